Background: an optimization exercise with open tools, aiming at small area. Do not read the settings as production practice.
At most, simulation tests tie the RTL to the original design; equivalence was not proved.
Runs are listed by start time; runs that overlapped did not see each other's results, and the first one shown may already differ from the original design.
Some runs may be left out. An edit can pass the tests and still lose a function that they never use.
No functional check of the RTL was part of runs 2, 3, 5 to 10, 13, 17, 18, 21, 23 and 27.
Power is estimated from default activity; no workload was simulated.

## flow/run.sh

```bash
#!/bin/bash
# synth_recipe.tcl (not shown) runs the flow's synth.tcl, then flattens the netlist and writes it again
# the make line also repeats each setting of config.mk as NAME=value (left out here)
make -C /OpenROAD-flow-scripts/flow DESIGN_CONFIG=/design/flow/config.mk WORK_HOME=/design/flow/orfs CLKGATE_MAP_FILE= SYNTH_SCRIPT=/design/flow/synth_recipe.tcl finish
```

## flow/config.mk

```make
export PLATFORM = sky130hd
export DESIGN_NAME = HandwashSensor
export DESIGN_NICKNAME = HandwashSensor
export VERILOG_FILES = /design/flow/design.v
export SDC_FILE = /design/flow/constraint.sdc
export NUM_CORES = 4
export LEC_CHECK = 0
export CAP_MARGIN = 20
export CORE_MARGIN = 2
export CORE_UTILIZATION = 40
export SLEW_MARGIN = 20
```

## flow/constraint.sdc

```tcl
create_clock -name core_clock -period 7.0 [get_ports {clk}]
set_input_delay 1.4000 -clock core_clock [delete_from_list [all_inputs] [get_ports {clk}]]
set_output_delay 1.4000 -clock core_clock [all_outputs]
set_load 0.01 [all_outputs]
```

## flow/design.v

```verilog
module HandwashSensor(
    input clk,
    input reset,
    input acceptLeftHandDistance,
    input [15:0] leftHandDistance,
    input acceptLeftHandGain,
    input [7:0] leftHandGain,
    input acceptRightHandDistance,
    input [15:0] rightHandDistance,
    input acceptRightHandGain,
    input [7:0] rightHandGain,
    output waterOn
);
reg [15:0] leftHandDistanceHeld;
 always@(posedge clk)  begin
     if(reset)
         leftHandDistanceHeld <= 0;
     else if(acceptLeftHandDistance)
         leftHandDistanceHeld <= leftHandDistance;
     else
         leftHandDistanceHeld <= leftHandDistanceHeld;
 end
reg [7:0] leftHandGainHeld;
 always@(posedge clk)  begin
     if(reset)
         leftHandGainHeld <= 0;
     else if(acceptLeftHandGain)
         leftHandGainHeld <= leftHandGain;
     else
         leftHandGainHeld <= leftHandGainHeld;
 end
reg [15:0] rightHandDistanceHeld;
 always@(posedge clk)  begin
     if(reset)
         rightHandDistanceHeld <= 0;
     else if(acceptRightHandDistance)
         rightHandDistanceHeld <= rightHandDistance;
     else
         rightHandDistanceHeld <= rightHandDistanceHeld;
 end
reg [7:0] rightHandGainHeld;
 always@(posedge clk)  begin
     if(reset)
         rightHandGainHeld <= 0;
     else if(acceptRightHandGain)
         rightHandGainHeld <= rightHandGain;
     else
         rightHandGainHeld <= rightHandGainHeld;
 end
wire [15:0] leftHand;
 wire [23:0] leftHandDistanceHeld_Mult_leftHandGainHeld;
 DSP48_AxB dsp_leftHandDistanceHeld_Mult_leftHandGainHeld(
     .CLK(clk),
     .A({ {9{1'b0}}, leftHandDistanceHeld}),
     .B({ {10{1'b0}}, leftHandGainHeld}),
     .P(leftHandDistanceHeld_Mult_leftHandGainHeld)
 );
 reg [16:0] leftHandDistanceHeld_Mult_leftHandGainHeld_ShiftR_7;
 always@(posedge clk) begin
     if(reset)
         leftHandDistanceHeld_Mult_leftHandGainHeld_ShiftR_7 <= 0;
     else
         leftHandDistanceHeld_Mult_leftHandGainHeld_ShiftR_7 <= leftHandDistanceHeld_Mult_leftHandGainHeld >> 7;
 end
 assign leftHand = leftHandDistanceHeld_Mult_leftHandGainHeld_ShiftR_7;
wire [15:0] rightHand;
 wire [23:0] rightHandDistanceHeld_Mult_rightHandGainHeld;
 DSP48_AxB dsp_rightHandDistanceHeld_Mult_rightHandGainHeld(
     .CLK(clk),
     .A({ {9{1'b0}}, rightHandDistanceHeld}),
     .B({ {10{1'b0}}, rightHandGainHeld}),
     .P(rightHandDistanceHeld_Mult_rightHandGainHeld)
 );
 reg [16:0] rightHandDistanceHeld_Mult_rightHandGainHeld_ShiftR_7;
 always@(posedge clk) begin
     if(reset)
         rightHandDistanceHeld_Mult_rightHandGainHeld_ShiftR_7 <= 0;
     else
         rightHandDistanceHeld_Mult_rightHandGainHeld_ShiftR_7 <= rightHandDistanceHeld_Mult_rightHandGainHeld >> 7;
 end
 assign rightHand = rightHandDistanceHeld_Mult_rightHandGainHeld_ShiftR_7;
parameter threshold = 1500;
assign waterOn = leftHand != 0 && rightHand != 0 && (leftHand < threshold || rightHand < threshold);
endmodule
module DSP48_AxB
   (CLK,
    A,
    B,
    P);
  input CLK;
  input [24:0]A;
  input [17:0]B;
  output [42:0]P;
assign P = A*B;
endmodule
```

==> results by group, run 1 <==
Status
  – Status: finished clean

Worst setup path
  – Reg2reg setup slack: 1.90 ns
  – WS Path Type: reg2reg
  – CP Capture Type: flip-flop
  – Worst Path Arrival: between 5 and 6 ns
  – Worst Path Required: 7.25 ns
  – Critical path peak fanout: 17
  – CP startpoint kind: flip-flop
  – CP dominant cell by count: fa_1
  – Crit path max-delay cell type: dfxtp_1
  – Worst r2r path cells: 16
  – Cell Chain, Critical Path: nand2_1 > fa_1 > fa_1 > inv_1 > fa_1 > inv_1 > fa_1 > inv_1 > ha_1 > a21oi_1 > o21ai_0 > a221oi_4 > o21bai_1 > a41o_1 > a21oi_1 > mux2_2
  – R2r startpoint: leftHandGainHeld[2]
  – Max stage delay on crit path: 0.62 ns

Timing
  – Max Fclk: 0.196 GHz
  – Tcrit/Tclk final: 0.729
  – Worst clock skew: 0.0152 ns
  – Fin Setup TNS: 0 ns
  – RSZ-0062 raised after global routing: false
  – Max_slew headroom: 0.349
  – Endpoints failing setup: 0
  – Worst Tran Pin Value: 0.973 ns
  – Tmin final: 5.10 ns
  – Hold Vio Cnt, Final: 0
  – Slew Limit Fails: 0
  – Worst setup margin: 1.90 ns

Hold path
  – Hold Path Depth: 2
  – Hold_sp: rightHandDistanceHeld[0]
  – Worst hold path class: reg2reg
  – Hold Crit Endpoint: rightHandDistanceHeld[0]

Synth
  – Yosys reg bits: 80
  – Async S/R FF share, synth: 0
  – Net count after synthesis: 1435
  – Avg Cell Area, Syn: 8.99 um2
  – Yosys cell types: 53
  – Seq/Total Area, Yosys: 0.156
  – Dominant synthesized flop cell: dfxtp_1
  – Number of synthesized flops with an enable pin: 0
  – Syn Inst Count: 1139
  – Synth Cell Area: ~10000 um2
  – Syn. warnings: 3

Clock network
  – Post-CTS Resized: 0
  – Inserted Clock Buffers: 9
  – Worst skew pair latency: 0.37 ns
  – Clock-pin slew on the worst setup and hold paths: ~0.08 ns
  – CTS tree: built
  – # H-tree levels: 3
  – Sink Count: 80
  – Root buf cell: clkbuf_16
  – # hold bufs at CTS: 0
  – Post-CTS setup repair buffer count: 0
  – Clk buf depth: 2

Global route
  – Global-route wire length before repair: 37800 um
  – Congestion Overflow GR: 0
  – Vias in the first global route: 7739
  – Initial antenna violation count: 0
  – GRT Util Overall: 0.177
  – Largest net degree at the start of global routing: 88

Pwr
  – Comb power frac: 0.241
  – Seq pwr share: 0.388
  – Switch Pwr: 0.468 mW
  – Int Pwr: 0.941 mW
  – Leak: about 5.6 nW
  – Pwr dens: 124 nW/um2
  – Sw Ratio: 0.332
  – Clock share of power: 0.371
  – Peak VDD IR: 0.0885 mV

Drt
  – Iter 0 DRT Violations: approximately 290
  – Drt pass-1 iters: 4
  – Via count: about 7300
  – Remaining routing DRC violations: 0
  – Remaining antenna violation count: 0
  – Avg WL per Cell: roughly 14 um
  – Vias/cell: 4.85
  – Routed WL: between 20000 and 25000 um

Place
  – Dpl ws: 1.91 ns
  – Buffers on Ports: 54
  – Post-DP HPWL: between 15000 and 20000 um
  – GPL Wtd Cong: ~0.83
  – Placed insts: between 1000 and 1500
  – DP Area: 11000 um2

Final layout
  – Fill cells: 2487
  – Share of cells above drive strength 1: 0.0222
  – Fin util: 0.451
  – Diodes inserted: 0
  – Design area: 11400 um2
  – Final nets: 1462
  – Area Overhead vs Synth: 11.0%
  – Fin cells: 1501

Floorplan
  – Starting Density: 0.407
  – Core ar.: 25200 um2
  – Num ports: 55
  – Die area: approximately 27000 um2
  – Die Wd: ~160 um
  – Die Height: 164 um
  – Num rows: 58

Flow run
  – Max cap viols: 0
[how the worst max path moves through the flow]
| stage | from | to | slack, ns | cells after the start |
|---|---|---|---|---|
| 3_3_place_gp | leftHandGainHeld[2] | flip-flop | 2.05 | 16 |
| 4_1_cts | leftHandGainHeld[2] | flip-flop | 1.87 | 16 |
| 6_report | leftHandGainHeld[2] | flip-flop | 1.90 | 16 |
| 5_1_grt | leftHandGainHeld[2] | flip-flop | 1.58 | 16 |
| 3_5_place_dp | leftHandGainHeld[2] | flip-flop | 1.91 | 16 |
| 2_1_floorplan | leftHandGainHeld[2] | flip-flop | 2.24 | 17 |
[power by group through the flow]
stage                     registers, mW  clock network, mW  logic (mW)
after floorplan                   0.519                  0       0.261
after global placement            0.557                  0       0.342
after detailed placement          0.557                  0       0.345
after CTS                         0.547              0.540       0.347
after global routing              0.554              0.558       0.394
final                             0.547              0.522       0.339
[per-stage QoR]
stage                     hold slack, ns  power, mW
after floorplan                    0.529      0.780
after global placement             0.614      0.899
after detailed placement           0.622      0.902
after CTS                          0.634       1.43
after global routing               0.669       1.51
final                              0.622       1.41
[state kept, by name (all words and copies together), names as in the netlist]
name,count
leftHandGainHeld,8
leftHandDistanceHeld_Mult_leftHandGainHeld_ShiftR_7,16
rightHandDistanceHeld_Mult_rightHandGainHeld_ShiftR_7,16
rightHandDistanceHeld,16
leftHandDistanceHeld,16
rightHandGainHeld,8
[cells in the mapped netlist (2+ instances only)]
library cell	n	area [um2]
a311oi_1	2	17.5
fa_1	164	3280
a21o_1	9	67.6
a31oi_1	3	18.8
nand2_1	105	394
and3_1	6	37.5
and4b_1	2	20.0
and4_1	3	26.3
nor2_1	93	349
a221oi_1	2	17.5
buf_1	8	30.0
mux2_1	2	22.5
dfxtp_1	80	1600
o21ai_0	18	90.1
ha_1	78	976
o21bai_1	6	45.0
o21ai_1	2	10.0
and2_1	169	1060
inv_1	189	709
mux2i_1	48	480
nand3_1	9	45.0
nor2b_1	7	43.8
nor3_1	6	30.0
xor2_1	12	105
or4_1	3	22.5
a221o_1	2	20.0
xnor2_1	19	166
clkbuf_1	31	116
nand2b_1	3	18.8
a211oi_1	2	15.0
nor4_1	5	31.3
a21oi_1	30	150
[layout make-up]
type | instances | area [um2] | share of cell area
multi-input cells | 831 | 7780 | 0.685
flip-flops and latches | 80 | 1600 | 0.141
inverters | 189 | 709 | 0.0624
repair buffers | 55 | 543 | 0.0478
well taps | 330 | 413 | 0.0363
clock buffers | 10 | 239 | 0.0210
clock inverters | 6 | 73.8 | 0.00650
[routing by layer]
metal / up-vias / global-route usage / part of all wire
met5: - / 0 / 0
met4: 0 / 0.0443 / 0.015
met3: 22 / 0.0250 / 0.025
met2: 101 / 0.318 / 0.50
met1: 3573 / 0.223 / 0.46
li1: 3585 / - / -
[critical path: cells and delay by family (launching register included)]
family	cells	cell delay, ns
compound gates	6	1.33
fa+ha+maj	5	2.39
buf+inv	3	0.16
flops	1	0.62
mux	1	0.34
simple gates	1	0.17
[logic make-up (layout without fill, tap and decap cells)]
group | count (synthesis) | in the layout | synth area share
AND/OR/NAND/NOR | 416 | 416 | 0.207
adder cells (fa/ha/maj) | 242 | 242 | 0.416
buffers and inverters | 228 | 260 | 0.0836
AO/OA/AOI/OAI | 91 | 91 | 0.0609
flip-flops | 80 | 80 | 0.156
multiplexers | 51 | 51 | 0.0502
XOR/XNOR | 31 | 31 | 0.0265
[layout by cell type (no fill, tap or decap), types with 3 or more instances in the layout]
cell type / instances
nor3_1: 6
fa_1: 164
nand2_1: 105
xor2_1: 12
and3_1: 6
nor2b_1: 7
and2_1: 169
a21o_1: 9
mux2i_1: 48
nor4_1: 5
or4_1: 3
clkdlybuf4s50_1: 53
o21ai_0: 18
a21oi_1: 30
xnor2_1: 19
clkbuf_16: 9
nand2b_1: 3
inv_1: 189
dfxtp_1: 80
a31oi_1: 3
nand3_1: 9
and4_1: 3
nor2_1: 93
ha_1: 78
o21bai_1: 6
==> run 2, diff against run 1 <==
==> flow/design.v (replaced) <==
module HandwashSensor(
    input clk,
    input reset,
    input acceptLeftHandDistance,
    input [15:0] leftHandDistance,
    input acceptLeftHandGain,
    input [7:0] leftHandGain,
    input acceptRightHandDistance,
    input [15:0] rightHandDistance,
    input acceptRightHandGain,
    input [7:0] rightHandGain,
    output waterOn
);
reg [15:0] leftHandDistanceHeld;
reg [7:0]  leftHandGainHeld;
reg [15:0] rightHandDistanceHeld;
reg [7:0]  rightHandGainHeld;
always @(posedge clk) begin
    if (reset) begin
        leftHandDistanceHeld  <= 16'd0;
        leftHandGainHeld      <= 8'd0;
        rightHandDistanceHeld <= 16'd0;
        rightHandGainHeld     <= 8'd0;
    end else begin
        if (acceptLeftHandDistance)  leftHandDistanceHeld  <= leftHandDistance;
        if (acceptLeftHandGain)      leftHandGainHeld      <= leftHandGain;
        if (acceptRightHandDistance) rightHandDistanceHeld <= rightHandDistance;
        if (acceptRightHandGain)     rightHandGainHeld     <= rightHandGain;
    end
end
wire l_pp_0_0 = leftHandDistanceHeld[0] & leftHandGainHeld[0];
wire l_pp_0_1 = leftHandDistanceHeld[0] & leftHandGainHeld[1];
wire l_pp_0_2 = leftHandDistanceHeld[0] & leftHandGainHeld[2];
wire l_pp_0_3 = leftHandDistanceHeld[0] & leftHandGainHeld[3];
wire l_pp_0_4 = leftHandDistanceHeld[0] & leftHandGainHeld[4];
wire l_pp_0_5 = leftHandDistanceHeld[0] & leftHandGainHeld[5];
wire l_pp_0_6 = leftHandDistanceHeld[0] & leftHandGainHeld[6];
wire l_pp_0_7 = leftHandDistanceHeld[0] & leftHandGainHeld[7];
wire l_pp_1_0 = leftHandDistanceHeld[1] & leftHandGainHeld[0];
wire l_pp_1_1 = leftHandDistanceHeld[1] & leftHandGainHeld[1];
wire l_pp_1_2 = leftHandDistanceHeld[1] & leftHandGainHeld[2];
wire l_pp_1_3 = leftHandDistanceHeld[1] & leftHandGainHeld[3];
wire l_pp_1_4 = leftHandDistanceHeld[1] & leftHandGainHeld[4];
wire l_pp_1_5 = leftHandDistanceHeld[1] & leftHandGainHeld[5];
wire l_pp_1_6 = leftHandDistanceHeld[1] & leftHandGainHeld[6];
wire l_pp_1_7 = leftHandDistanceHeld[1] & leftHandGainHeld[7];
wire l_pp_2_0 = leftHandDistanceHeld[2] & leftHandGainHeld[0];
wire l_pp_2_1 = leftHandDistanceHeld[2] & leftHandGainHeld[1];
wire l_pp_2_2 = leftHandDistanceHeld[2] & leftHandGainHeld[2];
wire l_pp_2_3 = leftHandDistanceHeld[2] & leftHandGainHeld[3];
wire l_pp_2_4 = leftHandDistanceHeld[2] & leftHandGainHeld[4];
wire l_pp_2_5 = leftHandDistanceHeld[2] & leftHandGainHeld[5];
wire l_pp_2_6 = leftHandDistanceHeld[2] & leftHandGainHeld[6];
wire l_pp_2_7 = leftHandDistanceHeld[2] & leftHandGainHeld[7];
wire l_pp_3_0 = leftHandDistanceHeld[3] & leftHandGainHeld[0];
wire l_pp_3_1 = leftHandDistanceHeld[3] & leftHandGainHeld[1];
wire l_pp_3_2 = leftHandDistanceHeld[3] & leftHandGainHeld[2];
wire l_pp_3_3 = leftHandDistanceHeld[3] & leftHandGainHeld[3];
wire l_pp_3_4 = leftHandDistanceHeld[3] & leftHandGainHeld[4];
wire l_pp_3_5 = leftHandDistanceHeld[3] & leftHandGainHeld[5];
wire l_pp_3_6 = leftHandDistanceHeld[3] & leftHandGainHeld[6];
wire l_pp_3_7 = leftHandDistanceHeld[3] & leftHandGainHeld[7];
wire l_pp_4_0 = leftHandDistanceHeld[4] & leftHandGainHeld[0];
wire l_pp_4_1 = leftHandDistanceHeld[4] & leftHandGainHeld[1];
wire l_pp_4_2 = leftHandDistanceHeld[4] & leftHandGainHeld[2];
wire l_pp_4_3 = leftHandDistanceHeld[4] & leftHandGainHeld[3];
wire l_pp_4_4 = leftHandDistanceHeld[4] & leftHandGainHeld[4];
wire l_pp_4_5 = leftHandDistanceHeld[4] & leftHandGainHeld[5];
wire l_pp_4_6 = leftHandDistanceHeld[4] & leftHandGainHeld[6];
wire l_pp_4_7 = leftHandDistanceHeld[4] & leftHandGainHeld[7];
wire l_pp_5_0 = leftHandDistanceHeld[5] & leftHandGainHeld[0];
wire l_pp_5_1 = leftHandDistanceHeld[5] & leftHandGainHeld[1];
wire l_pp_5_2 = leftHandDistanceHeld[5] & leftHandGainHeld[2];
wire l_pp_5_3 = leftHandDistanceHeld[5] & leftHandGainHeld[3];
wire l_pp_5_4 = leftHandDistanceHeld[5] & leftHandGainHeld[4];
wire l_pp_5_5 = leftHandDistanceHeld[5] & leftHandGainHeld[5];
wire l_pp_5_6 = leftHandDistanceHeld[5] & leftHandGainHeld[6];
wire l_pp_5_7 = leftHandDistanceHeld[5] & leftHandGainHeld[7];
wire l_pp_6_0 = leftHandDistanceHeld[6] & leftHandGainHeld[0];
wire l_pp_6_1 = leftHandDistanceHeld[6] & leftHandGainHeld[1];
wire l_pp_6_2 = leftHandDistanceHeld[6] & leftHandGainHeld[2];
wire l_pp_6_3 = leftHandDistanceHeld[6] & leftHandGainHeld[3];
wire l_pp_6_4 = leftHandDistanceHeld[6] & leftHandGainHeld[4];
wire l_pp_6_5 = leftHandDistanceHeld[6] & leftHandGainHeld[5];
wire l_pp_6_6 = leftHandDistanceHeld[6] & leftHandGainHeld[6];
wire l_pp_6_7 = leftHandDistanceHeld[6] & leftHandGainHeld[7];
wire l_pp_7_0 = leftHandDistanceHeld[7] & leftHandGainHeld[0];
wire l_pp_7_1 = leftHandDistanceHeld[7] & leftHandGainHeld[1];
wire l_pp_7_2 = leftHandDistanceHeld[7] & leftHandGainHeld[2];
wire l_pp_7_3 = leftHandDistanceHeld[7] & leftHandGainHeld[3];
wire l_pp_7_4 = leftHandDistanceHeld[7] & leftHandGainHeld[4];
wire l_pp_7_5 = leftHandDistanceHeld[7] & leftHandGainHeld[5];
wire l_pp_7_6 = leftHandDistanceHeld[7] & leftHandGainHeld[6];
wire l_pp_7_7 = leftHandDistanceHeld[7] & leftHandGainHeld[7];
wire l_pp_8_0 = leftHandDistanceHeld[8] & leftHandGainHeld[0];
wire l_pp_8_1 = leftHandDistanceHeld[8] & leftHandGainHeld[1];
wire l_pp_8_2 = leftHandDistanceHeld[8] & leftHandGainHeld[2];
wire l_pp_8_3 = leftHandDistanceHeld[8] & leftHandGainHeld[3];
wire l_pp_8_4 = leftHandDistanceHeld[8] & leftHandGainHeld[4];
wire l_pp_8_5 = leftHandDistanceHeld[8] & leftHandGainHeld[5];
wire l_pp_8_6 = leftHandDistanceHeld[8] & leftHandGainHeld[6];
wire l_pp_8_7 = leftHandDistanceHeld[8] & leftHandGainHeld[7];
wire l_pp_9_0 = leftHandDistanceHeld[9] & leftHandGainHeld[0];
wire l_pp_9_1 = leftHandDistanceHeld[9] & leftHandGainHeld[1];
wire l_pp_9_2 = leftHandDistanceHeld[9] & leftHandGainHeld[2];
wire l_pp_9_3 = leftHandDistanceHeld[9] & leftHandGainHeld[3];
wire l_pp_9_4 = leftHandDistanceHeld[9] & leftHandGainHeld[4];
wire l_pp_9_5 = leftHandDistanceHeld[9] & leftHandGainHeld[5];
wire l_pp_9_6 = leftHandDistanceHeld[9] & leftHandGainHeld[6];
wire l_pp_9_7 = leftHandDistanceHeld[9] & leftHandGainHeld[7];
wire l_pp_10_0 = leftHandDistanceHeld[10] & leftHandGainHeld[0];
wire l_pp_10_1 = leftHandDistanceHeld[10] & leftHandGainHeld[1];
wire l_pp_10_2 = leftHandDistanceHeld[10] & leftHandGainHeld[2];
wire l_pp_10_3 = leftHandDistanceHeld[10] & leftHandGainHeld[3];
wire l_pp_10_4 = leftHandDistanceHeld[10] & leftHandGainHeld[4];
wire l_pp_10_5 = leftHandDistanceHeld[10] & leftHandGainHeld[5];
wire l_pp_10_6 = leftHandDistanceHeld[10] & leftHandGainHeld[6];
wire l_pp_10_7 = leftHandDistanceHeld[10] & leftHandGainHeld[7];
wire l_pp_11_0 = leftHandDistanceHeld[11] & leftHandGainHeld[0];
wire l_pp_11_1 = leftHandDistanceHeld[11] & leftHandGainHeld[1];
wire l_pp_11_2 = leftHandDistanceHeld[11] & leftHandGainHeld[2];
wire l_pp_11_3 = leftHandDistanceHeld[11] & leftHandGainHeld[3];
wire l_pp_11_4 = leftHandDistanceHeld[11] & leftHandGainHeld[4];
wire l_pp_11_5 = leftHandDistanceHeld[11] & leftHandGainHeld[5];
wire l_pp_11_6 = leftHandDistanceHeld[11] & leftHandGainHeld[6];
wire l_pp_11_7 = leftHandDistanceHeld[11] & leftHandGainHeld[7];
wire l_pp_12_0 = leftHandDistanceHeld[12] & leftHandGainHeld[0];
wire l_pp_12_1 = leftHandDistanceHeld[12] & leftHandGainHeld[1];
wire l_pp_12_2 = leftHandDistanceHeld[12] & leftHandGainHeld[2];
wire l_pp_12_3 = leftHandDistanceHeld[12] & leftHandGainHeld[3];
wire l_pp_12_4 = leftHandDistanceHeld[12] & leftHandGainHeld[4];
wire l_pp_12_5 = leftHandDistanceHeld[12] & leftHandGainHeld[5];
wire l_pp_12_6 = leftHandDistanceHeld[12] & leftHandGainHeld[6];
wire l_pp_12_7 = leftHandDistanceHeld[12] & leftHandGainHeld[7];
wire l_pp_13_0 = leftHandDistanceHeld[13] & leftHandGainHeld[0];
wire l_pp_13_1 = leftHandDistanceHeld[13] & leftHandGainHeld[1];
wire l_pp_13_2 = leftHandDistanceHeld[13] & leftHandGainHeld[2];
wire l_pp_13_3 = leftHandDistanceHeld[13] & leftHandGainHeld[3];
wire l_pp_13_4 = leftHandDistanceHeld[13] & leftHandGainHeld[4];
wire l_pp_13_5 = leftHandDistanceHeld[13] & leftHandGainHeld[5];
wire l_pp_13_6 = leftHandDistanceHeld[13] & leftHandGainHeld[6];
wire l_pp_13_7 = leftHandDistanceHeld[13] & leftHandGainHeld[7];
wire l_pp_14_0 = leftHandDistanceHeld[14] & leftHandGainHeld[0];
wire l_pp_14_1 = leftHandDistanceHeld[14] & leftHandGainHeld[1];
wire l_pp_14_2 = leftHandDistanceHeld[14] & leftHandGainHeld[2];
wire l_pp_14_3 = leftHandDistanceHeld[14] & leftHandGainHeld[3];
wire l_pp_14_4 = leftHandDistanceHeld[14] & leftHandGainHeld[4];
wire l_pp_14_5 = leftHandDistanceHeld[14] & leftHandGainHeld[5];
wire l_pp_14_6 = leftHandDistanceHeld[14] & leftHandGainHeld[6];
wire l_pp_14_7 = leftHandDistanceHeld[14] & leftHandGainHeld[7];
wire l_pp_15_0 = leftHandDistanceHeld[15] & leftHandGainHeld[0];
wire l_pp_15_1 = leftHandDistanceHeld[15] & leftHandGainHeld[1];
wire l_pp_15_2 = leftHandDistanceHeld[15] & leftHandGainHeld[2];
wire l_pp_15_3 = leftHandDistanceHeld[15] & leftHandGainHeld[3];
wire l_pp_15_4 = leftHandDistanceHeld[15] & leftHandGainHeld[4];
wire l_pp_15_5 = leftHandDistanceHeld[15] & leftHandGainHeld[5];
wire l_pp_15_6 = leftHandDistanceHeld[15] & leftHandGainHeld[6];
wire l_pp_15_7 = leftHandDistanceHeld[15] & leftHandGainHeld[7];
wire l_c1 = l_pp_0_1 & l_pp_1_0;
wire l_c2 = (l_pp_0_2 & l_pp_1_1) | ((l_pp_0_2 | l_pp_1_1) & l_pp_2_0);
wire l_s3 = l_pp_0_2 ^ l_pp_1_1 ^ l_pp_2_0;
wire l_c4 = l_c1 & l_s3;
wire l_c5 = (l_pp_0_3 & l_pp_1_2) | ((l_pp_0_3 | l_pp_1_2) & l_pp_2_1);
wire l_s6 = l_pp_0_3 ^ l_pp_1_2 ^ l_pp_2_1;
wire l_c7 = (l_pp_3_0 & l_c2) | ((l_pp_3_0 | l_c2) & l_s6);
wire l_s8 = l_pp_3_0 ^ l_c2 ^ l_s6;
wire l_c9 = l_c4 & l_s8;
wire l_c10 = (l_pp_0_4 & l_pp_1_3) | ((l_pp_0_4 | l_pp_1_3) & l_pp_2_2);
wire l_s11 = l_pp_0_4 ^ l_pp_1_3 ^ l_pp_2_2;
wire l_c12 = (l_pp_3_1 & l_pp_4_0) | ((l_pp_3_1 | l_pp_4_0) & l_c5);
wire l_s13 = l_pp_3_1 ^ l_pp_4_0 ^ l_c5;
wire l_c14 = (l_s11 & l_c7) | ((l_s11 | l_c7) & l_s13);
wire l_s15 = l_s11 ^ l_c7 ^ l_s13;
wire l_c16 = l_c9 & l_s15;
wire l_c17 = (l_pp_0_5 & l_pp_1_4) | ((l_pp_0_5 | l_pp_1_4) & l_pp_2_3);
wire l_s18 = l_pp_0_5 ^ l_pp_1_4 ^ l_pp_2_3;
wire l_c19 = (l_pp_3_2 & l_pp_4_1) | ((l_pp_3_2 | l_pp_4_1) & l_pp_5_0);
wire l_s20 = l_pp_3_2 ^ l_pp_4_1 ^ l_pp_5_0;
wire l_c21 = (l_c10 & l_s18) | ((l_c10 | l_s18) & l_s20);
wire l_s22 = l_c10 ^ l_s18 ^ l_s20;
wire l_c23 = (l_c12 & l_s22) | ((l_c12 | l_s22) & l_c14);
wire l_s24 = l_c12 ^ l_s22 ^ l_c14;
wire l_c25 = l_c16 & l_s24;
wire l_c26 = (l_pp_0_6 & l_pp_1_5) | ((l_pp_0_6 | l_pp_1_5) & l_pp_2_4);
wire l_s27 = l_pp_0_6 ^ l_pp_1_5 ^ l_pp_2_4;
wire l_c28 = (l_pp_3_3 & l_pp_4_2) | ((l_pp_3_3 | l_pp_4_2) & l_pp_5_1);
wire l_s29 = l_pp_3_3 ^ l_pp_4_2 ^ l_pp_5_1;
wire l_c30 = (l_pp_6_0 & l_c17) | ((l_pp_6_0 | l_c17) & l_c19);
wire l_s31 = l_pp_6_0 ^ l_c17 ^ l_c19;
wire l_c32 = (l_s27 & l_s29) | ((l_s27 | l_s29) & l_c21);
wire l_s33 = l_s27 ^ l_s29 ^ l_c21;
wire l_c34 = (l_s31 & l_s33) | ((l_s31 | l_s33) & l_c23);
wire l_s35 = l_s31 ^ l_s33 ^ l_c23;
wire l_c36 = l_c25 & l_s35;
wire l_c37 = (l_pp_0_7 & l_pp_1_6) | ((l_pp_0_7 | l_pp_1_6) & l_pp_2_5);
wire l_s38 = l_pp_0_7 ^ l_pp_1_6 ^ l_pp_2_5;
wire l_c39 = (l_pp_3_4 & l_pp_4_3) | ((l_pp_3_4 | l_pp_4_3) & l_pp_5_2);
wire l_s40 = l_pp_3_4 ^ l_pp_4_3 ^ l_pp_5_2;
wire l_c41 = (l_pp_6_1 & l_pp_7_0) | ((l_pp_6_1 | l_pp_7_0) & l_c26);
wire l_s42 = l_pp_6_1 ^ l_pp_7_0 ^ l_c26;
wire l_c43 = (l_c28 & l_s38) | ((l_c28 | l_s38) & l_s40);
wire l_s44 = l_c28 ^ l_s38 ^ l_s40;
wire l_c45 = (l_c30 & l_s42) | ((l_c30 | l_s42) & l_s44);
wire l_s46 = l_c30 ^ l_s42 ^ l_s44;
wire l_c47 = (l_c32 & l_s46) | ((l_c32 | l_s46) & l_c34);
wire l_s48 = l_c32 ^ l_s46 ^ l_c34;
wire l_c49 = l_c36 & l_s48;
wire l_s50 = l_c36 ^ l_s48;
wire l_c51 = (l_pp_1_7 & l_pp_2_6) | ((l_pp_1_7 | l_pp_2_6) & l_pp_3_5);
wire l_s52 = l_pp_1_7 ^ l_pp_2_6 ^ l_pp_3_5;
wire l_c53 = (l_pp_4_4 & l_pp_5_3) | ((l_pp_4_4 | l_pp_5_3) & l_pp_6_2);
wire l_s54 = l_pp_4_4 ^ l_pp_5_3 ^ l_pp_6_2;
wire l_c55 = (l_pp_7_1 & l_pp_8_0) | ((l_pp_7_1 | l_pp_8_0) & l_c37);
wire l_s56 = l_pp_7_1 ^ l_pp_8_0 ^ l_c37;
wire l_c57 = (l_c39 & l_s52) | ((l_c39 | l_s52) & l_s54);
wire l_s58 = l_c39 ^ l_s52 ^ l_s54;
wire l_c59 = (l_c41 & l_c43) | ((l_c41 | l_c43) & l_s56);
wire l_s60 = l_c41 ^ l_c43 ^ l_s56;
wire l_c61 = (l_s58 & l_c45) | ((l_s58 | l_c45) & l_s60);
wire l_s62 = l_s58 ^ l_c45 ^ l_s60;
wire l_c63 = (l_s62 & l_c47) | ((l_s62 | l_c47) & l_c49);
wire l_s64 = l_s62 ^ l_c47 ^ l_c49;
wire l_c65 = (l_pp_2_7 & l_pp_3_6) | ((l_pp_2_7 | l_pp_3_6) & l_pp_4_5);
wire l_s66 = l_pp_2_7 ^ l_pp_3_6 ^ l_pp_4_5;
wire l_c67 = (l_pp_5_4 & l_pp_6_3) | ((l_pp_5_4 | l_pp_6_3) & l_pp_7_2);
wire l_s68 = l_pp_5_4 ^ l_pp_6_3 ^ l_pp_7_2;
wire l_c69 = (l_pp_8_1 & l_pp_9_0) | ((l_pp_8_1 | l_pp_9_0) & l_c51);
wire l_s70 = l_pp_8_1 ^ l_pp_9_0 ^ l_c51;
wire l_c71 = (l_c53 & l_s66) | ((l_c53 | l_s66) & l_s68);
wire l_s72 = l_c53 ^ l_s66 ^ l_s68;
wire l_c73 = (l_c55 & l_c57) | ((l_c55 | l_c57) & l_s70);
wire l_s74 = l_c55 ^ l_c57 ^ l_s70;
wire l_c75 = (l_s72 & l_c59) | ((l_s72 | l_c59) & l_s74);
wire l_s76 = l_s72 ^ l_c59 ^ l_s74;
wire l_c77 = (l_c61 & l_s76) | ((l_c61 | l_s76) & l_c63);
wire l_s78 = l_c61 ^ l_s76 ^ l_c63;
wire l_c79 = (l_pp_10_0 & l_pp_3_7) | ((l_pp_10_0 | l_pp_3_7) & l_pp_4_6);
wire l_s80 = l_pp_10_0 ^ l_pp_3_7 ^ l_pp_4_6;
wire l_c81 = (l_pp_5_5 & l_pp_6_4) | ((l_pp_5_5 | l_pp_6_4) & l_pp_7_3);
wire l_s82 = l_pp_5_5 ^ l_pp_6_4 ^ l_pp_7_3;
wire l_c83 = (l_pp_8_2 & l_pp_9_1) | ((l_pp_8_2 | l_pp_9_1) & l_c65);
wire l_s84 = l_pp_8_2 ^ l_pp_9_1 ^ l_c65;
wire l_c85 = (l_c67 & l_s80) | ((l_c67 | l_s80) & l_s82);
wire l_s86 = l_c67 ^ l_s80 ^ l_s82;
wire l_c87 = (l_c69 & l_c71) | ((l_c69 | l_c71) & l_s84);
wire l_s88 = l_c69 ^ l_c71 ^ l_s84;
wire l_c89 = (l_s86 & l_c73) | ((l_s86 | l_c73) & l_s88);
wire l_s90 = l_s86 ^ l_c73 ^ l_s88;
wire l_c91 = (l_c75 & l_s90) | ((l_c75 | l_s90) & l_c77);
wire l_s92 = l_c75 ^ l_s90 ^ l_c77;
wire l_c93 = (l_pp_10_1 & l_pp_11_0) | ((l_pp_10_1 | l_pp_11_0) & l_pp_4_7);
wire l_s94 = l_pp_10_1 ^ l_pp_11_0 ^ l_pp_4_7;
wire l_c95 = (l_pp_5_6 & l_pp_6_5) | ((l_pp_5_6 | l_pp_6_5) & l_pp_7_4);
wire l_s96 = l_pp_5_6 ^ l_pp_6_5 ^ l_pp_7_4;
wire l_c97 = (l_pp_8_3 & l_pp_9_2) | ((l_pp_8_3 | l_pp_9_2) & l_c79);
wire l_s98 = l_pp_8_3 ^ l_pp_9_2 ^ l_c79;
wire l_c99 = (l_c81 & l_s94) | ((l_c81 | l_s94) & l_s96);
wire l_s100 = l_c81 ^ l_s94 ^ l_s96;
wire l_c101 = (l_c83 & l_c85) | ((l_c83 | l_c85) & l_s98);
wire l_s102 = l_c83 ^ l_c85 ^ l_s98;
wire l_c103 = (l_s100 & l_c87) | ((l_s100 | l_c87) & l_s102);
wire l_s104 = l_s100 ^ l_c87 ^ l_s102;
wire l_c105 = (l_c89 & l_s104) | ((l_c89 | l_s104) & l_c91);
wire l_s106 = l_c89 ^ l_s104 ^ l_c91;
wire l_c107 = (l_pp_10_2 & l_pp_11_1) | ((l_pp_10_2 | l_pp_11_1) & l_pp_12_0);
wire l_s108 = l_pp_10_2 ^ l_pp_11_1 ^ l_pp_12_0;
wire l_c109 = (l_pp_5_7 & l_pp_6_6) | ((l_pp_5_7 | l_pp_6_6) & l_pp_7_5);
wire l_s110 = l_pp_5_7 ^ l_pp_6_6 ^ l_pp_7_5;
wire l_c111 = (l_pp_8_4 & l_pp_9_3) | ((l_pp_8_4 | l_pp_9_3) & l_c93);
wire l_s112 = l_pp_8_4 ^ l_pp_9_3 ^ l_c93;
wire l_c113 = (l_c95 & l_s108) | ((l_c95 | l_s108) & l_s110);
wire l_s114 = l_c95 ^ l_s108 ^ l_s110;
wire l_c115 = (l_c97 & l_c99) | ((l_c97 | l_c99) & l_s112);
wire l_s116 = l_c97 ^ l_c99 ^ l_s112;
wire l_c117 = (l_s114 & l_c101) | ((l_s114 | l_c101) & l_s116);
wire l_s118 = l_s114 ^ l_c101 ^ l_s116;
wire l_c119 = (l_c103 & l_s118) | ((l_c103 | l_s118) & l_c105);
wire l_s120 = l_c103 ^ l_s118 ^ l_c105;
wire l_c121 = (l_pp_10_3 & l_pp_11_2) | ((l_pp_10_3 | l_pp_11_2) & l_pp_12_1);
wire l_s122 = l_pp_10_3 ^ l_pp_11_2 ^ l_pp_12_1;
wire l_c123 = (l_pp_13_0 & l_pp_6_7) | ((l_pp_13_0 | l_pp_6_7) & l_pp_7_6);
wire l_s124 = l_pp_13_0 ^ l_pp_6_7 ^ l_pp_7_6;
wire l_c125 = (l_pp_8_5 & l_pp_9_4) | ((l_pp_8_5 | l_pp_9_4) & l_c107);
wire l_s126 = l_pp_8_5 ^ l_pp_9_4 ^ l_c107;
wire l_c127 = (l_c109 & l_s122) | ((l_c109 | l_s122) & l_s124);
wire l_s128 = l_c109 ^ l_s122 ^ l_s124;
wire l_c129 = (l_c111 & l_c113) | ((l_c111 | l_c113) & l_s126);
wire l_s130 = l_c111 ^ l_c113 ^ l_s126;
wire l_c131 = (l_s128 & l_c115) | ((l_s128 | l_c115) & l_s130);
wire l_s132 = l_s128 ^ l_c115 ^ l_s130;
wire l_c133 = (l_c117 & l_s132) | ((l_c117 | l_s132) & l_c119);
wire l_s134 = l_c117 ^ l_s132 ^ l_c119;
wire l_c135 = (l_pp_10_4 & l_pp_11_3) | ((l_pp_10_4 | l_pp_11_3) & l_pp_12_2);
wire l_s136 = l_pp_10_4 ^ l_pp_11_3 ^ l_pp_12_2;
wire l_c137 = (l_pp_13_1 & l_pp_14_0) | ((l_pp_13_1 | l_pp_14_0) & l_pp_7_7);
wire l_s138 = l_pp_13_1 ^ l_pp_14_0 ^ l_pp_7_7;
wire l_c139 = (l_pp_8_6 & l_pp_9_5) | ((l_pp_8_6 | l_pp_9_5) & l_c121);
wire l_s140 = l_pp_8_6 ^ l_pp_9_5 ^ l_c121;
wire l_c141 = (l_c123 & l_s136) | ((l_c123 | l_s136) & l_s138);
wire l_s142 = l_c123 ^ l_s136 ^ l_s138;
wire l_c143 = (l_c125 & l_c127) | ((l_c125 | l_c127) & l_s140);
wire l_s144 = l_c125 ^ l_c127 ^ l_s140;
wire l_c145 = (l_s142 & l_c129) | ((l_s142 | l_c129) & l_s144);
wire l_s146 = l_s142 ^ l_c129 ^ l_s144;
wire l_c147 = (l_c131 & l_s146) | ((l_c131 | l_s146) & l_c133);
wire l_s148 = l_c131 ^ l_s146 ^ l_c133;
wire l_c149 = (l_pp_10_5 & l_pp_11_4) | ((l_pp_10_5 | l_pp_11_4) & l_pp_12_3);
wire l_s150 = l_pp_10_5 ^ l_pp_11_4 ^ l_pp_12_3;
wire l_c151 = (l_pp_13_2 & l_pp_14_1) | ((l_pp_13_2 | l_pp_14_1) & l_pp_15_0);
wire l_s152 = l_pp_13_2 ^ l_pp_14_1 ^ l_pp_15_0;
wire l_c153 = (l_pp_8_7 & l_pp_9_6) | ((l_pp_8_7 | l_pp_9_6) & l_c135);
wire l_s154 = l_pp_8_7 ^ l_pp_9_6 ^ l_c135;
wire l_c155 = (l_c137 & l_s150) | ((l_c137 | l_s150) & l_s152);
wire l_s156 = l_c137 ^ l_s150 ^ l_s152;
wire l_c157 = (l_c139 & l_c141) | ((l_c139 | l_c141) & l_s154);
wire l_s158 = l_c139 ^ l_c141 ^ l_s154;
wire l_c159 = (l_s156 & l_c143) | ((l_s156 | l_c143) & l_s158);
wire l_s160 = l_s156 ^ l_c143 ^ l_s158;
wire l_c161 = (l_c145 & l_s160) | ((l_c145 | l_s160) & l_c147);
wire l_s162 = l_c145 ^ l_s160 ^ l_c147;
wire l_c163 = (l_pp_10_6 & l_pp_11_5) | ((l_pp_10_6 | l_pp_11_5) & l_pp_12_4);
wire l_s164 = l_pp_10_6 ^ l_pp_11_5 ^ l_pp_12_4;
wire l_c165 = (l_pp_13_3 & l_pp_14_2) | ((l_pp_13_3 | l_pp_14_2) & l_pp_15_1);
wire l_s166 = l_pp_13_3 ^ l_pp_14_2 ^ l_pp_15_1;
wire l_c167 = (l_pp_9_7 & l_c149) | ((l_pp_9_7 | l_c149) & l_c151);
wire l_s168 = l_pp_9_7 ^ l_c149 ^ l_c151;
wire l_c169 = (l_s164 & l_s166) | ((l_s164 | l_s166) & l_c153);
wire l_s170 = l_s164 ^ l_s166 ^ l_c153;
wire l_c171 = (l_c155 & l_s168) | ((l_c155 | l_s168) & l_c157);
wire l_s172 = l_c155 ^ l_s168 ^ l_c157;
wire l_c173 = (l_s170 & l_c159) | ((l_s170 | l_c159) & l_s172);
wire l_s174 = l_s170 ^ l_c159 ^ l_s172;
wire l_c175 = l_s174 & l_c161;
wire l_s176 = l_s174 ^ l_c161;
wire l_c177 = (l_pp_10_7 & l_pp_11_6) | ((l_pp_10_7 | l_pp_11_6) & l_pp_12_5);
wire l_s178 = l_pp_10_7 ^ l_pp_11_6 ^ l_pp_12_5;
wire l_c179 = (l_pp_13_4 & l_pp_14_3) | ((l_pp_13_4 | l_pp_14_3) & l_pp_15_2);
wire l_s180 = l_pp_13_4 ^ l_pp_14_3 ^ l_pp_15_2;
wire l_c181 = (l_c163 & l_c165) | ((l_c163 | l_c165) & l_s178);
wire l_s182 = l_c163 ^ l_c165 ^ l_s178;
wire l_c183 = (l_s180 & l_c167) | ((l_s180 | l_c167) & l_s182);
wire l_s184 = l_s180 ^ l_c167 ^ l_s182;
wire l_c185 = (l_c169 & l_s184) | ((l_c169 | l_s184) & l_c171);
wire l_s186 = l_c169 ^ l_s184 ^ l_c171;
wire l_c187 = (l_c173 & l_s186) | ((l_c173 | l_s186) & l_c175);
wire l_s188 = l_c173 ^ l_s186 ^ l_c175;
wire l_c189 = (l_pp_11_7 & l_pp_12_6) | ((l_pp_11_7 | l_pp_12_6) & l_pp_13_5);
wire l_s190 = l_pp_11_7 ^ l_pp_12_6 ^ l_pp_13_5;
wire l_c191 = (l_pp_14_4 & l_pp_15_3) | ((l_pp_14_4 | l_pp_15_3) & l_c177);
wire l_s192 = l_pp_14_4 ^ l_pp_15_3 ^ l_c177;
wire l_c193 = (l_c179 & l_s190) | ((l_c179 | l_s190) & l_c181);
wire l_s194 = l_c179 ^ l_s190 ^ l_c181;
wire l_c195 = (l_s192 & l_c183) | ((l_s192 | l_c183) & l_s194);
wire l_s196 = l_s192 ^ l_c183 ^ l_s194;
wire l_c197 = (l_s196 & l_c185) | ((l_s196 | l_c185) & l_c187);
wire l_s198 = l_s196 ^ l_c185 ^ l_c187;
wire l_c199 = (l_pp_12_7 & l_pp_13_6) | ((l_pp_12_7 | l_pp_13_6) & l_pp_14_5);
wire l_s200 = l_pp_12_7 ^ l_pp_13_6 ^ l_pp_14_5;
wire l_c201 = (l_pp_15_4 & l_c189) | ((l_pp_15_4 | l_c189) & l_s200);
wire l_s202 = l_pp_15_4 ^ l_c189 ^ l_s200;
wire l_c203 = (l_c191 & l_s202) | ((l_c191 | l_s202) & l_c193);
wire l_s204 = l_c191 ^ l_s202 ^ l_c193;
wire l_c205 = (l_c195 & l_s204) | ((l_c195 | l_s204) & l_c197);
wire l_s206 = l_c195 ^ l_s204 ^ l_c197;
wire l_c207 = (l_pp_13_7 & l_pp_14_6) | ((l_pp_13_7 | l_pp_14_6) & l_pp_15_5);
wire l_s208 = l_pp_13_7 ^ l_pp_14_6 ^ l_pp_15_5;
wire l_c209 = (l_c199 & l_s208) | ((l_c199 | l_s208) & l_c201);
wire l_s210 = l_c199 ^ l_s208 ^ l_c201;
wire l_c211 = (l_s210 & l_c203) | ((l_s210 | l_c203) & l_c205);
wire l_s212 = l_s210 ^ l_c203 ^ l_c205;
wire l_c213 = (l_pp_14_7 & l_pp_15_6) | ((l_pp_14_7 | l_pp_15_6) & l_c207);
wire l_s214 = l_pp_14_7 ^ l_pp_15_6 ^ l_c207;
wire l_c215 = (l_s214 & l_c209) | ((l_s214 | l_c209) & l_c211);
wire l_s216 = l_s214 ^ l_c209 ^ l_c211;
wire l_s217 = l_pp_15_7 ^ l_c213 ^ l_c215;
wire [15:0] lHand = {l_s217, l_s216, l_s212, l_s206, l_s198, l_s188, l_s176, l_s162, l_s148, l_s134, l_s120, l_s106, l_s92, l_s78, l_s64, l_s50};
wire r_pp_0_0 = rightHandDistanceHeld[0] & rightHandGainHeld[0];
wire r_pp_0_1 = rightHandDistanceHeld[0] & rightHandGainHeld[1];
wire r_pp_0_2 = rightHandDistanceHeld[0] & rightHandGainHeld[2];
wire r_pp_0_3 = rightHandDistanceHeld[0] & rightHandGainHeld[3];
wire r_pp_0_4 = rightHandDistanceHeld[0] & rightHandGainHeld[4];
wire r_pp_0_5 = rightHandDistanceHeld[0] & rightHandGainHeld[5];
wire r_pp_0_6 = rightHandDistanceHeld[0] & rightHandGainHeld[6];
wire r_pp_0_7 = rightHandDistanceHeld[0] & rightHandGainHeld[7];
wire r_pp_1_0 = rightHandDistanceHeld[1] & rightHandGainHeld[0];
wire r_pp_1_1 = rightHandDistanceHeld[1] & rightHandGainHeld[1];
wire r_pp_1_2 = rightHandDistanceHeld[1] & rightHandGainHeld[2];
wire r_pp_1_3 = rightHandDistanceHeld[1] & rightHandGainHeld[3];
wire r_pp_1_4 = rightHandDistanceHeld[1] & rightHandGainHeld[4];
wire r_pp_1_5 = rightHandDistanceHeld[1] & rightHandGainHeld[5];
wire r_pp_1_6 = rightHandDistanceHeld[1] & rightHandGainHeld[6];
wire r_pp_1_7 = rightHandDistanceHeld[1] & rightHandGainHeld[7];
wire r_pp_2_0 = rightHandDistanceHeld[2] & rightHandGainHeld[0];
wire r_pp_2_1 = rightHandDistanceHeld[2] & rightHandGainHeld[1];
wire r_pp_2_2 = rightHandDistanceHeld[2] & rightHandGainHeld[2];
wire r_pp_2_3 = rightHandDistanceHeld[2] & rightHandGainHeld[3];
wire r_pp_2_4 = rightHandDistanceHeld[2] & rightHandGainHeld[4];
wire r_pp_2_5 = rightHandDistanceHeld[2] & rightHandGainHeld[5];
wire r_pp_2_6 = rightHandDistanceHeld[2] & rightHandGainHeld[6];
wire r_pp_2_7 = rightHandDistanceHeld[2] & rightHandGainHeld[7];
wire r_pp_3_0 = rightHandDistanceHeld[3] & rightHandGainHeld[0];
wire r_pp_3_1 = rightHandDistanceHeld[3] & rightHandGainHeld[1];
wire r_pp_3_2 = rightHandDistanceHeld[3] & rightHandGainHeld[2];
wire r_pp_3_3 = rightHandDistanceHeld[3] & rightHandGainHeld[3];
wire r_pp_3_4 = rightHandDistanceHeld[3] & rightHandGainHeld[4];
wire r_pp_3_5 = rightHandDistanceHeld[3] & rightHandGainHeld[5];
wire r_pp_3_6 = rightHandDistanceHeld[3] & rightHandGainHeld[6];
wire r_pp_3_7 = rightHandDistanceHeld[3] & rightHandGainHeld[7];
wire r_pp_4_0 = rightHandDistanceHeld[4] & rightHandGainHeld[0];
wire r_pp_4_1 = rightHandDistanceHeld[4] & rightHandGainHeld[1];
wire r_pp_4_2 = rightHandDistanceHeld[4] & rightHandGainHeld[2];
wire r_pp_4_3 = rightHandDistanceHeld[4] & rightHandGainHeld[3];
wire r_pp_4_4 = rightHandDistanceHeld[4] & rightHandGainHeld[4];
wire r_pp_4_5 = rightHandDistanceHeld[4] & rightHandGainHeld[5];
wire r_pp_4_6 = rightHandDistanceHeld[4] & rightHandGainHeld[6];
wire r_pp_4_7 = rightHandDistanceHeld[4] & rightHandGainHeld[7];
wire r_pp_5_0 = rightHandDistanceHeld[5] & rightHandGainHeld[0];
wire r_pp_5_1 = rightHandDistanceHeld[5] & rightHandGainHeld[1];
wire r_pp_5_2 = rightHandDistanceHeld[5] & rightHandGainHeld[2];
wire r_pp_5_3 = rightHandDistanceHeld[5] & rightHandGainHeld[3];
wire r_pp_5_4 = rightHandDistanceHeld[5] & rightHandGainHeld[4];
wire r_pp_5_5 = rightHandDistanceHeld[5] & rightHandGainHeld[5];
wire r_pp_5_6 = rightHandDistanceHeld[5] & rightHandGainHeld[6];
wire r_pp_5_7 = rightHandDistanceHeld[5] & rightHandGainHeld[7];
wire r_pp_6_0 = rightHandDistanceHeld[6] & rightHandGainHeld[0];
wire r_pp_6_1 = rightHandDistanceHeld[6] & rightHandGainHeld[1];
wire r_pp_6_2 = rightHandDistanceHeld[6] & rightHandGainHeld[2];
wire r_pp_6_3 = rightHandDistanceHeld[6] & rightHandGainHeld[3];
wire r_pp_6_4 = rightHandDistanceHeld[6] & rightHandGainHeld[4];
wire r_pp_6_5 = rightHandDistanceHeld[6] & rightHandGainHeld[5];
wire r_pp_6_6 = rightHandDistanceHeld[6] & rightHandGainHeld[6];
wire r_pp_6_7 = rightHandDistanceHeld[6] & rightHandGainHeld[7];
wire r_pp_7_0 = rightHandDistanceHeld[7] & rightHandGainHeld[0];
wire r_pp_7_1 = rightHandDistanceHeld[7] & rightHandGainHeld[1];
wire r_pp_7_2 = rightHandDistanceHeld[7] & rightHandGainHeld[2];
wire r_pp_7_3 = rightHandDistanceHeld[7] & rightHandGainHeld[3];
wire r_pp_7_4 = rightHandDistanceHeld[7] & rightHandGainHeld[4];
wire r_pp_7_5 = rightHandDistanceHeld[7] & rightHandGainHeld[5];
wire r_pp_7_6 = rightHandDistanceHeld[7] & rightHandGainHeld[6];
wire r_pp_7_7 = rightHandDistanceHeld[7] & rightHandGainHeld[7];
wire r_pp_8_0 = rightHandDistanceHeld[8] & rightHandGainHeld[0];
wire r_pp_8_1 = rightHandDistanceHeld[8] & rightHandGainHeld[1];
wire r_pp_8_2 = rightHandDistanceHeld[8] & rightHandGainHeld[2];
wire r_pp_8_3 = rightHandDistanceHeld[8] & rightHandGainHeld[3];
wire r_pp_8_4 = rightHandDistanceHeld[8] & rightHandGainHeld[4];
wire r_pp_8_5 = rightHandDistanceHeld[8] & rightHandGainHeld[5];
wire r_pp_8_6 = rightHandDistanceHeld[8] & rightHandGainHeld[6];
wire r_pp_8_7 = rightHandDistanceHeld[8] & rightHandGainHeld[7];
wire r_pp_9_0 = rightHandDistanceHeld[9] & rightHandGainHeld[0];
wire r_pp_9_1 = rightHandDistanceHeld[9] & rightHandGainHeld[1];
wire r_pp_9_2 = rightHandDistanceHeld[9] & rightHandGainHeld[2];
wire r_pp_9_3 = rightHandDistanceHeld[9] & rightHandGainHeld[3];
wire r_pp_9_4 = rightHandDistanceHeld[9] & rightHandGainHeld[4];
wire r_pp_9_5 = rightHandDistanceHeld[9] & rightHandGainHeld[5];
wire r_pp_9_6 = rightHandDistanceHeld[9] & rightHandGainHeld[6];
wire r_pp_9_7 = rightHandDistanceHeld[9] & rightHandGainHeld[7];
wire r_pp_10_0 = rightHandDistanceHeld[10] & rightHandGainHeld[0];
wire r_pp_10_1 = rightHandDistanceHeld[10] & rightHandGainHeld[1];
wire r_pp_10_2 = rightHandDistanceHeld[10] & rightHandGainHeld[2];
wire r_pp_10_3 = rightHandDistanceHeld[10] & rightHandGainHeld[3];
wire r_pp_10_4 = rightHandDistanceHeld[10] & rightHandGainHeld[4];
wire r_pp_10_5 = rightHandDistanceHeld[10] & rightHandGainHeld[5];
wire r_pp_10_6 = rightHandDistanceHeld[10] & rightHandGainHeld[6];
wire r_pp_10_7 = rightHandDistanceHeld[10] & rightHandGainHeld[7];
wire r_pp_11_0 = rightHandDistanceHeld[11] & rightHandGainHeld[0];
wire r_pp_11_1 = rightHandDistanceHeld[11] & rightHandGainHeld[1];
wire r_pp_11_2 = rightHandDistanceHeld[11] & rightHandGainHeld[2];
wire r_pp_11_3 = rightHandDistanceHeld[11] & rightHandGainHeld[3];
wire r_pp_11_4 = rightHandDistanceHeld[11] & rightHandGainHeld[4];
wire r_pp_11_5 = rightHandDistanceHeld[11] & rightHandGainHeld[5];
wire r_pp_11_6 = rightHandDistanceHeld[11] & rightHandGainHeld[6];
wire r_pp_11_7 = rightHandDistanceHeld[11] & rightHandGainHeld[7];
wire r_pp_12_0 = rightHandDistanceHeld[12] & rightHandGainHeld[0];
wire r_pp_12_1 = rightHandDistanceHeld[12] & rightHandGainHeld[1];
wire r_pp_12_2 = rightHandDistanceHeld[12] & rightHandGainHeld[2];
wire r_pp_12_3 = rightHandDistanceHeld[12] & rightHandGainHeld[3];
wire r_pp_12_4 = rightHandDistanceHeld[12] & rightHandGainHeld[4];
wire r_pp_12_5 = rightHandDistanceHeld[12] & rightHandGainHeld[5];
wire r_pp_12_6 = rightHandDistanceHeld[12] & rightHandGainHeld[6];
wire r_pp_12_7 = rightHandDistanceHeld[12] & rightHandGainHeld[7];
wire r_pp_13_0 = rightHandDistanceHeld[13] & rightHandGainHeld[0];
wire r_pp_13_1 = rightHandDistanceHeld[13] & rightHandGainHeld[1];
wire r_pp_13_2 = rightHandDistanceHeld[13] & rightHandGainHeld[2];
wire r_pp_13_3 = rightHandDistanceHeld[13] & rightHandGainHeld[3];
wire r_pp_13_4 = rightHandDistanceHeld[13] & rightHandGainHeld[4];
wire r_pp_13_5 = rightHandDistanceHeld[13] & rightHandGainHeld[5];
wire r_pp_13_6 = rightHandDistanceHeld[13] & rightHandGainHeld[6];
wire r_pp_13_7 = rightHandDistanceHeld[13] & rightHandGainHeld[7];
wire r_pp_14_0 = rightHandDistanceHeld[14] & rightHandGainHeld[0];
wire r_pp_14_1 = rightHandDistanceHeld[14] & rightHandGainHeld[1];
wire r_pp_14_2 = rightHandDistanceHeld[14] & rightHandGainHeld[2];
wire r_pp_14_3 = rightHandDistanceHeld[14] & rightHandGainHeld[3];
wire r_pp_14_4 = rightHandDistanceHeld[14] & rightHandGainHeld[4];
wire r_pp_14_5 = rightHandDistanceHeld[14] & rightHandGainHeld[5];
wire r_pp_14_6 = rightHandDistanceHeld[14] & rightHandGainHeld[6];
wire r_pp_14_7 = rightHandDistanceHeld[14] & rightHandGainHeld[7];
wire r_pp_15_0 = rightHandDistanceHeld[15] & rightHandGainHeld[0];
wire r_pp_15_1 = rightHandDistanceHeld[15] & rightHandGainHeld[1];
wire r_pp_15_2 = rightHandDistanceHeld[15] & rightHandGainHeld[2];
wire r_pp_15_3 = rightHandDistanceHeld[15] & rightHandGainHeld[3];
wire r_pp_15_4 = rightHandDistanceHeld[15] & rightHandGainHeld[4];
wire r_pp_15_5 = rightHandDistanceHeld[15] & rightHandGainHeld[5];
wire r_pp_15_6 = rightHandDistanceHeld[15] & rightHandGainHeld[6];
wire r_pp_15_7 = rightHandDistanceHeld[15] & rightHandGainHeld[7];
wire r_c1 = r_pp_0_1 & r_pp_1_0;
wire r_c2 = (r_pp_0_2 & r_pp_1_1) | ((r_pp_0_2 | r_pp_1_1) & r_pp_2_0);
wire r_s3 = r_pp_0_2 ^ r_pp_1_1 ^ r_pp_2_0;
wire r_c4 = r_c1 & r_s3;
wire r_c5 = (r_pp_0_3 & r_pp_1_2) | ((r_pp_0_3 | r_pp_1_2) & r_pp_2_1);
wire r_s6 = r_pp_0_3 ^ r_pp_1_2 ^ r_pp_2_1;
wire r_c7 = (r_pp_3_0 & r_c2) | ((r_pp_3_0 | r_c2) & r_s6);
wire r_s8 = r_pp_3_0 ^ r_c2 ^ r_s6;
wire r_c9 = r_c4 & r_s8;
wire r_c10 = (r_pp_0_4 & r_pp_1_3) | ((r_pp_0_4 | r_pp_1_3) & r_pp_2_2);
wire r_s11 = r_pp_0_4 ^ r_pp_1_3 ^ r_pp_2_2;
wire r_c12 = (r_pp_3_1 & r_pp_4_0) | ((r_pp_3_1 | r_pp_4_0) & r_c5);
wire r_s13 = r_pp_3_1 ^ r_pp_4_0 ^ r_c5;
wire r_c14 = (r_s11 & r_c7) | ((r_s11 | r_c7) & r_s13);
wire r_s15 = r_s11 ^ r_c7 ^ r_s13;
wire r_c16 = r_c9 & r_s15;
wire r_c17 = (r_pp_0_5 & r_pp_1_4) | ((r_pp_0_5 | r_pp_1_4) & r_pp_2_3);
wire r_s18 = r_pp_0_5 ^ r_pp_1_4 ^ r_pp_2_3;
wire r_c19 = (r_pp_3_2 & r_pp_4_1) | ((r_pp_3_2 | r_pp_4_1) & r_pp_5_0);
wire r_s20 = r_pp_3_2 ^ r_pp_4_1 ^ r_pp_5_0;
wire r_c21 = (r_c10 & r_s18) | ((r_c10 | r_s18) & r_s20);
wire r_s22 = r_c10 ^ r_s18 ^ r_s20;
wire r_c23 = (r_c12 & r_s22) | ((r_c12 | r_s22) & r_c14);
wire r_s24 = r_c12 ^ r_s22 ^ r_c14;
wire r_c25 = r_c16 & r_s24;
wire r_c26 = (r_pp_0_6 & r_pp_1_5) | ((r_pp_0_6 | r_pp_1_5) & r_pp_2_4);
wire r_s27 = r_pp_0_6 ^ r_pp_1_5 ^ r_pp_2_4;
wire r_c28 = (r_pp_3_3 & r_pp_4_2) | ((r_pp_3_3 | r_pp_4_2) & r_pp_5_1);
wire r_s29 = r_pp_3_3 ^ r_pp_4_2 ^ r_pp_5_1;
wire r_c30 = (r_pp_6_0 & r_c17) | ((r_pp_6_0 | r_c17) & r_c19);
wire r_s31 = r_pp_6_0 ^ r_c17 ^ r_c19;
wire r_c32 = (r_s27 & r_s29) | ((r_s27 | r_s29) & r_c21);
wire r_s33 = r_s27 ^ r_s29 ^ r_c21;
wire r_c34 = (r_s31 & r_s33) | ((r_s31 | r_s33) & r_c23);
wire r_s35 = r_s31 ^ r_s33 ^ r_c23;
wire r_c36 = r_c25 & r_s35;
wire r_c37 = (r_pp_0_7 & r_pp_1_6) | ((r_pp_0_7 | r_pp_1_6) & r_pp_2_5);
wire r_s38 = r_pp_0_7 ^ r_pp_1_6 ^ r_pp_2_5;
wire r_c39 = (r_pp_3_4 & r_pp_4_3) | ((r_pp_3_4 | r_pp_4_3) & r_pp_5_2);
wire r_s40 = r_pp_3_4 ^ r_pp_4_3 ^ r_pp_5_2;
wire r_c41 = (r_pp_6_1 & r_pp_7_0) | ((r_pp_6_1 | r_pp_7_0) & r_c26);
wire r_s42 = r_pp_6_1 ^ r_pp_7_0 ^ r_c26;
wire r_c43 = (r_c28 & r_s38) | ((r_c28 | r_s38) & r_s40);
wire r_s44 = r_c28 ^ r_s38 ^ r_s40;
wire r_c45 = (r_c30 & r_s42) | ((r_c30 | r_s42) & r_s44);
wire r_s46 = r_c30 ^ r_s42 ^ r_s44;
wire r_c47 = (r_c32 & r_s46) | ((r_c32 | r_s46) & r_c34);
wire r_s48 = r_c32 ^ r_s46 ^ r_c34;
wire r_c49 = r_c36 & r_s48;
wire r_s50 = r_c36 ^ r_s48;
wire r_c51 = (r_pp_1_7 & r_pp_2_6) | ((r_pp_1_7 | r_pp_2_6) & r_pp_3_5);
wire r_s52 = r_pp_1_7 ^ r_pp_2_6 ^ r_pp_3_5;
wire r_c53 = (r_pp_4_4 & r_pp_5_3) | ((r_pp_4_4 | r_pp_5_3) & r_pp_6_2);
wire r_s54 = r_pp_4_4 ^ r_pp_5_3 ^ r_pp_6_2;
wire r_c55 = (r_pp_7_1 & r_pp_8_0) | ((r_pp_7_1 | r_pp_8_0) & r_c37);
wire r_s56 = r_pp_7_1 ^ r_pp_8_0 ^ r_c37;
wire r_c57 = (r_c39 & r_s52) | ((r_c39 | r_s52) & r_s54);
wire r_s58 = r_c39 ^ r_s52 ^ r_s54;
wire r_c59 = (r_c41 & r_c43) | ((r_c41 | r_c43) & r_s56);
wire r_s60 = r_c41 ^ r_c43 ^ r_s56;
wire r_c61 = (r_s58 & r_c45) | ((r_s58 | r_c45) & r_s60);
wire r_s62 = r_s58 ^ r_c45 ^ r_s60;
wire r_c63 = (r_s62 & r_c47) | ((r_s62 | r_c47) & r_c49);
wire r_s64 = r_s62 ^ r_c47 ^ r_c49;
wire r_c65 = (r_pp_2_7 & r_pp_3_6) | ((r_pp_2_7 | r_pp_3_6) & r_pp_4_5);
wire r_s66 = r_pp_2_7 ^ r_pp_3_6 ^ r_pp_4_5;
wire r_c67 = (r_pp_5_4 & r_pp_6_3) | ((r_pp_5_4 | r_pp_6_3) & r_pp_7_2);
wire r_s68 = r_pp_5_4 ^ r_pp_6_3 ^ r_pp_7_2;
wire r_c69 = (r_pp_8_1 & r_pp_9_0) | ((r_pp_8_1 | r_pp_9_0) & r_c51);
wire r_s70 = r_pp_8_1 ^ r_pp_9_0 ^ r_c51;
wire r_c71 = (r_c53 & r_s66) | ((r_c53 | r_s66) & r_s68);
wire r_s72 = r_c53 ^ r_s66 ^ r_s68;
wire r_c73 = (r_c55 & r_c57) | ((r_c55 | r_c57) & r_s70);
wire r_s74 = r_c55 ^ r_c57 ^ r_s70;
wire r_c75 = (r_s72 & r_c59) | ((r_s72 | r_c59) & r_s74);
wire r_s76 = r_s72 ^ r_c59 ^ r_s74;
wire r_c77 = (r_c61 & r_s76) | ((r_c61 | r_s76) & r_c63);
wire r_s78 = r_c61 ^ r_s76 ^ r_c63;
wire r_c79 = (r_pp_10_0 & r_pp_3_7) | ((r_pp_10_0 | r_pp_3_7) & r_pp_4_6);
wire r_s80 = r_pp_10_0 ^ r_pp_3_7 ^ r_pp_4_6;
wire r_c81 = (r_pp_5_5 & r_pp_6_4) | ((r_pp_5_5 | r_pp_6_4) & r_pp_7_3);
wire r_s82 = r_pp_5_5 ^ r_pp_6_4 ^ r_pp_7_3;
wire r_c83 = (r_pp_8_2 & r_pp_9_1) | ((r_pp_8_2 | r_pp_9_1) & r_c65);
wire r_s84 = r_pp_8_2 ^ r_pp_9_1 ^ r_c65;
wire r_c85 = (r_c67 & r_s80) | ((r_c67 | r_s80) & r_s82);
wire r_s86 = r_c67 ^ r_s80 ^ r_s82;
wire r_c87 = (r_c69 & r_c71) | ((r_c69 | r_c71) & r_s84);
wire r_s88 = r_c69 ^ r_c71 ^ r_s84;
wire r_c89 = (r_s86 & r_c73) | ((r_s86 | r_c73) & r_s88);
wire r_s90 = r_s86 ^ r_c73 ^ r_s88;
wire r_c91 = (r_c75 & r_s90) | ((r_c75 | r_s90) & r_c77);
wire r_s92 = r_c75 ^ r_s90 ^ r_c77;
wire r_c93 = (r_pp_10_1 & r_pp_11_0) | ((r_pp_10_1 | r_pp_11_0) & r_pp_4_7);
wire r_s94 = r_pp_10_1 ^ r_pp_11_0 ^ r_pp_4_7;
wire r_c95 = (r_pp_5_6 & r_pp_6_5) | ((r_pp_5_6 | r_pp_6_5) & r_pp_7_4);
wire r_s96 = r_pp_5_6 ^ r_pp_6_5 ^ r_pp_7_4;
wire r_c97 = (r_pp_8_3 & r_pp_9_2) | ((r_pp_8_3 | r_pp_9_2) & r_c79);
wire r_s98 = r_pp_8_3 ^ r_pp_9_2 ^ r_c79;
wire r_c99 = (r_c81 & r_s94) | ((r_c81 | r_s94) & r_s96);
wire r_s100 = r_c81 ^ r_s94 ^ r_s96;
wire r_c101 = (r_c83 & r_c85) | ((r_c83 | r_c85) & r_s98);
wire r_s102 = r_c83 ^ r_c85 ^ r_s98;
wire r_c103 = (r_s100 & r_c87) | ((r_s100 | r_c87) & r_s102);
wire r_s104 = r_s100 ^ r_c87 ^ r_s102;
wire r_c105 = (r_c89 & r_s104) | ((r_c89 | r_s104) & r_c91);
wire r_s106 = r_c89 ^ r_s104 ^ r_c91;
wire r_c107 = (r_pp_10_2 & r_pp_11_1) | ((r_pp_10_2 | r_pp_11_1) & r_pp_12_0);
wire r_s108 = r_pp_10_2 ^ r_pp_11_1 ^ r_pp_12_0;
wire r_c109 = (r_pp_5_7 & r_pp_6_6) | ((r_pp_5_7 | r_pp_6_6) & r_pp_7_5);
wire r_s110 = r_pp_5_7 ^ r_pp_6_6 ^ r_pp_7_5;
wire r_c111 = (r_pp_8_4 & r_pp_9_3) | ((r_pp_8_4 | r_pp_9_3) & r_c93);
wire r_s112 = r_pp_8_4 ^ r_pp_9_3 ^ r_c93;
wire r_c113 = (r_c95 & r_s108) | ((r_c95 | r_s108) & r_s110);
wire r_s114 = r_c95 ^ r_s108 ^ r_s110;
wire r_c115 = (r_c97 & r_c99) | ((r_c97 | r_c99) & r_s112);
wire r_s116 = r_c97 ^ r_c99 ^ r_s112;
wire r_c117 = (r_s114 & r_c101) | ((r_s114 | r_c101) & r_s116);
wire r_s118 = r_s114 ^ r_c101 ^ r_s116;
wire r_c119 = (r_c103 & r_s118) | ((r_c103 | r_s118) & r_c105);
wire r_s120 = r_c103 ^ r_s118 ^ r_c105;
wire r_c121 = (r_pp_10_3 & r_pp_11_2) | ((r_pp_10_3 | r_pp_11_2) & r_pp_12_1);
wire r_s122 = r_pp_10_3 ^ r_pp_11_2 ^ r_pp_12_1;
wire r_c123 = (r_pp_13_0 & r_pp_6_7) | ((r_pp_13_0 | r_pp_6_7) & r_pp_7_6);
wire r_s124 = r_pp_13_0 ^ r_pp_6_7 ^ r_pp_7_6;
wire r_c125 = (r_pp_8_5 & r_pp_9_4) | ((r_pp_8_5 | r_pp_9_4) & r_c107);
wire r_s126 = r_pp_8_5 ^ r_pp_9_4 ^ r_c107;
wire r_c127 = (r_c109 & r_s122) | ((r_c109 | r_s122) & r_s124);
wire r_s128 = r_c109 ^ r_s122 ^ r_s124;
wire r_c129 = (r_c111 & r_c113) | ((r_c111 | r_c113) & r_s126);
wire r_s130 = r_c111 ^ r_c113 ^ r_s126;
wire r_c131 = (r_s128 & r_c115) | ((r_s128 | r_c115) & r_s130);
wire r_s132 = r_s128 ^ r_c115 ^ r_s130;
wire r_c133 = (r_c117 & r_s132) | ((r_c117 | r_s132) & r_c119);
wire r_s134 = r_c117 ^ r_s132 ^ r_c119;
wire r_c135 = (r_pp_10_4 & r_pp_11_3) | ((r_pp_10_4 | r_pp_11_3) & r_pp_12_2);
wire r_s136 = r_pp_10_4 ^ r_pp_11_3 ^ r_pp_12_2;
wire r_c137 = (r_pp_13_1 & r_pp_14_0) | ((r_pp_13_1 | r_pp_14_0) & r_pp_7_7);
wire r_s138 = r_pp_13_1 ^ r_pp_14_0 ^ r_pp_7_7;
wire r_c139 = (r_pp_8_6 & r_pp_9_5) | ((r_pp_8_6 | r_pp_9_5) & r_c121);
wire r_s140 = r_pp_8_6 ^ r_pp_9_5 ^ r_c121;
wire r_c141 = (r_c123 & r_s136) | ((r_c123 | r_s136) & r_s138);
wire r_s142 = r_c123 ^ r_s136 ^ r_s138;
wire r_c143 = (r_c125 & r_c127) | ((r_c125 | r_c127) & r_s140);
wire r_s144 = r_c125 ^ r_c127 ^ r_s140;
wire r_c145 = (r_s142 & r_c129) | ((r_s142 | r_c129) & r_s144);
wire r_s146 = r_s142 ^ r_c129 ^ r_s144;
wire r_c147 = (r_c131 & r_s146) | ((r_c131 | r_s146) & r_c133);
wire r_s148 = r_c131 ^ r_s146 ^ r_c133;
wire r_c149 = (r_pp_10_5 & r_pp_11_4) | ((r_pp_10_5 | r_pp_11_4) & r_pp_12_3);
wire r_s150 = r_pp_10_5 ^ r_pp_11_4 ^ r_pp_12_3;
wire r_c151 = (r_pp_13_2 & r_pp_14_1) | ((r_pp_13_2 | r_pp_14_1) & r_pp_15_0);
wire r_s152 = r_pp_13_2 ^ r_pp_14_1 ^ r_pp_15_0;
wire r_c153 = (r_pp_8_7 & r_pp_9_6) | ((r_pp_8_7 | r_pp_9_6) & r_c135);
wire r_s154 = r_pp_8_7 ^ r_pp_9_6 ^ r_c135;
wire r_c155 = (r_c137 & r_s150) | ((r_c137 | r_s150) & r_s152);
wire r_s156 = r_c137 ^ r_s150 ^ r_s152;
wire r_c157 = (r_c139 & r_c141) | ((r_c139 | r_c141) & r_s154);
wire r_s158 = r_c139 ^ r_c141 ^ r_s154;
wire r_c159 = (r_s156 & r_c143) | ((r_s156 | r_c143) & r_s158);
wire r_s160 = r_s156 ^ r_c143 ^ r_s158;
wire r_c161 = (r_c145 & r_s160) | ((r_c145 | r_s160) & r_c147);
wire r_s162 = r_c145 ^ r_s160 ^ r_c147;
wire r_c163 = (r_pp_10_6 & r_pp_11_5) | ((r_pp_10_6 | r_pp_11_5) & r_pp_12_4);
wire r_s164 = r_pp_10_6 ^ r_pp_11_5 ^ r_pp_12_4;
wire r_c165 = (r_pp_13_3 & r_pp_14_2) | ((r_pp_13_3 | r_pp_14_2) & r_pp_15_1);
wire r_s166 = r_pp_13_3 ^ r_pp_14_2 ^ r_pp_15_1;
wire r_c167 = (r_pp_9_7 & r_c149) | ((r_pp_9_7 | r_c149) & r_c151);
wire r_s168 = r_pp_9_7 ^ r_c149 ^ r_c151;
wire r_c169 = (r_s164 & r_s166) | ((r_s164 | r_s166) & r_c153);
wire r_s170 = r_s164 ^ r_s166 ^ r_c153;
wire r_c171 = (r_c155 & r_s168) | ((r_c155 | r_s168) & r_c157);
wire r_s172 = r_c155 ^ r_s168 ^ r_c157;
wire r_c173 = (r_s170 & r_c159) | ((r_s170 | r_c159) & r_s172);
wire r_s174 = r_s170 ^ r_c159 ^ r_s172;
wire r_c175 = r_s174 & r_c161;
wire r_s176 = r_s174 ^ r_c161;
wire r_c177 = (r_pp_10_7 & r_pp_11_6) | ((r_pp_10_7 | r_pp_11_6) & r_pp_12_5);
wire r_s178 = r_pp_10_7 ^ r_pp_11_6 ^ r_pp_12_5;
wire r_c179 = (r_pp_13_4 & r_pp_14_3) | ((r_pp_13_4 | r_pp_14_3) & r_pp_15_2);
wire r_s180 = r_pp_13_4 ^ r_pp_14_3 ^ r_pp_15_2;
wire r_c181 = (r_c163 & r_c165) | ((r_c163 | r_c165) & r_s178);
wire r_s182 = r_c163 ^ r_c165 ^ r_s178;
wire r_c183 = (r_s180 & r_c167) | ((r_s180 | r_c167) & r_s182);
wire r_s184 = r_s180 ^ r_c167 ^ r_s182;
wire r_c185 = (r_c169 & r_s184) | ((r_c169 | r_s184) & r_c171);
wire r_s186 = r_c169 ^ r_s184 ^ r_c171;
wire r_c187 = (r_c173 & r_s186) | ((r_c173 | r_s186) & r_c175);
wire r_s188 = r_c173 ^ r_s186 ^ r_c175;
wire r_c189 = (r_pp_11_7 & r_pp_12_6) | ((r_pp_11_7 | r_pp_12_6) & r_pp_13_5);
wire r_s190 = r_pp_11_7 ^ r_pp_12_6 ^ r_pp_13_5;
wire r_c191 = (r_pp_14_4 & r_pp_15_3) | ((r_pp_14_4 | r_pp_15_3) & r_c177);
wire r_s192 = r_pp_14_4 ^ r_pp_15_3 ^ r_c177;
wire r_c193 = (r_c179 & r_s190) | ((r_c179 | r_s190) & r_c181);
wire r_s194 = r_c179 ^ r_s190 ^ r_c181;
wire r_c195 = (r_s192 & r_c183) | ((r_s192 | r_c183) & r_s194);
wire r_s196 = r_s192 ^ r_c183 ^ r_s194;
wire r_c197 = (r_s196 & r_c185) | ((r_s196 | r_c185) & r_c187);
wire r_s198 = r_s196 ^ r_c185 ^ r_c187;
wire r_c199 = (r_pp_12_7 & r_pp_13_6) | ((r_pp_12_7 | r_pp_13_6) & r_pp_14_5);
wire r_s200 = r_pp_12_7 ^ r_pp_13_6 ^ r_pp_14_5;
wire r_c201 = (r_pp_15_4 & r_c189) | ((r_pp_15_4 | r_c189) & r_s200);
wire r_s202 = r_pp_15_4 ^ r_c189 ^ r_s200;
wire r_c203 = (r_c191 & r_s202) | ((r_c191 | r_s202) & r_c193);
wire r_s204 = r_c191 ^ r_s202 ^ r_c193;
wire r_c205 = (r_c195 & r_s204) | ((r_c195 | r_s204) & r_c197);
wire r_s206 = r_c195 ^ r_s204 ^ r_c197;
wire r_c207 = (r_pp_13_7 & r_pp_14_6) | ((r_pp_13_7 | r_pp_14_6) & r_pp_15_5);
wire r_s208 = r_pp_13_7 ^ r_pp_14_6 ^ r_pp_15_5;
wire r_c209 = (r_c199 & r_s208) | ((r_c199 | r_s208) & r_c201);
wire r_s210 = r_c199 ^ r_s208 ^ r_c201;
wire r_c211 = (r_s210 & r_c203) | ((r_s210 | r_c203) & r_c205);
wire r_s212 = r_s210 ^ r_c203 ^ r_c205;
wire r_c213 = (r_pp_14_7 & r_pp_15_6) | ((r_pp_14_7 | r_pp_15_6) & r_c207);
wire r_s214 = r_pp_14_7 ^ r_pp_15_6 ^ r_c207;
wire r_c215 = (r_s214 & r_c209) | ((r_s214 | r_c209) & r_c211);
wire r_s216 = r_s214 ^ r_c209 ^ r_c211;
wire r_s217 = r_pp_15_7 ^ r_c213 ^ r_c215;
wire [15:0] rHand = {r_s217, r_s216, r_s212, r_s206, r_s198, r_s188, r_s176, r_s162, r_s148, r_s134, r_s120, r_s106, r_s92, r_s78, r_s64, r_s50};
reg waterOnReg;
always @(posedge clk) begin
    if (reset)
        waterOnReg <= 1'b0;
    else
        waterOnReg <= lHand != 16'd0 && rHand != 16'd0 &&
                      (lHand < 16'd1500 || rHand < 16'd1500);
end
assign waterOn = waterOnReg;
endmodule
==> run 2 against run 1 <==
- combinational power fell by 3%
- critical path type unchanged
- via count fell by 25%
- largest power group is now combinational logic
- power fell by 32%
- the layout now fails its checks (setup timing)
- design area fell by 19%
- register-to-register slack got worse by 3.2 ns
- synthesized cell count fell by 31%
==> results by group, run 2 <==
Timing
  – Hold WS: 0.546 ns (-0.0753 ns)
  – Max_slew headroom: 0.309 (-0.0405)
  – Fin Setup TNS: -1.29 ns (-1.29 ns)
  – Slew Limit Fails: 0 (unchanged)
  – Worst clock skew: 0.00499 ns (-0.0103 ns)
  – Tcrit/Tclk final: 1.18 (+0.456)
  – Worst setup margin: -1.29 ns (-3.19 ns)
  – Worst Tran Pin Value: 1.04 ns (+0.0638 ns)
  – Max Fclk: 0.121 GHz (-38%)
  – Tmin final: 8.29 ns (+3.19 ns)
  – RSZ-0062 raised after global routing: true
  – Endpoints failing setup: 1 (+1)
  – Hold Vio Cnt, Final: 0 (unchanged)

Pwr
  – Switch Pwr: 0.323 mW (-31%)
  – Sw Ratio: 0.338 (+0.00569)
  – Seq pwr share: 0.337 (-0.051)
  – Int Pwr: 0.634 mW (-33%)
  – Peak VDD IR: 0.0847 mV (-4.3%)
  – Clock share of power: 0.319 (-0.052)
  – Leak: 3.05 nW (-46%)
  – Pwr dens: 104 nW/um2 (-16%)
  – Comb power frac: 0.344 (+0.103)

Clock network
  – CTS tree: built
  – Clk buf depth: 2 (unchanged)
  – Inserted Clock Buffers: 5 (-4)
  – Sink Count: 49 (-39%)
  – Clock-pin slew on the worst setup and hold paths: 0.07 ns (about the same)
  – Worst skew pair latency: 0.31 ns (-0.06 ns)
  – # H-tree levels: 2 (-1)
  – Root buf cell: clkbuf_16

Final layout
  – Reg area: 1020 um2 (-36%)
  – Commonest non-fill, non-tap cell in the layout: fa_1
  – Diodes inserted: 0 (unchanged)
  – Most frequent cells in the layout: fa_1 (176), nand2_1 (164), inv_1 (98)
  – Final nets: 1125 (-23%)
  – Area of the multi-input gates: 6350 um2 (-18%)
  – Area Overhead vs Synth: 18.8%
  – Share of cells above drive strength 1: 0.158 (+0.136)
  – Fill cells: 1872 (-25%)
  – Regs by FF count: leftHandDistanceHeld x16, rightHandDistanceHeld x16
  – Design area: 9240 um2 (-19%)
  – Fin cells: 1127 (-25%)
  – Fin util: 0.479 (+0.0281)

Floorplan
  – Die area: 20600 um2 (-24%)
  – Num ports: 55 (unchanged)
  – Num rows: 51 (-12%)
  – Core ar.: 19300 um2 (-23%)
  – Die Wd: 143 um (-13%)
  – Die Height: 143 um (-13%)
  – Starting Density: 0.404 (-0.00305)

Worst setup path
  – Worst r2r path cells: 34 (+18)
  – Max stage delay on crit path: 0.57 ns (-0.05 ns)
  – Sum of buffers and inverters on the critical path: 8 (+5)
  – R2r startpoint: rightHandGainHeld[3]
  – Worst R2R End: waterOnReg
  – WS Path Type: reg2reg
  – Worst Path Arrival: 8.52 ns (+3.17 ns)
  – CP startpoint kind: flip-flop
  – Critical path peak fanout: 5 (-12)
  – CP dominant cell by count: fa_2
  – Worst Path Required: 7.22 ns (-0.03 ns)
  – Reg2reg setup slack: -1.29 ns (-3.19 ns)
  – Crit path max-delay cell type: fa_1
  – Top delay family on crit path: adder cells
  – CP Capture Type: flip-flop

Hold path
  – Worst hold path class: reg2reg
  – Hold_sp: rightHandGainHeld[3]
  – Hold Crit Endpoint: rightHandGainHeld[3]
  – Hold Path Depth: 2 (unchanged)

Drt
  – Remaining antenna violation count: 0 (unchanged)
  – Remaining routing DRC violations: 0 (unchanged)
  – Vias/cell: 4.85 (-0.11%)
  – Iter 0 DRT Violations: 292 (+2.1%)
  – Drt pass-1 iters: 5 (+1)
  – Via count: 5461 (-25%)
  – Routed WL: 18500 um (-15%)
  – Avg WL per Cell: 16.4 um (+14%)

Synth
  – Number of synthesized flops with an enable pin: 0 (unchanged)
  – Seq/Total Area, Yosys: 0.126 (-0.0303)
  – Net count after synthesis: 1049 (-27%)
  – Syn Inst Count: 785 (-31%)
  – Syn. warnings: 1 (-2)
  – Area fraction of the dominant cell type after synthesis: 0.530 (+0.210)
  – Yosys reg bits: 49 (-39%)
  – Synth top cells by count: fa_1 (206), nand2_1 (168), inv_1 (104), and2_1 (84), nor2_1 (53)
  – Yosys cell types: 31 (-42%)
  – Dominant synthesized flop cell: dfxtp_1
  – Synth Cell Area: 7780 um2 (-24%)
  – Main area contributors after synthesis: fa_1 (53%), dfxtp_1 (13%), nand2_1 (8.1%)
  – Count leader, synth: fa_1
  – Avg Cell Area, Syn: 9.91 um2 (+10%)
  – Async S/R FF share, synth: 0 (unchanged)
  – Yosys top cell by area: fa_1

Place
  – Placed insts: 1116 (-25%)
  – Post-DP HPWL: 15100 um (-13%)
  – GPL Wtd Cong: 0.838 (+0.62%)
  – Buffers on Ports: 54 (unchanged)
  – DP Area: 8980 um2 (-19%)

Flow run
  – Max cap viols: 0 (unchanged)

Status
  – Status: finished with violations
  – Failing Checks: setup timing

Global route
  – Vias in the first global route: 6037 (-22%)
  – Global-route wire length before repair: 31200 um (-18%)
  – Largest net degree at the start of global routing: 50 (-43%)
  – GRT Util Overall: 0.197 (+0.0205)
  – Congestion Overflow GR: 0 (unchanged)
  – Initial antenna violation count: 0 (unchanged)
-- run 2: cell count changes after synthesis, moves of 8 or more --
cell     previous run  this run
a21o_1              9         0
a21oi_1            30         0
and2_1            169        84
dfxtp_1            80        49
fa_1              164       206
ha_1               78         4
inv_1             189       104
nand2_1           105       168
nand3_1             9         1
nor2_1             93        53
o21ai_0            18         0
xnor2_1            19         2
xor2_1             12         2
-- run 2: timing repair --
action	in CTS	in global routing
setup buffers	2	1
hold buffers	0	0
gates cloned	0	0
pin swaps	5	14
endpoints found under the setup margin	1	1
resized for setup	8	21
-- run 2: logic make-up after synthesis --
| group | share of synthesized area |
|---|---|
| buffers and inverters | 0.0730 |
| adder cells (fa/ha/maj) | 0.537 |
| flip-flops | 0.126 |
| AO/OA/AOI/OAI | 0.00981 |
| XOR/XNOR | 0.00451 |
| AND/OR/NAND/NOR | 0.188 |
| multiplexers | 0.0618 |
-- run 2: tightest hold or removal path: cells and delay by family, from the launching register on --
family	cells	cell delay [ns]
DFF	1	0.38
muxes	1	0.07
and+or+nand+nor	1	0.07
-- run 2: through the flow --
stage	setup WS [ns]	total power, mW
detailed placement	-1.48	0.653
global placement	-1.28	0.651
CTS	-1.38	0.966
finish	-1.29	0.957
floorplan	-1.10	0.528
global route	-1.66	1.02
-- run 2: per-layer routing --
layer,global-route usage,vias to the layer above,routed length [um]
li1,-,2463,-
met1,0.283,2817,8220
met2,0.323,159,8970
met3,0.0347,22,1060
met4,0.0320,0,253
met5,0,-,0
-- run 2: worst max-delay path by stage --
stage,start,endpoint,slack (ns),cells past startpoint
after CTS,leftHandGainHeld[1],waterOnReg,-1.38,34
after detailed placement,leftHandDistanceHeld[1],waterOnReg,-1.48,36
after global routing,rightHandGainHeld[2],waterOnReg,-1.66,34
after floorplan,rightHandGainHeld[2],waterOnReg,-1.10,35
after global placement,leftHandDistanceHeld[1],waterOnReg,-1.28,36
final,rightHandGainHeld[3],waterOnReg,-1.29,34
-- run 2: cell type report --
cell class,instances,share of cell area
Clock buffer,7,0.0154
Inverter,104,0.0423
Timing Repair Buffer,112,0.106
Sequential cell,49,0.110
Tap cell,265,0.0359
Multi-Input combinational cell,589,0.687
Clock inverter,1,0.00325
-- run 2: power groups by stage --
stage | combinational, mW | sequential, mW | clock [mW]
after global placement | 0.322 | 0.329 | 0
after CTS | 0.330 | 0.323 | 0.314
final | 0.329 | 0.323 | 0.305
after global routing | 0.372 | 0.326 | 0.321
after floorplan | 0.209 | 0.319 | 0
after detailed placement | 0.324 | 0.329 | 0
==> run 3, diff against run 2 <==
--- a/flow/design.v
+++ b/flow/design.v
@@ -316,8 +316,8 @@
 wire l_s158 = l_c139 ^ l_c141 ^ l_s154;
 wire l_c159 = (l_s156 & l_c143) | ((l_s156 | l_c143) & l_s158);
 wire l_s160 = l_s156 ^ l_c143 ^ l_s158;
-wire l_c161 = (l_c145 & l_s160) | ((l_c145 | l_s160) & l_c147);
-wire l_s162 = l_c145 ^ l_s160 ^ l_c147;
+wire l_c161 = l_c145 & l_s160;
+wire l_s162 = l_c145 ^ l_s160;
 wire l_c163 = (l_pp_10_6 & l_pp_11_5) | ((l_pp_10_6 | l_pp_11_5) & l_pp_12_4);
 wire l_s164 = l_pp_10_6 ^ l_pp_11_5 ^ l_pp_12_4;
 wire l_c165 = (l_pp_13_3 & l_pp_14_2) | ((l_pp_13_3 | l_pp_14_2) & l_pp_15_1);
@@ -330,18 +330,18 @@
 wire l_s172 = l_c155 ^ l_s168 ^ l_c157;
 wire l_c173 = (l_s170 & l_c159) | ((l_s170 | l_c159) & l_s172);
 wire l_s174 = l_s170 ^ l_c159 ^ l_s172;
-wire l_c175 = l_s174 & l_c161;
-wire l_s176 = l_s174 ^ l_c161;
+wire l_c175 = l_c161 & l_s174;
+wire l_s176 = l_c161 ^ l_s174;
 wire l_c177 = (l_pp_10_7 & l_pp_11_6) | ((l_pp_10_7 | l_pp_11_6) & l_pp_12_5);
 wire l_s178 = l_pp_10_7 ^ l_pp_11_6 ^ l_pp_12_5;
 wire l_c179 = (l_pp_13_4 & l_pp_14_3) | ((l_pp_13_4 | l_pp_14_3) & l_pp_15_2);
 wire l_s180 = l_pp_13_4 ^ l_pp_14_3 ^ l_pp_15_2;
 wire l_c181 = (l_c163 & l_c165) | ((l_c163 | l_c165) & l_s178);
 wire l_s182 = l_c163 ^ l_c165 ^ l_s178;
-wire l_c183 = (l_s180 & l_c167) | ((l_s180 | l_c167) & l_s182);
-wire l_s184 = l_s180 ^ l_c167 ^ l_s182;
-wire l_c185 = (l_c169 & l_s184) | ((l_c169 | l_s184) & l_c171);
-wire l_s186 = l_c169 ^ l_s184 ^ l_c171;
+wire l_c183 = (l_s180 & l_c167) | ((l_s180 | l_c167) & l_c169);
+wire l_s184 = l_s180 ^ l_c167 ^ l_c169;
+wire l_c185 = (l_s182 & l_c171) | ((l_s182 | l_c171) & l_s184);
+wire l_s186 = l_s182 ^ l_c171 ^ l_s184;
 wire l_c187 = (l_c173 & l_s186) | ((l_c173 | l_s186) & l_c175);
 wire l_s188 = l_c173 ^ l_s186 ^ l_c175;
 wire l_c189 = (l_pp_11_7 & l_pp_12_6) | ((l_pp_11_7 | l_pp_12_6) & l_pp_13_5);
@@ -352,8 +352,8 @@
 wire l_s194 = l_c179 ^ l_s190 ^ l_c181;
 wire l_c195 = (l_s192 & l_c183) | ((l_s192 | l_c183) & l_s194);
 wire l_s196 = l_s192 ^ l_c183 ^ l_s194;
-wire l_c197 = (l_s196 & l_c185) | ((l_s196 | l_c185) & l_c187);
-wire l_s198 = l_s196 ^ l_c185 ^ l_c187;
+wire l_c197 = (l_c185 & l_s196) | ((l_c185 | l_s196) & l_c187);
+wire l_s198 = l_c185 ^ l_s196 ^ l_c187;
 wire l_c199 = (l_pp_12_7 & l_pp_13_6) | ((l_pp_12_7 | l_pp_13_6) & l_pp_14_5);
 wire l_s200 = l_pp_12_7 ^ l_pp_13_6 ^ l_pp_14_5;
 wire l_c201 = (l_pp_15_4 & l_c189) | ((l_pp_15_4 | l_c189) & l_s200);
@@ -373,7 +373,14 @@
 wire l_c215 = (l_s214 & l_c209) | ((l_s214 | l_c209) & l_c211);
 wire l_s216 = l_s214 ^ l_c209 ^ l_c211;
 wire l_s217 = l_pp_15_7 ^ l_c213 ^ l_c215;
-wire [15:0] lHand = {l_s217, l_s216, l_s212, l_s206, l_s198, l_s188, l_s176, l_s162, l_s148, l_s134, l_s120, l_s106, l_s92, l_s78, l_s64, l_s50};
+wire [7:0] l_top = {l_s217, l_s216, l_s212, l_s206, l_s198, l_s188, l_s176, l_s162};
+wire [7:0] l_low = {l_s148, l_s134, l_s120, l_s106, l_s92, l_s78, l_s64, l_s50};
+wire l_cK = l_c147;
+wire l_topZero = l_cK ? (l_top == 8'd255) : (l_top == 8'd0);
+wire l_topLtQ = l_cK ? ((l_top < 8'd4) | (l_top == 8'd255)) : (l_top < 8'd5);
+wire l_topEqQ = l_cK ? (l_top == 8'd4) : (l_top == 8'd5);
+wire l_nonZero = ~(l_topZero & (l_low == 8'd0));
+wire l_belowThreshold = l_topLtQ | (l_topEqQ & (l_low < 8'd220));
 wire r_pp_0_0 = rightHandDistanceHeld[0] & rightHandGainHeld[0];
 wire r_pp_0_1 = rightHandDistanceHeld[0] & rightHandGainHeld[1];
 wire r_pp_0_2 = rightHandDistanceHeld[0] & rightHandGainHeld[2];
@@ -662,8 +669,8 @@
 wire r_s158 = r_c139 ^ r_c141 ^ r_s154;
 wire r_c159 = (r_s156 & r_c143) | ((r_s156 | r_c143) & r_s158);
 wire r_s160 = r_s156 ^ r_c143 ^ r_s158;
-wire r_c161 = (r_c145 & r_s160) | ((r_c145 | r_s160) & r_c147);
-wire r_s162 = r_c145 ^ r_s160 ^ r_c147;
+wire r_c161 = r_c145 & r_s160;
+wire r_s162 = r_c145 ^ r_s160;
 wire r_c163 = (r_pp_10_6 & r_pp_11_5) | ((r_pp_10_6 | r_pp_11_5) & r_pp_12_4);
 wire r_s164 = r_pp_10_6 ^ r_pp_11_5 ^ r_pp_12_4;
 wire r_c165 = (r_pp_13_3 & r_pp_14_2) | ((r_pp_13_3 | r_pp_14_2) & r_pp_15_1);
@@ -676,18 +683,18 @@
 wire r_s172 = r_c155 ^ r_s168 ^ r_c157;
 wire r_c173 = (r_s170 & r_c159) | ((r_s170 | r_c159) & r_s172);
 wire r_s174 = r_s170 ^ r_c159 ^ r_s172;
-wire r_c175 = r_s174 & r_c161;
-wire r_s176 = r_s174 ^ r_c161;
+wire r_c175 = r_c161 & r_s174;
+wire r_s176 = r_c161 ^ r_s174;
 wire r_c177 = (r_pp_10_7 & r_pp_11_6) | ((r_pp_10_7 | r_pp_11_6) & r_pp_12_5);
 wire r_s178 = r_pp_10_7 ^ r_pp_11_6 ^ r_pp_12_5;
 wire r_c179 = (r_pp_13_4 & r_pp_14_3) | ((r_pp_13_4 | r_pp_14_3) & r_pp_15_2);
 wire r_s180 = r_pp_13_4 ^ r_pp_14_3 ^ r_pp_15_2;
 wire r_c181 = (r_c163 & r_c165) | ((r_c163 | r_c165) & r_s178);
 wire r_s182 = r_c163 ^ r_c165 ^ r_s178;
-wire r_c183 = (r_s180 & r_c167) | ((r_s180 | r_c167) & r_s182);
-wire r_s184 = r_s180 ^ r_c167 ^ r_s182;
-wire r_c185 = (r_c169 & r_s184) | ((r_c169 | r_s184) & r_c171);
-wire r_s186 = r_c169 ^ r_s184 ^ r_c171;
+wire r_c183 = (r_s180 & r_c167) | ((r_s180 | r_c167) & r_c169);
+wire r_s184 = r_s180 ^ r_c167 ^ r_c169;
+wire r_c185 = (r_s182 & r_c171) | ((r_s182 | r_c171) & r_s184);
+wire r_s186 = r_s182 ^ r_c171 ^ r_s184;
 wire r_c187 = (r_c173 & r_s186) | ((r_c173 | r_s186) & r_c175);
 wire r_s188 = r_c173 ^ r_s186 ^ r_c175;
 wire r_c189 = (r_pp_11_7 & r_pp_12_6) | ((r_pp_11_7 | r_pp_12_6) & r_pp_13_5);
@@ -698,8 +705,8 @@
 wire r_s194 = r_c179 ^ r_s190 ^ r_c181;
 wire r_c195 = (r_s192 & r_c183) | ((r_s192 | r_c183) & r_s194);
 wire r_s196 = r_s192 ^ r_c183 ^ r_s194;
-wire r_c197 = (r_s196 & r_c185) | ((r_s196 | r_c185) & r_c187);
-wire r_s198 = r_s196 ^ r_c185 ^ r_c187;
+wire r_c197 = (r_c185 & r_s196) | ((r_c185 | r_s196) & r_c187);
+wire r_s198 = r_c185 ^ r_s196 ^ r_c187;
 wire r_c199 = (r_pp_12_7 & r_pp_13_6) | ((r_pp_12_7 | r_pp_13_6) & r_pp_14_5);
 wire r_s200 = r_pp_12_7 ^ r_pp_13_6 ^ r_pp_14_5;
 wire r_c201 = (r_pp_15_4 & r_c189) | ((r_pp_15_4 | r_c189) & r_s200);
@@ -719,14 +726,20 @@
 wire r_c215 = (r_s214 & r_c209) | ((r_s214 | r_c209) & r_c211);
 wire r_s216 = r_s214 ^ r_c209 ^ r_c211;
 wire r_s217 = r_pp_15_7 ^ r_c213 ^ r_c215;
-wire [15:0] rHand = {r_s217, r_s216, r_s212, r_s206, r_s198, r_s188, r_s176, r_s162, r_s148, r_s134, r_s120, r_s106, r_s92, r_s78, r_s64, r_s50};
+wire [7:0] r_top = {r_s217, r_s216, r_s212, r_s206, r_s198, r_s188, r_s176, r_s162};
+wire [7:0] r_low = {r_s148, r_s134, r_s120, r_s106, r_s92, r_s78, r_s64, r_s50};
+wire r_cK = r_c147;
+wire r_topZero = r_cK ? (r_top == 8'd255) : (r_top == 8'd0);
+wire r_topLtQ = r_cK ? ((r_top < 8'd4) | (r_top == 8'd255)) : (r_top < 8'd5);
+wire r_topEqQ = r_cK ? (r_top == 8'd4) : (r_top == 8'd5);
+wire r_nonZero = ~(r_topZero & (r_low == 8'd0));
+wire r_belowThreshold = r_topLtQ | (r_topEqQ & (r_low < 8'd220));
 reg waterOnReg;
 always @(posedge clk) begin
     if (reset)
         waterOnReg <= 1'b0;
     else
-        waterOnReg <= lHand != 16'd0 && rHand != 16'd0 &&
-                      (lHand < 16'd1500 || rHand < 16'd1500);
+        waterOnReg <= l_nonZero & r_nonZero & (l_belowThreshold | r_belowThreshold);
 end
 assign waterOn = waterOnReg;
 endmodule
==> run 3 against run 2 <==
- critical path depth shrank 7
- synthesized cell count grew 8.0%
- sequential share of layout area shrank 0.24 points
- worst setup slack gained 1.6 ns
- now clean on timing, DRC and antenna
- first-iteration DRC count shrank 24%
- hold slack lost 0.036 ns
- fmax grew 24%
- clock power shrank 12%
- highest routed layer unchanged
==> results by group, run 3 <==
Synth
  – Number of synthesized flops with an enable pin: 0 (unchanged)
  – Yosys reg bits: 49 (unchanged)
  – Syn Inst Count: 848 (+8.0%)
  – Avg Cell Area, Syn: 9.57 um2 (-3.4%)
  – Dominant synthesized flop cell: dfxtp_1
  – Async S/R FF share, synth: 0 (unchanged)
  – Synth top cells by count: fa_1 (204), inv_1 (150), nand2_1 (144), and2_1 (112), nor2_1 (52)
  – Synth Cell Area: 8120 um2 (+4.3%)
  – Yosys cell types: 35 (+13%)
  – Count leader, synth: fa_1
  – Net count after synthesis: 1112 (+6.0%)
  – Yosys top cell by area: fa_1
  – Syn. warnings: 1 (unchanged)
  – Area fraction of the dominant cell type after synthesis: 0.503 (-0.0270)
  – Main area contributors after synthesis: fa_1 (50%), dfxtp_1 (12%), and2_1 (8.6%)
  – Seq/Total Area, Yosys: 0.121 (-0.00525)

Worst setup path
  – WS Path Type: reg2reg
  – Worst Path Required: 7.23 ns (about the same)
  – CP startpoint kind: flip-flop
  – Worst R2R End: waterOnReg
  – Worst Path Arrival: 6.92 ns (-1.60 ns)
  – Worst r2r path cells: 27 (-21%)
  – CP startpoint: rightHandGainHeld[1]
  – R2r startpoint: rightHandGainHeld[1]
  – Critical path peak fanout: 4 (-1)
  – CP Capture Type: flip-flop
  – Reg2reg setup slack: 0.31 ns (+1.61 ns)
  – Worst setup path end: waterOnReg

Final layout
  – Commonest non-fill, non-tap cell in the layout: fa_1
  – Reg area: 998 um2 (-1.8%)
  – Area Overhead vs Synth: 14.3%
  – Fill cells: 1971 (+5.3%)
  – Most frequent cells in the layout: fa_1 (199), inv_1 (150), nand2_1 (144)
  – Design area: 9270 um2 (+0.38%)
  – Diodes inserted: 0 (unchanged)
  – Share of cells above drive strength 1: 0.0776 (-0.0802)
  – Final nets: 1165 (+3.6%)
  – Fin cells: 1172 (+4.0%)
  – Regs by FF count: leftHandDistanceHeld x16, rightHandDistanceHeld x16
  – Area of the multi-input gates: 6430 um2 (+1.3%)

Timing
  – RSZ-0062 raised after global routing: false
  – Tcrit/Tclk final: 0.955 (-0.230)
  – Max_slew headroom: 0.284 (-0.0243)
  – Tmin final: 6.69 ns (-1.61 ns)
  – Worst clock skew: 0.00497 ns (-0.0000160 ns)
  – Worst Tran Pin Value: 1.07 ns (+0.0365 ns)
  – Endpoints failing setup: 0 (-1)
  – Max Fclk: 0.150 GHz (+24%)
  – Worst setup margin: 0.315 ns (+1.61 ns)
  – Hold WS: 0.510 ns (-0.0359 ns)
  – Slew Limit Fails: 0 (unchanged)
  – Hold Vio Cnt, Final: 0 (unchanged)

Clock network
  – CTS tree: built
  – # hold bufs at CTS: 0 (unchanged)
  – # H-tree levels: 2 (unchanged)
  – Clock-pin slew on the worst setup and hold paths: 0.08 ns (about the same)
  – Inserted Clock Buffers: 5 (unchanged)
  – Sink Count: 49 (unchanged)
  – Clk buf depth: 2 (unchanged)
  – Root buf cell: clkbuf_16
  – Worst skew pair latency: 0.31 ns (about the same)

Pwr
  – Seq pwr share: 0.358 (+0.021)
  – Peak VDD IR: 0.0817 mV (-3.6%)
  – Pwr dens: 97.6 nW/um2 (-5.9%)
  – Int Pwr: 0.578 mW (-8.8%)
  – Design Power: 0.905 mW (-5.5%)
  – Leak: 3.84 nW (+26%)
  – Clock share of power: 0.298 (-0.021)
  – Comb power frac: 0.344 (about the same)
  – Switch Pwr: 0.327 mW (+0.94%)
  – Sw Ratio: 0.361 (+0.0231)

Global route
  – GRT Util Overall: 0.184 (-0.0133)
  – Vias in the first global route: 6364 (+5.4%)
  – Congestion Overflow GR: 0 (unchanged)
  – Initial antenna violation count: 0 (unchanged)
  – Global-route wire length before repair: 31600 um (+1.4%)
  – Largest net degree at the start of global routing: 51 (+2.0%)

Drt
  – Iter 0 DRT Violations: 223 (-24%)
  – Vias/cell: 4.82 (-0.48%)
  – Remaining routing DRC violations: 0 (unchanged)
  – Remaining antenna violation count: 0 (unchanged)
  – Routed WL: 18100 um (-2.1%)
  – Via count: 5652 (+3.5%)
  – Avg WL per Cell: 15.5 um (-5.9%)
  – Drt pass-1 iters: 6 (+1)

Hold path
  – Hold Path Depth: 2 (unchanged)
  – Worst hold path class: reg2reg
  – Hold_sp: leftHandDistanceHeld[0]

Floorplan
  – Die Wd: 146 um (+2.1%)
  – Num ports: 55 (unchanged)
  – Core ar.: 20000 um2 (+4.0%)
  – Num rows: 52 (+2.0%)
  – Starting Density: 0.405 (+0.00139)
  – Die Height: 146 um (+2.1%)
  – Die area: 21400 um2 (+4.2%)

Place
  – DP Area: 9080 um2 (+1.1%)
  – Buffers on Ports: 54 (unchanged)
  – Placed insts: 1164 (+4.3%)
  – GPL Wtd Cong: 0.809 (-3.5%)
  – Dpl ws: -0.0715 ns (+1.41 ns)
  – Post-DP HPWL: 14900 um (-1.2%)

Status
  – Status: finished clean

Flow run
  – Max cap viols: 0 (unchanged)
-- run 3: how the worst min path moves through the flow --
stage                              end
4_1_cts            leftHandGainHeld[3]
3_3_place_gp   leftHandDistanceHeld[0]
5_1_grt        leftHandDistanceHeld[0]
2_1_floorplan     rightHandGainHeld[0]
6_report       leftHandDistanceHeld[0]
3_5_place_dp   leftHandDistanceHeld[0]
-- run 3: through the flow --
step / setup TNS (ns) / utilization
after global routing: 0 / 0.463
after floorplan: 0 / -
after detailed placement: -0.0715 / 0.453
after global placement: 0 / 0.453
after CTS: 0 / 0.461
final: 0 / 0.463
-- run 3: critical path, stage by stage (launching register included) --
cell	delay [ns]
dfxtp_1	0.41
nand2_1	0.09
fa_1	0.49
inv_1	0.05
fa_1	0.35
inv_1	0.08
fa_1	0.16
inv_1	0.05
fa_1	0.35
inv_1	0.07
fa_1	0.39
or4b_2	0.62
nor3_2	0.16
ha_1	0.17
inv_1	0.05
fa_1	0.35
inv_1	0.08
fa_1	0.18
fa_1	0.16
inv_1	0.05
fa_1	0.37
fa_1	0.38
fa_1	0.39
fa_1	0.51
nor2_1	0.05
o2111a_1	0.12
o31a_1	0.28
a211oi_2	0.21
-- run 3: power by group through the flow --
stage / clock network, mW / registers [mW] / logic, mW
floorplan: 0 / 0.319 / 0.200
global placement: 0 / 0.331 / 0.307
detailed placement: 0 / 0.330 / 0.312
CTS: 0.282 / 0.324 / 0.315
global route: 0.288 / 0.328 / 0.355
finish: 0.269 / 0.324 / 0.311
-- run 3: routing by layer --
| layer | global-route usage | part of all wire |
|---|---|---|
| met1 | 0.240 | 0.43 |
| met4 | 0.0282 | 0.011 |
| met3 | 0.0250 | 0.035 |
| met5 | 0 | 0 |
| met2 | 0.335 | 0.52 |
-- run 3: cell families (layout without fill, tap and decap cells) --
kind of cell | count (synthesis) | count (layout) | share of synthesized area
and+or+nand+nor | 332 | 332 | 0.200
adders and majority gates | 210 | 210 | 0.512
buffers and inverters | 193 | 247 | 0.0902
DFF | 49 | 49 | 0.121
muxes | 48 | 48 | 0.0592
AOI/OAI and AO/OA | 12 | 12 | 0.0120
xor gates and xnor gates | 4 | 4 | 0.00524
-- run 3: layout make-up --
type                       instances  area share
multi-input combinational        606       0.693
sequential                        49       0.108
timing repair buffer              89      0.0855
inverter                         150      0.0607
tap                              270      0.0364
clock buffer                       5      0.0135
clock inverter                     3     0.00283
-- run 3: timing repair --
action,4_1_cts,5_1_grt
setup buffers,0,0
endpoints found under the setup margin,1,1
cloned,0,0
resized for setup,3,17
pin swaps,0,3
==> run 4, diff against run 3 <==
--- a/flow/design.v
+++ b/flow/design.v
@@ -302,8 +302,8 @@
 wire l_s144 = l_c125 ^ l_c127 ^ l_s140;
 wire l_c145 = (l_s142 & l_c129) | ((l_s142 | l_c129) & l_s144);
 wire l_s146 = l_s142 ^ l_c129 ^ l_s144;
-wire l_c147 = (l_c131 & l_s146) | ((l_c131 | l_s146) & l_c133);
-wire l_s148 = l_c131 ^ l_s146 ^ l_c133;
+wire l_c147 = l_c131 & l_s146;
+wire l_s148 = l_c131 ^ l_s146;
 wire l_c149 = (l_pp_10_5 & l_pp_11_4) | ((l_pp_10_5 | l_pp_11_4) & l_pp_12_3);
 wire l_s150 = l_pp_10_5 ^ l_pp_11_4 ^ l_pp_12_3;
 wire l_c151 = (l_pp_13_2 & l_pp_14_1) | ((l_pp_13_2 | l_pp_14_1) & l_pp_15_0);
@@ -316,8 +316,8 @@
 wire l_s158 = l_c139 ^ l_c141 ^ l_s154;
 wire l_c159 = (l_s156 & l_c143) | ((l_s156 | l_c143) & l_s158);
 wire l_s160 = l_s156 ^ l_c143 ^ l_s158;
-wire l_c161 = l_c145 & l_s160;
-wire l_s162 = l_c145 ^ l_s160;
+wire l_c161 = (l_c145 & l_s160) | ((l_c145 | l_s160) & l_c147);
+wire l_s162 = l_c145 ^ l_s160 ^ l_c147;
 wire l_c163 = (l_pp_10_6 & l_pp_11_5) | ((l_pp_10_6 | l_pp_11_5) & l_pp_12_4);
 wire l_s164 = l_pp_10_6 ^ l_pp_11_5 ^ l_pp_12_4;
 wire l_c165 = (l_pp_13_3 & l_pp_14_2) | ((l_pp_13_3 | l_pp_14_2) & l_pp_15_1);
@@ -330,8 +330,8 @@
 wire l_s172 = l_c155 ^ l_s168 ^ l_c157;
 wire l_c173 = (l_s170 & l_c159) | ((l_s170 | l_c159) & l_s172);
 wire l_s174 = l_s170 ^ l_c159 ^ l_s172;
-wire l_c175 = l_c161 & l_s174;
-wire l_s176 = l_c161 ^ l_s174;
+wire l_c175 = l_s174 & l_c161;
+wire l_s176 = l_s174 ^ l_c161;
 wire l_c177 = (l_pp_10_7 & l_pp_11_6) | ((l_pp_10_7 | l_pp_11_6) & l_pp_12_5);
 wire l_s178 = l_pp_10_7 ^ l_pp_11_6 ^ l_pp_12_5;
 wire l_c179 = (l_pp_13_4 & l_pp_14_3) | ((l_pp_13_4 | l_pp_14_3) & l_pp_15_2);
@@ -373,14 +373,14 @@
 wire l_c215 = (l_s214 & l_c209) | ((l_s214 | l_c209) & l_c211);
 wire l_s216 = l_s214 ^ l_c209 ^ l_c211;
 wire l_s217 = l_pp_15_7 ^ l_c213 ^ l_c215;
-wire [7:0] l_top = {l_s217, l_s216, l_s212, l_s206, l_s198, l_s188, l_s176, l_s162};
-wire [7:0] l_low = {l_s148, l_s134, l_s120, l_s106, l_s92, l_s78, l_s64, l_s50};
-wire l_cK = l_c147;
-wire l_topZero = l_cK ? (l_top == 8'd255) : (l_top == 8'd0);
-wire l_topLtQ = l_cK ? ((l_top < 8'd4) | (l_top == 8'd255)) : (l_top < 8'd5);
-wire l_topEqQ = l_cK ? (l_top == 8'd4) : (l_top == 8'd5);
-wire l_nonZero = ~(l_topZero & (l_low == 8'd0));
-wire l_belowThreshold = l_topLtQ | (l_topEqQ & (l_low < 8'd220));
+wire [8:0] l_top = {l_s217, l_s216, l_s212, l_s206, l_s198, l_s188, l_s176, l_s162, l_s148};
+wire [6:0] l_low = {l_s134, l_s120, l_s106, l_s92, l_s78, l_s64, l_s50};
+wire l_cK = l_c133;
+wire l_topZero = l_cK ? (l_top == 9'd511) : (l_top == 9'd0);
+wire l_topLtQ = l_cK ? ((l_top < 9'd10) | (l_top == 9'd511)) : (l_top < 9'd11);
+wire l_topEqQ = l_cK ? (l_top == 9'd10) : (l_top == 9'd11);
+wire l_nonZero = ~(l_topZero & (l_low == 7'd0));
+wire l_belowThreshold = l_topLtQ | (l_topEqQ & (l_low < 7'd92));
 wire r_pp_0_0 = rightHandDistanceHeld[0] & rightHandGainHeld[0];
 wire r_pp_0_1 = rightHandDistanceHeld[0] & rightHandGainHeld[1];
 wire r_pp_0_2 = rightHandDistanceHeld[0] & rightHandGainHeld[2];
@@ -655,8 +655,8 @@
 wire r_s144 = r_c125 ^ r_c127 ^ r_s140;
 wire r_c145 = (r_s142 & r_c129) | ((r_s142 | r_c129) & r_s144);
 wire r_s146 = r_s142 ^ r_c129 ^ r_s144;
-wire r_c147 = (r_c131 & r_s146) | ((r_c131 | r_s146) & r_c133);
-wire r_s148 = r_c131 ^ r_s146 ^ r_c133;
+wire r_c147 = r_c131 & r_s146;
+wire r_s148 = r_c131 ^ r_s146;
 wire r_c149 = (r_pp_10_5 & r_pp_11_4) | ((r_pp_10_5 | r_pp_11_4) & r_pp_12_3);
 wire r_s150 = r_pp_10_5 ^ r_pp_11_4 ^ r_pp_12_3;
 wire r_c151 = (r_pp_13_2 & r_pp_14_1) | ((r_pp_13_2 | r_pp_14_1) & r_pp_15_0);
@@ -669,8 +669,8 @@
 wire r_s158 = r_c139 ^ r_c141 ^ r_s154;
 wire r_c159 = (r_s156 & r_c143) | ((r_s156 | r_c143) & r_s158);
 wire r_s160 = r_s156 ^ r_c143 ^ r_s158;
-wire r_c161 = r_c145 & r_s160;
-wire r_s162 = r_c145 ^ r_s160;
+wire r_c161 = (r_c145 & r_s160) | ((r_c145 | r_s160) & r_c147);
+wire r_s162 = r_c145 ^ r_s160 ^ r_c147;
 wire r_c163 = (r_pp_10_6 & r_pp_11_5) | ((r_pp_10_6 | r_pp_11_5) & r_pp_12_4);
 wire r_s164 = r_pp_10_6 ^ r_pp_11_5 ^ r_pp_12_4;
 wire r_c165 = (r_pp_13_3 & r_pp_14_2) | ((r_pp_13_3 | r_pp_14_2) & r_pp_15_1);
@@ -683,8 +683,8 @@
 wire r_s172 = r_c155 ^ r_s168 ^ r_c157;
 wire r_c173 = (r_s170 & r_c159) | ((r_s170 | r_c159) & r_s172);
 wire r_s174 = r_s170 ^ r_c159 ^ r_s172;
-wire r_c175 = r_c161 & r_s174;
-wire r_s176 = r_c161 ^ r_s174;
+wire r_c175 = r_s174 & r_c161;
+wire r_s176 = r_s174 ^ r_c161;
 wire r_c177 = (r_pp_10_7 & r_pp_11_6) | ((r_pp_10_7 | r_pp_11_6) & r_pp_12_5);
 wire r_s178 = r_pp_10_7 ^ r_pp_11_6 ^ r_pp_12_5;
 wire r_c179 = (r_pp_13_4 & r_pp_14_3) | ((r_pp_13_4 | r_pp_14_3) & r_pp_15_2);
@@ -726,14 +726,14 @@
 wire r_c215 = (r_s214 & r_c209) | ((r_s214 | r_c209) & r_c211);
 wire r_s216 = r_s214 ^ r_c209 ^ r_c211;
 wire r_s217 = r_pp_15_7 ^ r_c213 ^ r_c215;
-wire [7:0] r_top = {r_s217, r_s216, r_s212, r_s206, r_s198, r_s188, r_s176, r_s162};
-wire [7:0] r_low = {r_s148, r_s134, r_s120, r_s106, r_s92, r_s78, r_s64, r_s50};
-wire r_cK = r_c147;
-wire r_topZero = r_cK ? (r_top == 8'd255) : (r_top == 8'd0);
-wire r_topLtQ = r_cK ? ((r_top < 8'd4) | (r_top == 8'd255)) : (r_top < 8'd5);
-wire r_topEqQ = r_cK ? (r_top == 8'd4) : (r_top == 8'd5);
-wire r_nonZero = ~(r_topZero & (r_low == 8'd0));
-wire r_belowThreshold = r_topLtQ | (r_topEqQ & (r_low < 8'd220));
+wire [8:0] r_top = {r_s217, r_s216, r_s212, r_s206, r_s198, r_s188, r_s176, r_s162, r_s148};
+wire [6:0] r_low = {r_s134, r_s120, r_s106, r_s92, r_s78, r_s64, r_s50};
+wire r_cK = r_c133;
+wire r_topZero = r_cK ? (r_top == 9'd511) : (r_top == 9'd0);
+wire r_topLtQ = r_cK ? ((r_top < 9'd10) | (r_top == 9'd511)) : (r_top < 9'd11);
+wire r_topEqQ = r_cK ? (r_top == 9'd10) : (r_top == 9'd11);
+wire r_nonZero = ~(r_topZero & (r_low == 7'd0));
+wire r_belowThreshold = r_topLtQ | (r_topEqQ & (r_low < 7'd92));
 reg waterOnReg;
 always @(posedge clk) begin
     if (reset)
==> run 4 against run 3 <==
- still clean on timing, DRC and antenna
- final cell count shrank 1.9%
- clock power fell by 7.4%
- global-route usage is 0.70 points higher
- sequential share of layout area is 0.074 points higher
- synthesized area fell by 0.82%
- register-to-register slack improved by 0.13 ns
- critical path depth decreased by 6
- via count shrank 0.60%
- wire length rose by 1.6%
- synthesized cell count decreased by 0.35%
- design area is 2.2% lower
- combinational power down 4%
- critical endpoint unchanged
- largest cell class unchanged
==> results by group, run 4 <==
Clock network
  – Root buf cell: clkbuf_16
  – Inserted Clock Buffers: 5 (unchanged)
  – CTS tree: built
  – Clk buf depth: 2 (unchanged)
  – Clock-pin slew on the worst setup and hold paths: 0.07 ns (about the same)
  – # hold bufs at CTS: 0 (unchanged)
  – Sink Count: 49 (unchanged)
  – # H-tree levels: 2 (unchanged)
  – Worst skew pair latency: 0.31 ns (about the same)

Timing
  – RSZ-0062 raised after global routing: false
  – Endpoints failing setup: 0 (unchanged)
  – Worst Tran Pin Value: 1.04 ns (-0.0296 ns)
  – Tcrit/Tclk final: 0.937 (-0.0185)
  – Slew Limit Fails: 0 (unchanged)
  – Hold Vio Cnt, Final: 0 (unchanged)
  – Max Fclk: 0.153 GHz (+2.0%)
  – Worst clock skew: 0.00801 ns (+0.00304 ns)
  – Max_slew headroom: 0.302 (+0.0175)
  – Fin Setup TNS: 0 ns (unchanged)
  – Tmin final: 6.56 ns (-0.130 ns)

Drt
  – Drt pass-1 iters: 4 (-2)
  – Iter 0 DRT Violations: 219 (-1.8%)
  – Avg WL per Cell: 16.0 um (+3.6%)
  – Remaining antenna violation count: 0 (unchanged)
  – Remaining routing DRC violations: 0 (unchanged)
  – Vias/cell: 4.89 (+1.3%)
  – Routed WL: 18400 um (+1.6%)
  – Via count: 5618 (-0.60%)

Synth
  – Main combinational cell family by area after synthesis: adder cells
  – Net count after synthesis: 1109 (-0.27%)
  – Synth Cell Area: 8050 um2 (-0.82%)
  – Synth top cells by count: fa_1 (204), nand2_1 (156), inv_1 (137), and2_1 (98), nor2_1 (53)
  – Count leader, synth: fa_1
  – Yosys reg bits: 49 (unchanged)
  – Async S/R FF share, synth: 0 (unchanged)
  – Syn. warnings: 1 (unchanged)
  – Area fraction of the dominant cell type after synthesis: 0.507 (+0.00415)
  – Dominant synthesized flop cell: dfxtp_1
  – Syn Inst Count: 845 (-0.35%)
  – Mux cell area share after synthesis: 0.0597 (+0.000488)
  – Synth Area in Simple Gates: 0.197 (-0.00302)
  – Yosys cell types: 36 (+2.9%)
  – Yosys top cell by area: fa_1
  – Adder-cell share of the synthesized area: 0.517 (+0.00422)
  – Post-synthesis compound-gate area fraction: 0.0129 (+0.000876)
  – Post-Synth XOR/XNOR Area: 0.00544 (+0.000199)
  – Avg Cell Area, Syn: 9.53 um2 (-0.47%)
  – Main area contributors after synthesis: fa_1 (51%), dfxtp_1 (12%), and2_1 (7.6%)
  – Seq/Total Area, Yosys: 0.122 (+0.000996)
  – Number of synthesized flops with an enable pin: 0 (unchanged)

Worst setup path
  – Crit path max-delay cell type: fa_1
  – Max stage delay on crit path: 0.54 ns (-0.08 ns)
  – Cell Chain, Critical Path: nand2_1 > fa_1 > fa_1 > fa_1 > fa_1 > inv_1 > fa_1 > ha_1 > fa_1 > inv_1 > fa_1 > fa_1 > inv_1 > fa_1 > inv_1 > fa_1 > xor2_1 > xnor2_1 > and3_1 > or4_1 > o211a_1
  – Worst Path Arrival: 6.76 ns (-0.16 ns)
  – Top delay family on crit path: adder cells
  – Reg2reg setup slack: 0.44 ns (+0.13 ns)
  – CP Capture Type: flip-flop
  – Worst Path Required: 7.21 ns (-0.02 ns)
  – CP startpoint kind: flip-flop
  – R2r startpoint: leftHandDistanceHeld[12]
  – WS Path Type: reg2reg
  – CP dominant cell by count: fa_1
  – Sum of buffers and inverters on the critical path: 4 (-3)
  – CP startpoint: leftHandDistanceHeld[12]
  – Critical path peak fanout: 9 (+5)

Pwr
  – Leak: 3.67 nW (-4.6%)
  – Design Power: 0.888 mW (-1.8%)
  – Comb power frac: 0.338 (-0.006)
  – Switch Pwr: 0.317 mW (-3.1%)
  – Int Pwr: 0.571 mW (-1.2%)
  – Peak VDD IR: 0.0814 mV (-0.36%)
  – Clock share of power: 0.280 (-0.018)
  – Sw Ratio: 0.356 (-0.00446)
  – Pwr dens: 97.9 nW/um2 (+0.33%)
  – Seq pwr share: 0.382 (+0.024)

Global route
  – GRT Util Overall: 0.191 (+0.00704)
  – Largest net degree at the start of global routing: 51 (unchanged)
  – Congestion Overflow GR: 0 (unchanged)
  – Vias in the first global route: 6528 (+2.6%)
  – Initial antenna violation count: 0 (unchanged)
  – Global-route wire length before repair: 32400 um (+2.5%)

Final layout
  – Fill cells: 1942 (-1.5%)
  – Fin cells: 1150 (-1.9%)
  – Commonest non-fill, non-tap cell in the layout: fa_1
  – Most frequent cells in the layout: fa_1 (204), nand2_1 (156), inv_1 (137)
  – Area Overhead vs Synth: 12.7%
  – Diodes inserted: 0 (unchanged)
  – Share of cells above drive strength 1: 0.0441 (-0.0335)
  – Fin util: 0.463 (about the same)
  – Final nets: 1150 (-1.3%)
  – Regs by FF count: leftHandDistanceHeld x16, rightHandDistanceHeld x16

Floorplan
  – Die Height: 146 um (-0.40%)
  – Num rows: 51 (-1.9%)
  – Die area: 21300 um2 (-0.79%)
  – Core ar.: 19600 um2 (-2.2%)
  – Die Wd: 146 um (-0.40%)
  – Num ports: 55 (unchanged)
  – Starting Density: 0.411 (+0.00590)

Status
  – Status: finished clean

Place
  – Post-DP HPWL: 15000 um (+0.34%)
  – Buffers on Ports: 54 (unchanged)
  – GPL Wtd Cong: 0.829 (+2.4%)
  – Placed insts: 1144 (-1.7%)

Hold path
  – Worst hold path class: reg2reg
  – Hold_sp: leftHandDistanceHeld[5]

Flow run
  – Max cap viols: 0 (unchanged)
run 4: kinds of logic after synthesis:
kind of cell	Yosys count
and+or+nand+nor	335
adders and majority gates	210
buffers and inverters	184
DFF	49
muxes	48
AOI/OAI and AO/OA	14
xor gates and xnor gates	5
run 4: routing by layer:
metal  part of all wire  vias up  GRT usage
li1                   -     2561          -
met1               0.44     2917      0.249
met2               0.49      109      0.333
met3              0.041       31     0.0310
met4              0.022        0     0.0480
met5                  0        -          0
run 4: power by group through the flow:
stage	sequential (mW)	clock (mW)	combinational [mW]
detailed placement	0.345	0	0.304
floorplan	0.318	0	0.209
CTS	0.339	0.260	0.306
global placement	0.345	0	0.301
global route	0.343	0.266	0.344
finish	0.339	0.249	0.300
run 4: worst paths after layout:
check / end / cells past startpoint
setup / recovery: waterOnReg / 21
hold / removal: leftHandDistanceHeld[5] / 2
setup reg to reg: waterOnReg / 21
hold reg to reg: leftHandDistanceHeld[5] / 2
run 4: area by class of cell:
| cell class | count | area [um2] | area share |
|---|---|---|---|
| Multi-Input combinational cell | 612 | 6380 | 0.703 |
| Sequential cell | 49 | 983 | 0.108 |
| Timing Repair Buffer | 81 | 733 | 0.0808 |
| Inverter | 137 | 514 | 0.0567 |
| Tap cell | 265 | 332 | 0.0366 |
| Clock buffer | 5 | 125 | 0.0138 |
| Clock inverter | 1 | 5.00 | 0.000552 |
run 4: through the flow:
stage / instance area [um2] / hold WS, ns / setup WS, ns
2_1_floorplan: 8050 / 0.528 / 0.464
4_1_cts: 9070 / 0.551 / 0.338
6_report: 9070 / 0.542 / 0.444
3_5_place_dp: 8940 / 0.541 / 0.337
5_1_grt: 9070 / 0.566 / 0.0589
3_3_place_gp: 8940 / 0.506 / 0.470
run 4: timing repair:
action	in CTS	in global routing
gates resized for setup	0	3
setup buffers	0	0
setup endpoints to repair	0	1
run 4: tightest hold or removal path, stage by stage (launching register included):
cell and delay (ns):
dfxtp_1 0.33, mux2i_1 0.12, nor2_1 0.05
==> run 5, diff against run 4 <==
--- a/flow/design.v
+++ b/flow/design.v
@@ -234,12 +234,12 @@
 wire l_s76 = l_s72 ^ l_c59 ^ l_s74;
 wire l_c77 = (l_c61 & l_s76) | ((l_c61 | l_s76) & l_c63);
 wire l_s78 = l_c61 ^ l_s76 ^ l_c63;
-wire l_c79 = (l_pp_10_0 & l_pp_3_7) | ((l_pp_10_0 | l_pp_3_7) & l_pp_4_6);
-wire l_s80 = l_pp_10_0 ^ l_pp_3_7 ^ l_pp_4_6;
-wire l_c81 = (l_pp_5_5 & l_pp_6_4) | ((l_pp_5_5 | l_pp_6_4) & l_pp_7_3);
-wire l_s82 = l_pp_5_5 ^ l_pp_6_4 ^ l_pp_7_3;
-wire l_c83 = (l_pp_8_2 & l_pp_9_1) | ((l_pp_8_2 | l_pp_9_1) & l_c65);
-wire l_s84 = l_pp_8_2 ^ l_pp_9_1 ^ l_c65;
+wire l_c79 = (l_pp_3_7 & l_pp_4_6) | ((l_pp_3_7 | l_pp_4_6) & l_pp_5_5);
+wire l_s80 = l_pp_3_7 ^ l_pp_4_6 ^ l_pp_5_5;
+wire l_c81 = (l_pp_6_4 & l_pp_7_3) | ((l_pp_6_4 | l_pp_7_3) & l_pp_8_2);
+wire l_s82 = l_pp_6_4 ^ l_pp_7_3 ^ l_pp_8_2;
+wire l_c83 = (l_pp_9_1 & l_pp_10_0) | ((l_pp_9_1 | l_pp_10_0) & l_c65);
+wire l_s84 = l_pp_9_1 ^ l_pp_10_0 ^ l_c65;
 wire l_c85 = (l_c67 & l_s80) | ((l_c67 | l_s80) & l_s82);
 wire l_s86 = l_c67 ^ l_s80 ^ l_s82;
 wire l_c87 = (l_c69 & l_c71) | ((l_c69 | l_c71) & l_s84);
@@ -248,12 +248,12 @@
 wire l_s90 = l_s86 ^ l_c73 ^ l_s88;
 wire l_c91 = (l_c75 & l_s90) | ((l_c75 | l_s90) & l_c77);
 wire l_s92 = l_c75 ^ l_s90 ^ l_c77;
-wire l_c93 = (l_pp_10_1 & l_pp_11_0) | ((l_pp_10_1 | l_pp_11_0) & l_pp_4_7);
-wire l_s94 = l_pp_10_1 ^ l_pp_11_0 ^ l_pp_4_7;
-wire l_c95 = (l_pp_5_6 & l_pp_6_5) | ((l_pp_5_6 | l_pp_6_5) & l_pp_7_4);
-wire l_s96 = l_pp_5_6 ^ l_pp_6_5 ^ l_pp_7_4;
-wire l_c97 = (l_pp_8_3 & l_pp_9_2) | ((l_pp_8_3 | l_pp_9_2) & l_c79);
-wire l_s98 = l_pp_8_3 ^ l_pp_9_2 ^ l_c79;
+wire l_c93 = (l_pp_4_7 & l_pp_5_6) | ((l_pp_4_7 | l_pp_5_6) & l_pp_6_5);
+wire l_s94 = l_pp_4_7 ^ l_pp_5_6 ^ l_pp_6_5;
+wire l_c95 = (l_pp_7_4 & l_pp_8_3) | ((l_pp_7_4 | l_pp_8_3) & l_pp_9_2);
+wire l_s96 = l_pp_7_4 ^ l_pp_8_3 ^ l_pp_9_2;
+wire l_c97 = (l_pp_10_1 & l_pp_11_0) | ((l_pp_10_1 | l_pp_11_0) & l_c79);
+wire l_s98 = l_pp_10_1 ^ l_pp_11_0 ^ l_c79;
 wire l_c99 = (l_c81 & l_s94) | ((l_c81 | l_s94) & l_s96);
 wire l_s100 = l_c81 ^ l_s94 ^ l_s96;
 wire l_c101 = (l_c83 & l_c85) | ((l_c83 | l_c85) & l_s98);
@@ -262,12 +262,12 @@
 wire l_s104 = l_s100 ^ l_c87 ^ l_s102;
 wire l_c105 = (l_c89 & l_s104) | ((l_c89 | l_s104) & l_c91);
 wire l_s106 = l_c89 ^ l_s104 ^ l_c91;
-wire l_c107 = (l_pp_10_2 & l_pp_11_1) | ((l_pp_10_2 | l_pp_11_1) & l_pp_12_0);
-wire l_s108 = l_pp_10_2 ^ l_pp_11_1 ^ l_pp_12_0;
-wire l_c109 = (l_pp_5_7 & l_pp_6_6) | ((l_pp_5_7 | l_pp_6_6) & l_pp_7_5);
-wire l_s110 = l_pp_5_7 ^ l_pp_6_6 ^ l_pp_7_5;
-wire l_c111 = (l_pp_8_4 & l_pp_9_3) | ((l_pp_8_4 | l_pp_9_3) & l_c93);
-wire l_s112 = l_pp_8_4 ^ l_pp_9_3 ^ l_c93;
+wire l_c107 = (l_pp_5_7 & l_pp_6_6) | ((l_pp_5_7 | l_pp_6_6) & l_pp_7_5);
+wire l_s108 = l_pp_5_7 ^ l_pp_6_6 ^ l_pp_7_5;
+wire l_c109 = (l_pp_8_4 & l_pp_9_3) | ((l_pp_8_4 | l_pp_9_3) & l_pp_10_2);
+wire l_s110 = l_pp_8_4 ^ l_pp_9_3 ^ l_pp_10_2;
+wire l_c111 = (l_pp_11_1 & l_pp_12_0) | ((l_pp_11_1 | l_pp_12_0) & l_c93);
+wire l_s112 = l_pp_11_1 ^ l_pp_12_0 ^ l_c93;
 wire l_c113 = (l_c95 & l_s108) | ((l_c95 | l_s108) & l_s110);
 wire l_s114 = l_c95 ^ l_s108 ^ l_s110;
 wire l_c115 = (l_c97 & l_c99) | ((l_c97 | l_c99) & l_s112);
@@ -276,12 +276,12 @@
 wire l_s118 = l_s114 ^ l_c101 ^ l_s116;
 wire l_c119 = (l_c103 & l_s118) | ((l_c103 | l_s118) & l_c105);
 wire l_s120 = l_c103 ^ l_s118 ^ l_c105;
-wire l_c121 = (l_pp_10_3 & l_pp_11_2) | ((l_pp_10_3 | l_pp_11_2) & l_pp_12_1);
-wire l_s122 = l_pp_10_3 ^ l_pp_11_2 ^ l_pp_12_1;
-wire l_c123 = (l_pp_13_0 & l_pp_6_7) | ((l_pp_13_0 | l_pp_6_7) & l_pp_7_6);
-wire l_s124 = l_pp_13_0 ^ l_pp_6_7 ^ l_pp_7_6;
-wire l_c125 = (l_pp_8_5 & l_pp_9_4) | ((l_pp_8_5 | l_pp_9_4) & l_c107);
-wire l_s126 = l_pp_8_5 ^ l_pp_9_4 ^ l_c107;
+wire l_c121 = (l_pp_6_7 & l_pp_7_6) | ((l_pp_6_7 | l_pp_7_6) & l_pp_8_5);
+wire l_s122 = l_pp_6_7 ^ l_pp_7_6 ^ l_pp_8_5;
+wire l_c123 = (l_pp_9_4 & l_pp_10_3) | ((l_pp_9_4 | l_pp_10_3) & l_pp_11_2);
+wire l_s124 = l_pp_9_4 ^ l_pp_10_3 ^ l_pp_11_2;
+wire l_c125 = (l_pp_12_1 & l_pp_13_0) | ((l_pp_12_1 | l_pp_13_0) & l_c107);
+wire l_s126 = l_pp_12_1 ^ l_pp_13_0 ^ l_c107;
 wire l_c127 = (l_c109 & l_s122) | ((l_c109 | l_s122) & l_s124);
 wire l_s128 = l_c109 ^ l_s122 ^ l_s124;
 wire l_c129 = (l_c111 & l_c113) | ((l_c111 | l_c113) & l_s126);
@@ -290,12 +290,12 @@
 wire l_s132 = l_s128 ^ l_c115 ^ l_s130;
 wire l_c133 = (l_c117 & l_s132) | ((l_c117 | l_s132) & l_c119);
 wire l_s134 = l_c117 ^ l_s132 ^ l_c119;
-wire l_c135 = (l_pp_10_4 & l_pp_11_3) | ((l_pp_10_4 | l_pp_11_3) & l_pp_12_2);
-wire l_s136 = l_pp_10_4 ^ l_pp_11_3 ^ l_pp_12_2;
-wire l_c137 = (l_pp_13_1 & l_pp_14_0) | ((l_pp_13_1 | l_pp_14_0) & l_pp_7_7);
-wire l_s138 = l_pp_13_1 ^ l_pp_14_0 ^ l_pp_7_7;
-wire l_c139 = (l_pp_8_6 & l_pp_9_5) | ((l_pp_8_6 | l_pp_9_5) & l_c121);
-wire l_s140 = l_pp_8_6 ^ l_pp_9_5 ^ l_c121;
+wire l_c135 = (l_pp_7_7 & l_pp_8_6) | ((l_pp_7_7 | l_pp_8_6) & l_pp_9_5);
+wire l_s136 = l_pp_7_7 ^ l_pp_8_6 ^ l_pp_9_5;
+wire l_c137 = (l_pp_10_4 & l_pp_11_3) | ((l_pp_10_4 | l_pp_11_3) & l_pp_12_2);
+wire l_s138 = l_pp_10_4 ^ l_pp_11_3 ^ l_pp_12_2;
+wire l_c139 = (l_pp_13_1 & l_pp_14_0) | ((l_pp_13_1 | l_pp_14_0) & l_c121);
+wire l_s140 = l_pp_13_1 ^ l_pp_14_0 ^ l_c121;
 wire l_c141 = (l_c123 & l_s136) | ((l_c123 | l_s136) & l_s138);
 wire l_s142 = l_c123 ^ l_s136 ^ l_s138;
 wire l_c143 = (l_c125 & l_c127) | ((l_c125 | l_c127) & l_s140);
@@ -304,12 +304,12 @@
 wire l_s146 = l_s142 ^ l_c129 ^ l_s144;
 wire l_c147 = l_c131 & l_s146;
 wire l_s148 = l_c131 ^ l_s146;
-wire l_c149 = (l_pp_10_5 & l_pp_11_4) | ((l_pp_10_5 | l_pp_11_4) & l_pp_12_3);
-wire l_s150 = l_pp_10_5 ^ l_pp_11_4 ^ l_pp_12_3;
-wire l_c151 = (l_pp_13_2 & l_pp_14_1) | ((l_pp_13_2 | l_pp_14_1) & l_pp_15_0);
-wire l_s152 = l_pp_13_2 ^ l_pp_14_1 ^ l_pp_15_0;
-wire l_c153 = (l_pp_8_7 & l_pp_9_6) | ((l_pp_8_7 | l_pp_9_6) & l_c135);
-wire l_s154 = l_pp_8_7 ^ l_pp_9_6 ^ l_c135;
+wire l_c149 = (l_pp_8_7 & l_pp_9_6) | ((l_pp_8_7 | l_pp_9_6) & l_pp_10_5);
+wire l_s150 = l_pp_8_7 ^ l_pp_9_6 ^ l_pp_10_5;
+wire l_c151 = (l_pp_11_4 & l_pp_12_3) | ((l_pp_11_4 | l_pp_12_3) & l_pp_13_2);
+wire l_s152 = l_pp_11_4 ^ l_pp_12_3 ^ l_pp_13_2;
+wire l_c153 = (l_pp_14_1 & l_pp_15_0) | ((l_pp_14_1 | l_pp_15_0) & l_c135);
+wire l_s154 = l_pp_14_1 ^ l_pp_15_0 ^ l_c135;
 wire l_c155 = (l_c137 & l_s150) | ((l_c137 | l_s150) & l_s152);
 wire l_s156 = l_c137 ^ l_s150 ^ l_s152;
 wire l_c157 = (l_c139 & l_c141) | ((l_c139 | l_c141) & l_s154);
@@ -318,12 +318,12 @@
 wire l_s160 = l_s156 ^ l_c143 ^ l_s158;
 wire l_c161 = (l_c145 & l_s160) | ((l_c145 | l_s160) & l_c147);
 wire l_s162 = l_c145 ^ l_s160 ^ l_c147;
-wire l_c163 = (l_pp_10_6 & l_pp_11_5) | ((l_pp_10_6 | l_pp_11_5) & l_pp_12_4);
-wire l_s164 = l_pp_10_6 ^ l_pp_11_5 ^ l_pp_12_4;
-wire l_c165 = (l_pp_13_3 & l_pp_14_2) | ((l_pp_13_3 | l_pp_14_2) & l_pp_15_1);
-wire l_s166 = l_pp_13_3 ^ l_pp_14_2 ^ l_pp_15_1;
-wire l_c167 = (l_pp_9_7 & l_c149) | ((l_pp_9_7 | l_c149) & l_c151);
-wire l_s168 = l_pp_9_7 ^ l_c149 ^ l_c151;
+wire l_c163 = (l_pp_9_7 & l_pp_10_6) | ((l_pp_9_7 | l_pp_10_6) & l_pp_11_5);
+wire l_s164 = l_pp_9_7 ^ l_pp_10_6 ^ l_pp_11_5;
+wire l_c165 = (l_pp_12_4 & l_pp_13_3) | ((l_pp_12_4 | l_pp_13_3) & l_pp_14_2);
+wire l_s166 = l_pp_12_4 ^ l_pp_13_3 ^ l_pp_14_2;
+wire l_c167 = (l_pp_15_1 & l_c149) | ((l_pp_15_1 | l_c149) & l_c151);
+wire l_s168 = l_pp_15_1 ^ l_c149 ^ l_c151;
 wire l_c169 = (l_s164 & l_s166) | ((l_s164 | l_s166) & l_c153);
 wire l_s170 = l_s164 ^ l_s166 ^ l_c153;
 wire l_c171 = (l_c155 & l_s168) | ((l_c155 | l_s168) & l_c157);
@@ -587,12 +587,12 @@
 wire r_s76 = r_s72 ^ r_c59 ^ r_s74;
 wire r_c77 = (r_c61 & r_s76) | ((r_c61 | r_s76) & r_c63);
 wire r_s78 = r_c61 ^ r_s76 ^ r_c63;
-wire r_c79 = (r_pp_10_0 & r_pp_3_7) | ((r_pp_10_0 | r_pp_3_7) & r_pp_4_6);
-wire r_s80 = r_pp_10_0 ^ r_pp_3_7 ^ r_pp_4_6;
-wire r_c81 = (r_pp_5_5 & r_pp_6_4) | ((r_pp_5_5 | r_pp_6_4) & r_pp_7_3);
-wire r_s82 = r_pp_5_5 ^ r_pp_6_4 ^ r_pp_7_3;
-wire r_c83 = (r_pp_8_2 & r_pp_9_1) | ((r_pp_8_2 | r_pp_9_1) & r_c65);
-wire r_s84 = r_pp_8_2 ^ r_pp_9_1 ^ r_c65;
+wire r_c79 = (r_pp_3_7 & r_pp_4_6) | ((r_pp_3_7 | r_pp_4_6) & r_pp_5_5);
+wire r_s80 = r_pp_3_7 ^ r_pp_4_6 ^ r_pp_5_5;
+wire r_c81 = (r_pp_6_4 & r_pp_7_3) | ((r_pp_6_4 | r_pp_7_3) & r_pp_8_2);
+wire r_s82 = r_pp_6_4 ^ r_pp_7_3 ^ r_pp_8_2;
+wire r_c83 = (r_pp_9_1 & r_pp_10_0) | ((r_pp_9_1 | r_pp_10_0) & r_c65);
+wire r_s84 = r_pp_9_1 ^ r_pp_10_0 ^ r_c65;
 wire r_c85 = (r_c67 & r_s80) | ((r_c67 | r_s80) & r_s82);
 wire r_s86 = r_c67 ^ r_s80 ^ r_s82;
 wire r_c87 = (r_c69 & r_c71) | ((r_c69 | r_c71) & r_s84);
@@ -601,12 +601,12 @@
 wire r_s90 = r_s86 ^ r_c73 ^ r_s88;
 wire r_c91 = (r_c75 & r_s90) | ((r_c75 | r_s90) & r_c77);
 wire r_s92 = r_c75 ^ r_s90 ^ r_c77;
-wire r_c93 = (r_pp_10_1 & r_pp_11_0) | ((r_pp_10_1 | r_pp_11_0) & r_pp_4_7);
-wire r_s94 = r_pp_10_1 ^ r_pp_11_0 ^ r_pp_4_7;
-wire r_c95 = (r_pp_5_6 & r_pp_6_5) | ((r_pp_5_6 | r_pp_6_5) & r_pp_7_4);
-wire r_s96 = r_pp_5_6 ^ r_pp_6_5 ^ r_pp_7_4;
-wire r_c97 = (r_pp_8_3 & r_pp_9_2) | ((r_pp_8_3 | r_pp_9_2) & r_c79);
-wire r_s98 = r_pp_8_3 ^ r_pp_9_2 ^ r_c79;
+wire r_c93 = (r_pp_4_7 & r_pp_5_6) | ((r_pp_4_7 | r_pp_5_6) & r_pp_6_5);
+wire r_s94 = r_pp_4_7 ^ r_pp_5_6 ^ r_pp_6_5;
+wire r_c95 = (r_pp_7_4 & r_pp_8_3) | ((r_pp_7_4 | r_pp_8_3) & r_pp_9_2);
+wire r_s96 = r_pp_7_4 ^ r_pp_8_3 ^ r_pp_9_2;
+wire r_c97 = (r_pp_10_1 & r_pp_11_0) | ((r_pp_10_1 | r_pp_11_0) & r_c79);
+wire r_s98 = r_pp_10_1 ^ r_pp_11_0 ^ r_c79;
 wire r_c99 = (r_c81 & r_s94) | ((r_c81 | r_s94) & r_s96);
 wire r_s100 = r_c81 ^ r_s94 ^ r_s96;
 wire r_c101 = (r_c83 & r_c85) | ((r_c83 | r_c85) & r_s98);
@@ -615,12 +615,12 @@
 wire r_s104 = r_s100 ^ r_c87 ^ r_s102;
 wire r_c105 = (r_c89 & r_s104) | ((r_c89 | r_s104) & r_c91);
 wire r_s106 = r_c89 ^ r_s104 ^ r_c91;
-wire r_c107 = (r_pp_10_2 & r_pp_11_1) | ((r_pp_10_2 | r_pp_11_1) & r_pp_12_0);
-wire r_s108 = r_pp_10_2 ^ r_pp_11_1 ^ r_pp_12_0;
-wire r_c109 = (r_pp_5_7 & r_pp_6_6) | ((r_pp_5_7 | r_pp_6_6) & r_pp_7_5);
-wire r_s110 = r_pp_5_7 ^ r_pp_6_6 ^ r_pp_7_5;
-wire r_c111 = (r_pp_8_4 & r_pp_9_3) | ((r_pp_8_4 | r_pp_9_3) & r_c93);
-wire r_s112 = r_pp_8_4 ^ r_pp_9_3 ^ r_c93;
+wire r_c107 = (r_pp_5_7 & r_pp_6_6) | ((r_pp_5_7 | r_pp_6_6) & r_pp_7_5);
+wire r_s108 = r_pp_5_7 ^ r_pp_6_6 ^ r_pp_7_5;
+wire r_c109 = (r_pp_8_4 & r_pp_9_3) | ((r_pp_8_4 | r_pp_9_3) & r_pp_10_2);
+wire r_s110 = r_pp_8_4 ^ r_pp_9_3 ^ r_pp_10_2;
+wire r_c111 = (r_pp_11_1 & r_pp_12_0) | ((r_pp_11_1 | r_pp_12_0) & r_c93);
+wire r_s112 = r_pp_11_1 ^ r_pp_12_0 ^ r_c93;
 wire r_c113 = (r_c95 & r_s108) | ((r_c95 | r_s108) & r_s110);
 wire r_s114 = r_c95 ^ r_s108 ^ r_s110;
 wire r_c115 = (r_c97 & r_c99) | ((r_c97 | r_c99) & r_s112);
@@ -629,12 +629,12 @@
 wire r_s118 = r_s114 ^ r_c101 ^ r_s116;
 wire r_c119 = (r_c103 & r_s118) | ((r_c103 | r_s118) & r_c105);
 wire r_s120 = r_c103 ^ r_s118 ^ r_c105;
-wire r_c121 = (r_pp_10_3 & r_pp_11_2) | ((r_pp_10_3 | r_pp_11_2) & r_pp_12_1);
-wire r_s122 = r_pp_10_3 ^ r_pp_11_2 ^ r_pp_12_1;
-wire r_c123 = (r_pp_13_0 & r_pp_6_7) | ((r_pp_13_0 | r_pp_6_7) & r_pp_7_6);
-wire r_s124 = r_pp_13_0 ^ r_pp_6_7 ^ r_pp_7_6;
-wire r_c125 = (r_pp_8_5 & r_pp_9_4) | ((r_pp_8_5 | r_pp_9_4) & r_c107);
-wire r_s126 = r_pp_8_5 ^ r_pp_9_4 ^ r_c107;
+wire r_c121 = (r_pp_6_7 & r_pp_7_6) | ((r_pp_6_7 | r_pp_7_6) & r_pp_8_5);
+wire r_s122 = r_pp_6_7 ^ r_pp_7_6 ^ r_pp_8_5;
+wire r_c123 = (r_pp_9_4 & r_pp_10_3) | ((r_pp_9_4 | r_pp_10_3) & r_pp_11_2);
+wire r_s124 = r_pp_9_4 ^ r_pp_10_3 ^ r_pp_11_2;
+wire r_c125 = (r_pp_12_1 & r_pp_13_0) | ((r_pp_12_1 | r_pp_13_0) & r_c107);
+wire r_s126 = r_pp_12_1 ^ r_pp_13_0 ^ r_c107;
 wire r_c127 = (r_c109 & r_s122) | ((r_c109 | r_s122) & r_s124);
 wire r_s128 = r_c109 ^ r_s122 ^ r_s124;
 wire r_c129 = (r_c111 & r_c113) | ((r_c111 | r_c113) & r_s126);
@@ -643,12 +643,12 @@
 wire r_s132 = r_s128 ^ r_c115 ^ r_s130;
 wire r_c133 = (r_c117 & r_s132) | ((r_c117 | r_s132) & r_c119);
 wire r_s134 = r_c117 ^ r_s132 ^ r_c119;
-wire r_c135 = (r_pp_10_4 & r_pp_11_3) | ((r_pp_10_4 | r_pp_11_3) & r_pp_12_2);
-wire r_s136 = r_pp_10_4 ^ r_pp_11_3 ^ r_pp_12_2;
-wire r_c137 = (r_pp_13_1 & r_pp_14_0) | ((r_pp_13_1 | r_pp_14_0) & r_pp_7_7);
-wire r_s138 = r_pp_13_1 ^ r_pp_14_0 ^ r_pp_7_7;
-wire r_c139 = (r_pp_8_6 & r_pp_9_5) | ((r_pp_8_6 | r_pp_9_5) & r_c121);
-wire r_s140 = r_pp_8_6 ^ r_pp_9_5 ^ r_c121;
+wire r_c135 = (r_pp_7_7 & r_pp_8_6) | ((r_pp_7_7 | r_pp_8_6) & r_pp_9_5);
+wire r_s136 = r_pp_7_7 ^ r_pp_8_6 ^ r_pp_9_5;
+wire r_c137 = (r_pp_10_4 & r_pp_11_3) | ((r_pp_10_4 | r_pp_11_3) & r_pp_12_2);
+wire r_s138 = r_pp_10_4 ^ r_pp_11_3 ^ r_pp_12_2;
+wire r_c139 = (r_pp_13_1 & r_pp_14_0) | ((r_pp_13_1 | r_pp_14_0) & r_c121);
+wire r_s140 = r_pp_13_1 ^ r_pp_14_0 ^ r_c121;
 wire r_c141 = (r_c123 & r_s136) | ((r_c123 | r_s136) & r_s138);
 wire r_s142 = r_c123 ^ r_s136 ^ r_s138;
 wire r_c143 = (r_c125 & r_c127) | ((r_c125 | r_c127) & r_s140);
@@ -657,12 +657,12 @@
 wire r_s146 = r_s142 ^ r_c129 ^ r_s144;
 wire r_c147 = r_c131 & r_s146;
 wire r_s148 = r_c131 ^ r_s146;
-wire r_c149 = (r_pp_10_5 & r_pp_11_4) | ((r_pp_10_5 | r_pp_11_4) & r_pp_12_3);
-wire r_s150 = r_pp_10_5 ^ r_pp_11_4 ^ r_pp_12_3;
-wire r_c151 = (r_pp_13_2 & r_pp_14_1) | ((r_pp_13_2 | r_pp_14_1) & r_pp_15_0);
-wire r_s152 = r_pp_13_2 ^ r_pp_14_1 ^ r_pp_15_0;
-wire r_c153 = (r_pp_8_7 & r_pp_9_6) | ((r_pp_8_7 | r_pp_9_6) & r_c135);
-wire r_s154 = r_pp_8_7 ^ r_pp_9_6 ^ r_c135;
+wire r_c149 = (r_pp_8_7 & r_pp_9_6) | ((r_pp_8_7 | r_pp_9_6) & r_pp_10_5);
+wire r_s150 = r_pp_8_7 ^ r_pp_9_6 ^ r_pp_10_5;
+wire r_c151 = (r_pp_11_4 & r_pp_12_3) | ((r_pp_11_4 | r_pp_12_3) & r_pp_13_2);
+wire r_s152 = r_pp_11_4 ^ r_pp_12_3 ^ r_pp_13_2;
+wire r_c153 = (r_pp_14_1 & r_pp_15_0) | ((r_pp_14_1 | r_pp_15_0) & r_c135);
+wire r_s154 = r_pp_14_1 ^ r_pp_15_0 ^ r_c135;
 wire r_c155 = (r_c137 & r_s150) | ((r_c137 | r_s150) & r_s152);
 wire r_s156 = r_c137 ^ r_s150 ^ r_s152;
 wire r_c157 = (r_c139 & r_c141) | ((r_c139 | r_c141) & r_s154);
@@ -671,12 +671,12 @@
 wire r_s160 = r_s156 ^ r_c143 ^ r_s158;
 wire r_c161 = (r_c145 & r_s160) | ((r_c145 | r_s160) & r_c147);
 wire r_s162 = r_c145 ^ r_s160 ^ r_c147;
-wire r_c163 = (r_pp_10_6 & r_pp_11_5) | ((r_pp_10_6 | r_pp_11_5) & r_pp_12_4);
-wire r_s164 = r_pp_10_6 ^ r_pp_11_5 ^ r_pp_12_4;
-wire r_c165 = (r_pp_13_3 & r_pp_14_2) | ((r_pp_13_3 | r_pp_14_2) & r_pp_15_1);
-wire r_s166 = r_pp_13_3 ^ r_pp_14_2 ^ r_pp_15_1;
-wire r_c167 = (r_pp_9_7 & r_c149) | ((r_pp_9_7 | r_c149) & r_c151);
-wire r_s168 = r_pp_9_7 ^ r_c149 ^ r_c151;
+wire r_c163 = (r_pp_9_7 & r_pp_10_6) | ((r_pp_9_7 | r_pp_10_6) & r_pp_11_5);
+wire r_s164 = r_pp_9_7 ^ r_pp_10_6 ^ r_pp_11_5;
+wire r_c165 = (r_pp_12_4 & r_pp_13_3) | ((r_pp_12_4 | r_pp_13_3) & r_pp_14_2);
+wire r_s166 = r_pp_12_4 ^ r_pp_13_3 ^ r_pp_14_2;
+wire r_c167 = (r_pp_15_1 & r_c149) | ((r_pp_15_1 | r_c149) & r_c151);
+wire r_s168 = r_pp_15_1 ^ r_c149 ^ r_c151;
 wire r_c169 = (r_s164 & r_s166) | ((r_s164 | r_s166) & r_c153);
 wire r_s170 = r_s164 ^ r_s166 ^ r_c153;
 wire r_c171 = (r_c155 & r_s168) | ((r_c155 | r_s168) & r_c157);
==> flow/flow/run.sh (new file) <==
#!/bin/bash
# Own layout flow: the standard synthesis, then its combinational logic
# is rebuilt as an explicit gate netlist (flow/mulgen.py, same adder tree as
# the RTL, with inverted partial products so the full adders chain without
# inverters), then the standard layout steps from floorplan to finish.
set -euo pipefail
K=14
RES=orfs/results/${FLOW_PLATFORM}/HandwashSensor/base
LIB=${FLOW_HOME}/platforms/${FLOW_PLATFORM}/lib/sky130_fd_sc_hd__tt_025C_1v80.lib
YOSYS=$(command -v yosys || echo "${FLOW_HOME}/../tools/install/yosys/bin/yosys")

bash standard.sh synth > 1_standard_synth.log 2>&1
cp "$RES/1_2_yosys.v" standard_netlist.v
python3 flow/mulgen.py net "$K" standard_netlist.v net_pre.v > 2_mulgen.log 2>&1
MAP_LIB="$LIB" MAP_IN=net_pre.v MAP_TOP="$FLOW_TOP" MAP_OUT=net_post.v \
  "$YOSYS" -c flow/map.ys.tcl > 3_map_yosys.log 2>&1
cp net_post.v "$RES/1_2_yosys.v"
rm -f "$RES/1_synth.odb" "$RES/1_synth.sdc"
bash standard.sh finish \
  "BUFFER_PORTS_ARGS=-buffer_cell sky130_fd_sc_hd__buf_1" > 4_layout.log 2>&1
==> flow/flow/map.ys.tcl (new file) <==
# Map the tail logic of the rewritten netlist; cells already instantiated stay as they are.
set lib $::env(MAP_LIB)
yosys read_liberty -lib $lib
yosys read_verilog $::env(MAP_IN)
yosys hierarchy -check -top $::env(MAP_TOP)
yosys proc
yosys opt -fast
yosys techmap
yosys opt -fast
yosys abc -liberty $lib -dont_use sky130_fd_sc_hd__probe_p_8 -dont_use sky130_fd_sc_hd__probec_p_8 -dont_use sky130_fd_sc_hd__lpflow_* -D 7000
yosys opt_clean -purge
yosys hilomap -singleton -hicell sky130_fd_sc_hd__conb_1 HI -locell sky130_fd_sc_hd__conb_1 LO
yosys splitnets
yosys opt_clean -purge
yosys stat -liberty $lib
yosys check -assert
yosys write_verilog -noattr -nohex -nodec $::env(MAP_OUT)
==> flow/flow/mulgen.py (new file) <==
#!/usr/bin/env python3
"""Shared generator for the HandwashSensor datapath.

build(K) returns, per hand, the list of adder operations of the scaled
product dist*gain (bits [22:7]): a timing-ordered carry-save tree whose
last merges ripple.  The columns are split at K: the low section's
final carry (cK) is kept apart, and the tests on the top section are
made for both values of cK and selected.

emit_rtl() writes the design's Verilog; emit_net() writes a gate-level
netlist of the same structure (see run.sh)."""
import sys

T_PP = 0.9
D_FA_S, D_FA_C = 0.50, 0.30
D_HA_S, D_HA_C = 0.30, 0.20
HANDS = (("l", "leftHandDistanceHeld", "leftHandGainHeld"),
         ("r", "rightHandDistanceHeld", "rightHandGainHeld"))


def build(p, K):
    """ops: list of (kind, out_sum, out_carry, inputs); kind fa/ha.
    out_sum/out_carry are names or None when unused."""
    ops = []
    cols = [[] for _ in range(24)]
    for i in range(16):
        for j in range(8):
            cols[i + j].append((T_PP, ("pp", i, j)))
    cnt = [0]

    def new(kind):
        cnt[0] += 1
        return f"{p}_{kind}{cnt[0]}"
    final = {}
    chain = None
    for c in range(23):
        col = cols[c]
        keep_sum = c >= 7
        keep_carry = c < 22
        while len(col) > 1:
            col.sort(key=lambda x: x[0])
            if len(col) >= 3:
                (ta, a), (tb, b), (tc, cc) = col[:3]
                col = col[3:]
                t = max(ta, tb, tc)
                last = len(col) == 0
                co = s = None
                if keep_carry:
                    co = new("c")
                    if last and c == K - 1:
                        chain = (t + D_FA_C, co)
                    else:
                        cols[c + 1].append((t + D_FA_C, co))
                if not (last and not keep_sum):
                    s = new("s")
                    col.append((t + D_FA_S, s))
                ops.append(("fa", s, co, (a, b, cc)))
                if s is None:
                    break
            else:
                (ta, a), (tb, b) = col[:2]
                col = []
                t = max(ta, tb)
                co = s = None
                if keep_carry:
                    co = new("c")
                    if c == K - 1:
                        chain = (t + D_HA_C, co)
                    else:
                        cols[c + 1].append((t + D_HA_C, co))
                if keep_sum:
                    s = new("s")
                    col.append((t + D_HA_S, s))
                ops.append(("ha", s, co, (a, b)))
        cols[c] = col
        if keep_sum:
            assert col
            final[c] = col[0]
    return ops, final, chain


def tail_lines(p, K, final, chain, sig):
    """Zero / threshold tests; sig(x) gives the expression for signal x."""
    k = K - 7
    m = 23 - K
    q = 1500 >> k
    r = 1500 & ((1 << k) - 1)
    assert q >= 1
    top = [sig(final[c][1]) for c in range(K, 23)]
    low = [sig(final[c][1]) for c in range(7, K)]
    S, L, CK = f"{p}_top", f"{p}_low", f"{p}_cK"
    all1 = (1 << m) - 1
    return [
        f"wire [{m-1}:0] {S} = {{{', '.join(reversed(top))}}};",
        f"wire [{k-1}:0] {L} = {{{', '.join(reversed(low))}}};",
        f"wire {CK} = {sig(chain[1])};",
        f"wire {p}_topZero = {CK} ? ({S} == {m}'d{all1}) : ({S} == {m}'d0);",
        f"wire {p}_topLtQ = {CK} ? (({S} < {m}'d{q-1}) | ({S} == {m}'d{all1})) : ({S} < {m}'d{q});",
        f"wire {p}_topEqQ = {CK} ? ({S} == {m}'d{q-1}) : ({S} == {m}'d{q});",
        f"wire {p}_nonZero = ~({p}_topZero & ({L} == {k}'d0));",
        f"wire {p}_belowThreshold = {p}_topLtQ | ({p}_topEqQ & ({L} < {k}'d{r}));",
    ]


def emit_rtl(K, template, out):
    body = []
    for p, d, g in HANDS:
        ops, final, chain = build(p, K)

        def nm(x):
            return f"{p}_pp_{x[1]}_{x[2]}" if isinstance(x, tuple) else x
        for i in range(16):
            for j in range(8):
                body.append(f"wire {p}_pp_{i}_{j} = {d}[{i}] & {g}[{j}];")
        for kind, s, co, ins in ops:
            if kind == "fa":
                a, b, c = map(nm, ins)
                if co:
                    body.append(f"wire {co} = ({a} & {b}) | (({a} | {b}) & {c});")
                if s:
                    body.append(f"wire {s} = {a} ^ {b} ^ {c};")
            else:
                a, b = map(nm, ins)
                if co:
                    body.append(f"wire {co} = {a} & {b};")
                if s:
                    body.append(f"wire {s} = {a} ^ {b};")
        body += tail_lines(p, K, final, chain, nm)
    open(out, "w").write(open(template).read().replace("//@MULT@", "\n".join(body)))


CELL = "sky130_fd_sc_hd__"


class Net:
    def __init__(self):
        self.cells = []
        self.n = 0

    def cell(self, typ, pins):
        self.n += 1
        name = f"mg_{typ}_{self.n}"
        pl = ", ".join(f".{k}({v} )" if v.startswith("\\") else f".{k}({v})"
                       for k, v in pins.items())
        self.cells.append(f"  {CELL}{typ} {name} ({pl});")

    def wire(self, base):
        self.n += 1
        return f"mgn_{base}_{self.n}"


def emit_net(K, std_netlist, out):
    """Rewrite the standard netlist: keep its ports and flip-flops, and
    replace all combinational logic by the structure below.  Tail logic
    is left as assign statements for Yosys/ABC to map."""
    import re
    src = open(std_netlist).read()
    flops = re.findall(r"(sky130_fd_sc_hd__df\w+)\s+(\\\S+|\S+)\s*\((.*?)\);", src, re.S)
    header = src[src.index("module "):]
    header = header[:header.index(";") + 1]
    ports = re.findall(r"^\s*(input|output)\s*(\[\d+:\d+\])?\s*(\w+);", src, re.M)
    regs = {}
    for typ, name, body in flops:
        pins = dict((k, v.strip()) for k, v in re.findall(r"\.(\w+)\(([^()]*)\)", body))
        base = name.lstrip("\\").split("$")[0]
        regs[base] = (typ, name, pins)
    N = Net()
    W = []          # extra wire declarations
    A = []          # assigns
    dnet = {}       # register bit -> D net name
    for base in regs:
        dnet[base] = N.wire("d")
    # hold registers
    groups = [("acceptLeftHandDistance", "leftHandDistance", "leftHandDistanceHeld", 16),
              ("acceptLeftHandGain", "leftHandGain", "leftHandGainHeld", 8),
              ("acceptRightHandDistance", "rightHandDistance", "rightHandDistanceHeld", 16),
              ("acceptRightHandGain", "rightHandGain", "rightHandGainHeld", 8)]
    for acc, inp, held, w in groups:
        load, keep = N.wire("load"), N.wire("keep")
        N.cell("nor2b_1", {"A": "reset", "B_N": acc, "Y": load})
        N.cell("nor2_1", {"A": acc, "B": "reset", "Y": keep})
        for i in range(w):
            b = f"{held}[{i}]"
            q = regs[b][2]["Q"]
            N.cell("a22o_1", {"A1": load, "A2": f"{inp}[{i}]", "B1": keep, "B2": q,
                              "X": dnet[b]})
    body_tail = []
    for p, d, g in HANDS:
        ops, final, chain = build(p, K)
        pol = {}    # signal -> (net, inverted)
        qd = [regs[f"{d}[{i}]"][2]["Q"] for i in range(16)]
        qg = [regs[f"{g}[{j}]"][2]["Q"] for j in range(8)]
        for i in range(16):
            for j in range(8):
                n = N.wire(f"{p}pp")
                N.cell("nand2_1", {"A": qd[i], "B": qg[j], "Y": n})
                pol[("pp", i, j)] = (n, True)

        def get(x, want):
            net, inv = pol[x]
            if inv == want:
                return net
            n = N.wire("inv")
            N.cell("inv_1", {"A": net, "Y": n})
            return n
        for kind, s, co, ins in ops:
            invs = [pol[x][1] for x in ins]
            if kind == "fa":
                P = sum(invs) >= 2
                a, b, c = (get(x, P) for x in ins)
                if s and co:
                    ns, nc = N.wire("s"), N.wire("c")
                    N.cell("fa_1", {"A": a, "B": b, "CIN": c, "COUT": nc, "SUM": ns})
                    pol[s] = (ns, P)
                    pol[co] = (nc, P)
                elif co:
                    nc = N.wire("c")
                    N.cell("maj3_1", {"A": a, "B": b, "C": c, "X": nc})
                    pol[co] = (nc, P)
                else:
                    t, ns = N.wire("t"), N.wire("s")
                    N.cell("xor2_1", {"A": a, "B": b, "X": t})
                    N.cell("xor2_1", {"A": t, "B": c, "X": ns})
                    # xor of (possibly inverted) inputs: inverted iff P (odd count)
                    pol[s] = (ns, P)
            else:
                P = sum(invs) >= 1 and (sum(invs) == 2 or invs[0])
                a, b = (get(x, P) for x in ins)
                if not P:
                    if s and co:
                        ns, nc = N.wire("s"), N.wire("c")
                        N.cell("ha_1", {"A": a, "B": b, "COUT": nc, "SUM": ns})
                        pol[s], pol[co] = (ns, False), (nc, False)
                    elif co:
                        nc = N.wire("c")
                        N.cell("and2_1", {"A": a, "B": b, "X": nc})
                        pol[co] = (nc, False)
                    else:
                        ns = N.wire("s")
                        N.cell("xor2_1", {"A": a, "B": b, "X": ns})
                        pol[s] = (ns, False)
                else:
                    # inputs carry ~a, ~b: ~(a&b) = ~a | ~b, ~(a^b) = xnor(~a, ~b)
                    if co:
                        nc = N.wire("c")
                        N.cell("or2_1", {"A": a, "B": b, "X": nc})
                        pol[co] = (nc, True)
                    if s:
                        ns = N.wire("s")
                        N.cell("xnor2_1", {"A": a, "B": b, "Y": ns})
                        pol[s] = (ns, True)

        def sig(x):
            net, inv = pol[x]
            return f"~{net}" if inv else net
        body_tail += tail_lines(p, K, final, chain, sig)
    A.append(f"assign {dnet['waterOnReg']} = ~reset & l_nonZero & r_nonZero & (l_belowThreshold | r_belowThreshold);")
    assert set(regs) == set(dnet)
    lines = [header]
    for io, rng, nm in ports:
        lines.append(f"  {io} {rng + ' ' if rng else ''}{nm};")
    qnets = set()
    for base, (typ, name, pins) in regs.items():
        qn = pins["Q"]
        if not qn.startswith("waterOn") or qn != "waterOn":
            qnets.add(qn)
    for qn in sorted(qnets):
        lines.append(f"  wire {qn if not qn.startswith(chr(92)) else qn + ' '};")
    decl = set()
    for c in N.cells:
        for v in re.findall(r"\((mgn_\w+)\)", c):
            decl.add(v)
    decl.update(dnet.values())
    for v in sorted(decl):
        lines.append(f"  wire {v};")
    for base, (typ, name, pins) in regs.items():
        lines.append(f"  {typ} {name} (.CLK({pins['CLK']}), .D({dnet[base]}), .Q({pins['Q']}{' ' if pins['Q'].startswith(chr(92)) else ''}));")
    lines += N.cells
    lines += ["  " + x for x in body_tail]
    lines += ["  " + x for x in A]
    lines.append("endmodule")
    open(out, "w").write("\n".join(lines) + "\n")


if __name__ == "__main__":
    cmd = sys.argv[1]
    K = int(sys.argv[2])
    if cmd == "rtl":
        emit_rtl(K, sys.argv[3], sys.argv[4])
    else:
        emit_net(K, sys.argv[3], sys.argv[4])
==> flow/standard.sh (new file) <==
#!/bin/bash
# synth_recipe.tcl (not shown) runs the flow's synth.tcl, then flattens the netlist and writes it again
# the make line also repeats each setting of config.mk as NAME=value (left out here)
make -C /OpenROAD-flow-scripts/flow DESIGN_CONFIG=/design/flow/config.mk WORK_HOME=/design/flow/orfs CLKGATE_MAP_FILE= SYNTH_SCRIPT=/design/flow/synth_recipe.tcl "${@:-finish}"
removed: flow/run.sh
==> run 5 against run 4 <==
- first-iteration DRC count is 48% higher
- hold slack better by 0.0066 ns
- global-route usage up 1.2 points
- via count is 6.8% lower
- core utilization about the same
- clock power is 17% higher
- synthesized cell count is 25% lower
- worst setup slack got worse by 0.20 ns
- clock skew fell by 0.0024 ns
- non-clock buffer count grew 9
==> results by group, run 5 <==
Worst setup path
  – Cell Chain, Critical Path: nand2_1 > fa_1 > fa_1 > fa_1 > fa_1 > or2_1 > fa_1 > or2_1 > fa_1 > fa_1 > fa_1 > fa_1 > fa_1 > xor2_1 > or4_1 > o311a_1 > a211oi_1 > o22ai_1 > a21oi_1
  – Worst Path Arrival: 6.98 ns (+0.22 ns)
  – WS Path Type: reg2reg
  – Sum of buffers and inverters on the critical path: 0 (-4)
  – CP startpoint kind: flip-flop
  – Crit path max-delay cell type: fa_1
  – Max stage delay on crit path: 0.59 ns (+0.05 ns)
  – Critical path peak fanout: 6 (-3)
  – Worst Path Required: 7.23 ns (+0.02 ns)
  – CP Capture Type: flip-flop
  – CP startpoint: rightHandGainHeld[6]
  – R2r startpoint: rightHandGainHeld[6]
  – CP dominant cell by count: fa_1
  – Reg2reg setup slack: 0.25 ns (-0.20 ns)
  – Top delay family on crit path: adder cells

Synth
  – Syn. warnings: 1 (unchanged)
  – Net count after synthesis: 895 (-19%)
  – Synth Cell Area: 6950 um2 (-14%)
  – Syn Inst Count: 637 (-25%)
  – Avg Cell Area, Syn: 10.9 um2 (+14%)

Timing
  – RSZ-0062 raised after global routing: false
  – Endpoints failing setup: 0 (unchanged)
  – Max Fclk: 0.148 GHz (-2.9%)
  – Max_slew headroom: 0.471 (+0.169)
  – Tmin final: 6.75 ns (+0.197 ns)
  – Tcrit/Tclk final: 0.965 (+0.0281)
  – Worst clock skew: 0.00560 ns (-0.00242 ns)
  – Worst Tran Pin Value: 0.792 ns (-0.252 ns)
  – Hold WS: 0.548 ns (+0.00661 ns)
  – Slew Limit Fails: 0 (unchanged)
  – Fin Setup TNS: 0 ns (unchanged)
  – Hold Vio Cnt, Final: 0 (unchanged)

Global route
  – Global-route wire length before repair: 29200 um (-9.9%)
  – GRT Util Overall: 0.204 (+0.0123)
  – Vias in the first global route: 5927 (-9.2%)
  – Largest net degree at the start of global routing: 17 (-67%)
  – Initial antenna violation count: 0 (unchanged)
  – Congestion Overflow GR: 0 (unchanged)

Pwr
  – Pwr dens: 112 nW/um2 (+14%)
  – Design Power: 0.885 mW (-0.32%)
  – Leak: 1.60 nW (-56%)
  – Peak VDD IR: 0.102 mV (+25%)

Clock network
  – Root buf cell: clkbuf_16
  – # hold bufs at CTS: 0 (unchanged)
  – Clock-pin slew on the worst setup and hold paths: 0.07 ns (about the same)
  – Sink Count: 49 (unchanged)
  – Clk buf depth: 2 (unchanged)
  – Inserted Clock Buffers: 5 (unchanged)
  – CTS tree: built
  – # H-tree levels: 2 (unchanged)
  – Worst skew pair latency: 0.30 ns (about the same)

Drt
  – Drt pass-1 iters: 5 (+1)
  – Routed WL: 17300 um (-6.2%)
  – Remaining antenna violation count: 0 (unchanged)
  – Vias/cell: 5.46 (+12%)
  – Iter 0 DRT Violations: 325 (+48%)
  – Avg WL per Cell: 18.0 um (+12%)
  – Via count: 5237 (-6.8%)
  – Remaining routing DRC violations: 0 (unchanged)

Final layout
  – Most frequent cells in the layout: nand2_1 (258), fa_1 (200), buf_1 (54)
  – Final nets: 992 (-14%)
  – Fill cells: 1608 (-17%)
  – Regs by FF count: leftHandDistanceHeld x16, rightHandDistanceHeld x16
  – Fin util: 0.463 (about the same)
  – Diodes inserted: 0 (unchanged)
  – Area Overhead vs Synth: 14.2%
  – Share of cells above drive strength 1: 0.0966 (+0.0525)
  – Design area: 7930 um2 (-13%)
  – Commonest non-fill, non-tap cell in the layout: nand2_1

Floorplan
  – Num rows: 48 (-5.9%)
  – Die Wd: 136 um (-6.9%)
  – Die area: 18400 um2 (-13%)
  – Starting Density: 0.406 (-0.00510)
  – Die Height: 136 um (-6.9%)
  – Core ar.: 17100 um2 (-13%)
  – Num ports: 55 (unchanged)

Flow run
  – Max cap viols: 0 (unchanged)

Status
  – Status: finished clean

Place
  – Buffers on Ports: 54 (unchanged)
  – Post-DP HPWL: 14300 um (-4.2%)
  – GPL Wtd Cong: 0.837 (+0.94%)
  – DP Area: 7690 um2 (-14%)

Hold path
  – Worst hold path class: reg2reg
  – Hold_sp: rightHandDistanceHeld[9]
## run 5: power breakdown
| group | leakage (nW) | total, mW | switching, mW | internal (mW) |
|---|---|---|---|---|
| Combinational | 1.11 | 0.258 | 0.146 | 0.112 |
| Sequential | 0.412 | 0.335 | 0.0365 | 0.298 |
| Clock | 0.0831 | 0.292 | 0.114 | 0.179 |
## run 5: final cells by class
cell class	count	area, um2	area share
clock inverters	2	37.5	0.00473
well taps	225	282	0.0355
repair buffers	90	477	0.0601
flip-flops and latches	49	1010	0.127
inverters	1	3.75	0.000473
multi-input cells	587	5980	0.755
clock buffers	6	139	0.0175
## run 5: timing repair
action,4_1_cts,5_1_grt
resized for setup,0,26
endpoints found under the setup margin,0,1
hold endpoints to repair,0,0
buffers inserted,0,1
## run 5: worst paths after layout
path | cells past startpoint | to
min | 1 | rightHandDistanceHeld[9]
max reg2reg | 19 | waterOnReg
min reg2reg | 1 | rightHandDistanceHeld[9]
max | 19 | waterOnReg
## run 5: layer usage
layer	vias to the layer above	GRT usage	wire [um]
met5	-	0	0
met2	151	0.357	9020
met4	0	0.0596	369
met1	2795	0.268	7190
li1	2263	-	-
met3	28	0.0217	703
## run 5: through the flow
stage	std cells	worst slack [ns]
CTS	958	0.0668
floorplan	637	0.262
finish	960	0.248
global route	960	0.00993
detailed placement	950	0.109
global placement	950	0.223
==> run 6, diff against run 5 <==
--- a/flow/config.mk
+++ b/flow/config.mk
@@ -8,4 +8,5 @@
 export CAP_MARGIN = 20
 export CORE_MARGIN = 2
 export CORE_UTILIZATION = 40
+export GPL_TIMING_DRIVEN = 0
 export SLEW_MARGIN = 20
==> run 6 against run 5 <==
- critical endpoint unchanged
- sequential power increased by 5%
- critical path type unchanged
- fmax increased by 0.44%
- still clean on timing, DRC and antenna
- critical path depth unchanged
==> results by group, run 6 <==
Floorplan
  – Die Height: 136 um (unchanged)
  – Die Wd: 136 um (unchanged)
  – Core ar.: 17100 um2 (unchanged)
  – Num rows: 48 (unchanged)
  – Starting Density: 0.406 (unchanged)
  – Num ports: 55 (unchanged)
  – Die area: 18400 um2 (unchanged)

Clock network
  – # H-tree levels: 2 (unchanged)
  – Clock-pin slew on the worst setup and hold paths: 0.07 ns (about the same)
  – # hold bufs at CTS: 0 (unchanged)
  – Inserted Clock Buffers: 5 (unchanged)
  – CTS tree: built
  – Clk buf depth: 2 (unchanged)
  – Worst skew pair latency: 0.30 ns (about the same)
  – Root buf cell: clkbuf_16
  – Sink Count: 49 (unchanged)

Final layout
  – Design area: 7880 um2 (-0.62%)
  – Reg area: 1060 um2 (+5.3%)
  – Final nets: 980 (-1.2%)
  – Area Overhead vs Synth: 13.5%
  – Area of the multi-input gates: 5990 um2 (about the same)
  – Diodes inserted: 0 (unchanged)
  – Commonest non-fill, non-tap cell in the layout: nand2_1
  – Regs by FF count: leftHandDistanceHeld x16, rightHandDistanceHeld x16
  – Most frequent cells in the layout: nand2_1 (258), fa_1 (201), buf_1 (54)
  – Fill cells: 1596 (-0.75%)
  – Share of cells above drive strength 1: 0.0968 (+0.000220)

Drt
  – Via count: 5187 (-0.95%)
  – Avg WL per Cell: 18.0 um (-0.11%)
  – Vias/cell: 5.47 (+0.30%)
  – Iter 0 DRT Violations: 414 (+27%)
  – Drt pass-1 iters: 5 (unchanged)
  – Remaining antenna violation count: 0 (unchanged)
  – Remaining routing DRC violations: 0 (unchanged)
  – Routed WL: 17000 um (-1.4%)

Global route
  – GRT Util Overall: 0.197 (-0.00685)
  – Initial antenna violation count: 0 (unchanged)
  – Congestion Overflow GR: 0 (unchanged)
  – Global-route wire length before repair: 28100 um (-3.5%)
  – Vias in the first global route: 5731 (-3.3%)
  – Largest net degree at the start of global routing: 18 (+1)

Place
  – Buffers on Ports: 54 (unchanged)
  – DP Area: 7430 um2 (-3.4%)
  – Post-DP HPWL: 13300 um (-7.5%)
  – Dpl ws: -0.309 ns (-0.418 ns)
  – GPL Wtd Cong: 0.818 (-2.3%)

Worst setup path
  – CP dominant cell by count: fa_1
  – WS Path Type: reg2reg
  – Max stage delay on crit path: 0.55 ns (-0.04 ns)
  – Sum of buffers and inverters on the critical path: 0 (unchanged)
  – CP startpoint kind: flip-flop
  – CP Capture Type: flip-flop
  – Reg2reg setup slack: 0.28 ns (+0.03 ns)
  – Crit path max-delay cell type: or4_4
  – Cell Chain, Critical Path: nand2_1 > fa_1 > fa_1 > fa_1 > fa_1 > or2_1 > fa_1 > or2_1 > fa_1 > fa_2 > fa_2 > fa_1 > fa_1 > xor2_1 > or4_4 > o311a_1 > a211oi_2 > o22ai_1 > a21oi_1
  – Worst Path Arrival: 6.96 ns (-0.02 ns)
  – Top delay family on crit path: adder cells
  – Worst Path Required: 7.24 ns (about the same)
  – Critical path peak fanout: 11 (+5)

Timing
  – Max_slew headroom: 0.331 (-0.140)
  – Hold Vio Cnt, Final: 0 (unchanged)
  – Slew Limit Fails: 0 (unchanged)
  – Max Fclk: 0.149 GHz (+0.44%)
  – RSZ-0062 raised after global routing: false
  – Tcrit/Tclk final: 0.960 (-0.00427)
  – Worst clock skew: 0.00497 ns (-0.000628 ns)
  – Tmin final: 6.72 ns (-0.0299 ns)
  – Endpoints failing setup: 0 (unchanged)
  – Worst Tran Pin Value: 1.00 ns (+0.209 ns)
  – Hold WS: 0.557 ns (+0.00864 ns)
  – Worst setup margin: 0.277 ns (+0.0299 ns)

Pwr
  – Leak: 1.54 nW (-4.1%)
  – Pwr dens: 107 nW/um2 (-4.4%)
  – Design Power: 0.841 mW (-5.0%)
  – Peak VDD IR: 0.0760 mV (-25%)

Synth
  – Avg Cell Area, Syn: 10.9 um2 (unchanged)
  – Net count after synthesis: 895 (unchanged)
  – Synth Cell Area: 6950 um2 (unchanged)
  – Syn Inst Count: 637 (unchanged)
  – Syn. warnings: 1 (unchanged)

Flow run
  – Max cap viols: 0 (unchanged)

Hold path
  – Worst hold path class: reg2reg

Status
  – Status: finished clean
-- run 6: changes by cell type in the layout (fill, tap and decap cells not counted), moves of 5 or more --
cell | previous run | this run
dfxtp_4 | 1 | 17
dfxtp_1 | 30 | 19
buf_4 | 35 | 22
dfxtp_2 | 18 | 13
-- run 6: path summary, 6_finish.rpt --
check | cells after the start | to | startpoint
hold / removal | 1 | rightHandGainHeld[3] | rightHandGainHeld[3]
hold reg to reg | 1 | rightHandGainHeld[3] | rightHandGainHeld[3]
setup reg to reg | 19 | waterOnReg | rightHandGainHeld[4]
setup / recovery | 19 | waterOnReg | rightHandGainHeld[4]
-- run 6: per-layer routing --
metal | GRT usage | wire [um] | up-vias
li1 | - | - | 2252
met1 | 0.253 | 6710 | 2709
met2 | 0.347 | 8960 | 190
met3 | 0.0236 | 949 | 36
met4 | 0.0642 | 426 | 0
met5 | 0 | 0 | -
-- run 6: power breakdown --
part | total, mW | leakage, nW | switching, mW | internal, mW
registers | 0.352 | 0.420 | 0.0567 | 0.296
clock network | 0.258 | 0.0680 | 0.123 | 0.135
logic | 0.230 | 1.05 | 0.123 | 0.107
total | 0.841 | 1.54 | 0.303 | 0.538
-- run 6: final cells by class --
cell class | count | share of cell area
clock buffer | 5 | 0.0159
clock inverter | 3 | 0.00333
inverter | 1 | 0.000476
multi-input combinational | 587 | 0.760
sequential | 49 | 0.135
tap | 225 | 0.0357
timing repair buffer | 78 | 0.0502
-- run 6: per-stage QoR --
step / TNS [ns] / util / std cells
floorplan: 0 / - / 637
global placement: -0.203 / 0.434 / 916
detailed placement: -0.309 / 0.434 / 916
CTS: 0 / 0.445 / 924
global route: 0 / 0.460 / 948
finish: 0 / 0.460 / 948
-- run 6: timing repair --
action,in CTS,in global routing
pin swaps,0,0
resized for setup,22,31
setup buffers,0,24
endpoints found under the setup margin,1,1
endpoints found under the hold margin,0,0
-- run 6: worst reg2reg max path: stages, from the launching register on --
cell	delay (ns)
dfxtp_4	0.43
nand2_1	0.10
fa_1	0.47
fa_1	0.45
fa_1	0.53
fa_1	0.44
or2_1	0.24
fa_1	0.39
or2_1	0.24
fa_1	0.38
fa_2	0.35
fa_2	0.35
fa_1	0.39
fa_1	0.40
xor2_1	0.18
or4_4	0.55
o311a_1	0.31
a211oi_2	0.20
o22ai_1	0.11
a21oi_1	0.13
==> run 7, diff against run 6 <==
--- a/flow/flow/run.sh
+++ b/flow/flow/run.sh
@@ -17,4 +17,6 @@
 cp net_post.v "$RES/1_2_yosys.v"
 rm -f "$RES/1_synth.odb" "$RES/1_synth.sdc"
 bash standard.sh finish \
-  "BUFFER_PORTS_ARGS=-buffer_cell sky130_fd_sc_hd__buf_1" > 4_layout.log 2>&1
+  "BUFFER_PORTS_ARGS=-buffer_cell sky130_fd_sc_hd__buf_1" \
+  "CTS_ARGS=-sink_clustering_enable -repair_clock_nets -dont_use_dummy_load -buf_list sky130_fd_sc_hd__clkbuf_4 sky130_fd_sc_hd__clkbuf_8" \
+  > 4_layout.log 2>&1
==> run 7 against run 6 <==
- the flow now stops in 4_1_cts
- synthesized cell count unchanged
- synthesized area unchanged
==> results by group, run 7 <==
Place
  – Post-DP HPWL: 13300 um (unchanged)
  – Dpl ws: -0.309 ns (unchanged)
  – GPL Wtd Cong: 0.818 (unchanged)
  – DP Area: 7430 um2 (unchanged)
  – Buffers on Ports: 54 (unchanged)

Status
  – Error msg: [ERROR STA-0564] clock_tree_synthesis positional arguments not supported.
  – Status: stopped before the end
  – Stopping stage: 4_1_cts

Floorplan
  – Num rows: 48 (unchanged)
  – Starting Density: 0.406 (unchanged)
  – Die Height: 136 um (unchanged)
  – Num ports: 55 (unchanged)
  – Die Wd: 136 um (unchanged)

Synth
  – Syn Inst Count: 637 (unchanged)
  – Synth Cell Area: 6950 um2 (unchanged)
  – Syn. warnings: 1 (unchanged)
  – Avg Cell Area, Syn: 10.9 um2 (unchanged)
  – Net count after synthesis: 895 (unchanged)
## run 7: worst max path at each step
stage                         startpoint    endpoint  slack (ns)  depth (start not counted)
floorplan           rightHandGainHeld[7]  waterOnReg        0.26                         19
global placement    rightHandGainHeld[6]  waterOnReg       -0.20                         19
detailed placement  rightHandGainHeld[7]  waterOnReg       -0.31                         19
## run 7: per-stage QoR
stage          setup TNS [ns]  cells  hold WS [ns]
2_1_floorplan               0    637         0.566
3_5_place_dp           -0.309    916         0.641
3_3_place_gp           -0.203    916         0.633
## run 7: power by group through the flow
stage	sequential (mW)	clock [mW]	combinational [mW]
3_5_place_dp	0.364	0	0.210
3_3_place_gp	0.365	0	0.201
2_1_floorplan	0.339	0	0.156
==> run 8, diff against run 7 <==
--- a/flow/flow/run.sh
+++ b/flow/flow/run.sh
@@ -18,5 +18,5 @@
 rm -f "$RES/1_synth.odb" "$RES/1_synth.sdc"
 bash standard.sh finish \
   "BUFFER_PORTS_ARGS=-buffer_cell sky130_fd_sc_hd__buf_1" \
-  "CTS_ARGS=-sink_clustering_enable -repair_clock_nets -dont_use_dummy_load -buf_list sky130_fd_sc_hd__clkbuf_4 sky130_fd_sc_hd__clkbuf_8" \
+  "CTS_ARGS=-sink_clustering_enable -repair_clock_nets -dont_use_dummy_load -buf_list {sky130_fd_sc_hd__clkbuf_4 sky130_fd_sc_hd__clkbuf_8}" \
   > 4_layout.log 2>&1
==> run 8 against run 7 <==
- synthesized cell count did not move
- synthesized area did not move
- now clean on timing, DRC and antenna
==> results by group, run 8 <==
Synth
  – Syn Inst Count: 637 (unchanged)
  – Net count after synthesis: 895 (unchanged)
  – Avg Cell Area, Syn: 10.9 um2 (unchanged)
  – Syn. warnings: 1 (unchanged)
  – Synth Cell Area: 6950 um2 (unchanged)

Drt
  – Drt pass-1 iters: 6
  – Iter 0 DRT Violations: 311
  – Vias/cell: 5.47
  – Via count: 5172
  – Routed WL: 17000 um
  – Remaining routing DRC violations: 0
  – Avg WL per Cell: 18.0 um
  – Remaining antenna violation count: 0

Final layout
  – Diodes inserted: 0
  – Final nets: 981
  – Fill cells: 1612
  – Regs by FF count: leftHandDistanceHeld x16, rightHandDistanceHeld x16
  – Share of cells above drive strength 1: 0.0929
  – Commonest non-fill, non-tap cell in the layout: nand2_1
  – Most frequent cells in the layout: nand2_1 (258), fa_1 (202), buf_1 (54)
  – Area Overhead vs Synth: 12.1%
  – Fin util: 0.455

Pwr
  – Pwr dens: around 95 nW/um2
  – Sw Ratio: 0.371
  – Peak VDD IR: 0.0559 mV
  – Comb power frac: 0.311
  – Switch Pwr: 0.276 mW
  – Int Pwr: 0.467 mW
  – Leak: 1.51 nW
  – Seq pwr share: 0.473
  – Clock share of power: 0.216

Global route
  – GRT Util Overall: 0.195
  – Initial antenna violation count: 0
  – Largest net degree at the start of global routing: 18
  – Global-route wire length before repair: 28000 um
  – Vias in the first global route: 5694
  – Congestion Overflow GR: 0

Clock network
  – Inserted Clock Buffers: 5
  – Worst skew pair latency: 0.32 ns
  – Clk buf depth: 2
  – # H-tree levels: 2
  – Sink Count: around 50
  – CTS tree: built
  – Root buf cell: clkbuf_8
  – Clock-pin slew on the worst setup and hold paths: ~0.090 ns

Worst setup path
  – Worst Path Required: 7.23 ns
  – Cell Chain, Critical Path: nand2_1 > fa_1 > fa_1 > fa_1 > fa_1 > or2_1 > fa_1 > or2_1 > fa_1 > fa_2 > fa_2 > fa_1 > fa_1 > xor2_1 > or4_4 > o311a_1 > a211oi_2 > o22ai_1 > a21oi_1
  – WS Path Type: reg2reg
  – CP startpoint kind: flip-flop
  – CP Capture Type: flip-flop
  – CP dominant cell by count: fa_1
  – Max stage delay on crit path: 0.55 ns
  – Worst Path Arrival: roughly 7 ns
  – Top delay family on crit path: adder cells
  – Critical path peak fanout: 8
  – Crit path max-delay cell type: or4_4
  – Sum of buffers and inverters on the critical path: 0

Timing
  – Slew Limit Fails: 0
  – Endpoints failing setup: 0
  – Worst Tran Pin Value: 1.01 ns
  – Max Fclk: roughly 0.15 GHz
  – Worst clock skew: between 0.02 and 0.025 ns
  – Tmin final: 6.74 ns
  – Tcrit/Tclk final: 0.963
  – Hold Vio Cnt, Final: 0
  – Hold WS: approximately 0.54 ns
  – Max_slew headroom: 0.325

Floorplan
  – Die Wd: 136 um (unchanged)
  – Core ar.: 17100 um2
  – Num ports: 55 (unchanged)
  – Num rows: 48 (unchanged)
  – Starting Density: 0.406 (unchanged)
  – Die Height: 136 um (unchanged)
  – Die area: between 15000 and 20000 um2

Flow run
  – Max cap viols: 0

Status
  – Status: finished clean

Place
  – Buffers on Ports: 54 (unchanged)
  – Post-DP HPWL: 13300 um (unchanged)
  – GPL Wtd Cong: 0.818 (unchanged)

Hold path
  – Worst hold path class: reg2reg
-- run 8: metal layers --
| metal | global-route usage | up-vias | wire, um |
|---|---|---|---|
| met2 | 0.346 | 175 | 8870 |
| met5 | 0 | - | 0 |
| met4 | 0.0573 | 0 | 318 |
| met1 | 0.252 | 2725 | 6890 |
| li1 | - | 2250 | - |
| met3 | 0.0224 | 22 | 937 |
-- run 8: final cells by class --
cell class / instances / area, um2 / share of cell area
multi-input combinational: 587 / 5980 / 0.769
sequential: 49 / 1060 / 0.136
timing repair buffer: 79 / 388 / 0.0498
tap: 225 / 282 / 0.0362
clock buffer: 5 / 68.8 / 0.00884
inverter: 1 / 3.75 / 0.000482
-- run 8: worst paths after layout --
check | from | end | slack [ns] | cells past startpoint
setup reg to reg | rightHandGainHeld[7] | waterOnReg | 0.26 | 19
setup / recovery | rightHandGainHeld[7] | waterOnReg | 0.26 | 19
hold reg to reg | rightHandGainHeld[1] | rightHandGainHeld[1] | 0.54 | 1
hold / removal | rightHandGainHeld[1] | rightHandGainHeld[1] | 0.54 | 1
-- run 8: power groups by stage --
| stage | clock network [mW] | logic [mW] | registers (mW) |
|---|---|---|---|
| after floorplan | 0 | 0.156 | 0.339 |
| after global placement | 0 | 0.201 | 0.365 |
| after detailed placement | 0 | 0.210 | 0.364 |
| after CTS | 0.165 | 0.212 | 0.359 |
| after global routing | 0.171 | 0.261 | 0.356 |
| final | 0.160 | 0.231 | 0.351 |
-- run 8: per-stage QoR --
step	total power [mW]	setup slack [ns]	setup TNS (ns)	instance area, um2	cells
floorplan	0.494	0.262	0	6950	637
global placement	0.566	-0.203	-0.203	7430	916
detailed placement	0.575	-0.309	-0.309	7430	916
CTS	0.735	0.00704	0	7530	921
global route	0.789	-0.000742	-0.000742	7780	946
finish	0.743	0.259	0	7780	946
-- run 8: repair_timing --
| action | CTS | global route |
|---|---|---|
| setup buffers | 0 | 25 |
| gates resized for setup | 20 | 30 |
| hold buffers | 0 | 0 |
| endpoints found under the setup margin | 1 | 1 |
-- run 8: worst register-to-register path, cell delays in order (launching register included) --
cell,delay [ns]
dfxtp_4,0.43
nand2_1,0.10
fa_1,0.50
fa_1,0.43
fa_1,0.53
fa_1,0.44
or2_1,0.24
fa_1,0.39
or2_1,0.23
fa_1,0.38
fa_2,0.35
fa_2,0.35
fa_1,0.39
fa_1,0.40
xor2_1,0.18
or4_4,0.55
o311a_1,0.31
a211oi_2,0.20
o22ai_1,0.11
a21oi_1,0.14
==> run 9, diff against run 8 <==
--- a/flow/design.v
+++ b/flow/design.v
@@ -288,8 +288,8 @@
 wire l_s130 = l_c111 ^ l_c113 ^ l_s126;
 wire l_c131 = (l_s128 & l_c115) | ((l_s128 | l_c115) & l_s130);
 wire l_s132 = l_s128 ^ l_c115 ^ l_s130;
-wire l_c133 = (l_c117 & l_s132) | ((l_c117 | l_s132) & l_c119);
-wire l_s134 = l_c117 ^ l_s132 ^ l_c119;
+wire l_c133 = l_c117 & l_s132;
+wire l_s134 = l_c117 ^ l_s132;
 wire l_c135 = (l_pp_7_7 & l_pp_8_6) | ((l_pp_7_7 | l_pp_8_6) & l_pp_9_5);
 wire l_s136 = l_pp_7_7 ^ l_pp_8_6 ^ l_pp_9_5;
 wire l_c137 = (l_pp_10_4 & l_pp_11_3) | ((l_pp_10_4 | l_pp_11_3) & l_pp_12_2);
@@ -302,8 +302,8 @@
 wire l_s144 = l_c125 ^ l_c127 ^ l_s140;
 wire l_c145 = (l_s142 & l_c129) | ((l_s142 | l_c129) & l_s144);
 wire l_s146 = l_s142 ^ l_c129 ^ l_s144;
-wire l_c147 = l_c131 & l_s146;
-wire l_s148 = l_c131 ^ l_s146;
+wire l_c147 = (l_c131 & l_s146) | ((l_c131 | l_s146) & l_c133);
+wire l_s148 = l_c131 ^ l_s146 ^ l_c133;
 wire l_c149 = (l_pp_8_7 & l_pp_9_6) | ((l_pp_8_7 | l_pp_9_6) & l_pp_10_5);
 wire l_s150 = l_pp_8_7 ^ l_pp_9_6 ^ l_pp_10_5;
 wire l_c151 = (l_pp_11_4 & l_pp_12_3) | ((l_pp_11_4 | l_pp_12_3) & l_pp_13_2);
@@ -373,14 +373,14 @@
 wire l_c215 = (l_s214 & l_c209) | ((l_s214 | l_c209) & l_c211);
 wire l_s216 = l_s214 ^ l_c209 ^ l_c211;
 wire l_s217 = l_pp_15_7 ^ l_c213 ^ l_c215;
-wire [8:0] l_top = {l_s217, l_s216, l_s212, l_s206, l_s198, l_s188, l_s176, l_s162, l_s148};
-wire [6:0] l_low = {l_s134, l_s120, l_s106, l_s92, l_s78, l_s64, l_s50};
-wire l_cK = l_c133;
-wire l_topZero = l_cK ? (l_top == 9'd511) : (l_top == 9'd0);
-wire l_topLtQ = l_cK ? ((l_top < 9'd10) | (l_top == 9'd511)) : (l_top < 9'd11);
-wire l_topEqQ = l_cK ? (l_top == 9'd10) : (l_top == 9'd11);
-wire l_nonZero = ~(l_topZero & (l_low == 7'd0));
-wire l_belowThreshold = l_topLtQ | (l_topEqQ & (l_low < 7'd92));
+wire [9:0] l_top = {l_s217, l_s216, l_s212, l_s206, l_s198, l_s188, l_s176, l_s162, l_s148, l_s134};
+wire [5:0] l_low = {l_s120, l_s106, l_s92, l_s78, l_s64, l_s50};
+wire l_cK = l_c119;
+wire l_topZero = l_cK ? (l_top == 10'd1023) : (l_top == 10'd0);
+wire l_topLtQ = l_cK ? ((l_top < 10'd22) | (l_top == 10'd1023)) : (l_top < 10'd23);
+wire l_topEqQ = l_cK ? (l_top == 10'd22) : (l_top == 10'd23);
+wire l_nonZero = ~(l_topZero & (l_low == 6'd0));
+wire l_belowThreshold = l_topLtQ | (l_topEqQ & (l_low < 6'd28));
 wire r_pp_0_0 = rightHandDistanceHeld[0] & rightHandGainHeld[0];
 wire r_pp_0_1 = rightHandDistanceHeld[0] & rightHandGainHeld[1];
 wire r_pp_0_2 = rightHandDistanceHeld[0] & rightHandGainHeld[2];
@@ -641,8 +641,8 @@
 wire r_s130 = r_c111 ^ r_c113 ^ r_s126;
 wire r_c131 = (r_s128 & r_c115) | ((r_s128 | r_c115) & r_s130);
 wire r_s132 = r_s128 ^ r_c115 ^ r_s130;
-wire r_c133 = (r_c117 & r_s132) | ((r_c117 | r_s132) & r_c119);
-wire r_s134 = r_c117 ^ r_s132 ^ r_c119;
+wire r_c133 = r_c117 & r_s132;
+wire r_s134 = r_c117 ^ r_s132;
 wire r_c135 = (r_pp_7_7 & r_pp_8_6) | ((r_pp_7_7 | r_pp_8_6) & r_pp_9_5);
 wire r_s136 = r_pp_7_7 ^ r_pp_8_6 ^ r_pp_9_5;
 wire r_c137 = (r_pp_10_4 & r_pp_11_3) | ((r_pp_10_4 | r_pp_11_3) & r_pp_12_2);
@@ -655,8 +655,8 @@
 wire r_s144 = r_c125 ^ r_c127 ^ r_s140;
 wire r_c145 = (r_s142 & r_c129) | ((r_s142 | r_c129) & r_s144);
 wire r_s146 = r_s142 ^ r_c129 ^ r_s144;
-wire r_c147 = r_c131 & r_s146;
-wire r_s148 = r_c131 ^ r_s146;
+wire r_c147 = (r_c131 & r_s146) | ((r_c131 | r_s146) & r_c133);
+wire r_s148 = r_c131 ^ r_s146 ^ r_c133;
 wire r_c149 = (r_pp_8_7 & r_pp_9_6) | ((r_pp_8_7 | r_pp_9_6) & r_pp_10_5);
 wire r_s150 = r_pp_8_7 ^ r_pp_9_6 ^ r_pp_10_5;
 wire r_c151 = (r_pp_11_4 & r_pp_12_3) | ((r_pp_11_4 | r_pp_12_3) & r_pp_13_2);
@@ -726,14 +726,14 @@
 wire r_c215 = (r_s214 & r_c209) | ((r_s214 | r_c209) & r_c211);
 wire r_s216 = r_s214 ^ r_c209 ^ r_c211;
 wire r_s217 = r_pp_15_7 ^ r_c213 ^ r_c215;
-wire [8:0] r_top = {r_s217, r_s216, r_s212, r_s206, r_s198, r_s188, r_s176, r_s162, r_s148};
-wire [6:0] r_low = {r_s134, r_s120, r_s106, r_s92, r_s78, r_s64, r_s50};
-wire r_cK = r_c133;
-wire r_topZero = r_cK ? (r_top == 9'd511) : (r_top == 9'd0);
-wire r_topLtQ = r_cK ? ((r_top < 9'd10) | (r_top == 9'd511)) : (r_top < 9'd11);
-wire r_topEqQ = r_cK ? (r_top == 9'd10) : (r_top == 9'd11);
-wire r_nonZero = ~(r_topZero & (r_low == 7'd0));
-wire r_belowThreshold = r_topLtQ | (r_topEqQ & (r_low < 7'd92));
+wire [9:0] r_top = {r_s217, r_s216, r_s212, r_s206, r_s198, r_s188, r_s176, r_s162, r_s148, r_s134};
+wire [5:0] r_low = {r_s120, r_s106, r_s92, r_s78, r_s64, r_s50};
+wire r_cK = r_c119;
+wire r_topZero = r_cK ? (r_top == 10'd1023) : (r_top == 10'd0);
+wire r_topLtQ = r_cK ? ((r_top < 10'd22) | (r_top == 10'd1023)) : (r_top < 10'd23);
+wire r_topEqQ = r_cK ? (r_top == 10'd22) : (r_top == 10'd23);
+wire r_nonZero = ~(r_topZero & (r_low == 6'd0));
+wire r_belowThreshold = r_topLtQ | (r_topEqQ & (r_low < 6'd28));
 reg waterOnReg;
 always @(posedge clk) begin
     if (reset)
--- a/flow/flow/run.sh
+++ b/flow/flow/run.sh
@@ -4,7 +4,7 @@
 # the RTL, with inverted partial products so the full adders chain without
 # inverters), then the standard layout steps from floorplan to finish.
 set -euo pipefail
-K=14
+K=13
 RES=orfs/results/${FLOW_PLATFORM}/HandwashSensor/base
 LIB=${FLOW_HOME}/platforms/${FLOW_PLATFORM}/lib/sky130_fd_sc_hd__tt_025C_1v80.lib
 YOSYS=$(command -v yosys || echo "${FLOW_HOME}/../tools/install/yosys/bin/yosys")
@@ -17,6 +17,4 @@
 cp net_post.v "$RES/1_2_yosys.v"
 rm -f "$RES/1_synth.odb" "$RES/1_synth.sdc"
 bash standard.sh finish \
-  "BUFFER_PORTS_ARGS=-buffer_cell sky130_fd_sc_hd__buf_1" \
-  "CTS_ARGS=-sink_clustering_enable -repair_clock_nets -dont_use_dummy_load -buf_list {sky130_fd_sc_hd__clkbuf_4 sky130_fd_sc_hd__clkbuf_8}" \
-  > 4_layout.log 2>&1
+  "BUFFER_PORTS_ARGS=-buffer_cell sky130_fd_sc_hd__buf_1" > 4_layout.log 2>&1
--- a/flow/flow/mulgen.py
+++ b/flow/flow/mulgen.py
@@ -149,6 +149,79 @@
         return f"mgn_{base}_{self.n}"
 
 
+def late_tail(N, p, K, final, chain, pol):
+    """Tests of one hand, built so that the last signals of the adder
+    chain (its carry cK and the top low-section bit h) pass through only
+    a mux and one gate.  The early flags are assigns for ABC to map."""
+    k = K - 7
+    m = 23 - K
+    q = 1500 >> k
+    r = 1500 & ((1 << k) - 1)
+    all1 = (1 << m) - 1
+
+    def sig(x):
+        net, inv = pol[x]
+        return f"~{net}" if inv else net
+    top = [sig(final[c][1]) for c in range(K, 23)]
+    lowr = [sig(final[c][1]) for c in range(7, K - 1)]
+    S, L = f"{p}_top", f"{p}_lowr"
+    out = [
+        f"wire [{m-1}:0] {S} = {{{', '.join(reversed(top))}}};",
+        f"wire [{k-2}:0] {L} = {{{', '.join(reversed(lowr))}}};",
+        f"wire {p}_Z0 = {S} == {m}'d0;",
+        f"wire {p}_Z1 = {S} == {m}'d{all1};",
+        f"wire {p}_Lt0 = {S} < {m}'d{q};",
+        f"wire {p}_Lt1 = ({S} < {m}'d{q-1}) | ({S} == {m}'d{all1});",
+        f"wire {p}_E0 = {S} == {m}'d{q};",
+        f"wire {p}_E1 = {S} == {m}'d{q-1};",
+        f"wire {p}_LZr = {L} == {k-1}'d0;",
+    ]
+    for w in ("Z0", "Z1", "Lt0", "Lt1", "E0", "E1", "LZr", "Q"):
+        pass
+    hi = 1 << (k - 1)
+    rtop = bool(r & hi)
+    out.append(f"wire {p}_Q = {L} < {k-1}'d{r - hi if rtop else r};")
+    cnet, cinv = pol[chain[1]]
+    hnet, hinv = pol[final[K - 1][1]]
+    # mux on the (true) carry: S=1 selects A1
+    def mux(a0, a1, name):
+        o = N.wire(name)
+        if cinv:
+            a0, a1 = a1, a0
+        N.cell("mux2_1", {"A0": f"{p}_{a0}", "A1": f"{p}_{a1}", "S": cnet, "X": o})
+        return o
+    tz = mux("Z0", "Z1", "tz")
+    tl = mux("Lt0", "Lt1", "tl")
+    te = mux("E0", "E1", "te")
+    # nz = ~(tz & ~h & LZr)
+    if hinv:   # hnet = ~h
+        N.cell("nand3_1", {"A": tz, "B": hnet, "C": f"{p}_LZr", "Y": f"{p}_nz"})
+    else:
+        N.cell("nand3b_1", {"A_N": hnet, "B": tz, "C": f"{p}_LZr", "Y": f"{p}_nz"})
+    if rtop:
+        # lowLt = ~h | Q ; lt = tl | (te & (~h | Q))
+        if hinv:
+            t = N.wire("t")
+            N.cell("o21a_1", {"A1": hnet, "A2": f"{p}_Q", "B1": te, "X": t})
+        else:
+            # ~h | Q = ~(h & ~Q)
+            t = N.wire("t")
+            out.append(f"wire {p}_Qn = ~{p}_Q;")
+            hq = N.wire("hq")
+            N.cell("nand2_1", {"A": hnet, "B": f"{p}_Qn", "Y": hq})
+            N.cell("and2_1", {"A": hq, "B": te, "X": t})
+        N.cell("or2_1", {"A": tl, "B": t, "X": f"{p}_lt"})
+    else:
+        # lowLt = ~h & Q ; lt = tl | (te & ~h & Q)
+        if hinv:
+            N.cell("a31o_1", {"A1": te, "A2": hnet, "A3": f"{p}_Q", "B1": tl, "X": f"{p}_lt"})
+        else:
+            t = N.wire("t")
+            N.cell("and3b_1", {"A_N": hnet, "B": te, "C": f"{p}_Q", "X": t})
+            N.cell("or2_1", {"A": tl, "B": t, "X": f"{p}_lt"})
+    return out
+
+
 def emit_net(K, std_netlist, out):
     """Rewrite the standard netlist: keep its ports and flip-flops, and
     replace all combinational logic by the structure below.  Tail logic
@@ -253,8 +326,12 @@
         def sig(x):
             net, inv = pol[x]
             return f"~{net}" if inv else net
-        body_tail += tail_lines(p, K, final, chain, sig)
-    A.append(f"assign {dnet['waterOnReg']} = ~reset & l_nonZero & r_nonZero & (l_belowThreshold | r_belowThreshold);")
+        body_tail += late_tail(N, p, K, final, chain, pol)
+    # waterOn D = ~reset & nzL & nzR & (ltL | ltR)
+    lt = N.wire("lt")
+    N.cell("or2_1", {"A": "l_lt", "B": "r_lt", "X": lt})
+    N.cell("and4b_1", {"A_N": "reset", "B": "l_nz", "C": "r_nz", "D": lt,
+                       "X": dnet["waterOnReg"]})
     assert set(regs) == set(dnet)
     lines = [header]
     for io, rng, nm in ports:
@@ -268,9 +345,10 @@
         lines.append(f"  wire {qn if not qn.startswith(chr(92)) else qn + ' '};")
     decl = set()
     for c in N.cells:
-        for v in re.findall(r"\((mgn_\w+)\)", c):
+        for v in re.findall(r"\((mgn_\w+|[lr]_[A-Z]\w*)\)", c):
             decl.add(v)
     decl.update(dnet.values())
+    decl.update(f"{p}_{w}" for p in "lr" for w in ("nz", "lt"))
     for v in sorted(decl):
         lines.append(f"  wire {v};")
     for base, (typ, name, pins) in regs.items():
==> run 9 against run 8 <==
- register-to-register slack lost 0.07 ns
- sequential share of layout area decreased by 0.63 points
- final cell count grew 6.0%
- worst setup slack worse by 0.074 ns
- hold slack worse by 0.0061 ns
- global-route usage grew 2.7 points
- fmax decreased by 1.1%
- power increased by 25%
- flip-flop and latch count stayed put
- core utilization rose by 3.7 points
- critical path type unchanged
==> results by group, run 9 <==
Status
  – Status: finished clean

Floorplan
  – Num ports: 55 (unchanged)
  – Die area: 18700 um2 (+1.3%)
  – Num rows: 48 (unchanged)
  – Starting Density: 0.408 (+0.00269)
  – Core ar.: 17200 um2 (+0.70%)
  – Die Wd: 137 um (+0.66%)
  – Die Height: 137 um (+0.66%)

Place
  – Placed insts: 927 (+1.2%)
  – Post-DP HPWL: 13500 um (+1.9%)
  – Buffers on Ports: 54 (unchanged)
  – GPL Wtd Cong: 0.829 (+1.4%)

Final layout
  – Share of cells above drive strength 1: 0.205 (+0.112)
  – Fin util: 0.491 (+0.0366)
  – Final nets: 1034 (+5.4%)
  – Regs by FF count: leftHandDistanceHeld x16, rightHandDistanceHeld x16
  – Commonest non-fill, non-tap cell in the layout: nand2_1
  – Most frequent cells in the layout: nand2_1 (256), fa_1 (171), buf_4 (67)
  – Fin cells: 1003 (+6.0%)
  – Area Overhead vs Synth: 20.3%

Pwr
  – Leak: 1.89 nW (+25%)
  – Pwr dens: 110 nW/um2 (+15%)
  – Peak VDD IR: 0.128 mV (+130%)

Synth
  – Syn Inst Count: 648 (+1.7%)
  – Avg Cell Area, Syn: 10.9 um2 (-0.35%)
  – Syn. warnings: 1 (unchanged)
  – Synth Cell Area: 7040 um2 (+1.4%)
  – Net count after synthesis: 906 (+1.2%)

Global route
  – GRT Util Overall: 0.221 (+0.0266)
  – Congestion Overflow GR: 0 (unchanged)
  – Vias in the first global route: 6337 (+11%)
  – Largest net degree at the start of global routing: 18 (unchanged)
  – Global-route wire length before repair: 31500 um (+13%)
  – Initial antenna violation count: 1 (+1)

Timing
  – Max Fclk: 0.147 GHz (-1.1%)
  – Tmin final: 6.82 ns (+0.0742 ns)
  – Max_slew headroom: 0.446 (+0.120)
  – Worst Tran Pin Value: 0.831 ns (-0.179 ns)
  – Endpoints failing setup: 0 (unchanged)
  – RSZ-0062 raised after global routing: true
  – Worst clock skew: 0.00302 ns (-0.0199 ns)
  – Slew Limit Fails: 0 (unchanged)
  – Tcrit/Tclk final: 0.974 (+0.0106)
  – Hold Vio Cnt, Final: 0 (unchanged)

Clock network
  – Clock-pin slew on the worst setup and hold paths: 0.07 ns (-0.02 ns)
  – Sink Count: 49 (unchanged)
  – Worst skew pair latency: 0.31 ns (about the same)
  – # hold bufs at CTS: 0 (unchanged)
  – Root buf cell: clkbuf_16
  – Inserted Clock Buffers: 5 (unchanged)
  – # H-tree levels: 2 (unchanged)
  – CTS tree: built
  – Clk buf depth: 2 (unchanged)

Worst setup path
  – CP startpoint kind: flip-flop
  – Top delay family on crit path: adder cells
  – Crit path max-delay cell type: fa_1
  – Sum of buffers and inverters on the critical path: 0 (unchanged)
  – CP Capture Type: flip-flop
  – CP dominant cell by count: fa_2
  – Critical path peak fanout: 6 (-2)
  – R2r startpoint: rightHandGainHeld[2]
  – WS Path Type: reg2reg
  – Reg2reg setup slack: 0.18 ns (-0.07 ns)
  – Max stage delay on crit path: 0.52 ns (-0.03 ns)
  – Worst R2R End: waterOnReg
  – Worst Path Arrival: 7.07 ns (+0.10 ns)
  – Worst Path Required: 7.26 ns (+0.03 ns)
  – Cell Chain, Critical Path: nand2_2 > fa_1 > fa_2 > fa_1 > fa_1 > or2_1 > fa_2 > fa_2 > or2_1 > fa_2 > fa_2 > fa_2 > fa_2 > fa_2 > xor2_1 > or4_4 > nor4_4 > o21bai_4 > mux2_4 > a31o_1 > or2_1 > and4b_1
  – Worst r2r path cells: 22 (+3)

Drt
  – Avg WL per Cell: 18.6 um (+3.3%)
  – Via count: 5458 (+5.5%)
  – Remaining routing DRC violations: 0 (unchanged)
  – Drt pass-1 iters: 5 (-1)
  – Iter 0 DRT Violations: 338 (+8.7%)
  – Remaining antenna violation count: 0 (unchanged)
  – Vias/cell: 5.44 (-0.47%)
  – Routed WL: 18600 um (+9.5%)

Flow run
  – Max cap viols: 0 (unchanged)

Hold path
  – Hold Crit Endpoint: leftHandDistanceHeld[6]
  – Hold_sp: leftHandDistanceHeld[6]
  – Hold Path Depth: 1 (unchanged)
  – Worst hold path class: reg2reg
==> run 9: worst max path at each step <==
stage                 end  slack, ns  depth (start not counted)                      from
6_report       waterOnReg       0.18                         22      rightHandGainHeld[2]
5_1_grt        waterOnReg      -0.02                         22      rightHandGainHeld[2]
4_1_cts        waterOnReg    0.00006                         22   leftHandDistanceHeld[7]
3_5_place_dp   waterOnReg      -0.52                         22  rightHandDistanceHeld[4]
3_3_place_gp   waterOnReg      -0.39                         22   leftHandDistanceHeld[9]
2_1_floorplan  waterOnReg       0.01                         22   leftHandDistanceHeld[5]
==> run 9: per-layer routing <==
layer / up-vias / track usage / wire length, um
met5: - / 0 / 0
met3: 40 / 0.0504 / 1280
met2: 199 / 0.372 / 9300
li1: 2367 / - / -
met4: 0 / 0.0567 / 351
met1: 2852 / 0.291 / 7700
==> run 9: cell type report <==
class                   count  area, um2
clock buffers               5        125
flip-flops and latches     49       1100
inverters                   1       3.75
fillers                  1537       8770
multi-input cells         598       6210
diodes                      1       2.50
repair buffers            121        706
clock inverters             3       47.5
well taps                 225        282
==> run 9: what timing repair did <==
action / 4_1_cts / 5_1_grt
pin swaps: 8 / 16
setup endpoints to repair: 1 / 1
gates resized for setup: 67 / 25
setup buffers: 56 / 11
==> run 9: worst register-to-register path: cells and delay by family, from the launching register on <==
kind	cells	cell delay [ns]
compound gates	2	0.24
xor+xnor	1	0.16
fa+ha+maj	11	4.31
flops	1	0.41
mux	1	0.15
simple gates	7	1.50
==> run 9: where the power goes <==
| part | internal (mW) | switching, mW | total [mW] |
|---|---|---|---|
| Sequential | 0.294 | 0.0446 | 0.338 |
| Clock | 0.172 | 0.125 | 0.297 |
| Combinational | 0.139 | 0.156 | 0.295 |
==> run 9: stage by stage <==
stage	power, mW	hold slack, ns	setup TNS [ns]	worst slack [ns]	area (um2)
2_1_floorplan	0.509	0.518	0	0.0149	7070
3_3_place_gp	0.583	0.598	-0.388	-0.388	7550
3_5_place_dp	0.591	0.602	-0.521	-0.521	7560
4_1_cts	0.922	0.530	0	0.0000644	8300
5_1_grt	0.990	0.537	-0.0192	-0.0192	8470
6_report	0.931	0.536	0	0.185	8470
==> run 10, diff against run 9 <==
==> flow/design.v: back to that of run 5 <==
--- a/flow/flow/run.sh
+++ b/flow/flow/run.sh
@@ -4,7 +4,7 @@
 # the RTL, with inverted partial products so the full adders chain without
 # inverters), then the standard layout steps from floorplan to finish.
 set -euo pipefail
-K=13
+K=14
 RES=orfs/results/${FLOW_PLATFORM}/HandwashSensor/base
 LIB=${FLOW_HOME}/platforms/${FLOW_PLATFORM}/lib/sky130_fd_sc_hd__tt_025C_1v80.lib
 YOSYS=$(command -v yosys || echo "${FLOW_HOME}/../tools/install/yosys/bin/yosys")
==> run 10 against run 9 <==
- count of clock-buffer cells in the layout up 1
- first-iteration DRC count down 22%
- largest power group unchanged
- non-clock buffer count down 22
==> results by group, run 10 <==
Status
  – Status: finished clean

Floorplan
  – Num ports: 55 (unchanged)
  – Die Wd: 136 um (-0.14%)
  – Num rows: 48 (unchanged)
  – Starting Density: 0.407 (-0.00116)
  – Die Height: 136 um (-0.14%)
  – Die area: 18600 um2 (-0.28%)
  – Core ar.: 17200 um2 (unchanged)

Timing
  – Tcrit/Tclk final: 0.968 (-0.00606)
  – Endpoints failing setup: 0 (unchanged)
  – Hold Vio Cnt, Final: 0 (unchanged)
  – Tmin final: 6.77 ns (-0.0425 ns)
  – Worst clock skew: 0.00163 ns (-0.00139 ns)
  – Slew Limit Fails: 0 (unchanged)
  – Max Fclk: 0.148 GHz (+0.63%)
  – Max_slew headroom: 0.424 (-0.0217)
  – Worst Tran Pin Value: 0.863 ns (+0.0325 ns)
  – Hold WS: 0.515 ns (-0.0211 ns)

Final layout
  – Fin cells: 976 (-2.7%)
  – Final nets: 1008 (-2.5%)
  – Diodes inserted: 0 (-1)
  – Area Overhead vs Synth: 16.7%
  – Most frequent cells in the layout: nand2_1 (254), fa_1 (191), buf_1 (54)
  – Share of cells above drive strength 1: 0.148 (-0.0568)
  – Regs by FF count: leftHandDistanceHeld x16, rightHandDistanceHeld x16
  – Commonest non-fill, non-tap cell in the layout: nand2_1

Worst setup path
  – Worst R2R End: waterOnReg
  – CP Capture Type: flip-flop
  – Worst setup path end: waterOnReg
  – Reg2reg setup slack: 0.23 ns (+0.04 ns)
  – Worst r2r path cells: 19 (-14%)
  – Worst Path Required: 7.20 ns (-0.06 ns)
  – R2r startpoint: rightHandGainHeld[3]
  – Critical path peak fanout: 8 (+2)
  – CP startpoint kind: flip-flop
  – CP startpoint: rightHandGainHeld[3]
  – Worst Path Arrival: 6.98 ns (-0.09 ns)
  – WS Path Type: reg2reg

Pwr
  – Clock share of power: 0.297 (-0.022)
  – Sw Ratio: 0.360 (+0.00917)
  – Leak: 1.69 nW (-10%)
  – Seq pwr share: 0.393 (+0.029)
  – Int Pwr: 0.551 mW (-8.8%)
  – Comb power frac: 0.310 (-0.007)
  – Switch Pwr: 0.310 mW (-5.0%)
  – Peak VDD IR: 0.0897 mV (-30%)
  – Pwr dens: 105 nW/um2 (-4.4%)

Drt
  – Remaining routing DRC violations: 0 (unchanged)
  – Via count: 5254 (-3.7%)
  – Routed WL: 17200 um (-7.7%)
  – Avg WL per Cell: 17.6 um (-5.2%)
  – Iter 0 DRT Violations: 262 (-22%)
  – Remaining antenna violation count: 0 (unchanged)
  – Drt pass-1 iters: 7 (+2)
  – Vias/cell: 5.38 (-1.1%)

Global route
  – Global-route wire length before repair: 29000 um (-8.1%)
  – Vias in the first global route: 5814 (-8.3%)
  – Congestion Overflow GR: 0 (unchanged)
  – GRT Util Overall: 0.201 (-0.0206)
  – Initial antenna violation count: 0 (-1)
  – Largest net degree at the start of global routing: 18 (unchanged)

Place
  – GPL Wtd Cong: 0.825 (-0.57%)
  – Placed insts: 923 (-0.43%)
  – Buffers on Ports: 54 (unchanged)
  – Post-DP HPWL: 13100 um (-3.1%)

Clock network
  – CTS tree: built
  – Root buf cell: clkbuf_16
  – Inserted Clock Buffers: 5 (unchanged)
  – Worst skew pair latency: 0.30 ns (about the same)
  – Sink Count: 49 (unchanged)
  – Clock-pin slew on the worst setup and hold paths: 0.07 ns (about the same)
  – Clk buf depth: 2 (unchanged)
  – # hold bufs at CTS: 0 (unchanged)
  – # H-tree levels: 2 (unchanged)

Hold path
  – Worst hold path class: reg2reg

Synth
  – Syn Inst Count: 644 (-0.62%)
  – Syn. warnings: 1 (unchanged)
  – Synth Cell Area: 7020 um2 (-0.28%)
  – Net count after synthesis: 902 (-0.44%)
  – Avg Cell Area, Syn: 10.9 um2 (+0.34%)

Flow run
  – Max cap viols: 0 (unchanged)
run 10: repair_timing:
| action | 4_1_cts | 5_1_grt |
|---|---|---|
| setup endpoints to repair | 1 | 1 |
| pin swaps | 0 | 3 |
| gates resized for setup | 40 | 55 |
| buffers inserted | 2 | 43 |
run 10: final cells by class:
| cell class | instances | area (um2) |
|---|---|---|
| fill | 1592 | 9040 |
| multi-input combinational | 594 | 6090 |
| sequential | 49 | 1120 |
| timing repair buffer | 99 | 557 |
| tap | 225 | 282 |
| clock buffer | 6 | 129 |
| clock inverter | 2 | 15.0 |
| inverter | 1 | 3.75 |
run 10: layer usage:
| layer | vias up | share of wire | routed length, um | GRT usage |
|---|---|---|---|---|
| li1 | 2298 | - | - | - |
| met1 | 2795 | 0.43 | 7340 | 0.270 |
| met2 | 134 | 0.52 | 8860 | 0.348 |
| met3 | 27 | 0.043 | 743 | 0.0257 |
| met4 | 0 | 0.015 | 256 | 0.0434 |
| met5 | - | 0 | 0 | 0 |
run 10: power by group through the flow:
stage | logic, mW | registers, mW | clock network [mW]
2_1_floorplan | 0.166 | 0.339 | 0
3_3_place_gp | 0.213 | 0.366 | 0
3_5_place_dp | 0.221 | 0.366 | 0
4_1_cts | 0.225 | 0.359 | 0.263
5_1_grt | 0.304 | 0.342 | 0.272
6_report | 0.267 | 0.338 | 0.256
run 10: worst min-delay path by stage:
stage / end / cells after the start / slack, ns / start
finish: leftHandGainHeld[0] / 1 / 0.52 / leftHandGainHeld[0]
global route: leftHandGainHeld[0] / 1 / 0.52 / leftHandGainHeld[0]
CTS: leftHandDistanceHeld[0] / 1 / 0.58 / leftHandDistanceHeld[0]
detailed placement: leftHandDistanceHeld[0] / 1 / 0.66 / leftHandDistanceHeld[0]
global placement: leftHandDistanceHeld[0] / 1 / 0.65 / leftHandDistanceHeld[0]
floorplan: leftHandDistanceHeld[0] / 1 / 0.57 / leftHandDistanceHeld[0]
run 10: critical path, stage by stage (launching register included):
cell,delay [ns]
dfxtp_4,0.41
nand2_1,0.09
fa_1,0.51
fa_1,0.41
fa_1,0.42
fa_1,0.41
fa_1,0.40
fa_1,0.47
or2_1,0.24
fa_1,0.38
fa_1,0.39
fa_1,0.39
fa_1,0.38
fa_1,0.39
fa_2,0.38
mux2_1,0.33
o21a_1,0.10
or2_1,0.19
or2_1,0.19
and4b_1,0.19
run 10: per-stage QoR:
| step | power [mW] | setup TNS, ns | setup slack, ns | util | cell area (um2) |
|---|---|---|---|---|---|
| 2_1_floorplan | 0.505 | 0 | 0.125 | - | 7020 |
| 3_3_place_gp | 0.579 | -0.362 | -0.362 | 0.435 | 7500 |
| 3_5_place_dp | 0.587 | -0.439 | -0.439 | 0.436 | 7510 |
| 4_1_cts | 0.847 | 0 | 0.00101 | 0.449 | 7740 |
| 5_1_grt | 0.918 | -0.00679 | -0.00679 | 0.475 | 8190 |
| 6_report | 0.861 | 0 | 0.227 | 0.475 | 8190 |
==> run 11, diff against run 10 <==
--- a/flow/design.v
+++ b/flow/design.v
@@ -260,8 +260,8 @@
 wire l_s102 = l_c83 ^ l_c85 ^ l_s98;
 wire l_c103 = (l_s100 & l_c87) | ((l_s100 | l_c87) & l_s102);
 wire l_s104 = l_s100 ^ l_c87 ^ l_s102;
-wire l_c105 = (l_c89 & l_s104) | ((l_c89 | l_s104) & l_c91);
-wire l_s106 = l_c89 ^ l_s104 ^ l_c91;
+wire l_c105 = l_c89 & l_s104;
+wire l_s106 = l_c89 ^ l_s104;
 wire l_c107 = (l_pp_5_7 & l_pp_6_6) | ((l_pp_5_7 | l_pp_6_6) & l_pp_7_5);
 wire l_s108 = l_pp_5_7 ^ l_pp_6_6 ^ l_pp_7_5;
 wire l_c109 = (l_pp_8_4 & l_pp_9_3) | ((l_pp_8_4 | l_pp_9_3) & l_pp_10_2);
@@ -302,8 +302,8 @@
 wire l_s144 = l_c125 ^ l_c127 ^ l_s140;
 wire l_c145 = (l_s142 & l_c129) | ((l_s142 | l_c129) & l_s144);
 wire l_s146 = l_s142 ^ l_c129 ^ l_s144;
-wire l_c147 = l_c131 & l_s146;
-wire l_s148 = l_c131 ^ l_s146;
+wire l_c147 = (l_c131 & l_s146) | ((l_c131 | l_s146) & l_c133);
+wire l_s148 = l_c131 ^ l_s146 ^ l_c133;
 wire l_c149 = (l_pp_8_7 & l_pp_9_6) | ((l_pp_8_7 | l_pp_9_6) & l_pp_10_5);
 wire l_s150 = l_pp_8_7 ^ l_pp_9_6 ^ l_pp_10_5;
 wire l_c151 = (l_pp_11_4 & l_pp_12_3) | ((l_pp_11_4 | l_pp_12_3) & l_pp_13_2);
@@ -342,8 +342,8 @@
 wire l_s184 = l_s180 ^ l_c167 ^ l_c169;
 wire l_c185 = (l_s182 & l_c171) | ((l_s182 | l_c171) & l_s184);
 wire l_s186 = l_s182 ^ l_c171 ^ l_s184;
-wire l_c187 = (l_c173 & l_s186) | ((l_c173 | l_s186) & l_c175);
-wire l_s188 = l_c173 ^ l_s186 ^ l_c175;
+wire l_c187 = l_c173 & l_s186;
+wire l_s188 = l_c173 ^ l_s186;
 wire l_c189 = (l_pp_11_7 & l_pp_12_6) | ((l_pp_11_7 | l_pp_12_6) & l_pp_13_5);
 wire l_s190 = l_pp_11_7 ^ l_pp_12_6 ^ l_pp_13_5;
 wire l_c191 = (l_pp_14_4 & l_pp_15_3) | ((l_pp_14_4 | l_pp_15_3) & l_c177);
@@ -373,14 +373,16 @@
 wire l_c215 = (l_s214 & l_c209) | ((l_s214 | l_c209) & l_c211);
 wire l_s216 = l_s214 ^ l_c209 ^ l_c211;
 wire l_s217 = l_pp_15_7 ^ l_c213 ^ l_c215;
-wire [8:0] l_top = {l_s217, l_s216, l_s212, l_s206, l_s198, l_s188, l_s176, l_s162, l_s148};
-wire [6:0] l_low = {l_s134, l_s120, l_s106, l_s92, l_s78, l_s64, l_s50};
-wire l_cK = l_c133;
-wire l_topZero = l_cK ? (l_top == 9'd511) : (l_top == 9'd0);
-wire l_topLtQ = l_cK ? ((l_top < 9'd10) | (l_top == 9'd511)) : (l_top < 9'd11);
-wire l_topEqQ = l_cK ? (l_top == 9'd10) : (l_top == 9'd11);
-wire l_nonZero = ~(l_topZero & (l_low == 7'd0));
-wire l_belowThreshold = l_topLtQ | (l_topEqQ & (l_low < 7'd92));
+wire [3:0] l_sec0 = {l_s92, l_s78, l_s64, l_s50};
+wire l_cin1 = l_c91;
+wire [6:0] l_sec1_sum = {l_s176, l_s162, l_s148, l_s134, l_s120, l_s106} + l_cin1;
+wire [5:0] l_sec1 = l_sec1_sum[5:0];
+wire l_cin2 = l_c175 | l_sec1_sum[6];
+wire [6:0] l_sec2_sum = {l_s217, l_s216, l_s212, l_s206, l_s198, l_s188} + l_cin2;
+wire [5:0] l_sec2 = l_sec2_sum[5:0];
+wire [15:0] lHand = {l_sec2, l_sec1, l_sec0};
+wire l_nonZero = lHand != 16'd0;
+wire l_belowThreshold = lHand < 16'd1500;
 wire r_pp_0_0 = rightHandDistanceHeld[0] & rightHandGainHeld[0];
 wire r_pp_0_1 = rightHandDistanceHeld[0] & rightHandGainHeld[1];
 wire r_pp_0_2 = rightHandDistanceHeld[0] & rightHandGainHeld[2];
@@ -613,8 +615,8 @@
 wire r_s102 = r_c83 ^ r_c85 ^ r_s98;
 wire r_c103 = (r_s100 & r_c87) | ((r_s100 | r_c87) & r_s102);
 wire r_s104 = r_s100 ^ r_c87 ^ r_s102;
-wire r_c105 = (r_c89 & r_s104) | ((r_c89 | r_s104) & r_c91);
-wire r_s106 = r_c89 ^ r_s104 ^ r_c91;
+wire r_c105 = r_c89 & r_s104;
+wire r_s106 = r_c89 ^ r_s104;
 wire r_c107 = (r_pp_5_7 & r_pp_6_6) | ((r_pp_5_7 | r_pp_6_6) & r_pp_7_5);
 wire r_s108 = r_pp_5_7 ^ r_pp_6_6 ^ r_pp_7_5;
 wire r_c109 = (r_pp_8_4 & r_pp_9_3) | ((r_pp_8_4 | r_pp_9_3) & r_pp_10_2);
@@ -655,8 +657,8 @@
 wire r_s144 = r_c125 ^ r_c127 ^ r_s140;
 wire r_c145 = (r_s142 & r_c129) | ((r_s142 | r_c129) & r_s144);
 wire r_s146 = r_s142 ^ r_c129 ^ r_s144;
-wire r_c147 = r_c131 & r_s146;
-wire r_s148 = r_c131 ^ r_s146;
+wire r_c147 = (r_c131 & r_s146) | ((r_c131 | r_s146) & r_c133);
+wire r_s148 = r_c131 ^ r_s146 ^ r_c133;
 wire r_c149 = (r_pp_8_7 & r_pp_9_6) | ((r_pp_8_7 | r_pp_9_6) & r_pp_10_5);
 wire r_s150 = r_pp_8_7 ^ r_pp_9_6 ^ r_pp_10_5;
 wire r_c151 = (r_pp_11_4 & r_pp_12_3) | ((r_pp_11_4 | r_pp_12_3) & r_pp_13_2);
@@ -695,8 +697,8 @@
 wire r_s184 = r_s180 ^ r_c167 ^ r_c169;
 wire r_c185 = (r_s182 & r_c171) | ((r_s182 | r_c171) & r_s184);
 wire r_s186 = r_s182 ^ r_c171 ^ r_s184;
-wire r_c187 = (r_c173 & r_s186) | ((r_c173 | r_s186) & r_c175);
-wire r_s188 = r_c173 ^ r_s186 ^ r_c175;
+wire r_c187 = r_c173 & r_s186;
+wire r_s188 = r_c173 ^ r_s186;
 wire r_c189 = (r_pp_11_7 & r_pp_12_6) | ((r_pp_11_7 | r_pp_12_6) & r_pp_13_5);
 wire r_s190 = r_pp_11_7 ^ r_pp_12_6 ^ r_pp_13_5;
 wire r_c191 = (r_pp_14_4 & r_pp_15_3) | ((r_pp_14_4 | r_pp_15_3) & r_c177);
@@ -726,14 +728,16 @@
 wire r_c215 = (r_s214 & r_c209) | ((r_s214 | r_c209) & r_c211);
 wire r_s216 = r_s214 ^ r_c209 ^ r_c211;
 wire r_s217 = r_pp_15_7 ^ r_c213 ^ r_c215;
-wire [8:0] r_top = {r_s217, r_s216, r_s212, r_s206, r_s198, r_s188, r_s176, r_s162, r_s148};
-wire [6:0] r_low = {r_s134, r_s120, r_s106, r_s92, r_s78, r_s64, r_s50};
-wire r_cK = r_c133;
-wire r_topZero = r_cK ? (r_top == 9'd511) : (r_top == 9'd0);
-wire r_topLtQ = r_cK ? ((r_top < 9'd10) | (r_top == 9'd511)) : (r_top < 9'd11);
-wire r_topEqQ = r_cK ? (r_top == 9'd10) : (r_top == 9'd11);
-wire r_nonZero = ~(r_topZero & (r_low == 7'd0));
-wire r_belowThreshold = r_topLtQ | (r_topEqQ & (r_low < 7'd92));
+wire [3:0] r_sec0 = {r_s92, r_s78, r_s64, r_s50};
+wire r_cin1 = r_c91;
+wire [6:0] r_sec1_sum = {r_s176, r_s162, r_s148, r_s134, r_s120, r_s106} + r_cin1;
+wire [5:0] r_sec1 = r_sec1_sum[5:0];
+wire r_cin2 = r_c175 | r_sec1_sum[6];
+wire [6:0] r_sec2_sum = {r_s217, r_s216, r_s212, r_s206, r_s198, r_s188} + r_cin2;
+wire [5:0] r_sec2 = r_sec2_sum[5:0];
+wire [15:0] rHand = {r_sec2, r_sec1, r_sec0};
+wire r_nonZero = rHand != 16'd0;
+wire r_belowThreshold = rHand < 16'd1500;
 reg waterOnReg;
 always @(posedge clk) begin
     if (reset)
==> flow/flow/run.sh (replaced) <==
#!/bin/bash
# Own layout flow: the standard synthesis, then its combinational logic
# is rebuilt as an explicit gate netlist (flow/mulgen.py: the same adder
# tree as the RTL, with inverted partial products so the full adders chain
# without inverters, and carry-selected test flags), then the standard
# layout steps from floorplan to finish, with buf_1 port buffers and a
# clock tree of clkbuf_4/clkbuf_8 without dummy loads.
set -euo pipefail
BOUNDS=11,17
RES=orfs/results/${FLOW_PLATFORM}/HandwashSensor/base
LIB=${FLOW_HOME}/platforms/${FLOW_PLATFORM}/lib/sky130_fd_sc_hd__tt_025C_1v80.lib
YOSYS=$(command -v yosys || echo "${FLOW_HOME}/../tools/install/yosys/bin/yosys")

bash standard.sh synth > 1_standard_synth.log 2>&1
cp "$RES/1_2_yosys.v" standard_netlist.v
python3 flow/mulgen.py net "$BOUNDS" standard_netlist.v net_pre.v > 2_mulgen.log 2>&1
MAP_LIB="$LIB" MAP_IN=net_pre.v MAP_TOP="$FLOW_TOP" MAP_OUT=net_post.v \
  "$YOSYS" -c flow/map.ys.tcl > 3_map_yosys.log 2>&1
cp net_post.v "$RES/1_2_yosys.v"
rm -f "$RES/1_synth.odb" "$RES/1_synth.sdc"
bash standard.sh finish \
  "BUFFER_PORTS_ARGS=-buffer_cell sky130_fd_sc_hd__buf_1" \
  "CTS_ARGS=-sink_clustering_enable -repair_clock_nets -dont_use_dummy_load -buf_list {sky130_fd_sc_hd__clkbuf_4 sky130_fd_sc_hd__clkbuf_8}" \
  > 4_layout.log 2>&1
--- a/flow/flow/map.ys.tcl
+++ b/flow/flow/map.ys.tcl
@@ -8,6 +8,8 @@
 yosys techmap
 yosys opt -fast
 yosys abc -liberty $lib -dont_use sky130_fd_sc_hd__probe_p_8 -dont_use sky130_fd_sc_hd__probec_p_8 -dont_use sky130_fd_sc_hd__lpflow_* -D 7000
+yosys scratchpad -set flatten.separator _
+yosys flatten
 yosys opt_clean -purge
 yosys hilomap -singleton -hicell sky130_fd_sc_hd__conb_1 HI -locell sky130_fd_sc_hd__conb_1 LO
 yosys splitnets
==> flow/flow/mulgen.py (replaced) <==
#!/usr/bin/env python3
"""Shared generator for the HandwashSensor datapath.

Each hand's scaled value is bits [22:7] of dist*gain.  build() sums the
partial products column by column with full/half adders, always merging
the earliest-arriving bits (a carry-save tree whose last merges ripple).
The product columns are cut into sections at the columns in BOUNDS: the
first section (columns 0..BOUNDS[0]-1) ripples from column 0; every
later section ripples assuming no carry in, and its carry in is applied
afterwards (carry select on the section's test flags).

  python3 mulgen.py rtl B1,B2,... template.v out.v   -- the design's RTL
  python3 mulgen.py net B1,B2,... standard.v out.v   -- gate netlist (run.sh)
"""
import re
import sys

T_PP = 0.9
D_FA_S, D_FA_C = 0.50, 0.30
D_HA_S, D_HA_C = 0.30, 0.20
THRESH = 1500
HANDS = (("l", "leftHandDistanceHeld", "leftHandGainHeld"),
         ("r", "rightHandDistanceHeld", "rightHandGainHeld"))


def build(p, bounds):
    """Returns ops, final, cuts.  ops: (kind, sum, carry, inputs) with kind
    fa/ha and unused outputs None; final[c]: the one bit left in column
    c >= 7; cuts[b]: the ripple carry out of column b-1 that the section
    starting at column b does not take in."""
    ops = []
    cols = [[] for _ in range(24)]
    for i in range(16):
        for j in range(8):
            cols[i + j].append((T_PP, ("pp", i, j)))
    cnt = [0]

    def new(kind):
        cnt[0] += 1
        return f"{p}_{kind}{cnt[0]}"
    final, cuts = {}, {}
    for c in range(23):
        col = cols[c]
        keep_sum = c >= 7
        keep_carry = c < 22
        cut = (c + 1) in bounds
        while len(col) > 1:
            col.sort(key=lambda x: x[0])
            n3 = len(col) >= 3
            ins = col[:3] if n3 else col[:2]
            col = col[len(ins):]
            t = max(x[0] for x in ins)
            last = len(col) == 0
            co = s = None
            if keep_carry:
                co = new("c")
                tc = t + (D_FA_C if n3 else D_HA_C)
                if last and cut:
                    cuts[c + 1] = (tc, co)
                else:
                    cols[c + 1].append((tc, co))
            if keep_sum or not last:
                s = new("s")
                col.append((t + (D_FA_S if n3 else D_HA_S), s))
            ops.append(("fa" if n3 else "ha", s, co, tuple(x[1] for x in ins)))
        cols[c] = col
        if keep_sum:
            assert col
            final[c] = col[0]
    assert set(cuts) == set(bounds)
    return ops, final, cuts


def sections(bounds):
    """(start column, width, threshold bits) of each section, low first."""
    edges = [7] + list(bounds) + [23]
    out = []
    for a, b in zip(edges, edges[1:]):
        w = b - a
        out.append((a, w, (THRESH >> (a - 7)) & ((1 << w) - 1)))
    return out


def rtl_tail(p, bounds, final, cuts, nm):
    """The tests written plainly: each section's value plus its carry in."""
    secs = sections(bounds)
    lines = []
    vals = []
    carry = None
    for j, (a, w, _) in enumerate(secs):
        bits = [nm(final[c][1]) for c in range(a, a + w)]
        v = f"{p}_sec{j}"
        s0 = f"{{{', '.join(reversed(bits))}}}"
        if carry is None:
            lines.append(f"wire [{w-1}:0] {v} = {s0};")
        else:
            lines.append(f"wire [{w}:0] {v}_sum = {s0} + {carry};")
            lines.append(f"wire [{w-1}:0] {v} = {v}_sum[{w-1}:0];")
        vals.append(v)
        if a + w < 23:
            cin = cuts[a + w][1]
            if carry is None:
                carry = f"{p}_cin{j+1}"
                lines.append(f"wire {carry} = {cin};")
            else:
                nc = f"{p}_cin{j+1}"
                lines.append(f"wire {nc} = {cin} | {v}_sum[{w}];")
                carry = nc
    lines.append(f"wire [15:0] {p}Hand = {{{', '.join(reversed(vals))}}};")
    lines.append(f"wire {p}_nonZero = {p}Hand != 16'd0;")
    lines.append(f"wire {p}_belowThreshold = {p}Hand < 16'd{THRESH};")
    return lines


def emit_rtl(bounds, template, out):
    body = []
    for p, d, g in HANDS:
        ops, final, cuts = build(p, bounds)

        def nm(x):
            return f"{p}_pp_{x[1]}_{x[2]}" if isinstance(x, tuple) else x
        for i in range(16):
            for j in range(8):
                body.append(f"wire {p}_pp_{i}_{j} = {d}[{i}] & {g}[{j}];")
        for kind, s, co, ins in ops:
            if kind == "fa":
                a, b, c = map(nm, ins)
                if co:
                    body.append(f"wire {co} = ({a} & {b}) | (({a} | {b}) & {c});")
                if s:
                    body.append(f"wire {s} = {a} ^ {b} ^ {c};")
            else:
                a, b = map(nm, ins)
                if co:
                    body.append(f"wire {co} = {a} & {b};")
                if s:
                    body.append(f"wire {s} = {a} ^ {b};")
        body += rtl_tail(p, bounds, final, cuts, nm)
    open(out, "w").write(open(template).read().replace("//@MULT@", "\n".join(body)))


CELL = "sky130_fd_sc_hd__"


class Net:
    def __init__(self):
        self.cells = []
        self.n = 0
        self.wires = set()

    def cell(self, typ, pins):
        self.n += 1
        name = f"mg_{typ}_{self.n}"
        pl = ", ".join(f".{k}({v} )" if v.startswith("\\") else f".{k}({v})"
                       for k, v in pins.items())
        self.cells.append(f"  {CELL}{typ} {name} ({pl});")

    def wire(self, base):
        self.n += 1
        w = f"mgn_{base}_{self.n}"
        self.wires.add(w)
        return w

    def named(self, w):
        self.wires.add(w)
        return w


def net_tail(N, p, bounds, final, cuts, pol, early, fin):
    """Test flags of one hand.  early: assigns of constant comparisons on
    each section's carry-free sum (mapped by ABC, off the critical path);
    explicit cells for the carry recurrence and the carry-selected flags;
    fin: the last combination, mapped by ABC in a module of its own."""
    secs = sections(bounds)

    def sig(x):
        net, inv = pol[x]
        return f"~{net}" if inv else net
    carry = None        # (net, inverted) carry into the current section
    fins = []           # per section: (Z, L, E) net names, or None for constant
    for j, (a, w, k) in enumerate(secs):
        S = N.named(f"{p}_s{j}")
        bits = [sig(final[c][1]) for c in range(a, a + w)]
        early.append(f"wire [{w-1}:0] {S} = {{{', '.join(reversed(bits))}}};")
        all1 = (1 << w) - 1

        def flag(name, expr):
            n = N.named(f"{p}_{name}{j}")
            early.append(f"assign {n} = {expr};")
            return n
        if j == 0:
            z = flag("Z", f"{S} == {w}'d0")
            l = flag("L", f"{S} < {w}'d{k}") if k else None
            e = flag("E", f"{S} == {w}'d{k}") if k else z
        else:
            z0 = flag("Za", f"{S} == {w}'d0")
            z1 = flag("Zb", f"{S} == {w}'d{all1}")
            if k:
                l0 = flag("La", f"{S} < {w}'d{k}")
                l1 = flag("Lb", f"({S} < {w}'d{k-1})" + (f" | ({S} == {w}'d{all1})"))
                e0 = flag("Ea", f"{S} == {w}'d{k}")
                e1 = flag("Eb", f"{S} == {w}'d{k-1}")
            cnet, cinv = carry

            def mux(f0, f1, name):
                o = N.named(f"{p}_{name}{j}")
                if cinv:
                    f0, f1 = f1, f0
                N.cell("mux2_1", {"A0": f0, "A1": f1, "S": cnet, "X": o})
                return o
            z = mux(z0, z1, "Z")
            if k:
                l = mux(l0, l1, "L")
                e = mux(e0, e1, "E")
            else:
                l, e = None, z
        fins.append((z, l, e))
        # carry out of this section
        if a + w < 23:
            co_net, co_inv = pol_or(cuts[a + w][1], pol)
            if j == 0:
                carry = (co_net, co_inv)
            else:
                # c_next = cout0 | (c & allones)
                A = flag("A", f"{S} == {w}'d{all1}")
                nc = N.named(f"{p}_c{j+1}")
                cnet, cinv = carry
                if not cinv and not co_inv:
                    N.cell("a21o_1", {"A1": cnet, "A2": A, "B1": co_net, "X": nc})
                    carry = (nc, False)
                elif cinv and co_inv:
                    # ~c_next = ~cout0 & (~c | ~A)
                    An = flag("An", f"~({S} == {w}'d{all1})")
                    N.cell("o21a_1", {"A1": cnet, "A2": An, "B1": co_net, "X": nc})
                    carry = (nc, True)
                else:
                    # mixed polarity: let one inverter fix the carry in
                    t = N.wire("ci")
                    N.cell("inv_1", {"A": cnet, "Y": t})
                    cnet = t
                    cinv = not cinv
                    if not cinv:
                        N.cell("a21o_1", {"A1": cnet, "A2": A, "B1": co_net, "X": nc})
                        carry = (nc, False)
                    else:
                        An = flag("An", f"~({S} == {w}'d{all1})")
                        N.cell("o21a_1", {"A1": cnet, "A2": An, "B1": co_net, "X": nc})
                        carry = (nc, True)
    # LT = L_top | E_top & (L_.. | E_.. & (...))
    lt = "1'b0"
    for z, l, e in fins:
        lt = f"({l} | ({e} & {lt}))" if l else f"({e} & {lt})"
    nz = " & ".join(z for z, _, _ in fins)
    fin.append((p, [x for f in fins for x in f if x], lt, f"~({nz})"))


def pol_or(x, pol):
    return pol[x]


def emit_net(bounds, std_netlist, out):
    """Rewrite the standard netlist: keep its ports and flip-flops, and
    replace all combinational logic by the structure above."""
    src = open(std_netlist).read()
    flops = re.findall(r"(sky130_fd_sc_hd__df\w+)\s+(\\\S+|\S+)\s*\((.*?)\);", src, re.S)
    header = src[src.index("module "):]
    header = header[:header.index(";") + 1]
    ports = re.findall(r"^\s*(input|output)\s*(\[\d+:\d+\])?\s*(\w+);", src, re.M)
    regs = {}
    for typ, name, body in flops:
        pins = dict((k, v.strip()) for k, v in re.findall(r"\.(\w+)\(([^()]*)\)", body))
        base = name.lstrip("\\").split("$")[0]
        regs[base] = (typ, name, pins)
    N = Net()
    dnet = {base: N.wire("d") for base in regs}
    groups = [("acceptLeftHandDistance", "leftHandDistance", "leftHandDistanceHeld", 16),
              ("acceptLeftHandGain", "leftHandGain", "leftHandGainHeld", 8),
              ("acceptRightHandDistance", "rightHandDistance", "rightHandDistanceHeld", 16),
              ("acceptRightHandGain", "rightHandGain", "rightHandGainHeld", 8)]
    # hold registers: D = (accept & ~reset & in) | (~accept & ~reset & q)
    for acc, inp, held, w in groups:
        load, keep = N.wire("load"), N.wire("keep")
        N.cell("nor2b_1", {"A": "reset", "B_N": acc, "Y": load})
        N.cell("nor2_1", {"A": acc, "B": "reset", "Y": keep})
        for i in range(w):
            b = f"{held}[{i}]"
            N.cell("a22o_1", {"A1": load, "A2": f"{inp}[{i}]", "B1": keep,
                              "B2": regs[b][2]["Q"], "X": dnet[b]})
    early, fin = [], []
    for p, d, g in HANDS:
        ops, final, cuts = build(p, bounds)
        pol = {}    # signal -> (net, inverted)
        qd = [regs[f"{d}[{i}]"][2]["Q"] for i in range(16)]
        qg = [regs[f"{g}[{j}]"][2]["Q"] for j in range(8)]
        for i in range(16):
            for j in range(8):
                n = N.wire(f"{p}pp")
                N.cell("nand2_1", {"A": qd[i], "B": qg[j], "Y": n})
                pol[("pp", i, j)] = (n, True)

        def get(x, want):
            net, inv = pol[x]
            if inv == want:
                return net
            n = N.wire("inv")
            N.cell("inv_1", {"A": net, "Y": n})
            return n
        for kind, s, co, ins in ops:
            invs = [pol[x][1] for x in ins]
            if kind == "fa":
                P = sum(invs) >= 2
                a, b, c = (get(x, P) for x in ins)
                if s and co:
                    ns, nc = N.wire("s"), N.wire("c")
                    N.cell("fa_1", {"A": a, "B": b, "CIN": c, "COUT": nc, "SUM": ns})
                    pol[s], pol[co] = (ns, P), (nc, P)
                elif co:
                    nc = N.wire("c")
                    N.cell("maj3_1", {"A": a, "B": b, "C": c, "X": nc})
                    pol[co] = (nc, P)
                else:
                    t, ns = N.wire("t"), N.wire("s")
                    N.cell("xor2_1", {"A": a, "B": b, "X": t})
                    N.cell("xor2_1", {"A": t, "B": c, "X": ns})
                    pol[s] = (ns, P)
            else:
                P = sum(invs) == 2 or (sum(invs) == 1 and invs[0])
                a, b = (get(x, P) for x in ins)
                if not P:
                    if s and co:
                        ns, nc = N.wire("s"), N.wire("c")
                        N.cell("ha_1", {"A": a, "B": b, "COUT": nc, "SUM": ns})
                        pol[s], pol[co] = (ns, False), (nc, False)
                    elif co:
                        nc = N.wire("c")
                        N.cell("and2_1", {"A": a, "B": b, "X": nc})
                        pol[co] = (nc, False)
                    else:
                        ns = N.wire("s")
                        N.cell("xor2_1", {"A": a, "B": b, "X": ns})
                        pol[s] = (ns, False)
                else:
                    # inputs carry ~a, ~b: ~(a&b) = ~a | ~b, ~(a^b) = xnor(~a, ~b)
                    if co:
                        nc = N.wire("c")
                        N.cell("or2_1", {"A": a, "B": b, "X": nc})
                        pol[co] = (nc, True)
                    if s:
                        ns = N.wire("s")
                        N.cell("xnor2_1", {"A": a, "B": b, "Y": ns})
                        pol[s] = (ns, True)
        net_tail(N, p, bounds, final, cuts, pol, early, fin)
    # final combination per hand in its own module (mapped by ABC apart)
    mods = []
    for p, ins, lt, nz in fin:
        mods.append(f"module mgfin_{p}({', '.join(ins)}, lt, nz);\n"
                    f"  input {', '.join(ins)};\n  output lt, nz;\n"
                    f"  assign lt = {lt};\n  assign nz = {nz};\nendmodule\n")
        N.cell_inst = None
    insts = []
    for p, ins, lt, nz in fin:
        ltn, nzn = N.named(f"{p}_lt"), N.named(f"{p}_nz")
        pl = ", ".join(f".{x}({x})" for x in ins)
        insts.append(f"  mgfin_{p} mgfin_{p}_u ({pl}, .lt({ltn}), .nz({nzn}));")
    lt = N.wire("lt")
    N.cell("or2_1", {"A": "l_lt", "B": "r_lt", "X": lt})
    N.cell("and4b_1", {"A_N": "reset", "B": "l_nz", "C": "r_nz", "D": lt,
                       "X": dnet["waterOnReg"]})
    assert set(regs) == set(dnet)
    lines = [header]
    for io, rng, nm in ports:
        lines.append(f"  {io} {rng + ' ' if rng else ''}{nm};")
    for base, (typ, name, pins) in sorted(regs.items()):
        qn = pins["Q"]
        if qn != "waterOn":
            lines.append(f"  wire {qn + ' ' if qn.startswith(chr(92)) else qn};")
    for v in sorted(N.wires | set(dnet.values())):
        if not re.match(r"[lr]_s\d+$", v):
            lines.append(f"  wire {v};")
    for base, (typ, name, pins) in regs.items():
        q = pins["Q"] + (" " if pins["Q"].startswith("\\") else "")
        lines.append(f"  {typ} {name} (.CLK({pins['CLK']}), .D({dnet[base]}), .Q({q}));")
    lines += N.cells
    lines += insts
    lines += ["  " + x for x in early]
    lines.append("endmodule")
    open(out, "w").write("\n".join(lines) + "\n\n" + "\n".join(mods))


if __name__ == "__main__":
    cmd, bnd = sys.argv[1], [int(x) for x in sys.argv[2].split(",")]
    if cmd == "rtl":
        emit_rtl(bnd, sys.argv[3], sys.argv[4])
    else:
        emit_net(bnd, sys.argv[3], sys.argv[4])
==> run 11 against run 10 <==
- clock skew grew 0.012 ns
- largest cell class unchanged
- flip-flop and latch count is the same
- design area shrank 5.1%
- critical path type unchanged
- non-clock buffer count shrank 43
- still clean
- largest power group unchanged
==> results by group, run 11 <==
Status
  – Status: finished clean

Worst setup path
  – CP Capture Type: flip-flop
  – R2r startpoint: leftHandGainHeld[7]
  – CP startpoint kind: flip-flop
  – Cell Chain, Critical Path: nand2_1 > fa_1 > fa_1 > fa_1 > fa_1 > or2_1 > fa_1 > fa_1 > fa_1 > fa_1 > xnor2_1 > or4_1 > or3_1 > o21a_1 > mux2_1 > a21o_1 > or2_1 > and4b_1
  – Worst Path Required: 7.22 ns (+0.02 ns)
  – Worst Path Arrival: 6.97 ns (about the same)
  – Worst R2R End: waterOnReg
  – Critical path peak fanout: 16 (+8)
  – Top delay family on crit path: adder cells
  – CP dominant cell by count: fa_1
  – Max stage delay on crit path: 0.60 ns (+0.09 ns)
  – Worst r2r path cells: 18 (-1)
  – Sum of buffers and inverters on the critical path: 0 (unchanged)
  – Reg2reg setup slack: 0.26 ns (+0.03 ns)
  – Crit path max-delay cell type: or4_1
  – WS Path Type: reg2reg
  – CP Depth: 18 (-1)

Hold path
  – Hold Crit Endpoint: leftHandDistanceHeld[6]
  – Hold_sp: leftHandDistanceHeld[6]
  – Hold Path Depth: 1 (unchanged)
  – Worst hold path class: reg2reg

Clock network
  – # hold bufs at CTS: 0 (unchanged)
  – CTS tree: built
  – Clk buf depth: 2 (unchanged)
  – Clock-pin slew on the worst setup and hold paths: 0.09 ns (+0.02 ns)
  – Sink Count: 49 (unchanged)
  – Root buf cell: clkbuf_8
  – Inserted Clock Buffers: 5 (unchanged)
  – Worst skew pair latency: 0.33 ns (+0.03 ns)
  – # H-tree levels: 2 (unchanged)

Global route
  – Met3 Usage GRT: 0.0408 (+0.0151)
  – M1 GR Usage: 0.288 (+0.0171)
  – Vias in the first global route: 5883 (+1.2%)
  – Initial antenna violation count: 0 (unchanged)
  – Busiest grt layer: met2
  – Global-route wire length before repair: 29700 um (+2.5%)
  – Congestion Overflow GR: 0 (unchanged)
  – GRT met2 Usage: 0.330 (-0.0183)
  – GRT Util Overall: 0.204 (+0.00312)
  – Largest net degree at the start of global routing: 18 (unchanged)

Timing
  – Max Fclk: 0.148 GHz (+0.45%)
  – Worst Tran Pin Value: 0.802 ns (-0.0614 ns)
  – Tcrit/Tclk final: 0.963 (-0.00436)
  – Worst clock skew: 0.0132 ns (+0.0116 ns)
  – Tmin final: 6.74 ns (-0.0305 ns)
  – Max_slew headroom: 0.463 (+0.0392)
  – Slew Limit Fails: 0 (unchanged)
  – Endpoints failing setup: 0 (unchanged)
  – Hold Vio Cnt, Final: 0 (unchanged)
  – RSZ-0062 raised after global routing: false

Pwr
  – Switch Pwr: 0.290 mW (-6.5%)
  – Comb power frac: 0.314 (+0.004)
  – Design Power: 0.763 mW (-11%)
  – Peak VDD IR: 0.0866 mV (-3.5%)
  – Sw Ratio: 0.380 (+0.0202)
  – Clock share of power: 0.210 (-0.087)
  – Leak: 1.47 nW (-13%)
  – Pwr dens: 98.1 nW/um2 (-6.7%)
  – Seq pwr share: 0.477 (+0.084)
  – Int Pwr: 0.473 mW (-14%)

Drt
  – Via count: 5297 (+0.82%)
  – Remaining routing DRC violations: 0 (unchanged)
  – Iter 0 DRT Violations: 246 (-6.1%)
  – Vias/cell: 5.56 (+3.4%)
  – Drt pass-1 iters: 4 (-3)
  – Remaining antenna violation count: 0 (unchanged)
  – Routed WL: 17400 um (+1.5%)
  – Avg WL per Cell: 18.3 um (+4.0%)

Final layout
  – Fill cells: 1696 (+6.5%)
  – Regs by FF count: leftHandDistanceHeld x16, rightHandDistanceHeld x16
  – Final nets: 985 (-2.3%)
  – Area Overhead vs Synth: 8.61%
  – Share of cells above drive strength 1: 0.0413 (-0.107)
  – Commonest non-fill, non-tap cell in the layout: nand2_1
  – Most frequent cells in the layout: nand2_1 (262), fa_1 (202), buf_1 (54)
  – Fin util: 0.447 (-0.0288)
  – Diodes inserted: 0 (unchanged)

Floorplan
  – Num rows: 48 (unchanged)
  – Num ports: 55 (unchanged)
  – Die area: 19000 um2 (+1.9%)
  – Die Wd: 138 um (+0.96%)
  – Die Height: 138 um (+0.96%)
  – Core ar.: 17400 um2 (+1.0%)
  – Starting Density: 0.411 (+0.00383)

Synth
  – Avg Cell Area, Syn: 10.8 um2 (-1.4%)
  – Syn Inst Count: 666 (+3.4%)
  – Net count after synthesis: 922 (+2.2%)
  – Syn. warnings: 1 (unchanged)
  – Synth Cell Area: 7160 um2 (+2.0%)

Place
  – GPL Wtd Cong: 0.831 (+0.74%)
  – Post-DP HPWL: 13700 um (+4.5%)
  – Buffers on Ports: 54 (unchanged)

Flow run
  – Max cap viols: 0 (unchanged)
==> run 11: worst max path at each step <==
stage                     slack [ns]         end                 from
after global routing          0.0008  waterOnReg  leftHandGainHeld[7]
after global placement         -0.09  waterOnReg  leftHandGainHeld[7]
after detailed placement       -0.17  waterOnReg  leftHandGainHeld[7]
after CTS                       0.09  waterOnReg  leftHandGainHeld[7]
final                           0.26  waterOnReg  leftHandGainHeld[7]
after floorplan                 0.50  waterOnReg  leftHandGainHeld[7]
==> run 11: through the flow <==
step	setup WS [ns]	std cells	hold slack [ns]	setup TNS [ns]	instance area, um2
after global placement	-0.0865	945	0.654	-0.0865	7640
after CTS	0.0950	950	0.659	0	7720
after detailed placement	-0.166	945	0.649	-0.166	7640
after global routing	0.000790	952	0.651	0	7780
after floorplan	0.501	666	0.566	0	7160
final	0.258	952	0.618	0	7780
==> run 11: final cells by class <==
class	instances	area, um2	area share
sequential	49	1020	0.131
timing repair buffer	56	218	0.0280
multi-input combinational	617	6190	0.796
clock buffer	5	68.8	0.00885
tap	225	282	0.0362
==> run 11: worst reg2reg max path, delay by kind of cell, from the launching register on <==
kind | cells | cell delay, ns
xor+xnor | 1 | 0.21
mux | 1 | 0.32
compound gates | 2 | 0.37
simple gates | 6 | 1.72
flops | 1 | 0.51
fa+ha+maj | 8 | 3.51
==> run 11: power by group through the flow <==
stage	Sequential, mW	Clock [mW]	Combinational, mW
finish	0.363	0.160	0.239
global route	0.369	0.175	0.277
global placement	0.367	0	0.228
detailed placement	0.368	0	0.238
CTS	0.363	0.164	0.240
floorplan	0.339	0	0.180
==> run 11: what timing repair did <==
action / 4_1_cts / 5_1_grt
resized for setup: 6 / 19
buffers inserted: 0 / 2
setup endpoints to repair: 1 / 1
==> run 11: metal layers <==
metal / wire (um) / vias up
li1: - / 2295
met1: 7570 / 2810
met2: 8580 / 168
met3: 1060 / 24
met4: 245 / 0
met5: 0 / -
==> run 12, diff against run 11 <==
--- a/flow/flow/map.ys.tcl
+++ b/flow/flow/map.ys.tcl
@@ -7,7 +7,8 @@
 yosys opt -fast
 yosys techmap
 yosys opt -fast
-yosys abc -liberty $lib -dont_use sky130_fd_sc_hd__probe_p_8 -dont_use sky130_fd_sc_hd__probec_p_8 -dont_use sky130_fd_sc_hd__lpflow_* -D 7000
+yosys abc -liberty $lib -dont_use sky130_fd_sc_hd__probe_p_8 -dont_use sky130_fd_sc_hd__probec_p_8 -dont_use sky130_fd_sc_hd__lpflow_* -D 100 mgcar_*
+yosys abc -liberty $lib -dont_use sky130_fd_sc_hd__probe_p_8 -dont_use sky130_fd_sc_hd__probec_p_8 -dont_use sky130_fd_sc_hd__lpflow_* -D 7000 $::env(MAP_TOP) mgfin_*
 yosys scratchpad -set flatten.separator _
 yosys flatten
 yosys opt_clean -purge
--- a/flow/flow/mulgen.py
+++ b/flow/flow/mulgen.py
@@ -166,7 +166,7 @@
         return w
 
 
-def net_tail(N, p, bounds, final, cuts, pol, early, fin):
+def net_tail(N, p, bounds, final, cuts, pol, early, fin, cars, carinst):
     """Test flags of one hand.  early: assigns of constant comparisons on
     each section's carry-free sum (mapped by ABC, off the critical path);
     explicit cells for the carry recurrence and the carry-selected flags;
@@ -178,6 +178,7 @@
         return f"~{net}" if inv else net
     carry = None        # (net, inverted) carry into the current section
     fins = []           # per section: (Z, L, E) net names, or None for constant
+    flags, muxes = {}, {}
     for j, (a, w, k) in enumerate(secs):
         S = N.named(f"{p}_s{j}")
         bits = [sig(final[c][1]) for c in range(a, a + w)]
@@ -185,9 +186,11 @@
         all1 = (1 << w) - 1
 
         def flag(name, expr):
-            n = N.named(f"{p}_{name}{j}")
-            early.append(f"assign {n} = {expr};")
-            return n
+            if expr not in flags:
+                n = N.named(f"{p}_{name}{j}")
+                early.append(f"assign {n} = {expr};")
+                flags[expr] = n
+            return flags[expr]
         if j == 0:
             z = flag("Z", f"{S} == {w}'d0")
             l = flag("L", f"{S} < {w}'d{k}") if k else None
@@ -203,11 +206,14 @@
             cnet, cinv = carry
 
             def mux(f0, f1, name):
-                o = N.named(f"{p}_{name}{j}")
                 if cinv:
                     f0, f1 = f1, f0
-                N.cell("mux2_1", {"A0": f0, "A1": f1, "S": cnet, "X": o})
-                return o
+                key = (f0, f1, cnet)
+                if key not in muxes:
+                    o = N.named(f"{p}_{name}{j}")
+                    N.cell("mux2_1", {"A0": f0, "A1": f1, "S": cnet, "X": o})
+                    muxes[key] = o
+                return muxes[key]
             z = mux(z0, z1, "Z")
             if k:
                 l = mux(l0, l1, "L")
@@ -221,37 +227,33 @@
             if j == 0:
                 carry = (co_net, co_inv)
             else:
-                # c_next = cout0 | (c & allones)
-                A = flag("A", f"{S} == {w}'d{all1}")
-                nc = N.named(f"{p}_c{j+1}")
+                # c_next = cout0 | (c & all bits of the section's sum set),
+                # in a module of its own that ABC maps for speed
                 cnet, cinv = carry
-                if not cinv and not co_inv:
-                    N.cell("a21o_1", {"A1": cnet, "A2": A, "B1": co_net, "X": nc})
-                    carry = (nc, False)
-                elif cinv and co_inv:
-                    # ~c_next = ~cout0 & (~c | ~A)
-                    An = flag("An", f"~({S} == {w}'d{all1})")
-                    N.cell("o21a_1", {"A1": cnet, "A2": An, "B1": co_net, "X": nc})
-                    carry = (nc, True)
-                else:
-                    # mixed polarity: let one inverter fix the carry in
-                    t = N.wire("ci")
-                    N.cell("inv_1", {"A": cnet, "Y": t})
-                    cnet = t
-                    cinv = not cinv
-                    if not cinv:
-                        N.cell("a21o_1", {"A1": cnet, "A2": A, "B1": co_net, "X": nc})
-                        carry = (nc, False)
-                    else:
-                        An = flag("An", f"~({S} == {w}'d{all1})")
-                        N.cell("o21a_1", {"A1": cnet, "A2": An, "B1": co_net, "X": nc})
-                        carry = (nc, True)
+                nc = N.named(f"{p}_c{j+1}")
+                ins = [("ci", cnet, cinv), ("co", co_net, co_inv)] + \
+                      [(f"b{i}",) + pol[final[c][1]] for i, c in enumerate(range(a, a + w))]
+                expr = lambda n, v: f"~{n}" if v else n
+                body = " & ".join(expr(x[0], x[2]) for x in ins[2:])
+                cars.append(
+                    f"module mgcar_{p}{j}({', '.join(x[0] for x in ins)}, c);\n"
+                    f"  input {', '.join(x[0] for x in ins)};\n  output c;\n"
+                    f"  assign c = {expr('co', co_inv)} | ({expr('ci', cinv)} & {body});\n"
+                    f"endmodule\n")
+                pl = ", ".join(f".{x[0]}({x[1]})" for x in ins)
+                carinst.append(f"  mgcar_{p}{j} mgcar_{p}{j}_u ({pl}, .c({nc}));")
+                carry = (nc, False)
     # LT = L_top | E_top & (L_.. | E_.. & (...))
     lt = "1'b0"
     for z, l, e in fins:
         lt = f"({l} | ({e} & {lt}))" if l else f"({e} & {lt})"
     nz = " & ".join(z for z, _, _ in fins)
-    fin.append((p, [x for f in fins for x in f if x], lt, f"~({nz})"))
+    ins = []
+    for f in fins:
+        for x in f:
+            if x and x not in ins:
+                ins.append(x)
+    fin.append((p, ins, lt, f"~({nz})"))
 
 
 def pol_or(x, pol):
@@ -286,7 +288,7 @@
             b = f"{held}[{i}]"
             N.cell("a22o_1", {"A1": load, "A2": f"{inp}[{i}]", "B1": keep,
                               "B2": regs[b][2]["Q"], "X": dnet[b]})
-    early, fin = [], []
+    early, fin, cars, carinst = [], [], [], []
     for p, d, g in HANDS:
         ops, final, cuts = build(p, bounds)
         pol = {}    # signal -> (net, inverted)
@@ -349,7 +351,7 @@
                         ns = N.wire("s")
                         N.cell("xnor2_1", {"A": a, "B": b, "Y": ns})
                         pol[s] = (ns, True)
-        net_tail(N, p, bounds, final, cuts, pol, early, fin)
+        net_tail(N, p, bounds, final, cuts, pol, early, fin, cars, carinst)
     # final combination per hand in its own module (mapped by ABC apart)
     mods = []
     for p, ins, lt, nz in fin:
@@ -382,9 +384,10 @@
         lines.append(f"  {typ} {name} (.CLK({pins['CLK']}), .D({dnet[base]}), .Q({q}));")
     lines += N.cells
     lines += insts
+    lines += carinst
     lines += ["  " + x for x in early]
     lines.append("endmodule")
-    open(out, "w").write("\n".join(lines) + "\n\n" + "\n".join(mods))
+    open(out, "w").write("\n".join(lines) + "\n\n" + "\n".join(mods + cars))
 
 
 if __name__ == "__main__":
==> run 12 against run 11 <==
- core utilization decreased by 0.14 points
- worst setup slack got worse by 0.017 ns
- combinational power about the same
- critical path type unchanged
- largest cell class unchanged
- highest routed layer unchanged
==> results by group, run 12 <==
Hold path
  – Hold Path Depth: 1 (unchanged)
  – Worst hold path class: reg2reg
  – Hold Crit Endpoint: rightHandDistanceHeld[3]
  – Hold_sp: rightHandDistanceHeld[3]

Worst setup path
  – Worst Path Required: 7.22 ns (about the same)
  – CP startpoint: leftHandGainHeld[2]
  – R2r startpoint: leftHandGainHeld[2]
  – CP startpoint kind: flip-flop
  – Reg2reg setup slack: 0.24 ns (-0.02 ns)
  – Critical path peak fanout: 17 (+1)
  – Worst Path Arrival: 6.98 ns (about the same)
  – Worst R2R End: waterOnReg
  – WS Path Type: reg2reg
  – Worst r2r path cells: 17 (-1)
  – CP Capture Type: flip-flop

Final layout
  – Fill cells: 1671 (-1.5%)
  – Most frequent cells in the layout: nand2_1 (262), fa_1 (202), buf_1 (54)
  – Diodes inserted: 0 (unchanged)
  – Final nets: 983 (-0.20%)
  – Commonest non-fill, non-tap cell in the layout: nand2_1
  – Area Overhead vs Synth: 8.32%
  – Share of cells above drive strength 1: 0.0359 (-0.00540)
  – Design area: 7750 um2 (-0.32%)
  – Regs by FF count: leftHandDistanceHeld x16, rightHandDistanceHeld x16
  – Fin util: 0.445 (-0.00144)
  – Fin cells: 950 (-0.21%)

Pwr
  – Leak: 1.47 nW (about the same)
  – Design Power: 0.758 mW (-0.66%)
  – Pwr dens: 97.7 nW/um2 (-0.34%)
  – Peak VDD IR: 0.0809 mV (-6.6%)

Timing
  – Fin Setup TNS: 0 ns (unchanged)
  – Worst setup margin: 0.241 ns (-0.0170 ns)
  – Max Fclk: 0.148 GHz (-0.25%)
  – Worst Tran Pin Value: 1.08 ns (+0.275 ns)
  – Tcrit/Tclk final: 0.966 (+0.00243)
  – Hold WS: 0.689 ns (+0.0707 ns)
  – Hold Vio Cnt, Final: 0 (unchanged)
  – Worst clock skew: 0.0206 ns (+0.00743 ns)
  – Slew Limit Fails: 0 (unchanged)
  – Tmin final: 6.76 ns (+0.0170 ns)
  – Endpoints failing setup: 0 (unchanged)
  – Max_slew headroom: 0.280 (-0.183)

Global route
  – GRT Util Overall: 0.199 (-0.00451)
  – Largest net degree at the start of global routing: 18 (unchanged)
  – Initial antenna violation count: 0 (unchanged)
  – Vias in the first global route: 6035 (+2.6%)
  – Global-route wire length before repair: 29300 um (-1.2%)
  – Congestion Overflow GR: 0 (unchanged)

Drt
  – Vias/cell: 5.55 (-0.24%)
  – Routed WL: 16900 um (-2.9%)
  – Iter 0 DRT Violations: 281 (+14%)
  – Remaining antenna violation count: 0 (unchanged)
  – Remaining routing DRC violations: 0 (unchanged)
  – Avg WL per Cell: 17.8 um (-2.7%)
  – Via count: 5273 (-0.45%)
  – Drt pass-1 iters: 5 (+1)

Clock network
  – Inserted Clock Buffers: 5 (unchanged)
  – CTS tree: built
  – Post-CTS Resized: 16 (+10)
  – Sink Count: 49 (unchanged)
  – Clk buf depth: 2 (unchanged)
  – # H-tree levels: 2 (unchanged)
  – # hold bufs at CTS: 0 (unchanged)
  – Root buf cell: clkbuf_8
  – Post-CTS setup repair buffer count: 0 (unchanged)
  – Clock-pin slew on the worst setup and hold paths: 0.09 ns (about the same)
  – Worst skew pair latency: 0.32 ns (about the same)

Floorplan
  – Num ports: 55 (unchanged)
  – Die Wd: 138 um (about the same)
  – Core ar.: 17400 um2 (unchanged)
  – Die area: 19000 um2 (about the same)
  – Num rows: 48 (unchanged)
  – Starting Density: 0.411 (about the same)
  – Die Height: 138 um (about the same)

Place
  – DP Area: 7640 um2 (about the same)
  – Placed insts: 945 (unchanged)
  – GPL Wtd Cong: 0.822 (-1.1%)
  – Dpl ws: -0.228 ns (-0.0617 ns)
  – Buffers on Ports: 54 (unchanged)
  – Post-DP HPWL: 13400 um (-1.9%)

Synth
  – Net count after synthesis: 922 (unchanged)
  – Syn. warnings: 1 (unchanged)
  – Syn Inst Count: 666 (unchanged)
  – Synth Cell Area: 7160 um2 (about the same)
  – Avg Cell Area, Syn: 10.7 um2 (about the same)

Flow run
  – Max cap viols: 0 (unchanged)

Status
  – Status: finished clean
==> run 12: critical path, stage by stage, from the launching register on <==
cell and delay, ns:
dfxtp_2 0.61, nand2_1 0.15, fa_1 0.46, fa_1 0.44, fa_1 0.41, fa_1 0.39, fa_1 0.38, fa_1 0.49
or2_1 0.25, fa_1 0.40, fa_1 0.40, fa_1 0.46, or4_1 0.44, o41ai_2 0.38, mux2_1 0.38, a21o_1 0.16
or2_1 0.22, and4b_1 0.22
==> run 12: worst max path at each step <==
stage                 end  depth (start not counted)
3_5_place_dp   waterOnReg                         17
2_1_floorplan  waterOnReg                         17
3_3_place_gp   waterOnReg                         17
6_report       waterOnReg                         17
4_1_cts        waterOnReg                         17
5_1_grt        waterOnReg                         17
==> run 12: final cells by class <==
type / count / area [um2] / share of cell area
Multi-Input combinational cell: 617 / 6200 / 0.800
Timing Repair Buffer: 54 / 203 / 0.0261
Clock buffer: 5 / 68.8 / 0.00888
Tap cell: 225 / 282 / 0.0363
Sequential cell: 49 / 1000 / 0.129
==> run 12: per-layer routing <==
metal / share of wire / global-route usage / wire length [um]
met2: 0.49 / 0.339 / 8270
met3: 0.053 / 0.0272 / 895
met5: 0 / 0 / 0
met1: 0.44 / 0.268 / 7480
met4: 0.018 / 0.0595 / 300
==> run 12: report_power, final <==
part	leakage [nW]	total (mW)	internal (mW)	switching [mW]
sequential	0.410	0.364	0.298	0.0661
clock	0.0359	0.156	0.0646	0.0911
combinational	1.03	0.238	0.110	0.128
==> run 13, diff against run 12 <==
--- a/flow/design.v
+++ b/flow/design.v
@@ -246,8 +246,8 @@
 wire l_s88 = l_c69 ^ l_c71 ^ l_s84;
 wire l_c89 = (l_s86 & l_c73) | ((l_s86 | l_c73) & l_s88);
 wire l_s90 = l_s86 ^ l_c73 ^ l_s88;
-wire l_c91 = (l_c75 & l_s90) | ((l_c75 | l_s90) & l_c77);
-wire l_s92 = l_c75 ^ l_s90 ^ l_c77;
+wire l_c91 = l_c75 & l_s90;
+wire l_s92 = l_c75 ^ l_s90;
 wire l_c93 = (l_pp_4_7 & l_pp_5_6) | ((l_pp_4_7 | l_pp_5_6) & l_pp_6_5);
 wire l_s94 = l_pp_4_7 ^ l_pp_5_6 ^ l_pp_6_5;
 wire l_c95 = (l_pp_7_4 & l_pp_8_3) | ((l_pp_7_4 | l_pp_8_3) & l_pp_9_2);
@@ -260,8 +260,8 @@
 wire l_s102 = l_c83 ^ l_c85 ^ l_s98;
 wire l_c103 = (l_s100 & l_c87) | ((l_s100 | l_c87) & l_s102);
 wire l_s104 = l_s100 ^ l_c87 ^ l_s102;
-wire l_c105 = l_c89 & l_s104;
-wire l_s106 = l_c89 ^ l_s104;
+wire l_c105 = (l_c89 & l_s104) | ((l_c89 | l_s104) & l_c91);
+wire l_s106 = l_c89 ^ l_s104 ^ l_c91;
 wire l_c107 = (l_pp_5_7 & l_pp_6_6) | ((l_pp_5_7 | l_pp_6_6) & l_pp_7_5);
 wire l_s108 = l_pp_5_7 ^ l_pp_6_6 ^ l_pp_7_5;
 wire l_c109 = (l_pp_8_4 & l_pp_9_3) | ((l_pp_8_4 | l_pp_9_3) & l_pp_10_2);
@@ -302,8 +302,8 @@
 wire l_s144 = l_c125 ^ l_c127 ^ l_s140;
 wire l_c145 = (l_s142 & l_c129) | ((l_s142 | l_c129) & l_s144);
 wire l_s146 = l_s142 ^ l_c129 ^ l_s144;
-wire l_c147 = (l_c131 & l_s146) | ((l_c131 | l_s146) & l_c133);
-wire l_s148 = l_c131 ^ l_s146 ^ l_c133;
+wire l_c147 = l_c131 & l_s146;
+wire l_s148 = l_c131 ^ l_s146;
 wire l_c149 = (l_pp_8_7 & l_pp_9_6) | ((l_pp_8_7 | l_pp_9_6) & l_pp_10_5);
 wire l_s150 = l_pp_8_7 ^ l_pp_9_6 ^ l_pp_10_5;
 wire l_c151 = (l_pp_11_4 & l_pp_12_3) | ((l_pp_11_4 | l_pp_12_3) & l_pp_13_2);
@@ -342,8 +342,8 @@
 wire l_s184 = l_s180 ^ l_c167 ^ l_c169;
 wire l_c185 = (l_s182 & l_c171) | ((l_s182 | l_c171) & l_s184);
 wire l_s186 = l_s182 ^ l_c171 ^ l_s184;
-wire l_c187 = l_c173 & l_s186;
-wire l_s188 = l_c173 ^ l_s186;
+wire l_c187 = (l_c173 & l_s186) | ((l_c173 | l_s186) & l_c175);
+wire l_s188 = l_c173 ^ l_s186 ^ l_c175;
 wire l_c189 = (l_pp_11_7 & l_pp_12_6) | ((l_pp_11_7 | l_pp_12_6) & l_pp_13_5);
 wire l_s190 = l_pp_11_7 ^ l_pp_12_6 ^ l_pp_13_5;
 wire l_c191 = (l_pp_14_4 & l_pp_15_3) | ((l_pp_14_4 | l_pp_15_3) & l_c177);
@@ -352,8 +352,8 @@
 wire l_s194 = l_c179 ^ l_s190 ^ l_c181;
 wire l_c195 = (l_s192 & l_c183) | ((l_s192 | l_c183) & l_s194);
 wire l_s196 = l_s192 ^ l_c183 ^ l_s194;
-wire l_c197 = (l_c185 & l_s196) | ((l_c185 | l_s196) & l_c187);
-wire l_s198 = l_c185 ^ l_s196 ^ l_c187;
+wire l_c197 = l_c185 & l_s196;
+wire l_s198 = l_c185 ^ l_s196;
 wire l_c199 = (l_pp_12_7 & l_pp_13_6) | ((l_pp_12_7 | l_pp_13_6) & l_pp_14_5);
 wire l_s200 = l_pp_12_7 ^ l_pp_13_6 ^ l_pp_14_5;
 wire l_c201 = (l_pp_15_4 & l_c189) | ((l_pp_15_4 | l_c189) & l_s200);
@@ -373,14 +373,17 @@
 wire l_c215 = (l_s214 & l_c209) | ((l_s214 | l_c209) & l_c211);
 wire l_s216 = l_s214 ^ l_c209 ^ l_c211;
 wire l_s217 = l_pp_15_7 ^ l_c213 ^ l_c215;
-wire [3:0] l_sec0 = {l_s92, l_s78, l_s64, l_s50};
-wire l_cin1 = l_c91;
-wire [6:0] l_sec1_sum = {l_s176, l_s162, l_s148, l_s134, l_s120, l_s106} + l_cin1;
-wire [5:0] l_sec1 = l_sec1_sum[5:0];
-wire l_cin2 = l_c175 | l_sec1_sum[6];
-wire [6:0] l_sec2_sum = {l_s217, l_s216, l_s212, l_s206, l_s198, l_s188} + l_cin2;
-wire [5:0] l_sec2 = l_sec2_sum[5:0];
-wire [15:0] lHand = {l_sec2, l_sec1, l_sec0};
+wire [2:0] l_sec0 = {l_s78, l_s64, l_s50};
+wire l_cin1 = l_c77;
+wire [4:0] l_sec1_sum = {l_s134, l_s120, l_s106, l_s92} + l_cin1;
+wire [3:0] l_sec1 = l_sec1_sum[3:0];
+wire l_cin2 = l_c133 | l_sec1_sum[4];
+wire [4:0] l_sec2_sum = {l_s188, l_s176, l_s162, l_s148} + l_cin2;
+wire [3:0] l_sec2 = l_sec2_sum[3:0];
+wire l_cin3 = l_c187 | l_sec2_sum[4];
+wire [5:0] l_sec3_sum = {l_s217, l_s216, l_s212, l_s206, l_s198} + l_cin3;
+wire [4:0] l_sec3 = l_sec3_sum[4:0];
+wire [15:0] lHand = {l_sec3, l_sec2, l_sec1, l_sec0};
 wire l_nonZero = lHand != 16'd0;
 wire l_belowThreshold = lHand < 16'd1500;
 wire r_pp_0_0 = rightHandDistanceHeld[0] & rightHandGainHeld[0];
@@ -601,8 +604,8 @@
 wire r_s88 = r_c69 ^ r_c71 ^ r_s84;
 wire r_c89 = (r_s86 & r_c73) | ((r_s86 | r_c73) & r_s88);
 wire r_s90 = r_s86 ^ r_c73 ^ r_s88;
-wire r_c91 = (r_c75 & r_s90) | ((r_c75 | r_s90) & r_c77);
-wire r_s92 = r_c75 ^ r_s90 ^ r_c77;
+wire r_c91 = r_c75 & r_s90;
+wire r_s92 = r_c75 ^ r_s90;
 wire r_c93 = (r_pp_4_7 & r_pp_5_6) | ((r_pp_4_7 | r_pp_5_6) & r_pp_6_5);
 wire r_s94 = r_pp_4_7 ^ r_pp_5_6 ^ r_pp_6_5;
 wire r_c95 = (r_pp_7_4 & r_pp_8_3) | ((r_pp_7_4 | r_pp_8_3) & r_pp_9_2);
@@ -615,8 +618,8 @@
 wire r_s102 = r_c83 ^ r_c85 ^ r_s98;
 wire r_c103 = (r_s100 & r_c87) | ((r_s100 | r_c87) & r_s102);
 wire r_s104 = r_s100 ^ r_c87 ^ r_s102;
-wire r_c105 = r_c89 & r_s104;
-wire r_s106 = r_c89 ^ r_s104;
+wire r_c105 = (r_c89 & r_s104) | ((r_c89 | r_s104) & r_c91);
+wire r_s106 = r_c89 ^ r_s104 ^ r_c91;
 wire r_c107 = (r_pp_5_7 & r_pp_6_6) | ((r_pp_5_7 | r_pp_6_6) & r_pp_7_5);
 wire r_s108 = r_pp_5_7 ^ r_pp_6_6 ^ r_pp_7_5;
 wire r_c109 = (r_pp_8_4 & r_pp_9_3) | ((r_pp_8_4 | r_pp_9_3) & r_pp_10_2);
@@ -657,8 +660,8 @@
 wire r_s144 = r_c125 ^ r_c127 ^ r_s140;
 wire r_c145 = (r_s142 & r_c129) | ((r_s142 | r_c129) & r_s144);
 wire r_s146 = r_s142 ^ r_c129 ^ r_s144;
-wire r_c147 = (r_c131 & r_s146) | ((r_c131 | r_s146) & r_c133);
-wire r_s148 = r_c131 ^ r_s146 ^ r_c133;
+wire r_c147 = r_c131 & r_s146;
+wire r_s148 = r_c131 ^ r_s146;
 wire r_c149 = (r_pp_8_7 & r_pp_9_6) | ((r_pp_8_7 | r_pp_9_6) & r_pp_10_5);
 wire r_s150 = r_pp_8_7 ^ r_pp_9_6 ^ r_pp_10_5;
 wire r_c151 = (r_pp_11_4 & r_pp_12_3) | ((r_pp_11_4 | r_pp_12_3) & r_pp_13_2);
@@ -697,8 +700,8 @@
 wire r_s184 = r_s180 ^ r_c167 ^ r_c169;
 wire r_c185 = (r_s182 & r_c171) | ((r_s182 | r_c171) & r_s184);
 wire r_s186 = r_s182 ^ r_c171 ^ r_s184;
-wire r_c187 = r_c173 & r_s186;
-wire r_s188 = r_c173 ^ r_s186;
+wire r_c187 = (r_c173 & r_s186) | ((r_c173 | r_s186) & r_c175);
+wire r_s188 = r_c173 ^ r_s186 ^ r_c175;
 wire r_c189 = (r_pp_11_7 & r_pp_12_6) | ((r_pp_11_7 | r_pp_12_6) & r_pp_13_5);
 wire r_s190 = r_pp_11_7 ^ r_pp_12_6 ^ r_pp_13_5;
 wire r_c191 = (r_pp_14_4 & r_pp_15_3) | ((r_pp_14_4 | r_pp_15_3) & r_c177);
@@ -707,8 +710,8 @@
 wire r_s194 = r_c179 ^ r_s190 ^ r_c181;
 wire r_c195 = (r_s192 & r_c183) | ((r_s192 | r_c183) & r_s194);
 wire r_s196 = r_s192 ^ r_c183 ^ r_s194;
-wire r_c197 = (r_c185 & r_s196) | ((r_c185 | r_s196) & r_c187);
-wire r_s198 = r_c185 ^ r_s196 ^ r_c187;
+wire r_c197 = r_c185 & r_s196;
+wire r_s198 = r_c185 ^ r_s196;
 wire r_c199 = (r_pp_12_7 & r_pp_13_6) | ((r_pp_12_7 | r_pp_13_6) & r_pp_14_5);
 wire r_s200 = r_pp_12_7 ^ r_pp_13_6 ^ r_pp_14_5;
 wire r_c201 = (r_pp_15_4 & r_c189) | ((r_pp_15_4 | r_c189) & r_s200);
@@ -728,14 +731,17 @@
 wire r_c215 = (r_s214 & r_c209) | ((r_s214 | r_c209) & r_c211);
 wire r_s216 = r_s214 ^ r_c209 ^ r_c211;
 wire r_s217 = r_pp_15_7 ^ r_c213 ^ r_c215;
-wire [3:0] r_sec0 = {r_s92, r_s78, r_s64, r_s50};
-wire r_cin1 = r_c91;
-wire [6:0] r_sec1_sum = {r_s176, r_s162, r_s148, r_s134, r_s120, r_s106} + r_cin1;
-wire [5:0] r_sec1 = r_sec1_sum[5:0];
-wire r_cin2 = r_c175 | r_sec1_sum[6];
-wire [6:0] r_sec2_sum = {r_s217, r_s216, r_s212, r_s206, r_s198, r_s188} + r_cin2;
-wire [5:0] r_sec2 = r_sec2_sum[5:0];
-wire [15:0] rHand = {r_sec2, r_sec1, r_sec0};
+wire [2:0] r_sec0 = {r_s78, r_s64, r_s50};
+wire r_cin1 = r_c77;
+wire [4:0] r_sec1_sum = {r_s134, r_s120, r_s106, r_s92} + r_cin1;
+wire [3:0] r_sec1 = r_sec1_sum[3:0];
+wire r_cin2 = r_c133 | r_sec1_sum[4];
+wire [4:0] r_sec2_sum = {r_s188, r_s176, r_s162, r_s148} + r_cin2;
+wire [3:0] r_sec2 = r_sec2_sum[3:0];
+wire r_cin3 = r_c187 | r_sec2_sum[4];
+wire [5:0] r_sec3_sum = {r_s217, r_s216, r_s212, r_s206, r_s198} + r_cin3;
+wire [4:0] r_sec3 = r_sec3_sum[4:0];
+wire [15:0] rHand = {r_sec3, r_sec2, r_sec1, r_sec0};
 wire r_nonZero = rHand != 16'd0;
 wire r_belowThreshold = rHand < 16'd1500;
 reg waterOnReg;
--- a/flow/flow/run.sh
+++ b/flow/flow/run.sh
@@ -6,7 +6,7 @@
 # layout steps from floorplan to finish, with buf_1 port buffers and a
 # clock tree of clkbuf_4/clkbuf_8 without dummy loads.
 set -euo pipefail
-BOUNDS=11,17
+BOUNDS=10,14,18
 RES=orfs/results/${FLOW_PLATFORM}/HandwashSensor/base
 LIB=${FLOW_HOME}/platforms/${FLOW_PLATFORM}/lib/sky130_fd_sc_hd__tt_025C_1v80.lib
 YOSYS=$(command -v yosys || echo "${FLOW_HOME}/../tools/install/yosys/bin/yosys")
==> run 13 against run 12 <==
- still clean
- sequential power down 3%
- global-route usage down 1.3 points
- core utilization down 0.076 points
- final cell count up 2.1%
- count of clock-buffer cells in the layout unchanged
- synthesized cell count up 1.1%
- design area up 2.3%
- sequential share of layout area up 0.33 points
- wire length up 0.18%
- register-to-register slack better by 0.07 ns
- flip-flop and latch count unchanged
- non-clock buffer count up 9
- critical path type unchanged
- critical endpoint unchanged
- largest cell class unchanged
==> results by group, run 13 <==
Worst setup path
  – CP startpoint kind: flip-flop
  – Sum of buffers and inverters on the critical path: 0 (unchanged)
  – Max stage delay on crit path: 0.57 ns (-0.04 ns)
  – WS Path Type: reg2reg
  – Worst Path Arrival: 6.90 ns (-0.08 ns)
  – Critical path peak fanout: 17 (unchanged)
  – Worst Path Required: 7.21 ns (about the same)
  – Crit path max-delay cell type: or4_1
  – Reg2reg setup slack: 0.31 ns (+0.07 ns)
  – R2r startpoint: rightHandGainHeld[6]
  – Worst R2R End: waterOnReg
  – CP Capture Type: flip-flop
  – Top delay family on crit path: adder cells
  – Cell Chain, Critical Path: nand2_1 > fa_1 > fa_1 > fa_1 > fa_1 > or2_1 > fa_1 > fa_1 > fa_1 > or4_1 > o21ai_2 > or4b_1 > o21ai_0 > mux2_1 > nor2b_1 > or2_1 > and4b_1
  – CP dominant cell by count: fa_1
  – Worst r2r path cells: 17 (unchanged)

Hold path
  – Hold Path Depth: 1 (unchanged)
  – Hold Crit Endpoint: leftHandDistanceHeld[0]
  – Worst hold path class: reg2reg
  – Hold_sp: leftHandDistanceHeld[0]

Clock network
  – CTS tree: built
  – Clock-pin slew on the worst setup and hold paths: 0.09 ns (about the same)
  – Root buf cell: clkbuf_8
  – Worst skew pair latency: 0.32 ns (about the same)
  – Sink Count: 49 (unchanged)
  – # H-tree levels: 2 (unchanged)
  – Inserted Clock Buffers: 5 (unchanged)
  – Clk buf depth: 2 (unchanged)

Drt
  – Iter 0 DRT Violations: 291 (+3.6%)
  – Vias/cell: 5.49 (-1.1%)
  – Uppermost routed layer: met4
  – Met2 wire len: 8840 um (+6.9%)
  – Remaining antenna violation count: 0 (unchanged)
  – Metal3 WL: 817 um (-8.7%)
  – Drt pass-1 iters: 6 (+1)
  – Routed WL: 17000 um (+0.18%)
  – Avg WL per Cell: 17.5 um (-1.9%)
  – Remaining routing DRC violations: 0 (unchanged)
  – Via count: 5324 (+0.97%)
  – Wl on met1: 7020 um (-6.2%)

Timing
  – Slew Limit Fails: 0 (unchanged)
  – Fin Setup TNS: 0 ns (unchanged)
  – Worst clock skew: 0.0181 ns (-0.00253 ns)
  – Hold Vio Cnt, Final: 0 (unchanged)
  – Tcrit/Tclk final: 0.956 (-0.00947)
  – Max_slew headroom: 0.357 (+0.0774)
  – Worst Tran Pin Value: 0.962 ns (-0.114 ns)
  – Tmin final: 6.69 ns (-0.0663 ns)
  – RSZ-0062 raised after global routing: false
  – Endpoints failing setup: 0 (unchanged)
  – Max Fclk: 0.149 GHz (+0.99%)
  – Hold WS: 0.568 ns (-0.121 ns)

Global route
  – Initial antenna violation count: 0 (unchanged)
  – Largest net degree at the start of global routing: 18 (unchanged)
  – Global-route wire length before repair: 29100 um (-0.73%)
  – Congestion Overflow GR: 0 (unchanged)
  – GRT Util Overall: 0.186 (-0.0133)
  – Vias in the first global route: 5942 (-1.5%)

Floorplan
  – Core ar.: 17800 um2 (+2.4%)
  – Die Height: 138 um (+0.38%)
  – Starting Density: 0.404 (-0.00661)
  – Die area: 19100 um2 (+0.76%)
  – Num ports: 55 (unchanged)
  – Num rows: 49 (+2.1%)
  – Die Wd: 138 um (+0.38%)

Final layout
  – Regs by FF count: leftHandDistanceHeld x16, rightHandDistanceHeld x16
  – Fin cells: 970 (+2.1%)
  – Area Overhead vs Synth: 9.90%
  – Area of the multi-input gates: 6250 um2 (+0.87%)
  – Reg area: 1050 um2 (+4.9%)
  – Diodes inserted: 0 (unchanged)
  – Fin util: 0.444 (-0.000764)
  – Most frequent cells in the layout: nand2_1 (256), fa_1 (200), buf_1 (54)
  – Fill cells: 1709 (+2.3%)
  – Final nets: 997 (+1.4%)
  – Commonest non-fill, non-tap cell in the layout: nand2_1
  – Share of cells above drive strength 1: 0.0607 (+0.0249)

Pwr
  – Peak VDD IR: 0.0788 mV (-2.6%)
  – Clock share of power: 0.204 (-0.002)
  – Int Pwr: 0.473 mW (+0.14%)
  – Sw Ratio: 0.365 (-0.0115)
  – Switch Pwr: 0.272 mW (-4.7%)
  – Pwr dens: 94.0 nW/um2 (-3.8%)
  – Comb power frac: 0.321 (+0.007)
  – Design Power: 0.745 mW (-1.7%)
  – Leak: 1.48 nW (+0.52%)
  – Seq pwr share: 0.474 (-0.006)

Flow run
  – Max cap viols: 0 (unchanged)

Synth
  – Net count after synthesis: 927 (+0.54%)
  – Synth Cell Area: 7210 um2 (+0.79%)
  – Avg Cell Area, Syn: 10.7 um2 (-0.26%)
  – Syn. warnings: 1 (unchanged)
  – Syn Inst Count: 673 (+1.1%)

Status
  – Status: finished clean

Place
  – Placed insts: 956 (+1.2%)
  – GPL Wtd Cong: 0.797 (-3.0%)
  – Buffers on Ports: 54 (unchanged)
  – Post-DP HPWL: 13500 um (+0.86%)
-- run 13: timing repair --
action,4_1_cts,5_1_grt
endpoints found under the setup margin,1,1
gates resized for setup,19,27
hold buffers,0,0
buffers inserted,0,9
-- run 13: cell type report --
type / instances / share of cell area
Multi-Input combinational cell: 624 / 0.789
Timing Repair Buffer: 63 / 0.0341
Tap cell: 229 / 0.0361
Sequential cell: 49 / 0.132
Clock buffer: 5 / 0.00868
-- run 13: stage by stage --
stage	setup WS (ns)	area, um2
floorplan	0.459	7210
global placement	-0.331	7700
detailed placement	-0.439	7710
CTS	0.00386	7800
global route	0.00839	7930
finish	0.307	7930
-- run 13: layer usage --
| layer | track usage | vias up |
|---|---|---|
| met5 | 0 | - |
| met4 | 0.0521 | 0 |
| met3 | 0.0322 | 26 |
| met2 | 0.327 | 162 |
| met1 | 0.239 | 2788 |
| li1 | - | 2348 |
-- run 13: worst max path at each step --
stage,startpoint,to,slack (ns),cells after the start
finish,rightHandGainHeld[6],waterOnReg,0.31,17
global route,rightHandDistanceHeld[4],waterOnReg,0.008,17
CTS,rightHandGainHeld[2],waterOnReg,0.004,18
detailed placement,leftHandGainHeld[3],waterOnReg,-0.44,18
global placement,leftHandGainHeld[2],waterOnReg,-0.33,18
floorplan,leftHandGainHeld[3],waterOnReg,0.46,18
-- run 13: power by group through the flow --
stage	clock (mW)	combinational, mW	sequential, mW
2_1_floorplan	0	0.175	0.339
3_3_place_gp	0	0.221	0.364
3_5_place_dp	0	0.232	0.365
4_1_cts	0.160	0.233	0.360
5_1_grt	0.171	0.276	0.359
6_report	0.152	0.239	0.353
-- run 13: worst reg2reg max path: stages, from the launching register on --
cell     delay (ns)
dfxtp_2        0.56
nand2_1        0.13
fa_1           0.50
fa_1           0.44
fa_1           0.55
fa_1           0.44
or2_1          0.24
fa_1           0.38
fa_1           0.40
fa_1           0.53
or4_1          0.57
o21ai_2        0.23
or4b_1         0.47
o21ai_0        0.20
mux2_1         0.39
nor2b_1        0.14
or2_1          0.19
and4b_1        0.22
==> run 14, diff against run 13 <==
==> flow/design.v: back to that of run 11 <==
--- a/flow/flow/run.sh
+++ b/flow/flow/run.sh
@@ -6,7 +6,7 @@
 # layout steps from floorplan to finish, with buf_1 port buffers and a
 # clock tree of clkbuf_4/clkbuf_8 without dummy loads.
 set -euo pipefail
-BOUNDS=10,14,18
+BOUNDS=11,17
 RES=orfs/results/${FLOW_PLATFORM}/HandwashSensor/base
 LIB=${FLOW_HOME}/platforms/${FLOW_PLATFORM}/lib/sky130_fd_sc_hd__tt_025C_1v80.lib
 YOSYS=$(command -v yosys || echo "${FLOW_HOME}/../tools/install/yosys/bin/yosys")
--- a/flow/flow/mulgen.py
+++ b/flow/flow/mulgen.py
@@ -235,13 +235,22 @@
                       [(f"b{i}",) + pol[final[c][1]] for i, c in enumerate(range(a, a + w))]
                 expr = lambda n, v: f"~{n}" if v else n
                 body = " & ".join(expr(x[0], x[2]) for x in ins[2:])
+                # the section's own carry out is the latest input: it meets
+                # the rest (carry in and all-ones, mapped by ABC) in one gate
+                ins = [ins[0]] + ins[2:]
+                xn = N.named(f"{p}_x{j+1}")
                 cars.append(
-                    f"module mgcar_{p}{j}({', '.join(x[0] for x in ins)}, c);\n"
-                    f"  input {', '.join(x[0] for x in ins)};\n  output c;\n"
-                    f"  assign c = {expr('co', co_inv)} | ({expr('ci', cinv)} & {body});\n"
+                    f"module mgcar_{p}{j}({', '.join(x[0] for x in ins)}, x);\n"
+                    f"  input {', '.join(x[0] for x in ins)};\n  output x;\n"
+                    f"  assign x = {expr('ci', cinv)} & {body};\n"
                     f"endmodule\n")
                 pl = ", ".join(f".{x[0]}({x[1]})" for x in ins)
-                carinst.append(f"  mgcar_{p}{j} mgcar_{p}{j}_u ({pl}, .c({nc}));")
+                carinst.append(f"  mgcar_{p}{j} mgcar_{p}{j}_u ({pl}, .x({xn}));")
+                if co_inv:
+                    # c = x | ~co_net
+                    N.cell("nand2b_1", {"A_N": xn, "B": co_net, "Y": nc})
+                else:
+                    N.cell("or2_1", {"A": xn, "B": co_net, "X": nc})
                 carry = (nc, False)
     # LT = L_top | E_top & (L_.. | E_.. & (...))
     lt = "1'b0"
==> run 14 against run 13 <==
- combinational power about the same
- count of clock-buffer cells in the layout unchanged
- clock power increased by 6%
- sequential share of layout area decreased by 0.35 points
- critical path depth increased by 1
- hold slack improved by 0.11 ns
- critical path type unchanged
- critical endpoint unchanged
- largest cell class unchanged
- largest power group unchanged
==> results by group, run 14 <==
Final layout
  – Area Overhead vs Synth: 8.10%
  – Regs by FF count: leftHandDistanceHeld x16, rightHandDistanceHeld x16
  – Fin util: 0.445 (about the same)
  – Diodes inserted: 0 (unchanged)
  – Fin cells: 952 (-1.9%)
  – Final nets: 985 (-1.2%)
  – Share of cells above drive strength 1: 0.0289 (-0.0318)
  – Most frequent cells in the layout: nand2_1 (262), fa_1 (202), buf_1 (54)
  – Commonest non-fill, non-tap cell in the layout: nand2_1

Floorplan
  – Die Wd: 138 um (-0.33%)
  – Num rows: 48 (-2.0%)
  – Num ports: 55 (unchanged)
  – Die area: 19000 um2 (-0.66%)
  – Core ar.: 17400 um2 (-2.4%)
  – Starting Density: 0.411 (+0.00704)
  – Die Height: 138 um (-0.33%)

Place
  – GPL Wtd Cong: 0.834 (+4.6%)
  – Post-DP HPWL: 13800 um (+1.9%)
  – Placed insts: 947 (-0.94%)
  – Buffers on Ports: 54 (unchanged)
  – Dpl ws: -0.0635 ns (+0.376 ns)

Timing
  – Max_slew headroom: 0.429 (+0.0715)
  – Worst clock skew: 0.0170 ns (-0.00107 ns)
  – Hold Vio Cnt, Final: 0 (unchanged)
  – RSZ-0062 raised after global routing: false
  – Tmin final: 6.73 ns (+0.0349 ns)
  – Tcrit/Tclk final: 0.961 (+0.00499)
  – Slew Limit Fails: 0 (unchanged)
  – Max Fclk: 0.149 GHz (-0.52%)
  – Worst setup margin: 0.272 ns (-0.0349 ns)
  – Worst Tran Pin Value: 0.853 ns (-0.109 ns)
  – Endpoints failing setup: 0 (unchanged)

Hold path
  – Worst hold path class: reg2reg
  – Hold Crit Endpoint: leftHandGainHeld[7]
  – Hold_sp: leftHandGainHeld[7]
  – Hold Path Depth: 1 (unchanged)

Drt
  – Via count: 5334 (+0.19%)
  – Drt pass-1 iters: 5 (-1)
  – Iter 0 DRT Violations: 349 (+20%)
  – Remaining antenna violation count: 0 (unchanged)
  – Avg WL per Cell: 18.5 um (+5.6%)
  – Routed WL: 17600 um (+3.7%)
  – Remaining routing DRC violations: 0 (unchanged)
  – Vias/cell: 5.60 (+2.1%)

Clock network
  – Post-CTS setup repair buffer count: 0 (unchanged)
  – # H-tree levels: 2 (unchanged)
  – CTS tree: built
  – Worst skew pair latency: 0.33 ns (about the same)
  – Inserted Clock Buffers: 5 (unchanged)
  – Root buf cell: clkbuf_8
  – Clk buf depth: 2 (unchanged)
  – Clock-pin slew on the worst setup and hold paths: 0.09 ns (about the same)
  – Sink Count: 49 (unchanged)

Pwr
  – Leak: 1.47 nW (-0.83%)
  – Clock share of power: 0.211 (+0.007)
  – Pwr dens: 98.4 nW/um2 (+4.7%)
  – Seq pwr share: 0.479 (+0.005)
  – Peak VDD IR: 0.0728 mV (-7.5%)
  – Sw Ratio: 0.381 (+0.0156)
  – Comb power frac: 0.310 (-0.011)
  – Switch Pwr: 0.290 mW (+6.7%)
  – Int Pwr: 0.472 mW (-0.21%)

Worst setup path
  – Max stage delay on crit path: 0.60 ns (+0.03 ns)
  – Cell Chain, Critical Path: nand2_1 > fa_1 > fa_1 > fa_1 > fa_1 > or2_1 > fa_1 > fa_1 > fa_1 > fa_1 > xnor2_1 > or4_1 > nor4_1 > nand2b_1 > mux2_1 > a21o_1 > or2_1 > and4b_1
  – R2r startpoint: leftHandGainHeld[6]
  – WS Path Type: reg2reg
  – CP Capture Type: flip-flop
  – Reg2reg setup slack: 0.27 ns (-0.03 ns)
  – Critical path peak fanout: 17 (unchanged)
  – Crit path max-delay cell type: dfxtp_2
  – Sum of buffers and inverters on the critical path: 0 (unchanged)
  – Worst r2r path cells: 18 (+1)
  – CP startpoint kind: flip-flop
  – Worst R2R End: waterOnReg
  – CP dominant cell by count: fa_1
  – Worst Path Required: 7.22 ns (about the same)
  – Worst Path Arrival: 6.95 ns (+0.05 ns)
  – CP startpoint: leftHandGainHeld[6]
  – Top delay family on crit path: adder cells

Global route
  – GRT Util Overall: 0.203 (+0.0171)
  – Largest net degree at the start of global routing: 18 (unchanged)
  – Vias in the first global route: 5957 (+0.25%)
  – Global-route wire length before repair: 29600 um (+1.6%)
  – Initial antenna violation count: 0 (unchanged)
  – Congestion Overflow GR: 0 (unchanged)

Synth
  – Net count after synthesis: 924 (-0.32%)
  – Synth Cell Area: 7160 um2 (-0.68%)
  – Syn Inst Count: 668 (-0.74%)
  – Avg Cell Area, Syn: 10.7 um2 (about the same)
  – Syn. warnings: 1 (unchanged)

Status
  – Status: finished clean

Flow run
  – Max cap viols: 0 (unchanged)
[run 14: stage by stage]
step | setup TNS, ns | cell area (um2) | hold WS [ns] | total power, mW
detailed placement | -0.0635 | 7650 | 0.660 | 0.607
global route | 0 | 7740 | 0.694 | 0.823
global placement | 0 | 7650 | 0.653 | 0.595
finish | 0 | 7740 | 0.676 | 0.762
CTS | 0 | 7730 | 0.672 | 0.772
floorplan | 0 | 7160 | 0.566 | 0.518
[run 14: worst max path at each step]
stage | to | cells past startpoint
CTS | waterOnReg | 18
floorplan | waterOnReg | 18
global route | waterOnReg | 18
detailed placement | waterOnReg | 18
finish | waterOnReg | 18
global placement | waterOnReg | 18
[run 14: metal layers]
layer	track usage	vias up	share of wire
met5	0	-	0
met4	0.0533	0	0.021
met2	0.342	182	0.50
li1	-	2295	-
met1	0.282	2824	0.43
met3	0.0221	33	0.052
[run 14: final cells by class]
class	instances	area (um2)
fillers	1685	9670
multi-input cells	619	6190
flip-flops and latches	49	998
well taps	225	282
repair buffers	54	203
clock buffers	5	68.8
[run 14: power groups by stage]
| stage | clock network (mW) | logic, mW | registers, mW |
|---|---|---|---|
| final | 0.161 | 0.236 | 0.365 |
| after CTS | 0.169 | 0.240 | 0.363 |
| after floorplan | 0 | 0.180 | 0.339 |
| after global placement | 0 | 0.226 | 0.369 |
| after detailed placement | 0 | 0.239 | 0.369 |
| after global routing | 0.181 | 0.273 | 0.369 |
[run 14: timing repair]
action,in CTS,in global routing
resized for setup,3,10
hold buffers,0,0
setup endpoints to repair,1,1
==> run 15, diff against run 14 <==
--- a/flow/flow/mulgen.py
+++ b/flow/flow/mulgen.py
@@ -239,6 +239,23 @@
                 # the rest (carry in and all-ones, mapped by ABC) in one gate
                 ins = [ins[0]] + ins[2:]
                 xn = N.named(f"{p}_x{j+1}")
+                top = ins[-1]
+                if co_inv and top[2]:
+                    # c = ~(co_net & (top_net | ~x)), x = carry in & the
+                    # other bits all set: the section's last sum bit and
+                    # carry out, its latest signals, meet in one o21ai
+                    ins = ins[:-1]
+                    body = " & ".join(expr(x[0], x[2]) for x in ins[1:])
+                    cars.append(
+                        f"module mgcar_{p}{j}({', '.join(x[0] for x in ins)}, x);\n"
+                        f"  input {', '.join(x[0] for x in ins)};\n  output x;\n"
+                        f"  assign x = ~({expr('ci', cinv)} & {body});\n"
+                        f"endmodule\n")
+                    pl = ", ".join(f".{x[0]}({x[1]})" for x in ins)
+                    carinst.append(f"  mgcar_{p}{j} mgcar_{p}{j}_u ({pl}, .x({xn}));")
+                    N.cell("o21ai_0", {"A1": top[1], "A2": xn, "B1": co_net, "Y": nc})
+                    carry = (nc, False)
+                    continue
                 cars.append(
                     f"module mgcar_{p}{j}({', '.join(x[0] for x in ins)}, x);\n"
                     f"  input {', '.join(x[0] for x in ins)};\n  output x;\n"
==> run 15 against run 14 <==
- first-iteration DRC count shrank 2.3%
- largest power group unchanged
- non-clock buffer count is the same
- power is essentially flat
- synthesized area is essentially flat
- fmax grew 1.3%
- combinational power is essentially flat
- flip-flop and latch count is the same
- critical endpoint unchanged
- critical path type unchanged
- global-route usage shrank 0.063 points
==> results by group, run 15 <==
Place
  – Post-DP HPWL: 13600 um (-1.2%)
  – Buffers on Ports: 54 (unchanged)
  – GPL Wtd Cong: 0.832 (-0.24%)
  – DP Area: 7650 um2 (about the same)

Floorplan
  – Die Wd: 138 um (about the same)
  – Num rows: 48 (unchanged)
  – Starting Density: 0.411 (about the same)
  – Die area: 19000 um2 (about the same)
  – Core ar.: 17400 um2 (unchanged)
  – Die Height: 138 um (about the same)
  – Num ports: 55 (unchanged)

Status
  – Status: finished clean

Drt
  – Iter 0 DRT Violations: 341 (-2.3%)
  – Drt pass-1 iters: 9 (+4)
  – Remaining antenna violation count: 0 (unchanged)
  – Remaining routing DRC violations: 0 (unchanged)
  – Via count: 5261 (-1.4%)
  – Routed WL: 17200 um (-2.2%)
  – Vias/cell: 5.51 (-1.6%)
  – Avg WL per Cell: 18.0 um (-2.4%)

Worst setup path
  – Worst Path Arrival: 6.86 ns (-0.09 ns)
  – CP startpoint kind: flip-flop
  – WS Path Type: reg2reg
  – CP Capture Type: flip-flop
  – Worst Path Required: 7.22 ns (about the same)
  – Critical path peak fanout: 16 (-1)

Final layout
  – Share of cells above drive strength 1: 0.0247 (-0.00419)
  – Reg area: 992 um2 (-0.63%)
  – Area Overhead vs Synth: 8.02% (about the same)
  – Fill cells: 1675 (-0.59%)
  – Commonest non-fill, non-tap cell in the layout: nand2_1
  – Regs by FF count: leftHandDistanceHeld x16, rightHandDistanceHeld x16
  – Most frequent cells in the layout: nand2_1 (264), fa_1 (202), buf_1 (54)
  – Area of the multi-input gates: 6190 um2 (about the same)
  – Diodes inserted: 0 (unchanged)
  – Design area: 7740 um2 (-0.11%)
  – Final nets: 987 (+0.20%)

Clock network
  – Clock-pin slew on the worst setup and hold paths: 0.09 ns (about the same)
  – Inserted Clock Buffers: 5 (unchanged)
  – Worst skew pair latency: 0.31 ns (-0.02 ns)
  – Sink Count: 49 (unchanged)
  – # hold bufs at CTS: 0 (unchanged)
  – Root buf cell: clkbuf_8
  – CTS tree: built
  – Clk buf depth: 2 (unchanged)
  – # H-tree levels: 2 (unchanged)

Global route
  – Initial antenna violation count: 0 (unchanged)
  – Congestion Overflow GR: 0 (unchanged)
  – GRT Util Overall: 0.203 (-0.000632)
  – Largest net degree at the start of global routing: 18 (unchanged)
  – Vias in the first global route: 6000 (+0.72%)
  – Global-route wire length before repair: 29600 um (+0.14%)

Timing
  – RSZ-0062 raised after global routing: false
  – Worst clock skew: 0.00832 ns (-0.00872 ns)
  – Fin Setup TNS: 0 ns (unchanged)
  – Tmin final: 6.64 ns (-0.0887 ns)
  – Max Fclk: 0.151 GHz (+1.3%)
  – Max_slew headroom: 0.425 (-0.00361)
  – Tcrit/Tclk final: 0.948 (-0.0127)
  – Endpoints failing setup: 0 (unchanged)
  – Worst Tran Pin Value: 0.859 ns (+0.00539 ns)
  – Hold Vio Cnt, Final: 0 (unchanged)
  – Slew Limit Fails: 0 (unchanged)

Synth
  – Synth Cell Area: 7160 um2 (about the same)
  – Net count after synthesis: 926 (+0.22%)
  – Avg Cell Area, Syn: 10.7 um2 (-0.33%)
  – Syn Inst Count: 670 (+0.30%)
  – Syn. warnings: 1 (unchanged)

Flow run
  – Max cap viols: 0 (unchanged)

Pwr
  – Leak: 1.46 nW (-0.69%)
  – Design Power: 0.762 mW (about the same)
  – Peak VDD IR: 0.0730 mV (+0.28%)
  – Pwr dens: 98.4 nW/um2 (about the same)

Hold path
  – Worst hold path class: reg2reg
run 15: final cells by class:
class                           instances  share of cell area
Multi-Input combinational cell        621               0.800
Tap cell                              225              0.0364
Sequential cell                        49               0.128
Clock buffer                            5             0.00890
Timing Repair Buffer                   54              0.0262
run 15: through the flow:
| step | hold slack, ns | utilization | instances | worst slack (ns) |
|---|---|---|---|---|
| floorplan | 0.566 | - | 670 | 0.786 |
| global placement | 0.657 | 0.439 | 949 | 0.266 |
| detailed placement | 0.656 | 0.439 | 949 | 0.126 |
| CTS | 0.667 | 0.443 | 954 | 0.115 |
| global route | 0.698 | 0.444 | 954 | 0.0636 |
| finish | 0.670 | 0.444 | 954 | 0.361 |
run 15: worst max-delay path, stage by stage (launching register included):
cell and delay [ns]:
dfxtp_1 0.78, nand2_1 0.15, fa_1 0.42, fa_1 0.42, fa_1 0.42, fa_1 0.39, fa_1 0.39, fa_1 0.47
or2_1 0.24, fa_1 0.41, fa_1 0.40, fa_1 0.46, nor3_1 0.16, nand2_1 0.08, o21ai_0 0.39, mux2_1 0.37
a21o_1 0.16, or2_1 0.22, and4b_1 0.19
run 15: worst paths after layout:
| check | start | to | slack [ns] | depth (start not counted) |
|---|---|---|---|---|
| max | leftHandGainHeld[0] | waterOnReg | 0.36 | 18 |
| min | rightHandDistanceHeld[0] | rightHandDistanceHeld[0] | 0.67 | 1 |
| max reg2reg | leftHandGainHeld[0] | waterOnReg | 0.36 | 18 |
| min reg2reg | rightHandDistanceHeld[0] | rightHandDistanceHeld[0] | 0.67 | 1 |
run 15: per-layer routing:
metal | global-route usage | wire length, um | up-vias
met3 | 0.0305 | 1040 | 23
li1 | - | - | 2302
met4 | 0.0590 | 287 | 0
met1 | 0.272 | 7320 | 2770
met2 | 0.343 | 8570 | 166
met5 | 0 | 0 | -
run 15: what timing repair did:
action,4_1_cts,5_1_grt
resized for setup,0,9
setup endpoints to repair,0,1
buffers inserted,0,0
run 15: where the power goes:
group | total [mW] | switching (mW) | internal [mW]
clock network | 0.162 | 0.0970 | 0.0648
logic | 0.237 | 0.127 | 0.110
registers | 0.363 | 0.0658 | 0.297
==> run 16, diff against run 15 <==
--- a/flow/config.mk
+++ b/flow/config.mk
@@ -7,6 +7,6 @@
 export LEC_CHECK = 0
 export CAP_MARGIN = 20
 export CORE_MARGIN = 2
-export CORE_UTILIZATION = 40
+export CORE_UTILIZATION = 65
 export GPL_TIMING_DRIVEN = 0
 export SLEW_MARGIN = 20
==> run 16 against run 15 <==
- die area shrank 37%
- hold slack got worse by 0.015 ns
- largest power group unchanged
- synthesized area is the same
- highest routed layer unchanged
- non-clock buffer count did not move
- wire length is 7.3% lower
- still clean on timing, DRC and antenna
- power shrank 1.9%
- combinational power decreased by 2%
- first-iteration DRC count down 32%
- register-to-register slack got worse by 0.12 ns
- flip-flop and latch count unchanged
- critical path depth is the same
- sequential share of layout area rose by 0.19 points
==> results by group, run 16 <==
Status
  – Status: finished clean

Worst setup path
  – R2r startpoint: leftHandGainHeld[2]
  – CP Capture Type: flip-flop
  – Reg2reg setup slack: 0.24 ns (-0.12 ns)
  – Worst Path Required: 7.20 ns (-0.02 ns)
  – Worst Path Arrival: 6.96 ns (+0.10 ns)
  – Worst r2r path cells: 18 (unchanged)
  – CP startpoint kind: flip-flop
  – Critical path peak fanout: 17 (+1)
  – WS Path Type: reg2reg
  – Worst R2R End: waterOnReg

Drt
  – Routed WL: 16000 um (-7.3%)
  – Avg WL per Cell: 18.4 um (+1.8%)
  – Remaining routing DRC violations: 0 (unchanged)
  – Drt pass-1 iters: 5 (-4)
  – Remaining antenna violation count: 0 (unchanged)
  – Vias/cell: 6.02 (+9.2%)
  – Iter 0 DRT Violations: 233 (-32%)
  – Via count: 5231 (-0.57%)

Pwr
  – Design Power: 0.747 mW (-1.9%)
  – Pwr dens: 97.9 nW/um2 (-0.51%)
  – Leak: 1.46 nW (about the same)
  – Peak VDD IR: 0.103 mV (+41%)

Timing
  – Tcrit/Tclk final: 0.965 (+0.0169)
  – Max_slew headroom: 0.331 (-0.0939)
  – Fin Setup TNS: 0 ns (unchanged)
  – Slew Limit Fails: 0 (unchanged)
  – Hold Vio Cnt, Final: 0 (unchanged)
  – RSZ-0062 raised after global routing: false
  – Worst clock skew: 0.0135 ns (+0.00522 ns)
  – Tmin final: 6.76 ns (+0.119 ns)
  – Hold WS: 0.655 ns (-0.0150 ns)
  – Max Fclk: 0.148 GHz (-1.8%)
  – Worst Tran Pin Value: 1.00 ns (+0.143 ns)
  – Endpoints failing setup: 0 (unchanged)

Global route
  – Congestion Overflow GR: 0 (unchanged)
  – Initial antenna violation count: 0 (unchanged)
  – Global-route wire length before repair: 26400 um (-11%)
  – Largest net degree at the start of global routing: 18 (unchanged)
  – GRT Util Overall: 0.291 (+0.0882)
  – Vias in the first global route: 5477 (-8.7%)

Hold path
  – Worst hold path class: reg2reg
  – Hold Path Depth: 1 (unchanged)
  – Hold Crit Endpoint: rightHandDistanceHeld[0]
  – Hold_sp: rightHandDistanceHeld[0]

Final layout
  – Diodes inserted: 0 (unchanged)
  – Final nets: 987 (unchanged)
  – Fill cells: 842 (-50%)
  – Area Overhead vs Synth: 6.46%
  – Share of cells above drive strength 1: 0.0219 (-0.00274)
  – Commonest non-fill, non-tap cell in the layout: nand2_1
  – Most frequent cells in the layout: nand2_1 (264), fa_1 (202), buf_1 (54)
  – Design area: 7620 um2 (-1.4%)
  – Regs by FF count: leftHandDistanceHeld x16, rightHandDistanceHeld x16

Floorplan
  – Die Height: 109 um (-21%)
  – Num ports: 55 (unchanged)
  – Core ar.: 10800 um2 (-38%)
  – Die Wd: 109 um (-21%)
  – Starting Density: 0.664 (+0.252)
  – Die area: 11900 um2 (-37%)
  – Num rows: 38 (-21%)

Place
  – DP Area: 7540 um2 (-1.5%)
  – Buffers on Ports: 54 (unchanged)
  – GPL Wtd Cong: 0.894 (+7.4%)
  – Post-DP HPWL: 12700 um (-6.6%)

Synth
  – Avg Cell Area, Syn: 10.7 um2 (unchanged)
  – Net count after synthesis: 926 (unchanged)
  – Syn. warnings: 1 (unchanged)
  – Synth Cell Area: 7160 um2 (unchanged)
  – Syn Inst Count: 670 (unchanged)

Clock network
  – Clk buf depth: 2 (unchanged)
  – # H-tree levels: 2 (unchanged)
  – Sink Count: 49 (unchanged)
  – CTS tree: built
  – Clock-pin slew on the worst setup and hold paths: 0.10 ns (about the same)
  – Inserted Clock Buffers: 5 (unchanged)
  – Post-CTS setup repair buffer count: 0 (unchanged)
  – Root buf cell: clkbuf_8
  – Worst skew pair latency: 0.31 ns (about the same)
  – # hold bufs at CTS: 0 (unchanged)
  – Post-CTS Resized: 0 (unchanged)

Flow run
  – Max cap viols: 0 (unchanged)
[run 16: power breakdown]
part,switching (mW),internal [mW]
sequential,0.0606,0.297
clock,0.0910,0.0647
combinational,0.124,0.109
[run 16: area by class of cell]
class / instances / area [um2] / share of cell area
clock buffer: 5 / 68.8 / 0.00903
multi-input combinational: 621 / 6190 / 0.811
sequential: 49 / 992 / 0.130
tap: 140 / 175 / 0.0230
timing repair buffer: 54 / 203 / 0.0266
[run 16: worst max path at each step]
stage                         start    endpoint  slack (ns)  cells after the start
2_1_floorplan   leftHandGainHeld[7]  waterOnReg        0.79                     17
6_report        leftHandGainHeld[2]  waterOnReg        0.24                     18
4_1_cts        rightHandGainHeld[2]  waterOnReg        0.18                     18
5_1_grt         leftHandGainHeld[2]  waterOnReg        0.01                     18
3_3_place_gp   rightHandGainHeld[2]  waterOnReg        0.30                     18
3_5_place_dp   rightHandGainHeld[3]  waterOnReg        0.20                     18
[run 16: metrics by stage]
step | worst slack [ns] | util | std cells
2_1_floorplan | 0.786 | - | 670
3_3_place_gp | 0.304 | 0.699 | 864
3_5_place_dp | 0.203 | 0.699 | 864
4_1_cts | 0.180 | 0.705 | 869
5_1_grt | 0.0116 | 0.706 | 869
6_report | 0.242 | 0.706 | 869
[run 16: per-layer routing]
| layer | vias up | wire, um | track usage |
|---|---|---|---|
| li1 | 2300 | - | - |
| met1 | 2717 | 6400 | 0.384 |
| met2 | 192 | 8350 | 0.510 |
| met3 | 22 | 911 | 0.0353 |
| met4 | 0 | 309 | 0.0861 |
| met5 | - | 0 | 0 |
[run 16: critical path, cell delays in order, from the launching register on]
cell,delay (ns)
dfxtp_1,0.81
nand2_1,0.19
fa_1,0.51
fa_1,0.41
fa_1,0.42
fa_1,0.39
fa_1,0.40
fa_1,0.47
or2_1,0.23
fa_1,0.39
fa_1,0.39
fa_1,0.47
nor3_1,0.17
nand2_1,0.07
o21ai_0,0.36
mux2_1,0.36
a21o_1,0.18
or2_1,0.24
and4b_1,0.20
==> run 17, diff against run 16 <==
--- a/flow/design.v
+++ b/flow/design.v
@@ -342,8 +342,8 @@
 wire l_s184 = l_s180 ^ l_c167 ^ l_c169;
 wire l_c185 = (l_s182 & l_c171) | ((l_s182 | l_c171) & l_s184);
 wire l_s186 = l_s182 ^ l_c171 ^ l_s184;
-wire l_c187 = l_c173 & l_s186;
-wire l_s188 = l_c173 ^ l_s186;
+wire l_c187 = (l_c173 & l_s186) | ((l_c173 | l_s186) & l_c175);
+wire l_s188 = l_c173 ^ l_s186 ^ l_c175;
 wire l_c189 = (l_pp_11_7 & l_pp_12_6) | ((l_pp_11_7 | l_pp_12_6) & l_pp_13_5);
 wire l_s190 = l_pp_11_7 ^ l_pp_12_6 ^ l_pp_13_5;
 wire l_c191 = (l_pp_14_4 & l_pp_15_3) | ((l_pp_14_4 | l_pp_15_3) & l_c177);
@@ -352,8 +352,8 @@
 wire l_s194 = l_c179 ^ l_s190 ^ l_c181;
 wire l_c195 = (l_s192 & l_c183) | ((l_s192 | l_c183) & l_s194);
 wire l_s196 = l_s192 ^ l_c183 ^ l_s194;
-wire l_c197 = (l_c185 & l_s196) | ((l_c185 | l_s196) & l_c187);
-wire l_s198 = l_c185 ^ l_s196 ^ l_c187;
+wire l_c197 = l_c185 & l_s196;
+wire l_s198 = l_c185 ^ l_s196;
 wire l_c199 = (l_pp_12_7 & l_pp_13_6) | ((l_pp_12_7 | l_pp_13_6) & l_pp_14_5);
 wire l_s200 = l_pp_12_7 ^ l_pp_13_6 ^ l_pp_14_5;
 wire l_c201 = (l_pp_15_4 & l_c189) | ((l_pp_15_4 | l_c189) & l_s200);
@@ -375,11 +375,11 @@
 wire l_s217 = l_pp_15_7 ^ l_c213 ^ l_c215;
 wire [3:0] l_sec0 = {l_s92, l_s78, l_s64, l_s50};
 wire l_cin1 = l_c91;
-wire [6:0] l_sec1_sum = {l_s176, l_s162, l_s148, l_s134, l_s120, l_s106} + l_cin1;
-wire [5:0] l_sec1 = l_sec1_sum[5:0];
-wire l_cin2 = l_c175 | l_sec1_sum[6];
-wire [6:0] l_sec2_sum = {l_s217, l_s216, l_s212, l_s206, l_s198, l_s188} + l_cin2;
-wire [5:0] l_sec2 = l_sec2_sum[5:0];
+wire [7:0] l_sec1_sum = {l_s188, l_s176, l_s162, l_s148, l_s134, l_s120, l_s106} + l_cin1;
+wire [6:0] l_sec1 = l_sec1_sum[6:0];
+wire l_cin2 = l_c187 | l_sec1_sum[7];
+wire [5:0] l_sec2_sum = {l_s217, l_s216, l_s212, l_s206, l_s198} + l_cin2;
+wire [4:0] l_sec2 = l_sec2_sum[4:0];
 wire [15:0] lHand = {l_sec2, l_sec1, l_sec0};
 wire l_nonZero = lHand != 16'd0;
 wire l_belowThreshold = lHand < 16'd1500;
@@ -697,8 +697,8 @@
 wire r_s184 = r_s180 ^ r_c167 ^ r_c169;
 wire r_c185 = (r_s182 & r_c171) | ((r_s182 | r_c171) & r_s184);
 wire r_s186 = r_s182 ^ r_c171 ^ r_s184;
-wire r_c187 = r_c173 & r_s186;
-wire r_s188 = r_c173 ^ r_s186;
+wire r_c187 = (r_c173 & r_s186) | ((r_c173 | r_s186) & r_c175);
+wire r_s188 = r_c173 ^ r_s186 ^ r_c175;
 wire r_c189 = (r_pp_11_7 & r_pp_12_6) | ((r_pp_11_7 | r_pp_12_6) & r_pp_13_5);
 wire r_s190 = r_pp_11_7 ^ r_pp_12_6 ^ r_pp_13_5;
 wire r_c191 = (r_pp_14_4 & r_pp_15_3) | ((r_pp_14_4 | r_pp_15_3) & r_c177);
@@ -707,8 +707,8 @@
 wire r_s194 = r_c179 ^ r_s190 ^ r_c181;
 wire r_c195 = (r_s192 & r_c183) | ((r_s192 | r_c183) & r_s194);
 wire r_s196 = r_s192 ^ r_c183 ^ r_s194;
-wire r_c197 = (r_c185 & r_s196) | ((r_c185 | r_s196) & r_c187);
-wire r_s198 = r_c185 ^ r_s196 ^ r_c187;
+wire r_c197 = r_c185 & r_s196;
+wire r_s198 = r_c185 ^ r_s196;
 wire r_c199 = (r_pp_12_7 & r_pp_13_6) | ((r_pp_12_7 | r_pp_13_6) & r_pp_14_5);
 wire r_s200 = r_pp_12_7 ^ r_pp_13_6 ^ r_pp_14_5;
 wire r_c201 = (r_pp_15_4 & r_c189) | ((r_pp_15_4 | r_c189) & r_s200);
@@ -730,11 +730,11 @@
 wire r_s217 = r_pp_15_7 ^ r_c213 ^ r_c215;
 wire [3:0] r_sec0 = {r_s92, r_s78, r_s64, r_s50};
 wire r_cin1 = r_c91;
-wire [6:0] r_sec1_sum = {r_s176, r_s162, r_s148, r_s134, r_s120, r_s106} + r_cin1;
-wire [5:0] r_sec1 = r_sec1_sum[5:0];
-wire r_cin2 = r_c175 | r_sec1_sum[6];
-wire [6:0] r_sec2_sum = {r_s217, r_s216, r_s212, r_s206, r_s198, r_s188} + r_cin2;
-wire [5:0] r_sec2 = r_sec2_sum[5:0];
+wire [7:0] r_sec1_sum = {r_s188, r_s176, r_s162, r_s148, r_s134, r_s120, r_s106} + r_cin1;
+wire [6:0] r_sec1 = r_sec1_sum[6:0];
+wire r_cin2 = r_c187 | r_sec1_sum[7];
+wire [5:0] r_sec2_sum = {r_s217, r_s216, r_s212, r_s206, r_s198} + r_cin2;
+wire [4:0] r_sec2 = r_sec2_sum[4:0];
 wire [15:0] rHand = {r_sec2, r_sec1, r_sec0};
 wire r_nonZero = rHand != 16'd0;
 wire r_belowThreshold = rHand < 16'd1500;
--- a/flow/flow/run.sh
+++ b/flow/flow/run.sh
@@ -6,7 +6,7 @@
 # layout steps from floorplan to finish, with buf_1 port buffers and a
 # clock tree of clkbuf_4/clkbuf_8 without dummy loads.
 set -euo pipefail
-BOUNDS=11,17
+BOUNDS=11,18
 RES=orfs/results/${FLOW_PLATFORM}/HandwashSensor/base
 LIB=${FLOW_HOME}/platforms/${FLOW_PLATFORM}/lib/sky130_fd_sc_hd__tt_025C_1v80.lib
 YOSYS=$(command -v yosys || echo "${FLOW_HOME}/../tools/install/yosys/bin/yosys")
--- a/flow/flow/mulgen.py
+++ b/flow/flow/mulgen.py
@@ -240,6 +240,22 @@
                 ins = [ins[0]] + ins[2:]
                 xn = N.named(f"{p}_x{j+1}")
                 top = ins[-1]
+                if co_inv and top[2] and cinv:
+                    # c = ~(co_net & (ci_net | top_net | ~x)), x = the other
+                    # bits all set: carry in, last sum bit and carry out,
+                    # the latest signals, meet in one o31ai
+                    ins = ins[1:-1]
+                    body = " & ".join(expr(x[0], x[2]) for x in ins)
+                    cars.append(
+                        f"module mgcar_{p}{j}({', '.join(x[0] for x in ins)}, x);\n"
+                        f"  input {', '.join(x[0] for x in ins)};\n  output x;\n"
+                        f"  assign x = ~({body});\n"
+                        f"endmodule\n")
+                    pl = ", ".join(f".{x[0]}({x[1]})" for x in ins)
+                    carinst.append(f"  mgcar_{p}{j} mgcar_{p}{j}_u ({pl}, .x({xn}));")
+                    N.cell("o31ai_1", {"A1": cnet, "A2": top[1], "A3": xn, "B1": co_net, "Y": nc})
+                    carry = (nc, False)
+                    continue
                 if co_inv and top[2]:
                     # c = ~(co_net & (top_net | ~x)), x = carry in & the
                     # other bits all set: the section's last sum bit and
--- a/flow/config.mk
+++ b/flow/config.mk
@@ -7,6 +7,6 @@
 export LEC_CHECK = 0
 export CAP_MARGIN = 20
 export CORE_MARGIN = 2
-export CORE_UTILIZATION = 65
+export CORE_UTILIZATION = 40
 export GPL_TIMING_DRIVEN = 0
 export SLEW_MARGIN = 20
==> run 17 against run 16 <==
- still clean on timing, DRC and antenna
- critical path depth grew 2
- register-to-register slack is essentially flat
- power increased by 2.1%
- global-route usage shrank 7.8 points
- sequential share of layout area up 0.48 points
- via count grew 3.0%
- wire length increased by 16%
==> results by group, run 17 <==
Clock network
  – Root buf cell: clkbuf_8
  – # H-tree levels: 2 (unchanged)
  – Clock-pin slew on the worst setup and hold paths: 0.09 ns (about the same)
  – # hold bufs at CTS: 0 (unchanged)
  – Clk buf depth: 2 (unchanged)
  – Worst skew pair latency: 0.33 ns (+0.02 ns)
  – Inserted Clock Buffers: 5 (unchanged)
  – Sink Count: 49 (unchanged)
  – CTS tree: built

Final layout
  – Commonest non-fill, non-tap cell in the layout: nand2_1
  – Share of cells above drive strength 1: 0.0954 (+0.0735)
  – Regs by FF count: leftHandDistanceHeld x16, rightHandDistanceHeld x16
  – Fill cells: 1661 (+97%)
  – Most frequent cells in the layout: nand2_1 (265), fa_1 (199), buf_1 (54)
  – Area Overhead vs Synth: 12.0%
  – Diodes inserted: 0 (unchanged)
  – Final nets: 1002 (+1.5%)

Timing
  – Hold Vio Cnt, Final: 0 (unchanged)
  – Worst setup margin: 0.246 ns (+0.00389 ns)
  – Tmin final: 6.75 ns (-0.00389 ns)
  – Tcrit/Tclk final: 0.965 (about the same)
  – Slew Limit Fails: 0 (unchanged)
  – Max_slew headroom: 0.371 (+0.0403)
  – Endpoints failing setup: 0 (unchanged)
  – Worst clock skew: 0.0173 ns (+0.00371 ns)
  – Worst Tran Pin Value: 0.942 ns (-0.0594 ns)
  – Max Fclk: 0.148 GHz (about the same)

Global route
  – Initial antenna violation count: 0 (unchanged)
  – Vias in the first global route: 6085 (+11%)
  – GRT Util Overall: 0.213 (-0.0782)
  – Global-route wire length before repair: 30500 um (+15%)
  – Congestion Overflow GR: 0 (unchanged)
  – Largest net degree at the start of global routing: 18 (unchanged)

Pwr
  – Leak: 1.55 nW (+6.5%)
  – Switch Pwr: 0.290 mW (+5.3%)
  – Seq pwr share: 0.463 (-0.016)
  – Int Pwr: 0.473 mW (+0.32%)
  – Sw Ratio: 0.380 (+0.0113)
  – Pwr dens: 96.3 nW/um2 (-1.7%)
  – Peak VDD IR: 0.118 mV (+15%)
  – Design Power: 0.763 mW (+2.1%)
  – Clock share of power: 0.207 (about the same)
  – Comb power frac: 0.329 (+0.017)

Worst setup path
  – Crit path max-delay cell type: or4_4
  – Reg2reg setup slack: 0.25 ns (about the same)
  – R2r startpoint: leftHandGainHeld[5]
  – CP startpoint kind: flip-flop
  – Worst Path Required: 7.19 ns (about the same)
  – WS Path Type: reg2reg
  – CP dominant cell by count: fa_1
  – Cell Chain, Critical Path: nand2_1 > fa_1 > fa_2 > fa_1 > fa_1 > or2_1 > fa_1 > fa_1 > fa_1 > fa_1 > or2_1 > fa_2 > or4_4 > o21ai_2 > nand2_1 > mux2_1 > a21oi_1 > nor2b_1 > or2_1 > and4b_1
  – Worst Path Arrival: 6.94 ns (-0.02 ns)
  – Max stage delay on crit path: 0.59 ns (-0.22 ns)
  – Worst r2r path cells: 20 (+2)
  – Critical path peak fanout: 10 (-7)
  – Worst R2R End: waterOnReg
  – CP Capture Type: flip-flop

Floorplan
  – Num rows: 48 (+26%)
  – Die Height: 137 um (+26%)
  – Die Wd: 137 um (+26%)
  – Core ar.: 17300 um2 (+60%)
  – Starting Density: 0.409 (-0.255)
  – Die area: 18800 um2 (+58%)
  – Num ports: 55 (unchanged)

Drt
  – Remaining routing DRC violations: 0 (unchanged)
  – Avg WL per Cell: 19.1 um (+4.0%)
  – Routed WL: 18500 um (+16%)
  – Remaining antenna violation count: 0 (unchanged)
  – Drt pass-1 iters: 5 (unchanged)
  – Via count: 5389 (+3.0%)
  – Vias/cell: 5.56 (-7.6%)
  – Iter 0 DRT Violations: 299 (+28%)

Hold path
  – Hold Path Depth: 1 (unchanged)
  – Worst hold path class: reg2reg
  – Hold_sp: leftHandDistanceHeld[6]
  – Hold Crit Endpoint: leftHandDistanceHeld[6]

Synth
  – Syn. warnings: 1 (unchanged)
  – Avg Cell Area, Syn: 10.7 um2 (+0.20%)
  – Net count after synthesis: 916 (-1.1%)
  – Syn Inst Count: 660 (-1.5%)
  – Synth Cell Area: 7070 um2 (-1.3%)

Place
  – GPL Wtd Cong: 0.826 (-7.6%)
  – Buffers on Ports: 54 (unchanged)
  – Post-DP HPWL: 13700 um (+7.3%)
  – Dpl ws: -0.429 ns (-0.632 ns)

Status
  – Status: finished clean

Flow run
  – Max cap viols: 0 (unchanged)
## run 17: cell types whose count changed in the layout (fill, tap and decap cells not counted), sizes merged, moves of 2 or more
| cell | previous run | this run |
|---|---|---|
| nand3 | 10 | 7 |
| buf | 54 | 79 |
| a21o | 4 | 0 |
| mux2 | 13 | 8 |
| nand2b | 0 | 2 |
| nor3 | 14 | 7 |
| a21oi | 0 | 2 |
| nand4 | 0 | 2 |
| nor4 | 0 | 2 |
## run 17: area by class of cell
type / instances / area [um2] / area share
Multi-Input combinational cell: 611 / 6110 / 0.772
Sequential cell: 49 / 1070 / 0.135
Timing Repair Buffer: 79 / 388 / 0.0490
Tap cell: 225 / 282 / 0.0355
Clock buffer: 5 / 68.8 / 0.00869
## run 17: routing by layer
metal / GRT usage / share of wire / vias up
li1: - / - / 2311
met1: 0.301 / 0.44 / 2868
met2: 0.345 / 0.48 / 192
met3: 0.0404 / 0.069 / 18
met4: 0.0395 / 0.011 / 0
met5: 0 / 0 / -
## run 17: through the flow
step / cells / util / hold slack, ns / area (um2) / setup TNS (ns)
final: 969 / 0.458 / 0.560 / 7920 / 0
after global routing: 969 / 0.458 / 0.587 / 7920 / -0.0249
after CTS: 949 / 0.446 / 0.604 / 7710 / 0
after detailed placement: 939 / 0.437 / 0.675 / 7560 / -0.429
after global placement: 939 / 0.437 / 0.653 / 7550 / -0.305
after floorplan: 660 / - / 0.566 / 7070 / 0
## run 17: how the worst max path moves through the flow
stage | slack, ns | to | from | cells past startpoint
floorplan | 0.29 | waterOnReg | leftHandGainHeld[7] | 20
global placement | -0.31 | waterOnReg | leftHandGainHeld[7] | 20
finish | 0.25 | waterOnReg | leftHandGainHeld[5] | 20
global route | -0.02 | waterOnReg | leftHandGainHeld[7] | 20
detailed placement | -0.43 | waterOnReg | leftHandGainHeld[7] | 20
CTS | 0.008 | waterOnReg | leftHandGainHeld[4] | 20
## run 17: repair_timing
action / in CTS / in global routing
endpoints found under the setup margin: 1 / 1
buffers inserted: 5 / 20
resized for setup: 25 / 32
pin swaps: 0 / 0
## run 17: critical path: cells and delay by family (launching register included)
family	cells	cell delay [ns]
AND/OR/NAND/NOR	8	1.74
AO/OA/AOI/OAI	2	0.22
adder cells (fa/ha/maj)	9	3.88
flip-flops	1	0.45
multiplexers	1	0.30
## run 17: power groups by stage
stage	clock network, mW	logic [mW]	registers, mW
after floorplan	0	0.167	0.339
after global placement	0	0.215	0.367
after detailed placement	0	0.227	0.368
after CTS	0.164	0.234	0.359
after global routing	0.174	0.285	0.357
final	0.158	0.251	0.353
==> run 18, diff against run 17 <==
--- a/flow/flow/mulgen.py
+++ b/flow/flow/mulgen.py
@@ -240,22 +240,6 @@
                 ins = [ins[0]] + ins[2:]
                 xn = N.named(f"{p}_x{j+1}")
                 top = ins[-1]
-                if co_inv and top[2] and cinv:
-                    # c = ~(co_net & (ci_net | top_net | ~x)), x = the other
-                    # bits all set: carry in, last sum bit and carry out,
-                    # the latest signals, meet in one o31ai
-                    ins = ins[1:-1]
-                    body = " & ".join(expr(x[0], x[2]) for x in ins)
-                    cars.append(
-                        f"module mgcar_{p}{j}({', '.join(x[0] for x in ins)}, x);\n"
-                        f"  input {', '.join(x[0] for x in ins)};\n  output x;\n"
-                        f"  assign x = ~({body});\n"
-                        f"endmodule\n")
-                    pl = ", ".join(f".{x[0]}({x[1]})" for x in ins)
-                    carinst.append(f"  mgcar_{p}{j} mgcar_{p}{j}_u ({pl}, .x({xn}));")
-                    N.cell("o31ai_1", {"A1": cnet, "A2": top[1], "A3": xn, "B1": co_net, "Y": nc})
-                    carry = (nc, False)
-                    continue
                 if co_inv and top[2]:
                     # c = ~(co_net & (top_net | ~x)), x = carry in & the
                     # other bits all set: the section's last sum bit and
==> run 18 against run 17 <==
- non-clock buffer count is 3 higher
- largest cell class unchanged
- sequential power hardly changed
- power is 0.28% higher
- die area hardly changed
- critical path depth is 1 higher
- critical path type unchanged
==> results by group, run 18 <==
Drt
  – Remaining antenna violation count: 0 (unchanged)
  – Remaining routing DRC violations: 0 (unchanged)
  – Avg WL per Cell: 18.4 um (-3.7%)
  – Drt pass-1 iters: 5 (unchanged)
  – Routed WL: 17900 um (-3.4%)
  – Iter 0 DRT Violations: 370 (+24%)
  – Vias/cell: 5.45 (-2.0%)
  – Via count: 5299 (-1.7%)

Worst setup path
  – CP startpoint kind: flip-flop
  – Sum of buffers and inverters on the critical path: 1 (+1)
  – CP dominant cell by count: fa_1
  – Cell Chain, Critical Path: buf_12 > nand2_1 > fa_1 > fa_1 > fa_1 > fa_1 > or2_1 > fa_1 > fa_1 > fa_1 > fa_1 > or2_1 > fa_2 > or4_4 > o21ai_0 > nand2_1 > mux2_1 > a21oi_1 > nor2b_1 > or2_1 > and4b_1
  – Worst Path Arrival: 6.95 ns (about the same)
  – CP Capture Type: flip-flop
  – Worst Path Required: 7.20 ns (about the same)
  – WS Path Type: reg2reg
  – Crit path max-delay cell type: or4_4
  – Max stage delay on crit path: 0.57 ns (-0.02 ns)
  – Critical path peak fanout: 10 (unchanged)
  – Top delay family on crit path: adder cells

Place
  – Post-DP HPWL: 13400 um (-1.5%)
  – GPL Wtd Cong: 0.818 (-0.96%)
  – DP Area: 7560 um2 (about the same)
  – Placed insts: 939 (unchanged)
  – Buffers on Ports: 54 (unchanged)

Clock network
  – # H-tree levels: 2 (unchanged)
  – Clock-pin slew on the worst setup and hold paths: 0.10 ns (about the same)
  – Root buf cell: clkbuf_8
  – Clk buf depth: 2 (unchanged)
  – Sink Count: 49 (unchanged)
  – CTS tree: built
  – Worst skew pair latency: 0.33 ns (about the same)
  – Inserted Clock Buffers: 5 (unchanged)

Final layout
  – Fill cells: 1657 (-0.24%)
  – Fin cells: 972 (+0.31%)
  – Regs by FF count: leftHandDistanceHeld x16, rightHandDistanceHeld x16
  – Area Overhead vs Synth: 12.4%
  – Diodes inserted: 0 (unchanged)
  – Share of cells above drive strength 1: 0.0924 (-0.00306)
  – Design area: 7950 um2 (+0.32%)
  – Commonest non-fill, non-tap cell in the layout: nand2_1
  – Most frequent cells in the layout: nand2_1 (265), fa_1 (200), buf_1 (54)
  – Final nets: 1005 (+0.30%)

Floorplan
  – Starting Density: 0.409 (about the same)
  – Die Wd: 137 um (about the same)
  – Die Height: 137 um (about the same)
  – Num rows: 48 (unchanged)
  – Die area: 18700 um2 (about the same)
  – Core ar.: 17300 um2 (unchanged)
  – Num ports: 55 (unchanged)

Synth
  – Synth Cell Area: 7070 um2 (about the same)
  – Syn Inst Count: 660 (unchanged)
  – Syn. warnings: 1 (unchanged)
  – Net count after synthesis: 916 (unchanged)
  – Avg Cell Area, Syn: 10.7 um2 (about the same)

Global route
  – Initial antenna violation count: 0 (unchanged)
  – Vias in the first global route: 5940 (-2.4%)
  – Largest net degree at the start of global routing: 18 (unchanged)
  – Congestion Overflow GR: 0 (unchanged)
  – GRT Util Overall: 0.207 (-0.00550)
  – Global-route wire length before repair: 29700 um (-2.6%)

Pwr
  – Peak VDD IR: 0.114 mV (-3.6%)
  – Pwr dens: 96.3 nW/um2 (about the same)
  – Design Power: 0.765 mW (+0.28%)
  – Leak: 1.57 nW (+1.0%)

Timing
  – Tmin final: 6.75 ns (-0.00178 ns)
  – Endpoints failing setup: 0 (unchanged)
  – Hold WS: 0.578 ns (+0.0178 ns)
  – Fin Setup TNS: 0 ns (unchanged)
  – Tcrit/Tclk final: 0.965 (about the same)
  – Max Fclk: 0.148 GHz (about the same)
  – Slew Limit Fails: 0 (unchanged)
  – Max_slew headroom: 0.404 (+0.0323)
  – Worst clock skew: 0.0164 ns (-0.000838 ns)
  – Hold Vio Cnt, Final: 0 (unchanged)
  – Worst Tran Pin Value: 0.890 ns (-0.0515 ns)

Hold path
  – Worst hold path class: reg2reg

Status
  – Status: finished clean

Flow run
  – Max cap viols: 0 (unchanged)
==> run 18: final cells by class <==
class                   instances  area [um2]  share of cell area
multi-input cells             611        6100               0.768
flip-flops and latches         49        1050               0.133
repair buffers                 82         435              0.0548
well taps                     225         282              0.0354
clock buffers                   5        68.8             0.00866
==> run 18: per-layer routing <==
layer,track usage,vias up,routed length [um]
li1,-,2314,-
met1,0.289,2789,7820
met2,0.339,178,8680
met3,0.0389,18,1160
met4,0.0452,0,204
met5,0,-,0
==> run 18: where the power goes <==
part | internal [mW] | switching [mW]
Sequential | 0.296 | 0.0582
Clock | 0.0648 | 0.0959
Combinational | 0.115 | 0.136
==> run 18: worst paths after layout <==
kind | slack, ns | cells past startpoint | from | end
max | 0.25 | 21 | leftHandGainHeld[3] | waterOnReg
min | 0.58 | 1 | leftHandDistanceHeld[7] | leftHandDistanceHeld[7]
max reg2reg | 0.25 | 21 | leftHandGainHeld[3] | waterOnReg
min reg2reg | 0.58 | 1 | leftHandDistanceHeld[7] | leftHandDistanceHeld[7]
==> run 18: worst reg2reg max path, delay by kind of cell (launching register included) <==
family          cells  cell delay (ns)
buf+inv             1             0.14
fa+ha+maj           9             3.72
simple gates        8             1.72
mux                 1             0.30
flops               1             0.46
compound gates      2             0.28
==> run 18: metrics by stage <==
| step | setup WS [ns] | util |
|---|---|---|
| 3_3_place_gp | -0.339 | 0.437 |
| 4_1_cts | 0.00489 | 0.448 |
| 5_1_grt | -0.00232 | 0.459 |
| 3_5_place_dp | -0.487 | 0.437 |
| 6_report | 0.248 | 0.459 |
| 2_1_floorplan | 0.293 | - |
==> run 18: timing repair <==
item / CTS / global route
cloned: 0 / 0
buffers inserted: 9 / 19
hold buffers: 0 / 0
setup endpoints to repair: 1 / 1
gates resized for setup: 24 / 23
==> run 19, diff against run 18 <==
==> flow/design.v: back to that of run 11 <==
--- a/flow/flow/run.sh
+++ b/flow/flow/run.sh
@@ -6,7 +6,7 @@
 # layout steps from floorplan to finish, with buf_1 port buffers and a
 # clock tree of clkbuf_4/clkbuf_8 without dummy loads.
 set -euo pipefail
-BOUNDS=11,18
+BOUNDS=11,17
 RES=orfs/results/${FLOW_PLATFORM}/HandwashSensor/base
 LIB=${FLOW_HOME}/platforms/${FLOW_PLATFORM}/lib/sky130_fd_sc_hd__tt_025C_1v80.lib
 YOSYS=$(command -v yosys || echo "${FLOW_HOME}/../tools/install/yosys/bin/yosys")
--- a/flow/flow/mulgen.py
+++ b/flow/flow/mulgen.py
@@ -240,6 +240,22 @@
                 ins = [ins[0]] + ins[2:]
                 xn = N.named(f"{p}_x{j+1}")
                 top = ins[-1]
+                if co_inv and top[2] and cinv:
+                    # c = ~(co_net & (ci_net | top_net | ~x)), x = the other
+                    # bits all set: carry in, last sum bit and carry out,
+                    # the latest signals, meet in one o31ai
+                    ins = ins[1:-1]
+                    body = " & ".join(expr(x[0], x[2]) for x in ins)
+                    cars.append(
+                        f"module mgcar_{p}{j}({', '.join(x[0] for x in ins)}, x);\n"
+                        f"  input {', '.join(x[0] for x in ins)};\n  output x;\n"
+                        f"  assign x = ~({body});\n"
+                        f"endmodule\n")
+                    pl = ", ".join(f".{x[0]}({x[1]})" for x in ins)
+                    carinst.append(f"  mgcar_{p}{j} mgcar_{p}{j}_u ({pl}, .x({xn}));")
+                    N.cell("o31ai_1", {"A1": cnet, "A2": top[1], "A3": xn, "B1": co_net, "Y": nc})
+                    carry = (nc, False)
+                    continue
                 if co_inv and top[2]:
                     # c = ~(co_net & (top_net | ~x)), x = carry in & the
                     # other bits all set: the section's last sum bit and
==> run 19 against run 18 <==
- still clean on timing, DRC and antenna
- non-clock buffer count down 28
- combinational power down 4%
- hold slack better by 0.090 ns
- global-route usage down 0.80 points
- clock skew down 0.0076 ns
- critical path type unchanged
- critical endpoint unchanged
==> results by group, run 19 <==
Global route
  – Vias in the first global route: 5916 (-0.40%)
  – Congestion Overflow GR: 0 (unchanged)
  – Largest net degree at the start of global routing: 18 (unchanged)
  – Initial antenna violation count: 0 (unchanged)
  – GRT Util Overall: 0.199 (-0.00797)
  – Global-route wire length before repair: 29200 um (-1.7%)

Place
  – Placed insts: 949 (+1.1%)
  – Buffers on Ports: 54 (unchanged)
  – Post-DP HPWL: 13800 um (+2.8%)
  – GPL Wtd Cong: 0.825 (+0.86%)
  – Dpl ws: 0.229 ns (+0.717 ns)

Final layout
  – Fin cells: 954 (-1.9%)
  – Reg area: 987 um2 (-6.4%)
  – Share of cells above drive strength 1: 0.0192 (-0.0732)
  – Most frequent cells in the layout: nand2_1 (264), fa_1 (202), buf_1 (54)
  – Area of the multi-input gates: 6190 um2 (+1.5%)
  – Regs by FF count: leftHandDistanceHeld x16, rightHandDistanceHeld x16
  – Fill cells: 1707 (+3.0%)
  – Diodes inserted: 0 (unchanged)
  – Commonest non-fill, non-tap cell in the layout: nand2_1
  – Area Overhead vs Synth: 7.95%
  – Final nets: 987 (-1.8%)

Hold path
  – Hold_sp: rightHandDistanceHeld[0]
  – Hold Crit Endpoint: rightHandDistanceHeld[0]
  – Hold Path Depth: 1 (unchanged)
  – Worst hold path class: reg2reg

Timing
  – Tmin final: 6.75 ns (-0.00269 ns)
  – Hold WS: 0.668 ns (+0.0898 ns)
  – Max Fclk: 0.148 GHz (about the same)
  – RSZ-0062 raised after global routing: false
  – Fin Setup TNS: 0 ns (unchanged)
  – Worst setup margin: 0.251 ns (+0.00269 ns)
  – Worst clock skew: 0.00878 ns (-0.00764 ns)
  – Tcrit/Tclk final: 0.964 (about the same)
  – Hold Vio Cnt, Final: 0 (unchanged)
  – Max_slew headroom: 0.378 (-0.0255)
  – Endpoints failing setup: 0 (unchanged)
  – Worst Tran Pin Value: 0.928 ns (+0.0381 ns)
  – Slew Limit Fails: 0 (unchanged)

Clock network
  – Clock-pin slew on the worst setup and hold paths: 0.09 ns (about the same)
  – # hold bufs at CTS: 0 (unchanged)
  – CTS tree: built
  – Worst skew pair latency: 0.32 ns (about the same)
  – Root buf cell: clkbuf_8
  – # H-tree levels: 2 (unchanged)
  – Sink Count: 49 (unchanged)
  – Clk buf depth: 2 (unchanged)
  – Inserted Clock Buffers: 5 (unchanged)

Floorplan
  – Starting Density: 0.411 (+0.00279)
  – Num rows: 48 (unchanged)
  – Core ar.: 17400 um2 (+0.69%)
  – Die area: 19000 um2 (+1.3%)
  – Die Wd: 138 um (+0.67%)
  – Die Height: 138 um (+0.67%)
  – Num ports: 55 (unchanged)

Worst setup path
  – R2r startpoint: leftHandGainHeld[5]
  – Worst r2r path cells: 17 (-19%)
  – Worst R2R End: waterOnReg
  – CP startpoint kind: flip-flop
  – Critical path peak fanout: 17 (+7)
  – WS Path Type: reg2reg
  – CP Capture Type: flip-flop
  – Worst Path Arrival: 6.96 ns (about the same)
  – Worst Path Required: 7.21 ns (about the same)
  – Reg2reg setup slack: 0.25 ns (about the same)

Pwr
  – Switch Pwr: 0.292 mW (+0.64%)
  – Clock share of power: 0.212 (+0.002)
  – Int Pwr: 0.472 mW (-0.65%)
  – Seq pwr share: 0.473 (+0.010)
  – Sw Ratio: 0.382 (+0.00306)
  – Peak VDD IR: 0.0767 mV (-33%)
  – Design Power: 0.764 mW (-0.16%)
  – Comb power frac: 0.315 (-0.012)
  – Pwr dens: 98.7 nW/um2 (+2.6%)
  – Leak: 1.46 nW (-6.9%)

Drt
  – Iter 0 DRT Violations: 263 (-29%)
  – Remaining antenna violation count: 0 (unchanged)
  – Avg WL per Cell: 18.1 um (-1.3%)
  – Drt pass-1 iters: 5 (unchanged)
  – Remaining routing DRC violations: 0 (unchanged)
  – Via count: 5253 (-0.87%)
  – Vias/cell: 5.51 (+1.0%)
  – Routed WL: 17300 um (-3.2%)

Synth
  – Synth Cell Area: 7160 um2 (+1.4%)
  – Net count after synthesis: 926 (+1.1%)
  – Syn Inst Count: 670 (+1.5%)
  – Avg Cell Area, Syn: 10.7 um2 (-0.13%)
  – Syn. warnings: 1 (unchanged)

Status
  – Status: finished clean

Flow run
  – Max cap viols: 0 (unchanged)
run 19: cell types whose count changed in the layout (fill, tap and decap cells not counted), sizes merged, moves of 3 or more:
cell / before / now
mux2: 8 / 13
a21o: 0 / 4
nand3: 7 / 10
nor3: 5 / 12
buf: 81 / 54
o31ai: 0 / 4
o21ai: 3 / 0
nor4: 4 / 0
run 19: routing by layer:
metal | track usage | vias to the layer above | routed length (um)
met5 | 0 | - | 0
met4 | 0.0420 | 0 | 210
met3 | 0.0221 | 17 | 796
met2 | 0.341 | 150 | 8720
met1 | 0.276 | 2788 | 7580
li1 | - | 2298 | -
run 19: power by group through the flow:
stage / Sequential, mW / Combinational, mW / Clock [mW]
after floorplan: 0.339 / 0.181 / 0
after global placement: 0.365 / 0.229 / 0
after detailed placement: 0.366 / 0.241 / 0
after CTS: 0.360 / 0.243 / 0.169
after global routing: 0.367 / 0.275 / 0.178
final: 0.361 / 0.240 / 0.162
run 19: worst max-delay path, cell delays in order, from the launching register on:
cell and delay, ns:
dfxtp_1 0.84, nand2_1 0.15, fa_1 0.48, fa_1 0.44
fa_1 0.54, fa_1 0.44, or2_1 0.24, fa_1 0.39
fa_1 0.39, fa_1 0.38, fa_1 0.49, or3_1 0.47
mux2_1 0.33, mux2_1 0.28, a21o_1 0.16, a21o_1 0.17
or2_1 0.21, and4b_1 0.22
run 19: metrics by stage:
step           utilization  area, um2
2_1_floorplan            -       7160
3_3_place_gp         0.439       7650
3_5_place_dp         0.439       7650
4_1_cts              0.443       7720
5_1_grt              0.444       7730
6_report             0.444       7730
run 19: layout make-up:
type                    instances  area share
multi-input cells             621       0.801
flip-flops and latches         49       0.128
well taps                     225      0.0364
repair buffers                 54      0.0262
clock buffers                   5     0.00890
run 19: timing repair:
action,CTS,global route
setup endpoints to repair,0,1
buffers inserted,0,0
resized for setup,0,5
run 19: how the worst max path moves through the flow:
| stage | from | endpoint | slack, ns | depth (start not counted) |
|---|---|---|---|---|
| 5_1_grt | leftHandGainHeld[5] | waterOnReg | 0.01 | 18 |
| 6_report | leftHandGainHeld[5] | waterOnReg | 0.25 | 17 |
| 4_1_cts | leftHandGainHeld[4] | waterOnReg | 0.19 | 17 |
| 2_1_floorplan | leftHandGainHeld[7] | waterOnReg | 0.79 | 17 |
| 3_5_place_dp | leftHandGainHeld[4] | waterOnReg | 0.23 | 17 |
| 3_3_place_gp | leftHandGainHeld[7] | waterOnReg | 0.31 | 17 |
==> run 20, diff against run 19 <==
--- a/flow/flow/map.ys.tcl
+++ b/flow/flow/map.ys.tcl
@@ -8,7 +8,7 @@
 yosys techmap
 yosys opt -fast
 yosys abc -liberty $lib -dont_use sky130_fd_sc_hd__probe_p_8 -dont_use sky130_fd_sc_hd__probec_p_8 -dont_use sky130_fd_sc_hd__lpflow_* -D 100 mgcar_*
-yosys abc -liberty $lib -dont_use sky130_fd_sc_hd__probe_p_8 -dont_use sky130_fd_sc_hd__probec_p_8 -dont_use sky130_fd_sc_hd__lpflow_* -D 7000 $::env(MAP_TOP) mgfin_*
+yosys abc -liberty $lib -dont_use sky130_fd_sc_hd__probe_p_8 -dont_use sky130_fd_sc_hd__probec_p_8 -dont_use sky130_fd_sc_hd__lpflow_* -dont_use sky130_fd_sc_hd__or4* -dont_use sky130_fd_sc_hd__or3* -D 7000 $::env(MAP_TOP) mgfin_*
 yosys scratchpad -set flatten.separator _
 yosys flatten
 yosys opt_clean -purge
==> run 20 against run 19 <==
- fmax up 0.54%
- still clean on timing, DRC and antenna
- global-route usage grew 0.90 points
- final cell count increased by 0.21%
- sequential power up 1%
- hold slack improved by 0.018 ns
- highest routed layer unchanged
- sequential share of layout area decreased by 0.075 points
- core utilization hardly changed
- first-iteration DRC count fell by 4.2%
==> results by group, run 20 <==
Drt
  – Iter 0 DRT Violations: 252 (-4.2%)
  – Avg WL per Cell: 18.5 um (+1.9%)
  – Routed WL: 17700 um (+2.1%)
  – Vias/cell: 5.62 (+2.0%)
  – Remaining routing DRC violations: 0 (unchanged)
  – Via count: 5368 (+2.2%)
  – Remaining antenna violation count: 0 (unchanged)
  – Drt pass-1 iters: 5 (unchanged)

Timing
  – Max_slew headroom: 0.423 (+0.0450)
  – Worst clock skew: 0.00428 ns (-0.00449 ns)
  – Worst Tran Pin Value: 0.864 ns (-0.0645 ns)
  – Hold Vio Cnt, Final: 0 (unchanged)
  – Tcrit/Tclk final: 0.959 (-0.00519)
  – Fin Setup TNS: 0 ns (unchanged)
  – Max Fclk: 0.149 GHz (+0.54%)
  – Worst setup margin: 0.287 ns (+0.0363 ns)
  – Slew Limit Fails: 0 (unchanged)
  – Endpoints failing setup: 0 (unchanged)
  – Tmin final: 6.71 ns (-0.0363 ns)
  – RSZ-0062 raised after global routing: false

Global route
  – Initial antenna violation count: 0 (unchanged)
  – GRT Util Overall: 0.208 (+0.00898)
  – Vias in the first global route: 6266 (+5.9%)
  – Global-route wire length before repair: 30400 um (+4.3%)
  – Largest net degree at the start of global routing: 18 (unchanged)
  – Congestion Overflow GR: 0 (unchanged)

Worst setup path
  – Worst R2R End: waterOnReg
  – CP dominant cell by count: fa_1
  – Crit path max-delay cell type: dfxtp_1
  – R2r startpoint: leftHandGainHeld[2]
  – Critical path peak fanout: 17 (unchanged)
  – Top delay family on crit path: adder cells
  – Sum of buffers and inverters on the critical path: 0 (unchanged)
  – Worst r2r path cells: 16 (-1)
  – CP startpoint kind: flip-flop
  – WS Path Type: reg2reg
  – Max stage delay on crit path: 0.84 ns (about the same)
  – Cell Chain, Critical Path: nand2_1 > fa_1 > fa_1 > fa_1 > fa_1 > fa_1 > fa_1 > or2_1 > fa_1 > fa_1 > fa_1 > o31ai_1 > mux2_1 > a21o_1 > or2_1 > and4b_1
  – Worst Path Arrival: 6.92 ns (-0.04 ns)
  – Reg2reg setup slack: 0.29 ns (+0.04 ns)
  – Worst Path Required: 7.20 ns (about the same)
  – CP Capture Type: flip-flop

Place
  – Dpl ws: 0.258 ns (+0.0290 ns)
  – Buffers on Ports: 54 (unchanged)
  – DP Area: 7660 um2 (+0.15%)
  – Post-DP HPWL: 13900 um (+0.77%)
  – GPL Wtd Cong: 0.845 (+2.4%)

Synth
  – Syn. warnings: 1 (unchanged)
  – Syn Inst Count: 672 (+0.30%)
  – Net count after synthesis: 928 (+0.22%)
  – Avg Cell Area, Syn: 10.7 um2 (-0.14%)
  – Synth Cell Area: 7180 um2 (+0.16%)

Final layout
  – Most frequent cells in the layout: nand2_1 (263), fa_1 (202), buf_1 (54)
  – Area Overhead vs Synth: 7.86% (about the same)
  – Final nets: 989 (+0.20%)
  – Diodes inserted: 0 (unchanged)
  – Share of cells above drive strength 1: 0.0137 (-0.00552)
  – Design area: 7740 um2 (about the same)
  – Regs by FF count: leftHandDistanceHeld x16, rightHandDistanceHeld x16
  – Commonest non-fill, non-tap cell in the layout: nand2_1

Clock network
  – Root buf cell: clkbuf_8
  – Sink Count: 49 (unchanged)
  – Clock-pin slew on the worst setup and hold paths: 0.08 ns (about the same)
  – CTS tree: built
  – Worst skew pair latency: 0.31 ns (about the same)
  – Post-CTS setup repair buffer count: 0 (unchanged)
  – Clk buf depth: 2 (unchanged)
  – Inserted Clock Buffers: 5 (unchanged)
  – Post-CTS Resized: 0 (unchanged)
  – # hold bufs at CTS: 0 (unchanged)
  – # H-tree levels: 2 (unchanged)

Floorplan
  – Die Height: 138 um (about the same)
  – Die Wd: 138 um (about the same)
  – Starting Density: 0.412 (+0.000647)
  – Core ar.: 17400 um2 (unchanged)
  – Num ports: 55 (unchanged)
  – Die area: 19000 um2 (+0.15%)
  – Num rows: 48 (unchanged)

Hold path
  – Worst hold path class: reg2reg
  – Hold Path Depth: 1 (unchanged)
  – Hold Crit Endpoint: rightHandDistanceHeld[2]
  – Hold_sp: rightHandDistanceHeld[2]

Status
  – Status: finished clean

Pwr
  – Leak: 1.47 nW (+0.82%)
  – Pwr dens: 98.3 nW/um2 (-0.43%)
  – Design Power: 0.761 mW (-0.35%)
  – Peak VDD IR: 0.0832 mV (+8.4%)

Flow run
  – Max cap viols: 0 (unchanged)
[run 20: layer usage]
metal  up-vias  global-route usage  part of all wire
met4         0              0.0482             0.016
li1       2306                   -                 -
met5         -                   0                 0
met1      2799               0.279              0.42
met2       233               0.356              0.50
met3        30              0.0351             0.071
[run 20: report_power, final]
part | switching, mW | internal, mW | total, mW | leakage, nW
Sequential | 0.0683 | 0.297 | 0.365 | 0.405
Clock | 0.0917 | 0.0647 | 0.156 | 0.0359
Combinational | 0.129 | 0.110 | 0.240 | 1.03
[run 20: worst max-delay path by stage]
| stage | start | to | slack [ns] | cells after the start |
|---|---|---|---|---|
| after CTS | leftHandGainHeld[2] | waterOnReg | 0.25 | 16 |
| final | leftHandGainHeld[2] | waterOnReg | 0.29 | 16 |
| after detailed placement | leftHandGainHeld[2] | waterOnReg | 0.26 | 16 |
| after global placement | leftHandGainHeld[3] | waterOnReg | 0.39 | 16 |
| after global routing | leftHandGainHeld[2] | waterOnReg | 0.03 | 16 |
| after floorplan | leftHandGainHeld[3] | waterOnReg | 0.97 | 16 |
[run 20: cell type report]
class	count	area [um2]
fill	1668	9680
tap	225	282
clock buffer	5	68.8
timing repair buffer	54	203
sequential	49	982
multi-input combinational	622	6200
inverter	1	3.75
[run 20: stage by stage]
stage / utilization / hold slack (ns) / std cells
floorplan: - / 0.566 / 672
global placement: 0.440 / 0.657 / 951
detailed placement: 0.440 / 0.675 / 951
CTS: 0.444 / 0.688 / 956
global route: 0.444 / 0.727 / 956
finish: 0.444 / 0.686 / 956
==> run 21, diff against run 20 <==
--- a/flow/design.v
+++ b/flow/design.v
@@ -246,8 +246,8 @@
 wire l_s88 = l_c69 ^ l_c71 ^ l_s84;
 wire l_c89 = (l_s86 & l_c73) | ((l_s86 | l_c73) & l_s88);
 wire l_s90 = l_s86 ^ l_c73 ^ l_s88;
-wire l_c91 = (l_c75 & l_s90) | ((l_c75 | l_s90) & l_c77);
-wire l_s92 = l_c75 ^ l_s90 ^ l_c77;
+wire l_c91 = l_c75 & l_s90;
+wire l_s92 = l_c75 ^ l_s90;
 wire l_c93 = (l_pp_4_7 & l_pp_5_6) | ((l_pp_4_7 | l_pp_5_6) & l_pp_6_5);
 wire l_s94 = l_pp_4_7 ^ l_pp_5_6 ^ l_pp_6_5;
 wire l_c95 = (l_pp_7_4 & l_pp_8_3) | ((l_pp_7_4 | l_pp_8_3) & l_pp_9_2);
@@ -260,8 +260,8 @@
 wire l_s102 = l_c83 ^ l_c85 ^ l_s98;
 wire l_c103 = (l_s100 & l_c87) | ((l_s100 | l_c87) & l_s102);
 wire l_s104 = l_s100 ^ l_c87 ^ l_s102;
-wire l_c105 = l_c89 & l_s104;
-wire l_s106 = l_c89 ^ l_s104;
+wire l_c105 = (l_c89 & l_s104) | ((l_c89 | l_s104) & l_c91);
+wire l_s106 = l_c89 ^ l_s104 ^ l_c91;
 wire l_c107 = (l_pp_5_7 & l_pp_6_6) | ((l_pp_5_7 | l_pp_6_6) & l_pp_7_5);
 wire l_s108 = l_pp_5_7 ^ l_pp_6_6 ^ l_pp_7_5;
 wire l_c109 = (l_pp_8_4 & l_pp_9_3) | ((l_pp_8_4 | l_pp_9_3) & l_pp_10_2);
@@ -330,56 +330,54 @@
 wire l_s172 = l_c155 ^ l_s168 ^ l_c157;
 wire l_c173 = (l_s170 & l_c159) | ((l_s170 | l_c159) & l_s172);
 wire l_s174 = l_s170 ^ l_c159 ^ l_s172;
-wire l_c175 = l_s174 & l_c161;
-wire l_s176 = l_s174 ^ l_c161;
-wire l_c177 = (l_pp_10_7 & l_pp_11_6) | ((l_pp_10_7 | l_pp_11_6) & l_pp_12_5);
-wire l_s178 = l_pp_10_7 ^ l_pp_11_6 ^ l_pp_12_5;
-wire l_c179 = (l_pp_13_4 & l_pp_14_3) | ((l_pp_13_4 | l_pp_14_3) & l_pp_15_2);
-wire l_s180 = l_pp_13_4 ^ l_pp_14_3 ^ l_pp_15_2;
-wire l_c181 = (l_c163 & l_c165) | ((l_c163 | l_c165) & l_s178);
-wire l_s182 = l_c163 ^ l_c165 ^ l_s178;
-wire l_c183 = (l_s180 & l_c167) | ((l_s180 | l_c167) & l_c169);
-wire l_s184 = l_s180 ^ l_c167 ^ l_c169;
-wire l_c185 = (l_s182 & l_c171) | ((l_s182 | l_c171) & l_s184);
-wire l_s186 = l_s182 ^ l_c171 ^ l_s184;
-wire l_c187 = l_c173 & l_s186;
-wire l_s188 = l_c173 ^ l_s186;
-wire l_c189 = (l_pp_11_7 & l_pp_12_6) | ((l_pp_11_7 | l_pp_12_6) & l_pp_13_5);
-wire l_s190 = l_pp_11_7 ^ l_pp_12_6 ^ l_pp_13_5;
-wire l_c191 = (l_pp_14_4 & l_pp_15_3) | ((l_pp_14_4 | l_pp_15_3) & l_c177);
-wire l_s192 = l_pp_14_4 ^ l_pp_15_3 ^ l_c177;
-wire l_c193 = (l_c179 & l_s190) | ((l_c179 | l_s190) & l_c181);
-wire l_s194 = l_c179 ^ l_s190 ^ l_c181;
-wire l_c195 = (l_s192 & l_c183) | ((l_s192 | l_c183) & l_s194);
-wire l_s196 = l_s192 ^ l_c183 ^ l_s194;
-wire l_c197 = (l_c185 & l_s196) | ((l_c185 | l_s196) & l_c187);
-wire l_s198 = l_c185 ^ l_s196 ^ l_c187;
-wire l_c199 = (l_pp_12_7 & l_pp_13_6) | ((l_pp_12_7 | l_pp_13_6) & l_pp_14_5);
-wire l_s200 = l_pp_12_7 ^ l_pp_13_6 ^ l_pp_14_5;
-wire l_c201 = (l_pp_15_4 & l_c189) | ((l_pp_15_4 | l_c189) & l_s200);
-wire l_s202 = l_pp_15_4 ^ l_c189 ^ l_s200;
-wire l_c203 = (l_c191 & l_s202) | ((l_c191 | l_s202) & l_c193);
-wire l_s204 = l_c191 ^ l_s202 ^ l_c193;
-wire l_c205 = (l_c195 & l_s204) | ((l_c195 | l_s204) & l_c197);
-wire l_s206 = l_c195 ^ l_s204 ^ l_c197;
-wire l_c207 = (l_pp_13_7 & l_pp_14_6) | ((l_pp_13_7 | l_pp_14_6) & l_pp_15_5);
-wire l_s208 = l_pp_13_7 ^ l_pp_14_6 ^ l_pp_15_5;
-wire l_c209 = (l_c199 & l_s208) | ((l_c199 | l_s208) & l_c201);
-wire l_s210 = l_c199 ^ l_s208 ^ l_c201;
-wire l_c211 = (l_s210 & l_c203) | ((l_s210 | l_c203) & l_c205);
-wire l_s212 = l_s210 ^ l_c203 ^ l_c205;
-wire l_c213 = (l_pp_14_7 & l_pp_15_6) | ((l_pp_14_7 | l_pp_15_6) & l_c207);
-wire l_s214 = l_pp_14_7 ^ l_pp_15_6 ^ l_c207;
-wire l_c215 = (l_s214 & l_c209) | ((l_s214 | l_c209) & l_c211);
-wire l_s216 = l_s214 ^ l_c209 ^ l_c211;
-wire l_s217 = l_pp_15_7 ^ l_c213 ^ l_c215;
-wire [3:0] l_sec0 = {l_s92, l_s78, l_s64, l_s50};
-wire l_cin1 = l_c91;
-wire [6:0] l_sec1_sum = {l_s176, l_s162, l_s148, l_s134, l_s120, l_s106} + l_cin1;
+wire l_c175 = (l_pp_10_7 & l_pp_11_6) | ((l_pp_10_7 | l_pp_11_6) & l_pp_12_5);
+wire l_s176 = l_pp_10_7 ^ l_pp_11_6 ^ l_pp_12_5;
+wire l_c177 = (l_pp_13_4 & l_pp_14_3) | ((l_pp_13_4 | l_pp_14_3) & l_pp_15_2);
+wire l_s178 = l_pp_13_4 ^ l_pp_14_3 ^ l_pp_15_2;
+wire l_c179 = (l_c163 & l_c165) | ((l_c163 | l_c165) & l_s176);
+wire l_s180 = l_c163 ^ l_c165 ^ l_s176;
+wire l_c181 = (l_s178 & l_c167) | ((l_s178 | l_c167) & l_c169);
+wire l_s182 = l_s178 ^ l_c167 ^ l_c169;
+wire l_c183 = (l_s180 & l_c171) | ((l_s180 | l_c171) & l_s182);
+wire l_s184 = l_s180 ^ l_c171 ^ l_s182;
+wire l_c185 = l_c173 & l_s184;
+wire l_s186 = l_c173 ^ l_s184;
+wire l_c187 = (l_pp_11_7 & l_pp_12_6) | ((l_pp_11_7 | l_pp_12_6) & l_pp_13_5);
+wire l_s188 = l_pp_11_7 ^ l_pp_12_6 ^ l_pp_13_5;
+wire l_c189 = (l_pp_14_4 & l_pp_15_3) | ((l_pp_14_4 | l_pp_15_3) & l_c175);
+wire l_s190 = l_pp_14_4 ^ l_pp_15_3 ^ l_c175;
+wire l_c191 = (l_c177 & l_s188) | ((l_c177 | l_s188) & l_c179);
+wire l_s192 = l_c177 ^ l_s188 ^ l_c179;
+wire l_c193 = (l_s190 & l_c181) | ((l_s190 | l_c181) & l_s192);
+wire l_s194 = l_s190 ^ l_c181 ^ l_s192;
+wire l_c195 = (l_c183 & l_s194) | ((l_c183 | l_s194) & l_c185);
+wire l_s196 = l_c183 ^ l_s194 ^ l_c185;
+wire l_c197 = (l_pp_12_7 & l_pp_13_6) | ((l_pp_12_7 | l_pp_13_6) & l_pp_14_5);
+wire l_s198 = l_pp_12_7 ^ l_pp_13_6 ^ l_pp_14_5;
+wire l_c199 = (l_pp_15_4 & l_c187) | ((l_pp_15_4 | l_c187) & l_s198);
+wire l_s200 = l_pp_15_4 ^ l_c187 ^ l_s198;
+wire l_c201 = (l_c189 & l_s200) | ((l_c189 | l_s200) & l_c191);
+wire l_s202 = l_c189 ^ l_s200 ^ l_c191;
+wire l_c203 = (l_c193 & l_s202) | ((l_c193 | l_s202) & l_c195);
+wire l_s204 = l_c193 ^ l_s202 ^ l_c195;
+wire l_c205 = (l_pp_13_7 & l_pp_14_6) | ((l_pp_13_7 | l_pp_14_6) & l_pp_15_5);
+wire l_s206 = l_pp_13_7 ^ l_pp_14_6 ^ l_pp_15_5;
+wire l_c207 = (l_c197 & l_s206) | ((l_c197 | l_s206) & l_c199);
+wire l_s208 = l_c197 ^ l_s206 ^ l_c199;
+wire l_c209 = (l_s208 & l_c201) | ((l_s208 | l_c201) & l_c203);
+wire l_s210 = l_s208 ^ l_c201 ^ l_c203;
+wire l_c211 = (l_pp_14_7 & l_pp_15_6) | ((l_pp_14_7 | l_pp_15_6) & l_c205);
+wire l_s212 = l_pp_14_7 ^ l_pp_15_6 ^ l_c205;
+wire l_c213 = (l_s212 & l_c207) | ((l_s212 | l_c207) & l_c209);
+wire l_s214 = l_s212 ^ l_c207 ^ l_c209;
+wire l_s215 = l_pp_15_7 ^ l_c211 ^ l_c213;
+wire [2:0] l_sec0 = {l_s78, l_s64, l_s50};
+wire l_cin1 = l_c77;
+wire [6:0] l_sec1_sum = {l_s162, l_s148, l_s134, l_s120, l_s106, l_s92} + l_cin1;
 wire [5:0] l_sec1 = l_sec1_sum[5:0];
-wire l_cin2 = l_c175 | l_sec1_sum[6];
-wire [6:0] l_sec2_sum = {l_s217, l_s216, l_s212, l_s206, l_s198, l_s188} + l_cin2;
-wire [5:0] l_sec2 = l_sec2_sum[5:0];
+wire l_cin2 = l_c161 | l_sec1_sum[6];
+wire [7:0] l_sec2_sum = {l_s215, l_s214, l_s210, l_s204, l_s196, l_s186, l_s174} + l_cin2;
+wire [6:0] l_sec2 = l_sec2_sum[6:0];
 wire [15:0] lHand = {l_sec2, l_sec1, l_sec0};
 wire l_nonZero = lHand != 16'd0;
 wire l_belowThreshold = lHand < 16'd1500;
@@ -601,8 +599,8 @@
 wire r_s88 = r_c69 ^ r_c71 ^ r_s84;
 wire r_c89 = (r_s86 & r_c73) | ((r_s86 | r_c73) & r_s88);
 wire r_s90 = r_s86 ^ r_c73 ^ r_s88;
-wire r_c91 = (r_c75 & r_s90) | ((r_c75 | r_s90) & r_c77);
-wire r_s92 = r_c75 ^ r_s90 ^ r_c77;
+wire r_c91 = r_c75 & r_s90;
+wire r_s92 = r_c75 ^ r_s90;
 wire r_c93 = (r_pp_4_7 & r_pp_5_6) | ((r_pp_4_7 | r_pp_5_6) & r_pp_6_5);
 wire r_s94 = r_pp_4_7 ^ r_pp_5_6 ^ r_pp_6_5;
 wire r_c95 = (r_pp_7_4 & r_pp_8_3) | ((r_pp_7_4 | r_pp_8_3) & r_pp_9_2);
@@ -615,8 +613,8 @@
 wire r_s102 = r_c83 ^ r_c85 ^ r_s98;
 wire r_c103 = (r_s100 & r_c87) | ((r_s100 | r_c87) & r_s102);
 wire r_s104 = r_s100 ^ r_c87 ^ r_s102;
-wire r_c105 = r_c89 & r_s104;
-wire r_s106 = r_c89 ^ r_s104;
+wire r_c105 = (r_c89 & r_s104) | ((r_c89 | r_s104) & r_c91);
+wire r_s106 = r_c89 ^ r_s104 ^ r_c91;
 wire r_c107 = (r_pp_5_7 & r_pp_6_6) | ((r_pp_5_7 | r_pp_6_6) & r_pp_7_5);
 wire r_s108 = r_pp_5_7 ^ r_pp_6_6 ^ r_pp_7_5;
 wire r_c109 = (r_pp_8_4 & r_pp_9_3) | ((r_pp_8_4 | r_pp_9_3) & r_pp_10_2);
@@ -685,56 +683,54 @@
 wire r_s172 = r_c155 ^ r_s168 ^ r_c157;
 wire r_c173 = (r_s170 & r_c159) | ((r_s170 | r_c159) & r_s172);
 wire r_s174 = r_s170 ^ r_c159 ^ r_s172;
-wire r_c175 = r_s174 & r_c161;
-wire r_s176 = r_s174 ^ r_c161;
-wire r_c177 = (r_pp_10_7 & r_pp_11_6) | ((r_pp_10_7 | r_pp_11_6) & r_pp_12_5);
-wire r_s178 = r_pp_10_7 ^ r_pp_11_6 ^ r_pp_12_5;
-wire r_c179 = (r_pp_13_4 & r_pp_14_3) | ((r_pp_13_4 | r_pp_14_3) & r_pp_15_2);
-wire r_s180 = r_pp_13_4 ^ r_pp_14_3 ^ r_pp_15_2;
-wire r_c181 = (r_c163 & r_c165) | ((r_c163 | r_c165) & r_s178);
-wire r_s182 = r_c163 ^ r_c165 ^ r_s178;
-wire r_c183 = (r_s180 & r_c167) | ((r_s180 | r_c167) & r_c169);
-wire r_s184 = r_s180 ^ r_c167 ^ r_c169;
-wire r_c185 = (r_s182 & r_c171) | ((r_s182 | r_c171) & r_s184);
-wire r_s186 = r_s182 ^ r_c171 ^ r_s184;
-wire r_c187 = r_c173 & r_s186;
-wire r_s188 = r_c173 ^ r_s186;
-wire r_c189 = (r_pp_11_7 & r_pp_12_6) | ((r_pp_11_7 | r_pp_12_6) & r_pp_13_5);
-wire r_s190 = r_pp_11_7 ^ r_pp_12_6 ^ r_pp_13_5;
-wire r_c191 = (r_pp_14_4 & r_pp_15_3) | ((r_pp_14_4 | r_pp_15_3) & r_c177);
-wire r_s192 = r_pp_14_4 ^ r_pp_15_3 ^ r_c177;
-wire r_c193 = (r_c179 & r_s190) | ((r_c179 | r_s190) & r_c181);
-wire r_s194 = r_c179 ^ r_s190 ^ r_c181;
-wire r_c195 = (r_s192 & r_c183) | ((r_s192 | r_c183) & r_s194);
-wire r_s196 = r_s192 ^ r_c183 ^ r_s194;
-wire r_c197 = (r_c185 & r_s196) | ((r_c185 | r_s196) & r_c187);
-wire r_s198 = r_c185 ^ r_s196 ^ r_c187;
-wire r_c199 = (r_pp_12_7 & r_pp_13_6) | ((r_pp_12_7 | r_pp_13_6) & r_pp_14_5);
-wire r_s200 = r_pp_12_7 ^ r_pp_13_6 ^ r_pp_14_5;
-wire r_c201 = (r_pp_15_4 & r_c189) | ((r_pp_15_4 | r_c189) & r_s200);
-wire r_s202 = r_pp_15_4 ^ r_c189 ^ r_s200;
-wire r_c203 = (r_c191 & r_s202) | ((r_c191 | r_s202) & r_c193);
-wire r_s204 = r_c191 ^ r_s202 ^ r_c193;
-wire r_c205 = (r_c195 & r_s204) | ((r_c195 | r_s204) & r_c197);
-wire r_s206 = r_c195 ^ r_s204 ^ r_c197;
-wire r_c207 = (r_pp_13_7 & r_pp_14_6) | ((r_pp_13_7 | r_pp_14_6) & r_pp_15_5);
-wire r_s208 = r_pp_13_7 ^ r_pp_14_6 ^ r_pp_15_5;
-wire r_c209 = (r_c199 & r_s208) | ((r_c199 | r_s208) & r_c201);
-wire r_s210 = r_c199 ^ r_s208 ^ r_c201;
-wire r_c211 = (r_s210 & r_c203) | ((r_s210 | r_c203) & r_c205);
-wire r_s212 = r_s210 ^ r_c203 ^ r_c205;
-wire r_c213 = (r_pp_14_7 & r_pp_15_6) | ((r_pp_14_7 | r_pp_15_6) & r_c207);
-wire r_s214 = r_pp_14_7 ^ r_pp_15_6 ^ r_c207;
-wire r_c215 = (r_s214 & r_c209) | ((r_s214 | r_c209) & r_c211);
-wire r_s216 = r_s214 ^ r_c209 ^ r_c211;
-wire r_s217 = r_pp_15_7 ^ r_c213 ^ r_c215;
-wire [3:0] r_sec0 = {r_s92, r_s78, r_s64, r_s50};
-wire r_cin1 = r_c91;
-wire [6:0] r_sec1_sum = {r_s176, r_s162, r_s148, r_s134, r_s120, r_s106} + r_cin1;
+wire r_c175 = (r_pp_10_7 & r_pp_11_6) | ((r_pp_10_7 | r_pp_11_6) & r_pp_12_5);
+wire r_s176 = r_pp_10_7 ^ r_pp_11_6 ^ r_pp_12_5;
+wire r_c177 = (r_pp_13_4 & r_pp_14_3) | ((r_pp_13_4 | r_pp_14_3) & r_pp_15_2);
+wire r_s178 = r_pp_13_4 ^ r_pp_14_3 ^ r_pp_15_2;
+wire r_c179 = (r_c163 & r_c165) | ((r_c163 | r_c165) & r_s176);
+wire r_s180 = r_c163 ^ r_c165 ^ r_s176;
+wire r_c181 = (r_s178 & r_c167) | ((r_s178 | r_c167) & r_c169);
+wire r_s182 = r_s178 ^ r_c167 ^ r_c169;
+wire r_c183 = (r_s180 & r_c171) | ((r_s180 | r_c171) & r_s182);
+wire r_s184 = r_s180 ^ r_c171 ^ r_s182;
+wire r_c185 = r_c173 & r_s184;
+wire r_s186 = r_c173 ^ r_s184;
+wire r_c187 = (r_pp_11_7 & r_pp_12_6) | ((r_pp_11_7 | r_pp_12_6) & r_pp_13_5);
+wire r_s188 = r_pp_11_7 ^ r_pp_12_6 ^ r_pp_13_5;
+wire r_c189 = (r_pp_14_4 & r_pp_15_3) | ((r_pp_14_4 | r_pp_15_3) & r_c175);
+wire r_s190 = r_pp_14_4 ^ r_pp_15_3 ^ r_c175;
+wire r_c191 = (r_c177 & r_s188) | ((r_c177 | r_s188) & r_c179);
+wire r_s192 = r_c177 ^ r_s188 ^ r_c179;
+wire r_c193 = (r_s190 & r_c181) | ((r_s190 | r_c181) & r_s192);
+wire r_s194 = r_s190 ^ r_c181 ^ r_s192;
+wire r_c195 = (r_c183 & r_s194) | ((r_c183 | r_s194) & r_c185);
+wire r_s196 = r_c183 ^ r_s194 ^ r_c185;
+wire r_c197 = (r_pp_12_7 & r_pp_13_6) | ((r_pp_12_7 | r_pp_13_6) & r_pp_14_5);
+wire r_s198 = r_pp_12_7 ^ r_pp_13_6 ^ r_pp_14_5;
+wire r_c199 = (r_pp_15_4 & r_c187) | ((r_pp_15_4 | r_c187) & r_s198);
+wire r_s200 = r_pp_15_4 ^ r_c187 ^ r_s198;
+wire r_c201 = (r_c189 & r_s200) | ((r_c189 | r_s200) & r_c191);
+wire r_s202 = r_c189 ^ r_s200 ^ r_c191;
+wire r_c203 = (r_c193 & r_s202) | ((r_c193 | r_s202) & r_c195);
+wire r_s204 = r_c193 ^ r_s202 ^ r_c195;
+wire r_c205 = (r_pp_13_7 & r_pp_14_6) | ((r_pp_13_7 | r_pp_14_6) & r_pp_15_5);
+wire r_s206 = r_pp_13_7 ^ r_pp_14_6 ^ r_pp_15_5;
+wire r_c207 = (r_c197 & r_s206) | ((r_c197 | r_s206) & r_c199);
+wire r_s208 = r_c197 ^ r_s206 ^ r_c199;
+wire r_c209 = (r_s208 & r_c201) | ((r_s208 | r_c201) & r_c203);
+wire r_s210 = r_s208 ^ r_c201 ^ r_c203;
+wire r_c211 = (r_pp_14_7 & r_pp_15_6) | ((r_pp_14_7 | r_pp_15_6) & r_c205);
+wire r_s212 = r_pp_14_7 ^ r_pp_15_6 ^ r_c205;
+wire r_c213 = (r_s212 & r_c207) | ((r_s212 | r_c207) & r_c209);
+wire r_s214 = r_s212 ^ r_c207 ^ r_c209;
+wire r_s215 = r_pp_15_7 ^ r_c211 ^ r_c213;
+wire [2:0] r_sec0 = {r_s78, r_s64, r_s50};
+wire r_cin1 = r_c77;
+wire [6:0] r_sec1_sum = {r_s162, r_s148, r_s134, r_s120, r_s106, r_s92} + r_cin1;
 wire [5:0] r_sec1 = r_sec1_sum[5:0];
-wire r_cin2 = r_c175 | r_sec1_sum[6];
-wire [6:0] r_sec2_sum = {r_s217, r_s216, r_s212, r_s206, r_s198, r_s188} + r_cin2;
-wire [5:0] r_sec2 = r_sec2_sum[5:0];
+wire r_cin2 = r_c161 | r_sec1_sum[6];
+wire [7:0] r_sec2_sum = {r_s215, r_s214, r_s210, r_s204, r_s196, r_s186, r_s174} + r_cin2;
+wire [6:0] r_sec2 = r_sec2_sum[6:0];
 wire [15:0] rHand = {r_sec2, r_sec1, r_sec0};
 wire r_nonZero = rHand != 16'd0;
 wire r_belowThreshold = rHand < 16'd1500;
--- a/flow/flow/run.sh
+++ b/flow/flow/run.sh
@@ -6,7 +6,7 @@
 # layout steps from floorplan to finish, with buf_1 port buffers and a
 # clock tree of clkbuf_4/clkbuf_8 without dummy loads.
 set -euo pipefail
-BOUNDS=11,17
+BOUNDS=10,16
 RES=orfs/results/${FLOW_PLATFORM}/HandwashSensor/base
 LIB=${FLOW_HOME}/platforms/${FLOW_PLATFORM}/lib/sky130_fd_sc_hd__tt_025C_1v80.lib
 YOSYS=$(command -v yosys || echo "${FLOW_HOME}/../tools/install/yosys/bin/yosys")
--- a/flow/flow/map.ys.tcl
+++ b/flow/flow/map.ys.tcl
@@ -8,7 +8,7 @@
 yosys techmap
 yosys opt -fast
 yosys abc -liberty $lib -dont_use sky130_fd_sc_hd__probe_p_8 -dont_use sky130_fd_sc_hd__probec_p_8 -dont_use sky130_fd_sc_hd__lpflow_* -D 100 mgcar_*
-yosys abc -liberty $lib -dont_use sky130_fd_sc_hd__probe_p_8 -dont_use sky130_fd_sc_hd__probec_p_8 -dont_use sky130_fd_sc_hd__lpflow_* -dont_use sky130_fd_sc_hd__or4* -dont_use sky130_fd_sc_hd__or3* -D 7000 $::env(MAP_TOP) mgfin_*
+yosys abc -liberty $lib -dont_use sky130_fd_sc_hd__probe_p_8 -dont_use sky130_fd_sc_hd__probec_p_8 -dont_use sky130_fd_sc_hd__lpflow_* -D 7000 $::env(MAP_TOP) mgfin_*
 yosys scratchpad -set flatten.separator _
 yosys flatten
 yosys opt_clean -purge
==> run 21 against run 20 <==
- first-iteration DRC count increased by 45%
- synthesized cell count fell by 0.89%
- critical path type unchanged
- clock power increased by 7%
- still clean on timing, DRC and antenna
- critical endpoint unchanged
==> results by group, run 21 <==
Status
  – Status: finished clean

Final layout
  – Fin cells: 950 (-0.63%)
  – Area Overhead vs Synth: 8.23%
  – Final nets: 983 (-0.61%)
  – Regs by FF count: leftHandDistanceHeld x16, rightHandDistanceHeld x16
  – Share of cells above drive strength 1: 0.0331 (+0.0194)
  – Commonest non-fill, non-tap cell in the layout: nand2_1
  – Most frequent cells in the layout: nand2_1 (261), fa_1 (202), buf_1 (54)
  – Diodes inserted: 0 (unchanged)

Floorplan
  – Core ar.: 17400 um2 (-0.35%)
  – Num ports: 55 (unchanged)
  – Num rows: 48 (unchanged)
  – Die Wd: 138 um (-0.19%)
  – Die area: 19000 um2 (-0.38%)
  – Starting Density: 0.412 (about the same)
  – Die Height: 138 um (-0.19%)

Timing
  – Worst clock skew: 0.0233 ns (+0.0191 ns)
  – Tmin final: 6.66 ns (-0.0537 ns)
  – Hold Vio Cnt, Final: 0 (unchanged)
  – Max_slew headroom: 0.404 (-0.0196)
  – Fin Setup TNS: 0 ns (unchanged)
  – Endpoints failing setup: 0 (unchanged)
  – Slew Limit Fails: 0 (unchanged)
  – Max Fclk: 0.150 GHz (+0.81%)
  – RSZ-0062 raised after global routing: false
  – Worst Tran Pin Value: 0.894 ns (+0.0296 ns)
  – Tcrit/Tclk final: 0.951 (-0.00767)

Worst setup path
  – Worst Path Required: 7.24 ns (+0.04 ns)
  – Reg2reg setup slack: 0.34 ns (+0.05 ns)
  – Cell Chain, Critical Path: nand2_1 > fa_1 > fa_1 > fa_1 > fa_1 > or2_1 > fa_1 > fa_1 > fa_1 > fa_1 > fa_1 > a2111oi_1 > nand2_1 > mux2_1 > a21o_1 > a21o_1 > or2_1 > and4b_1
  – Max stage delay on crit path: 0.57 ns (-0.27 ns)
  – Crit path max-delay cell type: dfxtp_2
  – Worst R2R End: waterOnReg
  – CP dominant cell by count: fa_1
  – Worst Path Arrival: 6.90 ns (-0.02 ns)
  – CP startpoint: rightHandGainHeld[7]
  – CP startpoint kind: flip-flop
  – Critical path peak fanout: 17 (unchanged)
  – WS Path Type: reg2reg
  – Worst r2r path cells: 18 (+2)
  – CP Capture Type: flip-flop
  – R2r startpoint: rightHandGainHeld[7]
  – Worst setup path end: waterOnReg

Global route
  – Initial antenna violation count: 1 (+1)
  – Largest net degree at the start of global routing: 18 (unchanged)
  – Global-route wire length before repair: 30400 um (unchanged)
  – Congestion Overflow GR: 0 (unchanged)
  – GRT Util Overall: 0.210 (+0.00142)
  – Vias in the first global route: 6037 (-3.7%)

Pwr
  – Int Pwr: 0.476 mW (+0.89%)
  – Peak VDD IR: 0.0945 mV (+14%)
  – Seq pwr share: 0.472 (-0.008)
  – Comb power frac: 0.313 (-0.002)
  – Clock share of power: 0.216 (+0.010)
  – Leak: 1.43 nW (-2.8%)
  – Switch Pwr: 0.296 mW (+2.5%)
  – Pwr dens: 99.9 nW/um2 (+1.6%)
  – Sw Ratio: 0.384 (+0.00373)

Place
  – Buffers on Ports: 54 (unchanged)
  – Post-DP HPWL: 13900 um (about the same)
  – Placed insts: 945 (-0.63%)
  – GPL Wtd Cong: 0.814 (-3.6%)

Clock network
  – Sink Count: 49 (unchanged)
  – Post-CTS setup repair buffer count: 0 (unchanged)
  – Clk buf depth: 2 (unchanged)
  – Root buf cell: clkbuf_8
  – # H-tree levels: 2 (unchanged)
  – CTS tree: built
  – Clock-pin slew on the worst setup and hold paths: 0.10 ns (+0.02 ns)
  – Worst skew pair latency: 0.33 ns (+0.02 ns)
  – Inserted Clock Buffers: 5 (unchanged)

Flow run
  – Max cap viols: 0 (unchanged)

Drt
  – Via count: 5299 (-1.3%)
  – Routed WL: 17600 um (-0.15%)
  – Vias/cell: 5.58 (-0.66%)
  – Iter 0 DRT Violations: 365 (+45%)
  – Remaining routing DRC violations: 0 (unchanged)
  – Remaining antenna violation count: 0 (unchanged)
  – Avg WL per Cell: 18.6 um (+0.48%)
  – Drt pass-1 iters: 5 (unchanged)

Synth
  – Syn Inst Count: 666 (-0.89%)
  – Synth Cell Area: 7150 um2 (-0.40%)
  – Avg Cell Area, Syn: 10.7 um2 (+0.50%)
  – Net count after synthesis: 922 (-0.65%)
  – Syn. warnings: 1 (unchanged)

Hold path
  – Worst hold path class: reg2reg
  – Hold Path Depth: 1 (unchanged)
## run 21: changes by cell type in the layout (fill, tap and decap cells not counted), moves of 4 or more
cell | previous run | this run
dfxtp_1 | 48 | 35
dfxtp_2 | 1 | 14
nor2_1 | 16 | 12
or4_1 | 0 | 4
## run 21: timing repair
action / CTS / global route
hold buffers: 0 / 0
gates resized for setup: 6 / 11
endpoints found under the setup margin: 1 / 1
## run 21: how the worst min path moves through the flow
stage | slack, ns | start | endpoint
after CTS | 0.68 | leftHandDistanceHeld[10] | leftHandDistanceHeld[10]
after detailed placement | 0.67 | leftHandDistanceHeld[10] | leftHandDistanceHeld[10]
after floorplan | 0.57 | leftHandDistanceHeld[0] | leftHandDistanceHeld[0]
after global routing | 0.71 | leftHandDistanceHeld[10] | leftHandDistanceHeld[10]
final | 0.68 | rightHandDistanceHeld[0] | rightHandDistanceHeld[0]
after global placement | 0.65 | rightHandDistanceHeld[0] | rightHandDistanceHeld[0]
## run 21: through the flow
stage	power [mW]	hold slack [ns]	utilization	cell area, um2	setup slack (ns)
2_1_floorplan	0.519	0.566	-	7150	0.586
3_3_place_gp	0.598	0.648	0.440	7630	0.0854
3_5_place_dp	0.608	0.669	0.440	7640	-0.0907
4_1_cts	0.780	0.684	0.445	7720	0.00408
5_1_grt	0.834	0.711	0.446	7730	0.0455
6_report	0.772	0.676	0.446	7730	0.341
## run 21: per-layer routing
metal	share of wire	GRT usage	up-vias
met5	0	0	-
met2	0.48	0.346	212
met4	0.015	0.0424	0
met1	0.42	0.291	2762
li1	-	-	2298
met3	0.076	0.0390	27
## run 21: final cells by class
cell class                      count  area (um2)
Sequential cell                    49         998
Tap cell                          225         282
Timing Repair Buffer               54         203
Fill cell                        1659        9620
Clock buffer                        5        68.8
Multi-Input combinational cell    617        6180
## run 21: worst max-delay path: cells and delay by family, from the launching register on
| kind | cells | cell delay, ns |
|---|---|---|
| adders and majority gates | 9 | 4.01 |
| muxes | 1 | 0.31 |
| and+or+nand+nor | 5 | 0.90 |
| AOI/OAI and AO/OA | 3 | 0.77 |
| DFF | 1 | 0.57 |
## run 21: power groups by stage
stage	logic, mW	registers (mW)	clock network, mW
3_3_place_gp	0.230	0.367	0
2_1_floorplan	0.181	0.339	0
3_5_place_dp	0.241	0.367	0
5_1_grt	0.279	0.370	0.185
6_report	0.241	0.364	0.167
4_1_cts	0.243	0.361	0.176
==> run 22, diff against run 21 <==
--- a/flow/design.v
+++ b/flow/design.v
@@ -246,8 +246,8 @@
 wire l_s88 = l_c69 ^ l_c71 ^ l_s84;
 wire l_c89 = (l_s86 & l_c73) | ((l_s86 | l_c73) & l_s88);
 wire l_s90 = l_s86 ^ l_c73 ^ l_s88;
-wire l_c91 = l_c75 & l_s90;
-wire l_s92 = l_c75 ^ l_s90;
+wire l_c91 = (l_c75 & l_s90) | ((l_c75 | l_s90) & l_c77);
+wire l_s92 = l_c75 ^ l_s90 ^ l_c77;
 wire l_c93 = (l_pp_4_7 & l_pp_5_6) | ((l_pp_4_7 | l_pp_5_6) & l_pp_6_5);
 wire l_s94 = l_pp_4_7 ^ l_pp_5_6 ^ l_pp_6_5;
 wire l_c95 = (l_pp_7_4 & l_pp_8_3) | ((l_pp_7_4 | l_pp_8_3) & l_pp_9_2);
@@ -260,8 +260,8 @@
 wire l_s102 = l_c83 ^ l_c85 ^ l_s98;
 wire l_c103 = (l_s100 & l_c87) | ((l_s100 | l_c87) & l_s102);
 wire l_s104 = l_s100 ^ l_c87 ^ l_s102;
-wire l_c105 = (l_c89 & l_s104) | ((l_c89 | l_s104) & l_c91);
-wire l_s106 = l_c89 ^ l_s104 ^ l_c91;
+wire l_c105 = l_c89 & l_s104;
+wire l_s106 = l_c89 ^ l_s104;
 wire l_c107 = (l_pp_5_7 & l_pp_6_6) | ((l_pp_5_7 | l_pp_6_6) & l_pp_7_5);
 wire l_s108 = l_pp_5_7 ^ l_pp_6_6 ^ l_pp_7_5;
 wire l_c109 = (l_pp_8_4 & l_pp_9_3) | ((l_pp_8_4 | l_pp_9_3) & l_pp_10_2);
@@ -371,11 +371,11 @@
 wire l_c213 = (l_s212 & l_c207) | ((l_s212 | l_c207) & l_c209);
 wire l_s214 = l_s212 ^ l_c207 ^ l_c209;
 wire l_s215 = l_pp_15_7 ^ l_c211 ^ l_c213;
-wire [2:0] l_sec0 = {l_s78, l_s64, l_s50};
-wire l_cin1 = l_c77;
-wire [6:0] l_sec1_sum = {l_s162, l_s148, l_s134, l_s120, l_s106, l_s92} + l_cin1;
-wire [5:0] l_sec1 = l_sec1_sum[5:0];
-wire l_cin2 = l_c161 | l_sec1_sum[6];
+wire [3:0] l_sec0 = {l_s92, l_s78, l_s64, l_s50};
+wire l_cin1 = l_c91;
+wire [5:0] l_sec1_sum = {l_s162, l_s148, l_s134, l_s120, l_s106} + l_cin1;
+wire [4:0] l_sec1 = l_sec1_sum[4:0];
+wire l_cin2 = l_c161 | l_sec1_sum[5];
 wire [7:0] l_sec2_sum = {l_s215, l_s214, l_s210, l_s204, l_s196, l_s186, l_s174} + l_cin2;
 wire [6:0] l_sec2 = l_sec2_sum[6:0];
 wire [15:0] lHand = {l_sec2, l_sec1, l_sec0};
@@ -599,8 +599,8 @@
 wire r_s88 = r_c69 ^ r_c71 ^ r_s84;
 wire r_c89 = (r_s86 & r_c73) | ((r_s86 | r_c73) & r_s88);
 wire r_s90 = r_s86 ^ r_c73 ^ r_s88;
-wire r_c91 = r_c75 & r_s90;
-wire r_s92 = r_c75 ^ r_s90;
+wire r_c91 = (r_c75 & r_s90) | ((r_c75 | r_s90) & r_c77);
+wire r_s92 = r_c75 ^ r_s90 ^ r_c77;
 wire r_c93 = (r_pp_4_7 & r_pp_5_6) | ((r_pp_4_7 | r_pp_5_6) & r_pp_6_5);
 wire r_s94 = r_pp_4_7 ^ r_pp_5_6 ^ r_pp_6_5;
 wire r_c95 = (r_pp_7_4 & r_pp_8_3) | ((r_pp_7_4 | r_pp_8_3) & r_pp_9_2);
@@ -613,8 +613,8 @@
 wire r_s102 = r_c83 ^ r_c85 ^ r_s98;
 wire r_c103 = (r_s100 & r_c87) | ((r_s100 | r_c87) & r_s102);
 wire r_s104 = r_s100 ^ r_c87 ^ r_s102;
-wire r_c105 = (r_c89 & r_s104) | ((r_c89 | r_s104) & r_c91);
-wire r_s106 = r_c89 ^ r_s104 ^ r_c91;
+wire r_c105 = r_c89 & r_s104;
+wire r_s106 = r_c89 ^ r_s104;
 wire r_c107 = (r_pp_5_7 & r_pp_6_6) | ((r_pp_5_7 | r_pp_6_6) & r_pp_7_5);
 wire r_s108 = r_pp_5_7 ^ r_pp_6_6 ^ r_pp_7_5;
 wire r_c109 = (r_pp_8_4 & r_pp_9_3) | ((r_pp_8_4 | r_pp_9_3) & r_pp_10_2);
@@ -724,11 +724,11 @@
 wire r_c213 = (r_s212 & r_c207) | ((r_s212 | r_c207) & r_c209);
 wire r_s214 = r_s212 ^ r_c207 ^ r_c209;
 wire r_s215 = r_pp_15_7 ^ r_c211 ^ r_c213;
-wire [2:0] r_sec0 = {r_s78, r_s64, r_s50};
-wire r_cin1 = r_c77;
-wire [6:0] r_sec1_sum = {r_s162, r_s148, r_s134, r_s120, r_s106, r_s92} + r_cin1;
-wire [5:0] r_sec1 = r_sec1_sum[5:0];
-wire r_cin2 = r_c161 | r_sec1_sum[6];
+wire [3:0] r_sec0 = {r_s92, r_s78, r_s64, r_s50};
+wire r_cin1 = r_c91;
+wire [5:0] r_sec1_sum = {r_s162, r_s148, r_s134, r_s120, r_s106} + r_cin1;
+wire [4:0] r_sec1 = r_sec1_sum[4:0];
+wire r_cin2 = r_c161 | r_sec1_sum[5];
 wire [7:0] r_sec2_sum = {r_s215, r_s214, r_s210, r_s204, r_s196, r_s186, r_s174} + r_cin2;
 wire [6:0] r_sec2 = r_sec2_sum[6:0];
 wire [15:0] rHand = {r_sec2, r_sec1, r_sec0};
--- a/flow/flow/run.sh
+++ b/flow/flow/run.sh
@@ -6,7 +6,7 @@
 # layout steps from floorplan to finish, with buf_1 port buffers and a
 # clock tree of clkbuf_4/clkbuf_8 without dummy loads.
 set -euo pipefail
-BOUNDS=10,16
+BOUNDS=11,16
 RES=orfs/results/${FLOW_PLATFORM}/HandwashSensor/base
 LIB=${FLOW_HOME}/platforms/${FLOW_PLATFORM}/lib/sky130_fd_sc_hd__tt_025C_1v80.lib
 YOSYS=$(command -v yosys || echo "${FLOW_HOME}/../tools/install/yosys/bin/yosys")
==> run 22 against run 21 <==
- count of clock-buffer cells in the layout did not move
- final cell count fell by 0.63%
- still clean
- clock skew fell by 0.0057 ns
- hold slack got worse by 0.0022 ns
- combinational power fell by 4%
==> results by group, run 22 <==
Drt
  – Via count: 5182 (-2.2%)
  – Vias/cell: 5.49 (-1.6%)
  – Drt pass-1 iters: 5 (unchanged)
  – Iter 0 DRT Violations: 296 (-19%)
  – Remaining routing DRC violations: 0 (unchanged)
  – Avg WL per Cell: 18.0 um (-3.0%)
  – Uppermost routed layer: met5
  – Met2 wire len: 8500 um (-0.67%)
  – Wl on met1: 7390 um (-1.3%)
  – Remaining antenna violation count: 0 (unchanged)
  – Metal3 WL: 902 um (-32%)
  – Routed WL: 17000 um (-3.6%)

Worst setup path
  – CP startpoint kind: flip-flop
  – CP Capture Type: flip-flop
  – WS Path Type: reg2reg
  – Reg2reg setup slack: 0.26 ns (-0.08 ns)
  – R2r startpoint: leftHandGainHeld[3]
  – Worst Path Required: 7.21 ns (-0.03 ns)
  – Critical path peak fanout: 17 (unchanged)
  – Worst r2r path cells: 19 (+1)
  – Worst R2R End: waterOnReg
  – Worst Path Arrival: 6.95 ns (+0.05 ns)

Clock network
  – Root buf cell: clkbuf_8
  – Worst skew pair latency: 0.33 ns (about the same)
  – Clk buf depth: 2 (unchanged)
  – CTS tree: built
  – Sink Count: 49 (unchanged)
  – Post-CTS setup repair buffer count: 0 (unchanged)
  – # H-tree levels: 2 (unchanged)
  – Inserted Clock Buffers: 5 (unchanged)
  – Clock-pin slew on the worst setup and hold paths: 0.10 ns (about the same)

Floorplan
  – Die Wd: 137 um (-0.26%)
  – Num ports: 55 (unchanged)
  – Die Height: 137 um (-0.26%)
  – Num rows: 48 (unchanged)
  – Die area: 18900 um2 (-0.51%)
  – Core ar.: 17400 um2 (unchanged)
  – Starting Density: 0.410 (-0.00216)

Synth
  – Syn. warnings: 1 (unchanged)
  – Net count after synthesis: 916 (-0.65%)
  – Avg Cell Area, Syn: 10.8 um2 (+0.38%)
  – Synth Cell Area: 7110 um2 (-0.53%)
  – Syn Inst Count: 660 (-0.90%)

Timing
  – Worst Tran Pin Value: 0.976 ns (+0.0820 ns)
  – Slew Limit Fails: 0 (unchanged)
  – Tcrit/Tclk final: 0.963 (+0.0117)
  – RSZ-0062 raised after global routing: false
  – Max_slew headroom: 0.347 (-0.0569)
  – Max Fclk: 0.148 GHz (-1.2%)
  – Worst clock skew: 0.0176 ns (-0.00574 ns)
  – Hold Vio Cnt, Final: 0 (unchanged)
  – Tmin final: 6.74 ns (+0.0820 ns)
  – Fin Setup TNS: 0 ns (unchanged)
  – Endpoints failing setup: 0 (unchanged)

Final layout
  – Final nets: 977 (-0.61%)
  – Regs by FF count: leftHandDistanceHeld x16, rightHandDistanceHeld x16
  – Fin cells: 944 (-0.63%)
  – Commonest non-fill, non-tap cell in the layout: nand2_1
  – Share of cells above drive strength 1: 0.0195 (-0.0136)
  – Diodes inserted: 0 (unchanged)
  – Area Overhead vs Synth: 8.01%
  – Most frequent cells in the layout: nand2_1 (265), fa_1 (202), buf_1 (54)
  – Design area: 7680 um2 (-0.73%)

Pwr
  – Pwr dens: 98.8 nW/um2 (-1.1%)
  – Leak: 1.44 nW (+0.74%)
  – Comb power frac: 0.304 (-0.009)
  – Int Pwr: 0.470 mW (-1.2%)
  – Peak VDD IR: 0.0854 mV (-9.6%)
  – Switch Pwr: 0.288 mW (-2.8%)
  – Sw Ratio: 0.380 (-0.00388)
  – Seq pwr share: 0.475 (+0.003)
  – Clock share of power: 0.221 (+0.005)

Global route
  – Initial antenna violation count: 1 (unchanged)
  – GRT Util Overall: 0.199 (-0.0107)
  – Largest net degree at the start of global routing: 18 (unchanged)
  – Global-route wire length before repair: 29000 um (-4.8%)
  – Congestion Overflow GR: 0 (unchanged)
  – Vias in the first global route: 5912 (-2.1%)

Place
  – Buffers on Ports: 54 (unchanged)
  – DP Area: 7600 um2 (-0.49%)
  – GPL Wtd Cong: 0.817 (+0.39%)
  – Post-DP HPWL: 13700 um (-1.5%)
  – Placed insts: 939 (-0.63%)

Hold path
  – Worst hold path class: reg2reg
  – Hold Path Depth: 1 (unchanged)
  – Hold Crit Endpoint: rightHandDistanceHeld[15]
  – Hold_sp: rightHandDistanceHeld[15]

Flow run
  – Max cap viols: 0 (unchanged)

Status
  – Status: finished clean
run 22: repair_timing:
item / CTS / global route
endpoints found under the setup margin: 0 / 1
endpoints found under the hold margin: 0 / 0
resized for setup: 0 / 5
hold buffers: 0 / 0
run 22: worst max path at each step:
| stage | slack, ns | end | from |
|---|---|---|---|
| floorplan | 0.72 | waterOnReg | leftHandGainHeld[7] |
| detailed placement | 0.23 | waterOnReg | leftHandGainHeld[6] |
| global placement | 0.32 | waterOnReg | leftHandGainHeld[7] |
| CTS | 0.19 | waterOnReg | leftHandGainHeld[6] |
| global route | 0.003 | waterOnReg | rightHandGainHeld[6] |
| finish | 0.26 | waterOnReg | leftHandGainHeld[3] |
run 22: power by group through the flow:
stage          clock (mW)  sequential (mW)  combinational [mW]
5_1_grt             0.184            0.366               0.265
2_1_floorplan           0            0.339               0.175
3_3_place_gp            0            0.364               0.221
4_1_cts             0.177            0.359               0.233
6_report            0.168            0.360               0.231
3_5_place_dp            0            0.366               0.232
run 22: final cells by class:
| type | count | area (um2) |
|---|---|---|
| clock buffer | 5 | 68.8 |
| fill | 1670 | 9680 |
| multi-input combinational | 611 | 6140 |
| sequential | 49 | 987 |
| tap | 225 | 282 |
| timing repair buffer | 54 | 203 |
run 22: routing by layer:
layer / vias up / GRT usage
li1: 2258 / -
met1: 2751 / 0.263
met2: 153 / 0.343
met3: 18 / 0.0353
met4: 2 / 0.0418
met5: - / 0
run 22: critical path, stage by stage, from the launching register on:
cell and delay (ns):
dfxtp_1 0.79, nand2_1 0.18, fa_1 0.50, fa_1 0.41, fa_1 0.49, fa_1 0.40
fa_1 0.43, or2_1 0.25, fa_1 0.38, fa_1 0.39, fa_1 0.40, fa_1 0.38
xor2_1 0.16, and3_1 0.20, and4_1 0.22, a21o_1 0.18, mux2_1 0.29, a21o_1 0.15
or2_1 0.21, and4b_1 0.19
run 22: per-stage QoR:
step | worst slack [ns] | hold slack (ns) | utilization | total power [mW]
floorplan | 0.723 | 0.566 | - | 0.514
global placement | 0.321 | 0.648 | 0.438 | 0.586
detailed placement | 0.228 | 0.654 | 0.438 | 0.598
CTS | 0.189 | 0.670 | 0.442 | 0.769
global route | 0.00330 | 0.694 | 0.442 | 0.815
finish | 0.259 | 0.673 | 0.442 | 0.759
==> run 23, diff against run 22 <==
--- a/flow/design.v
+++ b/flow/design.v
@@ -260,8 +260,8 @@
 wire l_s102 = l_c83 ^ l_c85 ^ l_s98;
 wire l_c103 = (l_s100 & l_c87) | ((l_s100 | l_c87) & l_s102);
 wire l_s104 = l_s100 ^ l_c87 ^ l_s102;
-wire l_c105 = l_c89 & l_s104;
-wire l_s106 = l_c89 ^ l_s104;
+wire l_c105 = (l_c89 & l_s104) | ((l_c89 | l_s104) & l_c91);
+wire l_s106 = l_c89 ^ l_s104 ^ l_c91;
 wire l_c107 = (l_pp_5_7 & l_pp_6_6) | ((l_pp_5_7 | l_pp_6_6) & l_pp_7_5);
 wire l_s108 = l_pp_5_7 ^ l_pp_6_6 ^ l_pp_7_5;
 wire l_c109 = (l_pp_8_4 & l_pp_9_3) | ((l_pp_8_4 | l_pp_9_3) & l_pp_10_2);
@@ -274,8 +274,8 @@
 wire l_s116 = l_c97 ^ l_c99 ^ l_s112;
 wire l_c117 = (l_s114 & l_c101) | ((l_s114 | l_c101) & l_s116);
 wire l_s118 = l_s114 ^ l_c101 ^ l_s116;
-wire l_c119 = (l_c103 & l_s118) | ((l_c103 | l_s118) & l_c105);
-wire l_s120 = l_c103 ^ l_s118 ^ l_c105;
+wire l_c119 = l_c103 & l_s118;
+wire l_s120 = l_c103 ^ l_s118;
 wire l_c121 = (l_pp_6_7 & l_pp_7_6) | ((l_pp_6_7 | l_pp_7_6) & l_pp_8_5);
 wire l_s122 = l_pp_6_7 ^ l_pp_7_6 ^ l_pp_8_5;
 wire l_c123 = (l_pp_9_4 & l_pp_10_3) | ((l_pp_9_4 | l_pp_10_3) & l_pp_11_2);
@@ -371,11 +371,11 @@
 wire l_c213 = (l_s212 & l_c207) | ((l_s212 | l_c207) & l_c209);
 wire l_s214 = l_s212 ^ l_c207 ^ l_c209;
 wire l_s215 = l_pp_15_7 ^ l_c211 ^ l_c213;
-wire [3:0] l_sec0 = {l_s92, l_s78, l_s64, l_s50};
-wire l_cin1 = l_c91;
-wire [5:0] l_sec1_sum = {l_s162, l_s148, l_s134, l_s120, l_s106} + l_cin1;
-wire [4:0] l_sec1 = l_sec1_sum[4:0];
-wire l_cin2 = l_c161 | l_sec1_sum[5];
+wire [4:0] l_sec0 = {l_s106, l_s92, l_s78, l_s64, l_s50};
+wire l_cin1 = l_c105;
+wire [4:0] l_sec1_sum = {l_s162, l_s148, l_s134, l_s120} + l_cin1;
+wire [3:0] l_sec1 = l_sec1_sum[3:0];
+wire l_cin2 = l_c161 | l_sec1_sum[4];
 wire [7:0] l_sec2_sum = {l_s215, l_s214, l_s210, l_s204, l_s196, l_s186, l_s174} + l_cin2;
 wire [6:0] l_sec2 = l_sec2_sum[6:0];
 wire [15:0] lHand = {l_sec2, l_sec1, l_sec0};
@@ -613,8 +613,8 @@
 wire r_s102 = r_c83 ^ r_c85 ^ r_s98;
 wire r_c103 = (r_s100 & r_c87) | ((r_s100 | r_c87) & r_s102);
 wire r_s104 = r_s100 ^ r_c87 ^ r_s102;
-wire r_c105 = r_c89 & r_s104;
-wire r_s106 = r_c89 ^ r_s104;
+wire r_c105 = (r_c89 & r_s104) | ((r_c89 | r_s104) & r_c91);
+wire r_s106 = r_c89 ^ r_s104 ^ r_c91;
 wire r_c107 = (r_pp_5_7 & r_pp_6_6) | ((r_pp_5_7 | r_pp_6_6) & r_pp_7_5);
 wire r_s108 = r_pp_5_7 ^ r_pp_6_6 ^ r_pp_7_5;
 wire r_c109 = (r_pp_8_4 & r_pp_9_3) | ((r_pp_8_4 | r_pp_9_3) & r_pp_10_2);
@@ -627,8 +627,8 @@
 wire r_s116 = r_c97 ^ r_c99 ^ r_s112;
 wire r_c117 = (r_s114 & r_c101) | ((r_s114 | r_c101) & r_s116);
 wire r_s118 = r_s114 ^ r_c101 ^ r_s116;
-wire r_c119 = (r_c103 & r_s118) | ((r_c103 | r_s118) & r_c105);
-wire r_s120 = r_c103 ^ r_s118 ^ r_c105;
+wire r_c119 = r_c103 & r_s118;
+wire r_s120 = r_c103 ^ r_s118;
 wire r_c121 = (r_pp_6_7 & r_pp_7_6) | ((r_pp_6_7 | r_pp_7_6) & r_pp_8_5);
 wire r_s122 = r_pp_6_7 ^ r_pp_7_6 ^ r_pp_8_5;
 wire r_c123 = (r_pp_9_4 & r_pp_10_3) | ((r_pp_9_4 | r_pp_10_3) & r_pp_11_2);
@@ -724,11 +724,11 @@
 wire r_c213 = (r_s212 & r_c207) | ((r_s212 | r_c207) & r_c209);
 wire r_s214 = r_s212 ^ r_c207 ^ r_c209;
 wire r_s215 = r_pp_15_7 ^ r_c211 ^ r_c213;
-wire [3:0] r_sec0 = {r_s92, r_s78, r_s64, r_s50};
-wire r_cin1 = r_c91;
-wire [5:0] r_sec1_sum = {r_s162, r_s148, r_s134, r_s120, r_s106} + r_cin1;
-wire [4:0] r_sec1 = r_sec1_sum[4:0];
-wire r_cin2 = r_c161 | r_sec1_sum[5];
+wire [4:0] r_sec0 = {r_s106, r_s92, r_s78, r_s64, r_s50};
+wire r_cin1 = r_c105;
+wire [4:0] r_sec1_sum = {r_s162, r_s148, r_s134, r_s120} + r_cin1;
+wire [3:0] r_sec1 = r_sec1_sum[3:0];
+wire r_cin2 = r_c161 | r_sec1_sum[4];
 wire [7:0] r_sec2_sum = {r_s215, r_s214, r_s210, r_s204, r_s196, r_s186, r_s174} + r_cin2;
 wire [6:0] r_sec2 = r_sec2_sum[6:0];
 wire [15:0] rHand = {r_sec2, r_sec1, r_sec0};
--- a/flow/flow/run.sh
+++ b/flow/flow/run.sh
@@ -6,7 +6,7 @@
 # layout steps from floorplan to finish, with buf_1 port buffers and a
 # clock tree of clkbuf_4/clkbuf_8 without dummy loads.
 set -euo pipefail
-BOUNDS=11,16
+BOUNDS=12,16
 RES=orfs/results/${FLOW_PLATFORM}/HandwashSensor/base
 LIB=${FLOW_HOME}/platforms/${FLOW_PLATFORM}/lib/sky130_fd_sc_hd__tt_025C_1v80.lib
 YOSYS=$(command -v yosys || echo "${FLOW_HOME}/../tools/install/yosys/bin/yosys")
==> run 23 against run 22 <==
- fmax rose by 0.77%
- hold slack better by 0.014 ns
- critical path depth shrank 2
- die area shrank 0.24%
- via count increased by 0.35%
- sequential power about the same
- first-iteration DRC count increased by 19%
- register-to-register slack improved by 0.05 ns
- critical endpoint unchanged
==> results by group, run 23 <==
Status
  – Status: finished clean

Global route
  – Global-route wire length before repair: 30000 um (+3.7%)
  – Initial antenna violation count: 0 (-1)
  – Congestion Overflow GR: 0 (unchanged)
  – GRT Util Overall: 0.208 (+0.00892)
  – Largest net degree at the start of global routing: 18 (unchanged)
  – Vias in the first global route: 6011 (+1.7%)

Drt
  – Remaining antenna violation count: 0 (unchanged)
  – Iter 0 DRT Violations: 352 (+19%)
  – Drt pass-1 iters: 5 (unchanged)
  – Wl on met1: 7440 um (+0.65%)
  – Remaining routing DRC violations: 0 (unchanged)
  – Met2 wire len: 8600 um (+1.2%)
  – Uppermost routed layer: met4
  – Via count: 5200 (+0.35%)
  – Metal3 WL: 1170 um (+29%)
  – Routed WL: 17500 um (+2.7%)
  – Avg WL per Cell: 18.6 um (+3.4%)
  – Vias/cell: 5.54 (+0.99%)

Worst setup path
  – Worst Path Arrival: 6.90 ns (-0.05 ns)
  – Worst Path Required: 7.21 ns (about the same)
  – CP startpoint kind: flip-flop
  – CP Capture Type: flip-flop
  – Cell Chain, Critical Path: nand2_1 > fa_1 > fa_1 > fa_1 > fa_1 > fa_1 > fa_1 > or2_1 > fa_1 > fa_1 > fa_1 > fa_1 > o31ai_2 > mux2_1 > a21o_1 > or2_1 > and4b_1
  – Max stage delay on crit path: 0.60 ns (-0.19 ns)
  – CP dominant cell by count: fa_1
  – Crit path max-delay cell type: dfxtp_2
  – Critical path peak fanout: 17 (unchanged)
  – WS Path Type: reg2reg

Synth
  – Syn Inst Count: 654 (-0.91%)
  – Syn. warnings: 1 (unchanged)
  – Synth Cell Area: 7090 um2 (-0.25%)
  – Net count after synthesis: 910 (-0.66%)
  – Avg Cell Area, Syn: 10.8 um2 (+0.67%)

Clock network
  – # hold bufs at CTS: 0 (unchanged)
  – Worst skew pair latency: 0.32 ns (about the same)
  – Inserted Clock Buffers: 5 (unchanged)
  – # H-tree levels: 2 (unchanged)
  – Clock-pin slew on the worst setup and hold paths: 0.09 ns (about the same)
  – Post-CTS setup repair buffer count: 0 (unchanged)
  – Sink Count: 49 (unchanged)
  – Clk buf depth: 2 (unchanged)
  – CTS tree: built
  – Root buf cell: clkbuf_8

Final layout
  – Share of cells above drive strength 1: 0.0295 (+0.00998)
  – Most frequent cells in the layout: nand2_1 (257), fa_1 (202), buf_1 (54)
  – Area Overhead vs Synth: 8.26%
  – Regs by FF count: leftHandDistanceHeld x16, rightHandDistanceHeld x16
  – Commonest non-fill, non-tap cell in the layout: nand2_1
  – Design area: 7680 um2 (about the same)
  – Final nets: 971 (-0.61%)
  – Diodes inserted: 0 (unchanged)

Floorplan
  – Die area: 18800 um2 (-0.24%)
  – Num rows: 48 (unchanged)
  – Starting Density: 0.410 (about the same)
  – Core ar.: 17300 um2 (-0.35%)
  – Num ports: 55 (unchanged)
  – Die Wd: 137 um (-0.12%)
  – Die Height: 137 um (-0.12%)

Pwr
  – Pwr dens: 98.7 nW/um2 (about the same)
  – Leak: 1.43 nW (-0.61%)
  – Peak VDD IR: 0.0799 mV (-6.4%)
  – Design Power: 0.758 mW (about the same)

Place
  – GPL Wtd Cong: 0.818 (+0.11%)
  – DP Area: 7580 um2 (-0.26%)
  – Buffers on Ports: 54 (unchanged)
  – Post-DP HPWL: 13700 um (+0.20%)

Timing
  – Max_slew headroom: 0.409 (+0.0626)
  – Slew Limit Fails: 0 (unchanged)
  – Hold Vio Cnt, Final: 0 (unchanged)
  – Tmin final: 6.69 ns (-0.0517 ns)
  – RSZ-0062 raised after global routing: false
  – Max Fclk: 0.149 GHz (+0.77%)
  – Endpoints failing setup: 0 (unchanged)
  – Worst Tran Pin Value: 0.884 ns (-0.0914 ns)
  – Tcrit/Tclk final: 0.956 (-0.00739)
  – Worst clock skew: 0.00965 ns (-0.00795 ns)

Hold path
  – Worst hold path class: reg2reg

Flow run
  – Max cap viols: 0 (unchanged)
run 23: critical path, delay by kind of cell, from the launching register on:
family,cells,cell delay (ns)
adder cells (fa/ha/maj),10,4.28
AND/OR/NAND/NOR,4,0.76
flip-flops,1,0.60
AO/OA/AOI/OAI,2,0.58
multiplexers,1,0.36
run 23: worst paths after layout:
check	startpoint	end	slack, ns	cells after the start
hold reg to reg	rightHandDistanceHeld[0]	rightHandDistanceHeld[0]	0.69	1
setup / recovery	rightHandGainHeld[3]	waterOnReg	0.31	17
setup reg to reg	rightHandGainHeld[3]	waterOnReg	0.31	17
hold / removal	rightHandDistanceHeld[0]	rightHandDistanceHeld[0]	0.69	1
run 23: repair_timing:
action,in CTS,in global routing
pin swaps,0,0
setup endpoints to repair,1,1
resized for setup,3,9
run 23: final cells by class:
cell class / instances / area (um2)
fill: 1684 / 9620
inverter: 2 / 7.51
clock buffer: 5 / 68.8
sequential: 49 / 993
multi-input combinational: 603 / 6120
tap: 225 / 282
timing repair buffer: 54 / 203
run 23: through the flow:
stage          cells  hold slack (ns)   util  worst slack [ns]  TNS, ns
2_1_floorplan    654            0.566      -             0.592        0
3_3_place_gp     933            0.654  0.438            0.0478        0
3_5_place_dp     933            0.673  0.438           -0.0604  -0.0604
4_1_cts          938            0.683  0.443            0.0106        0
5_1_grt          938            0.700  0.444            0.0105        0
6_report         938            0.687  0.444             0.310        0
run 23: layer usage:
layer / up-vias / GRT usage
met3: 20 / 0.0356
met2: 174 / 0.342
met1: 2759 / 0.290
met4: 0 / 0.0458
met5: - / 0
li1: 2247 / -
run 23: power by group:
| group | switching, mW | internal [mW] | leakage (nW) |
|---|---|---|---|
| Sequential | 0.0658 | 0.297 | 0.408 |
| Clock | 0.0973 | 0.0648 | 0.0359 |
| Combinational | 0.123 | 0.110 | 0.987 |
==> run 24, diff against run 23 <==
==> flow/design.v: back to that of run 22 <==
--- a/flow/flow/run.sh
+++ b/flow/flow/run.sh
@@ -6,7 +6,7 @@
 # layout steps from floorplan to finish, with buf_1 port buffers and a
 # clock tree of clkbuf_4/clkbuf_8 without dummy loads.
 set -euo pipefail
-BOUNDS=12,16
+BOUNDS=11,16
 RES=orfs/results/${FLOW_PLATFORM}/HandwashSensor/base
 LIB=${FLOW_HOME}/platforms/${FLOW_PLATFORM}/lib/sky130_fd_sc_hd__tt_025C_1v80.lib
 YOSYS=$(command -v yosys || echo "${FLOW_HOME}/../tools/install/yosys/bin/yosys")
@@ -20,5 +20,5 @@
 rm -f "$RES/1_synth.odb" "$RES/1_synth.sdc"
 bash standard.sh finish \
   "BUFFER_PORTS_ARGS=-buffer_cell sky130_fd_sc_hd__buf_1" \
-  "CTS_ARGS=-sink_clustering_enable -repair_clock_nets -dont_use_dummy_load -buf_list {sky130_fd_sc_hd__clkbuf_4 sky130_fd_sc_hd__clkbuf_8}" \
+  "CTS_ARGS=-sink_clustering_enable -repair_clock_nets -dont_use_dummy_load -sink_clustering_size 25 -sink_clustering_max_diameter 150 -buf_list {sky130_fd_sc_hd__clkbuf_8}" \
   > 4_layout.log 2>&1
==> run 24 against run 23 <==
- still clean on timing, DRC and antenna
- synthesized cell count up 0.92%
- critical path depth up 2
- core utilization down 0.15 points
- count of clock-buffer cells in the layout unchanged
- power about the same
- flip-flop and latch count unchanged
- non-clock buffer count unchanged
- final cell count up 0.64%
==> results by group, run 24 <==
Drt
  – Iter 0 DRT Violations: 296 (-16%)
  – Routed WL: 17000 um (-2.7%)
  – Remaining routing DRC violations: 0 (unchanged)
  – Drt pass-1 iters: 5 (unchanged)
  – Via count: 5182 (-0.35%)
  – Vias/cell: 5.49 (-0.98%)
  – Remaining antenna violation count: 0 (unchanged)
  – Avg WL per Cell: 18.0 um (-3.3%)

Clock network
  – Worst skew pair latency: 0.33 ns (about the same)
  – Clock-pin slew on the worst setup and hold paths: 0.10 ns (about the same)
  – Post-CTS setup repair buffer count: 0 (unchanged)
  – Sink Count: 49 (unchanged)
  – CTS tree: built
  – # H-tree levels: 2 (unchanged)
  – Inserted Clock Buffers: 5 (unchanged)
  – Clk buf depth: 2 (unchanged)
  – Root buf cell: clkbuf_8

Place
  – Dpl ws: 0.228 ns (+0.289 ns)
  – Post-DP HPWL: 13700 um (-0.20%)
  – DP Area: 7600 um2 (+0.26%)
  – Buffers on Ports: 54 (unchanged)
  – Placed insts: 939 (+0.64%)
  – GPL Wtd Cong: 0.817 (-0.11%)

Status
  – Status: finished clean

Timing
  – Worst setup margin: 0.259 ns (-0.0517 ns)
  – Max_slew headroom: 0.347 (-0.0626)
  – Worst Tran Pin Value: 0.976 ns (+0.0914 ns)
  – Slew Limit Fails: 0 (unchanged)
  – Fin Setup TNS: 0 ns (unchanged)
  – Max Fclk: 0.148 GHz (-0.77%)
  – Worst clock skew: 0.0176 ns (+0.00795 ns)
  – Tcrit/Tclk final: 0.963 (+0.00739)
  – Tmin final: 6.74 ns (+0.0517 ns)
  – Endpoints failing setup: 0 (unchanged)
  – Hold Vio Cnt, Final: 0 (unchanged)
  – RSZ-0062 raised after global routing: false

Synth
  – Net count after synthesis: 916 (+0.66%)
  – Syn Inst Count: 660 (+0.92%)
  – Avg Cell Area, Syn: 10.8 um2 (-0.66%)
  – Syn. warnings: 1 (unchanged)
  – Synth Cell Area: 7110 um2 (+0.25%)

Hold path
  – Hold Path Depth: 1 (unchanged)
  – Hold_sp: rightHandDistanceHeld[15]
  – Hold Crit Endpoint: rightHandDistanceHeld[15]
  – Worst hold path class: reg2reg

Floorplan
  – Die Height: 137 um (+0.12%)
  – Core ar.: 17400 um2 (+0.35%)
  – Num rows: 48 (unchanged)
  – Num ports: 55 (unchanged)
  – Starting Density: 0.410 (about the same)
  – Die Wd: 137 um (+0.12%)
  – Die area: 18900 um2 (+0.24%)

Pwr
  – Clock share of power: 0.221 (+0.007)
  – Sw Ratio: 0.380 (+0.00274)
  – Seq pwr share: 0.475 (-0.004)
  – Peak VDD IR: 0.0854 mV (+6.9%)
  – Int Pwr: 0.470 mW (-0.36%)
  – Pwr dens: 98.8 nW/um2 (about the same)
  – Comb power frac: 0.304 (-0.003)
  – Leak: 1.44 nW (+0.62%)
  – Switch Pwr: 0.288 mW (+0.80%)

Worst setup path
  – Worst Path Required: 7.21 ns (about the same)
  – Reg2reg setup slack: 0.26 ns (-0.05 ns)
  – Crit path max-delay cell type: dfxtp_1
  – Cell Chain, Critical Path: nand2_1 > fa_1 > fa_1 > fa_1 > fa_1 > fa_1 > or2_1 > fa_1 > fa_1 > fa_1 > fa_1 > xor2_1 > and3_1 > and4_1 > a21o_1 > mux2_1 > a21o_1 > or2_1 > and4b_1
  – R2r startpoint: leftHandGainHeld[3]
  – Worst r2r path cells: 19 (+2)
  – CP dominant cell by count: fa_1
  – Worst Path Arrival: 6.95 ns (+0.05 ns)
  – CP startpoint kind: flip-flop
  – Worst R2R End: waterOnReg
  – WS Path Type: reg2reg
  – Max stage delay on crit path: 0.79 ns (+0.19 ns)
  – Critical path peak fanout: 17 (unchanged)
  – CP Capture Type: flip-flop

Final layout
  – Fin cells: 944 (+0.64%)
  – Diodes inserted: 0 (unchanged)
  – Most frequent cells in the layout: nand2_1 (265), fa_1 (202), buf_1 (54)
  – Design area: 7680 um2 (about the same)
  – Fill cells: 1670 (-0.83%)
  – Final nets: 977 (+0.62%)
  – Share of cells above drive strength 1: 0.0195 (-0.00998)
  – Regs by FF count: leftHandDistanceHeld x16, rightHandDistanceHeld x16
  – Area Overhead vs Synth: 8.01%
  – Commonest non-fill, non-tap cell in the layout: nand2_1

Global route
  – Vias in the first global route: 5912 (-1.6%)
  – GRT Util Overall: 0.199 (-0.00892)
  – Global-route wire length before repair: 29000 um (-3.6%)
  – Largest net degree at the start of global routing: 18 (unchanged)
  – Congestion Overflow GR: 0 (unchanged)
  – Initial antenna violation count: 1 (+1)

Flow run
  – Max cap viols: 0 (unchanged)
-- run 24: cell types whose count changed in the layout (fill, tap and decap cells not counted), moves of 5 or more --
cell / delta
dfxtp_2: -5
nand2_1: +8
dfxtp_1: +5
or3_1: -6
-- run 24: metrics by stage --
stage / util / power [mW] / hold slack, ns
2_1_floorplan: - / 0.514 / 0.566
3_3_place_gp: 0.438 / 0.586 / 0.648
3_5_place_dp: 0.438 / 0.598 / 0.654
4_1_cts: 0.442 / 0.769 / 0.670
5_1_grt: 0.442 / 0.815 / 0.694
6_report: 0.442 / 0.759 / 0.673
-- run 24: worst max-delay path, delay by kind of cell (launching register included) --
family / cells / cell delay [ns]
AO/OA/AOI/OAI: 2 / 0.33
adder cells (fa/ha/maj): 9 / 3.78
AND/OR/NAND/NOR: 6 / 1.25
XOR/XNOR: 1 / 0.16
flip-flops: 1 / 0.79
multiplexers: 1 / 0.29
-- run 24: layout make-up --
cell class,count,area (um2),share of cell area
multi-input combinational,611,6140,0.799
clock buffer,5,68.8,0.00896
timing repair buffer,54,203,0.0264
sequential,49,987,0.129
tap,225,282,0.0367
-- run 24: power groups by stage --
| stage | Sequential (mW) | Clock (mW) | Combinational, mW |
|---|---|---|---|
| CTS | 0.359 | 0.177 | 0.233 |
| finish | 0.360 | 0.168 | 0.231 |
| global route | 0.366 | 0.184 | 0.265 |
| global placement | 0.364 | 0 | 0.221 |
| detailed placement | 0.366 | 0 | 0.232 |
| floorplan | 0.339 | 0 | 0.175 |
-- run 24: worst max-delay path by stage --
| stage | from | end | slack [ns] | depth (start not counted) |
|---|---|---|---|---|
| after CTS | leftHandGainHeld[6] | waterOnReg | 0.19 | 19 |
| after global placement | leftHandGainHeld[7] | waterOnReg | 0.32 | 19 |
| after detailed placement | leftHandGainHeld[6] | waterOnReg | 0.23 | 19 |
| final | leftHandGainHeld[3] | waterOnReg | 0.26 | 19 |
| after global routing | rightHandGainHeld[6] | waterOnReg | 0.003 | 19 |
| after floorplan | leftHandGainHeld[7] | waterOnReg | 0.72 | 19 |
-- run 24: metal layers --
metal / track usage / part of all wire
met1: 0.263 / 0.43
met2: 0.343 / 0.50
met3: 0.0353 / 0.053
met4: 0.0418 / 0.011
met5: 0 / 0.00077
-- run 24: repair_timing --
| item | 4_1_cts | 5_1_grt |
|---|---|---|
| hold buffers | 0 | 0 |
| endpoints found under the setup margin | 0 | 1 |
| gates resized for setup | 0 | 5 |
==> run 25, diff against run 24 <==
--- a/flow/flow/run.sh
+++ b/flow/flow/run.sh
@@ -20,5 +20,5 @@
 rm -f "$RES/1_synth.odb" "$RES/1_synth.sdc"
 bash standard.sh finish \
   "BUFFER_PORTS_ARGS=-buffer_cell sky130_fd_sc_hd__buf_1" \
-  "CTS_ARGS=-sink_clustering_enable -repair_clock_nets -dont_use_dummy_load -sink_clustering_size 25 -sink_clustering_max_diameter 150 -buf_list {sky130_fd_sc_hd__clkbuf_8}" \
+  "CTS_ARGS=-sink_clustering_enable -repair_clock_nets -dont_use_dummy_load -sink_clustering_size 50 -sink_clustering_max_diameter 300 -buf_list {sky130_fd_sc_hd__clkbuf_16}" \
   > 4_layout.log 2>&1
==> run 25 against run 24 <==
- worst setup slack lost 0.0040 ns
- still clean on timing, DRC and antenna
- critical path type unchanged
- via count increased by 0.19%
- global-route usage decreased by 0.064 points
==> results by group, run 25 <==
Status
  – Status: finished clean

Final layout
  – Fin cells: 944 (unchanged)
  – Area Overhead vs Synth: 8.78%
  – Regs by FF count: leftHandDistanceHeld x16, rightHandDistanceHeld x16
  – Share of cells above drive strength 1: 0.0181 (-0.00139)
  – Most frequent cells in the layout: nand2_1 (265), fa_1 (202), buf_1 (54)
  – Final nets: 977 (unchanged)
  – Design area: 7730 um2 (+0.72%)
  – Diodes inserted: 0 (unchanged)
  – Commonest non-fill, non-tap cell in the layout: nand2_1

Worst setup path
  – Worst Path Arrival: 6.93 ns (-0.02 ns)
  – Worst Path Required: 7.19 ns (-0.02 ns)
  – Critical path peak fanout: 17 (unchanged)
  – CP dominant cell by count: fa_1
  – CP startpoint kind: flip-flop
  – CP Capture Type: flip-flop
  – Reg2reg setup slack: 0.25 ns (about the same)
  – Crit path max-delay cell type: dfxtp_1
  – Cell Chain, Critical Path: nand2_1 > fa_1 > fa_1 > fa_1 > fa_1 > fa_1 > or2_1 > fa_1 > fa_1 > fa_1 > fa_1 > xor2_1 > and3_1 > and4_1 > a21o_1 > mux2_1 > a21o_1 > or2_1 > and4b_1
  – Max stage delay on crit path: 0.78 ns (about the same)
  – WS Path Type: reg2reg

Pwr
  – Pwr dens: 107 nW/um2 (+8.3%)
  – Leak: 1.47 nW (+1.8%)
  – Peak VDD IR: 0.104 mV (+22%)
  – Design Power: 0.827 mW (+9.0%)

Place
  – Buffers on Ports: 54 (unchanged)
  – Placed insts: 939 (unchanged)
  – DP Area: 7600 um2 (unchanged)
  – GPL Wtd Cong: 0.817 (unchanged)
  – Post-DP HPWL: 13700 um (unchanged)

Synth
  – Syn Inst Count: 660 (unchanged)
  – Synth Cell Area: 7110 um2 (unchanged)
  – Syn. warnings: 1 (unchanged)
  – Avg Cell Area, Syn: 10.8 um2 (unchanged)
  – Net count after synthesis: 916 (unchanged)

Drt
  – Routed WL: 17000 um (about the same)
  – Drt pass-1 iters: 5 (unchanged)
  – Vias/cell: 5.50 (+0.19%)
  – Remaining antenna violation count: 0 (unchanged)
  – Avg WL per Cell: 18.0 um (about the same)
  – Via count: 5192 (+0.19%)
  – Iter 0 DRT Violations: 257 (-13%)
  – Remaining routing DRC violations: 0 (unchanged)

Timing
  – Worst clock skew: 0.0149 ns (-0.00272 ns)
  – Fin Setup TNS: 0 ns (unchanged)
  – Endpoints failing setup: 0 (unchanged)
  – Hold Vio Cnt, Final: 0 (unchanged)
  – Max_slew headroom: 0.345 (-0.00174)
  – Tcrit/Tclk final: 0.964 (about the same)
  – Hold WS: 0.671 ns (-0.00292 ns)
  – RSZ-0062 raised after global routing: false
  – Max Fclk: 0.148 GHz (about the same)
  – Worst Tran Pin Value: 0.978 ns (+0.00260 ns)
  – Slew Limit Fails: 0 (unchanged)
  – Tmin final: 6.75 ns (+0.00405 ns)

Floorplan
  – Die area: 18900 um2 (unchanged)
  – Core ar.: 17400 um2 (unchanged)
  – Num rows: 48 (unchanged)
  – Num ports: 55 (unchanged)
  – Die Height: 137 um (unchanged)
  – Starting Density: 0.410 (unchanged)
  – Die Wd: 137 um (unchanged)

Clock network
  – Post-CTS setup repair buffer count: 0 (unchanged)
  – Sink Count: 49 (unchanged)
  – Clk buf depth: 2 (unchanged)
  – # hold bufs at CTS: 0 (unchanged)
  – Inserted Clock Buffers: 5 (unchanged)
  – # H-tree levels: 2 (unchanged)
  – Root buf cell: clkbuf_16
  – CTS tree: built
  – Post-CTS Resized: 0 (unchanged)
  – Clock-pin slew on the worst setup and hold paths: 0.07 ns (-0.03 ns)
  – Worst skew pair latency: 0.30 ns (-0.03 ns)

Flow run
  – Max cap viols: 0 (unchanged)

Global route
  – Global-route wire length before repair: 29000 um (about the same)
  – Largest net degree at the start of global routing: 18 (unchanged)
  – GRT Util Overall: 0.198 (-0.000636)
  – Vias in the first global route: 5898 (-0.24%)
  – Congestion Overflow GR: 0 (unchanged)
  – Initial antenna violation count: 1 (unchanged)

Hold path
  – Worst hold path class: reg2reg
==> run 25: power breakdown <==
part           internal (mW)  total [mW]  switching, mW
clock network          0.127       0.236          0.109
registers              0.297       0.361         0.0635
logic                  0.108       0.230          0.122
total                  0.533       0.827          0.295
==> run 25: worst max-delay path, delay by kind of cell, from the launching register on <==
family	cells	cell delay [ns]
and+or+nand+nor	6	1.26
adders and majority gates	9	3.78
xor gates and xnor gates	1	0.16
AOI/OAI and AO/OA	2	0.33
DFF	1	0.78
muxes	1	0.29
==> run 25: stage by stage <==
stage	utilization	worst slack, ns
6_report	0.446	0.255
5_1_grt	0.446	0.0113
4_1_cts	0.445	0.198
3_5_place_dp	0.438	0.228
3_3_place_gp	0.438	0.321
2_1_floorplan	-	0.723
==> run 25: worst paths after layout <==
check | from | end | cells after the start
setup reg to reg | leftHandGainHeld[3] | waterOnReg | 19
hold reg to reg | rightHandDistanceHeld[15] | rightHandDistanceHeld[15] | 1
setup / recovery | leftHandGainHeld[3] | waterOnReg | 19
hold / removal | rightHandDistanceHeld[15] | rightHandDistanceHeld[15] | 1
==> run 25: area by class of cell <==
type	count	area [um2]
fill	1661	9620
multi-input combinational	611	6140
sequential	49	986
tap	225	282
timing repair buffer	54	203
clock buffer	5	125
==> run 25: routing by layer <==
layer / vias up / wire length [um] / global-route usage
li1: 2260 / - / -
met4: 2 / 166 / 0.0338
met1: 2756 / 7350 / 0.264
met2: 156 / 8530 / 0.345
met3: 18 / 942 / 0.0346
met5: - / 13 / 0
==> run 26, diff against run 25 <==
--- a/flow/design.v
+++ b/flow/design.v
@@ -260,8 +260,8 @@
 wire l_s102 = l_c83 ^ l_c85 ^ l_s98;
 wire l_c103 = (l_s100 & l_c87) | ((l_s100 | l_c87) & l_s102);
 wire l_s104 = l_s100 ^ l_c87 ^ l_s102;
-wire l_c105 = l_c89 & l_s104;
-wire l_s106 = l_c89 ^ l_s104;
+wire l_c105 = (l_c89 & l_s104) | ((l_c89 | l_s104) & l_c91);
+wire l_s106 = l_c89 ^ l_s104 ^ l_c91;
 wire l_c107 = (l_pp_5_7 & l_pp_6_6) | ((l_pp_5_7 | l_pp_6_6) & l_pp_7_5);
 wire l_s108 = l_pp_5_7 ^ l_pp_6_6 ^ l_pp_7_5;
 wire l_c109 = (l_pp_8_4 & l_pp_9_3) | ((l_pp_8_4 | l_pp_9_3) & l_pp_10_2);
@@ -274,8 +274,8 @@
 wire l_s116 = l_c97 ^ l_c99 ^ l_s112;
 wire l_c117 = (l_s114 & l_c101) | ((l_s114 | l_c101) & l_s116);
 wire l_s118 = l_s114 ^ l_c101 ^ l_s116;
-wire l_c119 = (l_c103 & l_s118) | ((l_c103 | l_s118) & l_c105);
-wire l_s120 = l_c103 ^ l_s118 ^ l_c105;
+wire l_c119 = l_c103 & l_s118;
+wire l_s120 = l_c103 ^ l_s118;
 wire l_c121 = (l_pp_6_7 & l_pp_7_6) | ((l_pp_6_7 | l_pp_7_6) & l_pp_8_5);
 wire l_s122 = l_pp_6_7 ^ l_pp_7_6 ^ l_pp_8_5;
 wire l_c123 = (l_pp_9_4 & l_pp_10_3) | ((l_pp_9_4 | l_pp_10_3) & l_pp_11_2);
@@ -330,54 +330,56 @@
 wire l_s172 = l_c155 ^ l_s168 ^ l_c157;
 wire l_c173 = (l_s170 & l_c159) | ((l_s170 | l_c159) & l_s172);
 wire l_s174 = l_s170 ^ l_c159 ^ l_s172;
-wire l_c175 = (l_pp_10_7 & l_pp_11_6) | ((l_pp_10_7 | l_pp_11_6) & l_pp_12_5);
-wire l_s176 = l_pp_10_7 ^ l_pp_11_6 ^ l_pp_12_5;
-wire l_c177 = (l_pp_13_4 & l_pp_14_3) | ((l_pp_13_4 | l_pp_14_3) & l_pp_15_2);
-wire l_s178 = l_pp_13_4 ^ l_pp_14_3 ^ l_pp_15_2;
-wire l_c179 = (l_c163 & l_c165) | ((l_c163 | l_c165) & l_s176);
-wire l_s180 = l_c163 ^ l_c165 ^ l_s176;
-wire l_c181 = (l_s178 & l_c167) | ((l_s178 | l_c167) & l_c169);
-wire l_s182 = l_s178 ^ l_c167 ^ l_c169;
-wire l_c183 = (l_s180 & l_c171) | ((l_s180 | l_c171) & l_s182);
-wire l_s184 = l_s180 ^ l_c171 ^ l_s182;
-wire l_c185 = l_c173 & l_s184;
-wire l_s186 = l_c173 ^ l_s184;
-wire l_c187 = (l_pp_11_7 & l_pp_12_6) | ((l_pp_11_7 | l_pp_12_6) & l_pp_13_5);
-wire l_s188 = l_pp_11_7 ^ l_pp_12_6 ^ l_pp_13_5;
-wire l_c189 = (l_pp_14_4 & l_pp_15_3) | ((l_pp_14_4 | l_pp_15_3) & l_c175);
-wire l_s190 = l_pp_14_4 ^ l_pp_15_3 ^ l_c175;
-wire l_c191 = (l_c177 & l_s188) | ((l_c177 | l_s188) & l_c179);
-wire l_s192 = l_c177 ^ l_s188 ^ l_c179;
-wire l_c193 = (l_s190 & l_c181) | ((l_s190 | l_c181) & l_s192);
-wire l_s194 = l_s190 ^ l_c181 ^ l_s192;
-wire l_c195 = (l_c183 & l_s194) | ((l_c183 | l_s194) & l_c185);
-wire l_s196 = l_c183 ^ l_s194 ^ l_c185;
-wire l_c197 = (l_pp_12_7 & l_pp_13_6) | ((l_pp_12_7 | l_pp_13_6) & l_pp_14_5);
-wire l_s198 = l_pp_12_7 ^ l_pp_13_6 ^ l_pp_14_5;
-wire l_c199 = (l_pp_15_4 & l_c187) | ((l_pp_15_4 | l_c187) & l_s198);
-wire l_s200 = l_pp_15_4 ^ l_c187 ^ l_s198;
-wire l_c201 = (l_c189 & l_s200) | ((l_c189 | l_s200) & l_c191);
-wire l_s202 = l_c189 ^ l_s200 ^ l_c191;
-wire l_c203 = (l_c193 & l_s202) | ((l_c193 | l_s202) & l_c195);
-wire l_s204 = l_c193 ^ l_s202 ^ l_c195;
-wire l_c205 = (l_pp_13_7 & l_pp_14_6) | ((l_pp_13_7 | l_pp_14_6) & l_pp_15_5);
-wire l_s206 = l_pp_13_7 ^ l_pp_14_6 ^ l_pp_15_5;
-wire l_c207 = (l_c197 & l_s206) | ((l_c197 | l_s206) & l_c199);
-wire l_s208 = l_c197 ^ l_s206 ^ l_c199;
-wire l_c209 = (l_s208 & l_c201) | ((l_s208 | l_c201) & l_c203);
-wire l_s210 = l_s208 ^ l_c201 ^ l_c203;
-wire l_c211 = (l_pp_14_7 & l_pp_15_6) | ((l_pp_14_7 | l_pp_15_6) & l_c205);
-wire l_s212 = l_pp_14_7 ^ l_pp_15_6 ^ l_c205;
-wire l_c213 = (l_s212 & l_c207) | ((l_s212 | l_c207) & l_c209);
-wire l_s214 = l_s212 ^ l_c207 ^ l_c209;
-wire l_s215 = l_pp_15_7 ^ l_c211 ^ l_c213;
-wire [3:0] l_sec0 = {l_s92, l_s78, l_s64, l_s50};
-wire l_cin1 = l_c91;
-wire [5:0] l_sec1_sum = {l_s162, l_s148, l_s134, l_s120, l_s106} + l_cin1;
-wire [4:0] l_sec1 = l_sec1_sum[4:0];
-wire l_cin2 = l_c161 | l_sec1_sum[5];
-wire [7:0] l_sec2_sum = {l_s215, l_s214, l_s210, l_s204, l_s196, l_s186, l_s174} + l_cin2;
-wire [6:0] l_sec2 = l_sec2_sum[6:0];
+wire l_c175 = l_s174 & l_c161;
+wire l_s176 = l_s174 ^ l_c161;
+wire l_c177 = (l_pp_10_7 & l_pp_11_6) | ((l_pp_10_7 | l_pp_11_6) & l_pp_12_5);
+wire l_s178 = l_pp_10_7 ^ l_pp_11_6 ^ l_pp_12_5;
+wire l_c179 = (l_pp_13_4 & l_pp_14_3) | ((l_pp_13_4 | l_pp_14_3) & l_pp_15_2);
+wire l_s180 = l_pp_13_4 ^ l_pp_14_3 ^ l_pp_15_2;
+wire l_c181 = (l_c163 & l_c165) | ((l_c163 | l_c165) & l_s178);
+wire l_s182 = l_c163 ^ l_c165 ^ l_s178;
+wire l_c183 = (l_s180 & l_c167) | ((l_s180 | l_c167) & l_c169);
+wire l_s184 = l_s180 ^ l_c167 ^ l_c169;
+wire l_c185 = (l_s182 & l_c171) | ((l_s182 | l_c171) & l_s184);
+wire l_s186 = l_s182 ^ l_c171 ^ l_s184;
+wire l_c187 = (l_c173 & l_s186) | ((l_c173 | l_s186) & l_c175);
+wire l_s188 = l_c173 ^ l_s186 ^ l_c175;
+wire l_c189 = (l_pp_11_7 & l_pp_12_6) | ((l_pp_11_7 | l_pp_12_6) & l_pp_13_5);
+wire l_s190 = l_pp_11_7 ^ l_pp_12_6 ^ l_pp_13_5;
+wire l_c191 = (l_pp_14_4 & l_pp_15_3) | ((l_pp_14_4 | l_pp_15_3) & l_c177);
+wire l_s192 = l_pp_14_4 ^ l_pp_15_3 ^ l_c177;
+wire l_c193 = (l_c179 & l_s190) | ((l_c179 | l_s190) & l_c181);
+wire l_s194 = l_c179 ^ l_s190 ^ l_c181;
+wire l_c195 = (l_s192 & l_c183) | ((l_s192 | l_c183) & l_s194);
+wire l_s196 = l_s192 ^ l_c183 ^ l_s194;
+wire l_c197 = l_c185 & l_s196;
+wire l_s198 = l_c185 ^ l_s196;
+wire l_c199 = (l_pp_12_7 & l_pp_13_6) | ((l_pp_12_7 | l_pp_13_6) & l_pp_14_5);
+wire l_s200 = l_pp_12_7 ^ l_pp_13_6 ^ l_pp_14_5;
+wire l_c201 = (l_pp_15_4 & l_c189) | ((l_pp_15_4 | l_c189) & l_s200);
+wire l_s202 = l_pp_15_4 ^ l_c189 ^ l_s200;
+wire l_c203 = (l_c191 & l_s202) | ((l_c191 | l_s202) & l_c193);
+wire l_s204 = l_c191 ^ l_s202 ^ l_c193;
+wire l_c205 = (l_c195 & l_s204) | ((l_c195 | l_s204) & l_c197);
+wire l_s206 = l_c195 ^ l_s204 ^ l_c197;
+wire l_c207 = (l_pp_13_7 & l_pp_14_6) | ((l_pp_13_7 | l_pp_14_6) & l_pp_15_5);
+wire l_s208 = l_pp_13_7 ^ l_pp_14_6 ^ l_pp_15_5;
+wire l_c209 = (l_c199 & l_s208) | ((l_c199 | l_s208) & l_c201);
+wire l_s210 = l_c199 ^ l_s208 ^ l_c201;
+wire l_c211 = (l_s210 & l_c203) | ((l_s210 | l_c203) & l_c205);
+wire l_s212 = l_s210 ^ l_c203 ^ l_c205;
+wire l_c213 = (l_pp_14_7 & l_pp_15_6) | ((l_pp_14_7 | l_pp_15_6) & l_c207);
+wire l_s214 = l_pp_14_7 ^ l_pp_15_6 ^ l_c207;
+wire l_c215 = (l_s214 & l_c209) | ((l_s214 | l_c209) & l_c211);
+wire l_s216 = l_s214 ^ l_c209 ^ l_c211;
+wire l_s217 = l_pp_15_7 ^ l_c213 ^ l_c215;
+wire [4:0] l_sec0 = {l_s106, l_s92, l_s78, l_s64, l_s50};
+wire l_cin1 = l_c105;
+wire [6:0] l_sec1_sum = {l_s188, l_s176, l_s162, l_s148, l_s134, l_s120} + l_cin1;
+wire [5:0] l_sec1 = l_sec1_sum[5:0];
+wire l_cin2 = l_c187 | l_sec1_sum[6];
+wire [5:0] l_sec2_sum = {l_s217, l_s216, l_s212, l_s206, l_s198} + l_cin2;
+wire [4:0] l_sec2 = l_sec2_sum[4:0];
 wire [15:0] lHand = {l_sec2, l_sec1, l_sec0};
 wire l_nonZero = lHand != 16'd0;
 wire l_belowThreshold = lHand < 16'd1500;
@@ -613,8 +615,8 @@
 wire r_s102 = r_c83 ^ r_c85 ^ r_s98;
 wire r_c103 = (r_s100 & r_c87) | ((r_s100 | r_c87) & r_s102);
 wire r_s104 = r_s100 ^ r_c87 ^ r_s102;
-wire r_c105 = r_c89 & r_s104;
-wire r_s106 = r_c89 ^ r_s104;
+wire r_c105 = (r_c89 & r_s104) | ((r_c89 | r_s104) & r_c91);
+wire r_s106 = r_c89 ^ r_s104 ^ r_c91;
 wire r_c107 = (r_pp_5_7 & r_pp_6_6) | ((r_pp_5_7 | r_pp_6_6) & r_pp_7_5);
 wire r_s108 = r_pp_5_7 ^ r_pp_6_6 ^ r_pp_7_5;
 wire r_c109 = (r_pp_8_4 & r_pp_9_3) | ((r_pp_8_4 | r_pp_9_3) & r_pp_10_2);
@@ -627,8 +629,8 @@
 wire r_s116 = r_c97 ^ r_c99 ^ r_s112;
 wire r_c117 = (r_s114 & r_c101) | ((r_s114 | r_c101) & r_s116);
 wire r_s118 = r_s114 ^ r_c101 ^ r_s116;
-wire r_c119 = (r_c103 & r_s118) | ((r_c103 | r_s118) & r_c105);
-wire r_s120 = r_c103 ^ r_s118 ^ r_c105;
+wire r_c119 = r_c103 & r_s118;
+wire r_s120 = r_c103 ^ r_s118;
 wire r_c121 = (r_pp_6_7 & r_pp_7_6) | ((r_pp_6_7 | r_pp_7_6) & r_pp_8_5);
 wire r_s122 = r_pp_6_7 ^ r_pp_7_6 ^ r_pp_8_5;
 wire r_c123 = (r_pp_9_4 & r_pp_10_3) | ((r_pp_9_4 | r_pp_10_3) & r_pp_11_2);
@@ -683,54 +685,56 @@
 wire r_s172 = r_c155 ^ r_s168 ^ r_c157;
 wire r_c173 = (r_s170 & r_c159) | ((r_s170 | r_c159) & r_s172);
 wire r_s174 = r_s170 ^ r_c159 ^ r_s172;
-wire r_c175 = (r_pp_10_7 & r_pp_11_6) | ((r_pp_10_7 | r_pp_11_6) & r_pp_12_5);
-wire r_s176 = r_pp_10_7 ^ r_pp_11_6 ^ r_pp_12_5;
-wire r_c177 = (r_pp_13_4 & r_pp_14_3) | ((r_pp_13_4 | r_pp_14_3) & r_pp_15_2);
-wire r_s178 = r_pp_13_4 ^ r_pp_14_3 ^ r_pp_15_2;
-wire r_c179 = (r_c163 & r_c165) | ((r_c163 | r_c165) & r_s176);
-wire r_s180 = r_c163 ^ r_c165 ^ r_s176;
-wire r_c181 = (r_s178 & r_c167) | ((r_s178 | r_c167) & r_c169);
-wire r_s182 = r_s178 ^ r_c167 ^ r_c169;
-wire r_c183 = (r_s180 & r_c171) | ((r_s180 | r_c171) & r_s182);
-wire r_s184 = r_s180 ^ r_c171 ^ r_s182;
-wire r_c185 = r_c173 & r_s184;
-wire r_s186 = r_c173 ^ r_s184;
-wire r_c187 = (r_pp_11_7 & r_pp_12_6) | ((r_pp_11_7 | r_pp_12_6) & r_pp_13_5);
-wire r_s188 = r_pp_11_7 ^ r_pp_12_6 ^ r_pp_13_5;
-wire r_c189 = (r_pp_14_4 & r_pp_15_3) | ((r_pp_14_4 | r_pp_15_3) & r_c175);
-wire r_s190 = r_pp_14_4 ^ r_pp_15_3 ^ r_c175;
-wire r_c191 = (r_c177 & r_s188) | ((r_c177 | r_s188) & r_c179);
-wire r_s192 = r_c177 ^ r_s188 ^ r_c179;
-wire r_c193 = (r_s190 & r_c181) | ((r_s190 | r_c181) & r_s192);
-wire r_s194 = r_s190 ^ r_c181 ^ r_s192;
-wire r_c195 = (r_c183 & r_s194) | ((r_c183 | r_s194) & r_c185);
-wire r_s196 = r_c183 ^ r_s194 ^ r_c185;
-wire r_c197 = (r_pp_12_7 & r_pp_13_6) | ((r_pp_12_7 | r_pp_13_6) & r_pp_14_5);
-wire r_s198 = r_pp_12_7 ^ r_pp_13_6 ^ r_pp_14_5;
-wire r_c199 = (r_pp_15_4 & r_c187) | ((r_pp_15_4 | r_c187) & r_s198);
-wire r_s200 = r_pp_15_4 ^ r_c187 ^ r_s198;
-wire r_c201 = (r_c189 & r_s200) | ((r_c189 | r_s200) & r_c191);
-wire r_s202 = r_c189 ^ r_s200 ^ r_c191;
-wire r_c203 = (r_c193 & r_s202) | ((r_c193 | r_s202) & r_c195);
-wire r_s204 = r_c193 ^ r_s202 ^ r_c195;
-wire r_c205 = (r_pp_13_7 & r_pp_14_6) | ((r_pp_13_7 | r_pp_14_6) & r_pp_15_5);
-wire r_s206 = r_pp_13_7 ^ r_pp_14_6 ^ r_pp_15_5;
-wire r_c207 = (r_c197 & r_s206) | ((r_c197 | r_s206) & r_c199);
-wire r_s208 = r_c197 ^ r_s206 ^ r_c199;
-wire r_c209 = (r_s208 & r_c201) | ((r_s208 | r_c201) & r_c203);
-wire r_s210 = r_s208 ^ r_c201 ^ r_c203;
-wire r_c211 = (r_pp_14_7 & r_pp_15_6) | ((r_pp_14_7 | r_pp_15_6) & r_c205);
-wire r_s212 = r_pp_14_7 ^ r_pp_15_6 ^ r_c205;
-wire r_c213 = (r_s212 & r_c207) | ((r_s212 | r_c207) & r_c209);
-wire r_s214 = r_s212 ^ r_c207 ^ r_c209;
-wire r_s215 = r_pp_15_7 ^ r_c211 ^ r_c213;
-wire [3:0] r_sec0 = {r_s92, r_s78, r_s64, r_s50};
-wire r_cin1 = r_c91;
-wire [5:0] r_sec1_sum = {r_s162, r_s148, r_s134, r_s120, r_s106} + r_cin1;
-wire [4:0] r_sec1 = r_sec1_sum[4:0];
-wire r_cin2 = r_c161 | r_sec1_sum[5];
-wire [7:0] r_sec2_sum = {r_s215, r_s214, r_s210, r_s204, r_s196, r_s186, r_s174} + r_cin2;
-wire [6:0] r_sec2 = r_sec2_sum[6:0];
+wire r_c175 = r_s174 & r_c161;
+wire r_s176 = r_s174 ^ r_c161;
+wire r_c177 = (r_pp_10_7 & r_pp_11_6) | ((r_pp_10_7 | r_pp_11_6) & r_pp_12_5);
+wire r_s178 = r_pp_10_7 ^ r_pp_11_6 ^ r_pp_12_5;
+wire r_c179 = (r_pp_13_4 & r_pp_14_3) | ((r_pp_13_4 | r_pp_14_3) & r_pp_15_2);
+wire r_s180 = r_pp_13_4 ^ r_pp_14_3 ^ r_pp_15_2;
+wire r_c181 = (r_c163 & r_c165) | ((r_c163 | r_c165) & r_s178);
+wire r_s182 = r_c163 ^ r_c165 ^ r_s178;
+wire r_c183 = (r_s180 & r_c167) | ((r_s180 | r_c167) & r_c169);
+wire r_s184 = r_s180 ^ r_c167 ^ r_c169;
+wire r_c185 = (r_s182 & r_c171) | ((r_s182 | r_c171) & r_s184);
+wire r_s186 = r_s182 ^ r_c171 ^ r_s184;
+wire r_c187 = (r_c173 & r_s186) | ((r_c173 | r_s186) & r_c175);
+wire r_s188 = r_c173 ^ r_s186 ^ r_c175;
+wire r_c189 = (r_pp_11_7 & r_pp_12_6) | ((r_pp_11_7 | r_pp_12_6) & r_pp_13_5);
+wire r_s190 = r_pp_11_7 ^ r_pp_12_6 ^ r_pp_13_5;
+wire r_c191 = (r_pp_14_4 & r_pp_15_3) | ((r_pp_14_4 | r_pp_15_3) & r_c177);
+wire r_s192 = r_pp_14_4 ^ r_pp_15_3 ^ r_c177;
+wire r_c193 = (r_c179 & r_s190) | ((r_c179 | r_s190) & r_c181);
+wire r_s194 = r_c179 ^ r_s190 ^ r_c181;
+wire r_c195 = (r_s192 & r_c183) | ((r_s192 | r_c183) & r_s194);
+wire r_s196 = r_s192 ^ r_c183 ^ r_s194;
+wire r_c197 = r_c185 & r_s196;
+wire r_s198 = r_c185 ^ r_s196;
+wire r_c199 = (r_pp_12_7 & r_pp_13_6) | ((r_pp_12_7 | r_pp_13_6) & r_pp_14_5);
+wire r_s200 = r_pp_12_7 ^ r_pp_13_6 ^ r_pp_14_5;
+wire r_c201 = (r_pp_15_4 & r_c189) | ((r_pp_15_4 | r_c189) & r_s200);
+wire r_s202 = r_pp_15_4 ^ r_c189 ^ r_s200;
+wire r_c203 = (r_c191 & r_s202) | ((r_c191 | r_s202) & r_c193);
+wire r_s204 = r_c191 ^ r_s202 ^ r_c193;
+wire r_c205 = (r_c195 & r_s204) | ((r_c195 | r_s204) & r_c197);
+wire r_s206 = r_c195 ^ r_s204 ^ r_c197;
+wire r_c207 = (r_pp_13_7 & r_pp_14_6) | ((r_pp_13_7 | r_pp_14_6) & r_pp_15_5);
+wire r_s208 = r_pp_13_7 ^ r_pp_14_6 ^ r_pp_15_5;
+wire r_c209 = (r_c199 & r_s208) | ((r_c199 | r_s208) & r_c201);
+wire r_s210 = r_c199 ^ r_s208 ^ r_c201;
+wire r_c211 = (r_s210 & r_c203) | ((r_s210 | r_c203) & r_c205);
+wire r_s212 = r_s210 ^ r_c203 ^ r_c205;
+wire r_c213 = (r_pp_14_7 & r_pp_15_6) | ((r_pp_14_7 | r_pp_15_6) & r_c207);
+wire r_s214 = r_pp_14_7 ^ r_pp_15_6 ^ r_c207;
+wire r_c215 = (r_s214 & r_c209) | ((r_s214 | r_c209) & r_c211);
+wire r_s216 = r_s214 ^ r_c209 ^ r_c211;
+wire r_s217 = r_pp_15_7 ^ r_c213 ^ r_c215;
+wire [4:0] r_sec0 = {r_s106, r_s92, r_s78, r_s64, r_s50};
+wire r_cin1 = r_c105;
+wire [6:0] r_sec1_sum = {r_s188, r_s176, r_s162, r_s148, r_s134, r_s120} + r_cin1;
+wire [5:0] r_sec1 = r_sec1_sum[5:0];
+wire r_cin2 = r_c187 | r_sec1_sum[6];
+wire [5:0] r_sec2_sum = {r_s217, r_s216, r_s212, r_s206, r_s198} + r_cin2;
+wire [4:0] r_sec2 = r_sec2_sum[4:0];
 wire [15:0] rHand = {r_sec2, r_sec1, r_sec0};
 wire r_nonZero = rHand != 16'd0;
 wire r_belowThreshold = rHand < 16'd1500;
--- a/flow/flow/run.sh
+++ b/flow/flow/run.sh
@@ -6,7 +6,7 @@
 # layout steps from floorplan to finish, with buf_1 port buffers and a
 # clock tree of clkbuf_4/clkbuf_8 without dummy loads.
 set -euo pipefail
-BOUNDS=11,16
+BOUNDS=12,18
 RES=orfs/results/${FLOW_PLATFORM}/HandwashSensor/base
 LIB=${FLOW_HOME}/platforms/${FLOW_PLATFORM}/lib/sky130_fd_sc_hd__tt_025C_1v80.lib
 YOSYS=$(command -v yosys || echo "${FLOW_HOME}/../tools/install/yosys/bin/yosys")
@@ -20,5 +20,5 @@
 rm -f "$RES/1_synth.odb" "$RES/1_synth.sdc"
 bash standard.sh finish \
   "BUFFER_PORTS_ARGS=-buffer_cell sky130_fd_sc_hd__buf_1" \
-  "CTS_ARGS=-sink_clustering_enable -repair_clock_nets -dont_use_dummy_load -sink_clustering_size 50 -sink_clustering_max_diameter 300 -buf_list {sky130_fd_sc_hd__clkbuf_16}" \
+  "CTS_ARGS=-sink_clustering_enable -repair_clock_nets -dont_use_dummy_load -buf_list {sky130_fd_sc_hd__clkbuf_4 sky130_fd_sc_hd__clkbuf_8}" \
   > 4_layout.log 2>&1
==> run 26 against run 25 <==
- via count rose by 0.79%
- first-iteration DRC count rose by 29%
- final cell count decreased by 0.11%
- register-to-register slack better by 0.06 ns
- still clean
- sequential share of layout area rose by 0.21 points
- highest routed layer is now met4
- clock skew is 0.0028 ns higher
==> results by group, run 26 <==
Status
  – Status: finished clean

Global route
  – Vias in the first global route: 5967 (+1.2%)
  – Global-route wire length before repair: 29700 um (+2.6%)
  – Initial antenna violation count: 0 (-1)
  – GRT Util Overall: 0.203 (+0.00474)
  – Congestion Overflow GR: 0 (unchanged)
  – Largest net degree at the start of global routing: 18 (unchanged)

Pwr
  – Pwr dens: 97.1 nW/um2 (-9.3%)
  – Comb power frac: 0.295 (+0.016)
  – Leak: 1.40 nW (-4.7%)
  – Switch Pwr: 0.279 mW (-5.3%)
  – Sw Ratio: 0.376 (+0.0199)
  – Peak VDD IR: 0.0877 mV (-16%)
  – Seq pwr share: 0.488 (+0.052)
  – Design Power: 0.742 mW (-10%)
  – Clock share of power: 0.217 (-0.069)
  – Int Pwr: 0.463 mW (-13%)

Final layout
  – Fin cells: 943 (-0.11%)
  – Design area: 7640 um2 (-1.1%)
  – Commonest non-fill, non-tap cell in the layout: nand2_1
  – Reg area: 991 um2 (+0.51%)
  – Regs by FF count: leftHandDistanceHeld x16, rightHandDistanceHeld x16
  – Most frequent cells in the layout: nand2_1 (260), fa_1 (202), buf_1 (54)
  – Area of the multi-input gates: 6090 um2 (-0.86%)
  – Fin util: 0.442 (-0.00359)
  – Share of cells above drive strength 1: 0.0237 (+0.00560)
  – Fill cells: 1715 (+3.3%)
  – Final nets: 976 (-0.10%)
  – Area Overhead vs Synth: 8.10%
  – Diodes inserted: 0 (unchanged)

Worst setup path
  – Top delay family on crit path: adder cells
  – Critical path peak fanout: 17 (unchanged)
  – R2r startpoint: rightHandGainHeld[4]
  – CP dominant cell by count: fa_1
  – Worst Path Required: 7.21 ns (+0.02 ns)
  – CP startpoint kind: flip-flop
  – Sum of buffers and inverters on the critical path: 0 (unchanged)
  – WS Path Type: reg2reg
  – Crit path max-delay cell type: dfxtp_1
  – Max stage delay on crit path: 0.81 ns (+0.03 ns)
  – Worst r2r path cells: 19 (unchanged)
  – Reg2reg setup slack: 0.31 ns (+0.06 ns)
  – CP Capture Type: flip-flop
  – CP Depth: 19 (unchanged)
  – Cell Chain, Critical Path: nand2_1 > fa_1 > fa_1 > fa_1 > fa_1 > or2_1 > fa_1 > fa_1 > fa_1 > or2_1 > fa_1 > nand3b_1 > nor4_1 > o21bai_1 > mux2_1 > a21oi_1 > nor2b_1 > or2_1 > and4b_1
  – Worst setup path end: waterOnReg
  – Worst R2R End: waterOnReg
  – CP startpoint: rightHandGainHeld[4]
  – Worst Path Arrival: 6.89 ns (-0.04 ns)

Flow run
  – Max cap viols: 0 (unchanged)

Drt
  – Remaining antenna violation count: 0 (unchanged)
  – Iter 0 DRT Violations: 332 (+29%)
  – Vias/cell: 5.55 (+0.90%)
  – Routed WL: 16900 um (-0.76%)
  – Drt pass-1 iters: 5 (unchanged)
  – Avg WL per Cell: 17.9 um (-0.66%)
  – Remaining routing DRC violations: 0 (unchanged)
  – Via count: 5233 (+0.79%)

Floorplan
  – Num ports: 55 (unchanged)
  – Die Height: 137 um (-0.25%)
  – Core ar.: 17300 um2 (-0.35%)
  – Die Wd: 137 um (-0.25%)
  – Starting Density: 0.409 (-0.000748)
  – Die area: 18800 um2 (-0.51%)
  – Num rows: 48 (unchanged)

Clock network
  – Clk buf depth: 2 (unchanged)
  – Sink Count: 49 (unchanged)
  – Clock-pin slew on the worst setup and hold paths: 0.10 ns (+0.03 ns)
  – CTS tree: built
  – # H-tree levels: 2 (unchanged)
  – # hold bufs at CTS: 0 (unchanged)
  – Root buf cell: clkbuf_8
  – Worst skew pair latency: 0.32 ns (+0.02 ns)
  – Inserted Clock Buffers: 5 (unchanged)

Timing
  – Max_slew headroom: 0.408 (+0.0632)
  – Max Fclk: 0.150 GHz (+0.88%)
  – RSZ-0062 raised after global routing: false
  – Worst setup margin: 0.313 ns (+0.0589 ns)
  – Tcrit/Tclk final: 0.955 (-0.00841)
  – Worst Tran Pin Value: 0.887 ns (-0.0914 ns)
  – Fin Setup TNS: 0 ns (unchanged)
  – Tmin final: 6.69 ns (-0.0589 ns)
  – Hold Vio Cnt, Final: 0 (unchanged)
  – Slew Limit Fails: 0 (unchanged)
  – Endpoints failing setup: 0 (unchanged)
  – Worst clock skew: 0.0177 ns (+0.00279 ns)
  – Hold WS: 0.682 ns (+0.0110 ns)

Place
  – Placed insts: 938 (-0.11%)
  – Buffers on Ports: 54 (unchanged)
  – Post-DP HPWL: 13500 um (-1.7%)
  – DP Area: 7570 um2 (-0.49%)
  – Dpl ws: 0.168 ns (-0.0601 ns)
  – GPL Wtd Cong: 0.799 (-2.2%)

Synth
  – Syn. warnings: 1 (unchanged)
  – Syn Inst Count: 659 (-0.15%)
  – Synth Cell Area: 7070 um2 (-0.53%)
  – Net count after synthesis: 915 (-0.11%)
  – Avg Cell Area, Syn: 10.7 um2 (-0.38%)

Hold path
  – Worst hold path class: reg2reg
## run 26: cell types whose count changed in the layout (fill, tap and decap cells not counted), sizes merged, moves of 4 or more
cell / previous run / this run
a21o: 6 / 0
or3: 0 / 6
nand2: 265 / 260
nand3: 5 / 10
a21oi: 0 / 4
clkinv: 0 / 4
mux2: 12 / 8
or4: 4 / 0
## run 26: worst min-delay path by stage
stage	endpoint	depth (start not counted)	slack (ns)	startpoint
after global routing	rightHandDistanceHeld[0]	1	0.70	rightHandDistanceHeld[0]
after floorplan	leftHandDistanceHeld[0]	1	0.57	leftHandDistanceHeld[0]
after CTS	leftHandDistanceHeld[6]	1	0.68	leftHandDistanceHeld[6]
final	rightHandDistanceHeld[6]	1	0.68	rightHandDistanceHeld[6]
after detailed placement	leftHandDistanceHeld[6]	1	0.67	leftHandDistanceHeld[6]
after global placement	rightHandDistanceHeld[0]	1	0.67	rightHandDistanceHeld[0]
## run 26: layout make-up
| type | count | area share |
|---|---|---|
| inverters | 4 | 0.00196 |
| clock buffers | 5 | 0.00900 |
| well taps | 225 | 0.0368 |
| repair buffers | 54 | 0.0265 |
| flip-flops and latches | 49 | 0.130 |
| multi-input cells | 606 | 0.796 |
## run 26: worst register-to-register path: stages (launching register included)
cell	delay (ns)
dfxtp_1	0.81
nand2_1	0.17
fa_1	0.48
fa_1	0.45
fa_1	0.54
fa_1	0.44
or2_1	0.24
fa_1	0.38
fa_1	0.39
fa_1	0.40
or2_1	0.23
fa_1	0.53
nand3b_1	0.19
nor4_1	0.29
o21bai_1	0.14
mux2_1	0.30
a21oi_1	0.15
nor2b_1	0.06
or2_1	0.19
and4b_1	0.19
## run 26: per-layer routing
metal,track usage,wire length [um],vias to the layer above
met5,0,0,-
met4,0.0487,338,0
met3,0.0356,1040,29
met2,0.335,8400,189
met1,0.280,7090,2760
li1,-,-,2255
## run 26: repair_timing
action | in CTS | in global routing
gates resized for setup | 0 | 8
buffers inserted | 0 | 0
endpoints found under the setup margin | 0 | 1
## run 26: power by group through the flow
stage	Combinational [mW]	Sequential [mW]	Clock (mW)
finish	0.219	0.362	0.161
global route	0.254	0.367	0.178
CTS	0.222	0.360	0.169
detailed placement	0.221	0.367	0
global placement	0.212	0.366	0
floorplan	0.165	0.339	0
==> run 27, diff against run 26 <==
--- a/flow/design.v
+++ b/flow/design.v
@@ -274,8 +274,8 @@
 wire l_s116 = l_c97 ^ l_c99 ^ l_s112;
 wire l_c117 = (l_s114 & l_c101) | ((l_s114 | l_c101) & l_s116);
 wire l_s118 = l_s114 ^ l_c101 ^ l_s116;
-wire l_c119 = l_c103 & l_s118;
-wire l_s120 = l_c103 ^ l_s118;
+wire l_c119 = (l_c103 & l_s118) | ((l_c103 | l_s118) & l_c105);
+wire l_s120 = l_c103 ^ l_s118 ^ l_c105;
 wire l_c121 = (l_pp_6_7 & l_pp_7_6) | ((l_pp_6_7 | l_pp_7_6) & l_pp_8_5);
 wire l_s122 = l_pp_6_7 ^ l_pp_7_6 ^ l_pp_8_5;
 wire l_c123 = (l_pp_9_4 & l_pp_10_3) | ((l_pp_9_4 | l_pp_10_3) & l_pp_11_2);
@@ -288,8 +288,8 @@
 wire l_s130 = l_c111 ^ l_c113 ^ l_s126;
 wire l_c131 = (l_s128 & l_c115) | ((l_s128 | l_c115) & l_s130);
 wire l_s132 = l_s128 ^ l_c115 ^ l_s130;
-wire l_c133 = (l_c117 & l_s132) | ((l_c117 | l_s132) & l_c119);
-wire l_s134 = l_c117 ^ l_s132 ^ l_c119;
+wire l_c133 = l_c117 & l_s132;
+wire l_s134 = l_c117 ^ l_s132;
 wire l_c135 = (l_pp_7_7 & l_pp_8_6) | ((l_pp_7_7 | l_pp_8_6) & l_pp_9_5);
 wire l_s136 = l_pp_7_7 ^ l_pp_8_6 ^ l_pp_9_5;
 wire l_c137 = (l_pp_10_4 & l_pp_11_3) | ((l_pp_10_4 | l_pp_11_3) & l_pp_12_2);
@@ -373,11 +373,11 @@
 wire l_c215 = (l_s214 & l_c209) | ((l_s214 | l_c209) & l_c211);
 wire l_s216 = l_s214 ^ l_c209 ^ l_c211;
 wire l_s217 = l_pp_15_7 ^ l_c213 ^ l_c215;
-wire [4:0] l_sec0 = {l_s106, l_s92, l_s78, l_s64, l_s50};
-wire l_cin1 = l_c105;
-wire [6:0] l_sec1_sum = {l_s188, l_s176, l_s162, l_s148, l_s134, l_s120} + l_cin1;
-wire [5:0] l_sec1 = l_sec1_sum[5:0];
-wire l_cin2 = l_c187 | l_sec1_sum[6];
+wire [5:0] l_sec0 = {l_s120, l_s106, l_s92, l_s78, l_s64, l_s50};
+wire l_cin1 = l_c119;
+wire [5:0] l_sec1_sum = {l_s188, l_s176, l_s162, l_s148, l_s134} + l_cin1;
+wire [4:0] l_sec1 = l_sec1_sum[4:0];
+wire l_cin2 = l_c187 | l_sec1_sum[5];
 wire [5:0] l_sec2_sum = {l_s217, l_s216, l_s212, l_s206, l_s198} + l_cin2;
 wire [4:0] l_sec2 = l_sec2_sum[4:0];
 wire [15:0] lHand = {l_sec2, l_sec1, l_sec0};
@@ -629,8 +629,8 @@
 wire r_s116 = r_c97 ^ r_c99 ^ r_s112;
 wire r_c117 = (r_s114 & r_c101) | ((r_s114 | r_c101) & r_s116);
 wire r_s118 = r_s114 ^ r_c101 ^ r_s116;
-wire r_c119 = r_c103 & r_s118;
-wire r_s120 = r_c103 ^ r_s118;
+wire r_c119 = (r_c103 & r_s118) | ((r_c103 | r_s118) & r_c105);
+wire r_s120 = r_c103 ^ r_s118 ^ r_c105;
 wire r_c121 = (r_pp_6_7 & r_pp_7_6) | ((r_pp_6_7 | r_pp_7_6) & r_pp_8_5);
 wire r_s122 = r_pp_6_7 ^ r_pp_7_6 ^ r_pp_8_5;
 wire r_c123 = (r_pp_9_4 & r_pp_10_3) | ((r_pp_9_4 | r_pp_10_3) & r_pp_11_2);
@@ -643,8 +643,8 @@
 wire r_s130 = r_c111 ^ r_c113 ^ r_s126;
 wire r_c131 = (r_s128 & r_c115) | ((r_s128 | r_c115) & r_s130);
 wire r_s132 = r_s128 ^ r_c115 ^ r_s130;
-wire r_c133 = (r_c117 & r_s132) | ((r_c117 | r_s132) & r_c119);
-wire r_s134 = r_c117 ^ r_s132 ^ r_c119;
+wire r_c133 = r_c117 & r_s132;
+wire r_s134 = r_c117 ^ r_s132;
 wire r_c135 = (r_pp_7_7 & r_pp_8_6) | ((r_pp_7_7 | r_pp_8_6) & r_pp_9_5);
 wire r_s136 = r_pp_7_7 ^ r_pp_8_6 ^ r_pp_9_5;
 wire r_c137 = (r_pp_10_4 & r_pp_11_3) | ((r_pp_10_4 | r_pp_11_3) & r_pp_12_2);
@@ -728,11 +728,11 @@
 wire r_c215 = (r_s214 & r_c209) | ((r_s214 | r_c209) & r_c211);
 wire r_s216 = r_s214 ^ r_c209 ^ r_c211;
 wire r_s217 = r_pp_15_7 ^ r_c213 ^ r_c215;
-wire [4:0] r_sec0 = {r_s106, r_s92, r_s78, r_s64, r_s50};
-wire r_cin1 = r_c105;
-wire [6:0] r_sec1_sum = {r_s188, r_s176, r_s162, r_s148, r_s134, r_s120} + r_cin1;
-wire [5:0] r_sec1 = r_sec1_sum[5:0];
-wire r_cin2 = r_c187 | r_sec1_sum[6];
+wire [5:0] r_sec0 = {r_s120, r_s106, r_s92, r_s78, r_s64, r_s50};
+wire r_cin1 = r_c119;
+wire [5:0] r_sec1_sum = {r_s188, r_s176, r_s162, r_s148, r_s134} + r_cin1;
+wire [4:0] r_sec1 = r_sec1_sum[4:0];
+wire r_cin2 = r_c187 | r_sec1_sum[5];
 wire [5:0] r_sec2_sum = {r_s217, r_s216, r_s212, r_s206, r_s198} + r_cin2;
 wire [4:0] r_sec2 = r_sec2_sum[4:0];
 wire [15:0] rHand = {r_sec2, r_sec1, r_sec0};
--- a/flow/flow/run.sh
+++ b/flow/flow/run.sh
@@ -6,7 +6,7 @@
 # layout steps from floorplan to finish, with buf_1 port buffers and a
 # clock tree of clkbuf_4/clkbuf_8 without dummy loads.
 set -euo pipefail
-BOUNDS=12,18
+BOUNDS=13,18
 RES=orfs/results/${FLOW_PLATFORM}/HandwashSensor/base
 LIB=${FLOW_HOME}/platforms/${FLOW_PLATFORM}/lib/sky130_fd_sc_hd__tt_025C_1v80.lib
 YOSYS=$(command -v yosys || echo "${FLOW_HOME}/../tools/install/yosys/bin/yosys")
==> run 27 against run 26 <==
- still clean on timing, DRC and antenna
- count of clock-buffer cells in the layout stayed put
- worst setup slack got worse by 0.063 ns
- via count shrank 1.4%
- core utilization increased by 0.36 points
- flip-flop and latch count did not move
- global-route usage shrank 0.85 points
- register-to-register slack got worse by 0.06 ns
- power is 0.49% higher
- clock skew is 0.0038 ns lower
- clock power hardly changed
- critical path type unchanged
- largest power group unchanged
==> results by group, run 27 <==
Status
  – Status: finished clean

Clock network
  – # H-tree levels: 2 (unchanged)
  – Clk buf depth: 2 (unchanged)
  – CTS tree: built
  – Clock-pin slew on the worst setup and hold paths: 0.10 ns (about the same)
  – Inserted Clock Buffers: 5 (unchanged)
  – Worst skew pair latency: 0.32 ns (about the same)
  – Sink Count: 49 (unchanged)
  – # hold bufs at CTS: 0 (unchanged)
  – Root buf cell: clkbuf_8

Pwr
  – Seq pwr share: 0.478 (-0.010)
  – Peak VDD IR: 0.0699 mV (-20%)
  – Int Pwr: 0.465 mW (+0.42%)
  – Comb power frac: 0.302 (+0.007)
  – Pwr dens: 96.8 nW/um2 (-0.33%)
  – Sw Ratio: 0.377 (+0.000458)
  – Switch Pwr: 0.281 mW (+0.61%)
  – Leak: 1.44 nW (+2.8%)
  – Clock share of power: 0.220 (+0.003)

Floorplan
  – Die Wd: 137 um (about the same)
  – Starting Density: 0.408 (-0.000434)
  – Core ar.: 17300 um2 (unchanged)
  – Die area: 18700 um2 (-0.10%)
  – Num rows: 48 (unchanged)
  – Die Height: 137 um (about the same)
  – Num ports: 55 (unchanged)

Drt
  – Remaining routing DRC violations: 0 (unchanged)
  – Vias/cell: 5.46 (-1.6%)
  – Remaining antenna violation count: 0 (unchanged)
  – Iter 0 DRT Violations: 259 (-22%)
  – Drt pass-1 iters: 5 (unchanged)
  – Avg WL per Cell: 17.4 um (-2.5%)
  – Routed WL: 16500 um (-2.3%)
  – Via count: 5161 (-1.4%)

Global route
  – GRT Util Overall: 0.194 (-0.00851)
  – Global-route wire length before repair: 28400 um (-4.4%)
  – Met3 Usage GRT: 0.0200 (-0.0156)
  – Vias in the first global route: 5789 (-3.0%)
  – Largest net degree at the start of global routing: 18 (unchanged)
  – Congestion Overflow GR: 0 (unchanged)
  – Initial antenna violation count: 0 (unchanged)
  – Busiest grt layer: met2
  – M1 GR Usage: 0.268 (-0.0124)
  – GRT met2 Usage: 0.328 (-0.00694)

Timing
  – Max Fclk: 0.148 GHz (-0.93%)
  – Tmin final: 6.75 ns (+0.0625 ns)
  – Worst clock skew: 0.0138 ns (-0.00384 ns)
  – Max_slew headroom: 0.311 (-0.0976)
  – Slew Limit Fails: 0 (unchanged)
  – Worst setup margin: 0.251 ns (-0.0625 ns)
  – Worst Tran Pin Value: 1.03 ns (+0.144 ns)
  – Endpoints failing setup: 0 (unchanged)
  – Tcrit/Tclk final: 0.964 (+0.00893)
  – Hold WS: 0.532 ns (-0.150 ns)
  – Hold Vio Cnt, Final: 0 (unchanged)
  – RSZ-0062 raised after global routing: false

Flow run
  – Max cap viols: 0 (unchanged)

Final layout
  – Area Overhead vs Synth: 9.10%
  – Regs by FF count: leftHandDistanceHeld x16, rightHandDistanceHeld x16
  – Final nets: 978 (+0.20%)
  – Design area: 7710 um2 (+0.82%)
  – Share of cells above drive strength 1: 0.0444 (+0.0208)
  – Diodes inserted: 0 (unchanged)
  – Most frequent cells in the layout: nand2_1 (258), fa_1 (201), buf_1 (54)
  – Commonest non-fill, non-tap cell in the layout: nand2_1

Worst setup path
  – Critical path peak fanout: 17 (unchanged)
  – CP startpoint kind: flip-flop
  – CP Capture Type: flip-flop
  – Worst Path Arrival: 6.97 ns (+0.08 ns)
  – WS Path Type: reg2reg
  – Worst Path Required: 7.22 ns (about the same)

Synth
  – Avg Cell Area, Syn: 10.8 um2 (+0.20%)
  – Syn Inst Count: 657 (-0.30%)
  – Syn. warnings: 1 (unchanged)
  – Net count after synthesis: 913 (-0.22%)
  – Synth Cell Area: 7060 um2 (-0.11%)

Hold path
  – Worst hold path class: reg2reg

Place
  – Dpl ws: -0.249 ns (-0.417 ns)
  – GPL Wtd Cong: 0.790 (-1.2%)
  – DP Area: 7550 um2 (-0.17%)
  – Buffers on Ports: 54 (unchanged)
  – Post-DP HPWL: 13200 um (-2.3%)
-- run 27: routing by layer --
| layer | up-vias | part of all wire |
|---|---|---|
| met2 | 133 | 0.51 |
| met5 | - | 0 |
| met1 | 2746 | 0.43 |
| met3 | 26 | 0.042 |
| met4 | 0 | 0.022 |
| li1 | 2256 | - |
-- run 27: critical path: stages, from the launching register on --
cell and delay, ns:
dfxtp_4 0.48, nand2_1 0.11, fa_1 0.44, fa_1 0.44, fa_1 0.43, fa_1 0.41
fa_1 0.39, fa_1 0.47, or2_1 0.24, fa_1 0.38, fa_1 0.39, fa_1 0.39
fa_1 0.39, fa_1 0.48, o31ai_2 0.31, mux2_1 0.39, nor2b_1 0.14, or2_1 0.20
and4b_1 0.20
-- run 27: worst paths after layout --
kind / from / to / slack [ns] / cells after the start
min reg2reg: rightHandGainHeld[2] / rightHandGainHeld[2] / 0.53 / 1
max: rightHandGainHeld[1] / waterOnReg / 0.25 / 18
max reg2reg: rightHandGainHeld[1] / waterOnReg / 0.25 / 18
min: rightHandGainHeld[2] / rightHandGainHeld[2] / 0.53 / 1
-- run 27: metrics by stage --
step / util / setup TNS [ns] / instances / power [mW]
finish: 0.446 / 0 / 945 / 0.746
global route: 0.446 / 0 / 945 / 0.801
CTS: 0.441 / 0 / 941 / 0.752
detailed placement: 0.437 / -0.249 / 936 / 0.586
global placement: 0.436 / -0.180 / 936 / 0.576
floorplan: - / 0 / 657 / 0.504
-- run 27: layout make-up --
class                   instances  area [um2]
well taps                     225         282
repair buffers                 58         233
fillers                      1634        9590
inverters                       1        3.75
flip-flops and latches         49        1020
clock buffers                   5        68.8
multi-input cells             607        6100
-- run 27: power groups by stage --
stage	logic (mW)	clock network, mW	registers [mW]
after floorplan	0.166	0	0.339
after global placement	0.210	0	0.366
after detailed placement	0.220	0	0.366
after CTS	0.222	0.171	0.359
after global routing	0.259	0.180	0.362
final	0.225	0.164	0.357
-- run 27: what timing repair did --
item / CTS / global route
resized for setup: 10 / 19
setup endpoints to repair: 1 / 1
setup buffers: 0 / 4
endpoints found under the hold margin: 0 / 0
==> run 28, diff against run 27 <==
==> flow/design.v: back to that of run 26 <==
--- a/flow/flow/run.sh
+++ b/flow/flow/run.sh
@@ -6,7 +6,7 @@
 # layout steps from floorplan to finish, with buf_1 port buffers and a
 # clock tree of clkbuf_4/clkbuf_8 without dummy loads.
 set -euo pipefail
-BOUNDS=13,18
+BOUNDS=12,18
 RES=orfs/results/${FLOW_PLATFORM}/HandwashSensor/base
 LIB=${FLOW_HOME}/platforms/${FLOW_PLATFORM}/lib/sky130_fd_sc_hd__tt_025C_1v80.lib
 YOSYS=$(command -v yosys || echo "${FLOW_HOME}/../tools/install/yosys/bin/yosys")
--- a/flow/flow/mulgen.py
+++ b/flow/flow/mulgen.py
@@ -179,6 +179,7 @@
     carry = None        # (net, inverted) carry into the current section
     fins = []           # per section: (Z, L, E) net names, or None for constant
     flags, muxes = {}, {}
+    invflag = set()
     for j, (a, w, k) in enumerate(secs):
         S = N.named(f"{p}_s{j}")
         bits = [sig(final[c][1]) for c in range(a, a + w)]
@@ -211,7 +212,9 @@
                 key = (f0, f1, cnet)
                 if key not in muxes:
                     o = N.named(f"{p}_{name}{j}")
-                    N.cell("mux2_1", {"A0": f0, "A1": f1, "S": cnet, "X": o})
+                    # inverting mux: its output is the complement of the flag
+                    N.cell("mux2i_1", {"A0": f0, "A1": f1, "S": cnet, "Y": o})
+                    invflag.add(o)
                     muxes[key] = o
                 return muxes[key]
             z = mux(z0, z1, "Z")
@@ -286,10 +289,12 @@
                     N.cell("or2_1", {"A": xn, "B": co_net, "X": nc})
                 carry = (nc, False)
     # LT = L_top | E_top & (L_.. | E_.. & (...))
+    def ref(x):
+        return f"~{x}" if x in invflag else x
     lt = "1'b0"
     for z, l, e in fins:
-        lt = f"({l} | ({e} & {lt}))" if l else f"({e} & {lt})"
-    nz = " & ".join(z for z, _, _ in fins)
+        lt = f"({ref(l)} | ({ref(e)} & {lt}))" if l else f"({ref(e)} & {lt})"
+    nz = " & ".join(ref(z) for z, _, _ in fins)
     ins = []
     for f in fins:
         for x in f:
==> run 28 against run 27 <==
- still clean
- flip-flop and latch count unchanged
- via count fell by 0.70%
- sequential power up 1%
- design area is 0.93% lower
- synthesized area barely moved
==> results by group, run 28 <==
Synth
  – Net count after synthesis: 915 (+0.22%)
  – Avg Cell Area, Syn: 10.7 um2 (-0.23%)
  – Synth Cell Area: 7070 um2 (about the same)
  – Syn. warnings: 1 (unchanged)
  – Syn Inst Count: 659 (+0.30%)

Global route
  – Largest net degree at the start of global routing: 18 (unchanged)
  – Vias in the first global route: 5871 (+1.4%)
  – Initial antenna violation count: 0 (unchanged)
  – GRT Util Overall: 0.195 (+0.00101)
  – Congestion Overflow GR: 0 (unchanged)
  – Global-route wire length before repair: 28400 um (about the same)

Drt
  – Avg WL per Cell: 17.5 um (+0.55%)
  – Vias/cell: 5.43 (-0.49%)
  – Via count: 5125 (-0.70%)
  – Drt pass-1 iters: 5 (unchanged)
  – Iter 0 DRT Violations: 233 (-10%)
  – Routed WL: 16500 um (+0.33%)
  – Remaining antenna violation count: 0 (unchanged)
  – Remaining routing DRC violations: 0 (unchanged)

Place
  – Post-DP HPWL: 13000 um (-1.4%)
  – Buffers on Ports: 54 (unchanged)
  – GPL Wtd Cong: 0.804 (+1.8%)
  – DP Area: 7560 um2 (about the same)

Worst setup path
  – R2r startpoint: leftHandGainHeld[2]
  – CP startpoint kind: flip-flop
  – Top delay family on crit path: adder cells
  – CP Capture Type: flip-flop
  – Max stage delay on crit path: 0.78 ns (+0.30 ns)
  – Sum of buffers and inverters on the critical path: 0 (unchanged)
  – Worst Path Arrival: 6.98 ns (about the same)
  – Worst Path Required: 7.22 ns (about the same)
  – WS Path Type: reg2reg
  – Critical path peak fanout: 17 (unchanged)
  – Crit path max-delay cell type: dfxtp_1
  – Reg2reg setup slack: 0.24 ns (about the same)
  – CP dominant cell by count: fa_1
  – CP startpoint: leftHandGainHeld[2]
  – Cell Chain, Critical Path: nand2_1 > fa_1 > fa_1 > fa_1 > fa_1 > fa_1 > fa_1 > or2_1 > fa_1 > fa_1 > fa_1 > fa_1 > o31ai_1 > mux2i_1 > a21oi_1 > or2_1 > and4b_1

Flow run
  – Max cap viols: 0 (unchanged)

Final layout
  – Final nets: 976 (-0.20%)
  – Commonest non-fill, non-tap cell in the layout: nand2_1
  – Area Overhead vs Synth: 8.02%
  – Area of the multi-input gates: 6080 um2 (-0.23%)
  – Regs by FF count: leftHandDistanceHeld x16, rightHandDistanceHeld x16
  – Share of cells above drive strength 1: 0.0167 (-0.0277)
  – Most frequent cells in the layout: nand2_1 (260), fa_1 (202), buf_1 (54)
  – Reg area: 985 um2 (-3.8%)
  – Design area: 7640 um2 (-0.93%)
  – Diodes inserted: 0 (unchanged)
  – Fill cells: 1649 (+0.92%)

Timing
  – Max_slew headroom: 0.409 (+0.0983)
  – Worst clock skew: 0.00885 ns (-0.00499 ns)
  – Tmin final: 6.76 ns (+0.0121 ns)
  – Fin Setup TNS: 0 ns (unchanged)
  – Tcrit/Tclk final: 0.966 (+0.00173)
  – Max Fclk: 0.148 GHz (-0.18%)
  – RSZ-0062 raised after global routing: false
  – Worst Tran Pin Value: 0.883 ns (-0.148 ns)
  – Hold Vio Cnt, Final: 0 (unchanged)
  – Endpoints failing setup: 0 (unchanged)
  – Slew Limit Fails: 0 (unchanged)

Status
  – Status: finished clean

Pwr
  – Leak: 1.42 nW (-0.85%)
  – Pwr dens: 96.8 nW/um2 (about the same)
  – Peak VDD IR: 0.0659 mV (-5.8%)

Clock network
  – Sink Count: 49 (unchanged)
  – Clock-pin slew on the worst setup and hold paths: 0.09 ns (about the same)
  – Inserted Clock Buffers: 5 (unchanged)
  – CTS tree: built
  – # H-tree levels: 2 (unchanged)
  – Worst skew pair latency: 0.32 ns (about the same)
  – Clk buf depth: 2 (unchanged)
  – Post-CTS setup repair buffer count: 0 (unchanged)
  – Root buf cell: clkbuf_8

Floorplan
  – Num ports: 55 (unchanged)
  – Starting Density: 0.409 (about the same)
  – Die Wd: 137 um (about the same)
  – Die area: 18800 um2 (about the same)
  – Core ar.: 17300 um2 (unchanged)
  – Num rows: 48 (unchanged)
  – Die Height: 137 um (about the same)

Hold path
  – Worst hold path class: reg2reg
  – Hold_sp: rightHandDistanceHeld[0]
[run 28: cell type report]
cell class / instances / area share
Clock buffer: 5 / 0.00901
Inverter: 4 / 0.00197
Multi-Input combinational cell: 606 / 0.797
Sequential cell: 49 / 0.129
Tap cell: 225 / 0.0369
Timing Repair Buffer: 54 / 0.0265
[run 28: repair_timing]
action | in CTS | in global routing
resized for setup | 0 | 3
endpoints found under the setup margin | 0 | 1
hold buffers | 0 | 0
[run 28: worst paths after layout]
kind / to / depth (start not counted)
max: waterOnReg / 17
min: rightHandDistanceHeld[0] / 1
max reg2reg: waterOnReg / 17
min reg2reg: rightHandDistanceHeld[0] / 1
[run 28: layer usage]
layer | vias to the layer above | track usage | share of wire
li1 | 2253 | - | -
met1 | 2728 | 0.257 | 0.43
met2 | 118 | 0.339 | 0.52
met3 | 26 | 0.0244 | 0.035
met4 | 0 | 0.0567 | 0.020
met5 | - | 0 | 0
[run 28: worst reg2reg max path: stages (launching register included)]
cell and delay [ns]:
dfxtp_1 0.78, nand2_1 0.19, fa_1 0.49, fa_1 0.43
fa_1 0.42, fa_1 0.39, fa_1 0.41, fa_1 0.47
or2_1 0.24, fa_1 0.39, fa_1 0.39, fa_1 0.39
fa_1 0.49, o31ai_1 0.36, mux2i_1 0.34, a21oi_1 0.07
or2_1 0.23, and4b_1 0.20
[run 28: power by group]
group          switching [mW]  leakage [nW]  internal (mW)
logic                   0.115         0.982         0.0998
clock network          0.0988        0.0359         0.0648
registers              0.0647         0.406          0.297
[run 28: metrics by stage]
stage	setup WS, ns	std cells	util	hold WS, ns	total power, mW
finish	0.239	943	0.441	0.666	0.739
global route	0.0106	943	0.441	0.708	0.794
CTS	0.170	943	0.441	0.674	0.748
detailed placement	0.188	938	0.437	0.659	0.583
global placement	0.288	938	0.437	0.658	0.574
floorplan	0.905	659	-	0.566	0.503

==> afterwards: timing with drivers on the ports <==
No port has a modelled driver above. Below, the same layouts with a new extraction and two added sets of constraints. Step 1 assumes that a clkbuf_16 drives the clock port and a buf_2 every other input. Step 2, shift: input delay + t, output delay - t, t = (earliest + latest rising clock arrival at the registers) / 2. This alone moves slack from input paths to output paths. Slacks: no drivers / after step 1 / after step 2; pairs: no drivers / after step 1.
run	shift t [ns]	setup WS [ns]	hold slack, ns	worst setup path after step 2
run 1	0.406	1.897 / 1.897 / 1.897	0.622 / 0.622 / 0.622	register to register
run 2	0.341	-1.292 / -1.292 / -1.292	0.546 / 0.546 / 0.546	register to register
run 3	0.342	0.315 / 0.315 / 0.315	0.510 / 0.510 / 0.510	register to register
run 4	0.343	0.444 / 0.444 / 0.444	0.542 / 0.542 / 0.542	register to register
run 5	0.335	0.248 / 0.248 / 0.248	0.548 / 0.548 / 0.548	register to register
run 6	0.342	0.277 / 0.277 / 0.277	0.557 / 0.557 / 0.557	register to register
run 8	0.341	0.259 / 0.259 / 0.259	0.542 / 0.542 / 0.542	register to register
run 9	0.349	0.185 / 0.185 / 0.185	0.536 / 0.536 / 0.536	register to register
run 10	0.341	0.227 / 0.227 / 0.227	0.515 / 0.515 / 0.515	register to register
run 11	0.351	0.258 / 0.258 / 0.258	0.618 / 0.618 / 0.618	register to register
run 12	0.349	0.241 / 0.241 / 0.241	0.689 / 0.689 / 0.689	register to register
run 13	0.343	0.307 / 0.307 / 0.307	0.568 / 0.568 / 0.568	register to register
run 14	0.352	0.272 / 0.272 / 0.272	0.676 / 0.676 / 0.676	register to register
run 15	0.353	0.361 / 0.361 / 0.361	0.670 / 0.670 / 0.670	register to register
run 16	0.339	0.242 / 0.242 / 0.242	0.655 / 0.655 / 0.655	register to register
run 17	0.352	0.246 / 0.246 / 0.246	0.560 / 0.560 / 0.560	register to register
run 18	0.344	0.248 / 0.248 / 0.248	0.578 / 0.578 / 0.578	register to register
run 19	0.347	0.251 / 0.251 / 0.251	0.668 / 0.668 / 0.668	register to register
run 20	0.337	0.287 / 0.287 / 0.287	0.686 / 0.686 / 0.686	register to register
run 21	0.354	0.341 / 0.341 / 0.341	0.676 / 0.676 / 0.676	register to register
run 22	0.353	0.259 / 0.259 / 0.259	0.673 / 0.673 / 0.673	register to register
run 23	0.345	0.310 / 0.310 / 0.310	0.687 / 0.687 / 0.687	register to register
run 24	0.353	0.259 / 0.259 / 0.259	0.673 / 0.673 / 0.673	register to register
run 25	0.334	0.255 / 0.255 / 0.255	0.671 / 0.671 / 0.671	register to register
run 26	0.345	0.313 / 0.313 / 0.313	0.682 / 0.682 / 0.682	register to register
run 27	0.348	0.251 / 0.251 / 0.251	0.532 / 0.532 / 0.532	register to register
run 28	0.353	0.239 / 0.239 / 0.239	0.666 / 0.666 / 0.666	register to register
